Context: an optimization exercise on an open-source flow, tuned for small area, a short achievable clock period and few clock cycles. The choices shown serve that exercise and are no tape-out recipe. In this exercise RTL edits were held to simulation tests only and were not proved equivalent to the original. Runs are listed by start time; runs that overlapped did not see each other's results, and the first one shown may already differ from the original design. Not every run is shown, and edits may drop behaviour that the tests do not exercise. Power and IR drop assume default switching activity.

===== config.mk =====
export PLATFORM = sky130hd
export DESIGN_NAME = Milestone1
export DESIGN_NICKNAME = Milestone1
export VERILOG_FILES = /design/flow/design.v
export SDC_FILE = /design/flow/constraint.sdc
export NUM_CORES = 4
export LEC_CHECK = 0
export CAP_MARGIN = 20
export CORE_MARGIN = 2
export CORE_UTILIZATION = 40
export PLACE_DENSITY = 0.6
export SLEW_MARGIN = 20

===== constraint.sdc =====
create_clock -name core_clock -period 12.0 [get_ports {Clock}]
set_input_delay 2.4000 -clock core_clock [delete_from_list [all_inputs] [get_ports {Clock}]]
set_output_delay 2.4000 -clock core_clock [all_outputs]
set_load 0.01 [all_outputs]

===== design.v =====
`timescale 1ns/100ps
`default_nettype none
module Milestone1 (
	   input  	logic	      	Clock,
	   input  	logic	      	Resetn,
	   input  	logic	      	Enable,
	   output 	logic	[17:0]	SRAM_address,
	   input  	logic	[15:0]	SRAM_read_data,
	   output 	logic	[15:0]	SRAM_write_data,
	   output 	logic 			SRAM_we_n
);
typedef enum logic [4:0]{
	S_M1_IDLE,
	S_M1_LI_FIRST_READ_V,
	S_M1_LI_FIRST_READ_U,
	S_M1_LI_FIRST_READ_Y,
	S_M1_LI_V1,
	S_M1_LI_U1,
	S_M1_LI_Y1,
	S_M1_LI_CALC_V,
	S_M1_LI_CALC_U,
	S_M1_CALC_FIRST_RB,
	S_M1_CALC_FIRST_G,
	S_M1_CALC_SECOND_RB,
	S_M1_CALC_SECOND_G,
	S_M1_CALC_V_PRIME,
	S_M1_CALC_U_PRIME,
	S_M1_LO_CALC_FIRST_RB,
	S_M1_LO_CALC_FIRST_G,
	S_M1_LO_CALC_SECOND_RB,
	S_M1_LO_CALC_SECOND_G,
	S_M1_LO_WRITE_BR,
	S_M1_LO_WRITE_GB
} Milestone1_state_type;
Milestone1_state_type M1_state;
parameter intit_Y_address = 18'd0,
		intit_U_address = 18'd38400,
		intit_V_address = 18'd57600,
		init_RGB_address = 18'd146944;
logic [31:0] result_a;
logic [31:0] result_b;
logic [31:0] result_c;
logic [31:0] temp_a;
logic [31:0] temp_b;
logic [31:0] temp_c;
logic [31:0] Op1;
logic [31:0] Op2;
logic [31:0] Op3;
logic [31:0] Op4;
logic [31:0] Op5;
logic [31:0] Op6;
logic [16:0] RGB_count;  
logic [15:0] Y_count;
logic [15:0] UV_count;
logic [7:0] U_odd;
logic [31:0] U_prime;
logic [7:0] U_buffer [5:0];	 
logic [7:0] V_odd;
logic [31:0] V_prime;
logic [7:0] V_buffer [5:0];
logic [7:0] Y_buffer [1:0];
logic read_UV_flag;
logic LP_flag;
logic [7:0] R_even;
logic [7:0] R_odd;
logic [31:0] R_temp;
logic [7:0] G_even;
logic [7:0] G_odd;
logic [31:0] G_temp;
logic [7:0] B_even;
logic [7:0] B_odd;
logic [31:0] B_temp;
assign temp_a = (Op1 * Op2);
assign temp_b = (Op3 * Op4);
assign temp_c = (Op5 * Op6);
assign result_a = {temp_a[31:0]};
assign result_b = {temp_b[31:0]};
assign result_c = {temp_c[31:0]};
assign R_temp = (result_a + result_c);
assign B_temp = (result_a + result_b);
assign G_temp = (result_a - result_b - result_c);
logic [7:0] Read_byte1;
logic [7:0] Read_byte2;
assign Read_byte1 = SRAM_read_data[7:0];
assign Read_byte2 = SRAM_read_data[15:8];
always_comb begin
	if(M1_state == S_M1_CALC_V_PRIME || M1_state == S_M1_LI_CALC_V || M1_state == S_M1_LO_WRITE_BR)begin
		Op1 = V_buffer[5] + V_buffer[0];
		Op2 = 31'd21;
		Op3 = V_buffer[4] + V_buffer[1];
		Op4 = 31'd52;
		Op5 = V_buffer[3] + V_buffer[2];
		Op6 = 31'd159;
	end else if (M1_state == S_M1_CALC_U_PRIME || M1_state == S_M1_LI_CALC_U || M1_state == S_M1_LO_WRITE_GB) begin
		Op1 = U_buffer[5] + U_buffer[0];
		Op2 = 31'd21;
		Op3 = U_buffer[4] + U_buffer[1];
		Op4 = 31'd52;
		Op5 = U_buffer[3] + U_buffer[2];
		Op6 = 31'd159;	
	end else if (M1_state == S_M1_CALC_FIRST_RB || M1_state == S_M1_LO_CALC_FIRST_RB) begin
		Op1 = Y_buffer[1] - 31'd16;
		Op2 = 31'd76284;
		Op3 = U_buffer[2] - 31'd128;
		Op4 = 31'd132251;
		Op5 = V_buffer[2] - 31'd128;
		Op6 = 31'd104595;
	end else if (M1_state == S_M1_CALC_SECOND_RB || M1_state == S_M1_LO_CALC_SECOND_RB) begin
		Op1 = Y_buffer[0] - 31'd16;
		Op2 = 31'd76284;
		Op3 = U_prime - 31'd128;
		Op4 = 31'd132251;
		Op5 = V_prime - 31'd128;
		Op6 = 31'd104595;
	end else if (M1_state == S_M1_CALC_FIRST_G || M1_state == S_M1_LO_CALC_FIRST_G) begin
		Op1 = Y_buffer[1] - 31'd16;
		Op2 = 31'd76284;
		Op3 = U_buffer[2] - 31'd128;
		Op4 = 31'd25624;
		Op5 = V_buffer[2] - 31'd128;
		Op6 = 31'd53281;
	end else if (M1_state == S_M1_CALC_SECOND_G || M1_state == S_M1_LO_CALC_SECOND_G) begin
		Op1 = Y_buffer[0] - 31'd16;
		Op2 = 31'd76284;
		Op3 = U_prime - 31'd128;
		Op4 = 31'd25624;
		Op5 = V_prime - 31'd128;
		Op6 = 31'd53281;
	end else begin
		Op1 = 31'd0;
		Op2 = 31'd0;
		Op3 = 31'd0;
		Op4 = 31'd0;
		Op5 = 31'd0;
		Op6 = 31'd0;
	end
end
always @(posedge Clock or negedge Resetn) begin
	if (~Resetn) begin
		SRAM_we_n <= 1'b1;
		SRAM_write_data <= 16'd0;
		SRAM_address <= 16'd0;
		read_UV_flag <= 1'b1;
		RGB_count <= 16'd0;
		Y_count <= 16'd0;
		UV_count <= 16'd0;
		LP_flag <= 1'b0;
		M1_state <= S_M1_IDLE;
	end	else begin
		case(M1_state)
			S_M1_IDLE:begin
				if (Enable == 1'b1) begin
					M1_state <= S_M1_LI_FIRST_READ_V;
					SRAM_address <= intit_V_address;
					RGB_count <= 16'd0;
					Y_count <= 16'd0;
					UV_count <= 16'd0;
				end
			end
			S_M1_LI_FIRST_READ_V:begin
				SRAM_address <= intit_U_address + UV_count;
				UV_count <= UV_count + 16'd1;
				SRAM_we_n <= 1'b1;
				M1_state <= S_M1_LI_FIRST_READ_U;
			end
			S_M1_LI_FIRST_READ_U:begin
				SRAM_address <= intit_Y_address + Y_count;
				Y_count <= Y_count + 16'd1;
				M1_state <= S_M1_LI_FIRST_READ_Y;
			end
			S_M1_LI_FIRST_READ_Y:begin
				V_buffer[5] <= SRAM_read_data[7:0];
				V_buffer[4] <= SRAM_read_data[15:8];
				V_buffer[3] <= SRAM_read_data[15:8];
				V_buffer[2] <= SRAM_read_data[15:8];
				V_buffer[1] <= SRAM_read_data[15:8];
				V_buffer[0] <= SRAM_read_data[15:8];
				SRAM_address <= intit_V_address + UV_count;
				M1_state <= S_M1_LI_V1;
			end
			S_M1_LI_V1:begin
				U_buffer[5] <= SRAM_read_data[7:0];
				U_buffer[4] <= SRAM_read_data[15:8];
				U_buffer[3] <= SRAM_read_data[15:8];
				U_buffer[2] <= SRAM_read_data[15:8];
				U_buffer[1] <= SRAM_read_data[15:8];
				U_buffer[0] <= SRAM_read_data[15:8];
				SRAM_address <= intit_U_address + UV_count;
				UV_count <= UV_count + 16'd1;
				M1_state <= S_M1_LI_U1;
			end
			S_M1_LI_U1:begin
				Y_buffer[1] <= SRAM_read_data[15:8];
				Y_buffer[0] <= SRAM_read_data[7:0];
				M1_state <= S_M1_LI_Y1;
			end
			S_M1_LI_Y1:begin
				V_buffer[5] <= SRAM_read_data[7:0];
				V_buffer[4] <= SRAM_read_data[15:8];
				V_buffer[3] <= V_buffer[5];
				V_buffer[2] <= V_buffer[4];
				V_buffer[1] <= V_buffer[3];
				V_buffer[0] <= V_buffer[2];
				M1_state <= S_M1_LI_CALC_V;
			end
			S_M1_LI_CALC_V:begin
				V_prime <= (result_a - result_b + result_c + 32'd128) >>> 8;
				U_buffer[5] <= SRAM_read_data[7:0] ;
				U_buffer[4] <= SRAM_read_data[15:8];
				U_buffer[3] <= U_buffer[5];
				U_buffer[2] <= U_buffer[4];
				U_buffer[1] <= U_buffer[3];
				U_buffer[0] <= U_buffer[2];
				M1_state <= S_M1_LI_CALC_U;
			end
			S_M1_LI_CALC_U:begin
				U_prime <= (result_a - result_b + result_c + 32'd128) >>> 8;
				M1_state <= S_M1_CALC_FIRST_RB;
			end
			S_M1_CALC_FIRST_RB:begin
				R_even <= (R_temp[31] == 1'd1)
					? 8'd0
					: |R_temp[30:24] ? 8'd255 : R_temp >>> 16;
				B_even <= (B_temp[31] == 1'd1)
					? 8'd0
					: |B_temp[30:24] ? 8'd255 : B_temp >>> 16;
				SRAM_we_n <= 1'b1;
				M1_state <= S_M1_CALC_FIRST_G;
				if(read_UV_flag == 1'b1) begin
					SRAM_address <= intit_V_address + UV_count;
				end else begin
					Y_count <= Y_count + 1'd1;
					SRAM_address <= intit_Y_address + Y_count;
				end
			end
			S_M1_CALC_FIRST_G:begin
				G_even <= (G_temp[31] == 1'd1)
							? 8'd0
							: |G_temp[30:24] ? 8'd255 : G_temp >>> 16;
				M1_state <= S_M1_CALC_SECOND_RB;
				if(read_UV_flag == 1'b1) begin
					UV_count <= UV_count + 1'd1;
					SRAM_address <= intit_U_address + UV_count;
				end
			end
			S_M1_CALC_SECOND_RB:begin
				R_odd <= (R_temp[31] == 1'd1)
							? 8'd0
							: |R_temp[30:24] ? 8'd255 : R_temp >>> 16;
				B_odd <= (B_temp[31] == 1'd1)
							? 8'd0
							: |B_temp[30:24] ? 8'd255 : B_temp >>> 16;
				M1_state <= S_M1_CALC_SECOND_G;
				if(read_UV_flag == 1'b1) begin
					Y_count <= Y_count + 1'd1;
					SRAM_we_n <= 1'b1;
					SRAM_address <= intit_Y_address + Y_count;
				end else begin
					SRAM_write_data <= {R_even, G_even};
					SRAM_we_n <= 1'b0;
					SRAM_address <= init_RGB_address + RGB_count;
					RGB_count <= RGB_count + 1'd1;
				end
			end
			S_M1_CALC_SECOND_G:begin
				G_odd <= (G_temp[31] == 1'd1)
							? 8'd0
							: |G_temp[30:24] ? 8'd255 : G_temp >>> 16;
				SRAM_we_n <= 1'b0;
				SRAM_address <= init_RGB_address + RGB_count;
				RGB_count <= RGB_count + 1'd1;
				M1_state <= S_M1_CALC_V_PRIME;
				if(read_UV_flag == 1'b1) begin
					V_odd <= {SRAM_read_data[7:0]};
					V_buffer[5] <= SRAM_read_data[15:8];
					V_buffer[4] <= V_buffer[5];
					V_buffer[3] <= V_buffer[4];
					V_buffer[2] <= V_buffer[3];
					V_buffer[1] <= V_buffer[2];
					V_buffer[0] <= V_buffer[1];
					SRAM_write_data <= {R_even, G_even};
				end else begin
					V_buffer[5] <= V_odd;
					V_buffer[4] <= V_buffer[5];
					V_buffer[3] <= V_buffer[4];
					V_buffer[2] <= V_buffer[3];
					V_buffer[1] <= V_buffer[2];
					V_buffer[0] <= V_buffer[1];
					SRAM_write_data <= {B_even, R_odd};
					Y_buffer[1] <= SRAM_read_data[15:8];
					Y_buffer[0] <= SRAM_read_data[7:0];
				end
			end
			S_M1_CALC_V_PRIME:begin
				V_prime <= (result_a - result_b + result_c + 32'd128) >>> 8;
				SRAM_address <= init_RGB_address + RGB_count;
				RGB_count <= RGB_count + 1'd1;
				M1_state <= S_M1_CALC_U_PRIME;
				if(read_UV_flag == 1'b1) begin
					SRAM_write_data <= {B_even, R_odd};
					U_odd <= {SRAM_read_data[7:0]};
					U_buffer[5] <= SRAM_read_data[15:8];
					U_buffer[4] <= U_buffer[5];
					U_buffer[3] <= U_buffer[4];
					U_buffer[2] <= U_buffer[3];
					U_buffer[1] <= U_buffer[2];
					U_buffer[0] <= U_buffer[1];						
				end else begin
					U_buffer[5] <= U_odd;
					U_buffer[4] <= U_buffer[5];
					U_buffer[3] <= U_buffer[4];
					U_buffer[2] <= U_buffer[3];
					U_buffer[1] <= U_buffer[2];
					U_buffer[0] <= U_buffer[1];	
					SRAM_write_data <= {G_odd, B_odd};
				end
			end
			S_M1_CALC_U_PRIME:begin
				U_prime <= (result_a - result_b + result_c + 32'd128) >>> 8;
				read_UV_flag <= ~read_UV_flag;
				if ((Y_count % 160) == 157) begin
					M1_state <= S_M1_LO_CALC_FIRST_RB;
				end else begin
					M1_state <= S_M1_CALC_FIRST_RB;
				end
				if(read_UV_flag == 1'b1) begin
					SRAM_address <= init_RGB_address + RGB_count;
					RGB_count <= RGB_count + 1'd1;
					SRAM_write_data <= {G_odd, B_odd};
					Y_buffer[1] <= SRAM_read_data[15:8];
					Y_buffer[0] <= SRAM_read_data[7:0];
				end else begin					
					SRAM_we_n <= 1'b1;
				end
			end
			S_M1_LO_CALC_FIRST_RB:begin
				SRAM_we_n <= 1'b1;
				if ((Y_count != 31'd38401)  && (LP_flag == 1'b0))begin
					SRAM_address <= intit_Y_address + Y_count;
					Y_count <= Y_count + 16'd1;
				end
				R_even <= (R_temp[31] == 1'd1)
					? 8'd0
					: |R_temp[30:24] ? 8'd255 : R_temp >>> 16;
				B_even <= (B_temp[31] == 1'd1)
					? 8'd0
					: |B_temp[30:24] ? 8'd255 : B_temp >>> 16;
				M1_state <= S_M1_LO_CALC_FIRST_G;
			end
			S_M1_LO_CALC_FIRST_G:begin
				G_even <= (G_temp[31] == 1'd1)
							? 8'd0
							: |G_temp[30:24] ? 8'd255 : G_temp >>> 16;
				M1_state <= S_M1_LO_CALC_SECOND_RB;
			end
			S_M1_LO_CALC_SECOND_RB:begin
				R_odd <= (R_temp[31] == 1'd1)
							? 8'd0
							: |R_temp[30:24] ? 8'd255 : R_temp >>> 16;
				B_odd <= (B_temp[31] == 1'd1)
							? 8'd0
							: |B_temp[30:24] ? 8'd255 : B_temp >>> 16;
				SRAM_we_n <= 1'b0;
				SRAM_write_data <= {R_even, G_even};
				SRAM_address <= init_RGB_address + RGB_count;
				RGB_count <= RGB_count + 1'd1;
				M1_state <= S_M1_LO_CALC_SECOND_G;
			end
			S_M1_LO_CALC_SECOND_G:begin
				G_odd <= (G_temp[31] == 1'd1)
							? 8'd0
							: |G_temp[30:24] ? 8'd255 : G_temp >>> 16;
				SRAM_address <= init_RGB_address + RGB_count;
				RGB_count <= RGB_count + 1'd1;
				SRAM_write_data <= {B_even, R_odd};
				M1_state <= S_M1_LO_WRITE_BR;
				if ((Y_count != 31'd38401) && (LP_flag == 1'b0)) begin
					V_buffer[5] <= V_odd;
					V_buffer[4] <= V_buffer[5];
					V_buffer[3] <= V_buffer[4];
					V_buffer[2] <= V_buffer[3];
					V_buffer[1] <= V_buffer[2];
					V_buffer[0] <= V_buffer[1];
					Y_buffer[1] <= SRAM_read_data[15:8];
					Y_buffer[0] <= SRAM_read_data[7:0];
				end
			end
			S_M1_LO_WRITE_BR:begin
				V_prime <= (result_a - result_b + result_c + 32'd128) >>> 8;
				SRAM_address <= init_RGB_address + RGB_count;
				RGB_count <= RGB_count + 1'd1;
				SRAM_write_data <= {G_odd, B_odd};
				if ((Y_count != 31'd38401)  && (LP_flag == 1'b0)) begin
					U_buffer[5] <= U_odd;
					U_buffer[4] <= U_buffer[5];
					U_buffer[3] <= U_buffer[4];
					U_buffer[2] <= U_buffer[3];
					U_buffer[1] <= U_buffer[2];
					U_buffer[0] <= U_buffer[1];	
				end
				M1_state <= S_M1_LO_WRITE_GB;
			end
			S_M1_LO_WRITE_GB:begin
				U_prime <= (result_a - result_b + result_c + 32'd128) >>> 8;
				if ((Y_count == 31'd38400) && (LP_flag == 1'b1)) begin
					LP_flag <= 1'b0;
					M1_state <= S_M1_IDLE;
				end else if(LP_flag == 1'b1)begin
					LP_flag <= 1'b0;
					SRAM_address <= intit_V_address + UV_count;
					M1_state <= S_M1_LI_FIRST_READ_V;
				end else if((Y_count % 160) == 0) begin
					LP_flag <= 1'b1;
					M1_state <= S_M1_LO_CALC_FIRST_RB;
				end else begin
					M1_state <= S_M1_LO_CALC_FIRST_RB;
				end	
				SRAM_we_n <= 1'b1;
			end
			default: M1_state <= S_M1_IDLE;
		endcase
	end
end
endmodule

===== run.sh =====
#!/bin/bash
# synth_recipe.tcl (not shown) runs the flow's synth.tcl, then flattens the netlist and writes it again
# the make line also repeats each setting of config.mk as NAME=value (left out here)
make -C /OpenROAD-flow-scripts/flow DESIGN_CONFIG=/design/flow/config.mk WORK_HOME=/design/flow/orfs CLKGATE_MAP_FILE= SYNTH_SCRIPT=/design/flow/synth_recipe.tcl finish

==> results.sh, run 1 <==
export IMPL_cp_end_kind="flip-flop"
export IMPL_postRouteAntennaNets=0
export IMPL_critPathArrivalTime_ps=11650
export IMPL_tritoncts="yes"
export IMPL_critPathKind="flip-flop to flip-flop"
export IMPL_crit_buf_inv=8
export IMPL_grt_pass1_vias=35699
export IMPL_status="no timing/DRC/antenna violations"
export IMPL_dp_hpwl_mm=109
export IMPL_clock_skew_ps=50.4
export IMPL_ir_worst_vdd_mv=0.882
export IMPL_antenna_found_initial=1
export IMPL_final_hold_viol_count=0
export IMPL_synth_warnings=4
export IMPL_yosysUniqueCellTypes=114
export IMPL_wl_mm=132
export IMPL_layout_drive_gt1_share_pct=7.22
export IMPL_portBuffers=53
export IMPL_cts_htree_levels=2
export IMPL_powerDensity_nw_per_um2=244
export IMPL_dieArea_um2=116000
export IMPL_setup_viol=0
export IMPL_clockBufferDepth=3
export IMPL_grt_max_degree=62
export IMPL_finalCriticalPeriod_ps=11360
export IMPL_required_ps=12300
export IMPL_slew_headroom_pct=32.2
export IMPL_viasPerCell=5.42
export IMPL_hp_class="flip-flop to flip-flop"
export IMPL_n_antenna_cell=0
export IMPL_start_util_pct=40.4
export IMPL_initialDrtViolationCount=2678
export IMPL_wl_per_cell_um=20.1
export IMPL_dp_slack_ps=-88.3
export IMPL_design_area_um2=50300
export IMPL_tightest_slew_ps=1020
export IMPL_place_congestion=0.942
export IMPL_grtUsageTotal_pct=22.9
export IMPL_ios=54
export IMPL_leakagePower_nw=24.1
export IMPL_timing_fmax_mhz=88.0
export IMPL_path_clk_slew_ps=60
export IMPL_drc=0
export IMPL_worstSetupStartpointType="flip-flop"
export IMPL_slew_violations=0
export IMPL_grt_pass1_wl_mm=208
export IMPL_grt_overflow=0
export IMPL_crit_slowest_cell="fa_1"
export IMPL_clk_latency_ps=610
export IMPL_clock_root_buffer="clkbuf_16"
export IMPL_area_growth_pct=10.7
export IMPL_hold_ws_ps=487
export IMPL_synth_seq_area_share_pct=19.8
export IMPL_total_power_mw=12.3
export IMPL_ys_dominant_reg_cell="edfxtp_1"
export IMPL_setup_slack_ps=642
export IMPL_cpLargestDelayFamily="compound AO/OA/AOI/OAI gates"
export IMPL_coreArea_um2=112000
export IMPL_synth_seq_cells=315
export IMPL_worstPathMaxFanout=14
export IMPL_synthCells=4861
export IMPL_ys_async_sr_fraction_pct=28.9
export IMPL_max_stage_delay_ps=520
export IMPL_syn_cell_area_um2=45400
export IMPL_num_rows=123
export IMPL_cts_sinks=315
export IMPL_fin_nets=6147
export IMPL_post_route_period_util_pct=94.6
export IMPL_dpl_cell_area_um2=48600
export IMPL_cts_buffers=40
export IMPL_dp_cells=6478
export IMPL_dr_total_vias=35536
export IMPL_drv_cap=0
export IMPL_synth_edff_count=224
export IMPL_fin_tns_setup_ps=0
export IMPL_finalNonFillerCells=6556
export IMPL_utilization_pct=44.7
export IMPL_avgSynthCellArea_um2=9.35
export IMPL_die_w_um=341
export IMPL_die_h_um=341
export IMPL_first_pass_iters=7
==> metal layers <==
layer / vias to the layer above / part of all wire, % / GRT usage, %
met1: 17640 / 45 / 32.2
li1: 16723 / - / -
met3: 154 / 5.7 / 2.77
met4: 0 / 2.2 / 4.87
met5: - / 0 / 0
met2: 1019 / 47 / 37.9
==> cell usage in the layout, fill, tap and decap left out, drive strengths merged, types with 66 or more instances in the layout <==
cell / netlist / routed
inv: 888 / 892
ha: 600 / 600
fa: 502 / 502
nor2: 347 / 347
nand2: 284 / 284
a21oi: 250 / 250
edfxtp: 224 / 224
xnor2: 196 / 196
o21ai: 168 / 168
buf: 27 / 148
nor3: 101 / 101
xor2: 95 / 95
dfrtp: 89 / 89
conb: 2 / 75
nand3: 66 / 66
==> registers in the layout, summed over array words and instances, names as in the netlist, 16 cells and up <==
register and count:
RGB_count 17, SRAM_address 18, SRAM_write_data 16, UV_count 16, U_buffer 48, U_prime 24, V_buffer 48, V_prime 24
Y_buffer 16, Y_count 16
==> synthesized netlist by cell type (42+ instances only) <==
master	instances	share of area (%)
inv_1	887	7.3
ha_1	600	17
fa_1	502	22
nor2_1	347	2.9
nand2_1	284	2.3
a21oi_1	246	2.7
edfxtp_1	224	15
xnor2_1	196	3.8
o21ai_0	158	1.7
clkbuf_1	123	1.0
nor3_1	99	1.1
xor2_1	95	1.8
dfrtp_1	89	4.9
nand3_1	64	0.71
a21o_1	63	1.0
a22oi_1	54	0.89
o21bai_1	52	0.86
and2_1	43	0.59
nor2b_1	42	0.58
o21a_1	42	0.69
==> worst reg2reg max path, delay by kind of cell, from the launching register on <==
family	cells	cell delay [ps]
flops	1	490
buf+inv	8	1180
simple gates	8	1740
xor+xnor	3	540
fa+ha+maj	9	3180
compound gates	19	3900
==> cells by family (layout without fill, tap and decap cells) <==
group,count (synthesis),after routing,synth area share [%]
AO/OA/AOI/OAI,974,974,15.0
XOR/XNOR,291,291,5.61
buffers and inverters,1042,1164,8.81
other,2,75,0.0165
AND/OR/NAND/NOR,1120,1120,11.8
flip-flops,315,315,19.8
adder cells (fa/ha/maj),1107,1107,38.8
multiplexers,10,10,0.251
==> area by class of cell <==
cell class | instances | area [um^2]
fillers | 10898 | 62200
multi-input cells | 3577 | 33000
flip-flops and latches | 315 | 9010
inverters | 892 | 3350
well taps | 1500 | 1880
repair buffers | 200 | 1660
clock buffers | 47 | 1070
clock inverters | 25 | 340
==> path summary, 6_finish.rpt <==
kind,cells after the start,slack [ps],end,from
max,47,640,G_odd[1],M1_state[4]
min,2,490,SRAM_address[1],SRAM_address[1]
max reg2reg,47,640,G_odd[1],M1_state[4]
min reg2reg,2,490,SRAM_address[1],SRAM_address[1]
max in group asynchronous,3,8900,LP_flag,Resetn
min in group asynchronous,2,1890,SRAM_write_data[1],Resetn
==> power breakdown <==
group / internal, mW / switching, mW / total (mW) / leakage [nW]
Combinational: 3.60 / 5.39 / 8.99 / 20.3
Clock: 0.760 / 0.557 / 1.32 / 0.672
Sequential: 1.89 / 0.0609 / 1.96 / 3.11
Total: 6.25 / 6.01 / 12.3 / 24.1
==> timing repair <==
item                                    in CTS  in global routing
pin swaps                                    0                 15
endpoints found under the setup margin       4                 68
gates resized for setup                      2                 63
hold buffers                                 0                  0
gates cloned                                 0                  0
setup buffers                                0                  5
Testbench counts, summed over its fixed seeds: cycles 1,858,568.
==> run 2: changes to the inputs <==
==> design.v (replaced) <==
`timescale 1ns/100ps
`default_nettype none
module Milestone1 (
	input  logic        Clock,
	input  logic        Resetn,
	input  logic        Enable,
	output logic [17:0] SRAM_address,
	input  logic [15:0] SRAM_read_data,
	output logic [15:0] SRAM_write_data,
	output logic        SRAM_we_n
);
localparam [17:0] U_BASE   = 18'd38400;
localparam [17:0] V_BASE   = 18'd57600;
localparam [17:0] RGB_BASE = 18'd146944;
logic       busy, first;
logic [7:0] col;
logic [3:0] ph;
logic [15:0] p;    
logic [14:0] q;    
logic [17:0] wa;   
logic [7:0] wU [0:5];
logic [7:0] wV [0:5];
logic [7:0] hU, vh1, vh2;
logic [15:0] Yh;
logic signed [8:0] FU, FV;
logic [7:0] B0h, G1h, B1h;
wire [7:0] rd_hi = SRAM_read_data[15:8];
wire [7:0] rd_lo = SRAM_read_data[7:0];
wire selV = (ph == 4'd1);
wire [7:0] fa = selV ? wV[0] : wU[0];
wire [7:0] fb = selV ? wV[1] : wU[1];
wire [7:0] fc = selV ? wV[2] : wU[2];
wire [7:0] fd = selV ? wV[3] : wU[3];
wire [7:0] fe = selV ? wV[4] : wU[4];
wire [7:0] ff = selV ? wV[5] : wU[5];
wire [8:0] s1 = fa + ff;
wire [8:0] s2 = fb + fe;
wire [8:0] s3 = fc + fd;
wire signed [17:0] s1s = {9'd0, s1};
wire signed [17:0] s2s = {9'd0, s2};
wire signed [17:0] s3s = {9'd0, s3};
wire signed [17:0] fs = s1s * 18'sd21 - s2s * 18'sd52 + s3s * 18'sd159 - 18'sd32640;
wire signed [8:0] fout = fs[16:8];
wire odd = (ph == 4'd3);
wire [7:0] py = odd ? Yh[7:0] : Yh[15:8];
wire signed [8:0] pu = odd ? FU : {~wU[2][7], ~wU[2][7], wU[2][6:0]};
wire signed [8:0] pv = odd ? FV : {~wV[2][7], ~wV[2][7], wV[2][6:0]};
wire signed [9:0] pyz = {2'b00, py};
wire signed [9:0] pys = pyz - 10'sd16;
wire signed [26:0] Yt = pys * 27'sd76284;
wire signed [26:0] XR = Yt + pv * 27'sd104595;
wire signed [26:0] XG = Yt - pu * 27'sd25624 - pv * 27'sd53281;
wire signed [26:0] XB = Yt + pu * 27'sd132251;
wire Nu = pu[8] & ~pu[7];
wire Nv = pv[8] & ~pv[7];
function automatic [7:0] clampc(input signed [26:0] x);
	clampc = x[26] ? 8'd0 : (|x[25:24]) ? 8'd255 : x[23:16];
endfunction
wire [7:0] Ro = Nv ? 8'd0 : clampc(XR);
wire [7:0] Go = (Nu | Nv) ? 8'd0 : clampc(XG);
wire [7:0] Bo = Nu ? 8'd0 : clampc(XB);
wire c159   = (col == 8'd159);
wire ceven  = ~col[0];
wire last_ph = c159 ? (ph == 4'd8) : (ph == 4'd4);
wire [7:0] ncol = last_ph ? (c159 ? 8'd0 : col + 8'd1) : col;
wire [3:0] nph  = last_ph ? 4'd0 : ph + 4'd1;
wire nc159 = (ncol == 8'd159);
wire nwrite = (nph == 4'd0) | (nph == 4'd3) | (nph == 4'd4);
wire nreadY = (nph == 4'd2 & ~nc159) | (nph == 4'd8);
wire nreadU = (nph == 4'd1 & ~ncol[0] & ncol <= 8'd154) | (nph == 4'd2 & nc159) | (nph == 4'd6);
wire nreadV = (nph == 4'd1 & (nc159 | (ncol[0] & ncol <= 8'd153))) | (nph == 4'd5) | (nph == 4'd7);
always_ff @(posedge Clock or negedge Resetn) begin
	if (~Resetn) begin
		busy <= 1'b0;
		SRAM_we_n <= 1'b1;
	end else begin
		if (~busy) begin
			SRAM_we_n <= 1'b1;
			if (Enable) busy <= 1'b1;
		end else begin
			SRAM_we_n <= ~(nwrite & ~first);
			if (ph == 4'd0 & col == 8'd0 & wa == 18'd0) begin
				busy <= 1'b0;
				SRAM_we_n <= 1'b1;
			end
		end
	end
end
always_ff @(posedge Clock) begin
	if (~busy) begin
		col <= 8'd159;
		ph <= 4'd1;
		p <= 16'd0;
		q <= 15'd0;
		wa <= RGB_BASE - 18'd3;
		first <= 1'b1;
		SRAM_address <= V_BASE;
	end else begin
		col <= ncol;
		ph <= nph;
		if (ph == 4'd8) first <= 1'b0;
		if (nwrite) begin
			SRAM_address <= wa;
			wa <= wa + 18'd1;
		end else if (nreadY) begin
			SRAM_address <= {2'b00, p};
			p <= p + 16'd1;
		end else if (nreadU) begin
			SRAM_address <= U_BASE + q;
			q <= q + 15'd1;
		end else if (nreadV) begin
			SRAM_address <= V_BASE + q;
		end
	end
end
wire cle153 = (col <= 8'd153);
wire cle154 = (col <= 8'd154);
wire cle155 = (col <= 8'd155);
wire [7:0] srcU = (ceven & cle154) ? rd_hi : (cle155 ? hU : wU[5]);
wire [7:0] srcV = cle155 ? vh1 : wV[5];
always_ff @(posedge Clock) begin
	case (ph)
	4'd0: begin
		FU <= fout;
		if (col == 8'd0) begin
			vh1 <= rd_hi;
			vh2 <= rd_lo;
		end
	end
	4'd1: begin
		FV <= fout;
		if (col == 8'd0) Yh <= SRAM_read_data;
	end
	4'd2: begin
		SRAM_write_data <= {Ro, Go};
		B0h <= Bo;
	end
	4'd3: begin
		SRAM_write_data <= {B0h, Ro};
		G1h <= Go;
		B1h <= Bo;
		if (c159) begin
			wV[0] <= rd_hi; wV[1] <= rd_hi; wV[2] <= rd_hi; wV[3] <= rd_lo;
		end else begin
			wU[0] <= wU[1]; wU[1] <= wU[2]; wU[2] <= wU[3]; wU[3] <= wU[4]; wU[4] <= wU[5]; wU[5] <= srcU;
			if (ceven & cle154) hU <= rd_lo;
			wV[0] <= wV[1]; wV[1] <= wV[2]; wV[2] <= wV[3]; wV[3] <= wV[4]; wV[4] <= wV[5]; wV[5] <= srcV;
			if (~ceven & cle153) begin
				vh1 <= rd_hi;
				vh2 <= rd_lo;
			end else if (ceven & cle154) begin
				vh1 <= vh2;
			end
		end
	end
	4'd4: begin
		SRAM_write_data <= {G1h, B1h};
		if (c159) begin
			wU[0] <= rd_hi; wU[1] <= rd_hi; wU[2] <= rd_hi; wU[3] <= rd_lo;
		end else begin
			Yh <= SRAM_read_data;
		end
	end
	4'd7: begin
		wV[4] <= rd_hi; wV[5] <= rd_lo;
	end
	4'd8: begin
		wU[4] <= rd_hi; wU[5] <= rd_lo;
	end
	default: ;
	endcase
end
endmodule
==> run 2 against run 1 <==
- first-iteration DRC count fell by 51%
- sequential cell count is 39 lower
- synthesized area decreased by 34%
- setup slack gained 200 ps
- largest cell class unchanged
==> results.sh, run 2 <==
export IMPL_status="no timing/DRC/antenna violations"
export IMPL_worstSetupStartpointType="flip-flop"
export IMPL_ff2ff_path_depth=39
export IMPL_syn_cell_area_um2=30000
export IMPL_synth_compound_area_share_pct=9.00
export IMPL_coreArea_um2=74300
export IMPL_area_growth_pct=8.90
export IMPL_grt_pass1_vias=20739
export IMPL_synthAdderAreaFrac_pct=38.6
export IMPL_layout_drive_gt1_share_pct=6.18
export IMPL_slew_violations=0
export IMPL_synthTopCellsByCount="570 x inv_1, 539 x ha_1, 309 x nand2_1, 242 x fa_1, 194 x edfxtp_1"
export IMPL_cts_hold_buf=0
export IMPL_reg2reg_slack_ps=840
export IMPL_dpl_cell_area_um2=31700
export IMPL_start_util_pct=40.4
export IMPL_crit_slowest_cell="fa_1"
export IMPL_synthMuxAreaShare_pct=4.31
export IMPL_fin_nets=3886
export IMPL_fillCellCount=7207
export IMPL_synth_edff_count=194
export IMPL_cts_sinks=276
export IMPL_yosysMostFrequentCell="inv_1"
export IMPL_yosys_area_share_simple_pct=10.8
export IMPL_cts_buffers=28
export IMPL_portBuffers=53
export IMPL_postRouteAntennaNets=0
export IMPL_n_antenna_cell=0
export IMPL_rsz0062_at_grt="no"
export IMPL_design_area_um2=32700
export IMPL_grt_pass1_wl_mm=112
export IMPL_synth_top_family_by_area="adder cells"
export IMPL_antenna_found_initial=1
export IMPL_multi_input_area_um2=20200
export IMPL_top_regs="wU x48, wV x48"
export IMPL_setup_viol=0
export IMPL_clock_root_buffer="clkbuf_16"
export IMPL_ys_dominant_reg_cell="edfxtp_1"
export IMPL_dr_total_vias=20834
export IMPL_die_w_um=278
export IMPL_cp_end_kind="flip-flop"
export IMPL_synth_warnings=3
export IMPL_wl_mm=70.5
export IMPL_grt_max_degree=76
export IMPL_hp_class="flip-flop to flip-flop"
export IMPL_place_congestion=0.874
export IMPL_clockBufferDepth=3
export IMPL_tightest_slew_ps=983
export IMPL_critPathKind="flip-flop to flip-flop"
export IMPL_clk_latency_ps=570
export IMPL_post_route_period_util_pct=93.0
export IMPL_synthXorXnorAreaFrac_pct=4.44
export IMPL_seq_area_um2=7480
export IMPL_dieArea_um2=77200
export IMPL_synth_top_cell_area_share_pct=22.5
export IMPL_slew_headroom_pct=32.6
export IMPL_max_stage_delay_ps=570
export IMPL_drv_cap=0
export IMPL_viasPerCell=5.11
export IMPL_drc=0
export IMPL_grtUsageTotal_pct=18.2
export IMPL_fin_tns_setup_ps=0
export IMPL_critPathArrivalTime_ps=11530
export IMPL_first_pass_iters=5
export IMPL_final_hold_viol_count=0
export IMPL_required_ps=12370
export IMPL_path_clk_slew_ps=60
export IMPL_ios=54
export IMPL_yosysUniqueCellTypes=92
export IMPL_finalCriticalPeriod_ps=11160
export IMPL_tritoncts="yes"
export IMPL_min_path_cells=2
export IMPL_synth_seq_cells=276
export IMPL_avgSynthCellArea_um2=9.89
export IMPL_synthTopCellsByArea="ha_1 22%, edfxtp_1 19%, fa_1 16%"
export IMPL_num_rows=100
export IMPL_yosysTopAreaCell="ha_1"
export IMPL_layout_commonest_cell="inv_1"
export IMPL_die_h_um=278
export IMPL_layout_common_cells="570 x inv_1, 539 x ha_1, 309 x nand2_1, 242 x fa_1, 194 x edfxtp_1"
export IMPL_cts_htree_levels=1
export IMPL_wl_per_cell_um=17.3
export IMPL_worstPathMaxFanout=39
export IMPL_initialDrtViolationCount=1319
export IMPL_dp_hpwl_mm=57.6
export IMPL_grt_overflow=0
export IMPL_timing_fmax_mhz=89.6
export IMPL_synth_seq_area_share_pct=24.9
export IMPL_ys_async_sr_fraction_pct=0.725
export IMPL_clock_skew_ps=34.4
export IMPL_synthCells=3033
## run 2: cell count changes after synthesis, moves of 88 or more
cell / delta
inv_1: -317
fa_1: -260
nor2_1: -260
a21oi_1: -139
xnor2_1: -94
dfrtp_1: -88
## run 2: critical path: cells and delay by family, from the launching register on
kind / cells / cell delay (ps)
buffers and inverters: 8 / 1450
XOR/XNOR: 1 / 150
AO/OA/AOI/OAI: 13 / 2550
AND/OR/NAND/NOR: 6 / 1330
multiplexers: 1 / 470
flip-flops: 1 / 490
adder cells (fa/ha/maj): 10 / 4460
## run 2: layout make-up
| class | instances | share of cell area, % |
|---|---|---|
| clock buffer | 43 | 2.51 |
| clock inverter | 9 | 0.349 |
| inverter | 574 | 6.60 |
| multi-input combinational | 2127 | 61.7 |
| sequential | 276 | 22.9 |
| tap | 969 | 3.71 |
| timing repair buffer | 79 | 2.22 |
## run 2: cells by family after synthesis
family / Yosys count
fa+ha+maj: 781
simple gates: 666
buf+inv: 630
compound gates: 409
flops: 276
xor+xnor: 152
mux: 119
## run 2: layer usage
metal	GRT usage [%]	vias up	wire (um)
li1	-	10301	-
met1	25.5	10042	33100
met2	30.1	427	32700
met3	2.32	64	3370
met4	3.89	0	1360
met5	0	-	0
## run 2: what timing repair did
item | CTS | global route
buffers inserted | 0 | 0
resized for setup | 0 | 4
setup endpoints to repair | 0 | 12
## run 2: per-stage QoR
step	hold slack (ps)	util (%)	cells	worst slack (ps)
4_1_cts	447	43.9	4077	478
3_5_place_dp	438	42.7	4025	544
3_3_place_gp	433	42.7	4025	791
5_1_grt	463	44.0	4077	5.67
2_1_floorplan	416	-	3033	671
6_report	445	44.0	4077	844
## run 2: path summary, 6_finish.rpt
| kind | startpoint | endpoint |
|---|---|---|
| max | ph[0] | SRAM_write_data[3] |
| max reg2reg | ph[0] | SRAM_write_data[3] |
| min reg2reg | first | first |
| max in group asynchronous | Resetn | SRAM_we_n |
| min in group asynchronous | Resetn | busy |
| min | first | first |
Testbench counts for the RTL of run 2, summed over its fixed seeds: cycles 1,543,760.
Power of run 2 is not shown: default switching activity piles up to over one toggle a cycle in this logic, so the estimate is an artifact.
==> run 3: changes to the inputs <==
--- a/design.v
+++ b/design.v
@@ -35,10 +35,274 @@
 wire [7:0] ff = selV ? wV[5] : wU[5];
-wire [8:0] s1 = fa + ff;
-wire [8:0] s2 = fb + fe;
-wire [8:0] s3 = fc + fd;
-wire signed [17:0] s1s = {9'd0, s1};
-wire signed [17:0] s2s = {9'd0, s2};
-wire signed [17:0] s3s = {9'd0, s3};
-wire signed [17:0] fs = s1s * 18'sd21 - s2s * 18'sd52 + s3s * 18'sd159 - 18'sd32640;
-wire signed [8:0] fout = fs[16:8];
+wire tf_0 = fa[5] ^ fa[3];
+wire tf_1 = fa[5] & fa[3];
+wire tf_2 = fa[6] ^ fa[4] ^ fa[2];
+wire tf_3 = (fa[6] & fa[4]) | (fa[6] & fa[2]) | (fa[4] & fa[2]);
+wire tf_4 = ~fb[4] ^ fb[2] ^ ~fb[0];
+wire tf_5 = (~fb[4] & fb[2]) | (~fb[4] & ~fb[0]) | (fb[2] & ~fb[0]);
+wire tf_6 = fa[7] ^ fa[5] ^ fa[3];
+wire tf_7 = (fa[7] & fa[5]) | (fa[7] & fa[3]) | (fa[5] & fa[3]);
+wire tf_8 = ~fb[5] ^ fb[3] ^ ~fb[1];
+wire tf_9 = (~fb[5] & fb[3]) | (~fb[5] & ~fb[1]) | (fb[3] & ~fb[1]);
+wire tf_10 = ~fc[7] ^ fc[2] ^ fc[0];
+wire tf_11 = (~fc[7] & fc[2]) | (~fc[7] & fc[0]) | (fc[2] & fc[0]);
+wire tf_12 = ~fd[7] ^ fd[2];
+wire tf_13 = ~fd[7] & fd[2];
+wire tf_14 = fa[6] ^ fa[4] ^ ~fb[6];
+wire tf_15 = (fa[6] & fa[4]) | (fa[6] & ~fb[6]) | (fa[4] & ~fb[6]);
+wire tf_16 = fb[4] ^ ~fb[2] ^ fc[3];
+wire tf_17 = (fb[4] & ~fb[2]) | (fb[4] & fc[3]) | (~fb[2] & fc[3]);
+wire tf_18 = fc[1] ^ fd[3] ^ fd[1];
+wire tf_19 = (fc[1] & fd[3]) | (fc[1] & fd[1]) | (fd[3] & fd[1]);
+wire tf_20 = fa[7] ^ fa[5] ^ ~fb[7];
+wire tf_21 = (fa[7] & fa[5]) | (fa[7] & ~fb[7]) | (fa[5] & ~fb[7]);
+wire tf_22 = fb[5] ^ ~fb[3] ^ fc[4];
+wire tf_23 = (fb[5] & ~fb[3]) | (fb[5] & fc[4]) | (~fb[3] & fc[4]);
+wire tf_24 = fc[2] ^ fd[4];
+wire tf_25 = fc[2] & fd[4];
+wire tf_26 = fa[6] ^ fb[6];
+wire tf_27 = fa[6] & fb[6];
+wire tf_28 = fa[4] ^ fa[2] ^ fa[0];
+wire tf_29 = (fa[4] & fa[2]) | (fa[4] & fa[0]) | (fa[2] & fa[0]);
+wire tf_30 = ~fb[2] ^ fb[0];
+wire tf_31 = ~fb[2] & fb[0];
+wire tf_32 = tf_0 ^ fa[1] ^ ~fb[3];
+wire tf_33 = (tf_0 & fa[1]) | (tf_0 & ~fb[3]) | (fa[1] & ~fb[3]);
+wire tf_34 = fb[1] ^ ~fc[5] ^ fc[0];
+wire tf_35 = (fb[1] & ~fc[5]) | (fb[1] & fc[0]) | (~fc[5] & fc[0]);
+wire tf_36 = ~fd[5] ^ fd[0] ^ ~fe[3];
+wire tf_37 = (~fd[5] & fd[0]) | (~fd[5] & ~fe[3]) | (fd[0] & ~fe[3]);
+wire tf_38 = tf_1 ^ tf_2 ^ tf_4;
+wire tf_39 = (tf_1 & tf_2) | (tf_1 & tf_4) | (tf_2 & tf_4);
+wire tf_40 = ~fc[6] ^ fc[1] ^ ~fd[6];
+wire tf_41 = (~fc[6] & fc[1]) | (~fc[6] & ~fd[6]) | (fc[1] & ~fd[6]);
+wire tf_42 = fd[1] ^ ~fe[4] ^ fe[2];
+wire tf_43 = (fd[1] & ~fe[4]) | (fd[1] & fe[2]) | (~fe[4] & fe[2]);
+wire tf_44 = ~fe[0] ^ ff[6];
+wire tf_45 = ~fe[0] & ff[6];
+wire tf_46 = tf_3 ^ tf_5 ^ tf_6;
+wire tf_47 = (tf_3 & tf_5) | (tf_3 & tf_6) | (tf_5 & tf_6);
+wire tf_48 = tf_8 ^ tf_10 ^ tf_12;
+wire tf_49 = (tf_8 & tf_10) | (tf_8 & tf_12) | (tf_10 & tf_12);
+wire tf_50 = fd[0] ^ ~fe[5] ^ fe[3];
+wire tf_51 = (fd[0] & ~fe[5]) | (fd[0] & fe[3]) | (~fe[5] & fe[3]);
+wire tf_52 = ~fe[1] ^ ff[7] ^ ff[5];
+wire tf_53 = (~fe[1] & ff[7]) | (~fe[1] & ff[5]) | (ff[7] & ff[5]);
+wire tf_54 = tf_7 ^ tf_9 ^ tf_11;
+wire tf_55 = (tf_7 & tf_9) | (tf_7 & tf_11) | (tf_9 & tf_11);
+wire tf_56 = tf_13 ^ tf_14 ^ tf_16;
+wire tf_57 = (tf_13 & tf_14) | (tf_13 & tf_16) | (tf_14 & tf_16);
+wire tf_58 = tf_18 ^ ~fe[6] ^ fe[4];
+wire tf_59 = (tf_18 & ~fe[6]) | (tf_18 & fe[4]) | (~fe[6] & fe[4]);
+wire tf_60 = ~fe[2] ^ ff[6] ^ ff[4];
+wire tf_61 = (~fe[2] & ff[6]) | (~fe[2] & ff[4]) | (ff[6] & ff[4]);
+wire tf_62 = tf_15 ^ tf_17 ^ tf_19;
+wire tf_63 = (tf_15 & tf_17) | (tf_15 & tf_19) | (tf_17 & tf_19);
+wire tf_64 = tf_20 ^ tf_22 ^ tf_24;
+wire tf_65 = (tf_20 & tf_22) | (tf_20 & tf_24) | (tf_22 & tf_24);
+wire tf_66 = fd[2] ^ ~fe[7] ^ fe[5];
+wire tf_67 = (fd[2] & ~fe[7]) | (fd[2] & fe[5]) | (~fe[7] & fe[5]);
+wire tf_68 = ~fe[3] ^ ff[7] ^ ff[5];
+wire tf_69 = (~fe[3] & ff[7]) | (~fe[3] & ff[5]) | (ff[7] & ff[5]);
+wire tf_70 = tf_21 ^ tf_23 ^ tf_25;
+wire tf_71 = (tf_21 & tf_23) | (tf_21 & tf_25) | (tf_23 & tf_25);
+wire tf_72 = tf_26 ^ ~fb[4] ^ fc[5];
+wire tf_73 = (tf_26 & ~fb[4]) | (tf_26 & fc[5]) | (~fb[4] & fc[5]);
+wire tf_74 = fc[3] ^ fd[5] ^ fd[3];
+wire tf_75 = (fc[3] & fd[5]) | (fc[3] & fd[3]) | (fd[5] & fd[3]);
+wire tf_76 = fe[6] ^ ~fe[4] ^ ff[6];
+wire tf_77 = (fe[6] & ~fe[4]) | (fe[6] & ff[6]) | (~fe[4] & ff[6]);
+wire tf_78 = tf_27 ^ fa[7] ^ fb[7];
+wire tf_79 = (tf_27 & fa[7]) | (tf_27 & fb[7]) | (fa[7] & fb[7]);
+wire tf_80 = ~fb[5] ^ fc[6] ^ fc[4];
+wire tf_81 = (~fb[5] & fc[6]) | (~fb[5] & fc[4]) | (fc[6] & fc[4]);
+wire tf_82 = fd[6] ^ fd[4] ^ fe[7];
+wire tf_83 = (fd[6] & fd[4]) | (fd[6] & fe[7]) | (fd[4] & fe[7]);
+wire tf_84 = ~fb[6] ^ fc[7];
+wire tf_85 = ~fb[6] & fc[7];
+wire tf_86 = fa[2] ^ fa[0] ^ ~fb[0];
+wire tf_87 = (fa[2] & fa[0]) | (fa[2] & ~fb[0]) | (fa[0] & ~fb[0]);
+wire tf_88 = fa[3] ^ fa[1] ^ ~fb[1];
+wire tf_89 = (fa[3] & fa[1]) | (fa[3] & ~fb[1]) | (fa[1] & ~fb[1]);
+wire tf_90 = ~fc[3] ^ ~fd[3] ^ ~fe[1];
+wire tf_91 = (~fc[3] & ~fd[3]) | (~fc[3] & ~fe[1]) | (~fd[3] & ~fe[1]);
+wire tf_92 = tf_28 ^ tf_30 ^ ~fc[4];
+wire tf_93 = (tf_28 & tf_30) | (tf_28 & ~fc[4]) | (tf_30 & ~fc[4]);
+wire tf_94 = ~fd[4] ^ ~fe[2] ^ fe[0];
+wire tf_95 = (~fd[4] & ~fe[2]) | (~fd[4] & fe[0]) | (~fe[2] & fe[0]);
+wire tf_96 = ff[4] ^ ff[2];
+wire tf_97 = ff[4] & ff[2];
+wire tf_98 = tf_29 ^ tf_31 ^ tf_32;
+wire tf_99 = (tf_29 & tf_31) | (tf_29 & tf_32) | (tf_31 & tf_32);
+wire tf_100 = tf_34 ^ tf_36 ^ fe[1];
+wire tf_101 = (tf_34 & tf_36) | (tf_34 & fe[1]) | (tf_36 & fe[1]);
+wire tf_102 = ff[5] ^ ff[3] ^ ff[1];
+wire tf_103 = (ff[5] & ff[3]) | (ff[5] & ff[1]) | (ff[3] & ff[1]);
+wire tf_104 = tf_33 ^ tf_35 ^ tf_37;
+wire tf_105 = (tf_33 & tf_35) | (tf_33 & tf_37) | (tf_35 & tf_37);
+wire tf_106 = tf_38 ^ tf_40 ^ tf_42;
+wire tf_107 = (tf_38 & tf_40) | (tf_38 & tf_42) | (tf_40 & tf_42);
+wire tf_108 = tf_44 ^ ff[4] ^ ff[2];
+wire tf_109 = (tf_44 & ff[4]) | (tf_44 & ff[2]) | (ff[4] & ff[2]);
+wire tf_110 = tf_39 ^ tf_41 ^ tf_43;
+wire tf_111 = (tf_39 & tf_41) | (tf_39 & tf_43) | (tf_41 & tf_43);
+wire tf_112 = tf_45 ^ tf_46 ^ tf_48;
+wire tf_113 = (tf_45 & tf_46) | (tf_45 & tf_48) | (tf_46 & tf_48);
+wire tf_114 = tf_50 ^ tf_52 ^ ff[3];
+wire tf_115 = (tf_50 & tf_52) | (tf_50 & ff[3]) | (tf_52 & ff[3]);
+wire tf_116 = tf_47 ^ tf_49 ^ tf_51;
+wire tf_117 = (tf_47 & tf_49) | (tf_47 & tf_51) | (tf_49 & tf_51);
+wire tf_118 = tf_53 ^ tf_54 ^ tf_56;
+wire tf_119 = (tf_53 & tf_54) | (tf_53 & tf_56) | (tf_54 & tf_56);
+wire tf_120 = tf_58 ^ tf_60 ^ 1'b1;
+wire tf_121 = (tf_58 & tf_60) | (tf_58 & 1'b1) | (tf_60 & 1'b1);
+wire tf_122 = tf_55 ^ tf_57 ^ tf_59;
+wire tf_123 = (tf_55 & tf_57) | (tf_55 & tf_59) | (tf_57 & tf_59);
+wire tf_124 = tf_61 ^ tf_62 ^ tf_64;
+wire tf_125 = (tf_61 & tf_62) | (tf_61 & tf_64) | (tf_62 & tf_64);
+wire tf_126 = tf_66 ^ tf_68 ^ 1'b1;
+wire tf_127 = (tf_66 & tf_68) | (tf_66 & 1'b1) | (tf_68 & 1'b1);
+wire tf_128 = tf_63 ^ tf_65 ^ tf_67;
+wire tf_129 = (tf_63 & tf_65) | (tf_63 & tf_67) | (tf_65 & tf_67);
+wire tf_130 = tf_69 ^ tf_70 ^ tf_72;
+wire tf_131 = (tf_69 & tf_70) | (tf_69 & tf_72) | (tf_70 & tf_72);
+wire tf_132 = tf_74 ^ tf_76 ^ 1'b1;
+wire tf_133 = (tf_74 & tf_76) | (tf_74 & 1'b1) | (tf_76 & 1'b1);
+wire tf_134 = tf_71 ^ tf_73 ^ tf_75;
+wire tf_135 = (tf_71 & tf_73) | (tf_71 & tf_75) | (tf_73 & tf_75);
+wire tf_136 = tf_77 ^ tf_78 ^ tf_80;
+wire tf_137 = (tf_77 & tf_78) | (tf_77 & tf_80) | (tf_78 & tf_80);
+wire tf_138 = tf_82 ^ ~fe[5] ^ ff[7];
+wire tf_139 = (tf_82 & ~fe[5]) | (tf_82 & ff[7]) | (~fe[5] & ff[7]);
+wire tf_140 = tf_79 ^ tf_81 ^ tf_83;
+wire tf_141 = (tf_79 & tf_81) | (tf_79 & tf_83) | (tf_81 & tf_83);
+wire tf_142 = tf_84 ^ fc[5] ^ fd[7];
+wire tf_143 = (tf_84 & fc[5]) | (tf_84 & fd[7]) | (fc[5] & fd[7]);
+wire tf_144 = fd[5] ^ ~fe[6] ^ 1'b1;
+wire tf_145 = (fd[5] & ~fe[6]) | (fd[5] & 1'b1) | (~fe[6] & 1'b1);
+wire tf_146 = tf_85 ^ ~fb[7] ^ fc[6];
+wire tf_147 = (tf_85 & ~fb[7]) | (tf_85 & fc[6]) | (~fb[7] & fc[6]);
+wire tf_148 = fd[6] ^ ~fe[7];
+wire tf_149 = fd[6] & ~fe[7];
+wire tf_150 = fa[1] ^ ~fc[1];
+wire tf_151 = fa[1] & ~fc[1];
+wire tf_152 = tf_86 ^ ~fc[2] ^ ~fd[2];
+wire tf_153 = (tf_86 & ~fc[2]) | (tf_86 & ~fd[2]) | (~fc[2] & ~fd[2]);
+wire tf_154 = ~fe[0] ^ ff[2];
+wire tf_155 = ~fe[0] & ff[2];
+wire tf_156 = tf_87 ^ tf_88 ^ tf_90;
+wire tf_157 = (tf_87 & tf_88) | (tf_87 & tf_90) | (tf_88 & tf_90);
+wire tf_158 = ff[3] ^ ff[1] ^ 1'b1;
+wire tf_159 = (ff[3] & ff[1]) | (ff[3] & 1'b1) | (ff[1] & 1'b1);
+wire tf_160 = tf_89 ^ tf_91 ^ tf_92;
+wire tf_161 = (tf_89 & tf_91) | (tf_89 & tf_92) | (tf_91 & tf_92);
+wire tf_162 = tf_94 ^ tf_96 ^ ff[0];
+wire tf_163 = (tf_94 & tf_96) | (tf_94 & ff[0]) | (tf_96 & ff[0]);
+wire tf_164 = tf_93 ^ tf_95 ^ tf_97;
+wire tf_165 = (tf_93 & tf_95) | (tf_93 & tf_97) | (tf_95 & tf_97);
+wire tf_166 = tf_98 ^ tf_100 ^ tf_102;
+wire tf_167 = (tf_98 & tf_100) | (tf_98 & tf_102) | (tf_100 & tf_102);
+wire tf_168 = tf_99 ^ tf_101 ^ tf_103;
+wire tf_169 = (tf_99 & tf_101) | (tf_99 & tf_103) | (tf_101 & tf_103);
+wire tf_170 = tf_104 ^ tf_106 ^ tf_108;
+wire tf_171 = (tf_104 & tf_106) | (tf_104 & tf_108) | (tf_106 & tf_108);
+wire tf_172 = tf_105 ^ tf_107 ^ tf_109;
+wire tf_173 = (tf_105 & tf_107) | (tf_105 & tf_109) | (tf_107 & tf_109);
+wire tf_174 = tf_110 ^ tf_112 ^ tf_114;
+wire tf_175 = (tf_110 & tf_112) | (tf_110 & tf_114) | (tf_112 & tf_114);
+wire tf_176 = tf_111 ^ tf_113 ^ tf_115;
+wire tf_177 = (tf_111 & tf_113) | (tf_111 & tf_115) | (tf_113 & tf_115);
+wire tf_178 = tf_116 ^ tf_118 ^ tf_120;
+wire tf_179 = (tf_116 & tf_118) | (tf_116 & tf_120) | (tf_118 & tf_120);
+wire tf_180 = tf_117 ^ tf_119 ^ tf_121;
+wire tf_181 = (tf_117 & tf_119) | (tf_117 & tf_121) | (tf_119 & tf_121);
+wire tf_182 = tf_122 ^ tf_124 ^ tf_126;
+wire tf_183 = (tf_122 & tf_124) | (tf_122 & tf_126) | (tf_124 & tf_126);
+wire tf_184 = tf_123 ^ tf_125 ^ tf_127;
+wire tf_185 = (tf_123 & tf_125) | (tf_123 & tf_127) | (tf_125 & tf_127);
+wire tf_186 = tf_128 ^ tf_130 ^ tf_132;
+wire tf_187 = (tf_128 & tf_130) | (tf_128 & tf_132) | (tf_130 & tf_132);
+wire tf_188 = tf_129 ^ tf_131 ^ tf_133;
+wire tf_189 = (tf_129 & tf_131) | (tf_129 & tf_133) | (tf_131 & tf_133);
+wire tf_190 = tf_134 ^ tf_136 ^ tf_138;
+wire tf_191 = (tf_134 & tf_136) | (tf_134 & tf_138) | (tf_136 & tf_138);
+wire tf_192 = tf_135 ^ tf_137 ^ tf_139;
+wire tf_193 = (tf_135 & tf_137) | (tf_135 & tf_139) | (tf_137 & tf_139);
+wire tf_194 = tf_140 ^ tf_142 ^ tf_144;
+wire tf_195 = (tf_140 & tf_142) | (tf_140 & tf_144) | (tf_142 & tf_144);
+wire tf_196 = tf_141 ^ tf_143 ^ tf_145;
+wire tf_197 = (tf_141 & tf_143) | (tf_141 & tf_145) | (tf_143 & tf_145);
+wire tf_198 = tf_146 ^ tf_148 ^ 1'b1;
+wire tf_199 = (tf_146 & tf_148) | (tf_146 & 1'b1) | (tf_148 & 1'b1);
+wire tf_200 = tf_147 ^ tf_149 ^ fc[7];
+wire tf_201 = (tf_147 & tf_149) | (tf_147 & fc[7]) | (tf_149 & fc[7]);
+wire tf_202 = fd[7] ^ 1'b1;
+wire tf_203 = fd[7] & 1'b1;
+wire tf_204 = fa[0] ^ ~fc[0];
+wire tf_205 = fa[0] & ~fc[0];
+wire tf_206 = tf_150 ^ ~fd[1] ^ ff[1];
+wire tf_207 = (tf_150 & ~fd[1]) | (tf_150 & ff[1]) | (~fd[1] & ff[1]);
+wire tf_208 = tf_151 ^ tf_152 ^ tf_154;
+wire tf_209 = (tf_151 & tf_152) | (tf_151 & tf_154) | (tf_152 & tf_154);
+wire tf_210 = tf_153 ^ tf_155 ^ tf_156;
+wire tf_211 = (tf_153 & tf_155) | (tf_153 & tf_156) | (tf_155 & tf_156);
+wire tf_212 = tf_157 ^ tf_159 ^ tf_160;
+wire tf_213 = (tf_157 & tf_159) | (tf_157 & tf_160) | (tf_159 & tf_160);
+wire tf_214 = tf_161 ^ tf_163 ^ tf_164;
+wire tf_215 = (tf_161 & tf_163) | (tf_161 & tf_164) | (tf_163 & tf_164);
+wire tf_216 = tf_165 ^ tf_167 ^ tf_168;
+wire tf_217 = (tf_165 & tf_167) | (tf_165 & tf_168) | (tf_167 & tf_168);
+wire tf_218 = tf_169 ^ tf_171 ^ tf_172;
+wire tf_219 = (tf_169 & tf_171) | (tf_169 & tf_172) | (tf_171 & tf_172);
+wire tf_220 = tf_173 ^ tf_175 ^ tf_176;
+wire tf_221 = (tf_173 & tf_175) | (tf_173 & tf_176) | (tf_175 & tf_176);
+wire tf_222 = tf_177 ^ tf_179 ^ tf_180;
+wire tf_223 = (tf_177 & tf_179) | (tf_177 & tf_180) | (tf_179 & tf_180);
+wire tf_224 = tf_181 ^ tf_183 ^ tf_184;
+wire tf_225 = (tf_181 & tf_183) | (tf_181 & tf_184) | (tf_183 & tf_184);
+wire tf_226 = tf_185 ^ tf_187 ^ tf_188;
+wire tf_227 = (tf_185 & tf_187) | (tf_185 & tf_188) | (tf_187 & tf_188);
+wire tf_228 = tf_189 ^ tf_191 ^ tf_192;
+wire tf_229 = (tf_189 & tf_191) | (tf_189 & tf_192) | (tf_191 & tf_192);
+wire tf_230 = tf_193 ^ tf_195 ^ tf_196;
+wire tf_231 = (tf_193 & tf_195) | (tf_193 & tf_196) | (tf_195 & tf_196);
+wire tf_232 = tf_197 ^ tf_199 ^ tf_200;
+wire tf_233 = (tf_197 & tf_199) | (tf_197 & tf_200) | (tf_199 & tf_200);
+wire tf_234 = tf_201 ^ tf_203;
+wire tf_235 = tf_201 & tf_203;
+wire tf_236 = tf_204 ^ ~fd[0];
+wire tf_237 = tf_204 & ~fd[0];
+wire tf_238 = tf_205 ^ tf_206 ^ 1'b1;
+wire tf_239 = (tf_205 & tf_206) | (tf_205 & 1'b1) | (tf_206 & 1'b1);
+wire tf_240 = tf_207 ^ tf_208 ^ ff[0];
+wire tf_241 = (tf_207 & tf_208) | (tf_207 & ff[0]) | (tf_208 & ff[0]);
+wire tf_242 = tf_209 ^ tf_210 ^ tf_158;
+wire tf_243 = (tf_209 & tf_210) | (tf_209 & tf_158) | (tf_210 & tf_158);
+wire tf_244 = tf_211 ^ tf_212 ^ tf_162;
+wire tf_245 = (tf_211 & tf_212) | (tf_211 & tf_162) | (tf_212 & tf_162);
+wire tf_246 = tf_213 ^ tf_214 ^ tf_166;
+wire tf_247 = (tf_213 & tf_214) | (tf_213 & tf_166) | (tf_214 & tf_166);
+wire tf_248 = tf_215 ^ tf_216 ^ tf_170;
+wire tf_249 = (tf_215 & tf_216) | (tf_215 & tf_170) | (tf_216 & tf_170);
+wire tf_250 = tf_217 ^ tf_218 ^ tf_174;
+wire tf_251 = (tf_217 & tf_218) | (tf_217 & tf_174) | (tf_218 & tf_174);
+wire tf_252 = tf_219 ^ tf_220 ^ tf_178;
+wire tf_253 = (tf_219 & tf_220) | (tf_219 & tf_178) | (tf_220 & tf_178);
+wire tf_254 = tf_221 ^ tf_222 ^ tf_182;
+wire tf_255 = (tf_221 & tf_222) | (tf_221 & tf_182) | (tf_222 & tf_182);
+wire tf_256 = tf_223 ^ tf_224 ^ tf_186;
+wire tf_257 = (tf_223 & tf_224) | (tf_223 & tf_186) | (tf_224 & tf_186);
+wire tf_258 = tf_225 ^ tf_226 ^ tf_190;
+wire tf_259 = (tf_225 & tf_226) | (tf_225 & tf_190) | (tf_226 & tf_190);
+wire tf_260 = tf_227 ^ tf_228 ^ tf_194;
+wire tf_261 = (tf_227 & tf_228) | (tf_227 & tf_194) | (tf_228 & tf_194);
+wire tf_262 = tf_229 ^ tf_230 ^ tf_198;
+wire tf_263 = (tf_229 & tf_230) | (tf_229 & tf_198) | (tf_230 & tf_198);
+wire tf_264 = tf_231 ^ tf_232 ^ tf_202;
+wire tf_265 = (tf_231 & tf_232) | (tf_231 & tf_202) | (tf_232 & tf_202);
+wire tf_266 = tf_233 ^ tf_234 ^ 1'b1;
+wire tf_267 = (tf_233 & tf_234) | (tf_233 & 1'b1) | (tf_234 & 1'b1);
+wire [16:0] tf_a = {tf_267, tf_265, tf_263, tf_261, tf_259, tf_257, tf_255, tf_253, tf_251, tf_249, tf_247, tf_245, tf_243, tf_241, tf_239, tf_237, tf_236};
+wire [16:0] tf_b = {tf_235, tf_266, tf_264, tf_262, tf_260, tf_258, tf_256, tf_254, tf_252, tf_250, tf_248, tf_246, tf_244, tf_242, tf_240, tf_238, ff[0]};
+wire [16:0] FS = tf_a + tf_b;
+wire signed [8:0] fout = FS[16:8];
 wire odd = (ph == 4'd3);
@@ -47,11 +311,536 @@
 wire signed [8:0] pv = odd ? FV : {~wV[2][7], ~wV[2][7], wV[2][6:0]};
-wire signed [9:0] pyz = {2'b00, py};
-wire signed [9:0] pys = pyz - 10'sd16;
-wire signed [26:0] Yt = pys * 27'sd76284;
-wire signed [26:0] XR = Yt + pv * 27'sd104595;
-wire signed [26:0] XG = Yt - pu * 27'sd25624 - pv * 27'sd53281;
-wire signed [26:0] XB = Yt + pu * 27'sd132251;
+wire txr_0 = py[5] ^ py[3];
+wire txr_1 = py[5] & py[3];
+wire txr_2 = py[6] ^ py[4] ^ py[2];
+wire txr_3 = (py[6] & py[4]) | (py[6] & py[2]) | (py[4] & py[2]);
+wire txr_4 = py[7] ^ py[5] ^ py[3];
+wire txr_5 = (py[7] & py[5]) | (py[7] & py[3]) | (py[5] & py[3]);
+wire txr_6 = py[0] ^ ~pv[5];
+wire txr_7 = py[0] & ~pv[5];
+wire txr_8 = py[6] ^ py[4] ^ py[1];
+wire txr_9 = (py[6] & py[4]) | (py[6] & py[1]) | (py[4] & py[1]);
+wire txr_10 = ~pv[6] ^ pv[4];
+wire txr_11 = ~pv[6] & pv[4];
+wire txr_12 = py[7] ^ py[5] ^ py[2];
+wire txr_13 = (py[7] & py[5]) | (py[7] & py[2]) | (py[5] & py[2]);
+wire txr_14 = ~pv[7] ^ pv[5] ^ ~pv[3];
+wire txr_15 = (~pv[7] & pv[5]) | (~pv[7] & ~pv[3]) | (pv[5] & ~pv[3]);
+wire txr_16 = py[6] ^ py[3] ^ pv[8];
+wire txr_17 = (py[6] & py[3]) | (py[6] & pv[8]) | (py[3] & pv[8]);
+wire txr_18 = ~py[4] ^ ~pv[6];
+wire txr_19 = ~py[4] & ~pv[6];
+wire txr_20 = ~py[5] ^ ~pv[7] ^ pv[5];
+wire txr_21 = (~py[5] & ~pv[7]) | (~py[5] & pv[5]) | (~pv[7] & pv[5]);
+wire txr_22 = ~py[6] ^ pv[8] ^ pv[6];
+wire txr_23 = (~py[6] & pv[8]) | (~py[6] & pv[6]) | (pv[8] & pv[6]);
+wire txr_24 = pv[4] ^ pv[1];
+wire txr_25 = pv[4] & pv[1];
+wire txr_26 = ~py[7] ^ py[0] ^ pv[7];
+wire txr_27 = (~py[7] & py[0]) | (~py[7] & pv[7]) | (py[0] & pv[7]);
+wire txr_28 = pv[5] ^ pv[2] ^ 1'b1;
+wire txr_29 = (pv[5] & pv[2]) | (pv[5] & 1'b1) | (pv[2] & 1'b1);
+wire txr_30 = py[1] ^ ~pv[8] ^ pv[6];
+wire txr_31 = (py[1] & ~pv[8]) | (py[1] & pv[6]) | (~pv[8] & pv[6]);
+wire txr_32 = pv[3] ^ 1'b1;
+wire txr_33 = pv[3] & 1'b1;
+wire txr_34 = py[2] ^ py[0] ^ pv[7];
+wire txr_35 = (py[2] & py[0]) | (py[2] & pv[7]) | (py[0] & pv[7]);
+wire txr_36 = pv[4] ^ ~pv[0] ^ 1'b1;
+wire txr_37 = (pv[4] & ~pv[0]) | (pv[4] & 1'b1) | (~pv[0] & 1'b1);
+wire txr_38 = py[3] ^ py[1] ^ ~pv[8];
+wire txr_39 = (py[3] & py[1]) | (py[3] & ~pv[8]) | (py[1] & ~pv[8]);
+wire txr_40 = pv[5] ^ ~pv[1];
+wire txr_41 = pv[5] & ~pv[1];
+wire txr_42 = py[4] ^ py[2] ^ py[0];
+wire txr_43 = (py[4] & py[2]) | (py[4] & py[0]) | (py[2] & py[0]);
+wire txr_44 = pv[6] ^ ~pv[2] ^ pv[0];
+wire txr_45 = (pv[6] & ~pv[2]) | (pv[6] & pv[0]) | (~pv[2] & pv[0]);
+wire txr_46 = txr_0 ^ py[1] ^ pv[7];
+wire txr_47 = (txr_0 & py[1]) | (txr_0 & pv[7]) | (py[1] & pv[7]);
+wire txr_48 = ~pv[3] ^ pv[1] ^ 1'b1;
+wire txr_49 = (~pv[3] & pv[1]) | (~pv[3] & 1'b1) | (pv[1] & 1'b1);
+wire txr_50 = txr_1 ^ txr_2 ^ ~pv[8];
+wire txr_51 = (txr_1 & txr_2) | (txr_1 & ~pv[8]) | (txr_2 & ~pv[8]);
+wire txr_52 = ~pv[4] ^ pv[2] ^ ~pv[0];
+wire txr_53 = (~pv[4] & pv[2]) | (~pv[4] & ~pv[0]) | (pv[2] & ~pv[0]);
+wire txr_54 = txr_3 ^ txr_4 ^ txr_6;
+wire txr_55 = (txr_3 & txr_4) | (txr_3 & txr_6) | (txr_4 & txr_6);
+wire txr_56 = pv[3] ^ ~pv[1] ^ 1'b1;
+wire txr_57 = (pv[3] & ~pv[1]) | (pv[3] & 1'b1) | (~pv[1] & 1'b1);
+wire txr_58 = txr_5 ^ txr_7 ^ txr_8;
+wire txr_59 = (txr_5 & txr_7) | (txr_5 & txr_8) | (txr_7 & txr_8);
+wire txr_60 = txr_10 ^ ~pv[2] ^ pv[0];
+wire txr_61 = (txr_10 & ~pv[2]) | (txr_10 & pv[0]) | (~pv[2] & pv[0]);
+wire txr_62 = txr_9 ^ txr_11 ^ txr_12;
+wire txr_63 = (txr_9 & txr_11) | (txr_9 & txr_12) | (txr_11 & txr_12);
+wire txr_64 = txr_14 ^ pv[1] ^ 1'b1;
+wire txr_65 = (txr_14 & pv[1]) | (txr_14 & 1'b1) | (pv[1] & 1'b1);
+wire txr_66 = txr_13 ^ txr_15 ^ txr_16;
+wire txr_67 = (txr_13 & txr_15) | (txr_13 & txr_16) | (txr_15 & txr_16);
+wire txr_68 = pv[6] ^ ~pv[4] ^ pv[2];
+wire txr_69 = (pv[6] & ~pv[4]) | (pv[6] & pv[2]) | (~pv[4] & pv[2]);
+wire txr_70 = txr_17 ^ py[7] ^ py[4];
+wire txr_71 = (txr_17 & py[7]) | (txr_17 & py[4]) | (py[7] & py[4]);
+wire txr_72 = pv[7] ^ ~pv[5] ^ pv[3];
+wire txr_73 = (pv[7] & ~pv[5]) | (pv[7] & pv[3]) | (~pv[5] & pv[3]);
+wire txr_74 = py[5] ^ ~pv[8] ^ ~pv[6];
+wire txr_75 = (py[5] & ~pv[8]) | (py[5] & ~pv[6]) | (~pv[8] & ~pv[6]);
+wire txr_76 = py[6] ^ ~pv[7];
+wire txr_77 = py[6] & ~pv[7];
+wire txr_78 = ~py[0] ^ ~pv[2];
+wire txr_79 = ~py[0] & ~pv[2];
+wire txr_80 = ~py[1] ^ ~pv[3];
+wire txr_81 = ~py[1] & ~pv[3];
+wire txr_82 = ~py[2] ^ ~pv[4] ^ pv[2];
+wire txr_83 = (~py[2] & ~pv[4]) | (~py[2] & pv[2]) | (~pv[4] & pv[2]);
+wire txr_84 = ~py[3] ^ ~pv[5] ^ pv[3];
+wire txr_85 = (~py[3] & ~pv[5]) | (~py[3] & pv[3]) | (~pv[5] & pv[3]);
+wire txr_86 = txr_18 ^ pv[4] ^ pv[2];
+wire txr_87 = (txr_18 & pv[4]) | (txr_18 & pv[2]) | (pv[4] & pv[2]);
+wire txr_88 = txr_19 ^ txr_20 ^ pv[3];
+wire txr_89 = (txr_19 & txr_20) | (txr_19 & pv[3]) | (txr_20 & pv[3]);
+wire txr_90 = txr_21 ^ txr_22 ^ txr_24;
+wire txr_91 = (txr_21 & txr_22) | (txr_21 & txr_24) | (txr_22 & txr_24);
+wire txr_92 = txr_23 ^ txr_25 ^ txr_26;
+wire txr_93 = (txr_23 & txr_25) | (txr_23 & txr_26) | (txr_25 & txr_26);
+wire txr_94 = txr_27 ^ txr_29 ^ txr_30;
+wire txr_95 = (txr_27 & txr_29) | (txr_27 & txr_30) | (txr_29 & txr_30);
+wire txr_96 = txr_31 ^ txr_33 ^ txr_34;
+wire txr_97 = (txr_31 & txr_33) | (txr_31 & txr_34) | (txr_33 & txr_34);
+wire txr_98 = txr_35 ^ txr_37 ^ txr_38;
+wire txr_99 = (txr_35 & txr_37) | (txr_35 & txr_38) | (txr_37 & txr_38);
+wire txr_100 = txr_39 ^ txr_41 ^ txr_42;
+wire txr_101 = (txr_39 & txr_41) | (txr_39 & txr_42) | (txr_41 & txr_42);
+wire txr_102 = txr_43 ^ txr_45 ^ txr_46;
+wire txr_103 = (txr_43 & txr_45) | (txr_43 & txr_46) | (txr_45 & txr_46);
+wire txr_104 = txr_47 ^ txr_49 ^ txr_50;
+wire txr_105 = (txr_47 & txr_49) | (txr_47 & txr_50) | (txr_49 & txr_50);
+wire txr_106 = txr_51 ^ txr_53 ^ txr_54;
+wire txr_107 = (txr_51 & txr_53) | (txr_51 & txr_54) | (txr_53 & txr_54);
+wire txr_108 = txr_55 ^ txr_57 ^ txr_58;
+wire txr_109 = (txr_55 & txr_57) | (txr_55 & txr_58) | (txr_57 & txr_58);
+wire txr_110 = txr_59 ^ txr_61 ^ txr_62;
+wire txr_111 = (txr_59 & txr_61) | (txr_59 & txr_62) | (txr_61 & txr_62);
+wire txr_112 = txr_63 ^ txr_65 ^ txr_66;
+wire txr_113 = (txr_63 & txr_65) | (txr_63 & txr_66) | (txr_65 & txr_66);
+wire txr_114 = txr_67 ^ txr_69 ^ txr_70;
+wire txr_115 = (txr_67 & txr_69) | (txr_67 & txr_70) | (txr_69 & txr_70);
+wire txr_116 = txr_71 ^ txr_73 ^ txr_74;
+wire txr_117 = (txr_71 & txr_73) | (txr_71 & txr_74) | (txr_73 & txr_74);
+wire txr_118 = txr_75 ^ txr_76 ^ pv[5];
+wire txr_119 = (txr_75 & txr_76) | (txr_75 & pv[5]) | (txr_76 & pv[5]);
+wire txr_120 = txr_77 ^ py[7] ^ pv[8];
+wire txr_121 = (txr_77 & py[7]) | (txr_77 & pv[8]) | (py[7] & pv[8]);
+wire txr_122 = txr_78 ^ pv[0];
+wire txr_123 = txr_78 & pv[0];
+wire txr_124 = txr_79 ^ txr_80 ^ pv[1];
+wire txr_125 = (txr_79 & txr_80) | (txr_79 & pv[1]) | (txr_80 & pv[1]);
+wire txr_126 = txr_81 ^ txr_82 ^ pv[0];
+wire txr_127 = (txr_81 & txr_82) | (txr_81 & pv[0]) | (txr_82 & pv[0]);
+wire txr_128 = txr_83 ^ txr_84 ^ pv[1];
+wire txr_129 = (txr_83 & txr_84) | (txr_83 & pv[1]) | (txr_84 & pv[1]);
+wire txr_130 = txr_85 ^ txr_86 ^ 1'b1;
+wire txr_131 = (txr_85 & txr_86) | (txr_85 & 1'b1) | (txr_86 & 1'b1);
+wire txr_132 = txr_87 ^ txr_88 ^ pv[0];
+wire txr_133 = (txr_87 & txr_88) | (txr_87 & pv[0]) | (txr_88 & pv[0]);
+wire txr_134 = txr_89 ^ txr_90 ^ 1'b1;
+wire txr_135 = (txr_89 & txr_90) | (txr_89 & 1'b1) | (txr_90 & 1'b1);
+wire txr_136 = txr_91 ^ txr_92 ^ txr_28;
+wire txr_137 = (txr_91 & txr_92) | (txr_91 & txr_28) | (txr_92 & txr_28);
+wire txr_138 = txr_93 ^ txr_94 ^ txr_32;
+wire txr_139 = (txr_93 & txr_94) | (txr_93 & txr_32) | (txr_94 & txr_32);
+wire txr_140 = txr_95 ^ txr_96 ^ txr_36;
+wire txr_141 = (txr_95 & txr_96) | (txr_95 & txr_36) | (txr_96 & txr_36);
+wire txr_142 = txr_97 ^ txr_98 ^ txr_40;
+wire txr_143 = (txr_97 & txr_98) | (txr_97 & txr_40) | (txr_98 & txr_40);
+wire txr_144 = txr_99 ^ txr_100 ^ txr_44;
+wire txr_145 = (txr_99 & txr_100) | (txr_99 & txr_44) | (txr_100 & txr_44);
+wire txr_146 = txr_101 ^ txr_102 ^ txr_48;
+wire txr_147 = (txr_101 & txr_102) | (txr_101 & txr_48) | (txr_102 & txr_48);
+wire txr_148 = txr_103 ^ txr_104 ^ txr_52;
+wire txr_149 = (txr_103 & txr_104) | (txr_103 & txr_52) | (txr_104 & txr_52);
+wire txr_150 = txr_105 ^ txr_106 ^ txr_56;
+wire txr_151 = (txr_105 & txr_106) | (txr_105 & txr_56) | (txr_106 & txr_56);
+wire txr_152 = txr_107 ^ txr_108 ^ txr_60;
+wire txr_153 = (txr_107 & txr_108) | (txr_107 & txr_60) | (txr_108 & txr_60);
+wire txr_154 = txr_109 ^ txr_110 ^ txr_64;
+wire txr_155 = (txr_109 & txr_110) | (txr_109 & txr_64) | (txr_110 & txr_64);
+wire txr_156 = txr_111 ^ txr_112 ^ txr_68;
+wire txr_157 = (txr_111 & txr_112) | (txr_111 & txr_68) | (txr_112 & txr_68);
+wire txr_158 = txr_113 ^ txr_114 ^ txr_72;
+wire txr_159 = (txr_113 & txr_114) | (txr_113 & txr_72) | (txr_114 & txr_72);
+wire txr_160 = txr_115 ^ txr_116 ^ pv[4];
+wire txr_161 = (txr_115 & txr_116) | (txr_115 & pv[4]) | (txr_116 & pv[4]);
+wire txr_162 = txr_117 ^ txr_118 ^ 1'b1;
+wire txr_163 = (txr_117 & txr_118) | (txr_117 & 1'b1) | (txr_118 & 1'b1);
+wire txr_164 = txr_119 ^ txr_120 ^ pv[6];
+wire txr_165 = (txr_119 & txr_120) | (txr_119 & pv[6]) | (txr_120 & pv[6]);
+wire txr_166 = txr_121 ^ pv[7] ^ 1'b1;
+wire txr_167 = (txr_121 & pv[7]) | (txr_121 & 1'b1) | (pv[7] & 1'b1);
+wire [26:0] txr_a = {1'b1, txr_167, txr_165, txr_163, txr_161, txr_159, txr_157, txr_155, txr_153, txr_151, txr_149, txr_147, txr_145, txr_143, txr_141, txr_139, txr_137, txr_135, txr_133, txr_131, txr_129, txr_127, txr_125, txr_123, txr_122, ~pv[1], ~pv[0]};
+wire [26:0] txr_b = {1'b0, ~pv[8], txr_166, txr_164, txr_162, txr_160, txr_158, txr_156, txr_154, txr_152, txr_150, txr_148, txr_146, txr_144, txr_142, txr_140, txr_138, txr_136, txr_134, txr_132, txr_130, txr_128, txr_126, txr_124, 1'b1, 1'b0, 1'b1};
+wire [26:0] XR = txr_a + txr_b;
+wire txg_0 = py[7] ^ py[5];
+wire txg_1 = py[7] & py[5];
+wire txg_2 = py[6] ^ py[4] ^ py[1];
+wire txg_3 = (py[6] & py[4]) | (py[6] & py[1]) | (py[4] & py[1]);
+wire txg_4 = py[7] ^ py[5];
+wire txg_5 = py[7] & py[5];
+wire txg_6 = py[4] ^ py[2] ^ py[0];
+wire txg_7 = (py[4] & py[2]) | (py[4] & py[0]) | (py[2] & py[0]);
+wire txg_8 = pu[8] ^ ~pu[3];
+wire txg_9 = pu[8] & ~pu[3];
+wire txg_10 = py[5] ^ py[3] ^ py[1];
+wire txg_11 = (py[5] & py[3]) | (py[5] & py[1]) | (py[3] & py[1]);
+wire txg_12 = ~pu[4] ^ pu[1];
+wire txg_13 = ~pu[4] & pu[1];
+wire txg_14 = py[6] ^ py[4] ^ py[2];
+wire txg_15 = (py[6] & py[4]) | (py[6] & py[2]) | (py[4] & py[2]);
+wire txg_16 = ~pu[5] ^ pu[2] ^ ~pu[0];
+wire txg_17 = (~pu[5] & pu[2]) | (~pu[5] & ~pu[0]) | (pu[2] & ~pu[0]);
+wire txg_18 = ~pv[3] ^ pv[1];
+wire txg_19 = ~pv[3] & pv[1];
+wire txg_20 = txg_0 ^ py[3] ^ py[0];
+wire txg_21 = (txg_0 & py[3]) | (txg_0 & py[0]) | (py[3] & py[0]);
+wire txg_22 = ~pu[6] ^ pu[3] ^ ~pu[1];
+wire txg_23 = (~pu[6] & pu[3]) | (~pu[6] & ~pu[1]) | (pu[3] & ~pu[1]);
+wire txg_24 = ~pv[4] ^ pv[2] ^ ~pv[0];
+wire txg_25 = (~pv[4] & pv[2]) | (~pv[4] & ~pv[0]) | (pv[2] & ~pv[0]);
+wire txg_26 = txg_1 ^ txg_2 ^ ~pu[7];
+wire txg_27 = (txg_1 & txg_2) | (txg_1 & ~pu[7]) | (txg_2 & ~pu[7]);
+wire txg_28 = pu[4] ^ ~pu[2] ^ ~pv[5];
+wire txg_29 = (pu[4] & ~pu[2]) | (pu[4] & ~pv[5]) | (~pu[2] & ~pv[5]);
+wire txg_30 = pv[3] ^ ~pv[1] ^ 1'b1;
+wire txg_31 = (pv[3] & ~pv[1]) | (pv[3] & 1'b1) | (~pv[1] & 1'b1);
+wire txg_32 = txg_3 ^ txg_4 ^ py[2];
+wire txg_33 = (txg_3 & txg_4) | (txg_3 & py[2]) | (txg_4 & py[2]);
+wire txg_34 = pu[8] ^ pu[5] ^ ~pu[3];
+wire txg_35 = (pu[8] & pu[5]) | (pu[8] & ~pu[3]) | (pu[5] & ~pu[3]);
+wire txg_36 = ~pv[6] ^ pv[4] ^ ~pv[2];
+wire txg_37 = (~pv[6] & pv[4]) | (~pv[6] & ~pv[2]) | (pv[4] & ~pv[2]);
+wire txg_38 = txg_5 ^ py[6] ^ py[3];
+wire txg_39 = (txg_5 & py[6]) | (txg_5 & py[3]) | (py[6] & py[3]);
+wire txg_40 = pu[6] ^ ~pu[4] ^ ~pv[7];
+wire txg_41 = (pu[6] & ~pu[4]) | (pu[6] & ~pv[7]) | (~pu[4] & ~pv[7]);
+wire txg_42 = pv[5] ^ ~pv[3] ^ 1'b1;
+wire txg_43 = (pv[5] & ~pv[3]) | (pv[5] & 1'b1) | (~pv[3] & 1'b1);
+wire txg_44 = py[7] ^ py[4] ^ pu[7];
+wire txg_45 = (py[7] & py[4]) | (py[7] & pu[7]) | (py[4] & pu[7]);
+wire txg_46 = ~pu[5] ^ pv[8] ^ pv[6];
+wire txg_47 = (~pu[5] & pv[8]) | (~pu[5] & pv[6]) | (pv[8] & pv[6]);
+wire txg_48 = ~pv[4] ^ 1'b1;
+wire txg_49 = ~pv[4] & 1'b1;
+wire txg_50 = py[5] ^ ~pu[8] ^ ~pu[6];
+wire txg_51 = (py[5] & ~pu[8]) | (py[5] & ~pu[6]) | (~pu[8] & ~pu[6]);
+wire txg_52 = pv[7] ^ ~pv[5];
+wire txg_53 = pv[7] & ~pv[5];
+wire txg_54 = py[6] ^ ~pu[7];
+wire txg_55 = py[6] & ~pu[7];
+wire txg_56 = ~py[3] ^ pu[2];
+wire txg_57 = ~py[3] & pu[2];
+wire txg_58 = ~py[4] ^ pu[3] ^ ~pu[1];
+wire txg_59 = (~py[4] & pu[3]) | (~py[4] & ~pu[1]) | (pu[3] & ~pu[1]);
+wire txg_60 = ~py[5] ^ pu[4] ^ ~pu[2];
+wire txg_61 = (~py[5] & pu[4]) | (~py[5] & ~pu[2]) | (pu[4] & ~pu[2]);
+wire txg_62 = ~pv[7] ^ ~pv[2];
+wire txg_63 = ~pv[7] & ~pv[2];
+wire txg_64 = ~py[6] ^ pu[5] ^ ~pu[3];
+wire txg_65 = (~py[6] & pu[5]) | (~py[6] & ~pu[3]) | (pu[5] & ~pu[3]);
+wire txg_66 = pv[8] ^ ~pv[3] ^ 1'b1;
+wire txg_67 = (pv[8] & ~pv[3]) | (pv[8] & 1'b1) | (~pv[3] & 1'b1);
+wire txg_68 = ~py[7] ^ py[0] ^ pu[6];
+wire txg_69 = (~py[7] & py[0]) | (~py[7] & pu[6]) | (py[0] & pu[6]);
+wire txg_70 = ~pu[4] ^ ~pv[4] ^ 1'b1;
+wire txg_71 = (~pu[4] & ~pv[4]) | (~pu[4] & 1'b1) | (~pv[4] & 1'b1);
+wire txg_72 = py[1] ^ pu[7] ^ ~pu[5];
+wire txg_73 = (py[1] & pu[7]) | (py[1] & ~pu[5]) | (pu[7] & ~pu[5]);
+wire txg_74 = ~pu[0] ^ ~pv[5] ^ 1'b1;
+wire txg_75 = (~pu[0] & ~pv[5]) | (~pu[0] & 1'b1) | (~pv[5] & 1'b1);
+wire txg_76 = py[2] ^ py[0] ^ ~pu[8];
+wire txg_77 = (py[2] & py[0]) | (py[2] & ~pu[8]) | (py[0] & ~pu[8]);
+wire txg_78 = ~pu[6] ^ ~pu[1] ^ ~pv[6];
+wire txg_79 = (~pu[6] & ~pu[1]) | (~pu[6] & ~pv[6]) | (~pu[1] & ~pv[6]);
+wire txg_80 = py[3] ^ py[1] ^ ~pu[7];
+wire txg_81 = (py[3] & py[1]) | (py[3] & ~pu[7]) | (py[1] & ~pu[7]);
+wire txg_82 = ~pu[2] ^ ~pv[7] ^ ~pv[0];
+wire txg_83 = (~pu[2] & ~pv[7]) | (~pu[2] & ~pv[0]) | (~pv[7] & ~pv[0]);
+wire txg_84 = txg_6 ^ txg_8 ^ pu[0];
+wire txg_85 = (txg_6 & txg_8) | (txg_6 & pu[0]) | (txg_8 & pu[0]);
+wire txg_86 = pv[8] ^ ~pv[1] ^ 1'b1;
+wire txg_87 = (pv[8] & ~pv[1]) | (pv[8] & 1'b1) | (~pv[1] & 1'b1);
+wire txg_88 = txg_7 ^ txg_9 ^ txg_10;
+wire txg_89 = (txg_7 & txg_9) | (txg_7 & txg_10) | (txg_9 & txg_10);
+wire txg_90 = txg_12 ^ ~pv[2] ^ pv[0];
+wire txg_91 = (txg_12 & ~pv[2]) | (txg_12 & pv[0]) | (~pv[2] & pv[0]);
+wire txg_92 = txg_11 ^ txg_13 ^ txg_14;
+wire txg_93 = (txg_11 & txg_13) | (txg_11 & txg_14) | (txg_13 & txg_14);
+wire txg_94 = txg_16 ^ txg_18 ^ 1'b1;
+wire txg_95 = (txg_16 & txg_18) | (txg_16 & 1'b1) | (txg_18 & 1'b1);
+wire txg_96 = txg_15 ^ txg_17 ^ txg_19;
+wire txg_97 = (txg_15 & txg_17) | (txg_15 & txg_19) | (txg_17 & txg_19);
+wire txg_98 = txg_20 ^ txg_22 ^ txg_24;
+wire txg_99 = (txg_20 & txg_22) | (txg_20 & txg_24) | (txg_22 & txg_24);
+wire txg_100 = txg_21 ^ txg_23 ^ txg_25;
+wire txg_101 = (txg_21 & txg_23) | (txg_21 & txg_25) | (txg_23 & txg_25);
+wire txg_102 = txg_26 ^ txg_28 ^ txg_30;
+wire txg_103 = (txg_26 & txg_28) | (txg_26 & txg_30) | (txg_28 & txg_30);
+wire txg_104 = txg_27 ^ txg_29 ^ txg_31;
+wire txg_105 = (txg_27 & txg_29) | (txg_27 & txg_31) | (txg_29 & txg_31);
+wire txg_106 = txg_32 ^ txg_34 ^ txg_36;
+wire txg_107 = (txg_32 & txg_34) | (txg_32 & txg_36) | (txg_34 & txg_36);
+wire txg_108 = txg_33 ^ txg_35 ^ txg_37;
+wire txg_109 = (txg_33 & txg_35) | (txg_33 & txg_37) | (txg_35 & txg_37);
+wire txg_110 = txg_38 ^ txg_40 ^ txg_42;
+wire txg_111 = (txg_38 & txg_40) | (txg_38 & txg_42) | (txg_40 & txg_42);
+wire txg_112 = txg_39 ^ txg_41 ^ txg_43;
+wire txg_113 = (txg_39 & txg_41) | (txg_39 & txg_43) | (txg_41 & txg_43);
+wire txg_114 = txg_44 ^ txg_46 ^ txg_48;
+wire txg_115 = (txg_44 & txg_46) | (txg_44 & txg_48) | (txg_46 & txg_48);
+wire txg_116 = txg_45 ^ txg_47 ^ txg_49;
+wire txg_117 = (txg_45 & txg_47) | (txg_45 & txg_49) | (txg_47 & txg_49);
+wire txg_118 = txg_50 ^ txg_52 ^ 1'b1;
+wire txg_119 = (txg_50 & txg_52) | (txg_50 & 1'b1) | (txg_52 & 1'b1);
+wire txg_120 = txg_51 ^ txg_53 ^ txg_54;
+wire txg_121 = (txg_51 & txg_53) | (txg_51 & txg_54) | (txg_53 & txg_54);
+wire txg_122 = ~pv[8] ^ ~pv[6] ^ 1'b1;
+wire txg_123 = (~pv[8] & ~pv[6]) | (~pv[8] & 1'b1) | (~pv[6] & 1'b1);
+wire txg_124 = txg_55 ^ py[7] ^ pu[8];
+wire txg_125 = (txg_55 & py[7]) | (txg_55 & pu[8]) | (py[7] & pu[8]);
+wire txg_126 = ~pv[7] ^ 1'b1;
+wire txg_127 = ~pv[7] & 1'b1;
+wire txg_128 = txg_56 ^ ~pu[0];
+wire txg_129 = txg_56 & ~pu[0];
+wire txg_130 = txg_57 ^ txg_58 ^ ~pv[6];
+wire txg_131 = (txg_57 & txg_58) | (txg_57 & ~pv[6]) | (txg_58 & ~pv[6]);
+wire txg_132 = txg_59 ^ txg_60 ^ txg_62;
+wire txg_133 = (txg_59 & txg_60) | (txg_59 & txg_62) | (txg_60 & txg_62);
+wire txg_134 = txg_61 ^ txg_63 ^ txg_64;
+wire txg_135 = (txg_61 & txg_63) | (txg_61 & txg_64) | (txg_63 & txg_64);
+wire txg_136 = txg_65 ^ txg_67 ^ txg_68;
+wire txg_137 = (txg_65 & txg_67) | (txg_65 & txg_68) | (txg_67 & txg_68);
+wire txg_138 = txg_69 ^ txg_71 ^ txg_72;
+wire txg_139 = (txg_69 & txg_71) | (txg_69 & txg_72) | (txg_71 & txg_72);
+wire txg_140 = txg_73 ^ txg_75 ^ txg_76;
+wire txg_141 = (txg_73 & txg_75) | (txg_73 & txg_76) | (txg_75 & txg_76);
+wire txg_142 = txg_77 ^ txg_79 ^ txg_80;
+wire txg_143 = (txg_77 & txg_79) | (txg_77 & txg_80) | (txg_79 & txg_80);
+wire txg_144 = txg_81 ^ txg_83 ^ txg_84;
+wire txg_145 = (txg_81 & txg_83) | (txg_81 & txg_84) | (txg_83 & txg_84);
+wire txg_146 = txg_85 ^ txg_87 ^ txg_88;
+wire txg_147 = (txg_85 & txg_87) | (txg_85 & txg_88) | (txg_87 & txg_88);
+wire txg_148 = txg_89 ^ txg_91 ^ txg_92;
+wire txg_149 = (txg_89 & txg_91) | (txg_89 & txg_92) | (txg_91 & txg_92);
+wire txg_150 = txg_93 ^ txg_95 ^ txg_96;
+wire txg_151 = (txg_93 & txg_95) | (txg_93 & txg_96) | (txg_95 & txg_96);
+wire txg_152 = txg_97 ^ txg_99 ^ txg_100;
+wire txg_153 = (txg_97 & txg_99) | (txg_97 & txg_100) | (txg_99 & txg_100);
+wire txg_154 = txg_101 ^ txg_103 ^ txg_104;
+wire txg_155 = (txg_101 & txg_103) | (txg_101 & txg_104) | (txg_103 & txg_104);
+wire txg_156 = txg_105 ^ txg_107 ^ txg_108;
+wire txg_157 = (txg_105 & txg_107) | (txg_105 & txg_108) | (txg_107 & txg_108);
+wire txg_158 = txg_109 ^ txg_111 ^ txg_112;
+wire txg_159 = (txg_109 & txg_111) | (txg_109 & txg_112) | (txg_111 & txg_112);
+wire txg_160 = txg_113 ^ txg_115 ^ txg_116;
+wire txg_161 = (txg_113 & txg_115) | (txg_113 & txg_116) | (txg_115 & txg_116);
+wire txg_162 = txg_117 ^ txg_119 ^ txg_120;
+wire txg_163 = (txg_117 & txg_119) | (txg_117 & txg_120) | (txg_119 & txg_120);
+wire txg_164 = txg_121 ^ txg_123 ^ txg_124;
+wire txg_165 = (txg_121 & txg_123) | (txg_121 & txg_124) | (txg_123 & txg_124);
+wire txg_166 = txg_125 ^ txg_127 ^ pv[8];
+wire txg_167 = (txg_125 & txg_127) | (txg_125 & pv[8]) | (txg_127 & pv[8]);
+wire txg_168 = ~py[0] ^ ~pv[2];
+wire txg_169 = ~py[0] & ~pv[2];
+wire txg_170 = ~py[1] ^ pu[0] ^ ~pv[3];
+wire txg_171 = (~py[1] & pu[0]) | (~py[1] & ~pv[3]) | (pu[0] & ~pv[3]);
+wire txg_172 = ~py[2] ^ pu[1] ^ ~pv[4];
+wire txg_173 = (~py[2] & pu[1]) | (~py[2] & ~pv[4]) | (pu[1] & ~pv[4]);
+wire txg_174 = txg_128 ^ ~pv[5] ^ ~pv[0];
+wire txg_175 = (txg_128 & ~pv[5]) | (txg_128 & ~pv[0]) | (~pv[5] & ~pv[0]);
+wire txg_176 = txg_129 ^ txg_130 ^ ~pv[1];
+wire txg_177 = (txg_129 & txg_130) | (txg_129 & ~pv[1]) | (txg_130 & ~pv[1]);
+wire txg_178 = txg_131 ^ txg_132 ^ 1'b1;
+wire txg_179 = (txg_131 & txg_132) | (txg_131 & 1'b1) | (txg_132 & 1'b1);
+wire txg_180 = txg_133 ^ txg_134 ^ txg_66;
+wire txg_181 = (txg_133 & txg_134) | (txg_133 & txg_66) | (txg_134 & txg_66);
+wire txg_182 = txg_135 ^ txg_136 ^ txg_70;
+wire txg_183 = (txg_135 & txg_136) | (txg_135 & txg_70) | (txg_136 & txg_70);
+wire txg_184 = txg_137 ^ txg_138 ^ txg_74;
+wire txg_185 = (txg_137 & txg_138) | (txg_137 & txg_74) | (txg_138 & txg_74);
+wire txg_186 = txg_139 ^ txg_140 ^ txg_78;
+wire txg_187 = (txg_139 & txg_140) | (txg_139 & txg_78) | (txg_140 & txg_78);
+wire txg_188 = txg_141 ^ txg_142 ^ txg_82;
+wire txg_189 = (txg_141 & txg_142) | (txg_141 & txg_82) | (txg_142 & txg_82);
+wire txg_190 = txg_143 ^ txg_144 ^ txg_86;
+wire txg_191 = (txg_143 & txg_144) | (txg_143 & txg_86) | (txg_144 & txg_86);
+wire txg_192 = txg_145 ^ txg_146 ^ txg_90;
+wire txg_193 = (txg_145 & txg_146) | (txg_145 & txg_90) | (txg_146 & txg_90);
+wire txg_194 = txg_147 ^ txg_148 ^ txg_94;
+wire txg_195 = (txg_147 & txg_148) | (txg_147 & txg_94) | (txg_148 & txg_94);
+wire txg_196 = txg_149 ^ txg_150 ^ txg_98;
+wire txg_197 = (txg_149 & txg_150) | (txg_149 & txg_98) | (txg_150 & txg_98);
+wire txg_198 = txg_151 ^ txg_152 ^ txg_102;
+wire txg_199 = (txg_151 & txg_152) | (txg_151 & txg_102) | (txg_152 & txg_102);
+wire txg_200 = txg_153 ^ txg_154 ^ txg_106;
+wire txg_201 = (txg_153 & txg_154) | (txg_153 & txg_106) | (txg_154 & txg_106);
+wire txg_202 = txg_155 ^ txg_156 ^ txg_110;
+wire txg_203 = (txg_155 & txg_156) | (txg_155 & txg_110) | (txg_156 & txg_110);
+wire txg_204 = txg_157 ^ txg_158 ^ txg_114;
+wire txg_205 = (txg_157 & txg_158) | (txg_157 & txg_114) | (txg_158 & txg_114);
+wire txg_206 = txg_159 ^ txg_160 ^ txg_118;
+wire txg_207 = (txg_159 & txg_160) | (txg_159 & txg_118) | (txg_160 & txg_118);
+wire txg_208 = txg_161 ^ txg_162 ^ txg_122;
+wire txg_209 = (txg_161 & txg_162) | (txg_161 & txg_122) | (txg_162 & txg_122);
+wire txg_210 = txg_163 ^ txg_164 ^ txg_126;
+wire txg_211 = (txg_163 & txg_164) | (txg_163 & txg_126) | (txg_164 & txg_126);
+wire txg_212 = txg_165 ^ txg_166 ^ 1'b1;
+wire txg_213 = (txg_165 & txg_166) | (txg_165 & 1'b1) | (txg_166 & 1'b1);
+wire [26:0] txg_a = {1'b1, txg_213, txg_211, txg_209, txg_207, txg_205, txg_203, txg_201, txg_199, txg_197, txg_195, txg_193, txg_191, txg_189, txg_187, txg_185, txg_183, txg_181, txg_179, txg_177, txg_175, txg_173, txg_171, txg_169, txg_168, ~pv[1], ~pv[0]};
+wire [26:0] txg_b = {1'b0, txg_167, txg_212, txg_210, txg_208, txg_206, txg_204, txg_202, txg_200, txg_198, txg_196, txg_194, txg_192, txg_190, txg_188, txg_186, txg_184, txg_182, txg_180, txg_178, txg_176, txg_174, txg_172, txg_170, 1'b1, 1'b0, 1'b1};
+wire [26:0] XG = txg_a + txg_b;
+wire txb_0 = py[4] ^ py[2];
+wire txb_1 = py[4] & py[2];
+wire txb_2 = ~py[4] ^ ~pu[6];
+wire txb_3 = ~py[4] & ~pu[6];
+wire txb_4 = ~py[5] ^ ~pu[7] ^ ~pu[5];
+wire txb_5 = (~py[5] & ~pu[7]) | (~py[5] & ~pu[5]) | (~pu[7] & ~pu[5]);
+wire txb_6 = ~py[6] ^ pu[8] ^ ~pu[6];
+wire txb_7 = (~py[6] & pu[8]) | (~py[6] & ~pu[6]) | (pu[8] & ~pu[6]);
+wire txb_8 = pu[3] ^ pu[1];
+wire txb_9 = pu[3] & pu[1];
+wire txb_10 = ~py[7] ^ py[0] ^ ~pu[7];
+wire txb_11 = (~py[7] & py[0]) | (~py[7] & ~pu[7]) | (py[0] & ~pu[7]);
+wire txb_12 = pu[4] ^ pu[2] ^ 1'b1;
+wire txb_13 = (pu[4] & pu[2]) | (pu[4] & 1'b1) | (pu[2] & 1'b1);
+wire txb_14 = py[1] ^ pu[8] ^ pu[5];
+wire txb_15 = (py[1] & pu[8]) | (py[1] & pu[5]) | (pu[8] & pu[5]);
+wire txb_16 = pu[3] ^ pu[0] ^ 1'b1;
+wire txb_17 = (pu[3] & pu[0]) | (pu[3] & 1'b1) | (pu[0] & 1'b1);
+wire txb_18 = py[2] ^ py[0] ^ pu[6];
+wire txb_19 = (py[2] & py[0]) | (py[2] & pu[6]) | (py[0] & pu[6]);
+wire txb_20 = pu[4] ^ pu[1];
+wire txb_21 = pu[4] & pu[1];
+wire txb_22 = py[3] ^ py[1] ^ pu[7];
+wire txb_23 = (py[3] & py[1]) | (py[3] & pu[7]) | (py[1] & pu[7]);
+wire txb_24 = pu[5] ^ pu[2] ^ 1'b1;
+wire txb_25 = (pu[5] & pu[2]) | (pu[5] & 1'b1) | (pu[2] & 1'b1);
+wire txb_26 = txb_0 ^ py[0] ^ ~pu[8];
+wire txb_27 = (txb_0 & py[0]) | (txb_0 & ~pu[8]) | (py[0] & ~pu[8]);
+wire txb_28 = pu[6] ^ pu[3] ^ 1'b1;
+wire txb_29 = (pu[6] & pu[3]) | (pu[6] & 1'b1) | (pu[3] & 1'b1);
+wire txb_30 = txb_1 ^ py[5] ^ py[3];
+wire txb_31 = (txb_1 & py[5]) | (txb_1 & py[3]) | (py[5] & py[3]);
+wire txb_32 = py[1] ^ pu[7] ^ pu[4];
+wire txb_33 = (py[1] & pu[7]) | (py[1] & pu[4]) | (pu[7] & pu[4]);
+wire txb_34 = py[6] ^ py[4] ^ py[2];
+wire txb_35 = (py[6] & py[4]) | (py[6] & py[2]) | (py[4] & py[2]);
+wire txb_36 = ~pu[8] ^ pu[5] ^ 1'b1;
+wire txb_37 = (~pu[8] & pu[5]) | (~pu[8] & 1'b1) | (pu[5] & 1'b1);
+wire txb_38 = py[7] ^ py[5] ^ py[3];
+wire txb_39 = (py[7] & py[5]) | (py[7] & py[3]) | (py[5] & py[3]);
+wire txb_40 = py[0] ^ pu[6];
+wire txb_41 = py[0] & pu[6];
+wire txb_42 = py[6] ^ py[4] ^ py[1];
+wire txb_43 = (py[6] & py[4]) | (py[6] & py[1]) | (py[4] & py[1]);
+wire txb_44 = pu[7] ^ pu[0];
+wire txb_45 = pu[7] & pu[0];
+wire txb_46 = py[7] ^ py[5] ^ py[2];
+wire txb_47 = (py[7] & py[5]) | (py[7] & py[2]) | (py[5] & py[2]);
+wire txb_48 = ~pu[8] ^ pu[1];
+wire txb_49 = ~pu[8] & pu[1];
+wire txb_50 = py[6] ^ py[3] ^ pu[2];
+wire txb_51 = (py[6] & py[3]) | (py[6] & pu[2]) | (py[3] & pu[2]);
+wire txb_52 = ~py[1] ^ ~pu[3];
+wire txb_53 = ~py[1] & ~pu[3];
+wire txb_54 = ~py[2] ^ ~pu[4];
+wire txb_55 = ~py[2] & ~pu[4];
+wire txb_56 = ~py[3] ^ ~pu[5] ^ ~pu[3];
+wire txb_57 = (~py[3] & ~pu[5]) | (~py[3] & ~pu[3]) | (~pu[5] & ~pu[3]);
+wire txb_58 = txb_2 ^ ~pu[4] ^ pu[1];
+wire txb_59 = (txb_2 & ~pu[4]) | (txb_2 & pu[1]) | (~pu[4] & pu[1]);
+wire txb_60 = txb_3 ^ txb_4 ^ pu[2];
+wire txb_61 = (txb_3 & txb_4) | (txb_3 & pu[2]) | (txb_4 & pu[2]);
+wire txb_62 = txb_5 ^ txb_6 ^ txb_8;
+wire txb_63 = (txb_5 & txb_6) | (txb_5 & txb_8) | (txb_6 & txb_8);
+wire txb_64 = txb_7 ^ txb_9 ^ txb_10;
+wire txb_65 = (txb_7 & txb_9) | (txb_7 & txb_10) | (txb_9 & txb_10);
+wire txb_66 = txb_11 ^ txb_13 ^ txb_14;
+wire txb_67 = (txb_11 & txb_13) | (txb_11 & txb_14) | (txb_13 & txb_14);
+wire txb_68 = txb_15 ^ txb_17 ^ txb_18;
+wire txb_69 = (txb_15 & txb_17) | (txb_15 & txb_18) | (txb_17 & txb_18);
+wire txb_70 = txb_19 ^ txb_21 ^ txb_22;
+wire txb_71 = (txb_19 & txb_21) | (txb_19 & txb_22) | (txb_21 & txb_22);
+wire txb_72 = txb_23 ^ txb_25 ^ txb_26;
+wire txb_73 = (txb_23 & txb_25) | (txb_23 & txb_26) | (txb_25 & txb_26);
+wire txb_74 = txb_27 ^ txb_29 ^ txb_30;
+wire txb_75 = (txb_27 & txb_29) | (txb_27 & txb_30) | (txb_29 & txb_30);
+wire txb_76 = txb_31 ^ txb_33 ^ txb_34;
+wire txb_77 = (txb_31 & txb_33) | (txb_31 & txb_34) | (txb_33 & txb_34);
+wire txb_78 = txb_35 ^ txb_37 ^ txb_38;
+wire txb_79 = (txb_35 & txb_37) | (txb_35 & txb_38) | (txb_37 & txb_38);
+wire txb_80 = txb_39 ^ txb_41 ^ txb_42;
+wire txb_81 = (txb_39 & txb_41) | (txb_39 & txb_42) | (txb_41 & txb_42);
+wire txb_82 = txb_43 ^ txb_45 ^ txb_46;
+wire txb_83 = (txb_43 & txb_45) | (txb_43 & txb_46) | (txb_45 & txb_46);
+wire txb_84 = txb_47 ^ txb_49 ^ txb_50;
+wire txb_85 = (txb_47 & txb_49) | (txb_47 & txb_50) | (txb_49 & txb_50);
+wire txb_86 = txb_51 ^ py[7] ^ py[4];
+wire txb_87 = (txb_51 & py[7]) | (txb_51 & py[4]) | (py[7] & py[4]);
+wire txb_88 = py[5] ^ pu[4];
+wire txb_89 = py[5] & pu[4];
+wire txb_90 = py[6] ^ pu[5];
+wire txb_91 = py[6] & pu[5];
+wire txb_92 = py[7] ^ pu[6];
+wire txb_93 = py[7] & pu[6];
+wire txb_94 = ~py[0] ^ ~pu[2];
+wire txb_95 = ~py[0] & ~pu[2];
+wire txb_96 = txb_52 ^ ~pu[1] ^ 1'b1;
+wire txb_97 = (txb_52 & ~pu[1]) | (txb_52 & 1'b1) | (~pu[1] & 1'b1);
+wire txb_98 = txb_53 ^ txb_54 ^ ~pu[2];
+wire txb_99 = (txb_53 & txb_54) | (txb_53 & ~pu[2]) | (txb_54 & ~pu[2]);
+wire txb_100 = txb_55 ^ txb_56 ^ pu[0];
+wire txb_101 = (txb_55 & txb_56) | (txb_55 & pu[0]) | (txb_56 & pu[0]);
+wire txb_102 = txb_57 ^ txb_58 ^ 1'b1;
+wire txb_103 = (txb_57 & txb_58) | (txb_57 & 1'b1) | (txb_58 & 1'b1);
+wire txb_104 = txb_59 ^ txb_60 ^ pu[0];
+wire txb_105 = (txb_59 & txb_60) | (txb_59 & pu[0]) | (txb_60 & pu[0]);
+wire txb_106 = txb_61 ^ txb_62 ^ 1'b1;
+wire txb_107 = (txb_61 & txb_62) | (txb_61 & 1'b1) | (txb_62 & 1'b1);
+wire txb_108 = txb_63 ^ txb_64 ^ txb_12;
+wire txb_109 = (txb_63 & txb_64) | (txb_63 & txb_12) | (txb_64 & txb_12);
+wire txb_110 = txb_65 ^ txb_66 ^ txb_16;
+wire txb_111 = (txb_65 & txb_66) | (txb_65 & txb_16) | (txb_66 & txb_16);
+wire txb_112 = txb_67 ^ txb_68 ^ txb_20;
+wire txb_113 = (txb_67 & txb_68) | (txb_67 & txb_20) | (txb_68 & txb_20);
+wire txb_114 = txb_69 ^ txb_70 ^ txb_24;
+wire txb_115 = (txb_69 & txb_70) | (txb_69 & txb_24) | (txb_70 & txb_24);
+wire txb_116 = txb_71 ^ txb_72 ^ txb_28;
+wire txb_117 = (txb_71 & txb_72) | (txb_71 & txb_28) | (txb_72 & txb_28);
+wire txb_118 = txb_73 ^ txb_74 ^ txb_32;
+wire txb_119 = (txb_73 & txb_74) | (txb_73 & txb_32) | (txb_74 & txb_32);
+wire txb_120 = txb_75 ^ txb_76 ^ txb_36;
+wire txb_121 = (txb_75 & txb_76) | (txb_75 & txb_36) | (txb_76 & txb_36);
+wire txb_122 = txb_77 ^ txb_78 ^ txb_40;
+wire txb_123 = (txb_77 & txb_78) | (txb_77 & txb_40) | (txb_78 & txb_40);
+wire txb_124 = txb_79 ^ txb_80 ^ txb_44;
+wire txb_125 = (txb_79 & txb_80) | (txb_79 & txb_44) | (txb_80 & txb_44);
+wire txb_126 = txb_81 ^ txb_82 ^ txb_48;
+wire txb_127 = (txb_81 & txb_82) | (txb_81 & txb_48) | (txb_82 & txb_48);
+wire txb_128 = txb_83 ^ txb_84 ^ 1'b1;
+wire txb_129 = (txb_83 & txb_84) | (txb_83 & 1'b1) | (txb_84 & 1'b1);
+wire txb_130 = txb_85 ^ txb_86 ^ pu[3];
+wire txb_131 = (txb_85 & txb_86) | (txb_85 & pu[3]) | (txb_86 & pu[3]);
+wire txb_132 = txb_87 ^ txb_88 ^ 1'b1;
+wire txb_133 = (txb_87 & txb_88) | (txb_87 & 1'b1) | (txb_88 & 1'b1);
+wire txb_134 = txb_89 ^ txb_90 ^ 1'b1;
+wire txb_135 = (txb_89 & txb_90) | (txb_89 & 1'b1) | (txb_90 & 1'b1);
+wire txb_136 = txb_91 ^ txb_92 ^ 1'b1;
+wire txb_137 = (txb_91 & txb_92) | (txb_91 & 1'b1) | (txb_92 & 1'b1);
+wire txb_138 = txb_93 ^ pu[7] ^ 1'b1;
+wire txb_139 = (txb_93 & pu[7]) | (txb_93 & 1'b1) | (pu[7] & 1'b1);
+wire [26:0] txb_a = {1'b1, txb_139, txb_137, txb_135, txb_133, txb_131, txb_129, txb_127, txb_125, txb_123, txb_121, txb_119, txb_117, txb_115, txb_113, txb_111, txb_109, txb_107, txb_105, txb_103, txb_101, txb_99, txb_97, txb_95, txb_94, ~pu[1], ~pu[0]};
+wire [26:0] txb_b = {1'b0, ~pu[8], txb_138, txb_136, txb_134, txb_132, txb_130, txb_128, txb_126, txb_124, txb_122, txb_120, txb_118, txb_116, txb_114, txb_112, txb_110, txb_108, txb_106, txb_104, txb_102, txb_100, txb_98, txb_96, ~pu[0], 1'b0, 1'b1};
+wire [26:0] XB = txb_a + txb_b;
 wire Nu = pu[8] & ~pu[7];
 wire Nv = pv[8] & ~pv[7];
-function automatic [7:0] clampc(input signed [26:0] x);
+function automatic [7:0] clampc(input [26:0] x);
 	clampc = x[26] ? 8'd0 : (|x[25:24]) ? 8'd255 : x[23:16];
==> run 3 against run 2 <==
- cell count fell by 16%
- synthesized area fell by 17%
- still clean on timing, DRC and antenna
- routed wire length fell by 4.1%
- setup slack improved by 2200 ps
- synthesized cell count fell by 18%
- largest cell class unchanged
- sequential share of layout area rose by 4.4 points
- utilization rose by 0.60 points
- clock-buffer cell count fell by 8
- register-to-register slack improved by 2200 ps
==> results.sh, run 3 <==
export IMPL_start_util_pct=40.4
export IMPL_avgSynthCellArea_um2=9.98
export IMPL_slew_headroom_pct=31.8
export IMPL_grt_pass1_wl_mm=108
export IMPL_portBuffers=53
export IMPL_ff2ff_path_depth=24
export IMPL_critPathKind="flip-flop to flip-flop"
export IMPL_ys_dominant_reg_cell="edfxtp_1"
export IMPL_post_route_period_util_pct=74.3
export IMPL_cts_buffers=30
export IMPL_postRouteAntennaNets=0
export IMPL_clock_root_buffer="clkbuf_16"
export IMPL_first_pass_iters=5
export IMPL_dp_cells=3354
export IMPL_fin_tns_setup_ps=0
export IMPL_final_hold_viol_count=0
export IMPL_cp_end_kind="flip-flop"
export IMPL_timing_fmax_mhz=112
export IMPL_status="no timing/DRC/antenna violations"
export IMPL_grt_max_degree=54
export IMPL_clockBufferDepth=3
export IMPL_synth_top_cell_area_share_pct=23.4
export IMPL_ys_async_sr_fraction_pct=0.725
export IMPL_cts_sinks=276
export IMPL_layout_drive_gt1_share_pct=6.41
export IMPL_grt_pass1_vias=18813
export IMPL_drc=0
export IMPL_finalNonFillerCells=3410
export IMPL_cts_resized=0
export IMPL_synthTopCellsByArea="edfxtp_1 23%, fa_1 22%, ha_1 10%"
export IMPL_dp_hpwl_mm=54.2
export IMPL_tightest_slew_ps=1020
export IMPL_slew_violations=0
export IMPL_layout_commonest_cell="inv_1"
export IMPL_ios=54
export IMPL_crit_end="SRAM_write_data[3]"
export IMPL_worstSetupStartpointType="flip-flop"
export IMPL_yosysUniqueCellTypes=94
export IMPL_area_growth_pct=10.2
export IMPL_r2r_end="SRAM_write_data[3]"
export IMPL_drv_cap=0
export IMPL_clock_skew_ps=56.3
export IMPL_hp_class="flip-flop to flip-flop"
export IMPL_die_w_um=254
export IMPL_yosysTopAreaCell="edfxtp_1"
export IMPL_syn_cell_area_um2=24900
export IMPL_grtUsageTotal_pct=21.7
export IMPL_required_ps=12390
export IMPL_dieArea_um2=64300
export IMPL_viasPerCell=5.21
export IMPL_cts_htree_levels=1
export IMPL_fin_nets=3048
export IMPL_cts_hold_buf=0
export IMPL_finalCriticalPeriod_ps=8910
export IMPL_postCtsSetupBuffers=0
export IMPL_antenna_found_initial=1
export IMPL_setup_slack_ps=3090
export IMPL_synth_edff_count=194
export IMPL_clk_latency_ps=610
export IMPL_reg2reg_from="ph[2]"
export IMPL_synth_warnings=3
export IMPL_initialDrtViolationCount=1129
export IMPL_layout_common_cells="460 x inv_1, 338 x nand2_1, 276 x fa_1, 204 x ha_1, 194 x edfxtp_1"
export IMPL_dr_total_vias=17783
export IMPL_synth_seq_cells=276
export IMPL_coreArea_um2=61600
export IMPL_critPathLaunch="ph[2]"
export IMPL_grt_overflow=0
export IMPL_reg2reg_slack_ps=3090
export IMPL_worstPathMaxFanout=53
export IMPL_critPathArrivalTime_ps=9310
export IMPL_synthTopCellsByCount="461 x inv_1, 338 x nand2_1, 276 x fa_1, 204 x ha_1, 194 x edfxtp_1"
export IMPL_wl_mm=67.6
export IMPL_setup_viol=0
export IMPL_hold_ws_ps=458
export IMPL_die_h_um=254
export IMPL_top_regs="wU x48, wV x48"
export IMPL_tritoncts="yes"
export IMPL_place_congestion=0.945
export IMPL_path_clk_slew_ps=70
export IMPL_rsz0062_at_grt="no"
export IMPL_n_antenna_cell=0
export IMPL_wl_per_cell_um=19.8
export IMPL_num_rows=91
export IMPL_synthCells=2496
export IMPL_dp_slack_ps=3210
export IMPL_yosysMostFrequentCell="inv_1"
export IMPL_synth_seq_area_share_pct=30.0
[run 3: changes by cell type in the layout (fill, tap and decap cells not counted), moves of 22 or more]
cell | previous run | this run
ha_1 | 539 | 204
and2_1 | 43 | 12
o21bai_1 | 27 | 3
nand2_1 | 309 | 338
inv_1 | 570 | 460
mux2_2 | 82 | 43
nor2_1 | 87 | 114
xnor2_1 | 102 | 43
fa_1 | 242 | 276
a21o_1 | 41 | 19
mux2i_1 | 37 | 63
[run 3: critical path: stages (launching register included)]
cell	delay (ps)
dfxtp_1	550
nor2_1	160
nand2_1	580
clkinv_2	980
mux2i_1	1070
xnor2_1	240
xnor2_1	460
inv_1	140
fa_1	520
inv_1	50
fa_1	410
fa_1	540
inv_1	70
fa_1	490
inv_1	40
ha_1	330
nand4_1	130
nor4_1	320
o311a_1	240
a41oi_1	70
and4b_1	240
o21ai_0	180
o31a_1	510
o21ai_0	190
o211ai_1	140
[run 3: how the worst min path moves through the flow]
stage,start,end,slack (ps),depth (start not counted)
floorplan,first,first,420,2
CTS,SRAM_address[4],SRAM_address[4],460,2
global route,first,first,480,2
detailed placement,SRAM_address[4],SRAM_address[4],450,2
finish,SRAM_address[7],SRAM_address[7],460,2
global placement,SRAM_address[4],SRAM_address[4],450,2
[run 3: per-stage QoR]
step                      instance area (um^2)  utilization (%)
after floorplan                          24900                -
after global placement                   26400             42.9
after global routing                     27400             44.6
final                                    27400             44.6
after detailed placement                 26400             42.9
after CTS                                27400             44.6
[run 3: cell type report]
class	count	area [um^2]
Clock buffer	35	769
Clock inverter	21	233
Fill cell	5840	34200
Inverter	462	1740
Multi-Input combinational cell	1693	15400
Sequential cell	276	7480
Tap cell	837	1050
Timing Repair Buffer	86	778
[run 3: cells by family (layout without fill, tap and decap cells)]
family | after synthesis | in the layout | synth area share (%)
simple gates | 662 | 662 | 12.0
buf+inv | 527 | 604 | 8.19
fa+ha+maj | 482 | 482 | 32.5
compound gates | 369 | 369 | 10.1
flops | 276 | 276 | 30.0
mux | 107 | 107 | 4.52
xor+xnor | 73 | 73 | 2.57
[run 3: per-layer routing]
| metal | wire (um) | up-vias | GRT usage, % |
|---|---|---|---|
| li1 | - | 8404 | - |
| met1 | 29500 | 8795 | 28.8 |
| met2 | 33200 | 491 | 37.9 |
| met3 | 3080 | 93 | 2.53 |
| met4 | 1800 | 0 | 5.43 |
| met5 | 0 | - | 0 |
Testbench counts for the RTL of run 3, summed over its fixed seeds: cycles 1,543,760.
Power of run 3 is left out for the same reason.
==> run 4: changes to the inputs <==
--- a/design.v
+++ b/design.v
@@ -28,3 +28,3 @@
 wire [7:0] rd_lo = SRAM_read_data[7:0];
-wire selV = (ph == 4'd1);
+logic selV;   
 wire [7:0] fa = selV ? wV[0] : wU[0];
@@ -307,6 +307,15 @@
 wire signed [8:0] fout = FS[16:8];
-wire odd = (ph == 4'd3);
-wire [7:0] py = odd ? Yh[7:0] : Yh[15:8];
-wire signed [8:0] pu = odd ? FU : {~wU[2][7], ~wU[2][7], wU[2][6:0]};
-wire signed [8:0] pv = odd ? FV : {~wV[2][7], ~wV[2][7], wV[2][6:0]};
+logic [7:0] py;
+logic signed [8:0] pu, pv;
+always_ff @(posedge Clock) begin
+	if (selV) begin
+		py <= Yh[15:8];
+		pu <= {~wU[2][7], ~wU[2][7], wU[2][6:0]};
+		pv <= {~wV[2][7], ~wV[2][7], wV[2][6:0]};
+	end else begin
+		py <= Yh[7:0];
+		pu <= FU;
+		pv <= FV;
+	end
+end
 wire txr_0 = py[5] ^ py[3];
@@ -857,5 +866,5 @@
 wire nwrite = (nph == 4'd0) | (nph == 4'd3) | (nph == 4'd4);
-wire nreadY = (nph == 4'd2 & ~nc159) | (nph == 4'd8);
+wire nreadY = (nph == 4'd2 & ~nc159) | (nph == 4'd7);
 wire nreadU = (nph == 4'd1 & ~ncol[0] & ncol <= 8'd154) | (nph == 4'd2 & nc159) | (nph == 4'd6);
-wire nreadV = (nph == 4'd1 & (nc159 | (ncol[0] & ncol <= 8'd153))) | (nph == 4'd5) | (nph == 4'd7);
+wire nreadV = (nph == 4'd1 & (nc159 | (ncol[0] & ncol <= 8'd153))) | (nph == 4'd5) | (nph == 4'd8);
 always_ff @(posedge Clock or negedge Resetn) begin
@@ -885,2 +894,3 @@
 		first <= 1'b1;
+		selV <= 1'b1;
 		SRAM_address <= V_BASE;
@@ -889,2 +899,3 @@
 		ph <= nph;
+		selV <= (nph == 4'd1);
 		if (ph == 4'd8) first <= 1'b0;
@@ -913,2 +924,6 @@
 		FU <= fout;
+		if (col == 8'd0) Yh <= SRAM_read_data;
+	end
+	4'd1: begin
+		FV <= fout;
 		if (col == 8'd0) begin
@@ -918,6 +933,2 @@
 	end
-	4'd1: begin
-		FV <= fout;
-		if (col == 8'd0) Yh <= SRAM_read_data;
-	end
 	4'd2: begin
--- a/config.mk
+++ b/config.mk
@@ -11,2 +11,3 @@
 export PLACE_DENSITY = 0.6
+export SETUP_SLACK_MARGIN = 5
 export SLEW_MARGIN = 20
==> run 4 against run 3 <==
- critical path type unchanged
- sequential cell count up 27
- critical endpoint is now FV[8]
- die area rose by 0.43%
- via count shrank 3.0%
- worst hold slack got worse by 19 ps
- setup slack improved by 2200 ps
- cell count fell by 2.8%
- global-route usage fell by 1.6 points
- non-clock buffer count shrank 11
==> results.sh, run 4 <==
export IMPL_status="no timing/DRC/antenna violations"
export IMPL_clk_latency_ps=580
export IMPL_reg2reg_from="selV"
export IMPL_antenna_found_initial=0
export IMPL_slew_headroom_pct=28.8
export IMPL_worstPathMaxFanout=20
export IMPL_worstSetupStartpointType="flip-flop"
export IMPL_tightest_slew_ps=1070
export IMPL_grt_overflow=0
export IMPL_synth_seq_area_share_pct=32.1
export IMPL_synthTopCellsByCount="467 x inv_1, 293 x nand2_1, 287 x fa_1, 195 x ha_1, 194 x edfxtp_1"
export IMPL_ys_dominant_reg_cell="edfxtp_1"
export IMPL_seq_area_um2=8020
export IMPL_dp_hpwl_mm=49.5
export IMPL_path_clk_slew_ps=60
export IMPL_cts_htree_levels=1
export IMPL_top_regs="wU x48, wV x48"
export IMPL_grt_max_degree=63
export IMPL_drc=0
export IMPL_yosysTopAreaCell="edfxtp_1"
export IMPL_critPathKind="flip-flop to flip-flop"
export IMPL_slew_violations=0
export IMPL_synth_edff_count=194
export IMPL_synth_seq_cells=303
export IMPL_ys_async_sr_fraction_pct=0.660
export IMPL_ios=54
export IMPL_critPathArrivalTime_ps=7020
export IMPL_grtUsageTotal_pct=20.1
export IMPL_layout_commonest_cell="inv_1"
export IMPL_hold_ws_ps=439
export IMPL_portBuffers=53
export IMPL_required_ps=12320
export IMPL_ff2ff_path_depth=20
export IMPL_die_w_um=254
export IMPL_crit_end="FV[8]"
export IMPL_clock_root_buffer="clkbuf_16"
export IMPL_multi_input_area_um2=15000
export IMPL_drv_cap=0
export IMPL_setup_viol=0
export IMPL_syn_cell_area_um2=25000
export IMPL_wl_mm=63.5
export IMPL_grt_pass1_wl_mm=101
export IMPL_finalCriticalPeriod_ps=6700
export IMPL_die_h_um=254
export IMPL_fin_nets=2954
export IMPL_first_pass_iters=9
export IMPL_clock_skew_ps=24.3
export IMPL_post_route_period_util_pct=55.8
export IMPL_setup_slack_ps=5300
export IMPL_postRouteAntennaNets=0
export IMPL_critPathLaunch="selV"
export IMPL_fillCellCount=5911
export IMPL_dp_slack_ps=4320
export IMPL_start_util_pct=40.5
export IMPL_num_rows=91
export IMPL_avgSynthCellArea_um2=10.4
export IMPL_coreArea_um2=61700
export IMPL_synth_top_cell_area_share_pct=23.3
export IMPL_cts_sinks=303
export IMPL_yosysMostFrequentCell="inv_1"
export IMPL_tritoncts="yes"
export IMPL_cp_end_kind="flip-flop"
export IMPL_cts_hold_buf=0
export IMPL_initialDrtViolationCount=1167
export IMPL_utilization_pct=44.6
export IMPL_area_growth_pct=9.93
export IMPL_n_antenna_cell=0
export IMPL_synthTopCellsByArea="edfxtp_1 23%, fa_1 23%, ha_1 9.8%"
export IMPL_wl_per_cell_um=19.2
export IMPL_yosysUniqueCellTypes=84
export IMPL_rsz0062_at_grt="no"
export IMPL_dr_total_vias=17247
export IMPL_hp_class="flip-flop to flip-flop"
export IMPL_synth_warnings=3
export IMPL_reg2reg_slack_ps=5300
export IMPL_r2r_end="FV[8]"
export IMPL_cts_buffers=31
export IMPL_viasPerCell=5.20
export IMPL_grt_pass1_vias=17994
export IMPL_dieArea_um2=64600
export IMPL_fin_tns_setup_ps=0
export IMPL_timing_fmax_mhz=149
export IMPL_place_congestion=0.924
export IMPL_synthCells=2413
export IMPL_final_hold_viol_count=0
export IMPL_clockBufferDepth=3
export IMPL_layout_common_cells="466 x inv_1, 293 x nand2_1, 287 x fa_1, 195 x ha_1, 194 x edfxtp_1"
export IMPL_layout_drive_gt1_share_pct=5.53
==> run 4: stage by stage <==
stage	area, um^2	std cells
after floorplan	25000	2413
after global placement	26400	3250
after detailed placement	26400	3250
after CTS	27400	3310
after global routing	27500	3314
final	27500	3314
==> run 4: worst min path at each step <==
stage	startpoint	endpoint	slack [ps]	cells past startpoint
2_1_floorplan	first	first	420	2
3_3_place_gp	first	first	430	2
3_5_place_dp	first	first	430	2
4_1_cts	first	first	440	2
5_1_grt	first	first	490	2
6_report	first	first	440	2
==> run 4: layer usage <==
metal  part of all wire [%]  track usage (%)  vias to the layer above
li1                       -                -                     8067
met1                     45             27.8                     8695
met2                     47             33.3                      401
met3                    5.4             3.05                       84
met4                    2.2             4.89                        0
met5                      0                0                        -
==> run 4: logic make-up after synthesis <==
family                   count (synthesis)  synth area share, %
AO/OA/AOI/OAI                          321                 9.11
XOR/XNOR                                71                 2.49
adder cells (fa/ha/maj)                484                 32.8
buffers and inverters                  535                 8.18
flip-flops                             303                 32.1
multiplexers                           104                 4.41
AND/OR/NAND/NOR                        595                 10.9
==> run 4: timing repair <==
action                     in CTS  in global routing
cloned                          1                  0
setup buffers                   2                  4
resized for setup               3                  2
setup endpoints to repair       8                  2
==> run 4: worst max-delay path, cell delays in order (launching register included) <==
cell,delay (ps)
dfxtp_4,440
buf_12,210
mux2_2,410
fa_1,480
fa_1,530
inv_1,60
fa_1,530
inv_1,50
fa_1,390
inv_1,90
fa_1,430
inv_1,90
fa_1,420
ha_1,210
or4_1,400
a211o_1,340
a31oi_4,250
o21ai_2,130
o41a_1,390
and4_1,210
or3_1,380
==> run 4: layout make-up <==
class                   instances  area share (%)
multi-input cells            1575            54.4
flip-flops and latches        303            29.2
inverters                     467            6.37
well taps                     837            3.81
clock buffers                  43            2.98
repair buffers                 75            2.78
clock inverters                14           0.432
Testbench counts for the RTL of run 4, summed over its fixed seeds: cycles 1,543,760.
Power of run 4 is left out for the same reason.
==> run 5: changes to the inputs <==
--- a/config.mk
+++ b/config.mk
@@ -11,3 +11,2 @@
 export PLACE_DENSITY = 0.6
-export SETUP_SLACK_MARGIN = 5
 export SLEW_MARGIN = 20
==> run 5 against run 4 <==
- clock-buffer cell count did not move
- sequential cell count did not move
- still clean
- critical endpoint unchanged
- critical path depth did not move
- critical path type unchanged
- worst hold slack got worse by 0.50 ps
- design area fell by 0.49%
- via count fell by 0.32%
==> results.sh, run 5 <==
export IMPL_layout_common_cells="466 x inv_1, 293 x nand2_1, 287 x fa_1, 195 x ha_1, 194 x edfxtp_1"
export IMPL_grt_pass1_vias=17951
export IMPL_cts_hold_buf=0
export IMPL_fin_tns_setup_ps=0
export IMPL_crit_slowest_cell="dfxtp_4"
export IMPL_ios=54
export IMPL_final_hold_viol_count=0
export IMPL_clock_skew_ps=23.6
export IMPL_critPathKind="flip-flop to flip-flop"
export IMPL_die_h_um=254
export IMPL_ys_async_sr_fraction_pct=0.660
export IMPL_num_rows=91
export IMPL_fin_nets=2947
export IMPL_slew_violations=0
export IMPL_crit_chain="buf_4 -> mux2_2 -> fa_1 -> fa_1 -> inv_1 -> fa_1 -> inv_1 -> fa_1 -> inv_1 -> fa_1 -> inv_1 -> fa_1 -> ha_1 -> or4_1 -> a211o_1 -> a31oi_2 -> o21ai_1 -> o41a_1 -> and4_1 -> or3_1"
export IMPL_worstPathMaxFanout=42
export IMPL_synth_warnings=3
export IMPL_drc=0
export IMPL_grt_pass1_wl_mm=99.9
export IMPL_place_congestion=0.924
export IMPL_coreArea_um2=61700
export IMPL_ys_dominant_reg_cell="edfxtp_1"
export IMPL_post_route_period_util_pct=63.3
export IMPL_initialDrtViolationCount=1095
export IMPL_dr_total_vias=17191
export IMPL_dieArea_um2=64600
export IMPL_layout_drive_gt1_share_pct=5.22
export IMPL_multi_input_area_um2=15000
export IMPL_synth_edff_count=194
export IMPL_avgSynthCellArea_um2=10.4
export IMPL_grt_overflow=0
export IMPL_drv_cap=0
export IMPL_grtUsageTotal_pct=20.0
export IMPL_status="no timing/DRC/antenna violations"
export IMPL_die_w_um=254
export IMPL_postCtsSetupBuffers=0
export IMPL_synthTopCellsByCount="467 x inv_1, 293 x nand2_1, 287 x fa_1, 195 x ha_1, 194 x edfxtp_1"
export IMPL_cts_htree_levels=1
export IMPL_seq_area_um2=8020
export IMPL_viasPerCell=5.20
export IMPL_crit_buf_inv=5
export IMPL_reg2reg_from="selV"
export IMPL_finalCriticalPeriod_ps=7590
export IMPL_dp_hpwl_mm=49.5
export IMPL_critPathLaunch="selV"
export IMPL_first_pass_iters=8
export IMPL_synth_top_cell_area_share_pct=23.3
export IMPL_clk_latency_ps=580
export IMPL_start_util_pct=40.5
export IMPL_yosysTopAreaCell="edfxtp_1"
export IMPL_wl_per_cell_um=19.0
export IMPL_synth_seq_area_share_pct=32.1
export IMPL_tritoncts="yes"
export IMPL_cts_resized=0
export IMPL_tightest_slew_ps=1030
export IMPL_cpLargestDelayFamily="adder cells"
export IMPL_worstSetupStartpointType="flip-flop"
export IMPL_timing_fmax_mhz=132
export IMPL_yosysMostFrequentCell="inv_1"
export IMPL_required_ps=12320
export IMPL_syn_cell_area_um2=25000
export IMPL_clock_root_buffer="clkbuf_16"
export IMPL_portBuffers=53
export IMPL_hp_start="first"
export IMPL_setup_viol=0
export IMPL_grt_max_degree=63
export IMPL_yosysUniqueCellTypes=84
export IMPL_area_growth_pct=9.39
export IMPL_cts_sinks=303
export IMPL_clockBufferDepth=3
export IMPL_synthTopCellsByArea="edfxtp_1 23%, fa_1 23%, ha_1 9.8%"
export IMPL_layout_commonest_cell="inv_1"
export IMPL_top_regs="wU x48, wV x48"
export IMPL_antenna_found_initial=0
export IMPL_cp_end_kind="flip-flop"
export IMPL_synthCells=2413
export IMPL_max_stage_delay_ps=780
export IMPL_wl_mm=63.0
export IMPL_cp_common_cell="fa_1"
export IMPL_cts_buffers=31
export IMPL_hp_class="flip-flop to flip-flop"
export IMPL_rsz0062_at_grt="no"
export IMPL_fillCellCount=5925
export IMPL_postRouteAntennaNets=0
export IMPL_reg2reg_slack_ps=4410
export IMPL_critPathArrivalTime_ps=7910
export IMPL_n_antenna_cell=0
export IMPL_path_clk_slew_ps=60
export IMPL_synth_seq_cells=303
export IMPL_slew_headroom_pct=31.1
run 5: cell count changes in the layout (fill, tap and decap cells not counted):
cell	previous run	this run
o21ai_2	2	1
a31oi_4	1	0
o21ai_1	1	2
buf_12	3	0
bufbuf_16	1	0
a31oi_2	0	1
buf_8	1	0
buf_4	17	15
run 5: path summary, 6_finish.rpt:
| check | depth (start not counted) | endpoint |
|---|---|---|
| setup / recovery | 20 | FV[8] |
| hold / removal | 2 | first |
| setup reg to reg | 20 | FV[8] |
| hold reg to reg | 2 | first |
| max in group asynchronous | 1 | SRAM_we_n |
| min in group asynchronous | 1 | busy |
run 5: kinds of logic after synthesis:
group                      Yosys count  synth area share, %
xor gates and xnor gates            71                 2.49
muxes                              104                 4.41
DFF                                303                 32.1
AOI/OAI and AO/OA                  321                 9.11
buffers and inverters              535                 8.18
adders and majority gates          484                 32.8
and+or+nand+nor                    595                 10.9
run 5: per-layer routing:
metal / part of all wire, % / vias up / GRT usage, % / wire length, um
met3: 5.3 / 79 / 3.05 / 3320
met1: 45 / 8655 / 27.6 / 28600
met5: 0 / - / 0 / 0
met4: 2.2 / 0 / 4.89 / 1390
li1: - / 8054 / - / -
met2: 47 / 403 / 32.9 / 29600
run 5: worst reg2reg max path, stage by stage, from the launching register on:
cell and delay [ps]:
dfxtp_4 780, buf_4 600, mux2_2 470, fa_1 480
fa_1 530, inv_1 60, fa_1 530, inv_1 50
fa_1 390, inv_1 90, fa_1 430, inv_1 90
fa_1 420, ha_1 210, or4_1 400, a211o_1 320
a31oi_2 280, o21ai_1 200, o41a_1 420, and4_1 210
or3_1 380
run 5: per-stage QoR:
stage | instance area, um^2 | utilization [%] | worst slack (ps) | std cells | hold slack (ps)
finish | 27400 | 44.3 | 4410 | 3307 | 439
global route | 27400 | 44.3 | 4100 | 3307 | 491
CTS | 27400 | 44.3 | 4340 | 3307 | 444
detailed placement | 26400 | 42.8 | 4320 | 3250 | 435
global placement | 26400 | 42.8 | 4420 | 3250 | 435
floorplan | 25000 | - | 5180 | 2413 | 416
run 5: layout make-up:
class / count / share of cell area [%]
multi-input cells: 1575 / 54.7
flip-flops and latches: 303 / 29.3
inverters: 467 / 6.41
well taps: 837 / 3.83
clock buffers: 43 / 3.00
repair buffers: 68 / 2.35
clock inverters: 14 / 0.434
Power of run 5 is left out for the same reason.
==> run 6: changes to the inputs <==
==> design.v (replaced) <==
`timescale 1ns/100ps
`default_nettype none
module Milestone1 (
	input  logic        Clock,
	input  logic        Resetn,
	input  logic        Enable,
	output logic [17:0] SRAM_address,
	input  logic [15:0] SRAM_read_data,
	output logic [15:0] SRAM_write_data,
	output logic        SRAM_we_n
);
localparam [17:0] U_BASE   = 18'd38400;
localparam [17:0] V_BASE   = 18'd57600;
localparam [17:0] RGB_BASE = 18'd146944;
logic       busy, first;
logic [7:0] col;
logic [3:0] ph;
logic [15:0] p;    
logic [14:0] q;    
logic [17:0] wa;   
logic [7:0] wU [0:5];
logic [7:0] wV [0:5];
logic [7:0] hU, vh1, vh2;
logic [15:0] Yh;
logic signed [8:0] FU;
logic [7:0] B0h, G1h, B1h;
wire [7:0] rd_hi = SRAM_read_data[15:8];
wire [7:0] rd_lo = SRAM_read_data[7:0];
logic selV;   
wire [7:0] fa = selV ? wV[0] : wU[0];
wire [7:0] fb = selV ? wV[1] : wU[1];
wire [7:0] fc = selV ? wV[2] : wU[2];
wire [7:0] fd = selV ? wV[3] : wU[3];
wire [7:0] fe = selV ? wV[4] : wU[4];
wire [7:0] ff = selV ? wV[5] : wU[5];
logic [8:0] s1, s2, s3;
always_ff @(posedge Clock) begin
	s1 <= fa + ff;
	s2 <= fb + fe;
	s3 <= fc + fd;
end
wire tf_0 = s1[7] ^ s1[5];
wire tf_1 = s1[7] & s1[5];
wire tf_2 = s1[8] ^ s1[6];
wire tf_3 = s1[8] & s1[6];
wire tf_4 = s1[5] ^ s1[3];
wire tf_5 = s1[5] & s1[3];
wire tf_6 = s1[6] ^ s1[4] ^ s1[2];
wire tf_7 = (s1[6] & s1[4]) | (s1[6] & s1[2]) | (s1[4] & s1[2]);
wire tf_8 = s2[4] ^ s2[0] ^ s3[6];
wire tf_9 = (s2[4] & s2[0]) | (s2[4] & s3[6]) | (s2[0] & s3[6]);
wire tf_10 = tf_0 ^ s1[3] ^ s2[3];
wire tf_11 = (tf_0 & s1[3]) | (tf_0 & s2[3]) | (s1[3] & s2[3]);
wire tf_12 = s2[5] ^ s2[1] ^ s3[7];
wire tf_13 = (s2[5] & s2[1]) | (s2[5] & s3[7]) | (s2[1] & s3[7]);
wire tf_14 = s3[2] ^ s3[0];
wire tf_15 = s3[2] & s3[0];
wire tf_16 = tf_1 ^ tf_2 ^ s1[4];
wire tf_17 = (tf_1 & tf_2) | (tf_1 & s1[4]) | (tf_2 & s1[4]);
wire tf_18 = s2[4] ^ s3[3] ^ s3[1];
wire tf_19 = (s2[4] & s3[3]) | (s2[4] & s3[1]) | (s3[3] & s3[1]);
wire tf_20 = s2[6] ^ s2[2] ^ s3[8];
wire tf_21 = (s2[6] & s2[2]) | (s2[6] & s3[8]) | (s2[2] & s3[8]);
wire tf_22 = tf_3 ^ s1[7] ^ s1[5];
wire tf_23 = (tf_3 & s1[7]) | (tf_3 & s1[5]) | (s1[7] & s1[5]);
wire tf_24 = s2[5] ^ s3[4] ^ s3[2];
wire tf_25 = (s2[5] & s3[4]) | (s2[5] & s3[2]) | (s3[4] & s3[2]);
wire tf_26 = s2[7] ^ s2[3];
wire tf_27 = s2[7] & s2[3];
wire tf_28 = s1[8] ^ s1[6] ^ s2[6];
wire tf_29 = (s1[8] & s1[6]) | (s1[8] & s2[6]) | (s1[6] & s2[6]);
wire tf_30 = s2[8] ^ s2[4];
wire tf_31 = s2[8] & s2[4];
wire tf_32 = s3[5] ^ s3[3];
wire tf_33 = s3[5] & s3[3];
wire tf_34 = s1[7] ^ s2[7] ^ s3[6];
wire tf_35 = (s1[7] & s2[7]) | (s1[7] & s3[6]) | (s2[7] & s3[6]);
wire tf_36 = s1[8] ^ s2[8];
wire tf_37 = s1[8] & s2[8];
wire tf_38 = s1[2] ^ s1[0];
wire tf_39 = s1[2] & s1[0];
wire tf_40 = s1[3] ^ s1[1];
wire tf_41 = s1[3] & s1[1];
wire tf_42 = s1[4] ^ s1[2] ^ s1[0];
wire tf_43 = (s1[4] & s1[2]) | (s1[4] & s1[0]) | (s1[2] & s1[0]);
wire tf_44 = s2[2] ^ s3[4];
wire tf_45 = s2[2] | s3[4];
wire tf_46 = tf_4 ^ s1[1] ^ s2[1];
wire tf_47 = (tf_4 & s1[1]) | (tf_4 & s2[1]) | (s1[1] & s2[1]);
wire tf_48 = ~s3[0];
wire tf_49 = tf_48 ^ s2[3] ^ s3[5];
wire tf_50 = (tf_48 & s2[3]) | (tf_48 & s3[5]) | (s2[3] & s3[5]);
wire tf_51 = tf_5 ^ tf_6 ^ s2[2];
wire tf_52 = (tf_5 & tf_6) | (tf_5 & s2[2]) | (tf_6 & s2[2]);
wire tf_53 = ~s3[1];
wire tf_54 = tf_53 ^ tf_8;
wire tf_55 = tf_53 & tf_8;
wire tf_56 = tf_7 ^ tf_10 ^ tf_14;
wire tf_57 = (tf_7 & tf_10) | (tf_7 & tf_14) | (tf_10 & tf_14);
wire tf_58 = tf_9 ^ tf_12;
wire tf_59 = tf_9 & tf_12;
wire tf_60 = tf_11 ^ tf_15 ^ tf_16;
wire tf_61 = (tf_11 & tf_15) | (tf_11 & tf_16) | (tf_15 & tf_16);
wire tf_62 = ~tf_18;
wire tf_63 = tf_62 ^ tf_13 ^ tf_20;
wire tf_64 = (tf_62 & tf_13) | (tf_62 & tf_20) | (tf_13 & tf_20);
wire tf_65 = tf_17 ^ tf_19 ^ tf_22;
wire tf_66 = (tf_17 & tf_19) | (tf_17 & tf_22) | (tf_19 & tf_22);
wire tf_67 = ~tf_24;
wire tf_68 = tf_67 ^ tf_21 ^ tf_26;
wire tf_69 = (tf_67 & tf_21) | (tf_67 & tf_26) | (tf_21 & tf_26);
wire tf_70 = tf_23 ^ tf_25 ^ tf_28;
wire tf_71 = (tf_23 & tf_25) | (tf_23 & tf_28) | (tf_25 & tf_28);
wire tf_72 = ~tf_32;
wire tf_73 = tf_72 ^ tf_27 ^ tf_30;
wire tf_74 = (tf_72 & tf_27) | (tf_72 & tf_30) | (tf_27 & tf_30);
wire tf_75 = tf_29 ^ tf_33 ^ tf_34;
wire tf_76 = (tf_29 & tf_33) | (tf_29 & tf_34) | (tf_33 & tf_34);
wire tf_77 = ~s3[4];
wire tf_78 = tf_77 ^ tf_31 ^ s2[5];
wire tf_79 = (tf_77 & tf_31) | (tf_77 & s2[5]) | (tf_31 & s2[5]);
wire tf_80 = tf_35 ^ tf_36 ^ s3[7];
wire tf_81 = (tf_35 & tf_36) | (tf_35 & s3[7]) | (tf_36 & s3[7]);
wire tf_82 = ~s3[5];
wire tf_83 = tf_82 ^ s2[6];
wire tf_84 = tf_82 & s2[6];
wire tf_85 = tf_37 ^ s3[8] ^ s3[6];
wire tf_86 = (tf_37 & s3[8]) | (tf_37 & s3[6]) | (s3[8] & s3[6]);
wire tf_87 = s2[0] ^ s3[2];
wire tf_88 = s2[0] | s3[2];
wire tf_89 = ~s2[1];
wire tf_90 = tf_39 ^ tf_40 ^ tf_89;
wire tf_91 = (tf_39 & tf_40) | (tf_39 & tf_89) | (tf_40 & tf_89);
wire tf_92 = tf_41 ^ tf_42 ^ tf_44;
wire tf_93 = (tf_41 & tf_42) | (tf_41 & tf_44) | (tf_42 & tf_44);
wire tf_94 = ~tf_45;
wire tf_95 = tf_43 ^ tf_46 ^ tf_94;
wire tf_96 = (tf_43 & tf_46) | (tf_43 & tf_94) | (tf_46 & tf_94);
wire tf_97 = ~tf_50;
wire tf_98 = tf_47 ^ tf_51 ^ tf_97;
wire tf_99 = (tf_47 & tf_51) | (tf_47 & tf_97) | (tf_51 & tf_97);
wire tf_100 = ~tf_55;
wire tf_101 = tf_52 ^ tf_56 ^ tf_100;
wire tf_102 = (tf_52 & tf_56) | (tf_52 & tf_100) | (tf_56 & tf_100);
wire tf_103 = ~tf_59;
wire tf_104 = tf_57 ^ tf_60 ^ tf_103;
wire tf_105 = (tf_57 & tf_60) | (tf_57 & tf_103) | (tf_60 & tf_103);
wire tf_106 = ~tf_64;
wire tf_107 = tf_61 ^ tf_65 ^ tf_106;
wire tf_108 = (tf_61 & tf_65) | (tf_61 & tf_106) | (tf_65 & tf_106);
wire tf_109 = ~tf_69;
wire tf_110 = tf_66 ^ tf_70 ^ tf_109;
wire tf_111 = (tf_66 & tf_70) | (tf_66 & tf_109) | (tf_70 & tf_109);
wire tf_112 = ~tf_74;
wire tf_113 = tf_71 ^ tf_75 ^ tf_112;
wire tf_114 = (tf_71 & tf_75) | (tf_71 & tf_112) | (tf_75 & tf_112);
wire tf_115 = ~tf_79;
wire tf_116 = tf_76 ^ tf_80 ^ tf_115;
wire tf_117 = (tf_76 & tf_80) | (tf_76 & tf_115) | (tf_80 & tf_115);
wire tf_118 = tf_81 ^ tf_85 ^ s2[7];
wire tf_119 = (tf_81 & tf_85) | (tf_81 & s2[7]) | (tf_85 & s2[7]);
wire tf_120 = tf_86 ^ s2[8] ^ s3[7];
wire tf_121 = (tf_86 & s2[8]) | (tf_86 & s3[7]) | (s2[8] & s3[7]);
wire tf_122 = s1[1] ^ s3[1];
wire tf_123 = s1[1] & ~s3[1];
wire tf_124 = tf_87 ^ tf_38 ^ 1'b1;
wire tf_125 = (tf_87 & tf_38) | (tf_87 & 1'b1) | (tf_38 & 1'b1);
wire tf_126 = ~tf_90;
wire tf_127 = tf_126 ^ tf_88 ^ s3[3];
wire tf_128 = (tf_126 & tf_88) | (tf_126 & s3[3]) | (tf_88 & s3[3]);
wire tf_129 = tf_91 ^ tf_92 ^ s2[0];
wire tf_130 = (tf_91 & tf_92) | (tf_91 & s2[0]) | (tf_92 & s2[0]);
wire tf_131 = ~tf_49;
wire tf_132 = tf_93 ^ tf_95 ^ tf_131;
wire tf_133 = (tf_93 & tf_95) | (tf_93 & tf_131) | (tf_95 & tf_131);
wire tf_134 = ~tf_54;
wire tf_135 = tf_96 ^ tf_98 ^ tf_134;
wire tf_136 = (tf_96 & tf_98) | (tf_96 & tf_134) | (tf_98 & tf_134);
wire tf_137 = ~tf_58;
wire tf_138 = tf_99 ^ tf_101 ^ tf_137;
wire tf_139 = (tf_99 & tf_101) | (tf_99 & tf_137) | (tf_101 & tf_137);
wire tf_140 = ~tf_63;
wire tf_141 = tf_102 ^ tf_104 ^ tf_140;
wire tf_142 = (tf_102 & tf_104) | (tf_102 & tf_140) | (tf_104 & tf_140);
wire tf_143 = ~tf_68;
wire tf_144 = tf_105 ^ tf_107 ^ tf_143;
wire tf_145 = (tf_105 & tf_107) | (tf_105 & tf_143) | (tf_107 & tf_143);
wire tf_146 = ~tf_73;
wire tf_147 = tf_108 ^ tf_110 ^ tf_146;
wire tf_148 = (tf_108 & tf_110) | (tf_108 & tf_146) | (tf_110 & tf_146);
wire tf_149 = ~tf_78;
wire tf_150 = tf_111 ^ tf_113 ^ tf_149;
wire tf_151 = (tf_111 & tf_113) | (tf_111 & tf_149) | (tf_113 & tf_149);
wire tf_152 = ~tf_83;
wire tf_153 = tf_114 ^ tf_116 ^ tf_152;
wire tf_154 = (tf_114 & tf_116) | (tf_114 & tf_152) | (tf_116 & tf_152);
wire tf_155 = ~tf_84;
wire tf_156 = tf_117 ^ tf_118 ^ tf_155;
wire tf_157 = (tf_117 & tf_118) | (tf_117 & tf_155) | (tf_118 & tf_155);
wire tf_158 = ~s2[7];
wire tf_159 = tf_119 ^ tf_120 ^ tf_158;
wire tf_160 = (tf_119 & tf_120) | (tf_119 & tf_158) | (tf_120 & tf_158);
wire tf_161 = tf_121 ^ s2[8] ^ s3[8];
wire tf_162 = (tf_121 & s2[8]) | (tf_121 & s3[8]) | (s2[8] & s3[8]);
wire [16:0] tf_a = {tf_162, tf_160, tf_157, tf_154, tf_151, tf_148, tf_145, tf_142, tf_139, tf_136, tf_133, tf_130, ~tf_128, tf_125, tf_123, ~s3[0], s3[0]};
wire [16:0] tf_b = {~s2[8], tf_161, tf_159, tf_156, tf_153, tf_150, tf_147, tf_144, tf_141, tf_138, tf_135, tf_132, tf_129, ~tf_127, tf_124, ~tf_122, s1[0]};
wire [16:0] FS = tf_a + tf_b;
wire signed [8:0] fout = FS[16:8];
logic [7:0] py;
logic signed [8:0] pu, pv;
always_ff @(posedge Clock) begin
	if (selV) begin
		py <= Yh[15:8];
		pu <= {~wU[2][7], ~wU[2][7], wU[2][6:0]};
		pv <= {~wV[2][7], ~wV[2][7], wV[2][6:0]};
	end else begin
		py <= Yh[7:0];
		pu <= FU;
		pv <= fout;
	end
end
wire txr_0 = py[5] ^ py[3];
wire txr_1 = py[5] & py[3];
wire txr_2 = py[6] ^ py[4] ^ py[2];
wire txr_3 = (py[6] & py[4]) | (py[6] & py[2]) | (py[4] & py[2]);
wire txr_4 = py[7] ^ py[5] ^ py[3];
wire txr_5 = (py[7] & py[5]) | (py[7] & py[3]) | (py[5] & py[3]);
wire txr_6 = py[0] ^ pv[3];
wire txr_7 = py[0] & pv[3];
wire txr_8 = py[6] ^ py[4] ^ py[1];
wire txr_9 = (py[6] & py[4]) | (py[6] & py[1]) | (py[4] & py[1]);
wire txr_10 = pv[4] ^ pv[0];
wire txr_11 = pv[4] & pv[0];
wire txr_12 = py[7] ^ py[5] ^ py[2];
wire txr_13 = (py[7] & py[5]) | (py[7] & py[2]) | (py[5] & py[2]);
wire txr_14 = pv[7] ^ pv[3];
wire txr_15 = pv[7] & pv[3];
wire txr_16 = py[6] ^ py[3] ^ pv[8];
wire txr_17 = (py[6] & py[3]) | (py[6] & pv[8]) | (py[3] & pv[8]);
wire txr_18 = pv[4] ^ pv[2];
wire txr_19 = pv[4] & pv[2];
wire txr_20 = pv[5] ^ pv[3] ^ pv[0];
wire txr_21 = (pv[5] & pv[3]) | (pv[5] & pv[0]) | (pv[3] & pv[0]);
wire txr_22 = pv[8] ^ pv[6] ^ pv[4];
wire txr_23 = (pv[8] & pv[6]) | (pv[8] & pv[4]) | (pv[6] & pv[4]);
wire txr_24 = py[0] ^ pv[7] ^ pv[5];
wire txr_25 = (py[0] & pv[7]) | (py[0] & pv[5]) | (pv[7] & pv[5]);
wire txr_26 = ~pv[2];
wire txr_27 = txr_26 ^ py[7];
wire txr_28 = txr_26 & py[7];
wire txr_29 = py[1] ^ pv[6] ^ pv[3];
wire txr_30 = (py[1] & pv[6]) | (py[1] & pv[3]) | (pv[6] & pv[3]);
wire txr_31 = py[2] ^ py[0] ^ pv[7];
wire txr_32 = (py[2] & py[0]) | (py[2] & pv[7]) | (py[0] & pv[7]);
wire txr_33 = ~pv[4];
wire txr_34 = txr_33 ^ pv[0];
wire txr_35 = txr_33 & pv[0];
wire txr_36 = py[3] ^ py[1] ^ pv[5];
wire txr_37 = (py[3] & py[1]) | (py[3] & pv[5]) | (py[1] & pv[5]);
wire txr_38 = pv[8] ^ pv[1];
wire txr_39 = pv[8] | pv[1];
wire txr_40 = py[4] ^ py[2] ^ py[0];
wire txr_41 = (py[4] & py[2]) | (py[4] & py[0]) | (py[2] & py[0]);
wire txr_42 = ~pv[2];
wire txr_43 = pv[6] ^ pv[0] ^ txr_42;
wire txr_44 = (pv[6] & pv[0]) | (pv[6] & txr_42) | (pv[0] & txr_42);
wire txr_45 = txr_0 ^ py[1] ^ pv[7];
wire txr_46 = (txr_0 & py[1]) | (txr_0 & pv[7]) | (py[1] & pv[7]);
wire txr_47 = ~pv[1];
wire txr_48 = txr_47 ^ pv[3];
wire txr_49 = txr_47 & pv[3];
wire txr_50 = txr_1 ^ txr_2 ^ pv[2];
wire txr_51 = (txr_1 & txr_2) | (txr_1 & pv[2]) | (txr_2 & pv[2]);
wire txr_52 = pv[8] ^ pv[4] ^ pv[0];
wire txr_53 = (pv[8] & pv[4]) | (pv[8] & pv[0]) | (pv[4] & pv[0]);
wire txr_54 = txr_3 ^ txr_4 ^ txr_6;
wire txr_55 = (txr_3 & txr_4) | (txr_3 & txr_6) | (txr_4 & txr_6);
wire txr_56 = pv[5] ^ pv[1];
wire txr_57 = pv[5] & pv[1];
wire txr_58 = txr_5 ^ txr_7 ^ txr_8;
wire txr_59 = (txr_5 & txr_7) | (txr_5 & txr_8) | (txr_7 & txr_8);
wire txr_60 = ~txr_10;
wire txr_61 = txr_60 ^ pv[6] ^ pv[2];
wire txr_62 = (txr_60 & pv[6]) | (txr_60 & pv[2]) | (pv[6] & pv[2]);
wire txr_63 = txr_9 ^ txr_11 ^ txr_12;
wire txr_64 = (txr_9 & txr_11) | (txr_9 & txr_12) | (txr_11 & txr_12);
wire txr_65 = ~txr_14;
wire txr_66 = pv[5] ^ pv[1] ^ txr_65;
wire txr_67 = (pv[5] & pv[1]) | (pv[5] & txr_65) | (pv[1] & txr_65);
wire txr_68 = txr_13 ^ txr_16 ^ pv[6];
wire txr_69 = (txr_13 & txr_16) | (txr_13 & pv[6]) | (txr_16 & pv[6]);
wire txr_70 = ~pv[2];
wire txr_71 = txr_70 ^ txr_15 ^ pv[4];
wire txr_72 = (txr_70 & txr_15) | (txr_70 & pv[4]) | (txr_15 & pv[4]);
wire txr_73 = txr_17 ^ py[7] ^ py[4];
wire txr_74 = (txr_17 & py[7]) | (txr_17 & py[4]) | (py[7] & py[4]);
wire txr_75 = ~pv[5];
wire txr_76 = pv[7] ^ pv[3] ^ txr_75;
wire txr_77 = (pv[7] & pv[3]) | (pv[7] & txr_75) | (pv[3] & txr_75);
wire txr_78 = ~pv[8];
wire txr_79 = py[5] ^ pv[4] ^ txr_78;
wire txr_80 = (py[5] & pv[4]) | (py[5] & txr_78) | (pv[4] & txr_78);
wire txr_81 = py[6] ^ pv[5];
wire txr_82 = py[6] & pv[5];
wire txr_83 = py[0] ^ pv[2];
wire txr_84 = py[0] | pv[2];
wire txr_85 = py[1] ^ pv[3];
wire txr_86 = py[1] | pv[3];
wire txr_87 = ~py[2];
wire txr_88 = pv[2] ^ pv[0] ^ txr_87;
wire txr_89 = (pv[2] & pv[0]) | (pv[2] & txr_87) | (pv[0] & txr_87);
wire txr_90 = ~py[3];
wire txr_91 = pv[3] ^ pv[1] ^ txr_90;
wire txr_92 = (pv[3] & pv[1]) | (pv[3] & txr_90) | (pv[1] & txr_90);
wire txr_93 = py[4] ^ pv[6];
wire txr_94 = py[4] & pv[6];
wire txr_95 = ~py[5];
wire txr_96 = txr_19 ^ txr_20 ^ txr_95;
wire txr_97 = (txr_19 & txr_20) | (txr_19 & txr_95) | (txr_20 & txr_95);
wire txr_98 = txr_21 ^ txr_22 ^ py[6];
wire txr_99 = (txr_21 & txr_22) | (txr_21 & py[6]) | (txr_22 & py[6]);
wire txr_100 = ~py[6];
wire txr_101 = txr_23 ^ txr_24 ^ txr_100;
wire txr_102 = (txr_23 & txr_24) | (txr_23 & txr_100) | (txr_24 & txr_100);
wire txr_103 = txr_25 ^ txr_29 ^ pv[8];
wire txr_104 = (txr_25 & txr_29) | (txr_25 & pv[8]) | (txr_29 & pv[8]);
wire txr_105 = ~pv[8];
wire txr_106 = txr_30 ^ txr_31 ^ txr_105;
wire txr_107 = (txr_30 & txr_31) | (txr_30 & txr_105) | (txr_31 & txr_105);
wire txr_108 = txr_32 ^ txr_36 ^ txr_38;
wire txr_109 = (txr_32 & txr_36) | (txr_32 & txr_38) | (txr_36 & txr_38);
wire txr_110 = txr_37 ^ txr_40 ^ txr_43;
wire txr_111 = (txr_37 & txr_40) | (txr_37 & txr_43) | (txr_40 & txr_43);
wire txr_112 = txr_41 ^ txr_44 ^ txr_45;
wire txr_113 = (txr_41 & txr_44) | (txr_41 & txr_45) | (txr_44 & txr_45);
wire txr_114 = ~txr_49;
wire txr_115 = txr_46 ^ txr_50 ^ txr_114;
wire txr_116 = (txr_46 & txr_50) | (txr_46 & txr_114) | (txr_50 & txr_114);
wire txr_117 = ~txr_53;
wire txr_118 = txr_51 ^ txr_54 ^ txr_117;
wire txr_119 = (txr_51 & txr_54) | (txr_51 & txr_117) | (txr_54 & txr_117);
wire txr_120 = ~txr_57;
wire txr_121 = txr_55 ^ txr_58 ^ txr_120;
wire txr_122 = (txr_55 & txr_58) | (txr_55 & txr_120) | (txr_58 & txr_120);
wire txr_123 = txr_59 ^ txr_63 ^ txr_66;
wire txr_124 = (txr_59 & txr_63) | (txr_59 & txr_66) | (txr_63 & txr_66);
wire txr_125 = txr_64 ^ txr_67 ^ txr_68;
wire txr_126 = (txr_64 & txr_67) | (txr_64 & txr_68) | (txr_67 & txr_68);
wire txr_127 = txr_69 ^ txr_73 ^ txr_76;
wire txr_128 = (txr_69 & txr_73) | (txr_69 & txr_76) | (txr_73 & txr_76);
wire txr_129 = txr_74 ^ txr_77 ^ txr_79;
wire txr_130 = (txr_74 & txr_77) | (txr_74 & txr_79) | (txr_77 & txr_79);
wire txr_131 = ~pv[7];
wire txr_132 = txr_80 ^ txr_81 ^ txr_131;
wire txr_133 = (txr_80 & txr_81) | (txr_80 & txr_131) | (txr_81 & txr_131);
wire txr_134 = txr_82 ^ py[7] ^ pv[8];
wire txr_135 = (txr_82 & py[7]) | (txr_82 & pv[8]) | (py[7] & pv[8]);
wire txr_136 = txr_83 ^ pv[0];
wire txr_137 = txr_83 & pv[0];
wire txr_138 = ~txr_84;
wire txr_139 = txr_85 ^ pv[1] ^ txr_138;
wire txr_140 = (txr_85 & pv[1]) | (txr_85 & txr_138) | (pv[1] & txr_138);
wire txr_141 = ~txr_88;
wire txr_142 = txr_141 ^ txr_86 ^ pv[4];
wire txr_143 = (txr_141 & txr_86) | (txr_141 & pv[4]) | (txr_86 & pv[4]);
wire txr_144 = ~pv[5];
wire txr_145 = txr_89 ^ txr_91 ^ txr_144;
wire txr_146 = (txr_89 & txr_91) | (txr_89 & txr_144) | (txr_91 & txr_144);
wire txr_147 = ~txr_93;
wire txr_148 = txr_92 ^ txr_18 ^ txr_147;
wire txr_149 = (txr_92 & txr_18) | (txr_92 & txr_147) | (txr_18 & txr_147);
wire txr_150 = ~txr_96;
wire txr_151 = txr_150 ^ txr_94 ^ pv[7];
wire txr_152 = (txr_150 & txr_94) | (txr_150 & pv[7]) | (txr_94 & pv[7]);
wire txr_153 = txr_97 ^ txr_98 ^ pv[1];
wire txr_154 = (txr_97 & txr_98) | (txr_97 & pv[1]) | (txr_98 & pv[1]);
wire txr_155 = ~txr_27;
wire txr_156 = txr_99 ^ txr_101 ^ txr_155;
wire txr_157 = (txr_99 & txr_101) | (txr_99 & txr_155) | (txr_101 & txr_155);
wire txr_158 = ~txr_28;
wire txr_159 = txr_102 ^ txr_103 ^ txr_158;
wire txr_160 = (txr_102 & txr_103) | (txr_102 & txr_158) | (txr_103 & txr_158);
wire txr_161 = ~txr_34;
wire txr_162 = txr_104 ^ txr_106 ^ txr_161;
wire txr_163 = (txr_104 & txr_106) | (txr_104 & txr_161) | (txr_106 & txr_161);
wire txr_164 = ~txr_35;
wire txr_165 = txr_107 ^ txr_108 ^ txr_164;
wire txr_166 = (txr_107 & txr_108) | (txr_107 & txr_164) | (txr_108 & txr_164);
wire txr_167 = ~txr_39;
wire txr_168 = txr_109 ^ txr_110 ^ txr_167;
wire txr_169 = (txr_109 & txr_110) | (txr_109 & txr_167) | (txr_110 & txr_167);
wire txr_170 = ~txr_48;
wire txr_171 = txr_111 ^ txr_112 ^ txr_170;
wire txr_172 = (txr_111 & txr_112) | (txr_111 & txr_170) | (txr_112 & txr_170);
wire txr_173 = ~txr_52;
wire txr_174 = txr_113 ^ txr_115 ^ txr_173;
wire txr_175 = (txr_113 & txr_115) | (txr_113 & txr_173) | (txr_115 & txr_173);
wire txr_176 = ~txr_56;
wire txr_177 = txr_116 ^ txr_118 ^ txr_176;
wire txr_178 = (txr_116 & txr_118) | (txr_116 & txr_176) | (txr_118 & txr_176);
wire txr_179 = ~txr_61;
wire txr_180 = txr_119 ^ txr_121 ^ txr_179;
wire txr_181 = (txr_119 & txr_121) | (txr_119 & txr_179) | (txr_121 & txr_179);
wire txr_182 = ~txr_62;
wire txr_183 = txr_122 ^ txr_123 ^ txr_182;
wire txr_184 = (txr_122 & txr_123) | (txr_122 & txr_182) | (txr_123 & txr_182);
wire txr_185 = ~txr_71;
wire txr_186 = txr_124 ^ txr_125 ^ txr_185;
wire txr_187 = (txr_124 & txr_125) | (txr_124 & txr_185) | (txr_125 & txr_185);
wire txr_188 = ~txr_72;
wire txr_189 = txr_126 ^ txr_127 ^ txr_188;
wire txr_190 = (txr_126 & txr_127) | (txr_126 & txr_188) | (txr_127 & txr_188);
wire txr_191 = ~pv[6];
wire txr_192 = txr_128 ^ txr_129 ^ txr_191;
wire txr_193 = (txr_128 & txr_129) | (txr_128 & txr_191) | (txr_129 & txr_191);
wire txr_194 = txr_130 ^ txr_132 ^ 1'b1;
wire txr_195 = (txr_130 & txr_132) | (txr_130 & 1'b1) | (txr_132 & 1'b1);
wire txr_196 = txr_133 ^ txr_134 ^ pv[6];
wire txr_197 = (txr_133 & txr_134) | (txr_133 & pv[6]) | (txr_134 & pv[6]);
wire txr_198 = txr_135 ^ pv[7] ^ 1'b1;
wire txr_199 = (txr_135 & pv[7]) | (txr_135 & 1'b1) | (pv[7] & 1'b1);
wire [26:0] txr_a = {1'b1, txr_199, txr_197, txr_195, txr_193, txr_190, txr_187, txr_184, txr_181, txr_178, txr_175, txr_172, txr_169, txr_166, txr_163, txr_160, txr_157, txr_154, ~txr_152, txr_149, txr_146, ~txr_143, txr_140, txr_137, txr_136, ~pv[1], ~pv[0]};
wire [26:0] txr_b = {1'b0, ~pv[8], txr_198, txr_196, txr_194, txr_192, txr_189, txr_186, txr_183, txr_180, txr_177, txr_174, txr_171, txr_168, txr_165, txr_162, txr_159, txr_156, txr_153, ~txr_151, txr_148, txr_145, ~txr_142, txr_139, 1'b1, 1'b0, 1'b1};
wire txg_0 = py[7] ^ py[5];
wire txg_1 = py[7] & py[5];
wire txg_2 = py[6] ^ py[4] ^ py[1];
wire txg_3 = (py[6] & py[4]) | (py[6] & py[1]) | (py[4] & py[1]);
wire txg_4 = py[7] ^ py[5];
wire txg_5 = py[7] & py[5];
wire txg_6 = py[4] ^ py[2] ^ py[0];
wire txg_7 = (py[4] & py[2]) | (py[4] & py[0]) | (py[2] & py[0]);
wire txg_8 = pu[8] ^ pu[0];
wire txg_9 = pu[8] & pu[0];
wire txg_10 = py[5] ^ py[3] ^ py[1];
wire txg_11 = (py[5] & py[3]) | (py[5] & py[1]) | (py[3] & py[1]);
wire txg_12 = pu[1] ^ pv[0];
wire txg_13 = pu[1] & pv[0];
wire txg_14 = py[6] ^ py[4] ^ py[2];
wire txg_15 = (py[6] & py[4]) | (py[6] & py[2]) | (py[4] & py[2]);
wire txg_16 = pu[5] ^ pu[0] ^ pv[3];
wire txg_17 = (pu[5] & pu[0]) | (pu[5] & pv[3]) | (pu[0] & pv[3]);
wire txg_18 = pu[2] ^ pv[1];
wire txg_19 = pu[2] & pv[1];
wire txg_20 = txg_0 ^ py[3] ^ py[0];
wire txg_21 = (txg_0 & py[3]) | (txg_0 & py[0]) | (py[3] & py[0]);
wire txg_22 = pu[6] ^ pu[1] ^ pv[4];
wire txg_23 = (pu[6] & pu[1]) | (pu[6] & pv[4]) | (pu[1] & pv[4]);
wire txg_24 = ~pv[0];
wire txg_25 = pu[3] ^ pv[2] ^ txg_24;
wire txg_26 = (pu[3] & pv[2]) | (pu[3] & txg_24) | (pv[2] & txg_24);
wire txg_27 = txg_1 ^ txg_2 ^ pu[4];
wire txg_28 = (txg_1 & txg_2) | (txg_1 & pu[4]) | (txg_2 & pu[4]);
wire txg_29 = pu[7] ^ pu[2] ^ pv[5];
wire txg_30 = (pu[7] & pu[2]) | (pu[7] & pv[5]) | (pu[2] & pv[5]);
wire txg_31 = ~pv[3];
wire txg_32 = txg_31 ^ pv[1];
wire txg_33 = txg_31 & pv[1];
wire txg_34 = txg_3 ^ txg_4 ^ py[2];
wire txg_35 = (txg_3 & txg_4) | (txg_3 & py[2]) | (txg_4 & py[2]);
wire txg_36 = pu[8] ^ pu[5] ^ pv[4];
wire txg_37 = (pu[8] & pu[5]) | (pu[8] & pv[4]) | (pu[5] & pv[4]);
wire txg_38 = pu[3] ^ pv[6] ^ pv[2];
wire txg_39 = (pu[3] & pv[6]) | (pu[3] & pv[2]) | (pv[6] & pv[2]);
wire txg_40 = txg_5 ^ py[6] ^ py[3];
wire txg_41 = (txg_5 & py[6]) | (txg_5 & py[3]) | (py[6] & py[3]);
wire txg_42 = pu[4] ^ pv[7] ^ pv[3];
wire txg_43 = (pu[4] & pv[7]) | (pu[4] & pv[3]) | (pv[7] & pv[3]);
wire txg_44 = pu[6] ^ pv[5] ^ 1'b1;
wire txg_45 = (pu[6] & pv[5]) | (pu[6] & 1'b1) | (pv[5] & 1'b1);
wire txg_46 = py[7] ^ py[4] ^ pu[7];
wire txg_47 = (py[7] & py[4]) | (py[7] & pu[7]) | (py[4] & pu[7]);
wire txg_48 = pu[5] ^ pv[4];
wire txg_49 = pu[5] & pv[4];
wire txg_50 = pv[8] ^ pv[6];
wire txg_51 = pv[8] & pv[6];
wire txg_52 = pu[8] ^ pu[6] ^ pv[5];
wire txg_53 = (pu[8] & pu[6]) | (pu[8] & pv[5]) | (pu[6] & pv[5]);
wire txg_54 = py[5] ^ pv[7];
wire txg_55 = py[5] & pv[7];
wire txg_56 = pu[7] ^ pv[8];
wire txg_57 = pu[7] | pv[8];
wire txg_58 = py[3] ^ pu[0];
wire txg_59 = py[3] | pu[0];
wire txg_60 = py[4] ^ pu[1] ^ pv[6];
wire txg_61 = (py[4] & pu[1]) | (py[4] & pv[6]) | (pu[1] & pv[6]);
wire txg_62 = py[5] ^ pu[2] ^ pv[7];
wire txg_63 = (py[5] & pu[2]) | (py[5] & pv[7]) | (pu[2] & pv[7]);
wire txg_64 = py[6] ^ pu[3] ^ pv[3];
wire txg_65 = (py[6] & pu[3]) | (py[6] & pv[3]) | (pu[3] & pv[3]);
wire txg_66 = pu[5] ^ pv[8] ^ 1'b1;
wire txg_67 = (pu[5] & pv[8]) | (pu[5] & 1'b1) | (pv[8] & 1'b1);
wire txg_68 = py[7] ^ pu[4] ^ pv[4];
wire txg_69 = (py[7] & pu[4]) | (py[7] & pv[4]) | (pu[4] & pv[4]);
wire txg_70 = py[0] ^ pu[6] ^ 1'b1;
wire txg_71 = (py[0] & pu[6]) | (py[0] & 1'b1) | (pu[6] & 1'b1);
wire txg_72 = pu[5] ^ pu[0] ^ pv[5];
wire txg_73 = (pu[5] & pu[0]) | (pu[5] & pv[5]) | (pu[0] & pv[5]);
wire txg_74 = py[1] ^ pu[7] ^ 1'b1;
wire txg_75 = (py[1] & pu[7]) | (py[1] & 1'b1) | (pu[7] & 1'b1);
wire txg_76 = pu[8] ^ pu[6] ^ pu[1];
wire txg_77 = (pu[8] & pu[6]) | (pu[8] & pu[1]) | (pu[6] & pu[1]);
wire txg_78 = ~pv[6];
wire txg_79 = py[2] ^ py[0] ^ txg_78;
wire txg_80 = (py[2] & py[0]) | (py[2] & txg_78) | (py[0] & txg_78);
wire txg_81 = pu[7] ^ pu[2] ^ pv[7];
wire txg_82 = (pu[7] & pu[2]) | (pu[7] & pv[7]) | (pu[2] & pv[7]);
wire txg_83 = ~pv[0];
wire txg_84 = py[3] ^ py[1] ^ txg_83;
wire txg_85 = (py[3] & py[1]) | (py[3] & txg_83) | (py[1] & txg_83);
wire txg_86 = txg_6 ^ txg_8 ^ pv[8];
wire txg_87 = (txg_6 & txg_8) | (txg_6 & pv[8]) | (txg_8 & pv[8]);
wire txg_88 = pu[3] ^ pv[1];
wire txg_89 = pu[3] & pv[1];
wire txg_90 = txg_7 ^ txg_9 ^ txg_10;
wire txg_91 = (txg_7 & txg_9) | (txg_7 & txg_10) | (txg_9 & txg_10);
wire txg_92 = ~txg_12;
wire txg_93 = txg_92 ^ pu[4] ^ pv[2];
wire txg_94 = (txg_92 & pu[4]) | (txg_92 & pv[2]) | (pu[4] & pv[2]);
wire txg_95 = txg_11 ^ txg_13 ^ txg_14;
wire txg_96 = (txg_11 & txg_13) | (txg_11 & txg_14) | (txg_13 & txg_14);
wire txg_97 = ~txg_18;
wire txg_98 = txg_97 ^ txg_16;
wire txg_99 = txg_97 & txg_16;
wire txg_100 = txg_15 ^ txg_19 ^ txg_20;
wire txg_101 = (txg_15 & txg_19) | (txg_15 & txg_20) | (txg_19 & txg_20);
wire txg_102 = ~txg_25;
wire txg_103 = txg_102 ^ txg_17 ^ txg_22;
wire txg_104 = (txg_102 & txg_17) | (txg_102 & txg_22) | (txg_17 & txg_22);
wire txg_105 = txg_21 ^ txg_26 ^ txg_27;
wire txg_106 = (txg_21 & txg_26) | (txg_21 & txg_27) | (txg_26 & txg_27);
wire txg_107 = txg_23 ^ txg_29 ^ txg_32;
wire txg_108 = (txg_23 & txg_29) | (txg_23 & txg_32) | (txg_29 & txg_32);
wire txg_109 = txg_28 ^ txg_34 ^ txg_36;
wire txg_110 = (txg_28 & txg_34) | (txg_28 & txg_36) | (txg_34 & txg_36);
wire txg_111 = txg_30 ^ txg_33 ^ txg_38;
wire txg_112 = (txg_30 & txg_33) | (txg_30 & txg_38) | (txg_33 & txg_38);
wire txg_113 = txg_35 ^ txg_37 ^ txg_40;
wire txg_114 = (txg_35 & txg_37) | (txg_35 & txg_40) | (txg_37 & txg_40);
wire txg_115 = ~txg_44;
wire txg_116 = txg_115 ^ txg_39 ^ txg_42;
wire txg_117 = (txg_115 & txg_39) | (txg_115 & txg_42) | (txg_39 & txg_42);
wire txg_118 = txg_41 ^ txg_45 ^ txg_46;
wire txg_119 = (txg_41 & txg_45) | (txg_41 & txg_46) | (txg_45 & txg_46);
wire txg_120 = ~txg_50;
wire txg_121 = txg_120 ^ txg_43 ^ txg_48;
wire txg_122 = (txg_120 & txg_43) | (txg_120 & txg_48) | (txg_43 & txg_48);
wire txg_123 = txg_47 ^ txg_51 ^ txg_54;
wire txg_124 = (txg_47 & txg_51) | (txg_47 & txg_54) | (txg_51 & txg_54);
wire txg_125 = txg_49 ^ txg_52;
wire txg_126 = txg_49 & txg_52;
wire txg_127 = txg_55 ^ txg_56 ^ py[6];
wire txg_128 = (txg_55 & txg_56) | (txg_55 & py[6]) | (txg_56 & py[6]);
wire txg_129 = txg_53 ^ pv[6];
wire txg_130 = txg_53 & pv[6];
wire txg_131 = txg_57 ^ pv[7];
wire txg_132 = txg_57 & pv[7];
wire txg_133 = py[7] ^ pu[8];
wire txg_134 = py[7] & pu[8];
wire txg_135 = txg_58 ^ pu[2];
wire txg_136 = txg_58 & pu[2];
wire txg_137 = txg_59 ^ txg_60 ^ pv[1];
wire txg_138 = (txg_59 & txg_60) | (txg_59 & pv[1]) | (txg_60 & pv[1]);
wire txg_139 = ~txg_61;
wire txg_140 = pv[2] ^ pu[4] ^ txg_139;
wire txg_141 = (pv[2] & pu[4]) | (pv[2] & txg_139) | (pu[4] & txg_139);
wire txg_142 = txg_63 ^ pv[2] ^ txg_64;
wire txg_143 = (txg_63 & pv[2]) | (txg_63 & txg_64) | (pv[2] & txg_64);
wire txg_144 = ~txg_65;
wire txg_145 = txg_67 ^ txg_70 ^ txg_144;
wire txg_146 = (txg_67 & txg_70) | (txg_67 & txg_144) | (txg_70 & txg_144);
wire txg_147 = ~txg_69;
wire txg_148 = txg_71 ^ txg_74 ^ txg_147;
wire txg_149 = (txg_71 & txg_74) | (txg_71 & txg_147) | (txg_74 & txg_147);
wire txg_150 = ~txg_73;
wire txg_151 = txg_75 ^ txg_79 ^ txg_150;
wire txg_152 = (txg_75 & txg_79) | (txg_75 & txg_150) | (txg_79 & txg_150);
wire txg_153 = ~txg_77;
wire txg_154 = txg_80 ^ txg_84 ^ txg_153;
wire txg_155 = (txg_80 & txg_84) | (txg_80 & txg_153) | (txg_84 & txg_153);
wire txg_156 = ~txg_82;
wire txg_157 = txg_85 ^ txg_86 ^ txg_156;
wire txg_158 = (txg_85 & txg_86) | (txg_85 & txg_156) | (txg_86 & txg_156);
wire txg_159 = ~txg_89;
wire txg_160 = txg_87 ^ txg_90 ^ txg_159;
wire txg_161 = (txg_87 & txg_90) | (txg_87 & txg_159) | (txg_90 & txg_159);
wire txg_162 = ~txg_94;
wire txg_163 = txg_91 ^ txg_95 ^ txg_162;
wire txg_164 = (txg_91 & txg_95) | (txg_91 & txg_162) | (txg_95 & txg_162);
wire txg_165 = ~txg_99;
wire txg_166 = txg_96 ^ txg_100 ^ txg_165;
wire txg_167 = (txg_96 & txg_100) | (txg_96 & txg_165) | (txg_100 & txg_165);
wire txg_168 = ~txg_104;
wire txg_169 = txg_101 ^ txg_105 ^ txg_168;
wire txg_170 = (txg_101 & txg_105) | (txg_101 & txg_168) | (txg_105 & txg_168);
wire txg_171 = ~txg_108;
wire txg_172 = txg_106 ^ txg_109 ^ txg_171;
wire txg_173 = (txg_106 & txg_109) | (txg_106 & txg_171) | (txg_109 & txg_171);
wire txg_174 = ~txg_112;
wire txg_175 = txg_110 ^ txg_113 ^ txg_174;
wire txg_176 = (txg_110 & txg_113) | (txg_110 & txg_174) | (txg_113 & txg_174);
wire txg_177 = ~txg_117;
wire txg_178 = txg_114 ^ txg_118 ^ txg_177;
wire txg_179 = (txg_114 & txg_118) | (txg_114 & txg_177) | (txg_118 & txg_177);
wire txg_180 = ~txg_122;
wire txg_181 = txg_119 ^ txg_123 ^ txg_180;
wire txg_182 = (txg_119 & txg_123) | (txg_119 & txg_180) | (txg_123 & txg_180);
wire txg_183 = ~txg_126;
wire txg_184 = txg_124 ^ txg_127 ^ txg_183;
wire txg_185 = (txg_124 & txg_127) | (txg_124 & txg_183) | (txg_127 & txg_183);
wire txg_186 = ~txg_130;
wire txg_187 = txg_128 ^ txg_133 ^ txg_186;
wire txg_188 = (txg_128 & txg_133) | (txg_128 & txg_186) | (txg_133 & txg_186);
wire txg_189 = ~txg_132;
wire txg_190 = txg_134 ^ pv[8] ^ txg_189;
wire txg_191 = (txg_134 & pv[8]) | (txg_134 & txg_189) | (pv[8] & txg_189);
wire txg_192 = py[0] ^ pv[2];
wire txg_193 = py[0] | pv[2];
wire txg_194 = ~pu[0];
wire txg_195 = txg_194 ^ py[1] ^ pv[3];
wire txg_196 = (txg_194 & py[1]) | (txg_194 & pv[3]) | (py[1] & pv[3]);
wire txg_197 = ~pu[1];
wire txg_198 = txg_197 ^ py[2] ^ pv[4];
wire txg_199 = (txg_197 & py[2]) | (txg_197 & pv[4]) | (py[2] & pv[4]);
wire txg_200 = ~txg_135;
wire txg_201 = txg_200 ^ pv[5] ^ pv[0];
wire txg_202 = (txg_200 & pv[5]) | (txg_200 & pv[0]) | (pv[5] & pv[0]);
wire txg_203 = ~txg_137;
wire txg_204 = txg_136 ^ pu[3] ^ txg_203;
wire txg_205 = (txg_136 & pu[3]) | (txg_136 & txg_203) | (pu[3] & txg_203);
wire txg_206 = ~txg_140;
wire txg_207 = txg_206 ^ txg_138 ^ txg_62;
wire txg_208 = (txg_206 & txg_138) | (txg_206 & txg_62) | (txg_138 & txg_62);
wire txg_209 = ~txg_142;
wire txg_210 = txg_141 ^ txg_66 ^ txg_209;
wire txg_211 = (txg_141 & txg_66) | (txg_141 & txg_209) | (txg_66 & txg_209);
wire txg_212 = ~txg_145;
wire txg_213 = txg_212 ^ txg_143 ^ txg_68;
wire txg_214 = (txg_212 & txg_143) | (txg_212 & txg_68) | (txg_143 & txg_68);
wire txg_215 = ~txg_72;
wire txg_216 = txg_146 ^ txg_148 ^ txg_215;
wire txg_217 = (txg_146 & txg_148) | (txg_146 & txg_215) | (txg_148 & txg_215);
wire txg_218 = ~txg_76;
wire txg_219 = txg_149 ^ txg_151 ^ txg_218;
wire txg_220 = (txg_149 & txg_151) | (txg_149 & txg_218) | (txg_151 & txg_218);
wire txg_221 = ~txg_81;
wire txg_222 = txg_152 ^ txg_154 ^ txg_221;
wire txg_223 = (txg_152 & txg_154) | (txg_152 & txg_221) | (txg_154 & txg_221);
wire txg_224 = ~txg_88;
wire txg_225 = txg_155 ^ txg_157 ^ txg_224;
wire txg_226 = (txg_155 & txg_157) | (txg_155 & txg_224) | (txg_157 & txg_224);
wire txg_227 = ~txg_93;
wire txg_228 = txg_158 ^ txg_160 ^ txg_227;
wire txg_229 = (txg_158 & txg_160) | (txg_158 & txg_227) | (txg_160 & txg_227);
wire txg_230 = ~txg_98;
wire txg_231 = txg_161 ^ txg_163 ^ txg_230;
wire txg_232 = (txg_161 & txg_163) | (txg_161 & txg_230) | (txg_163 & txg_230);
wire txg_233 = ~txg_103;
wire txg_234 = txg_164 ^ txg_166 ^ txg_233;
wire txg_235 = (txg_164 & txg_166) | (txg_164 & txg_233) | (txg_166 & txg_233);
wire txg_236 = ~txg_107;
wire txg_237 = txg_167 ^ txg_169 ^ txg_236;
wire txg_238 = (txg_167 & txg_169) | (txg_167 & txg_236) | (txg_169 & txg_236);
wire txg_239 = ~txg_111;
wire txg_240 = txg_170 ^ txg_172 ^ txg_239;
wire txg_241 = (txg_170 & txg_172) | (txg_170 & txg_239) | (txg_172 & txg_239);
wire txg_242 = ~txg_116;
wire txg_243 = txg_173 ^ txg_175 ^ txg_242;
wire txg_244 = (txg_173 & txg_175) | (txg_173 & txg_242) | (txg_175 & txg_242);
wire txg_245 = ~txg_121;
wire txg_246 = txg_176 ^ txg_178 ^ txg_245;
wire txg_247 = (txg_176 & txg_178) | (txg_176 & txg_245) | (txg_178 & txg_245);
wire txg_248 = ~txg_125;
wire txg_249 = txg_179 ^ txg_181 ^ txg_248;
wire txg_250 = (txg_179 & txg_181) | (txg_179 & txg_248) | (txg_181 & txg_248);
wire txg_251 = ~txg_129;
wire txg_252 = txg_182 ^ txg_184 ^ txg_251;
wire txg_253 = (txg_182 & txg_184) | (txg_182 & txg_251) | (txg_184 & txg_251);
wire txg_254 = ~txg_131;
wire txg_255 = txg_185 ^ txg_187 ^ txg_254;
wire txg_256 = (txg_185 & txg_187) | (txg_185 & txg_254) | (txg_187 & txg_254);
wire txg_257 = txg_188 ^ txg_190 ^ 1'b1;
wire txg_258 = (txg_188 & txg_190) | (txg_188 & 1'b1) | (txg_190 & 1'b1);
wire [26:0] txg_a = {1'b1, txg_258, txg_256, txg_253, txg_250, txg_247, txg_244, txg_241, txg_238, txg_235, txg_232, txg_229, txg_226, txg_223, txg_220, txg_217, ~txg_214, txg_211, ~txg_208, txg_205, ~txg_202, ~txg_199, ~txg_196, ~txg_193, txg_192, ~pv[1], ~pv[0]};
wire [26:0] txg_b = {1'b0, txg_191, txg_257, txg_255, txg_252, txg_249, txg_246, txg_243, txg_240, txg_237, txg_234, txg_231, txg_228, txg_225, txg_222, txg_219, txg_216, ~txg_213, txg_210, ~txg_207, txg_204, ~txg_201, ~txg_198, ~txg_195, 1'b1, 1'b0, 1'b1};
wire txb_0 = py[4] ^ py[2];
wire txb_1 = py[4] & py[2];
wire txb_2 = py[4] ^ pu[6];
wire txb_3 = py[4] | pu[6];
wire txb_4 = py[5] ^ pu[7] ^ pu[5];
wire txb_5 = (py[5] & pu[7]) | (py[5] & pu[5]) | (pu[7] & pu[5]);
wire txb_6 = pu[8] ^ pu[3] ^ pu[1];
wire txb_7 = (pu[8] & pu[3]) | (pu[8] & pu[1]) | (pu[3] & pu[1]);
wire txb_8 = py[6] ^ pu[6];
wire txb_9 = py[6] | pu[6];
wire txb_10 = py[0] ^ pu[4] ^ pu[2];
wire txb_11 = (py[0] & pu[4]) | (py[0] & pu[2]) | (pu[4] & pu[2]);
wire txb_12 = py[7] ^ pu[7];
wire txb_13 = py[7] & pu[7];
wire txb_14 = py[1] ^ pu[8] ^ pu[5];
wire txb_15 = (py[1] & pu[8]) | (py[1] & pu[5]) | (pu[8] & pu[5]);
wire txb_16 = pu[3] ^ pu[0] ^ 1'b1;
wire txb_17 = (pu[3] & pu[0]) | (pu[3] & 1'b1) | (pu[0] & 1'b1);
wire txb_18 = py[2] ^ py[0] ^ pu[6];
wire txb_19 = (py[2] & py[0]) | (py[2] & pu[6]) | (py[0] & pu[6]);
wire txb_20 = pu[4] ^ pu[1];
wire txb_21 = pu[4] & pu[1];
wire txb_22 = py[3] ^ py[1] ^ pu[7];
wire txb_23 = (py[3] & py[1]) | (py[3] & pu[7]) | (py[1] & pu[7]);
wire txb_24 = pu[5] ^ pu[2] ^ 1'b1;
wire txb_25 = (pu[5] & pu[2]) | (pu[5] & 1'b1) | (pu[2] & 1'b1);
wire txb_26 = txb_0 ^ py[0] ^ pu[6];
wire txb_27 = (txb_0 & py[0]) | (txb_0 & pu[6]) | (py[0] & pu[6]);
wire txb_28 = ~pu[3];
wire txb_29 = txb_28 ^ pu[8];
wire txb_30 = txb_28 & pu[8];
wire txb_31 = txb_1 ^ py[5] ^ py[3];
wire txb_32 = (txb_1 & py[5]) | (txb_1 & py[3]) | (py[5] & py[3]);
wire txb_33 = py[1] ^ pu[7] ^ pu[4];
wire txb_34 = (py[1] & pu[7]) | (py[1] & pu[4]) | (pu[7] & pu[4]);
wire txb_35 = py[6] ^ py[4] ^ py[2];
wire txb_36 = (py[6] & py[4]) | (py[6] & py[2]) | (py[4] & py[2]);
wire txb_37 = ~pu[5];
wire txb_38 = txb_37 ^ pu[8];
wire txb_39 = txb_37 & pu[8];
wire txb_40 = py[7] ^ py[5] ^ py[3];
wire txb_41 = (py[7] & py[5]) | (py[7] & py[3]) | (py[5] & py[3]);
wire txb_42 = py[0] ^ pu[6];
wire txb_43 = py[0] & pu[6];
wire txb_44 = py[6] ^ py[4] ^ py[1];
wire txb_45 = (py[6] & py[4]) | (py[6] & py[1]) | (py[4] & py[1]);
wire txb_46 = pu[7] ^ pu[0];
wire txb_47 = pu[7] & pu[0];
wire txb_48 = py[7] ^ py[5] ^ py[2];
wire txb_49 = (py[7] & py[5]) | (py[7] & py[2]) | (py[5] & py[2]);
wire txb_50 = pu[1] ^ pu[8];
wire txb_51 = pu[1] & ~pu[8];
wire txb_52 = py[6] ^ py[3] ^ pu[2];
wire txb_53 = (py[6] & py[3]) | (py[6] & pu[2]) | (py[3] & pu[2]);
wire txb_54 = py[1] ^ pu[3];
wire txb_55 = py[1] | pu[3];
wire txb_56 = py[2] ^ pu[4];
wire txb_57 = py[2] | pu[4];
wire txb_58 = py[3] ^ pu[5] ^ pu[3];
wire txb_59 = (py[3] & pu[5]) | (py[3] & pu[3]) | (pu[5] & pu[3]);
wire txb_60 = ~pu[4];
wire txb_61 = txb_2 ^ pu[1] ^ txb_60;
wire txb_62 = (txb_2 & pu[1]) | (txb_2 & txb_60) | (pu[1] & txb_60);
wire txb_63 = ~txb_3;
wire txb_64 = pu[2] ^ pu[0] ^ txb_63;
wire txb_65 = (pu[2] & pu[0]) | (pu[2] & txb_63) | (pu[0] & txb_63);
wire txb_66 = ~txb_5;
wire txb_67 = txb_6 ^ txb_8 ^ txb_66;
wire txb_68 = (txb_6 & txb_8) | (txb_6 & txb_66) | (txb_8 & txb_66);
wire txb_69 = ~txb_9;
wire txb_70 = txb_7 ^ txb_10 ^ txb_69;
wire txb_71 = (txb_7 & txb_10) | (txb_7 & txb_69) | (txb_10 & txb_69);
wire txb_72 = txb_11 ^ txb_14 ^ txb_16;
wire txb_73 = (txb_11 & txb_14) | (txb_11 & txb_16) | (txb_14 & txb_16);
wire txb_74 = txb_15 ^ txb_17 ^ txb_18;
wire txb_75 = (txb_15 & txb_17) | (txb_15 & txb_18) | (txb_17 & txb_18);
wire txb_76 = txb_19 ^ txb_21 ^ txb_22;
wire txb_77 = (txb_19 & txb_21) | (txb_19 & txb_22) | (txb_21 & txb_22);
wire txb_78 = txb_23 ^ txb_25 ^ txb_26;
wire txb_79 = (txb_23 & txb_25) | (txb_23 & txb_26) | (txb_25 & txb_26);
wire txb_80 = txb_27 ^ txb_31 ^ txb_33;
wire txb_81 = (txb_27 & txb_31) | (txb_27 & txb_33) | (txb_31 & txb_33);
wire txb_82 = txb_32 ^ txb_34 ^ txb_35;
wire txb_83 = (txb_32 & txb_34) | (txb_32 & txb_35) | (txb_34 & txb_35);
wire txb_84 = txb_36 ^ txb_40 ^ txb_42;
wire txb_85 = (txb_36 & txb_40) | (txb_36 & txb_42) | (txb_40 & txb_42);
wire txb_86 = txb_41 ^ txb_43 ^ txb_44;
wire txb_87 = (txb_41 & txb_43) | (txb_41 & txb_44) | (txb_43 & txb_44);
wire txb_88 = txb_45 ^ txb_47 ^ txb_48;
wire txb_89 = (txb_45 & txb_47) | (txb_45 & txb_48) | (txb_47 & txb_48);
wire txb_90 = txb_49 ^ txb_51 ^ txb_52;
wire txb_91 = (txb_49 & txb_51) | (txb_49 & txb_52) | (txb_51 & txb_52);
wire txb_92 = txb_53 ^ py[7] ^ py[4];
wire txb_93 = (txb_53 & py[7]) | (txb_53 & py[4]) | (py[7] & py[4]);
wire txb_94 = py[5] ^ pu[4];
wire txb_95 = py[5] & pu[4];
wire txb_96 = py[6] ^ pu[5];
wire txb_97 = py[6] & pu[5];
wire txb_98 = py[7] ^ pu[6];
wire txb_99 = py[7] & pu[6];
wire txb_100 = py[0] ^ pu[2];
wire txb_101 = py[0] | pu[2];
wire txb_102 = ~txb_54;
wire txb_103 = txb_102 ^ pu[1];
wire txb_104 = txb_102 & pu[1];
wire txb_105 = ~txb_56;
wire txb_106 = txb_105 ^ txb_55 ^ pu[2];
wire txb_107 = (txb_105 & txb_55) | (txb_105 & pu[2]) | (txb_55 & pu[2]);
wire txb_108 = ~pu[0];
wire txb_109 = txb_108 ^ txb_57 ^ txb_58;
wire txb_110 = (txb_108 & txb_57) | (txb_108 & txb_58) | (txb_57 & txb_58);
wire txb_111 = ~txb_61;
wire txb_112 = txb_111 ^ txb_59;
wire txb_113 = txb_111 & txb_59;
wire txb_114 = ~txb_4;
wire txb_115 = txb_62 ^ txb_64 ^ txb_114;
wire txb_116 = (txb_62 & txb_64) | (txb_62 & txb_114) | (txb_64 & txb_114);
wire txb_117 = txb_65 ^ txb_67 ^ 1'b1;
wire txb_118 = (txb_65 & txb_67) | (txb_65 & 1'b1) | (txb_67 & 1'b1);
wire txb_119 = ~txb_12;
wire txb_120 = txb_68 ^ txb_70 ^ txb_119;
wire txb_121 = (txb_68 & txb_70) | (txb_68 & txb_119) | (txb_70 & txb_119);
wire txb_122 = ~txb_13;
wire txb_123 = txb_71 ^ txb_72 ^ txb_122;
wire txb_124 = (txb_71 & txb_72) | (txb_71 & txb_122) | (txb_72 & txb_122);
wire txb_125 = txb_73 ^ txb_74 ^ txb_20;
wire txb_126 = (txb_73 & txb_74) | (txb_73 & txb_20) | (txb_74 & txb_20);
wire txb_127 = txb_75 ^ txb_76 ^ txb_24;
wire txb_128 = (txb_75 & txb_76) | (txb_75 & txb_24) | (txb_76 & txb_24);
wire txb_129 = ~txb_29;
wire txb_130 = txb_77 ^ txb_78 ^ txb_129;
wire txb_131 = (txb_77 & txb_78) | (txb_77 & txb_129) | (txb_78 & txb_129);
wire txb_132 = ~txb_30;
wire txb_133 = txb_79 ^ txb_80 ^ txb_132;
wire txb_134 = (txb_79 & txb_80) | (txb_79 & txb_132) | (txb_80 & txb_132);
wire txb_135 = ~txb_38;
wire txb_136 = txb_81 ^ txb_82 ^ txb_135;
wire txb_137 = (txb_81 & txb_82) | (txb_81 & txb_135) | (txb_82 & txb_135);
wire txb_138 = ~txb_39;
wire txb_139 = txb_83 ^ txb_84 ^ txb_138;
wire txb_140 = (txb_83 & txb_84) | (txb_83 & txb_138) | (txb_84 & txb_138);
wire txb_141 = txb_85 ^ txb_86 ^ txb_46;
wire txb_142 = (txb_85 & txb_86) | (txb_85 & txb_46) | (txb_86 & txb_46);
wire txb_143 = ~txb_50;
wire txb_144 = txb_87 ^ txb_88 ^ txb_143;
wire txb_145 = (txb_87 & txb_88) | (txb_87 & txb_143) | (txb_88 & txb_143);
wire txb_146 = txb_89 ^ txb_90 ^ 1'b1;
wire txb_147 = (txb_89 & txb_90) | (txb_89 & 1'b1) | (txb_90 & 1'b1);
wire txb_148 = txb_91 ^ txb_92 ^ pu[3];
wire txb_149 = (txb_91 & txb_92) | (txb_91 & pu[3]) | (txb_92 & pu[3]);
wire txb_150 = txb_93 ^ txb_94 ^ 1'b1;
wire txb_151 = (txb_93 & txb_94) | (txb_93 & 1'b1) | (txb_94 & 1'b1);
wire txb_152 = txb_95 ^ txb_96 ^ 1'b1;
wire txb_153 = (txb_95 & txb_96) | (txb_95 & 1'b1) | (txb_96 & 1'b1);
wire txb_154 = txb_97 ^ txb_98 ^ 1'b1;
wire txb_155 = (txb_97 & txb_98) | (txb_97 & 1'b1) | (txb_98 & 1'b1);
wire txb_156 = txb_99 ^ pu[7] ^ 1'b1;
wire txb_157 = (txb_99 & pu[7]) | (txb_99 & 1'b1) | (pu[7] & 1'b1);
wire [26:0] txb_a = {1'b1, txb_157, txb_155, txb_153, txb_151, txb_149, txb_147, txb_145, txb_142, txb_140, txb_137, txb_134, txb_131, txb_128, txb_126, txb_124, txb_121, txb_118, txb_116, ~txb_113, ~txb_110, ~txb_107, ~txb_104, ~txb_101, txb_100, ~pu[1], ~pu[0]};
wire [26:0] txb_b = {1'b0, ~pu[8], txb_156, txb_154, txb_152, txb_150, txb_148, txb_146, txb_144, txb_141, txb_139, txb_136, txb_133, txb_130, txb_127, txb_125, txb_123, txb_120, txb_117, txb_115, ~txb_112, ~txb_109, ~txb_106, ~txb_103, ~pu[0], 1'b0, 1'b1};
wire [16:0] lr = {1'b0, txr_a[15:0]} + {1'b0, txr_b[15:0]};
wire [16:0] lg = {1'b0, txg_a[15:0]} + {1'b0, txg_b[15:0]};
wire [16:0] lb = {1'b0, txb_a[15:0]} + {1'b0, txb_b[15:0]};
logic [10:0] hra, hrb, hga, hgb, hba, hbb;
logic cr, cg, cb, Nu, Nv;
always_ff @(posedge Clock) begin
	hra <= txr_a[26:16]; hrb <= txr_b[26:16]; cr <= lr[16];
	hga <= txg_a[26:16]; hgb <= txg_b[26:16]; cg <= lg[16];
	hba <= txb_a[26:16]; hbb <= txb_b[26:16]; cb <= lb[16];
	Nu <= pu[8] & ~pu[7];
	Nv <= pv[8] & ~pv[7];
end
wire [10:0] XR = hra + hrb + {10'd0, cr};
wire [10:0] XG = hga + hgb + {10'd0, cg};
wire [10:0] XB = hba + hbb + {10'd0, cb};
function automatic [7:0] clampc(input [10:0] x);
	clampc = x[10] ? 8'd0 : (|x[9:8]) ? 8'd255 : x[7:0];
endfunction
wire [7:0] Ro = Nv ? 8'd0 : clampc(XR);
wire [7:0] Go = (Nu | Nv) ? 8'd0 : clampc(XG);
wire [7:0] Bo = Nu ? 8'd0 : clampc(XB);
wire c159   = (col == 8'd159);
wire ceven  = ~col[0];
wire last_ph = c159 ? (ph == 4'd8) : (ph == 4'd4);
wire [7:0] ncol = last_ph ? (c159 ? 8'd0 : col + 8'd1) : col;
wire [3:0] nph  = last_ph ? 4'd0 : ph + 4'd1;
wire nc159 = (ncol == 8'd159);
wire nwrite = (nph == 4'd0) | (nph == 4'd1) | (nph == 4'd4);
wire nreadY = (nph == 4'd3 & ~nc159) | (nph == 4'd7);
wire nreadU = (nph == 4'd2 & ~ncol[0] & ncol <= 8'd154) | (nph == 4'd3 & nc159) | (nph == 4'd6);
wire nreadV = (nph == 4'd2 & (nc159 | (ncol[0] & ncol <= 8'd153))) | (nph == 4'd5) | (nph == 4'd8);
always_ff @(posedge Clock or negedge Resetn) begin
	if (~Resetn) begin
		busy <= 1'b0;
		SRAM_we_n <= 1'b1;
	end else begin
		if (~busy) begin
			SRAM_we_n <= 1'b1;
			if (Enable) busy <= 1'b1;
		end else begin
			SRAM_we_n <= ~(nwrite & ~first);
			if (ph == 4'd1 & col == 8'd0 & wa == 18'd0) begin
				busy <= 1'b0;
				SRAM_we_n <= 1'b1;
			end
		end
	end
end
always_ff @(posedge Clock) begin
	if (~busy) begin
		col <= 8'd159;
		ph <= 4'd2;
		p <= 16'd0;
		q <= 15'd0;
		wa <= RGB_BASE - 18'd3;
		first <= 1'b1;
		selV <= 1'b0;
		SRAM_address <= V_BASE;
	end else begin
		col <= ncol;
		ph <= nph;
		selV <= (nph == 4'd1);
		if (ph == 4'd0 & col == 8'd0) first <= 1'b0;
		if (nwrite) begin
			SRAM_address <= wa;
			wa <= wa + 18'd1;
		end else if (nreadY) begin
			SRAM_address <= {2'b00, p};
			p <= p + 16'd1;
		end else if (nreadU) begin
			SRAM_address <= U_BASE + q;
			q <= q + 15'd1;
		end else if (nreadV) begin
			SRAM_address <= V_BASE + q;
		end
	end
end
wire cle153 = (col <= 8'd153);
wire cle154 = (col <= 8'd154);
wire cle155 = (col <= 8'd155);
wire [7:0] srcU = (ceven & cle154) ? rd_hi : (cle155 ? hU : wU[5]);
wire [7:0] srcV = cle155 ? vh1 : wV[5];
always_ff @(posedge Clock) begin
	case (ph)
	4'd0: begin
		Yh <= SRAM_read_data;
		SRAM_write_data <= {G1h, B1h};
	end
	4'd1: begin
		FU <= fout;
		if (col == 8'd0) begin
			vh1 <= rd_hi;
			vh2 <= rd_lo;
		end
	end
	4'd3: begin
		SRAM_write_data <= {Ro, Go};
		B0h <= Bo;
	end
	4'd4: begin
		SRAM_write_data <= {B0h, Ro};
		G1h <= Go;
		B1h <= Bo;
		if (c159) begin
			wV[0] <= rd_hi; wV[1] <= rd_hi; wV[2] <= rd_hi; wV[3] <= rd_lo;
		end else begin
			wU[0] <= wU[1]; wU[1] <= wU[2]; wU[2] <= wU[3]; wU[3] <= wU[4]; wU[4] <= wU[5]; wU[5] <= srcU;
			if (ceven & cle154) hU <= rd_lo;
			wV[0] <= wV[1]; wV[1] <= wV[2]; wV[2] <= wV[3]; wV[3] <= wV[4]; wV[4] <= wV[5]; wV[5] <= srcV;
			if (~ceven & cle153) begin
				vh1 <= rd_hi;
				vh2 <= rd_lo;
			end else if (ceven & cle154) begin
				vh1 <= vh2;
			end
		end
	end
	4'd5: begin
		wU[0] <= rd_hi; wU[1] <= rd_hi; wU[2] <= rd_hi; wU[3] <= rd_lo;
	end
	4'd7: begin
		wV[4] <= rd_hi; wV[5] <= rd_lo;
	end
	4'd8: begin
		wU[4] <= rd_hi; wU[5] <= rd_lo;
	end
	default: ;
	endcase
end
endmodule
--- a/config.mk
+++ b/config.mk
@@ -11,2 +11,3 @@
 export PLACE_DENSITY = 0.6
+export SETUP_SLACK_MARGIN = 5
 export SLEW_MARGIN = 20
==> run 6 against run 5 <==
- worst hold slack gained 19 ps
- synthesized cell count shrank 1.3%
- highest routed layer unchanged
- setup slack improved by 2500 ps
- via count shrank 3.0%
==> results.sh, run 6 <==
export IMPL_grt_pass1_vias=17360
export IMPL_cts_sinks=386
export IMPL_top_regs="wU x48, wV x48"
export IMPL_setup_viol=0
export IMPL_cts_hold_buf=0
export IMPL_portBuffers=53
export IMPL_synthTopCellsByArea="edfxtp_1 22%, fa_1 19%, dfxtp_1 16%"
export IMPL_avgSynthCellArea_um2=10.7
export IMPL_area_growth_pct=12.0
export IMPL_postCtsSetupBuffers=0
export IMPL_cp_end_kind="flip-flop"
export IMPL_start_util_pct=40.4
export IMPL_path_clk_slew_ps=60
export IMPL_slew_headroom_pct=26.2
export IMPL_synth_edff_count=185
export IMPL_crit_chain="ha_1 -> inv_1 -> fa_1 -> inv_1 -> fa_1 -> inv_1 -> fa_1 -> inv_1 -> fa_1 -> ha_1 -> or2_2 -> a221oi_1 -> o21ai_0 -> nand2_1 -> o21ai_0 -> o21ai_0 -> nor2b_1 -> xnor2_1 -> mux2_2"
export IMPL_postRouteAntennaNets=0
export IMPL_worstPathMaxFanout=3
export IMPL_ios=54
export IMPL_layout_commonest_cell="inv_1"
export IMPL_dieArea_um2=65700
export IMPL_critPathKind="flip-flop to flip-flop"
export IMPL_final_hold_viol_count=0
export IMPL_yosysMostFrequentCell="inv_1"
export IMPL_coreArea_um2=63000
export IMPL_grtUsageTotal_pct=18.5
export IMPL_clock_skew_ps=25.2
export IMPL_required_ps=12450
export IMPL_finalCriticalPeriod_ps=5100
export IMPL_synth_seq_area_share_pct=37.7
export IMPL_grt_pass1_wl_mm=95.7
export IMPL_yosysUniqueCellTypes=82
export IMPL_grt_overflow=0
export IMPL_cts_resized=0
export IMPL_fillCellCount=5837
export IMPL_tightest_slew_ps=1110
export IMPL_wl_mm=59.6
export IMPL_syn_cell_area_um2=25500
export IMPL_drc=0
export IMPL_critPathArrivalTime_ps=5550
export IMPL_die_w_um=256
export IMPL_cts_htree_levels=2
export IMPL_layout_common_cells="417 x inv_1, 286 x nand2_1, 243 x fa_1, 206 x ha_1, 198 x dfxtp_1"
export IMPL_synth_top_cell_area_share_pct=21.8
export IMPL_max_stage_delay_ps=510
export IMPL_viasPerCell=5.02
export IMPL_status="no timing/DRC/antenna violations"
export IMPL_ys_async_sr_fraction_pct=0.518
export IMPL_clock_root_buffer="clkbuf_16"
export IMPL_worstSetupStartpointType="flip-flop"
export IMPL_hp_class="flip-flop to flip-flop"
export IMPL_drv_cap=0
export IMPL_synthCells=2382
export IMPL_die_h_um=256
export IMPL_multi_input_area_um2=14100
export IMPL_cts_buffers=44
export IMPL_tritoncts="yes"
export IMPL_clockBufferDepth=3
export IMPL_timing_fmax_mhz=196
export IMPL_slew_violations=0
export IMPL_dp_hpwl_mm=45.4
export IMPL_crit_slowest_cell="fa_1"
export IMPL_rsz0062_at_grt="no"
export IMPL_fin_nets=2910
export IMPL_layout_drive_gt1_share_pct=8.11
export IMPL_n_antenna_cell=0
export IMPL_synthTopCellsByCount="417 x inv_1, 287 x nand2_1, 243 x fa_1, 206 x ha_1, 199 x dfxtp_1"
export IMPL_antenna_found_initial=1
export IMPL_num_rows=92
export IMPL_ys_dominant_reg_cell="dfxtp_1"
export IMPL_initialDrtViolationCount=972
export IMPL_fin_tns_setup_ps=0
export IMPL_place_congestion=0.874
export IMPL_wl_per_cell_um=17.9
export IMPL_seq_area_um2=9600
export IMPL_synth_warnings=3
export IMPL_first_pass_iters=5
export IMPL_dr_total_vias=16670
export IMPL_synth_seq_cells=386
export IMPL_yosysTopAreaCell="edfxtp_1"
export IMPL_post_route_period_util_pct=42.5
export IMPL_clk_latency_ps=580
export IMPL_grt_max_degree=58
-- run 6: cell count changes in the layout (fill, tap and decap cells not counted), sizes merged, moves of 29 or more --
cell / before / now
mux2: 49 / 81
fa: 287 / 243
dfxtp: 107 / 199
o21ai: 68 / 97
inv: 468 / 421
-- run 6: cell type report --
type                            instances  area share [%]
Sequential cell                       386            33.6
Clock buffer                           60            4.47
Inverter                              418            5.50
Clock inverter                         22           0.882
Tap cell                              846            3.71
Timing Repair Buffer                   74            2.41
Multi-Input combinational cell       1518            49.4
-- run 6: cells by family after synthesis --
family          share of synthesized area [%]
buf+inv                                  7.17
compound gates                           8.03
simple gates                             10.2
fa+ha+maj                                29.2
flops                                    37.7
xor+xnor                                 2.92
mux                                      4.76
-- run 6: critical path: cells and delay by family (launching register included) --
kind	cells	cell delay [ps]
compound gates	4	980
xor+xnor	1	110
fa+ha+maj	6	2490
buf+inv	4	220
flops	1	350
mux	1	260
simple gates	3	580
-- run 6: per-stage QoR --
stage / cell area (um^2) / std cells / setup slack [ps] / hold slack (ps) / utilization, %
after floorplan: 25500 / 2382 / 7500 / 425 / -
after global routing: 28500 / 3324 / 6590 / 488 / 45.3
after CTS: 28500 / 3323 / 6950 / 464 / 45.3
after detailed placement: 27000 / 3241 / 6980 / 453 / 42.8
final: 28500 / 3324 / 6900 / 457 / 45.3
after global placement: 27000 / 3241 / 7120 / 453 / 42.8
-- run 6: per-layer routing --
layer	wire length (um)	GRT usage [%]	part of all wire, %	vias up
met5	0	0	0	-
met4	1290	4.73	2.2	0
met3	2870	2.97	4.8	76
met2	27800	30.4	47	370
met1	27600	25.3	46	8258
li1	-	-	-	7966
-- run 6: worst paths after layout --
path                                   end  cells past startpoint  slack (ps)            start
setup reg to reg                     pv[7]                     19        6900            s1[5]
hold reg to reg            SRAM_address[1]                      2         460  SRAM_address[1]
hold / removal             SRAM_address[1]                      2         460  SRAM_address[1]
min in group asynchronous             busy                      1        1970           Resetn
max in group asynchronous        SRAM_we_n                      1        9820           Resetn
setup / recovery                     pv[7]                     19        6900            s1[5]
Testbench counts for the RTL of run 6, summed over its fixed seeds: cycles 1,543,760.
Power of run 6 is left out for the same reason.
==> run 7: changes to the inputs <==
--- a/design.v
+++ b/design.v
@@ -18,3 +18,2 @@
 logic [15:0] p;    
-logic [14:0] q;    
 logic [17:0] wa;   
@@ -867,3 +866,3 @@
 wire ceven  = ~col[0];
-wire last_ph = c159 ? (ph == 4'd8) : (ph == 4'd4);
+wire last_ph = c159 ? (ph == 4'd9) : (ph == 4'd4);
 wire [7:0] ncol = last_ph ? (c159 ? 8'd0 : col + 8'd1) : col;
@@ -872,5 +871,7 @@
 wire nwrite = (nph == 4'd0) | (nph == 4'd1) | (nph == 4'd4);
-wire nreadY = (nph == 4'd3 & ~nc159) | (nph == 4'd7);
-wire nreadU = (nph == 4'd2 & ~ncol[0] & ncol <= 8'd154) | (nph == 4'd3 & nc159) | (nph == 4'd6);
-wire nreadV = (nph == 4'd2 & (nc159 | (ncol[0] & ncol <= 8'd153))) | (nph == 4'd5) | (nph == 4'd8);
+wire nreadY = (nph == 4'd3 & ~nc159) | (nph == 4'd8);
+wire nreadU = (nph == 4'd2 & (nc159 | ~ncol[0] & ncol <= 8'd154)) | (nph == 4'd6);
+wire nreadV = (nph == 4'd3 & nc159) | (nph == 4'd2 & ncol[0] & ncol <= 8'd153) | (nph == 4'd7) | (nph == 4'd9);
+wire [1:0] uvoff = (nc159 & (nph == 4'd2 | nph == 4'd3)) ? 2'd0 : (nph == 4'd6 | nph == 4'd7) ? 2'd1 : 2'd2;
+wire [17:0] uvaddr = (nreadU ? U_BASE : V_BASE) + {16'd0, uvoff} + {3'd0, p[15:1]};
 always_ff @(posedge Clock or negedge Resetn) begin
@@ -897,3 +898,2 @@
 		p <= 16'd0;
-		q <= 15'd0;
 		wa <= RGB_BASE - 18'd3;
@@ -901,3 +901,3 @@
 		selV <= 1'b0;
-		SRAM_address <= V_BASE;
+		SRAM_address <= U_BASE;
 	end else begin
@@ -913,7 +913,4 @@
 			p <= p + 16'd1;
-		end else if (nreadU) begin
-			SRAM_address <= U_BASE + q;
-			q <= q + 15'd1;
-		end else if (nreadV) begin
-			SRAM_address <= V_BASE + q;
+		end else begin
+			SRAM_address <= uvaddr;    
 		end
@@ -924,4 +921,34 @@
 wire cle155 = (col <= 8'd155);
-wire [7:0] srcU = (ceven & cle154) ? rd_hi : (cle155 ? hU : wU[5]);
-wire [7:0] srcV = cle155 ? vh1 : wV[5];
+wire c0 = (col == 8'd0);
+wire rsU = c159 & (ph >= 4'd4);
+wire rsV = c159 & (ph >= 4'd5) | c0 & (ph == 4'd0);
+wire shU = (ph == 4'd4) | rsU;
+wire shV = (ph == 4'd4) & ~c159 | rsV;
+wire uhi  = rsU ? (ph == 4'd4 | ph == 4'd8) : (ceven & cle154);
+wire urep = rsU ? (ph == 4'd5 | ph == 4'd6) : ~cle155;
+wire vhi  = rsV & (ph == 4'd5 | ph == 4'd9);
+wire vrep = rsV ? (ph == 4'd6 | ph == 4'd7) : ~cle155;
+wire [7:0] srcU = uhi ? rd_hi : (urep ? wU[5] : hU);
+wire [7:0] srcV = vhi ? rd_hi : (vrep ? wV[5] : vh1);
+always_ff @(posedge Clock) begin
+	if (shU) begin
+		wU[0] <= wU[1]; wU[1] <= wU[2]; wU[2] <= wU[3]; wU[3] <= wU[4]; wU[4] <= wU[5]; wU[5] <= srcU;
+		if (uhi) hU <= rd_lo;
+	end
+	if (shV) begin
+		wV[0] <= wV[1]; wV[1] <= wV[2]; wV[2] <= wV[3]; wV[3] <= wV[4]; wV[4] <= wV[5]; wV[5] <= srcV;
+	end
+	if ((ph == 4'd4 & ~ceven & cle153) | (c0 & ph == 4'd1)) begin
+		vh1 <= rd_hi;
+		vh2 <= rd_lo;
+	end else if (vhi) begin
+		vh1 <= rd_lo;
+	end else if (ph == 4'd4 & ceven & cle154) begin
+		vh1 <= vh2;
+	end
+end
+always_ff @(posedge Clock) begin
+	FU <= fout;
+	B0h <= Bo;
+end
 always_ff @(posedge Clock) begin
@@ -932,13 +959,3 @@
 	end
-	4'd1: begin
-		FU <= fout;
-		if (col == 8'd0) begin
-			vh1 <= rd_hi;
-			vh2 <= rd_lo;
-		end
-	end
-	4'd3: begin
-		SRAM_write_data <= {Ro, Go};
-		B0h <= Bo;
-	end
+	4'd3: SRAM_write_data <= {Ro, Go};
 	4'd4: begin
@@ -947,24 +964,2 @@
 		B1h <= Bo;
-		if (c159) begin
-			wV[0] <= rd_hi; wV[1] <= rd_hi; wV[2] <= rd_hi; wV[3] <= rd_lo;
-		end else begin
-			wU[0] <= wU[1]; wU[1] <= wU[2]; wU[2] <= wU[3]; wU[3] <= wU[4]; wU[4] <= wU[5]; wU[5] <= srcU;
-			if (ceven & cle154) hU <= rd_lo;
-			wV[0] <= wV[1]; wV[1] <= wV[2]; wV[2] <= wV[3]; wV[3] <= wV[4]; wV[4] <= wV[5]; wV[5] <= srcV;
-			if (~ceven & cle153) begin
-				vh1 <= rd_hi;
-				vh2 <= rd_lo;
-			end else if (ceven & cle154) begin
-				vh1 <= vh2;
-			end
-		end
-	end
-	4'd5: begin
-		wU[0] <= rd_hi; wU[1] <= rd_hi; wU[2] <= rd_hi; wU[3] <= rd_lo;
-	end
-	4'd7: begin
-		wV[4] <= rd_hi; wV[5] <= rd_lo;
-	end
-	4'd8: begin
-		wU[4] <= rd_hi; wU[5] <= rd_lo;
 	end
==> run 7 against run 6 <==
- non-clock buffer count fell by 2
- routed wire length down 11%
- sequential share of layout area rose by 0.52 points
- fmax is 4.4% lower
- synthesized area down 6.6%
- via count decreased by 11%
- global-route usage fell by 0.31 points
- utilization barely moved
- die area down 6.5%
- cell count fell by 11%
- clock-buffer cell count decreased by 11
==> results.sh, run 7 <==
export IMPL_num_rows=89
export IMPL_synth_compound_area_share_pct=8.54
export IMPL_busiest_layer="met2"
export IMPL_synth_warnings=3
export IMPL_grt_pass1_vias=15827
export IMPL_clock_root_buffer="clkbuf_16"
export IMPL_tightest_slew_ps=1010
export IMPL_die_h_um=248
export IMPL_finalCriticalPeriod_ps=5340
export IMPL_coreArea_um2=58900
export IMPL_dp_hpwl_mm=40.8
export IMPL_cp_end_kind="flip-flop"
export IMPL_crit_slowest_cell="inv_2"
export IMPL_viasPerCell=5.04
export IMPL_design_area_um2=26700
export IMPL_cts_sinks=371
export IMPL_grtUsageTotal_pct=18.1
export IMPL_yosysUniqueCellTypes=78
export IMPL_n_antenna_cell=0
export IMPL_ff2ff_path_depth=20
export IMPL_layout_commonest_cell="inv_1"
export IMPL_post_route_period_util_pct=44.5
export IMPL_synthXorXnorAreaFrac_pct=2.91
export IMPL_synthAdderAreaFrac_pct=31.5
export IMPL_use_met3_pct=2.66
export IMPL_use_met1_pct=24.2
export IMPL_synthMuxAreaShare_pct=4.64
export IMPL_met2_usage_pct=30.7
export IMPL_cts_resized=0
export IMPL_worstPathMaxFanout=34
export IMPL_portBuffers=53
export IMPL_synth_seq_area_share_pct=38.3
export IMPL_yosysTopAreaCell="edfxtp_1"
export IMPL_dieArea_um2=61400
export IMPL_setup_viol=0
export IMPL_die_w_um=248
export IMPL_first_pass_iters=6
export IMPL_synthCells=2072
export IMPL_dr_total_vias=14884
export IMPL_cts_buffers=42
export IMPL_synth_edff_count=168
export IMPL_initialDrtViolationCount=810
export IMPL_max_stage_delay_ps=610
export IMPL_critPathKind="flip-flop to flip-flop"
export IMPL_r2r_end="SRAM_address[14]"
export IMPL_yosysMostFrequentCell="inv_1"
export IMPL_path_clk_slew_ps=60
export IMPL_wl_per_cell_um=18.1
export IMPL_postCtsSetupBuffers=0
export IMPL_wl_mm=53.3
export IMPL_hold_ws_ps=435
export IMPL_area_growth_pct=12.3
export IMPL_rsz0062_at_grt="no"
export IMPL_synth_top_cell_area_share_pct=21.2
export IMPL_yosys_area_share_simple_pct=7.00
export IMPL_critPathArrivalTime_ps=5820
export IMPL_grt_max_degree=64
export IMPL_avgSynthCellArea_um2=11.5
export IMPL_fin_tns_setup_ps=0
export IMPL_timing_fmax_mhz=187
export IMPL_synth_top_family_by_area="adder cells"
export IMPL_synthTopCellsByCount="393 x inv_1, 244 x fa_1, 209 x ha_1, 201 x dfxtp_1, 168 x edfxtp_1"
export IMPL_synthTopCellsByArea="edfxtp_1 21%, fa_1 21%, dfxtp_1 17%"
export IMPL_hp_class="flip-flop to flip-flop"
export IMPL_layout_drive_gt1_share_pct=8.82
export IMPL_top_regs="wU x48, wV x48"
export IMPL_drc=0
export IMPL_layout_common_cells="393 x inv_1, 244 x fa_1, 209 x ha_1, 200 x dfxtp_1, 168 x edfxtp_1"
export IMPL_grt_pass1_wl_mm=86.2
export IMPL_start_util_pct=40.4
export IMPL_final_hold_viol_count=0
export IMPL_slew_headroom_pct=32.5
export IMPL_reg2reg_slack_ps=6660
export IMPL_drv_cap=0
export IMPL_synth_seq_cells=371
export IMPL_status="no timing/DRC/antenna violations"
export IMPL_ys_dominant_reg_cell="dfxtp_1"
export IMPL_cts_hold_buf=0
export IMPL_dpl_cell_area_um2=25300
export IMPL_place_congestion=0.879
export IMPL_min_path_cells=0
export IMPL_ios=54
export IMPL_cts_htree_levels=2
export IMPL_tritoncts="yes"
export IMPL_reg2reg_from="ph[0]"
export IMPL_hp_start="wV[1][5]"
export IMPL_antenna_found_initial=0
export IMPL_worstSetupStartpointType="flip-flop"
export IMPL_grt_overflow=0
export IMPL_required_ps=12480
export IMPL_ys_async_sr_fraction_pct=0.539
export IMPL_utilization_pct=45.3
export IMPL_crit_chain="inv_1 -> ha_1 -> nand3b_1 -> inv_2 -> o21ai_2 -> or4_1 -> and4bb_4 -> nand4b_4 -> nand2_1 -> o211a_1 -> inv_1 -> ha_1 -> and3_1 -> a31oi_1 -> o21ai_0 -> a311oi_1 -> nor2_1 -> xnor2_1 -> or3_1 -> a21oi_1"
export IMPL_slew_violations=0
export IMPL_fin_nets=2617
export IMPL_clock_skew_ps=11.3
export IMPL_postRouteAntennaNets=0
export IMPL_clockBufferDepth=3
export IMPL_syn_cell_area_um2=23800
export IMPL_clk_latency_ps=560
export IMPL_hold_path_endpoint="wV[0][5]"
[run 7: cell types whose count changed after synthesis, sizes merged, moves of 10 or more]
| cell | delta |
|---|---|
| edfxtp | -17 |
| a21boi | -19 |
| and2 | -23 |
| xnor2 | -11 |
| nor3 | -10 |
| clkbuf | -16 |
| inv | -24 |
| nand2 | -203 |
| nor2 | -11 |
| o21ai | -35 |
| a21oi | +21 |
[run 7: layout make-up]
class / instances / area (um^2)
clock inverters: 28 / 292
multi-input cells: 1264 / 13000
flip-flops and latches: 371 / 9120
fillers: 5394 / 32200
well taps: 773 / 967
inverters: 394 / 1480
repair buffers: 72 / 673
clock buffers: 49 / 1140
[run 7: per-layer routing]
layer | share of wire [%] | vias to the layer above | wire length (um)
li1 | - | 7081 | -
met4 | 2.2 | 0 | 1160
met3 | 3.6 | 74 | 1940
met1 | 45 | 7492 | 24000
met2 | 49 | 237 | 26200
met5 | 0 | - | 0
[run 7: per-stage QoR]
step / cells / setup slack, ps
after CTS: 2951 / 6670
final: 2951 / 6660
after detailed placement: 2874 / 6710
after global routing: 2951 / 6230
after global placement: 2873 / 6850
after floorplan: 2072 / 7180
[run 7: cells by family (layout without fill, tap and decap cells)]
group	count (synthesis)	count (layout)
and+or+nand+nor	324	324
DFF	371	371
adders and majority gates	453	453
buffers and inverters	437	543
AOI/OAI and AO/OA	308	308
xor gates and xnor gates	79	79
muxes	100	100
[run 7: worst max path at each step]
stage	startpoint	endpoint	slack, ps	depth (start not counted)
floorplan	s1[6]	pv[8]	7180	16
global placement	s1[7]	pv[8]	6850	16
detailed placement	ph[0]	SRAM_address[14]	6710	20
CTS	ph[0]	SRAM_address[14]	6670	20
global route	ph[0]	SRAM_address[14]	6230	20
finish	ph[0]	SRAM_address[14]	6660	20
[run 7: critical path: cells and delay by family, from the launching register on]
family,cells,cell delay [ps]
buffers and inverters,3,850
DFF,1,400
adders and majority gates,2,470
xor gates and xnor gates,1,130
and+or+nand+nor,8,1920
AOI/OAI and AO/OA,6,1460
Testbench counts for the RTL of run 7, summed over its fixed seeds: cycles 1,545,688.
Power of run 7 is left out for the same reason.
==> run 8: changes to the inputs <==
--- a/design.v
+++ b/design.v
@@ -14,3 +14,3 @@
 localparam [17:0] RGB_BASE = 18'd146944;
-logic       busy, first;
+logic       busy, first, oddB;
 logic [7:0] col;
@@ -23,3 +23,2 @@
 logic [15:0] Yh;
-logic signed [8:0] FU;
 logic [7:0] B0h, G1h, B1h;
@@ -205,4 +204,13 @@
 wire [16:0] tf_b = {~s2[8], tf_161, tf_159, tf_156, tf_153, tf_150, tf_147, tf_144, tf_141, tf_138, tf_135, tf_132, tf_129, ~tf_127, tf_124, ~tf_122, s1[0]};
-wire [16:0] FS = tf_a + tf_b;
-wire signed [8:0] fout = FS[16:8];
+wire [8:0] fl = {1'b0, tf_a[7:0]} + {1'b0, tf_b[7:0]};
+logic [8:0] FUa, FUb, FVa, FVb;
+logic FUc, FVc;
+always_ff @(posedge Clock) begin
+	if (ph == 4'd1) begin
+		FUa <= tf_a[16:8]; FUb <= tf_b[16:8]; FUc <= fl[8];
+	end
+	FVa <= tf_a[16:8]; FVb <= tf_b[16:8]; FVc <= fl[8];
+end
+wire [8:0] FU = FUa + FUb + {8'd0, FUc};
+wire [8:0] FV = FVa + FVb + {8'd0, FVc};
 logic [7:0] py;
@@ -217,3 +225,3 @@
 		pu <= FU;
-		pv <= fout;
+		pv <= FV;
 	end
@@ -865,2 +873,3 @@
 wire c159   = (col == 8'd159);
+wire c0     = (col == 8'd0);
 wire ceven  = ~col[0];
@@ -870,7 +879,6 @@
 wire nc159 = (ncol == 8'd159);
-wire nwrite = (nph == 4'd0) | (nph == 4'd1) | (nph == 4'd4);
+wire nwrite = (nph == 4'd1) | (nph == 4'd2) | (nph == 4'd4);
 wire nreadY = (nph == 4'd3 & ~nc159) | (nph == 4'd8);
-wire nreadU = (nph == 4'd2 & (nc159 | ~ncol[0] & ncol <= 8'd154)) | (nph == 4'd6);
-wire nreadV = (nph == 4'd3 & nc159) | (nph == 4'd2 & ncol[0] & ncol <= 8'd153) | (nph == 4'd7) | (nph == 4'd9);
-wire [1:0] uvoff = (nc159 & (nph == 4'd2 | nph == 4'd3)) ? 2'd0 : (nph == 4'd6 | nph == 4'd7) ? 2'd1 : 2'd2;
+wire nreadU = (nph == 4'd0 & (nc159 | ~ncol[0] & ncol <= 8'd154)) | (nph == 4'd5);
+wire [1:0] uvoff = (nc159 & (nph == 4'd0 | nph == 4'd3)) ? 2'd0 : (nph == 4'd5 | nph == 4'd7) ? 2'd1 : 2'd2;
 wire [17:0] uvaddr = (nreadU ? U_BASE : V_BASE) + {16'd0, uvoff} + {3'd0, p[15:1]};
@@ -886,3 +894,3 @@
 			SRAM_we_n <= ~(nwrite & ~first);
-			if (ph == 4'd1 & col == 8'd0 & wa == 18'd0) begin
+			if (ph == 4'd2 & c0 & wa == 18'd0) begin
 				busy <= 1'b0;
@@ -896,7 +904,8 @@
 		col <= 8'd159;
-		ph <= 4'd2;
+		ph <= 4'd0;
 		p <= 16'd0;
-		wa <= RGB_BASE - 18'd3;
+		wa <= RGB_BASE - 18'd5;
 		first <= 1'b1;
 		selV <= 1'b0;
+		oddB <= 1'b0;
 		SRAM_address <= U_BASE;
@@ -906,3 +915,4 @@
 		selV <= (nph == 4'd1);
-		if (ph == 4'd0 & col == 8'd0) first <= 1'b0;
+		oddB <= (ph == 4'd4);
+		if (ph == 4'd1 & c0) first <= 1'b0;
 		if (nwrite) begin
@@ -921,9 +931,8 @@
 wire cle155 = (col <= 8'd155);
-wire c0 = (col == 8'd0);
-wire rsU = c159 & (ph >= 4'd4);
+wire rsU = c159 & (ph >= 4'd2) & (ph != 4'd6) & (ph != 4'd9);
 wire rsV = c159 & (ph >= 4'd5) | c0 & (ph == 4'd0);
-wire shU = (ph == 4'd4) | rsU;
-wire shV = (ph == 4'd4) & ~c159 | rsV;
-wire uhi  = rsU ? (ph == 4'd4 | ph == 4'd8) : (ceven & cle154);
-wire urep = rsU ? (ph == 4'd5 | ph == 4'd6) : ~cle155;
+wire shU = (ph == 4'd2) | rsU;
+wire shV = (ph == 4'd2) & ~c159 | rsV;
+wire uhi  = c159 ? (ph == 4'd2 | ph == 4'd7) : (ceven & cle154);
+wire urep = c159 ? (ph == 4'd3 | ph == 4'd4) : ~cle155;
 wire vhi  = rsV & (ph == 4'd5 | ph == 4'd9);
@@ -940,3 +949,3 @@
 	end
-	if ((ph == 4'd4 & ~ceven & cle153) | (c0 & ph == 4'd1)) begin
+	if ((ph == 4'd2 & ~ceven & cle153) | (c0 & ph == 4'd1)) begin
 		vh1 <= rd_hi;
@@ -945,3 +954,3 @@
 		vh1 <= rd_lo;
-	end else if (ph == 4'd4 & ceven & cle154) begin
+	end else if (ph == 4'd2 & ceven & cle154) begin
 		vh1 <= vh2;
@@ -950,13 +959,7 @@
 always_ff @(posedge Clock) begin
-	FU <= fout;
-	B0h <= Bo;
-end
-always_ff @(posedge Clock) begin
-	case (ph)
-	4'd0: begin
-		Yh <= SRAM_read_data;
-		SRAM_write_data <= {G1h, B1h};
-	end
-	4'd3: SRAM_write_data <= {Ro, Go};
-	4'd4: begin
+	if (ph == 4'd0) Yh <= SRAM_read_data;
+	if (ph == 4'd3) begin
+		SRAM_write_data <= {Ro, Go};
+		B0h <= Bo;
+	end else if (oddB) begin
 		SRAM_write_data <= {B0h, Ro};
@@ -964,5 +967,5 @@
 		B1h <= Bo;
+	end else if (ph == 4'd1) begin
+		SRAM_write_data <= {G1h, B1h};
 	end
-	default: ;
-	endcase
 end
==> run 8 against run 7 <==
- still clean on timing, DRC and antenna
- design area up 5.4%
- sequential cell count up 30
- setup slack better by 580 ps
- synthesized cell count up 4.2%
==> results.sh, run 8 <==
export IMPL_grt_pass1_vias=16471
export IMPL_die_h_um=254
export IMPL_hp_class="flip-flop to flip-flop"
export IMPL_portBuffers=53
export IMPL_dr_total_vias=15714
export IMPL_cts_resized=0
export IMPL_synthMuxAreaShare_pct=3.95
export IMPL_syn_cell_area_um2=25000
export IMPL_cts_hold_buf=0
export IMPL_postCtsSetupBuffers=0
export IMPL_worstSetupStartpointType="flip-flop"
export IMPL_grt_pass1_wl_mm=90.0
export IMPL_clock_skew_ps=23.4
export IMPL_synthCells=2158
export IMPL_required_ps=12440
export IMPL_wl_mm=56.2
export IMPL_synthTopCellsByCount="417 x inv_1, 248 x fa_1, 215 x ha_1, 204 x dfxtp_1, 195 x edfxtp_1"
export IMPL_ys_dominant_reg_cell="dfxtp_1"
export IMPL_synth_edff_count=195
export IMPL_grt_max_degree=96
export IMPL_grt_overflow=0
export IMPL_viasPerCell=5.06
export IMPL_dieArea_um2=64400
export IMPL_layout_common_cells="417 x inv_1, 248 x fa_1, 215 x ha_1, 203 x dfxtp_1, 195 x edfxtp_1"
export IMPL_antenna_found_initial=4
export IMPL_fin_tns_setup_ps=0
export IMPL_top_regs="wU x48, wV x48"
export IMPL_cts_sinks=401
export IMPL_rsz0062_at_grt="no"
export IMPL_synth_warnings=3
export IMPL_wl_per_cell_um=18.1
export IMPL_ios=54
export IMPL_synthTopCellsByArea="edfxtp_1 23%, fa_1 20%, dfxtp_1 16%"
export IMPL_postRouteAntennaNets=0
export IMPL_path_clk_slew_ps=60
export IMPL_setup_viol=0
export IMPL_cts_buffers=45
export IMPL_clk_latency_ps=590
export IMPL_tightest_slew_ps=1060
export IMPL_first_pass_iters=5
export IMPL_grtUsageTotal_pct=18.1
export IMPL_die_w_um=254
export IMPL_critPathKind="flip-flop to flip-flop"
export IMPL_synth_compound_area_share_pct=8.73
export IMPL_drc=0
export IMPL_finalCriticalPeriod_ps=4760
export IMPL_slew_violations=0
export IMPL_critPathArrivalTime_ps=5200
export IMPL_synth_seq_area_share_pct=40.0
export IMPL_ys_async_sr_fraction_pct=0.499
export IMPL_n_antenna_cell=0
export IMPL_synth_top_cell_area_share_pct=23.5
export IMPL_timing_fmax_mhz=210
export IMPL_reg2reg_slack_ps=7240
export IMPL_cts_htree_levels=2
export IMPL_synthXorXnorAreaFrac_pct=3.04
export IMPL_area_growth_pct=12.8
export IMPL_synth_top_family_by_area="adder cells"
export IMPL_place_congestion=0.899
export IMPL_post_route_period_util_pct=39.7
export IMPL_yosysMostFrequentCell="inv_1"
export IMPL_fin_nets=2716
export IMPL_layout_commonest_cell="inv_1"
export IMPL_initialDrtViolationCount=887
export IMPL_yosysUniqueCellTypes=77
export IMPL_slew_headroom_pct=27.2
export IMPL_cp_end_kind="flip-flop"
export IMPL_drv_cap=0
export IMPL_start_util_pct=40.4
export IMPL_coreArea_um2=61700
export IMPL_final_hold_viol_count=0
export IMPL_utilization_pct=45.6
export IMPL_yosys_area_share_simple_pct=6.59
export IMPL_clockBufferDepth=3
export IMPL_dp_hpwl_mm=43.0
export IMPL_worstPathMaxFanout=12
export IMPL_synthAdderAreaFrac_pct=30.7
export IMPL_status="no timing/DRC/antenna violations"
export IMPL_layout_drive_gt1_share_pct=7.79
export IMPL_avgSynthCellArea_um2=11.6
export IMPL_clock_root_buffer="clkbuf_16"
export IMPL_yosysTopAreaCell="edfxtp_1"
export IMPL_tritoncts="yes"
export IMPL_synth_seq_cells=401
export IMPL_num_rows=91
==> run 8: cell types whose count changed in the layout (fill, tap and decap cells not counted), sizes merged, moves of 9 or more <==
cell,previous run,this run
a22oi,22,1
a2111oi,2,11
mux2,79,61
edfxtp,168,195
o21ai,62,81
mux2i,21,30
clkbuf,49,64
nand2,84,93
inv,400,418
==> run 8: routing by layer <==
metal | GRT usage, % | vias to the layer above | wire length (um)
met5 | 0 | - | 12
met4 | 5.61 | 2 | 1520
met3 | 3.14 | 90 | 2710
met2 | 30.3 | 351 | 27200
met1 | 23.9 | 7888 | 24800
li1 | - | 7383 | -
==> run 8: worst max-delay path, cell delays in order (launching register included) <==
cell and delay, ps:
dfxtp_1 440, inv_1 140, ha_1 260, and3b_1 280
o21ai_1 220, and2_1 480, o2bb2ai_1 240, and3_1 220
and2_2 160, a22oi_1 110, o21ai_0 280, fa_1 290
and3b_1 230, a31o_2 250, a21oi_1 230, o21bai_1 140
a41oi_1 310, nor2b_1 80, o211ai_1 160, a21oi_1 90
==> run 8: kinds of logic (layout without fill, tap and decap cells) <==
group | Yosys count | in the layout
compound gates | 329 | 329
xor+xnor | 85 | 85
fa+ha+maj | 463 | 463
buf+inv | 461 | 574
flops | 401 | 401
mux | 91 | 91
simple gates | 328 | 328
==> run 8: final timing paths <==
check / start / endpoint / cells after the start
setup / recovery: ph[0] / SRAM_address[16] / 19
hold / removal: wV[3][0] / wV[2][0] / 0
setup reg to reg: ph[0] / SRAM_address[16] / 19
hold reg to reg: wV[3][0] / wV[2][0] / 0
max in group asynchronous: Resetn / SRAM_we_n / 1
min in group asynchronous: Resetn / busy / 1
==> run 8: per-stage QoR <==
stage | hold WS (ps) | cell area [um^2] | setup WS, ps | instances
2_1_floorplan | 415 | 25000 | 8040 | 2158
3_3_place_gp | 425 | 26500 | 7410 | 3023
3_5_place_dp | 430 | 26500 | 7280 | 3023
4_1_cts | 445 | 28100 | 7260 | 3107
5_1_grt | 448 | 28100 | 6870 | 3108
6_report | 443 | 28100 | 7240 | 3108
==> run 8: layout make-up <==
class                      instances  area, um^2
fill                            5721       33600
multi-input combinational       1296       13300
sequential                       401        9990
inverter                         418        1570
clock buffer                      64        1310
tap                              837        1050
timing repair buffer              72         693
clock inverter                    20         279
Testbench counts for the RTL of run 8, summed over its fixed seeds: cycles 1,545,712.
Power of run 8 is left out for the same reason.
==> run 9: changes to the inputs <==
--- a/design.v
+++ b/design.v
@@ -879,6 +879,21 @@
 wire nc159 = (ncol == 8'd159);
-wire nwrite = (nph == 4'd1) | (nph == 4'd2) | (nph == 4'd4);
-wire nreadY = (nph == 4'd3 & ~nc159) | (nph == 4'd8);
-wire nreadU = (nph == 4'd0 & (nc159 | ~ncol[0] & ncol <= 8'd154)) | (nph == 4'd5);
-wire [1:0] uvoff = (nc159 & (nph == 4'd0 | nph == 4'd3)) ? 2'd0 : (nph == 4'd5 | nph == 4'd7) ? 2'd1 : 2'd2;
+wire last_n = nc159 ? (nph == 4'd9) : (nph == 4'd4);
+wire [7:0] nncol = last_n ? (nc159 ? 8'd0 : ncol + 8'd1) : ncol;
+wire [3:0] nnph  = last_n ? 4'd0 : nph + 4'd1;
+wire nnc159 = (nncol == 8'd159);
+logic nwrite, nreadY, nreadU;
+logic [1:0] uvoff;    
+always_ff @(posedge Clock) begin
+	if (~busy) begin
+		nwrite <= 1'b1;     
+		nreadY <= 1'b0;
+		nreadU <= 1'b0;
+		uvoff <= 2'd0;
+	end else begin
+		nwrite <= (nnph == 4'd1) | (nnph == 4'd2) | (nnph == 4'd4);
+		nreadY <= (nnph == 4'd3 & ~nnc159) | (nnph == 4'd8);
+		nreadU <= (nnph == 4'd0 & (nnc159 | ~nncol[0] & nncol <= 8'd154)) | (nnph == 4'd5);
+		uvoff <= (nnc159 & (nnph == 4'd0 | nnph == 4'd3)) ? 2'd0 : (nnph == 4'd5 | nnph == 4'd7) ? 2'd1 : 2'd2;
+	end
+end
 wire [17:0] uvaddr = (nreadU ? U_BASE : V_BASE) + {16'd0, uvoff} + {3'd0, p[15:1]};
==> run 9 against run 8 <==
- setup slack better by 560 ps
- synthesized cell count up 3.6%
- routed wire length is 0.90% lower
- clock-buffer cell count is 1 lower
- synthesized area is 1.5% higher
- clock skew increased by 19 ps
- worst hold slack got worse by 4.9 ps
- register-to-register slack better by 560 ps
- critical endpoint is now cg
==> results.sh, run 9 <==
export IMPL_slew_violations=0
export IMPL_tightest_slew_ps=1030
export IMPL_clock_skew_ps=42.0
export IMPL_dpl_cell_area_um2=26900
export IMPL_synth_seq_cells=406
export IMPL_cts_htree_levels=2
export IMPL_layout_common_cells="414 x inv_1, 248 x fa_1, 220 x ha_1, 208 x dfxtp_1, 195 x edfxtp_1"
export IMPL_coreArea_um2=62900
export IMPL_clk_latency_ps=610
export IMPL_avgSynthCellArea_um2=11.3
export IMPL_top_regs="wU x48, wV x48"
export IMPL_clock_root_buffer="clkbuf_16"
export IMPL_synth_top_cell_area_share_pct=23.1
export IMPL_yosysMostFrequentCell="inv_1"
export IMPL_synthTopCellsByArea="edfxtp_1 23%, fa_1 20%, dfxtp_1 17%"
export IMPL_dp_hpwl_mm=43.3
export IMPL_slew_headroom_pct=31.5
export IMPL_reg2reg_from="pv[6]"
export IMPL_synthTopCellsByCount="414 x inv_1, 248 x fa_1, 220 x ha_1, 209 x dfxtp_1, 195 x edfxtp_1"
export IMPL_setup_viol=0
export IMPL_die_h_um=256
export IMPL_min_path_cells=2
export IMPL_viasPerCell=4.92
export IMPL_grt_overflow=0
export IMPL_layout_drive_gt1_share_pct=7.27
export IMPL_syn_cell_area_um2=25300
export IMPL_synth_edff_count=195
export IMPL_dp_cells=3098
export IMPL_n_antenna_cell=0
export IMPL_yosysTopAreaCell="edfxtp_1"
export IMPL_setup_slack_ps=7810
export IMPL_num_rows=92
export IMPL_cts_resized=0
export IMPL_initialDrtViolationCount=811
export IMPL_ff2ff_path_depth=13
export IMPL_post_route_period_util_pct=35.0
export IMPL_cts_hold_buf=0
export IMPL_tritoncts="yes"
export IMPL_area_growth_pct=12.2
export IMPL_portBuffers=53
export IMPL_layout_commonest_cell="inv_1"
export IMPL_timing_fmax_mhz=238
export IMPL_status="no timing/DRC/antenna violations"
export IMPL_use_met1_pct=23.7
export IMPL_critPathLaunch="pv[6]"
export IMPL_grt_pass1_wl_mm=90.6
export IMPL_dr_total_vias=15669
export IMPL_wl_per_cell_um=17.5
export IMPL_hp_class="flip-flop to flip-flop"
export IMPL_cts_sinks=406
export IMPL_worstPathMaxFanout=10
export IMPL_finalCriticalPeriod_ps=4190
export IMPL_busiest_layer="met2"
export IMPL_postRouteAntennaNets=0
export IMPL_fin_tns_setup_ps=0
export IMPL_synthCells=2236
export IMPL_cp_end_kind="flip-flop"
export IMPL_grt_max_degree=89
export IMPL_cts_buffers=46
export IMPL_met2_usage_pct=29.0
export IMPL_synth_warnings=3
export IMPL_critPathArrivalTime_ps=4650
export IMPL_start_util_pct=40.3
export IMPL_critPathKind="flip-flop to flip-flop"
export IMPL_r2r_end="cg"
export IMPL_finalNonFillerCells=3185
export IMPL_path_clk_slew_ps=60
export IMPL_die_w_um=256
export IMPL_required_ps=12460
export IMPL_yosysUniqueCellTypes=76
export IMPL_place_congestion=0.923
export IMPL_dieArea_um2=65400
export IMPL_drv_cap=0
export IMPL_rsz0062_at_grt="no"
export IMPL_design_area_um2=28400
export IMPL_synth_seq_area_share_pct=39.8
export IMPL_ys_async_sr_fraction_pct=0.493
export IMPL_final_hold_viol_count=0
export IMPL_wl_mm=55.7
export IMPL_reg2reg_slack_ps=7810
export IMPL_postCtsSetupBuffers=0
export IMPL_ys_dominant_reg_cell="dfxtp_1"
export IMPL_dp_slack_ps=7870
export IMPL_drc=0
export IMPL_antenna_found_initial=5
export IMPL_worstSetupStartpointType="flip-flop"
export IMPL_ios=54
export IMPL_hold_path_endpoint="first"
export IMPL_first_pass_iters=5
export IMPL_grtUsageTotal_pct=17.5
export IMPL_fin_nets=2788
export IMPL_use_met3_pct=2.45
export IMPL_clockBufferDepth=3
export IMPL_hp_start="first"
export IMPL_grt_pass1_vias=16503
[run 9: cell count changes in the layout (fill, tap and decap cells not counted), sizes merged, moves of 9 or more]
| cell | delta |
|---|---|
| nor2 | +37 |
| o21ai | +23 |
| nor3 | +17 |
| a21oi | +12 |
| a221oi | -12 |
| and3 | -11 |
| nand3 | -11 |
| o221ai | -10 |
| o21a | +9 |
[run 9: cell families after synthesis]
group | after synthesis | synth area share, %
AO/OA/AOI/OAI | 353 | 8.72
AND/OR/NAND/NOR | 365 | 7.11
XOR/XNOR | 86 | 2.97
flip-flops | 406 | 39.8
multiplexers | 94 | 4.02
adder cells (fa/ha/maj) | 468 | 30.4
buffers and inverters | 464 | 6.91
[run 9: how the worst max path moves through the flow]
stage / cells past startpoint / slack [ps] / endpoint
detailed placement: 14 / 7870 / cg
global route: 14 / 7610 / cg
CTS: 14 / 7810 / cg
global placement: 14 / 7940 / cg
finish: 13 / 7810 / cg
floorplan: 6 / 6880 / wV[5][0]
[run 9: routing by layer]
metal,routed length (um),vias up
met5,8,-
met4,1520,2
met3,2150,83
met2,26500,307
met1,25500,7688
li1,-,7589
[run 9: layout make-up]
cell class                      count  area (um^2)
Clock buffer                       63         1310
Clock inverter                     23          256
Fill cell                        5843        34400
Inverter                          415         1560
Multi-Input combinational cell   1366        13500
Sequential cell                   406        10100
Tap cell                          846         1060
Timing Repair Buffer               66          648
[run 9: worst max-delay path, cell delays in order, from the launching register on]
cell,delay [ps]
dfxtp_1,750
inv_1,330
fa_1,580
inv_1,50
fa_1,470
inv_1,50
fa_1,450
ha_1,300
o21a_1,100
o21ai_0,180
a21oi_1,110
o211ai_1,260
a31oi_1,130
a211o_1,280
[run 9: through the flow]
stage               utilization (%)  hold WS (ps)
global placement               42.7           422
finish                         45.3           438
CTS                            45.2           441
detailed placement             42.7           430
floorplan                         -           418
global route                   45.3           453
Testbench counts for the RTL of run 9, summed over its fixed seeds: cycles 1,545,712.
Power of run 9 is left out for the same reason.
==> run 10: changes to the inputs <==
--- a/config.mk
+++ b/config.mk
@@ -7,2 +7,3 @@
 export LEC_CHECK = 0
+export ABC_CLOCK_PERIOD_IN_PS = 4000
 export CAP_MARGIN = 20
==> run 10 against run 9 <==
- fmax did not move
- non-clock buffer count unchanged
- critical path type unchanged
- clock skew unchanged
- register-to-register slack is essentially flat
==> results.sh, run 10 <==
export IMPL_rsz0062_at_grt="no"
export IMPL_initialDrtViolationCount=811
export IMPL_tightest_slew_ps=1030
export IMPL_grt_pass1_vias=16503
export IMPL_slew_headroom_pct=31.5
export IMPL_path_clk_slew_ps=60
export IMPL_clockBufferDepth=3
export IMPL_r2r_end="cg"
export IMPL_postRouteAntennaNets=0
export IMPL_crit_chain="inv_1 -> fa_1 -> inv_1 -> fa_1 -> inv_1 -> fa_1 -> ha_1 -> o21a_1 -> o21ai_0 -> a21oi_1 -> o211ai_1 -> a31oi_1 -> a211o_1"
export IMPL_yosysTopAreaCell="edfxtp_1"
export IMPL_critPathArrivalTime_ps=4650
export IMPL_hp_start="first"
export IMPL_synth_seq_cells=406
export IMPL_n_antenna_cell=0
export IMPL_timing_fmax_mhz=238
export IMPL_worstSetupStartpointType="flip-flop"
export IMPL_synth_top_cell_area_share_pct=23.1
export IMPL_m1WireLength_mm=25.5
export IMPL_cts_buffers=46
export IMPL_ys_dominant_reg_cell="dfxtp_1"
export IMPL_place_congestion=0.923
export IMPL_met3_length_mm=2.15
export IMPL_synth_seq_area_share_pct=39.8
export IMPL_drv_cap=0
export IMPL_drc=0
export IMPL_clock_root_buffer="clkbuf_16"
export IMPL_finalCriticalPeriod_ps=4190
export IMPL_grtUsageTotal_pct=17.5
export IMPL_min_path_cells=2
export IMPL_antenna_found_initial=5
export IMPL_max_stage_delay_ps=750
export IMPL_cts_htree_levels=2
export IMPL_grt_overflow=0
export IMPL_area_growth_pct=12.2
export IMPL_yosysMostFrequentCell="inv_1"
export IMPL_postCtsSetupBuffers=0
export IMPL_status="no timing/DRC/antenna violations"
export IMPL_cts_resized=0
export IMPL_final_hold_viol_count=0
export IMPL_cp_end_kind="flip-flop"
export IMPL_layout_common_cells="414 x inv_1, 248 x fa_1, 220 x ha_1, 208 x dfxtp_1, 195 x edfxtp_1"
export IMPL_cts_hold_buf=0
export IMPL_tritoncts="yes"
export IMPL_start_util_pct=40.3
export IMPL_die_h_um=256
export IMPL_synth_edff_count=195
export IMPL_reg2reg_from="pv[6]"
export IMPL_reg2reg_slack_ps=7810
export IMPL_ys_async_sr_fraction_pct=0.493
export IMPL_layout_drive_gt1_share_pct=7.27
export IMPL_hp_class="flip-flop to flip-flop"
export IMPL_fin_tns_setup_ps=0
export IMPL_setup_viol=0
export IMPL_wl_per_cell_um=17.5
export IMPL_dieArea_um2=65400
export IMPL_synthTopCellsByCount="414 x inv_1, 248 x fa_1, 220 x ha_1, 209 x dfxtp_1, 195 x edfxtp_1"
export IMPL_synth_warnings=3
export IMPL_dr_wl_met2_mm=26.5
export IMPL_cts_sinks=406
export IMPL_clock_skew_ps=42.0
export IMPL_fillCellCount=5843
export IMPL_dp_hpwl_mm=43.3
export IMPL_crit_slowest_cell="dfxtp_1"
export IMPL_coreArea_um2=62900
export IMPL_avgSynthCellArea_um2=11.3
export IMPL_crit_buf_inv=3
export IMPL_highest_layer="met5"
export IMPL_worstPathMaxFanout=10
export IMPL_cpLargestDelayFamily="adder cells"
export IMPL_post_route_period_util_pct=35.0
export IMPL_clk_latency_ps=610
export IMPL_ios=54
export IMPL_ff2ff_path_depth=13
export IMPL_required_ps=12460
export IMPL_grt_pass1_wl_mm=90.6
export IMPL_critPathKind="flip-flop to flip-flop"
export IMPL_first_pass_iters=5
export IMPL_slew_violations=0
export IMPL_synthCells=2236
export IMPL_top_regs="wU x48, wV x48"
export IMPL_portBuffers=53
export IMPL_dr_total_vias=15669
export IMPL_wl_mm=55.7
export IMPL_die_w_um=256
export IMPL_grt_max_degree=89
export IMPL_fin_nets=2788
export IMPL_hold_path_endpoint="first"
export IMPL_layout_commonest_cell="inv_1"
export IMPL_viasPerCell=4.92
export IMPL_yosysUniqueCellTypes=76
export IMPL_num_rows=92
export IMPL_synthTopCellsByArea="edfxtp_1 23%, fa_1 20%, dfxtp_1 17%"
export IMPL_syn_cell_area_um2=25300
## run 10: cell counts after synthesis
No cell type changed its count.
## run 10: per-layer routing
layer	track usage, %	vias up
met2	29.0	307
met5	0	-
met4	5.51	2
met3	2.45	83
met1	23.7	7688
li1	-	7589
## run 10: cell type report
cell class,count,area [um^2],share of cell area [%]
tap,846,1060,3.72
sequential,406,10100,35.5
clock inverter,23,256,0.902
clock buffer,63,1310,4.59
timing repair buffer,66,648,2.28
inverter,415,1560,5.48
multi-input combinational,1366,13500,47.5
## run 10: how the worst max path moves through the flow
stage,cells past startpoint,start,slack (ps),endpoint
after floorplan,6,col[0],6880,wV[5][0]
after global placement,14,py[3],7940,cg
after detailed placement,14,py[3],7870,cg
after CTS,14,py[3],7810,cg
after global routing,14,py[3],7610,cg
final,13,pv[6],7810,cg
## run 10: kinds of logic after synthesis
group,Yosys count,synth area share [%]
multiplexers,94,4.02
AND/OR/NAND/NOR,365,7.11
adder cells (fa/ha/maj),468,30.4
AO/OA/AOI/OAI,353,8.72
buffers and inverters,464,6.91
flip-flops,406,39.8
XOR/XNOR,86,2.97
## run 10: per-stage QoR
step	hold WS, ps	cells	setup slack (ps)	area [um^2]	util [%]
floorplan	418	2236	6880	25300	-
global placement	422	3098	7940	26900	42.7
detailed placement	430	3098	7870	26900	42.7
CTS	441	3184	7810	28400	45.2
global route	453	3185	7610	28400	45.3
finish	438	3185	7810	28400	45.3
## run 10: tightest hold or removal path, stage by stage, from the launching register on
cell and delay, ps:
dfxtp_1 300, nand2_1 50, nand2_1 40
Power of run 10 is left out for the same reason.
==> run 11: changes to the inputs <==
--- a/config.mk
+++ b/config.mk
@@ -7,7 +7,6 @@
 export LEC_CHECK = 0
-export ABC_CLOCK_PERIOD_IN_PS = 4000
 export CAP_MARGIN = 20
 export CORE_MARGIN = 2
-export CORE_UTILIZATION = 40
-export PLACE_DENSITY = 0.6
+export CORE_UTILIZATION = 60
+export PLACE_DENSITY = 0.75
 export SETUP_SLACK_MARGIN = 5
==> run 11 against run 10 <==
- via count grew 2.4%
- synthesized area is the same
- non-clock buffer count shrank 2
- cell count shrank 9.9%
- setup slack gained 140 ps
- worst hold slack gained 0.54 ps
- sequential cell count is the same
- global-route usage grew 8.9 points
- die area shrank 33%
- design area shrank 1.8%
- clock-buffer cell count is the same
- utilization grew 21 points
==> results.sh, run 11 <==
export IMPL_start_util_pct=60.6
export IMPL_ios=54
export IMPL_dp_hpwl_mm=42.9
export IMPL_final_hold_viol_count=0
export IMPL_layout_commonest_cell="inv_1"
export IMPL_grtUsageTotal_pct=26.4
export IMPL_synthTopCellsByArea="edfxtp_1 23%, fa_1 20%, dfxtp_1 17%"
export IMPL_synth_warnings=3
export IMPL_grt_overflow=0
export IMPL_wl_mm=55.6
export IMPL_clock_skew_ps=26.4
export IMPL_clockBufferDepth=3
export IMPL_yosysUniqueCellTypes=76
export IMPL_status="no timing/DRC/antenna violations"
export IMPL_synthCells=2236
export IMPL_fillCellCount=3116
export IMPL_drv_cap=0
export IMPL_hold_ws_ps=439
export IMPL_busiest_layer="met2"
export IMPL_num_rows=75
export IMPL_synth_seq_cells=406
export IMPL_n_antenna_cell=0
export IMPL_ys_async_sr_fraction_pct=0.493
export IMPL_cts_htree_levels=2
export IMPL_path_clk_slew_ps=60
export IMPL_cp_end_kind="flip-flop"
export IMPL_postCtsSetupBuffers=0
export IMPL_grt_pass1_vias=16770
export IMPL_critPathArrivalTime_ps=4520
export IMPL_slew_headroom_pct=26.1
export IMPL_post_route_period_util_pct=33.8
export IMPL_clk_latency_ps=590
export IMPL_ys_dominant_reg_cell="dfxtp_1"
export IMPL_die_w_um=210
export IMPL_initialDrtViolationCount=1053
export IMPL_hp_class="flip-flop to flip-flop"
export IMPL_cts_resized=0
export IMPL_cts_sinks=406
export IMPL_rsz0062_at_grt="no"
export IMPL_slew_violations=0
export IMPL_cts_hold_buf=0
export IMPL_drc=0
export IMPL_grt_pass1_wl_mm=90.0
export IMPL_synth_top_cell_area_share_pct=23.1
export IMPL_area_growth_pct=10.2
export IMPL_first_pass_iters=6
export IMPL_met2_usage_pct=44.2
export IMPL_wl_per_cell_um=19.4
export IMPL_synth_edff_count=195
export IMPL_die_h_um=210
export IMPL_tightest_slew_ps=1110
export IMPL_finalCriticalPeriod_ps=4060
export IMPL_top_regs="wU x48, wV x48"
export IMPL_use_met3_pct=3.56
export IMPL_antenna_found_initial=0
export IMPL_use_met1_pct=35.7
export IMPL_avgSynthCellArea_um2=11.3
export IMPL_synthTopCellsByCount="414 x inv_1, 248 x fa_1, 220 x ha_1, 209 x dfxtp_1, 195 x edfxtp_1"
export IMPL_place_congestion=0.957
export IMPL_clock_root_buffer="clkbuf_16"
export IMPL_cts_buffers=43
export IMPL_portBuffers=53
export IMPL_syn_cell_area_um2=25300
export IMPL_postRouteAntennaNets=0
export IMPL_viasPerCell=5.59
export IMPL_tritoncts="yes"
export IMPL_grt_max_degree=89
export IMPL_critPathKind="flip-flop to flip-flop"
export IMPL_layout_drive_gt1_share_pct=6.95
export IMPL_dieArea_um2=43900
export IMPL_layout_common_cells="414 x inv_1, 248 x fa_1, 220 x ha_1, 208 x dfxtp_1, 195 x edfxtp_1"
export IMPL_worstSetupStartpointType="flip-flop"
export IMPL_fin_nets=2783
export IMPL_yosysTopAreaCell="edfxtp_1"
export IMPL_synth_seq_area_share_pct=39.8
export IMPL_coreArea_um2=41900
export IMPL_yosysMostFrequentCell="inv_1"
export IMPL_required_ps=12460
export IMPL_fin_tns_setup_ps=0
export IMPL_worstPathMaxFanout=10
export IMPL_setup_viol=0
export IMPL_dr_total_vias=16048
export IMPL_timing_fmax_mhz=246
## run 11: changes by cell type in the layout (fill, tap and decap cells not counted), sizes merged
cell	previous run	this run
inv	417	415
bufinv	3	2
buf	13	11
clkinvlp	2	1
clkinv	16	14
## run 11: per-stage QoR
step           instance area [um^2]  instances  setup WS [ps]  util [%]
6_report                      27900       2870           7940      66.7
5_1_grt                       27900       2870           7720      66.7
4_1_cts                       27900       2870           7910      66.7
3_5_place_dp                  26500       2790           7920      63.2
3_3_place_gp                  26500       2790           7970      63.2
2_1_floorplan                 25300       2236           6880         -
## run 11: cells by family after synthesis
logic type | Yosys count | share of synthesized area (%)
AND/OR/NAND/NOR | 365 | 7.11
XOR/XNOR | 86 | 2.97
buffers and inverters | 464 | 6.91
flip-flops | 406 | 39.8
adder cells (fa/ha/maj) | 468 | 30.4
multiplexers | 94 | 4.02
AO/OA/AOI/OAI | 353 | 8.72
## run 11: layer usage
metal	wire length [um]	part of all wire (%)
met3	2720	4.9
met4	1770	3.2
met5	0	0
met2	26900	48
met1	24200	44
## run 11: final cells by class
type | instances | area, um^2 | share of cell area (%)
inverter | 415 | 1560 | 5.58
timing repair buffer | 64 | 613 | 2.19
tap | 539 | 674 | 2.41
clock inverter | 17 | 208 | 0.743
clock buffer | 63 | 1260 | 4.52
sequential | 406 | 10100 | 36.1
multi-input combinational | 1366 | 13500 | 48.4
## run 11: path summary, 6_finish.rpt
path	endpoint	cells past startpoint	slack (ps)	from
setup reg to reg	cg	13	7940	pv[6]
max in group asynchronous	SRAM_we_n	1	9820	Resetn
min in group asynchronous	busy	1	1980	Resetn
hold / removal	wV[2][7]	0	440	wV[3][7]
hold reg to reg	wV[2][7]	0	440	wV[3][7]
setup / recovery	cg	13	7940	pv[6]
## run 11: critical path, cell delays in order (launching register included)
cell and delay (ps):
dfxtp_1 740, inv_1 310, fa_1 550, inv_1 50, fa_1 480, inv_1 50, fa_1 450, ha_1 300
o21a_1 100, o21ai_0 150, a21oi_1 90, o211ai_1 250, a31oi_1 130, a211o_1 280
Power of run 11 is left out for the same reason.
==> run 12: changes to the inputs <==
--- a/config.mk
+++ b/config.mk
@@ -7,2 +7,3 @@
 export LEC_CHECK = 0
+export ABC_AREA = 1
 export CAP_MARGIN = 20
==> run 12 against run 11 <==
- still clean
- design area is 0.64% higher
- clock skew is 7.8 ps lower
- utilization is 0.28 points higher
- clock-buffer cell count is 1 lower
- sequential share of layout area is 0.24 points lower
- register-to-register slack better by 70 ps
- worst hold slack worse by 1.1 ps
- fmax is 1.4% higher
- cell count is 13% higher
- die area is 0.54% higher
==> results.sh, run 12 <==
export IMPL_yosysMostFrequentCell="inv_1"
export IMPL_path_clk_slew_ps=70
export IMPL_worstSetupStartpointType="flip-flop"
export IMPL_wl_per_cell_um=17.6
export IMPL_synth_seq_cells=406
export IMPL_synth_edff_count=195
export IMPL_syn_cell_area_um2=25500
export IMPL_final_hold_viol_count=0
export IMPL_rsz0062_at_grt="no"
export IMPL_clock_skew_ps=18.6
export IMPL_fin_tns_setup_ps=0
export IMPL_grt_max_degree=76
export IMPL_grt_overflow=0
export IMPL_num_rows=75
export IMPL_postRouteAntennaNets=0
export IMPL_grt_pass1_vias=18486
export IMPL_slew_violations=0
export IMPL_crit_buf_inv=1
export IMPL_cts_buffers=44
export IMPL_yosysUniqueCellTypes=57
export IMPL_hp_class="flip-flop to flip-flop"
export IMPL_synth_top_cell_area_share_pct=23.0
export IMPL_timing_fmax_mhz=250
export IMPL_drv_cap=0
export IMPL_fin_nets=3141
export IMPL_layout_commonest_cell="inv_1"
export IMPL_top_regs="wU x48, wV x48"
export IMPL_ios=54
export IMPL_place_congestion=0.949
export IMPL_crit_slowest_cell="clkdlybuf4s50_1"
export IMPL_dieArea_um2=44100
export IMPL_ff2ff_path_depth=12
export IMPL_portBuffers=53
export IMPL_coreArea_um2=41900
export IMPL_reg2reg_from="pv[6]"
export IMPL_initialDrtViolationCount=1274
export IMPL_postCtsSetupBuffers=0
export IMPL_ys_dominant_reg_cell="dfxtp_1"
export IMPL_tightest_slew_ps=1010
export IMPL_worstPathMaxFanout=1
export IMPL_required_ps=9600
export IMPL_synthTopCellsByArea="edfxtp_1 23%, fa_1 19%, dfxtp_1 16%"
export IMPL_status="no timing/DRC/antenna violations"
export IMPL_drc=0
export IMPL_avgSynthCellArea_um2=9.88
export IMPL_synthTopCellsByCount="556 x inv_1, 399 x nand2_1, 248 x fa_1, 220 x ha_1, 209 x dfxtp_1"
export IMPL_critPathKind="flip-flop to output port"
export IMPL_min_path_cells=0
export IMPL_die_h_um=210
export IMPL_die_w_um=210
export IMPL_crit_chain="clkdlybuf4s50_1"
export IMPL_clk_latency_ps=590
export IMPL_cts_hold_buf=0
export IMPL_post_route_period_util_pct=33.3
export IMPL_critPathArrivalTime_ps=1600
export IMPL_cp_end_kind="output port"
export IMPL_ys_async_sr_fraction_pct=0.493
export IMPL_wl_mm=57.0
export IMPL_dr_total_vias=17491
export IMPL_antenna_found_initial=1
export IMPL_yosysTopAreaCell="edfxtp_1"
export IMPL_first_pass_iters=5
export IMPL_synth_warnings=3
export IMPL_max_stage_delay_ps=520
export IMPL_clock_root_buffer="clkbuf_16"
export IMPL_synth_seq_area_share_pct=39.6
export IMPL_fillCellCount=3122
export IMPL_cts_resized=0
export IMPL_setup_viol=0
export IMPL_viasPerCell=5.42
export IMPL_hp_start="wU[4][1]"
export IMPL_finalCriticalPeriod_ps=4000
export IMPL_dp_hpwl_mm=43.9
export IMPL_cpLargestDelayFamily="buffers and inverters"
export IMPL_cts_sinks=406
export IMPL_start_util_pct=60.8
export IMPL_grtUsageTotal_pct=27.0
export IMPL_synthCells=2580
export IMPL_layout_common_cells="556 x inv_1, 399 x nand2_1, 248 x fa_1, 220 x ha_1, 208 x dfxtp_1"
export IMPL_cp_depth=1
export IMPL_cts_htree_levels=2
export IMPL_clockBufferDepth=3
export IMPL_critPathLaunch="SRAM_we_n"
export IMPL_area_growth_pct=10.3
export IMPL_layout_drive_gt1_share_pct=5.17
export IMPL_tritoncts="yes"
export IMPL_grt_pass1_wl_mm=93.1
export IMPL_slew_headroom_pct=32.8
==> run 12: per-layer routing <==
| metal | routed length, um | GRT usage [%] | vias up |
|---|---|---|---|
| li1 | - | - | 8327 |
| met1 | 23700 | 34.1 | 8509 |
| met2 | 28200 | 47.1 | 516 |
| met3 | 3010 | 4.25 | 139 |
| met4 | 2080 | 9.83 | 0 |
| met5 | 0 | 0 | - |
==> run 12: cells by family (layout without fill, tap and decap cells) <==
logic type | count (synthesis) | in the layout | synth area share (%)
flops | 406 | 406 | 39.6
simple gates | 740 | 740 | 12.4
mux | 2 | 2 | 0.0786
buf+inv | 599 | 709 | 8.89
xor+xnor | 54 | 54 | 1.86
fa+ha+maj | 468 | 468 | 30.3
compound gates | 311 | 311 | 6.88
other cells | 0 | 1 | 0
==> run 12: worst paths after layout <==
| check | to | slack (ps) |
|---|---|---|
| worst max-delay path | SRAM_we_n | 8000 |
| worst min-delay path | wU[3][1] | 440 |
| worst max register to register | cg | 8010 |
| worst min register to register | wU[3][1] | 440 |
| max in group asynchronous | SRAM_we_n | 9810 |
| min in group asynchronous | busy | 1990 |
==> run 12: final cells by class <==
type | count | area, um^2 | area share (%)
Timing Repair Buffer | 65 | 621 | 2.21
Tap cell | 539 | 674 | 2.40
Sequential cell | 406 | 10100 | 35.9
Antenna cell | 1 | 2.50 | 0.00890
Clock buffer | 62 | 1260 | 4.48
Multi-Input combinational cell | 1575 | 13200 | 46.8
Inverter | 562 | 2110 | 7.50
Clock inverter | 20 | 198 | 0.703
==> run 12: metrics by stage <==
stage | std cells | hold slack, ps | instance area [um^2] | setup slack (ps) | utilization (%)
2_1_floorplan | 2580 | 412 | 25500 | 6700 | -
3_3_place_gp | 3147 | 422 | 26700 | 8120 | 63.5
3_5_place_dp | 3147 | 431 | 26700 | 7980 | 63.5
4_1_cts | 3229 | 439 | 28100 | 7960 | 67.0
5_1_grt | 3229 | 453 | 28100 | 7770 | 67.0
6_report | 3230 | 438 | 28100 | 8000 | 67.0
Power of run 12 is left out for the same reason.
==> run 13: changes to the inputs <==
--- a/config.mk
+++ b/config.mk
@@ -7,7 +7,6 @@
 export LEC_CHECK = 0
-export ABC_AREA = 1
 export CAP_MARGIN = 20
 export CORE_MARGIN = 2
-export CORE_UTILIZATION = 60
-export PLACE_DENSITY = 0.75
+export CORE_UTILIZATION = 75
+export PLACE_DENSITY = 0.85
 export SETUP_SLACK_MARGIN = 5
==> run 13 against run 12 <==
- clock skew grew 12 ps
- still clean
- design area shrank 1.3%
- fmax shrank 3.5%
- cell count shrank 14%
- largest cell class unchanged
==> results.sh, run 13 <==
export IMPL_synth_seq_cells=406
export IMPL_clockBufferDepth=3
export IMPL_seq_area_um2=10100
export IMPL_cp_end_kind="flip-flop"
export IMPL_synth_top_cell_area_share_pct=23.1
export IMPL_clock_skew_ps=30.7
export IMPL_postRouteAntennaNets=0
export IMPL_hold_ws_ps=444
export IMPL_dp_hpwl_mm=42.8
export IMPL_multi_input_area_um2=13500
export IMPL_setup_viol=0
export IMPL_die_h_um=188
export IMPL_synth_seq_area_share_pct=39.8
export IMPL_cpLargestDelayFamily="adder cells"
export IMPL_yosysUniqueCellTypes=76
export IMPL_timing_fmax_mhz=241
export IMPL_grtUsageTotal_pct=34.2
export IMPL_postCtsSetupBuffers=0
export IMPL_crit_chain="inv_1 -> fa_1 -> inv_1 -> fa_1 -> fa_1 -> fa_1 -> ha_1 -> o211ai_1 -> a31oi_1 -> a211o_1"
export IMPL_wl_per_cell_um=20.8
export IMPL_num_rows=67
export IMPL_crit_slowest_cell="dfxtp_1"
export IMPL_yosysMostFrequentCell="inv_1"
export IMPL_clk_latency_ps=570
export IMPL_status="no timing/DRC/antenna violations"
export IMPL_first_pass_iters=5
export IMPL_n_antenna_cell=0
export IMPL_path_clk_slew_ps=70
export IMPL_cp_depth=10
export IMPL_place_congestion=0.939
export IMPL_synth_warnings=3
export IMPL_ys_async_sr_fraction_pct=0.493
export IMPL_clock_root_buffer="clkbuf_16"
export IMPL_crit_buf_inv=2
export IMPL_slew_headroom_pct=21.8
export IMPL_viasPerCell=5.99
export IMPL_tightest_slew_ps=1160
export IMPL_avgSynthCellArea_um2=11.3
export IMPL_hp_class="flip-flop to flip-flop"
export IMPL_cts_buffers=43
export IMPL_coreArea_um2=33400
export IMPL_final_hold_viol_count=0
export IMPL_ios=54
export IMPL_worstPathMaxFanout=8
export IMPL_grt_pass1_wl_mm=93.2
export IMPL_layout_drive_gt1_share_pct=6.86
export IMPL_slew_violations=0
export IMPL_area_growth_pct=9.50
export IMPL_hp_start="wV[4][5]"
export IMPL_cp_common_cell="fa_1"
export IMPL_dp_slack_ps=7880
export IMPL_post_route_period_util_pct=34.6
export IMPL_critPathKind="flip-flop to flip-flop"
export IMPL_top_regs="wU x48, wV x48"
export IMPL_start_util_pct=76.0
export IMPL_portBuffers=53
export IMPL_synthCells=2236
export IMPL_syn_cell_area_um2=25300
export IMPL_fin_tns_setup_ps=0
export IMPL_grt_max_degree=70
export IMPL_cts_sinks=406
export IMPL_fin_nets=2783
export IMPL_grt_overflow=0
export IMPL_drv_cap=0
export IMPL_setup_slack_ps=7850
export IMPL_dr_total_vias=16652
export IMPL_yosysTopAreaCell="edfxtp_1"
export IMPL_cts_resized=0
export IMPL_dieArea_um2=35300
export IMPL_min_path_cells=0
export IMPL_rsz0062_at_grt="no"
export IMPL_critPathArrivalTime_ps=4610
export IMPL_initialDrtViolationCount=1468
export IMPL_synthTopCellsByCount="414 x inv_1, 248 x fa_1, 220 x ha_1, 209 x dfxtp_1, 195 x edfxtp_1"
export IMPL_antenna_found_initial=0
export IMPL_drc=0
export IMPL_finalCriticalPeriod_ps=4150
export IMPL_layout_common_cells="414 x inv_1, 248 x fa_1, 220 x ha_1, 208 x dfxtp_1, 195 x edfxtp_1"
export IMPL_required_ps=12460
export IMPL_fillCellCount=1877
export IMPL_synthTopCellsByArea="edfxtp_1 23%, fa_1 20%, dfxtp_1 17%"
export IMPL_layout_commonest_cell="inv_1"
export IMPL_tritoncts="yes"
export IMPL_wl_mm=57.8
export IMPL_ff2ff_path_depth=10
export IMPL_max_stage_delay_ps=710
export IMPL_reg2reg_from="py[6]"
export IMPL_die_w_um=188
export IMPL_grt_pass1_vias=17704
export IMPL_critPathLaunch="py[6]"
export IMPL_synth_edff_count=195
export IMPL_ys_dominant_reg_cell="dfxtp_1"
export IMPL_cts_htree_levels=2
export IMPL_cts_hold_buf=0
export IMPL_worstSetupStartpointType="flip-flop"
[run 13: cell count changes after synthesis, sizes merged, moves of 29 or more]
cell,before,now
inv,560,414
mux2,0,63
mux2i,2,31
nand2,419,96
nand3,69,22
nor2,184,104
xnor2,12,49
[run 13: routing by layer]
layer,GRT usage (%),wire (um),up-vias
li1,-,-,7581
met1,44.9,23000,8201
met2,56.9,27900,712
met3,6.20,4580,158
met4,14.1,2320,0
met5,0,0,-
[run 13: final cells by class]
type / instances / area share, %
multi-input cells: 1366 / 48.7
flip-flops and latches: 406 / 36.4
inverters: 415 / 5.61
clock buffers: 64 / 4.68
repair buffers: 64 / 2.21
well taps: 448 / 2.02
clock inverters: 16 / 0.370
[run 13: path summary, 6_finish.rpt]
path | slack (ps) | to
max | 7850 | cg
min in group asynchronous | 2020 | busy
min | 440 | wV[3][5]
max in group asynchronous | 9780 | SRAM_we_n
min reg2reg | 440 | wV[3][5]
max reg2reg | 7850 | cg
[run 13: per-stage QoR]
stage	area, um^2	std cells	utilization (%)
final	27800	2779	83.2
after global routing	27800	2779	83.2
after CTS	27800	2779	83.2
after detailed placement	26400	2699	79.0
after global placement	26300	2699	79.0
after floorplan	25300	2236	-
[run 13: cells by family (layout without fill, tap and decap cells)]
group | count (synthesis) | after routing | synth area share (%)
DFF | 406 | 406 | 39.8
and+or+nand+nor | 365 | 365 | 7.11
adders and majority gates | 468 | 468 | 30.4
buffers and inverters | 464 | 559 | 6.91
muxes | 94 | 94 | 4.02
AOI/OAI and AO/OA | 353 | 353 | 8.72
xor gates and xnor gates | 86 | 86 | 2.97
Power of run 13 is left out for the same reason.
==> run 14: changes to the inputs <==
--- a/config.mk
+++ b/config.mk
@@ -9,4 +9,5 @@
 export CORE_MARGIN = 2
-export CORE_UTILIZATION = 75
-export PLACE_DENSITY = 0.85
+export CORE_UTILIZATION = 60
+export CTS_BUF_LIST = sky130_fd_sc_hd__clkbuf_4 sky130_fd_sc_hd__clkbuf_8
+export PLACE_DENSITY = 0.75
 export SETUP_SLACK_MARGIN = 5
==> run 14 against run 13 <==
- still clean on timing, DRC and antenna
- global-route usage fell by 7.9 points
- routed wire length decreased by 3.8%
- register-to-register slack about the same
- via count shrank 2.7%
- die area up 24%
- critical path type unchanged
- critical endpoint unchanged
- largest cell class unchanged
- highest routed layer is now met5
==> results.sh, run 14 <==
export IMPL_critPathArrivalTime_ps=4660
export IMPL_rsz0062_at_grt="no"
export IMPL_yosysTopAreaCell="edfxtp_1"
export IMPL_synth_compound_area_share_pct=8.72
export IMPL_synth_warnings=3
export IMPL_highest_layer="met5"
export IMPL_grt_pass1_vias=16889
export IMPL_dr_total_vias=16195
export IMPL_dieArea_um2=43900
export IMPL_yosysMostFrequentCell="inv_1"
export IMPL_met3_length_mm=3.01
export IMPL_ios=54
export IMPL_antenna_found_initial=1
export IMPL_syn_cell_area_um2=25300
export IMPL_wl_mm=55.6
export IMPL_die_h_um=210
export IMPL_yosys_area_share_simple_pct=7.11
export IMPL_reg2reg_slack_ps=7870
export IMPL_grt_pass1_wl_mm=89.6
export IMPL_r2r_end="cg"
export IMPL_synth_seq_cells=406
export IMPL_cts_sinks=406
export IMPL_path_clk_slew_ps=70
export IMPL_min_path_cells=0
export IMPL_drv_cap=0
export IMPL_clockBufferDepth=3
export IMPL_crit_buf_inv=3
export IMPL_synthAdderAreaFrac_pct=30.4
export IMPL_postRouteAntennaNets=0
export IMPL_cpLargestDelayFamily="adder cells"
export IMPL_crit_chain="inv_1 -> fa_1 -> inv_1 -> fa_1 -> inv_1 -> fa_1 -> ha_1 -> o21a_1 -> o21ai_0 -> a21oi_1 -> o211ai_1 -> a31oi_1 -> a211o_1"
export IMPL_crit_slowest_cell="dfxtp_1"
export IMPL_num_rows=75
export IMPL_postCtsSetupBuffers=0
export IMPL_ff2ff_path_depth=13
export IMPL_tightest_slew_ps=1090
export IMPL_portBuffers=53
export IMPL_cts_hold_buf=0
export IMPL_post_route_period_util_pct=34.4
export IMPL_layout_drive_gt1_share_pct=8.91
export IMPL_cts_buffers=71
export IMPL_dp_hpwl_mm=42.9
export IMPL_hp_start="wU[5][2]"
export IMPL_clock_root_buffer="clkbuf_8"
export IMPL_synthCells=2236
export IMPL_yosysUniqueCellTypes=76
export IMPL_first_pass_iters=7
export IMPL_clk_latency_ps=660
export IMPL_hp_class="flip-flop to flip-flop"
export IMPL_required_ps=12530
export IMPL_die_w_um=210
export IMPL_synthTopCellsByCount="414 x inv_1, 248 x fa_1, 220 x ha_1, 209 x dfxtp_1, 195 x edfxtp_1"
export IMPL_synthXorXnorAreaFrac_pct=2.97
export IMPL_dr_wl_met2_mm=26.5
export IMPL_clock_skew_ps=51.6
export IMPL_n_antenna_cell=0
export IMPL_top_regs="wU x48, wV x48"
export IMPL_avgSynthCellArea_um2=11.3
export IMPL_cp_end_kind="flip-flop"
export IMPL_grt_max_degree=89
export IMPL_drc=0
export IMPL_worstPathMaxFanout=10
export IMPL_viasPerCell=5.55
export IMPL_max_stage_delay_ps=770
export IMPL_fin_nets=2811
export IMPL_synthMuxAreaShare_pct=4.02
export IMPL_area_growth_pct=10.8
export IMPL_m1WireLength_mm=24.1
export IMPL_initialDrtViolationCount=1014
export IMPL_final_hold_viol_count=0
export IMPL_synth_seq_area_share_pct=39.8
export IMPL_synth_edff_count=195
export IMPL_layout_commonest_cell="inv_1"
export IMPL_tritoncts="yes"
export IMPL_cts_resized=0
export IMPL_grtUsageTotal_pct=26.3
export IMPL_ys_async_sr_fraction_pct=0.493
export IMPL_slew_headroom_pct=27.7
export IMPL_reg2reg_from="pv[6]"
export IMPL_fillCellCount=3109
export IMPL_slew_violations=0
export IMPL_synth_top_cell_area_share_pct=23.1
export IMPL_timing_fmax_mhz=242
export IMPL_coreArea_um2=41900
export IMPL_synthTopCellsByArea="edfxtp_1 23%, fa_1 20%, dfxtp_1 17%"
export IMPL_critPathKind="flip-flop to flip-flop"
export IMPL_grt_overflow=0
export IMPL_synth_top_family_by_area="adder cells"
export IMPL_start_util_pct=60.6
export IMPL_status="no timing/DRC/antenna violations"
export IMPL_place_congestion=0.957
export IMPL_layout_common_cells="414 x inv_1, 248 x fa_1, 220 x ha_1, 208 x dfxtp_1, 195 x edfxtp_1"
export IMPL_hold_path_endpoint="wU[4][2]"
export IMPL_setup_viol=0
export IMPL_wl_per_cell_um=19.1
export IMPL_worstSetupStartpointType="flip-flop"
export IMPL_cts_htree_levels=3
export IMPL_ys_dominant_reg_cell="dfxtp_1"
export IMPL_fin_tns_setup_ps=0
export IMPL_finalCriticalPeriod_ps=4130
-- run 14: changes by cell type in the layout (fill, tap and decap cells not counted), moves of 3 or more --
cell,change
bufinv_16,+7
clkbuf_8,+76
clkbuf_4,+17
clkbuf_1,-11
inv_8,+3
clkinv_2,-3
clkinv_1,+7
clkbuf_16,-47
-- run 14: metrics by stage --
step                      utilization [%]  cell area, um^2  instances  hold slack [ps]  worst slack [ps]
final                                67.1            28100       2918              395              7870
after global routing                 67.1            28100       2918              404              7740
after CTS                            67.1            28100       2918              397              7850
after detailed placement             63.2            26500       2790              429              7920
after global placement               63.2            26500       2790              422              7970
after floorplan                         -            25300       2236              418              6880
-- run 14: metal layers --
| metal | global-route usage, % | vias to the layer above |
|---|---|---|
| li1 | - | 7661 |
| met1 | 35.0 | 7929 |
| met2 | 43.0 | 468 |
| met3 | 5.16 | 135 |
| met4 | 10.2 | 2 |
| met5 | 0 | - |
-- run 14: cell type report --
type                            count  area, um^2  share of cell area, %
Clock inverter                     29         355                   1.27
Tap cell                          539         674                   2.40
Sequential cell                   406       10100                   36.0
Clock buffer                       99        1260                   4.47
Multi-Input combinational cell   1366       13500                   48.2
Timing Repair Buffer               64         613                   2.18
Inverter                          415        1560                   5.55
-- run 14: worst max path at each step --
stage                     startpoint        end  slack, ps  depth (start not counted)
after floorplan               col[0]   wV[5][0]       6880                          6
after global placement         py[0]         cg       7970                         10
after detailed placement       py[2]         cg       7920                         10
after CTS                  SRAM_we_n  SRAM_we_n       7850                          1
after global routing           py[2]         cg       7740                         10
final                          pv[6]         cg       7870                         13
-- run 14: logic make-up after synthesis --
| kind of cell | after synthesis |
|---|---|
| AOI/OAI and AO/OA | 353 |
| muxes | 94 |
| adders and majority gates | 468 |
| buffers and inverters | 464 |
| and+or+nand+nor | 365 |
| DFF | 406 |
| xor gates and xnor gates | 86 |
Power of run 14 is left out for the same reason.
==> run 15: changes to the inputs <==
==> flow/run.sh (new file) <==
#!/bin/bash
set -euo pipefail
sed 's/SETUP_SLACK_MARGIN=5 /SETUP_SLACK_MARGIN=8 /' standard.sh > standard_margin.sh
grep -q 'SETUP_SLACK_MARGIN=8 ' standard_margin.sh
bash standard_margin.sh > standard_margin.log 2>&1
==> standard.sh (new file) <==
#!/bin/bash
# synth_recipe.tcl (not shown) runs the flow's synth.tcl, then flattens the netlist and writes it again
# the make line also repeats each setting of config.mk as NAME=value (left out here)
make -C /OpenROAD-flow-scripts/flow DESIGN_CONFIG=/design/flow/config.mk WORK_HOME=/design/flow/orfs CLKGATE_MAP_FILE= SYNTH_SCRIPT=/design/flow/synth_recipe.tcl "${@:-finish}"
--- a/config.mk
+++ b/config.mk
@@ -10,3 +10,2 @@
 export CORE_UTILIZATION = 60
-export CTS_BUF_LIST = sky130_fd_sc_hd__clkbuf_4 sky130_fd_sc_hd__clkbuf_8
 export PLACE_DENSITY = 0.75
removed: run.sh
==> run 15 against run 14 <==
- global-route usage down 0.26 points
- non-clock buffer count is the same
- routed wire length decreased by 0.79%
- register-to-register slack better by 310 ps
- design area down 0.24%
- synthesized area is the same
- clock-buffer cell count is 35 lower
- setup slack improved by 270 ps
- via count is 0.79% lower
- clock skew down 25 ps
- largest cell class unchanged
- highest routed layer is now met4
==> results.sh, run 15 <==
export IMPL_wl_mm=55.2
export IMPL_finalCriticalPeriod_ps=3860
export IMPL_die_h_um=210
export IMPL_grtUsageTotal_pct=26.0
export IMPL_die_w_um=210
export IMPL_yosysUniqueCellTypes=76
export IMPL_postRouteAntennaNets=0
export IMPL_layout_common_cells="414 x inv_1, 248 x fa_1, 220 x ha_1, 198 x dfxtp_1, 195 x edfxtp_1"
export IMPL_clock_skew_ps=26.8
export IMPL_dr_total_vias=16067
export IMPL_synth_top_family_by_area="adder cells"
export IMPL_highest_layer="met4"
export IMPL_tritoncts="yes"
export IMPL_met3_length_mm=3.37
export IMPL_setup_slack_ps=8140
export IMPL_crit_slowest_cell="clkdlybuf4s50_1"
export IMPL_ys_async_sr_fraction_pct=0.493
export IMPL_synthXorXnorAreaFrac_pct=2.97
export IMPL_yosysMostFrequentCell="inv_1"
export IMPL_portBuffers=53
export IMPL_synth_warnings=3
export IMPL_critPathArrivalTime_ps=1460
export IMPL_dieArea_um2=43900
export IMPL_synthCells=2236
export IMPL_synth_seq_area_share_pct=39.8
export IMPL_synthTopCellsByCount="414 x inv_1, 248 x fa_1, 220 x ha_1, 209 x dfxtp_1, 195 x edfxtp_1"
export IMPL_clock_root_buffer="clkbuf_16"
export IMPL_worstPathMaxFanout=1
export IMPL_timing_fmax_mhz=259
export IMPL_clockBufferDepth=3
export IMPL_area_growth_pct=10.5
export IMPL_rsz0062_at_grt="no"
export IMPL_grt_pass1_wl_mm=89.0
export IMPL_yosysTopAreaCell="edfxtp_1"
export IMPL_layout_commonest_cell="inv_1"
export IMPL_cts_sinks=406
export IMPL_slew_headroom_pct=33.2
export IMPL_synth_edff_count=195
export IMPL_cpLargestDelayFamily="buffers and inverters"
export IMPL_grt_max_degree=67
export IMPL_cts_buffers=43
export IMPL_first_pass_iters=5
export IMPL_synthAdderAreaFrac_pct=30.4
export IMPL_cp_end_kind="output port"
export IMPL_status="no timing/DRC/antenna violations"
export IMPL_dp_slack_ps=7900
export IMPL_fin_tns_setup_ps=0
export IMPL_synth_seq_cells=406
export IMPL_grt_overflow=0
export IMPL_initialDrtViolationCount=1136
export IMPL_ys_dominant_reg_cell="dfxtp_1"
export IMPL_slew_violations=0
export IMPL_critPathKind="flip-flop to output port"
export IMPL_synthTopCellsByArea="edfxtp_1 23%, fa_1 20%, dfxtp_1 17%"
export IMPL_synth_compound_area_share_pct=8.72
export IMPL_setup_viol=0
export IMPL_layout_drive_gt1_share_pct=7.38
export IMPL_dr_wl_met2_mm=25.9
export IMPL_grt_pass1_vias=16826
export IMPL_synthMuxAreaShare_pct=4.02
export IMPL_syn_cell_area_um2=25300
export IMPL_max_stage_delay_ps=540
export IMPL_drc=0
export IMPL_fin_nets=2783
export IMPL_viasPerCell=5.60
export IMPL_dp_hpwl_mm=42.2
export IMPL_cts_htree_levels=2
export IMPL_n_antenna_cell=0
export IMPL_coreArea_um2=41900
export IMPL_postCtsSetupBuffers=0
export IMPL_cts_hold_buf=0
export IMPL_crit_buf_inv=1
export IMPL_start_util_pct=60.6
export IMPL_synth_top_cell_area_share_pct=23.1
export IMPL_worstSetupStartpointType="flip-flop"
export IMPL_path_clk_slew_ps=60
export IMPL_tightest_slew_ps=1000
export IMPL_drv_cap=0
export IMPL_ios=54
export IMPL_m1WireLength_mm=23.8
export IMPL_required_ps=9600
export IMPL_wl_per_cell_um=19.2
export IMPL_place_congestion=0.967
export IMPL_clk_latency_ps=580
export IMPL_avgSynthCellArea_um2=11.3
export IMPL_antenna_found_initial=0
export IMPL_post_route_period_util_pct=32.2
export IMPL_yosys_area_share_simple_pct=7.11
export IMPL_top_regs="wU x48, wV x48"
export IMPL_hp_class="flip-flop to flip-flop"
export IMPL_crit_chain="clkdlybuf4s50_1"
export IMPL_final_hold_viol_count=0
export IMPL_num_rows=75
-- run 15: changes by cell type in the layout (fill, tap and decap cells not counted), moves of 3 or more --
cell and delta:
bufinv_16 -3, clkbuf_1 +12, clkbuf_16 +45, clkbuf_4 -17
clkbuf_8 -75, clkinv_1 -8, dfxtp_1 -10, dfxtp_2 +8
inv_8 -3
-- run 15: what timing repair did --
action                                 CTS  global route
setup endpoints to repair                2            12
endpoints found under the hold margin    0             0
resized for setup                        4            13
pin swaps                                0             0
-- run 15: path summary, 6_finish.rpt --
kind                       slack (ps)  cells after the start              end       startpoint
max                              8140                      1  SRAM_address[4]  SRAM_address[4]
min                               450                      0         wV[0][3]         wV[1][3]
max reg2reg                      8180                     13               cg            pv[6]
min reg2reg                       450                      0         wV[0][3]         wV[1][3]
max in group asynchronous        9830                      1        SRAM_we_n           Resetn
min in group asynchronous        1970                      1             busy           Resetn
-- run 15: kinds of logic after synthesis --
group	Yosys count
AOI/OAI and AO/OA	353
xor gates and xnor gates	86
adders and majority gates	468
buffers and inverters	464
DFF	406
muxes	94
and+or+nand+nor	365
-- run 15: final cells by class --
cell class              count  area (um^2)
clock inverters            16          238
repair buffers             64          612
inverters                 415         1560
flip-flops and latches    406        10100
fillers                  3061        13800
multi-input cells        1366        13500
clock buffers              64         1270
well taps                 539          674
-- run 15: metrics by stage --
step	util, %	area [um^2]	std cells	hold slack [ps]
2_1_floorplan	-	25300	2236	418
3_3_place_gp	63.2	26500	2790	422
3_5_place_dp	63.2	26500	2790	427
4_1_cts	66.8	28000	2870	443
5_1_grt	66.9	28000	2870	449
6_report	66.9	28000	2870	445
-- run 15: metal layers --
layer,track usage (%),vias up
met4,10.2,0
li1,-,7574
met3,4.91,116
met2,42.6,504
met1,34.7,7873
met5,0,-
-- run 15: worst reg2reg max path, cell delays in order (launching register included) --
cell and delay (ps):
dfxtp_2 540, inv_1 240, fa_1 550, inv_1 50, fa_1 490, inv_1 60
fa_1 440, ha_1 300, o21a_1 100, o21ai_0 170, a21oi_1 100, o211ai_1 230
a31oi_1 130, a211o_1 280
Power of run 15 is left out for the same reason.
==> run 16: changes to the inputs <==
==> flow/run.sh (replaced) <==
#!/bin/bash
set -euo pipefail
sed 's/SETUP_SLACK_MARGIN=5 /SETUP_SLACK_MARGIN=8.6 /' standard.sh > standard_margin.sh
grep -q 'SETUP_SLACK_MARGIN=8.6 ' standard_margin.sh
bash standard_margin.sh > standard_margin.log 2>&1
==> run 16 against run 15 <==
- cell count grew 1.6%
- design area grew 1.8%
- die area is the same
- routed wire length grew 2.9%
- non-clock buffer count grew 46
- critical path depth is the same
- largest cell class unchanged
- still clean
- register-to-register slack gained 340 ps
- synthesized cell count is the same
==> results.sh, run 16 <==
export IMPL_status="no timing/DRC/antenna violations"
export IMPL_grt_overflow=0
export IMPL_critPathKind="flip-flop to output port"
export IMPL_max_stage_delay_ps=530
export IMPL_dp_hpwl_mm=42.5
export IMPL_clockBufferDepth=3
export IMPL_reg2reg_from="pv[3]"
export IMPL_ys_async_sr_fraction_pct=0.493
export IMPL_hp_class="flip-flop to flip-flop"
export IMPL_timing_fmax_mhz=278
export IMPL_crit_buf_inv=1
export IMPL_clk_latency_ps=580
export IMPL_synth_edff_count=195
export IMPL_layout_commonest_cell="inv_1"
export IMPL_yosysUniqueCellTypes=76
export IMPL_wl_per_cell_um=19.5
export IMPL_viasPerCell=5.65
export IMPL_antenna_found_initial=1
export IMPL_portBuffers=53
export IMPL_layout_drive_gt1_share_pct=14.1
export IMPL_avgSynthCellArea_um2=11.3
export IMPL_fin_tns_setup_ps=0
export IMPL_slew_headroom_pct=31.5
export IMPL_final_hold_viol_count=0
export IMPL_finalCriticalPeriod_ps=3600
export IMPL_initialDrtViolationCount=1235
export IMPL_cts_buffers=43
export IMPL_first_pass_iters=6
export IMPL_clock_root_buffer="clkbuf_16"
export IMPL_worstPathMaxFanout=1
export IMPL_layout_common_cells="404 x inv_1, 246 x fa_1, 214 x ha_1, 195 x edfxtp_1, 164 x dfxtp_1"
export IMPL_ys_dominant_reg_cell="dfxtp_1"
export IMPL_synthCells=2236
export IMPL_die_h_um=210
export IMPL_slew_violations=0
export IMPL_cts_sinks=406
export IMPL_critPathArrivalTime_ps=1200
export IMPL_hold_ws_ps=436
export IMPL_setup_viol=0
export IMPL_dieArea_um2=43900
export IMPL_cpLargestDelayFamily="flip-flops"
export IMPL_synth_top_cell_area_share_pct=23.1
export IMPL_hp_start="wU[1][6]"
export IMPL_synth_warnings=3
export IMPL_crit_chain="buf_6"
export IMPL_synth_seq_area_share_pct=39.8
export IMPL_postRouteAntennaNets=0
export IMPL_synth_seq_cells=406
export IMPL_die_w_um=210
export IMPL_clock_skew_ps=15.2
export IMPL_dr_total_vias=16476
export IMPL_grt_pass1_vias=16826
export IMPL_synthTopCellsByArea="edfxtp_1 23%, fa_1 20%, dfxtp_1 17%"
export IMPL_post_route_period_util_pct=30.0
export IMPL_grt_pass1_wl_mm=89.8
export IMPL_grt_max_degree=60
export IMPL_rsz0062_at_grt="yes"
export IMPL_yosysMostFrequentCell="inv_1"
export IMPL_num_rows=75
export IMPL_coreArea_um2=41900
export IMPL_crit_slowest_cell="dfstp_2"
export IMPL_start_util_pct=60.6
export IMPL_tritoncts="yes"
export IMPL_drc=0
export IMPL_worstSetupStartpointType="flip-flop"
export IMPL_required_ps=9600
export IMPL_cts_htree_levels=2
export IMPL_ios=54
export IMPL_top_regs="wU x48, wV x48"
export IMPL_grtUsageTotal_pct=26.4
export IMPL_tightest_slew_ps=1020
export IMPL_yosysTopAreaCell="edfxtp_1"
export IMPL_wl_mm=56.8
export IMPL_cp_end_kind="output port"
export IMPL_synthTopCellsByCount="414 x inv_1, 248 x fa_1, 220 x ha_1, 209 x dfxtp_1, 195 x edfxtp_1"
export IMPL_critPathLaunch="SRAM_we_n"
export IMPL_path_clk_slew_ps=70
export IMPL_place_congestion=0.920
export IMPL_area_growth_pct=12.5
export IMPL_syn_cell_area_um2=25300
export IMPL_drv_cap=0
export IMPL_fin_nets=2829
-- run 16: changes by cell type in the layout (fill, tap and decap cells not counted), sizes merged --
cell,previous run,this run
buf,11,92
clkdlybuf4s50,52,18
clkbuf,64,56
clkinv,8,16
clkinvlp,1,8
inv,418,412
bufinv,4,2
diode,0,1
dlygate4sd2,1,0
-- run 16: layout make-up --
| type | count | area (um^2) |
|---|---|---|
| clock buffer | 56 | 1190 |
| fill | 3024 | 13300 |
| clock inverter | 23 | 223 |
| antenna | 1 | 2.50 |
| tap | 539 | 674 |
| inverter | 415 | 1580 |
| timing repair buffer | 110 | 877 |
| sequential | 406 | 10200 |
| multi-input combinational | 1366 | 13800 |
-- run 16: cell families after synthesis --
logic type	after synthesis	synth area share, %
flip-flops	406	39.8
AND/OR/NAND/NOR	365	7.11
XOR/XNOR	86	2.97
buffers and inverters	464	6.91
multiplexers	94	4.02
adder cells (fa/ha/maj)	468	30.4
AO/OA/AOI/OAI	353	8.72
-- run 16: path summary, 6_finish.rpt --
| path | endpoint | slack, ps | cells past startpoint |
|---|---|---|---|
| setup / recovery | SRAM_we_n | 8400 | 1 |
| hold / removal | wU[0][6] | 440 | 0 |
| setup reg to reg | cg | 8520 | 12 |
| hold reg to reg | wU[0][6] | 440 | 0 |
| max in group asynchronous | SRAM_we_n | 9820 | 1 |
| min in group asynchronous | busy | 1980 | 1 |
-- run 16: what timing repair did --
action | 4_1_cts | 5_1_grt
endpoints found under the setup margin | 66 | 99
gates cloned | 0 | 0
pin swaps | 15 | 29
gates resized for setup | 193 | 76
hold buffers | 0 | 0
buffers inserted | 15 | 32
-- run 16: per-layer routing --
layer / vias to the layer above / GRT usage [%] / part of all wire (%)
met5: - / 0 / 0
met1: 8146 / 36.0 / 43
met4: 0 / 10.1 / 3.7
met3: 125 / 4.26 / 5.7
met2: 506 / 43.0 / 47
li1: 7699 / - / -
-- run 16: metrics by stage --
step	area (um^2)	setup WS, ps	utilization (%)	std cells
after floorplan	25400	8600	-	2236
after global placement	26500	8240	63.3	2789
after detailed placement	26500	8190	63.3	2789
after CTS	28000	8370	66.9	2883
after global routing	28500	8370	68.2	2915
final	28500	8400	68.2	2916
Power of run 16 is left out for the same reason.
==> run 17: changes to the inputs <==
==> flow/run.sh (replaced) <==
#!/bin/bash
set -euo pipefail
sed 's/SETUP_SLACK_MARGIN=5 /SETUP_SLACK_MARGIN=9.0 /' standard.sh > standard_margin.sh
grep -q 'SETUP_SLACK_MARGIN=9.0 ' standard_margin.sh
bash standard_margin.sh > standard_margin.log 2>&1
==> run 17 against run 16 <==
- cell count is 3.2% higher
- clock skew is 20 ps higher
- fmax is 0.48% lower
- via count is 3.4% higher
- synthesized area stayed put
- register-to-register slack better by 70 ps
- still clean on timing, DRC and antenna
- die area stayed put
- sequential share of layout area is 1.8 points lower
==> results.sh, run 17 <==
export IMPL_fin_tns_setup_ps=0
export IMPL_rsz0062_at_grt="yes"
export IMPL_clk_latency_ps=600
export IMPL_coreArea_um2=41900
export IMPL_dp_hpwl_mm=42.7
export IMPL_cts_sinks=406
export IMPL_crit_slowest_cell="dfstp_2"
export IMPL_final_hold_viol_count=0
export IMPL_max_stage_delay_ps=530
export IMPL_start_util_pct=60.6
export IMPL_drv_cap=0
export IMPL_synth_seq_area_share_pct=39.8
export IMPL_n_antenna_cell=0
export IMPL_die_h_um=210
export IMPL_worstPathMaxFanout=1
export IMPL_yosysTopAreaCell="edfxtp_1"
export IMPL_wl_per_cell_um=20.2
export IMPL_layout_common_cells="382 x inv_1, 227 x fa_1, 208 x ha_1, 195 x edfxtp_1, 154 x dfxtp_1"
export IMPL_layout_drive_gt1_share_pct=22.5
export IMPL_synthCells=2236
export IMPL_wl_mm=60.9
export IMPL_dr_total_vias=17032
export IMPL_synth_top_cell_area_share_pct=23.1
export IMPL_tritoncts="yes"
export IMPL_cpLargestDelayFamily="flip-flops"
export IMPL_ys_async_sr_fraction_pct=0.493
export IMPL_num_rows=75
export IMPL_synthXorXnorAreaFrac_pct=2.97
export IMPL_clock_skew_ps=35.0
export IMPL_reg2reg_from="py[4]"
export IMPL_setup_viol=0
export IMPL_synthTopCellsByCount="414 x inv_1, 248 x fa_1, 220 x ha_1, 209 x dfxtp_1, 195 x edfxtp_1"
export IMPL_hold_ws_ps=441
export IMPL_r2r_end="cg"
export IMPL_first_pass_iters=5
export IMPL_synth_seq_cells=406
export IMPL_fillCellCount=2781
export IMPL_slew_violations=0
export IMPL_min_path_cells=0
export IMPL_fin_nets=2922
export IMPL_slew_headroom_pct=35.0
export IMPL_synthMuxAreaShare_pct=4.02
export IMPL_ys_dominant_reg_cell="dfxtp_1"
export IMPL_crit_buf_inv=1
export IMPL_top_regs="wU x48, wV x48"
export IMPL_place_congestion=0.951
export IMPL_finalCriticalPeriod_ps=3620
export IMPL_critPathKind="flip-flop to output port"
export IMPL_hp_start="wU[4][0]"
export IMPL_crit_chain="buf_6"
export IMPL_die_w_um=210
export IMPL_postRouteAntennaNets=0
export IMPL_synth_warnings=3
export IMPL_timing_fmax_mhz=277
export IMPL_grtUsageTotal_pct=28.0
export IMPL_ff2ff_path_depth=11
export IMPL_cts_hold_buf=0
export IMPL_ios=54
export IMPL_drc=0
export IMPL_clockBufferDepth=3
export IMPL_grt_pass1_wl_mm=94.6
export IMPL_grt_overflow=0
export IMPL_cts_buffers=44
export IMPL_hp_class="flip-flop to flip-flop"
export IMPL_status="no timing/DRC/antenna violations"
export IMPL_yosysMostFrequentCell="inv_1"
export IMPL_viasPerCell=5.66
export IMPL_cts_htree_levels=2
export IMPL_reg2reg_slack_ps=8590
export IMPL_antenna_found_initial=0
export IMPL_worstSetupStartpointType="flip-flop"
export IMPL_syn_cell_area_um2=25300
export IMPL_path_clk_slew_ps=60
export IMPL_synth_edff_count=195
export IMPL_avgSynthCellArea_um2=11.3
export IMPL_cp_end_kind="output port"
export IMPL_synth_top_family_by_area="adder cells"
export IMPL_synthAdderAreaFrac_pct=30.4
export IMPL_design_area_um2=30200
export IMPL_critPathArrivalTime_ps=1220
export IMPL_post_route_period_util_pct=30.1
export IMPL_clock_root_buffer="clkbuf_16"
export IMPL_synth_compound_area_share_pct=8.72
export IMPL_required_ps=9600
export IMPL_synthTopCellsByArea="edfxtp_1 23%, fa_1 20%, dfxtp_1 17%"
export IMPL_layout_commonest_cell="inv_1"
export IMPL_yosys_area_share_simple_pct=7.11
export IMPL_grt_max_degree=42
export IMPL_initialDrtViolationCount=1327
export IMPL_hold_path_endpoint="wU[3][0]"
export IMPL_yosysUniqueCellTypes=76
export IMPL_tightest_slew_ps=973
export IMPL_area_growth_pct=19.0
export IMPL_portBuffers=53
export IMPL_dieArea_um2=43900
export IMPL_utilization_pct=72.1
export IMPL_dpl_cell_area_um2=26500
export IMPL_grt_pass1_vias=17472
[run 17: area by class of cell]
cell class	count	area, um^2	share of cell area (%)
clock buffer	60	1190	3.96
clock inverter	22	278	0.921
tap	539	674	2.24
timing repair buffer	201	1770	5.88
inverter	415	1610	5.34
sequential	406	10200	33.9
multi-input combinational	1367	14400	47.7
[run 17: kinds of logic after synthesis]
group | count (synthesis)
adders and majority gates | 468
buffers and inverters | 464
DFF | 406
and+or+nand+nor | 365
AOI/OAI and AO/OA | 353
muxes | 94
xor gates and xnor gates | 86
[run 17: worst max path at each step]
stage | slack [ps] | endpoint | depth (start not counted) | start
after floorplan | 8680 | cg | 11 | py[4]
after global routing | 8350 | SRAM_we_n | 1 | SRAM_we_n
after CTS | 8350 | SRAM_we_n | 1 | SRAM_we_n
after detailed placement | 8250 | cg | 12 | pu[3]
final | 8380 | SRAM_we_n | 1 | SRAM_we_n
after global placement | 8270 | cg | 12 | pu[3]
[run 17: what timing repair did]
action                                  4_1_cts  5_1_grt
endpoints found under the setup margin      179      169
pin swaps                                    75       69
cloned                                        2        0
buffers inserted                             86       53
resized for setup                           338      137
[run 17: per-stage QoR]
stage               setup WS, ps  cells
floorplan                   8680   2236
global placement            8270   2787
detailed placement          8250   2787
CTS                         8350   2957
global route                8350   3010
finish                      8380   3010
[run 17: routing by layer]
metal	share of wire, %	GRT usage, %	vias to the layer above
li1	-	-	7886
met1	42	37.9	8450
met2	48	45.5	574
met3	6.3	4.62	122
met4	3.5	11.2	0
met5	0	0	-
Power of run 17 is left out for the same reason.
==> run 18: changes to the inputs <==
==> flow/run.sh (replaced) <==
#!/bin/bash
set -euo pipefail
sed 's/SETUP_SLACK_MARGIN=5 /SETUP_SLACK_MARGIN=8.6 /' standard.sh > standard_margin.sh
grep -q 'SETUP_SLACK_MARGIN=8.6 ' standard_margin.sh
bash standard_margin.sh > standard_margin.log 2>&1
--- a/config.mk
+++ b/config.mk
@@ -10,2 +10,4 @@
 export CORE_UTILIZATION = 60
+export CTS_CLUSTER_DIAMETER = 60
+export CTS_CLUSTER_SIZE = 30
 export PLACE_DENSITY = 0.75
==> run 18 against run 17 <==
- critical path type unchanged
- fmax is essentially flat
- highest routed layer unchanged
- via count shrank 4.5%
- still clean on timing, DRC and antenna
- register-to-register slack lost 100 ps
- critical path depth is the same
- clock skew shrank 11 ps
- sequential cell count is the same
- worst hold slack is essentially flat
- routed wire length shrank 7.9%
- setup slack lost 1.4 ps
==> results.sh, run 18 <==
export IMPL_antenna_found_initial=0
export IMPL_hp_start="wU[5][1]"
export IMPL_die_h_um=210
export IMPL_path_clk_slew_ps=100
export IMPL_final_hold_viol_count=0
export IMPL_crit_buf_inv=1
export IMPL_timing_fmax_mhz=276
export IMPL_num_rows=75
export IMPL_cpLargestDelayFamily="flip-flops"
export IMPL_die_w_um=210
export IMPL_coreArea_um2=41900
export IMPL_dr_total_vias=16269
export IMPL_viasPerCell=5.62
export IMPL_r2r_end="cg"
export IMPL_drc=0
export IMPL_clk_latency_ps=610
export IMPL_critPathKind="flip-flop to output port"
export IMPL_rsz0062_at_grt="yes"
export IMPL_clock_skew_ps=24.1
export IMPL_max_stage_delay_ps=540
export IMPL_reg2reg_from="py[2]"
export IMPL_min_path_cells=0
export IMPL_yosysMostFrequentCell="inv_1"
export IMPL_tightest_slew_ps=1020
export IMPL_cts_htree_levels=1
export IMPL_dieArea_um2=43900
export IMPL_start_util_pct=60.6
export IMPL_grt_overflow=0
export IMPL_synthTopCellsByArea="edfxtp_1 23%, fa_1 20%, dfxtp_1 17%"
export IMPL_yosysUniqueCellTypes=76
export IMPL_post_route_period_util_pct=30.1
export IMPL_synth_seq_area_share_pct=39.8
export IMPL_worstPathMaxFanout=1
export IMPL_grt_max_degree=60
export IMPL_fin_tns_setup_ps=0
export IMPL_wl_per_cell_um=19.4
export IMPL_layout_common_cells="405 x inv_1, 246 x fa_1, 212 x ha_1, 195 x edfxtp_1, 164 x dfxtp_1"
export IMPL_grt_pass1_wl_mm=88.7
export IMPL_avgSynthCellArea_um2=11.3
export IMPL_layout_drive_gt1_share_pct=13.8
export IMPL_clock_root_buffer="clkbuf_16"
export IMPL_setup_viol=0
export IMPL_ys_dominant_reg_cell="dfxtp_1"
export IMPL_top_regs="wU x48, wV x48"
export IMPL_ys_async_sr_fraction_pct=0.493
export IMPL_status="no timing/DRC/antenna violations"
export IMPL_ios=54
export IMPL_wl_mm=56.1
export IMPL_drv_cap=0
export IMPL_synth_warnings=3
export IMPL_synthCells=2236
export IMPL_finalCriticalPeriod_ps=3620
export IMPL_clockBufferDepth=3
export IMPL_cp_end_kind="output port"
export IMPL_portBuffers=53
export IMPL_hp_class="flip-flop to flip-flop"
export IMPL_fin_nets=2817
export IMPL_slew_headroom_pct=31.2
export IMPL_synth_seq_cells=406
export IMPL_synthTopCellsByCount="414 x inv_1, 248 x fa_1, 220 x ha_1, 209 x dfxtp_1, 195 x edfxtp_1"
export IMPL_critPathArrivalTime_ps=1220
export IMPL_tritoncts="yes"
export IMPL_n_antenna_cell=0
export IMPL_worstSetupStartpointType="flip-flop"
export IMPL_cts_buffers=31
export IMPL_synth_edff_count=195
export IMPL_first_pass_iters=6
export IMPL_hold_path_endpoint="wU[4][1]"
export IMPL_area_growth_pct=11.7
export IMPL_grtUsageTotal_pct=25.9
export IMPL_postRouteAntennaNets=0
export IMPL_reg2reg_slack_ps=8490
export IMPL_crit_chain="buf_6"
export IMPL_ff2ff_path_depth=11
export IMPL_crit_slowest_cell="dfstp_2"
export IMPL_grt_pass1_vias=16591
export IMPL_required_ps=9600
export IMPL_synth_top_cell_area_share_pct=23.1
export IMPL_syn_cell_area_um2=25300
export IMPL_initialDrtViolationCount=1406
export IMPL_slew_violations=0
export IMPL_layout_commonest_cell="inv_1"
export IMPL_cts_sinks=406
export IMPL_dp_hpwl_mm=42.5
export IMPL_yosysTopAreaCell="edfxtp_1"
export IMPL_place_congestion=0.920
-- run 18: layout make-up --
cell class	instances	area [um^2]
clock buffers	31	776
clock inverters	26	429
fillers	3030	13500
inverters	415	1580
multi-input cells	1366	13800
flip-flops and latches	406	10200
well taps	539	674
repair buffers	110	873
-- run 18: worst register-to-register path, stage by stage (launching register included) --
cell,delay (ps)
dfxtp_4,350
buf_4,150
inv_4,60
fa_1,530
inv_1,90
fa_1,570
fa_1,430
fa_1,510
ha_1,320
o211ai_1,100
a31oi_1,60
a211o_1,230
-- run 18: what timing repair did --
| action | in CTS | in global routing |
|---|---|---|
| resized for setup | 196 | 76 |
| setup buffers | 14 | 33 |
| hold buffers | 0 | 0 |
| setup endpoints to repair | 64 | 106 |
| pin swaps | 14 | 29 |
-- run 18: worst max path at each step --
stage,start,end,slack [ps],cells past startpoint
after floorplan,py[0],cg,8600,11
after global placement,py[6],cg,8240,10
after detailed placement,py[6],cg,8190,10
after CTS,SRAM_we_n,SRAM_we_n,8350,1
after global routing,SRAM_we_n,SRAM_we_n,8350,1
final,SRAM_we_n,SRAM_we_n,8380,1
-- run 18: logic make-up after synthesis --
group,count (synthesis),synth area share [%]
compound gates,353,8.72
mux,94,4.02
fa+ha+maj,468,30.4
simple gates,365,7.11
flops,406,39.8
buf+inv,464,6.91
xor+xnor,86,2.97
-- run 18: layer usage --
layer	up-vias	wire, um	GRT usage, %	share of wire, %
li1	7651	-	-	-
met1	8045	24500	36.0	44
met2	461	26800	42.9	48
met3	112	2960	3.29	5.3
met4	0	1780	8.44	3.2
met5	-	0	0	0
-- run 18: per-stage QoR --
| step | std cells | hold WS, ps | util (%) | setup WS [ps] | cell area, um^2 |
|---|---|---|---|---|---|
| 3_5_place_dp | 2789 | 429 | 63.3 | 8190 | 26500 |
| 6_report | 2893 | 440 | 67.7 | 8380 | 28300 |
| 2_1_floorplan | 2236 | 418 | - | 8600 | 25400 |
| 3_3_place_gp | 2789 | 423 | 63.3 | 8240 | 26500 |
| 5_1_grt | 2893 | 451 | 67.7 | 8350 | 28300 |
| 4_1_cts | 2860 | 439 | 66.4 | 8350 | 27800 |
Power of run 18 is left out for the same reason.
==> run 19: changes to the inputs <==
--- a/config.mk
+++ b/config.mk
@@ -10,4 +10,4 @@
 export CORE_UTILIZATION = 60
-export CTS_CLUSTER_DIAMETER = 60
-export CTS_CLUSTER_SIZE = 30
+export CTS_CLUSTER_DIAMETER = 100
+export CTS_CLUSTER_SIZE = 24
 export PLACE_DENSITY = 0.75
==> run 19 against run 18 <==
- sequential cell count unchanged
- clock skew down 12 ps
- highest routed layer unchanged
- utilization down 1.4 points
- global-route usage down 0.092 points
- still clean on timing, DRC and antenna
- worst hold slack better by 7.6 ps
- cell count down 0.73%
- routed wire length down 0.75%
==> results.sh, run 19 <==
export IMPL_status="no timing/DRC/antenna violations"
export IMPL_grt_pass1_wl_mm=88.3
export IMPL_critPathArrivalTime_ps=1190
export IMPL_cts_htree_levels=1
export IMPL_drc=0
export IMPL_rsz0062_at_grt="yes"
export IMPL_area_growth_pct=9.43
export IMPL_avgSynthCellArea_um2=11.3
export IMPL_required_ps=9600
export IMPL_ios=54
export IMPL_reg2reg_from="py[2]"
export IMPL_wl_per_cell_um=19.4
export IMPL_cpLargestDelayFamily="flip-flops"
export IMPL_cts_buffers=21
export IMPL_worstPathMaxFanout=1
export IMPL_cp_depth=1
export IMPL_tritoncts="yes"
export IMPL_finalCriticalPeriod_ps=3590
export IMPL_portBuffers=53
export IMPL_layout_commonest_cell="inv_1"
export IMPL_synth_top_cell_area_share_pct=23.1
export IMPL_yosysTopAreaCell="edfxtp_1"
export IMPL_synth_seq_cells=406
export IMPL_layout_common_cells="405 x inv_1, 246 x fa_1, 213 x ha_1, 195 x edfxtp_1, 163 x dfxtp_1"
export IMPL_postRouteAntennaNets=0
export IMPL_coreArea_um2=41900
export IMPL_fillCellCount=3124
export IMPL_yosysMostFrequentCell="inv_1"
export IMPL_tightest_slew_ps=1040
export IMPL_top_regs="wU x48, wV x48"
export IMPL_viasPerCell=5.61
export IMPL_dpl_cell_area_um2=26500
export IMPL_die_h_um=210
export IMPL_critPathKind="flip-flop to output port"
export IMPL_synthTopCellsByArea="edfxtp_1 23%, fa_1 20%, dfxtp_1 17%"
export IMPL_syn_cell_area_um2=25300
export IMPL_worstSetupStartpointType="flip-flop"
export IMPL_clock_skew_ps=12.5
export IMPL_ys_dominant_reg_cell="dfxtp_1"
export IMPL_slew_headroom_pct=30.2
export IMPL_slew_violations=0
export IMPL_fin_nets=2805
export IMPL_reg2reg_slack_ps=8470
export IMPL_design_area_um2=27700
export IMPL_start_util_pct=60.6
export IMPL_final_hold_viol_count=0
export IMPL_cp_end_kind="output port"
export IMPL_hp_class="flip-flop to flip-flop"
export IMPL_max_stage_delay_ps=540
export IMPL_synth_edff_count=195
export IMPL_ff2ff_path_depth=11
export IMPL_crit_buf_inv=1
export IMPL_drv_cap=0
export IMPL_ys_async_sr_fraction_pct=0.493
export IMPL_synth_seq_area_share_pct=39.8
export IMPL_n_antenna_cell=0
export IMPL_synthTopCellsByCount="414 x inv_1, 248 x fa_1, 220 x ha_1, 209 x dfxtp_1, 195 x edfxtp_1"
export IMPL_timing_fmax_mhz=278
export IMPL_place_congestion=0.920
export IMPL_setup_viol=0
export IMPL_r2r_end="cg"
export IMPL_dieArea_um2=43900
export IMPL_first_pass_iters=5
export IMPL_layout_drive_gt1_share_pct=12.6
export IMPL_num_rows=75
export IMPL_crit_chain="buf_6"
export IMPL_clk_latency_ps=560
export IMPL_initialDrtViolationCount=1335
export IMPL_synthCells=2236
export IMPL_fin_tns_setup_ps=0
export IMPL_grtUsageTotal_pct=25.8
export IMPL_min_path_cells=0
export IMPL_grt_max_degree=60
export IMPL_hold_path_endpoint="wU[0][0]"
export IMPL_cts_sinks=406
export IMPL_path_clk_slew_ps=90
export IMPL_dp_hpwl_mm=42.5
export IMPL_crit_slowest_cell="dfstp_2"
export IMPL_synth_warnings=3
export IMPL_dr_total_vias=16104
export IMPL_grt_overflow=0
export IMPL_clockBufferDepth=3
export IMPL_post_route_period_util_pct=29.9
export IMPL_hp_start="wU[1][0]"
export IMPL_antenna_found_initial=0
export IMPL_yosysUniqueCellTypes=76
export IMPL_wl_mm=55.7
export IMPL_grt_pass1_vias=16476
export IMPL_cts_hold_buf=0
export IMPL_die_w_um=210
export IMPL_clock_root_buffer="clkbuf_16"
[run 19: changes by cell type in the layout (fill, tap and decap cells not counted), sizes merged]
cell      before  now
clkinv         8    2
inv          424  412
clkinvlp       7    4
buf           92   90
bufinv         2    0
clkbuf        31   35
[run 19: metal layers]
metal	GRT usage, %	share of wire, %
met3	3.04	5.6
met2	42.7	48
met5	0	0
met4	7.70	3.0
met1	36.3	44
[run 19: through the flow]
step | util (%) | setup WS, ps | std cells | hold slack, ps
2_1_floorplan | - | 8600 | 2236 | 418
3_3_place_gp | 63.3 | 8240 | 2789 | 423
6_report | 66.3 | 8410 | 2872 | 448
5_1_grt | 66.3 | 8370 | 2872 | 454
3_5_place_dp | 63.3 | 8190 | 2789 | 429
4_1_cts | 65.1 | 8390 | 2842 | 451
[run 19: logic make-up after synthesis]
group / count (synthesis) / share of synthesized area (%)
fa+ha+maj: 468 / 30.4
buf+inv: 464 / 6.91
flops: 406 / 39.8
simple gates: 365 / 7.11
compound gates: 353 / 8.72
mux: 94 / 4.02
xor+xnor: 86 / 2.97
[run 19: timing repair]
item | 4_1_cts | 5_1_grt
endpoints found under the setup margin | 64 | 109
buffers inserted | 15 | 30
cloned | 0 | 0
pin swaps | 9 | 28
resized for setup | 198 | 73
[run 19: worst max path at each step]
stage	startpoint	endpoint
floorplan	py[0]	cg
global placement	py[6]	cg
detailed placement	py[6]	cg
CTS	SRAM_we_n	SRAM_we_n
global route	SRAM_we_n	SRAM_we_n
finish	SRAM_we_n	SRAM_we_n
[run 19: cell type report]
cell class / instances / area, um^2 / area share [%]
multi-input combinational: 1366 / 13800 / 49.7
sequential: 406 / 10200 / 36.7
inverter: 415 / 1570 / 5.67
timing repair buffer: 108 / 877 / 3.16
tap: 539 / 674 / 2.43
clock buffer: 35 / 598 / 2.16
clock inverter: 3 / 36.3 / 0.131
Power of run 19 is left out for the same reason.
==> run 20: changes to the inputs <==
--- a/config.mk
+++ b/config.mk
@@ -7,2 +7,3 @@
 export LEC_CHECK = 0
+export ABC_AREA = 1
 export CAP_MARGIN = 20
==> run 20 against run 19 <==
- critical endpoint unchanged
- synthesized area increased by 0.55%
- utilization is 0.37 points higher
- worst hold slack got worse by 9.5 ps
==> results.sh, run 20 <==
export IMPL_die_h_um=210
export IMPL_antenna_found_initial=1
export IMPL_status="no timing/DRC/antenna violations"
export IMPL_slew_headroom_pct=33.3
export IMPL_clockBufferDepth=3
export IMPL_coreArea_um2=41900
export IMPL_dr_total_vias=17581
export IMPL_viasPerCell=5.43
export IMPL_crit_chain="buf_6"
export IMPL_yosysMostFrequentCell="inv_1"
export IMPL_layout_drive_gt1_share_pct=9.67
export IMPL_avgSynthCellArea_um2=9.88
export IMPL_grt_pass1_wl_mm=92.8
export IMPL_slew_violations=0
export IMPL_drv_cap=0
export IMPL_grt_overflow=0
export IMPL_cts_hold_buf=0
export IMPL_top_regs="wU x48, wV x48"
export IMPL_synth_top_cell_area_share_pct=23.0
export IMPL_worstSetupStartpointType="flip-flop"
export IMPL_initialDrtViolationCount=1259
export IMPL_crit_slowest_cell="dfstp_2"
export IMPL_first_pass_iters=7
export IMPL_area_growth_pct=9.69
export IMPL_required_ps=9600
export IMPL_fin_nets=3169
export IMPL_max_stage_delay_ps=540
export IMPL_tightest_slew_ps=999
export IMPL_synth_edff_count=195
export IMPL_fin_tns_setup_ps=0
export IMPL_timing_fmax_mhz=277
export IMPL_ios=54
export IMPL_worstPathMaxFanout=1
export IMPL_synth_seq_area_share_pct=39.6
export IMPL_die_w_um=210
export IMPL_ys_dominant_reg_cell="dfxtp_1"
export IMPL_dieArea_um2=44100
export IMPL_cpLargestDelayFamily="flip-flops"
export IMPL_crit_buf_inv=1
export IMPL_syn_cell_area_um2=25500
export IMPL_clk_latency_ps=580
export IMPL_synth_warnings=3
export IMPL_postRouteAntennaNets=0
export IMPL_place_congestion=0.943
export IMPL_post_route_period_util_pct=30.1
export IMPL_n_antenna_cell=0
export IMPL_synthCells=2580
export IMPL_grtUsageTotal_pct=26.9
export IMPL_critPathArrivalTime_ps=1210
export IMPL_finalCriticalPeriod_ps=3610
export IMPL_drc=0
export IMPL_setup_viol=0
export IMPL_synthTopCellsByArea="edfxtp_1 23%, fa_1 19%, dfxtp_1 16%"
export IMPL_cp_end_kind="output port"
export IMPL_layout_common_cells="543 x inv_1, 395 x nand2_1, 245 x fa_1, 212 x ha_1, 195 x edfxtp_1"
export IMPL_wl_mm=57.6
export IMPL_path_clk_slew_ps=100
export IMPL_layout_commonest_cell="inv_1"
export IMPL_synth_seq_cells=406
export IMPL_rsz0062_at_grt="yes"
export IMPL_critPathKind="flip-flop to output port"
export IMPL_tritoncts="yes"
export IMPL_synthTopCellsByCount="556 x inv_1, 399 x nand2_1, 248 x fa_1, 220 x ha_1, 209 x dfxtp_1"
export IMPL_dp_hpwl_mm=44.6
export IMPL_clock_root_buffer="clkbuf_16"
export IMPL_clock_skew_ps=30.6
export IMPL_grt_max_degree=76
export IMPL_num_rows=75
export IMPL_hp_class="flip-flop to flip-flop"
export IMPL_start_util_pct=60.8
export IMPL_cts_buffers=22
export IMPL_grt_pass1_vias=18014
export IMPL_ys_async_sr_fraction_pct=0.493
export IMPL_yosysTopAreaCell="edfxtp_1"
export IMPL_wl_per_cell_um=17.8
export IMPL_cts_sinks=406
export IMPL_yosysUniqueCellTypes=57
export IMPL_portBuffers=53
export IMPL_cts_htree_levels=1
export IMPL_final_hold_viol_count=0
-- run 20: final timing paths --
check                                 end       from  cells past startpoint  slack, ps
worst min register to register   wV[3][2]   wV[4][2]                      0        440
worst max register to register         cg      py[0]                     10       8650
max in group asynchronous       SRAM_we_n     Resetn                      1       9840
worst min-delay path             wV[3][2]   wV[4][2]                      0        440
worst max-delay path            SRAM_we_n  SRAM_we_n                      1       8390
min in group asynchronous            busy     Resetn                      1       1960
-- run 20: per-stage QoR --
step / cell area, um^2 / setup slack (ps) / utilization [%] / cells / hold slack [ps]
after floorplan: 25500 / 8640 / - / 2580 / 411
after global placement: 26700 / 8230 / 63.6 / 3147 / 422
after detailed placement: 26700 / 8240 / 63.6 / 3147 / 430
after CTS: 27400 / 8370 / 65.3 / 3201 / 436
after global routing: 28000 / 8360 / 66.6 / 3237 / 459
final: 28000 / 8390 / 66.6 / 3237 / 439
-- run 20: layout make-up --
class,count,area (um^2)
clock inverters,4,78.8
repair buffers,115,923
fillers,3179,14000
inverters,562,2140
clock buffers,36,603
multi-input cells,1575,13300
flip-flops and latches,406,10200
well taps,539,674
-- run 20: layer usage --
| metal | up-vias | track usage (%) | part of all wire, % |
|---|---|---|---|
| met5 | - | 0 | 0 |
| met4 | 0 | 10.0 | 3.9 |
| met3 | 116 | 3.75 | 5.7 |
| met2 | 521 | 46.4 | 49 |
| met1 | 8589 | 34.8 | 41 |
| li1 | 8355 | - | - |
-- run 20: repair_timing --
item                                    CTS  global route
endpoints found under the setup margin   65            86
gates resized for setup                 193            87
pin swaps                                 8            22
setup buffers                            14            36
gates cloned                              0             0
-- run 20: cell families after synthesis --
family                     Yosys count  synth area share (%)
DFF                                406                  39.6
adders and majority gates          468                  30.3
and+or+nand+nor                    740                  12.4
xor gates and xnor gates            54                  1.86
buffers and inverters              599                  8.89
muxes                                2                0.0786
AOI/OAI and AO/OA                  311                  6.88
Power of run 20 is left out for the same reason.
==> run 21: changes to the inputs <==
--- a/design.v
+++ b/design.v
@@ -22,3 +22,3 @@
 logic [7:0] hU, vh1, vh2;
-logic [15:0] Yh;
+logic [7:0] Y1h;    
 logic [7:0] B0h, G1h, B1h;
@@ -27,2 +27,3 @@
 logic selV;   
+logic selE;   
 wire [7:0] fa = selV ? wV[0] : wU[0];
@@ -218,4 +219,4 @@
 always_ff @(posedge Clock) begin
-	if (selV) begin
-		py <= Yh[15:8];
+	if (selE) begin
+		py <= rd_hi;       
 		pu <= {~wU[2][7], ~wU[2][7], wU[2][6:0]};
@@ -223,3 +224,3 @@
 	end else begin
-		py <= Yh[7:0];
+		py <= Y1h;
 		pu <= FU;
@@ -924,2 +925,3 @@
 		selV <= 1'b0;
+		selE <= 1'b0;
 		oddB <= 1'b0;
@@ -930,2 +932,3 @@
 		selV <= (nph == 4'd1);
+		selE <= (nph == 4'd0);
 		oddB <= (ph == 4'd4);
@@ -974,4 +977,4 @@
 always_ff @(posedge Clock) begin
-	if (ph == 4'd0) Yh <= SRAM_read_data;
-	if (ph == 4'd3) begin
+	if (ph == 4'd0) Y1h <= rd_lo;
+	if (ph == 4'd2) begin
 		SRAM_write_data <= {Ro, Go};
--- a/config.mk
+++ b/config.mk
@@ -7,3 +7,2 @@
 export LEC_CHECK = 0
-export ABC_AREA = 1
 export CAP_MARGIN = 20
==> run 21 against run 20 <==
- synthesized cell count fell by 14%
- register-to-register slack got worse by 360 ps
- fmax fell by 2.7%
- sequential cell count fell by 7
- design area fell by 1.6%
- clock skew fell by 8.8 ps
==> results.sh, run 21 <==
export IMPL_status="no timing/DRC/antenna violations"
export IMPL_grtUsageTotal_pct=26.3
export IMPL_fin_nets=2795
export IMPL_crit_buf_inv=2
export IMPL_multi_input_area_um2=13800
export IMPL_wl_mm=56.6
export IMPL_cts_hold_buf=0
export IMPL_clock_root_buffer="clkbuf_16"
export IMPL_final_hold_viol_count=0
export IMPL_seq_area_um2=9970
export IMPL_worstPathMaxFanout=2
export IMPL_fillCellCount=3138
export IMPL_slew_headroom_pct=32.7
export IMPL_tritoncts="yes"
export IMPL_die_w_um=209
export IMPL_synthMuxAreaShare_pct=4.47
export IMPL_reg2reg_from="py[2]"
export IMPL_clock_skew_ps=21.9
export IMPL_layout_drive_gt1_share_pct=12.7
export IMPL_top_regs="wU x48, wV x48"
export IMPL_drv_cap=0
export IMPL_cts_sinks=399
export IMPL_rsz0062_at_grt="yes"
export IMPL_hp_start="wV[3][0]"
export IMPL_synth_seq_cells=399
export IMPL_yosysMostFrequentCell="inv_1"
export IMPL_hp_class="flip-flop to flip-flop"
export IMPL_layout_commonest_cell="inv_1"
export IMPL_yosys_area_share_simple_pct=7.55
export IMPL_yosysUniqueCellTypes=78
export IMPL_grt_max_degree=50
export IMPL_critPathLaunch="py[2]"
export IMPL_initialDrtViolationCount=1107
export IMPL_coreArea_um2=41700
export IMPL_synthXorXnorAreaFrac_pct=3.03
export IMPL_fin_tns_setup_ps=0
export IMPL_dp_hpwl_mm=43.6
export IMPL_critPathArrivalTime_ps=4160
export IMPL_yosysTopAreaCell="edfxtp_1"
export IMPL_worstSetupStartpointType="flip-flop"
export IMPL_ios=54
export IMPL_critPathKind="flip-flop to flip-flop"
export IMPL_tightest_slew_ps=1010
export IMPL_crit_chain="fa_1 -> inv_2 -> fa_1 -> inv_1 -> fa_1 -> fa_1 -> ha_1 -> a211o_1 -> or3_1 -> o21bai_1 -> o21ai_1"
export IMPL_ys_dominant_reg_cell="dfxtp_1"
export IMPL_avgSynthCellArea_um2=11.3
export IMPL_grt_pass1_vias=16527
export IMPL_synthTopCellsByCount="408 x inv_1, 248 x fa_1, 221 x ha_1, 210 x dfxtp_1, 187 x edfxtp_1"
export IMPL_synthTopCellsByArea="edfxtp_1 22%, fa_1 20%, dfxtp_1 17%"
export IMPL_cp_end_kind="flip-flop"
export IMPL_wl_per_cell_um=19.8
export IMPL_required_ps=12450
export IMPL_dr_total_vias=16098
export IMPL_dieArea_um2=43600
export IMPL_grt_overflow=0
export IMPL_layout_common_cells="396 x inv_1, 247 x fa_1, 215 x ha_1, 187 x edfxtp_1, 165 x dfxtp_1"
export IMPL_synth_compound_area_share_pct=8.13
export IMPL_cp_common_cell="fa_1"
export IMPL_path_clk_slew_ps=90
export IMPL_postRouteAntennaNets=0
export IMPL_finalCriticalPeriod_ps=3710
export IMPL_drc=0
export IMPL_first_pass_iters=5
export IMPL_synth_edff_count=187
export IMPL_synth_warnings=3
export IMPL_max_stage_delay_ps=550
export IMPL_antenna_found_initial=2
export IMPL_synth_top_family_by_area="adder cells"
export IMPL_n_antenna_cell=0
export IMPL_clockBufferDepth=3
export IMPL_grt_pass1_wl_mm=89.7
export IMPL_area_growth_pct=9.27
export IMPL_portBuffers=53
export IMPL_synthCells=2223
export IMPL_clk_latency_ps=560
export IMPL_cts_buffers=21
export IMPL_synthAdderAreaFrac_pct=30.7
export IMPL_num_rows=75
export IMPL_synth_seq_area_share_pct=39.2
export IMPL_viasPerCell=5.63
export IMPL_syn_cell_area_um2=25200
export IMPL_setup_viol=0
export IMPL_synth_top_cell_area_share_pct=22.3
export IMPL_timing_fmax_mhz=269
export IMPL_start_util_pct=60.4
export IMPL_die_h_um=209
export IMPL_post_route_period_util_pct=30.9
export IMPL_crit_slowest_cell="fa_1"
export IMPL_cts_htree_levels=1
export IMPL_place_congestion=0.940
export IMPL_cpLargestDelayFamily="adder cells"
export IMPL_slew_violations=0
export IMPL_ys_async_sr_fraction_pct=0.501
==> run 21: cell types whose count changed in the layout (fill, tap and decap cells not counted), sizes merged, moves of 34 or more <==
cell   delta
nand2   -322
inv     -149
nor2     -94
mux2     +68
xnor2    +42
nand3    -38
o21ai    -35
mux2i    +34
==> run 21: repair_timing <==
action / 4_1_cts / 5_1_grt
setup endpoints to repair: 69 / 78
resized for setup: 197 / 67
setup buffers: 26 / 23
pin swaps: 3 / 25
==> run 21: final timing paths <==
check                           slack (ps)         to  cells past startpoint
worst min-delay path                   450   wV[2][0]                      0
worst max-delay path                  8290         cg                     11
min in group asynchronous             1990       busy                      1
worst min register to register         450   wV[2][0]                      0
worst max register to register        8290         cg                     11
max in group asynchronous             9810  SRAM_we_n                      1
==> run 21: per-layer routing <==
layer	wire length (um)	up-vias	part of all wire [%]	GRT usage [%]
met3	3710	68	6.6	3.73
met2	26700	453	47	42.8
li1	-	7557	-	-
met4	998	0	1.8	4.70
met1	25100	8020	44	38.4
met5	0	-	0	0
==> run 21: final cells by class <==
cell class | instances | share of cell area, %
multi-input cells | 1365 | 50.1
flip-flops and latches | 399 | 36.2
inverters | 409 | 5.69
repair buffers | 111 | 3.17
well taps | 539 | 2.45
clock buffers | 35 | 2.14
clock inverters | 3 | 0.164
==> run 21: cells by family (layout without fill, tap and decap cells) <==
family          Yosys count  in the layout
compound gates          328            328
xor+xnor                 87             87
fa+ha+maj               469            469
buf+inv                 459            558
flops                   399            399
mux                     104            104
simple gates            377            377
==> run 21: through the flow <==
step / utilization (%) / setup WS [ps] / instance area, um^2 / hold slack (ps) / instances
after detailed placement: 63.1 / 8030 / 26300 / 429 / 2774
after global routing: 66.0 / 8210 / 27500 / 456 / 2861
after global placement: 63.1 / 8110 / 26300 / 424 / 2774
final: 66.0 / 8290 / 27500 / 451 / 2861
after floorplan: - / 8450 / 25200 / 418 / 2223
after CTS: 65.0 / 8330 / 27100 / 452 / 2838
Testbench counts for the RTL of run 21, summed over its fixed seeds: cycles 1,545,712.
Power of run 21 is left out for the same reason.
==> run 22: changes to the inputs <==
--- a/design.v
+++ b/design.v
@@ -853,5 +853,6 @@
 wire [16:0] lr = {1'b0, txr_a[15:0]} + {1'b0, txr_b[15:0]};
-wire [16:0] lg = {1'b0, txg_a[15:0]} + {1'b0, txg_b[15:0]};
+wire [12:0] lg = {1'b0, txg_a[11:0]} + {1'b0, txg_b[11:0]};    
 wire [16:0] lb = {1'b0, txb_a[15:0]} + {1'b0, txb_b[15:0]};
-logic [10:0] hra, hrb, hga, hgb, hba, hbb;
+logic [10:0] hra, hrb, hba, hbb;
+logic [14:0] hga, hgb;
 logic cr, cg, cb, Nu, Nv;
@@ -859,3 +860,3 @@
 	hra <= txr_a[26:16]; hrb <= txr_b[26:16]; cr <= lr[16];
-	hga <= txg_a[26:16]; hgb <= txg_b[26:16]; cg <= lg[16];
+	hga <= txg_a[26:12]; hgb <= txg_b[26:12]; cg <= lg[12];
 	hba <= txb_a[26:16]; hbb <= txb_b[26:16]; cb <= lb[16];
@@ -865,3 +866,4 @@
 wire [10:0] XR = hra + hrb + {10'd0, cr};
-wire [10:0] XG = hga + hgb + {10'd0, cg};
+wire [14:0] XGw = hga + hgb + {14'd0, cg};
+wire [10:0] XG = XGw[14:4];
 wire [10:0] XB = hba + hbb + {10'd0, cb};
==> run 22 against run 21 <==
- still clean on timing, DRC and antenna
- register-to-register slack gained 340 ps
- critical path depth fell by 10
- utilization is 0.43 points higher
- first-iteration DRC count is 6.8% higher
- synthesized cell count is 0.58% higher
- cell count is 0.70% higher
- sequential share of layout area about the same
- global-route usage hardly changed
- non-clock buffer count increased by 9
- largest cell class unchanged
==> results.sh, run 22 <==
export IMPL_tritoncts="yes"
export IMPL_ff2ff_path_depth=9
export IMPL_synthTopCellsByArea="edfxtp_1 22%, fa_1 19%, dfxtp_1 17%"
export IMPL_clock_root_buffer="clkbuf_16"
export IMPL_worstSetupStartpointType="flip-flop"
export IMPL_cts_buffers=21
export IMPL_cts_htree_levels=1
export IMPL_dieArea_um2=44400
export IMPL_clockBufferDepth=3
export IMPL_synth_seq_area_share_pct=39.2
export IMPL_ios=54
export IMPL_drc=0
export IMPL_cts_hold_buf=0
export IMPL_rsz0062_at_grt="yes"
export IMPL_worstPathMaxFanout=1
export IMPL_layout_common_cells="388 x inv_1, 245 x fa_1, 218 x ha_1, 187 x edfxtp_1, 173 x dfxtp_1"
export IMPL_portBuffers=53
export IMPL_coreArea_um2=42000
export IMPL_synth_edff_count=187
export IMPL_viasPerCell=5.66
export IMPL_initialDrtViolationCount=1182
export IMPL_top_regs="wU x48, wV x48"
export IMPL_yosysUniqueCellTypes=96
export IMPL_die_h_um=211
export IMPL_fin_tns_setup_ps=0
export IMPL_area_growth_pct=9.08
export IMPL_required_ps=9600
export IMPL_grt_overflow=0
export IMPL_grt_max_degree=50
export IMPL_layout_drive_gt1_share_pct=13.2
export IMPL_grt_pass1_wl_mm=90.7
export IMPL_first_pass_iters=5
export IMPL_cp_end_kind="output port"
export IMPL_reg2reg_from="py[4]"
export IMPL_critPathLaunch="SRAM_we_n"
export IMPL_avgSynthCellArea_um2=11.5
export IMPL_yosysTopAreaCell="edfxtp_1"
export IMPL_slew_violations=0
export IMPL_crit_buf_inv=1
export IMPL_final_hold_viol_count=0
export IMPL_hp_class="flip-flop to flip-flop"
export IMPL_layout_commonest_cell="inv_1"
export IMPL_num_rows=75
export IMPL_setup_viol=0
export IMPL_reg2reg_slack_ps=8630
export IMPL_path_clk_slew_ps=100
export IMPL_max_stage_delay_ps=550
export IMPL_synth_top_cell_area_share_pct=21.9
export IMPL_place_congestion=0.946
export IMPL_critPathKind="flip-flop to output port"
export IMPL_clk_latency_ps=570
export IMPL_dr_total_vias=16295
export IMPL_cts_sinks=407
export IMPL_antenna_found_initial=2
export IMPL_fillCellCount=3228
export IMPL_crit_slowest_cell="dfstp_2"
export IMPL_ys_dominant_reg_cell="dfxtp_1"
export IMPL_crit_end="SRAM_we_n"
export IMPL_start_util_pct=60.9
export IMPL_synthCells=2236
export IMPL_cp_depth=1
export IMPL_die_w_um=211
export IMPL_syn_cell_area_um2=25600
export IMPL_status="no timing/DRC/antenna violations"
export IMPL_yosysMostFrequentCell="inv_1"
export IMPL_clock_skew_ps=22.1
export IMPL_critPathArrivalTime_ps=1210
export IMPL_timing_fmax_mhz=277
export IMPL_wl_mm=57.3
export IMPL_n_antenna_cell=0
export IMPL_postRouteAntennaNets=0
export IMPL_ys_async_sr_fraction_pct=0.491
export IMPL_synth_warnings=3
export IMPL_slew_headroom_pct=33.8
export IMPL_drv_cap=0
export IMPL_post_route_period_util_pct=30.1
export IMPL_cpLargestDelayFamily="flip-flops"
export IMPL_synth_seq_cells=407
export IMPL_wl_per_cell_um=19.9
export IMPL_r2r_end="cr"
export IMPL_fin_nets=2815
export IMPL_synthTopCellsByCount="396 x inv_1, 246 x fa_1, 222 x ha_1, 218 x dfxtp_1, 187 x edfxtp_1"
export IMPL_grt_pass1_vias=16988
export IMPL_tightest_slew_ps=991
export IMPL_dp_hpwl_mm=43.9
export IMPL_finalCriticalPeriod_ps=3610
export IMPL_grtUsageTotal_pct=26.4
export IMPL_crit_chain="buf_6"
run 22: area by class of cell:
cell class	count	area [um^2]	area share (%)
multi-input cells	1381	14100	50.4
repair buffers	120	932	3.34
clock buffers	32	567	2.03
repair inverters	1	5.00	0.0179
well taps	539	674	2.41
clock inverters	5	40.0	0.143
flip-flops and latches	407	10100	36.2
inverters	396	1510	5.39
run 22: worst min-delay path by stage:
stage	slack (ps)	endpoint	from	depth (start not counted)
after CTS	450	wV[0][5]	wV[1][5]	0
after floorplan	420	first	first	2
after detailed placement	430	wU[2][2]	wU[3][2]	0
final	450	wU[2][7]	wU[3][7]	0
after global routing	460	wV[2][6]	wV[3][6]	0
after global placement	420	wV[2][7]	wV[3][7]	0
run 22: per-stage QoR:
stage	area (um^2)	hold WS, ps	setup slack (ps)	util (%)	instances
2_1_floorplan	25600	418	8610	-	2236
3_3_place_gp	26700	422	8260	63.5	2789
3_5_place_dp	26700	432	8150	63.5	2789
4_1_cts	27500	453	8370	65.3	2842
5_1_grt	27900	462	8360	66.5	2881
6_report	27900	449	8390	66.5	2881
run 22: metal layers:
metal	vias to the layer above	track usage [%]	routed length, um
li1	7681	-	-
met1	8047	35.4	24700
met2	454	45.0	27800
met3	111	3.35	2990
met4	2	8.23	1750
met5	-	0	11
run 22: cell families (layout without fill, tap and decap cells):
family,count (synthesis),in the layout,share of synthesized area [%]
adders and majority gates,468,468,30.1
buffers and inverters,448,554,6.80
DFF,407,407,39.2
AOI/OAI and AO/OA,359,359,9.07
and+or+nand+nor,351,351,7.07
muxes,108,108,4.58
xor gates and xnor gates,95,95,3.25
run 22: what timing repair did:
action | CTS | global route
pin swaps | 11 | 21
endpoints found under the setup margin | 93 | 92
setup buffers | 15 | 39
resized for setup | 214 | 54
hold endpoints to repair | 0 | 0
gates cloned | 1 | 0
Testbench counts for the RTL of run 22, summed over its fixed seeds: cycles 1,545,712.
Power of run 22 is left out for the same reason.
==> run 23: changes to the inputs <==
==> flow/run.sh (replaced) <==
#!/bin/bash
set -euo pipefail
sed 's/SETUP_SLACK_MARGIN=5 /SETUP_SLACK_MARGIN=8.4 /' standard.sh > standard_margin.sh
grep -q 'SETUP_SLACK_MARGIN=8.4 ' standard_margin.sh
bash standard_margin.sh > standard_margin.log 2>&1
==> run 23 against run 22 <==
- sequential share of layout area increased by 0.24 points
- utilization is 0.75 points lower
- routed wire length shrank 4.6%
- synthesized area unchanged
- setup slack better by 14 ps
- clock-buffer cell count increased by 2
- sequential cell count is the same
- first-iteration DRC count decreased by 8.5%
- critical endpoint unchanged
==> results.sh, run 23 <==
export IMPL_slew_violations=0
export IMPL_synth_seq_cells=407
export IMPL_cts_buffers=21
export IMPL_grtUsageTotal_pct=25.2
export IMPL_n_antenna_cell=0
export IMPL_synthTopCellsByArea="edfxtp_1 22%, fa_1 19%, dfxtp_1 17%"
export IMPL_crit_chain="buf_6"
export IMPL_syn_cell_area_um2=25600
export IMPL_ys_dominant_reg_cell="dfxtp_1"
export IMPL_synth_top_cell_area_share_pct=21.9
export IMPL_die_h_um=211
export IMPL_first_pass_iters=5
export IMPL_portBuffers=53
export IMPL_tritoncts="yes"
export IMPL_fin_tns_setup_ps=0
export IMPL_critPathLaunch="SRAM_we_n"
export IMPL_finalCriticalPeriod_ps=3600
export IMPL_top_regs="wU x48, wV x48"
export IMPL_synth_warnings=3
export IMPL_drc=0
export IMPL_drv_cap=0
export IMPL_coreArea_um2=42000
export IMPL_max_stage_delay_ps=540
export IMPL_synth_compound_area_share_pct=9.07
export IMPL_hp_class="flip-flop to flip-flop"
export IMPL_initialDrtViolationCount=1081
export IMPL_clockBufferDepth=3
export IMPL_start_util_pct=60.9
export IMPL_clock_root_buffer="clkbuf_16"
export IMPL_avgSynthCellArea_um2=11.5
export IMPL_yosysTopAreaCell="edfxtp_1"
export IMPL_slew_headroom_pct=32.4
export IMPL_reg2reg_slack_ps=8480
export IMPL_clk_latency_ps=560
export IMPL_num_rows=75
export IMPL_r2r_end="uvoff[1]"
export IMPL_place_congestion=0.911
export IMPL_worstSetupStartpointType="flip-flop"
export IMPL_synthCells=2236
export IMPL_dp_hpwl_mm=42.8
export IMPL_grt_pass1_wl_mm=87.2
export IMPL_layout_commonest_cell="inv_1"
export IMPL_ff2ff_path_depth=18
export IMPL_area_growth_pct=7.85
export IMPL_synthMuxAreaShare_pct=4.58
export IMPL_dpl_cell_area_um2=26700
export IMPL_ios=54
export IMPL_yosys_area_share_simple_pct=7.07
export IMPL_crit_buf_inv=1
export IMPL_required_ps=9600
export IMPL_viasPerCell=5.64
export IMPL_synthTopCellsByCount="396 x inv_1, 246 x fa_1, 222 x ha_1, 218 x dfxtp_1, 187 x edfxtp_1"
export IMPL_tightest_slew_ps=1010
export IMPL_yosysUniqueCellTypes=96
export IMPL_die_w_um=211
export IMPL_ys_async_sr_fraction_pct=0.491
export IMPL_seq_area_um2=10100
export IMPL_wl_per_cell_um=19.1
export IMPL_setup_viol=0
export IMPL_status="no timing/DRC/antenna violations"
export IMPL_clock_skew_ps=21.1
export IMPL_layout_common_cells="392 x inv_1, 246 x fa_1, 218 x ha_1, 194 x dfxtp_1, 187 x edfxtp_1"
export IMPL_multi_input_area_um2=14000
export IMPL_wl_mm=54.7
export IMPL_dr_total_vias=16089
export IMPL_cts_htree_levels=1
export IMPL_path_clk_slew_ps=100
export IMPL_postRouteAntennaNets=0
export IMPL_cts_sinks=407
export IMPL_design_area_um2=27600
export IMPL_cpLargestDelayFamily="flip-flops"
export IMPL_synthAdderAreaFrac_pct=30.1
export IMPL_synthXorXnorAreaFrac_pct=3.25
export IMPL_crit_slowest_cell="dfstp_2"
export IMPL_crit_end="SRAM_we_n"
export IMPL_yosysMostFrequentCell="inv_1"
export IMPL_timing_fmax_mhz=278
export IMPL_final_hold_viol_count=0
export IMPL_synth_top_family_by_area="adder cells"
export IMPL_grt_max_degree=50
export IMPL_grt_pass1_vias=16644
export IMPL_critPathArrivalTime_ps=1200
export IMPL_cp_end_kind="output port"
export IMPL_dieArea_um2=44400
export IMPL_worstPathMaxFanout=1
export IMPL_layout_drive_gt1_share_pct=9.50
export IMPL_critPathKind="flip-flop to output port"
export IMPL_reg2reg_from="col[0]"
export IMPL_synth_edff_count=187
export IMPL_rsz0062_at_grt="yes"
export IMPL_fillCellCount=3178
export IMPL_grt_overflow=0
export IMPL_cp_depth=1
export IMPL_post_route_period_util_pct=30.0
export IMPL_antenna_found_initial=3
export IMPL_synth_seq_area_share_pct=39.2
export IMPL_fin_nets=2788
==> run 23: changes by cell type in the layout (fill, tap and decap cells not counted), sizes merged <==
| cell | before | now |
|---|---|---|
| dlygate4sd2 | 0 | 10 |
| clkinvlp | 5 | 4 |
| clkinv | 2 | 0 |
| clkbuf | 32 | 42 |
| buf | 102 | 45 |
| clkdlybuf4s15 | 0 | 13 |
| bufinv | 0 | 1 |
==> run 23: how the worst min path moves through the flow <==
stage | from | to | slack [ps] | cells past startpoint
floorplan | first | first | 420 | 2
finish | wU[3][4] | wU[2][4] | 450 | 0
CTS | wV[1][5] | wV[0][5] | 450 | 0
global placement | wV[3][4] | wV[2][4] | 420 | 0
global route | wU[3][2] | wU[2][2] | 460 | 0
detailed placement | wV[1][5] | wV[0][5] | 430 | 0
==> run 23: metal layers <==
layer,routed length (um),track usage [%]
met5,10,0
met4,1970,8.31
met3,3110,3.85
met2,26400,43.1
met1,23200,33.2
==> run 23: cell type report <==
| type | instances | area share [%] |
|---|---|---|
| multi-input cells | 1381 | 50.5 |
| flip-flops and latches | 407 | 36.5 |
| inverters | 396 | 5.42 |
| repair buffers | 94 | 2.81 |
| well taps | 539 | 2.44 |
| clock buffers | 34 | 2.08 |
| clock inverters | 4 | 0.226 |
==> run 23: metrics by stage <==
step / util, % / cells / worst slack, ps / hold slack [ps]
3_3_place_gp: 63.5 / 2795 / 7970 / 422
3_5_place_dp: 63.5 / 2795 / 7870 / 428
6_report: 65.7 / 2855 / 8400 / 447
2_1_floorplan: - / 2236 / 8460 / 418
5_1_grt: 65.7 / 2855 / 8320 / 462
4_1_cts: 65.2 / 2838 / 8370 / 449
==> run 23: logic make-up (layout without fill, tap and decap cells) <==
family,after synthesis,after routing
mux,108,108
fa+ha+maj,468,468
xor+xnor,95,95
simple gates,351,351
buf+inv,448,528
flops,407,407
compound gates,359,359
==> run 23: what timing repair did <==
action / CTS / global route
setup endpoints to repair: 44 / 56
hold buffers: 0 / 0
buffers inserted: 5 / 17
gates resized for setup: 81 / 56
pin swaps: 2 / 4
Power of run 23 is left out for the same reason.
==> run 24: changes to the inputs <==
==> flow/run.sh (replaced) <==
#!/bin/bash
set -euo pipefail
sed 's/SETUP_SLACK_MARGIN=5 /SETUP_SLACK_MARGIN=8.2 /' standard.sh > standard_margin.sh
grep -q 'SETUP_SLACK_MARGIN=8.2 ' standard_margin.sh
bash standard_margin.sh > standard_margin.log 2>&1
==> run 24 against run 23 <==
- still clean on timing, DRC and antenna
- worst hold slack worse by 1.1 ps
- global-route usage hardly changed
- utilization is 0.34 points lower
- highest routed layer unchanged
==> results.sh, run 24 <==
export IMPL_layout_drive_gt1_share_pct=7.68
export IMPL_hp_class="flip-flop to flip-flop"
export IMPL_portBuffers=53
export IMPL_max_stage_delay_ps=530
export IMPL_die_h_um=211
export IMPL_tritoncts="yes"
export IMPL_drc=0
export IMPL_cpLargestDelayFamily="flip-flops"
export IMPL_tightest_slew_ps=1010
export IMPL_worstSetupStartpointType="flip-flop"
export IMPL_drv_cap=0
export IMPL_clk_latency_ps=560
export IMPL_layout_common_cells="396 x inv_1, 246 x fa_1, 219 x ha_1, 204 x dfxtp_1, 187 x edfxtp_1"
export IMPL_first_pass_iters=5
export IMPL_cts_buffers=21
export IMPL_required_ps=9600
export IMPL_synthTopCellsByCount="396 x inv_1, 246 x fa_1, 222 x ha_1, 218 x dfxtp_1, 187 x edfxtp_1"
export IMPL_initialDrtViolationCount=1006
export IMPL_clock_root_buffer="clkbuf_16"
export IMPL_slew_headroom_pct=32.7
export IMPL_num_rows=75
export IMPL_yosysTopAreaCell="edfxtp_1"
export IMPL_critPathKind="flip-flop to output port"
export IMPL_yosysMostFrequentCell="inv_1"
export IMPL_ys_dominant_reg_cell="dfxtp_1"
export IMPL_syn_cell_area_um2=25600
export IMPL_ios=54
export IMPL_viasPerCell=5.66
export IMPL_cts_sinks=407
export IMPL_finalCriticalPeriod_ps=3720
export IMPL_place_congestion=0.911
export IMPL_start_util_pct=60.9
export IMPL_cts_hold_buf=0
export IMPL_synth_seq_area_share_pct=39.2
export IMPL_synth_top_cell_area_share_pct=21.9
export IMPL_crit_slowest_cell="dfstp_2"
export IMPL_clock_skew_ps=18.9
export IMPL_path_clk_slew_ps=90
export IMPL_critPathArrivalTime_ps=1320
export IMPL_synth_warnings=3
export IMPL_setup_viol=0
export IMPL_synth_seq_cells=407
export IMPL_dp_hpwl_mm=42.8
export IMPL_yosysUniqueCellTypes=96
export IMPL_dr_total_vias=16096
export IMPL_rsz0062_at_grt="yes"
export IMPL_cp_end_kind="output port"
export IMPL_final_hold_viol_count=0
export IMPL_wl_per_cell_um=19.2
export IMPL_hold_ws_ps=446
export IMPL_crit_buf_inv=1
export IMPL_coreArea_um2=42000
export IMPL_grtUsageTotal_pct=25.2
export IMPL_postRouteAntennaNets=0
export IMPL_post_route_period_util_pct=31.0
export IMPL_antenna_found_initial=3
export IMPL_timing_fmax_mhz=269
export IMPL_avgSynthCellArea_um2=11.5
export IMPL_dieArea_um2=44400
export IMPL_slew_violations=0
export IMPL_synthTopCellsByArea="edfxtp_1 22%, fa_1 19%, dfxtp_1 17%"
export IMPL_finalNonFillerCells=2844
export IMPL_wl_mm=54.5
export IMPL_n_antenna_cell=0
export IMPL_cts_htree_levels=1
export IMPL_ys_async_sr_fraction_pct=0.491
export IMPL_fin_nets=2777
export IMPL_die_w_um=211
export IMPL_top_regs="wU x48, wV x48"
export IMPL_dp_cells=2795
export IMPL_worstPathMaxFanout=1
export IMPL_area_growth_pct=7.29
export IMPL_grt_pass1_vias=16634
export IMPL_fin_tns_setup_ps=0
export IMPL_grt_max_degree=50
export IMPL_crit_chain="clkdlybuf4s15_1"
export IMPL_synth_edff_count=187
export IMPL_synthCells=2236
export IMPL_clockBufferDepth=3
export IMPL_layout_commonest_cell="inv_1"
export IMPL_status="no timing/DRC/antenna violations"
export IMPL_grt_overflow=0
export IMPL_grt_pass1_wl_mm=87.2
[run 24: cell count changes in the layout (fill, tap and decap cells not counted), sizes merged]
| cell | previous run | this run |
|---|---|---|
| dlygate4sd2 | 10 | 34 |
| buf | 45 | 30 |
| clkdlybuf4s15 | 13 | 1 |
| clkbuf | 42 | 34 |
| clkinvlp | 4 | 1 |
| inv | 395 | 398 |
[run 24: what timing repair did]
item                       4_1_cts  5_1_grt
pin swaps                        1        3
resized for setup               43       22
setup endpoints to repair       41        7
cloned                           0        0
setup buffers                    2        9
[run 24: layer usage]
layer / track usage, % / part of all wire (%) / vias to the layer above
li1: - / - / 7622
met4: 8.31 / 3.7 / 2
met5: 0 / 0.022 / -
met1: 33.1 / 43 / 7923
met3: 3.85 / 5.3 / 103
met2: 43.2 / 48 / 446
[run 24: logic make-up (layout without fill, tap and decap cells)]
logic type | count (synthesis) | count (layout) | share of synthesized area [%]
xor+xnor | 95 | 95 | 3.25
buf+inv | 448 | 517 | 6.80
mux | 108 | 108 | 4.58
fa+ha+maj | 468 | 468 | 30.1
flops | 407 | 407 | 39.2
compound gates | 359 | 359 | 9.07
simple gates | 351 | 351 | 7.07
[run 24: final cells by class]
class | instances | area (um^2)
Fill cell | 3205 | 14600
Clock buffer | 34 | 574
Timing Repair Buffer | 83 | 713
Inverter | 396 | 1490
Multi-Input combinational cell | 1381 | 13900
Sequential cell | 407 | 10100
Clock inverter | 4 | 62.6
Tap cell | 539 | 674
[run 24: metrics by stage]
stage | setup slack, ps | area [um^2] | utilization (%)
2_1_floorplan | 8460 | 25600 | -
3_3_place_gp | 7970 | 26700 | 63.5
3_5_place_dp | 7870 | 26700 | 63.5
4_1_cts | 8170 | 27300 | 65.1
5_1_grt | 8160 | 27500 | 65.4
6_report | 8280 | 27500 | 65.4
[run 24: path summary, 6_finish.rpt]
path                       startpoint         to  slack, ps  depth (start not counted)
max in group asynchronous      Resetn  SRAM_we_n       9820                          1
min                          wU[3][4]   wU[2][4]        450                          0
min reg2reg                  wU[3][4]   wU[2][4]        450                          0
max                         SRAM_we_n  SRAM_we_n       8280                          1
max reg2reg                     pu[5]         cb       8390                         10
min in group asynchronous      Resetn       busy       1980                          1
[run 24: worst reg2reg max path: cells and delay by family (launching register included)]
kind                       cells  cell delay [ps]
AOI/OAI and AO/OA              3              410
adders and majority gates      4             1890
buffers and inverters          2              380
DFF                            1              710
and+or+nand+nor                1              100
Power of run 24 is left out for the same reason.

==> afterwards: timing with drivers on the ports <==
In the flow no input, the clock included, has a driving cell. The finished layouts below were timed again as built, in two steps.
Step 1 assumes that a clkbuf_16 drives the clock port and a buf_2 every other input.
Step 2 also shifts input and output timing later by t, the mid clock arrival at the registers, as if the neighbouring blocks saw the same clock.
Three values: no drivers, after step 1, after step 2; two values: the first two.
run	t (ns)	setup WS [ns]	worst data-port slew with drivers (ns)
run 1	0.650	0.642 / 0.642 / 0.642	0.04
run 2	0.611	0.844 / 0.844 / 0.844	0.03
run 3	0.645	3.087 / 3.087 / 3.087	0.04
run 4	0.623	5.300 / 5.300 / 5.300	0.04
run 5	0.621	4.410 / 4.410 / 4.410	0.04
run 6	0.633	6.900 / 6.900 / 6.900	0.03
run 7	0.615	6.664 / 6.664 / 6.664	0.03
run 8	0.639	7.241 / 7.241 / 7.241	0.04
run 9	0.641	7.806 / 7.806 / 7.806	0.04
run 10	0.641	7.806 / 7.806 / 7.806	0.04
run 11	0.637	7.941 / 7.923 / 7.941	0.03
run 12	0.629	7.998 / 7.945 / 8.009	0.05
run 13	0.605	7.854 / 7.854 / 7.854	0.04
run 14	0.691	7.867 / 7.842 / 7.867	0.03
run 15	0.627	8.142 / 8.086 / 8.181	0.03
run 16	0.630	8.401 / 8.345 / 8.457	0.04
run 17	0.642	8.384 / 8.328 / 8.503	0.04
run 18	0.654	8.382 / 8.324 / 8.458	0.04
run 19	0.607	8.407 / 8.350 / 8.452	0.04
run 20	0.619	8.390 / 8.337 / 8.541	0.04
run 21	0.607	8.289 / 8.289 / 8.289	0.03
run 22	0.611	8.391 / 8.337 / 8.552	0.03
run 23	0.611	8.405 / 8.345 / 8.479	0.03
run 24	0.609	8.278 / 8.222 / 8.388	0.03
After both steps every run listed still meets setup and hold.
